Source: an optimization exercise on an open RTL-to-GDS flow (aim: small area, a short achievable clock period and few clock cycles per item). Production flows keep margins and buffers that such runs may drop. RTL that was checked went through simulation tests only; none was proved equivalent to the original. Runs are listed by start time; runs that overlapped did not see each other's results, and the first one shown may already differ from the original design. The series may have gaps, and a smaller design here may also do less where the tests do not look. For runs 3 to 10, 15, 17, 18 and 35, only the layout was checked, not whether the RTL still works. Power figures rest on the tool's default switching activity, not on a simulated workload.

==> design/flow/design.v <==
module booth2Encoder(
  input  [3:0] input_multiplier,
  output [1:0] output_X2,
  output [1:0] output_inv,
  output [1:0] output_set0
);
  wire [4:0] multiplier2 = {input_multiplier,1'h0};  
  wire [2:0] bits_0 = multiplier2[2:0];  
  wire [2:0] bits_1 = multiplier2[4:2];  
  wire  X2Bools_0 = ~(bits_0[0] ^ bits_0[1]);  
  wire  invBools_0 = bits_0[2];  
  wire [2:0] _set0Bools_0_T_1 = ~bits_0;  
  wire  set0Bools_0 = &bits_0 | &_set0Bools_0_T_1;  
  wire  X2Bools_1 = ~(bits_1[0] ^ bits_1[1]);  
  wire  invBools_1 = bits_1[2];  
  wire [2:0] _set0Bools_1_T_1 = ~bits_1;  
  wire  set0Bools_1 = &bits_1 | &_set0Bools_1_T_1;  
  assign output_X2 = {X2Bools_1,X2Bools_0};  
  assign output_inv = {invBools_1,invBools_0};  
  assign output_set0 = {set0Bools_1,set0Bools_0};  
endmodule
module ppGenerator(
  input        clock,
  input        reset,
  input  [3:0] inputData_multiplicand,
  input  [1:0] inputCtrl_X2,
  input  [1:0] inputCtrl_inv,
  input  [1:0] inputCtrl_Set0,
  output [7:0] outputData_pp_out_0,
  output [7:0] outputData_pp_out_1,
  output [7:0] outputData_sig_out
);
  reg [7:0] pp_0;  
  reg [7:0] pp_1;  
  reg [7:0] sign_com;  
  wire [4:0] _pp_X2_0_T_2 = {inputData_multiplicand,1'h0};  
  wire [4:0] _pp_X2_0_T_4 = {inputData_multiplicand[3],inputData_multiplicand};  
  wire [4:0] pp_X2_0 = inputCtrl_X2[0] ? _pp_X2_0_T_2 : _pp_X2_0_T_4;  
  wire [4:0] pp_set_0 = inputCtrl_Set0[0] ? $signed(5'sh0) : $signed(pp_X2_0);  
  wire [4:0] _pp_inv_0_T_3 = ~pp_set_0;  
  wire  E_inv_0 = inputCtrl_Set0[0] ? inputCtrl_inv[0] : inputCtrl_inv[0] ^ inputData_multiplicand[3];  
  wire  E_0 = ~E_inv_0;  
  wire [4:0] pp_temp_0_lo_lo = inputCtrl_inv[0] ? $signed(_pp_inv_0_T_3) : $signed(pp_set_0);  
  wire [7:0] pp_temp_0 = {E_0,E_inv_0,E_inv_0,pp_temp_0_lo_lo};  
  wire [4:0] pp_X2_1 = inputCtrl_X2[1] ? _pp_X2_0_T_2 : _pp_X2_0_T_4;  
  wire [4:0] pp_set_1 = inputCtrl_Set0[1] ? $signed(5'sh0) : $signed(pp_X2_1);  
  wire [4:0] _pp_inv_1_T_3 = ~pp_set_1;  
  wire  E_inv_1 = inputCtrl_Set0[1] ? inputCtrl_inv[1] : inputCtrl_inv[1] ^ inputData_multiplicand[3];  
  wire  E_1 = ~E_inv_1;  
  wire [4:0] pp_temp_1_lo_lo = inputCtrl_inv[1] ? $signed(_pp_inv_1_T_3) : $signed(pp_set_1);  
  wire [7:0] pp_temp_1 = {2'h1,E_1,pp_temp_1_lo_lo};  
  wire [7:0] _pp_1_T_3 = {pp_temp_1[5:0],1'h0,inputCtrl_inv[0]};  
  wire [3:0] _sign_com_T_2 = {1'h0,inputCtrl_inv[1],2'h0};  
  assign outputData_pp_out_0 = pp_0;  
  assign outputData_pp_out_1 = pp_1;  
  assign outputData_sig_out = sign_com;  
  always @(posedge clock) begin
    if (reset) begin  
      pp_0 <= 8'sh0;  
    end else begin
      pp_0 <= pp_temp_0;  
    end
    if (reset) begin  
      pp_1 <= 8'sh0;  
    end else begin
      pp_1 <= _pp_1_T_3;  
    end
    if (reset) begin  
      sign_com <= 8'sh0;  
    end else begin
      sign_com <= {{4{_sign_com_T_2[3]}},_sign_com_T_2};  
    end
  end
endmodule
module RCA(
  input  [7:0] input_a_in,
  input  [7:0] input_b_in,
  output [7:0] output_S
);
  wire  g_comb_0 = input_a_in[0] & input_b_in[0];  
  wire  p_comb_0 = input_a_in[0] ^ input_b_in[0];  
  wire  g_comb_1 = input_a_in[1] & input_b_in[1];  
  wire  p_comb_1 = input_a_in[1] ^ input_b_in[1];  
  wire  s_comb_1 = p_comb_1 ^ g_comb_0;  
  wire  c_comb_2 = g_comb_0 & p_comb_1 | g_comb_1;  
  wire  g_comb_2 = input_a_in[2] & input_b_in[2];  
  wire  p_comb_2 = input_a_in[2] ^ input_b_in[2];  
  wire  s_comb_2 = p_comb_2 ^ c_comb_2;  
  wire  c_comb_3 = c_comb_2 & p_comb_2 | g_comb_2;  
  wire  g_comb_3 = input_a_in[3] & input_b_in[3];  
  wire  p_comb_3 = input_a_in[3] ^ input_b_in[3];  
  wire  s_comb_3 = p_comb_3 ^ c_comb_3;  
  wire  c_comb_4 = c_comb_3 & p_comb_3 | g_comb_3;  
  wire  g_comb_4 = input_a_in[4] & input_b_in[4];  
  wire  p_comb_4 = input_a_in[4] ^ input_b_in[4];  
  wire  s_comb_4 = p_comb_4 ^ c_comb_4;  
  wire  c_comb_5 = c_comb_4 & p_comb_4 | g_comb_4;  
  wire  g_comb_5 = input_a_in[5] & input_b_in[5];  
  wire  p_comb_5 = input_a_in[5] ^ input_b_in[5];  
  wire  s_comb_5 = p_comb_5 ^ c_comb_5;  
  wire  c_comb_6 = c_comb_5 & p_comb_5 | g_comb_5;  
  wire  g_comb_6 = input_a_in[6] & input_b_in[6];  
  wire  p_comb_6 = input_a_in[6] ^ input_b_in[6];  
  wire  s_comb_6 = p_comb_6 ^ c_comb_6;  
  wire  c_comb_7 = c_comb_6 & p_comb_6 | g_comb_6;  
  wire  p_comb_7 = input_a_in[7] ^ input_b_in[7];  
  wire  s_comb_7 = p_comb_7 ^ c_comb_7;  
  assign output_S = {s_comb_7,s_comb_6,s_comb_5,s_comb_4,s_comb_3,s_comb_2,s_comb_1,p_comb_0};  
endmodule
module pp_compressor3_2(
  input  [7:0] input_pp0_in,
  input  [7:0] input_pp1_in,
  input  [7:0] input_pp2_in,
  output [7:0] output_S,
  output [7:0] output_C
);
  wire  g_comb_0 = input_pp0_in[0] & input_pp1_in[0];  
  wire  p_comb_0 = input_pp0_in[0] ^ input_pp1_in[0];  
  wire  s_comb_0 = p_comb_0 ^ input_pp2_in[0];  
  wire  c_comb_0 = input_pp2_in[0] & p_comb_0 | g_comb_0;  
  wire  g_comb_1 = input_pp0_in[1] & input_pp1_in[1];  
  wire  p_comb_1 = input_pp0_in[1] ^ input_pp1_in[1];  
  wire  s_comb_1 = p_comb_1 ^ input_pp2_in[1];  
  wire  c_comb_1 = input_pp2_in[1] & p_comb_1 | g_comb_1;  
  wire  g_comb_2 = input_pp0_in[2] & input_pp1_in[2];  
  wire  p_comb_2 = input_pp0_in[2] ^ input_pp1_in[2];  
  wire  s_comb_2 = p_comb_2 ^ input_pp2_in[2];  
  wire  c_comb_2 = input_pp2_in[2] & p_comb_2 | g_comb_2;  
  wire  g_comb_3 = input_pp0_in[3] & input_pp1_in[3];  
  wire  p_comb_3 = input_pp0_in[3] ^ input_pp1_in[3];  
  wire  s_comb_3 = p_comb_3 ^ input_pp2_in[3];  
  wire  c_comb_3 = input_pp2_in[3] & p_comb_3 | g_comb_3;  
  wire  g_comb_4 = input_pp0_in[4] & input_pp1_in[4];  
  wire  p_comb_4 = input_pp0_in[4] ^ input_pp1_in[4];  
  wire  s_comb_4 = p_comb_4 ^ input_pp2_in[4];  
  wire  c_comb_4 = input_pp2_in[4] & p_comb_4 | g_comb_4;  
  wire  g_comb_5 = input_pp0_in[5] & input_pp1_in[5];  
  wire  p_comb_5 = input_pp0_in[5] ^ input_pp1_in[5];  
  wire  s_comb_5 = p_comb_5 ^ input_pp2_in[5];  
  wire  c_comb_5 = input_pp2_in[5] & p_comb_5 | g_comb_5;  
  wire  g_comb_6 = input_pp0_in[6] & input_pp1_in[6];  
  wire  p_comb_6 = input_pp0_in[6] ^ input_pp1_in[6];  
  wire  s_comb_6 = p_comb_6 ^ input_pp2_in[6];  
  wire  c_comb_6 = input_pp2_in[6] & p_comb_6 | g_comb_6;  
  wire  g_comb_7 = input_pp0_in[7] & input_pp1_in[7];  
  wire  p_comb_7 = input_pp0_in[7] ^ input_pp1_in[7];  
  wire  s_comb_7 = p_comb_7 ^ input_pp2_in[7];  
  wire  c_comb_7 = input_pp2_in[7] & p_comb_7 | g_comb_7;  
  wire [7:0] _output_C_T = {c_comb_7,c_comb_6,c_comb_5,c_comb_4,c_comb_3,c_comb_2,c_comb_1,c_comb_0};  
  assign output_S = {s_comb_7,s_comb_6,s_comb_5,s_comb_4,s_comb_3,s_comb_2,s_comb_1,s_comb_0};  
  assign output_C = {_output_C_T[6:0],1'h0};  
endmodule
module wallaceTree(
  input  [7:0] io_data_i_0,
  input  [7:0] io_data_i_1,
  input  [7:0] io_data_i_2,
  output [7:0] io_data_o
);
  wire [7:0] rca_input_a_in;  
  wire [7:0] rca_input_b_in;  
  wire [7:0] rca_output_S;  
  wire [7:0] layer1CSA_0_input_pp0_in;  
  wire [7:0] layer1CSA_0_input_pp1_in;  
  wire [7:0] layer1CSA_0_input_pp2_in;  
  wire [7:0] layer1CSA_0_output_S;  
  wire [7:0] layer1CSA_0_output_C;  
  RCA rca (  
    .input_a_in(rca_input_a_in),
    .input_b_in(rca_input_b_in),
    .output_S(rca_output_S)
  );
  pp_compressor3_2 layer1CSA_0 (  
    .input_pp0_in(layer1CSA_0_input_pp0_in),
    .input_pp1_in(layer1CSA_0_input_pp1_in),
    .input_pp2_in(layer1CSA_0_input_pp2_in),
    .output_S(layer1CSA_0_output_S),
    .output_C(layer1CSA_0_output_C)
  );
  assign io_data_o = rca_output_S;  
  assign rca_input_a_in = layer1CSA_0_output_S;  
  assign rca_input_b_in = layer1CSA_0_output_C;  
  assign layer1CSA_0_input_pp0_in = io_data_i_0;  
  assign layer1CSA_0_input_pp1_in = io_data_i_1;  
  assign layer1CSA_0_input_pp2_in = io_data_i_2;  
endmodule
module Multiplier(
  input        clock,
  input        reset,
  input  [3:0] input_multiplicand,
  input  [3:0] input_multiplier,
  output [7:0] output_product
);
  wire [3:0] booth2_encoder_input_multiplier;  
  wire [1:0] booth2_encoder_output_X2;  
  wire [1:0] booth2_encoder_output_inv;  
  wire [1:0] booth2_encoder_output_set0;  
  wire  pp_generator_clock;  
  wire  pp_generator_reset;  
  wire [3:0] pp_generator_inputData_multiplicand;  
  wire [1:0] pp_generator_inputCtrl_X2;  
  wire [1:0] pp_generator_inputCtrl_inv;  
  wire [1:0] pp_generator_inputCtrl_Set0;  
  wire [7:0] pp_generator_outputData_pp_out_0;  
  wire [7:0] pp_generator_outputData_pp_out_1;  
  wire [7:0] pp_generator_outputData_sig_out;  
  wire [7:0] wallace_tree_io_data_i_0;  
  wire [7:0] wallace_tree_io_data_i_1;  
  wire [7:0] wallace_tree_io_data_i_2;  
  wire [7:0] wallace_tree_io_data_o;  
  booth2Encoder booth2_encoder (  
    .input_multiplier(booth2_encoder_input_multiplier),
    .output_X2(booth2_encoder_output_X2),
    .output_inv(booth2_encoder_output_inv),
    .output_set0(booth2_encoder_output_set0)
  );
  ppGenerator pp_generator (  
    .clock(pp_generator_clock),
    .reset(pp_generator_reset),
    .inputData_multiplicand(pp_generator_inputData_multiplicand),
    .inputCtrl_X2(pp_generator_inputCtrl_X2),
    .inputCtrl_inv(pp_generator_inputCtrl_inv),
    .inputCtrl_Set0(pp_generator_inputCtrl_Set0),
    .outputData_pp_out_0(pp_generator_outputData_pp_out_0),
    .outputData_pp_out_1(pp_generator_outputData_pp_out_1),
    .outputData_sig_out(pp_generator_outputData_sig_out)
  );
  wallaceTree wallace_tree (  
    .io_data_i_0(wallace_tree_io_data_i_0),
    .io_data_i_1(wallace_tree_io_data_i_1),
    .io_data_i_2(wallace_tree_io_data_i_2),
    .io_data_o(wallace_tree_io_data_o)
  );
  assign output_product = wallace_tree_io_data_o;  
  assign booth2_encoder_input_multiplier = input_multiplier;  
  assign pp_generator_clock = clock;
  assign pp_generator_reset = reset;
  assign pp_generator_inputData_multiplicand = input_multiplicand;  
  assign pp_generator_inputCtrl_X2 = booth2_encoder_output_X2;  
  assign pp_generator_inputCtrl_inv = booth2_encoder_output_inv;  
  assign pp_generator_inputCtrl_Set0 = booth2_encoder_output_set0;  
  assign wallace_tree_io_data_i_0 = pp_generator_outputData_pp_out_0;  
  assign wallace_tree_io_data_i_1 = pp_generator_outputData_pp_out_1;  
  assign wallace_tree_io_data_i_2 = pp_generator_outputData_sig_out;  
endmodule
module RCA_1(
  input  [15:0] input_a_in,
  input  [15:0] input_b_in,
  output [15:0] output_S
);
  wire  g_comb_0 = input_a_in[0] & input_b_in[0];  
  wire  p_comb_0 = input_a_in[0] ^ input_b_in[0];  
  wire  g_comb_1 = input_a_in[1] & input_b_in[1];  
  wire  p_comb_1 = input_a_in[1] ^ input_b_in[1];  
  wire  s_comb_1 = p_comb_1 ^ g_comb_0;  
  wire  c_comb_2 = g_comb_0 & p_comb_1 | g_comb_1;  
  wire  g_comb_2 = input_a_in[2] & input_b_in[2];  
  wire  p_comb_2 = input_a_in[2] ^ input_b_in[2];  
  wire  s_comb_2 = p_comb_2 ^ c_comb_2;  
  wire  c_comb_3 = c_comb_2 & p_comb_2 | g_comb_2;  
  wire  g_comb_3 = input_a_in[3] & input_b_in[3];  
  wire  p_comb_3 = input_a_in[3] ^ input_b_in[3];  
  wire  s_comb_3 = p_comb_3 ^ c_comb_3;  
  wire  c_comb_4 = c_comb_3 & p_comb_3 | g_comb_3;  
  wire  g_comb_4 = input_a_in[4] & input_b_in[4];  
  wire  p_comb_4 = input_a_in[4] ^ input_b_in[4];  
  wire  s_comb_4 = p_comb_4 ^ c_comb_4;  
  wire  c_comb_5 = c_comb_4 & p_comb_4 | g_comb_4;  
  wire  g_comb_5 = input_a_in[5] & input_b_in[5];  
  wire  p_comb_5 = input_a_in[5] ^ input_b_in[5];  
  wire  s_comb_5 = p_comb_5 ^ c_comb_5;  
  wire  c_comb_6 = c_comb_5 & p_comb_5 | g_comb_5;  
  wire  g_comb_6 = input_a_in[6] & input_b_in[6];  
  wire  p_comb_6 = input_a_in[6] ^ input_b_in[6];  
  wire  s_comb_6 = p_comb_6 ^ c_comb_6;  
  wire  c_comb_7 = c_comb_6 & p_comb_6 | g_comb_6;  
  wire  g_comb_7 = input_a_in[7] & input_b_in[7];  
  wire  p_comb_7 = input_a_in[7] ^ input_b_in[7];  
  wire  s_comb_7 = p_comb_7 ^ c_comb_7;  
  wire  c_comb_8 = c_comb_7 & p_comb_7 | g_comb_7;  
  wire  g_comb_8 = input_a_in[8] & input_b_in[8];  
  wire  p_comb_8 = input_a_in[8] ^ input_b_in[8];  
  wire  s_comb_8 = p_comb_8 ^ c_comb_8;  
  wire  c_comb_9 = c_comb_8 & p_comb_8 | g_comb_8;  
  wire  g_comb_9 = input_a_in[9] & input_b_in[9];  
  wire  p_comb_9 = input_a_in[9] ^ input_b_in[9];  
  wire  s_comb_9 = p_comb_9 ^ c_comb_9;  
  wire  c_comb_10 = c_comb_9 & p_comb_9 | g_comb_9;  
  wire  g_comb_10 = input_a_in[10] & input_b_in[10];  
  wire  p_comb_10 = input_a_in[10] ^ input_b_in[10];  
  wire  s_comb_10 = p_comb_10 ^ c_comb_10;  
  wire  c_comb_11 = c_comb_10 & p_comb_10 | g_comb_10;  
  wire  g_comb_11 = input_a_in[11] & input_b_in[11];  
  wire  p_comb_11 = input_a_in[11] ^ input_b_in[11];  
  wire  s_comb_11 = p_comb_11 ^ c_comb_11;  
  wire  c_comb_12 = c_comb_11 & p_comb_11 | g_comb_11;  
  wire  g_comb_12 = input_a_in[12] & input_b_in[12];  
  wire  p_comb_12 = input_a_in[12] ^ input_b_in[12];  
  wire  s_comb_12 = p_comb_12 ^ c_comb_12;  
  wire  c_comb_13 = c_comb_12 & p_comb_12 | g_comb_12;  
  wire  g_comb_13 = input_a_in[13] & input_b_in[13];  
  wire  p_comb_13 = input_a_in[13] ^ input_b_in[13];  
  wire  s_comb_13 = p_comb_13 ^ c_comb_13;  
  wire  c_comb_14 = c_comb_13 & p_comb_13 | g_comb_13;  
  wire  g_comb_14 = input_a_in[14] & input_b_in[14];  
  wire  p_comb_14 = input_a_in[14] ^ input_b_in[14];  
  wire  s_comb_14 = p_comb_14 ^ c_comb_14;  
  wire  c_comb_15 = c_comb_14 & p_comb_14 | g_comb_14;  
  wire  p_comb_15 = input_a_in[15] ^ input_b_in[15];  
  wire  s_comb_15 = p_comb_15 ^ c_comb_15;  
  wire [7:0] output_S_lo = {s_comb_7,s_comb_6,s_comb_5,s_comb_4,s_comb_3,s_comb_2,s_comb_1,p_comb_0};  
  assign output_S = {s_comb_15,s_comb_14,s_comb_13,s_comb_12,s_comb_11,s_comb_10,s_comb_9,s_comb_8,output_S_lo};  
endmodule
module MacUnit(
  input         clock,
  input         reset,
  input  [3:0]  io_in_a,
  input  [3:0]  io_in_b,
  input  [15:0] io_in_c,
  output [15:0] io_out_c
);
  wire  mul_clock;  
  wire  mul_reset;  
  wire [3:0] mul_input_multiplicand;  
  wire [3:0] mul_input_multiplier;  
  wire [7:0] mul_output_product;  
  wire [15:0] rca_input_a_in;  
  wire [15:0] rca_input_b_in;  
  wire [15:0] rca_output_S;  
  wire [7:0] _rca_input_a_in_T_2 = mul_output_product[7] ? 8'hff : 8'h0;  
  Multiplier mul (  
    .clock(mul_clock),
    .reset(mul_reset),
    .input_multiplicand(mul_input_multiplicand),
    .input_multiplier(mul_input_multiplier),
    .output_product(mul_output_product)
  );
  RCA_1 rca (  
    .input_a_in(rca_input_a_in),
    .input_b_in(rca_input_b_in),
    .output_S(rca_output_S)
  );
  assign io_out_c = rca_output_S;  
  assign mul_clock = clock;
  assign mul_reset = reset;
  assign mul_input_multiplicand = io_in_a;  
  assign mul_input_multiplier = io_in_b;  
  assign rca_input_a_in = {_rca_input_a_in_T_2,mul_output_product};  
  assign rca_input_b_in = io_in_c;  
endmodule
module PE(
  input         clock,
  input         reset,
  input         io_in_control_ctrl_send_data,
  input         io_in_control_ctrl_stall_data,
  input  [3:0]  io_in_a,
  input  [3:0]  io_in_b,
  input  [15:0] io_in_c,
  output        io_out_control_ctrl_send_data,
  output        io_out_control_ctrl_stall_data,
  output [3:0]  io_out_a,
  output [3:0]  io_out_b,
  output [15:0] io_out_c
);
  wire  mac_clock;  
  wire  mac_reset;  
  wire [3:0] mac_io_in_a;  
  wire [3:0] mac_io_in_b;  
  wire [15:0] mac_io_in_c;  
  wire [15:0] mac_io_out_c;  
  reg [3:0] a_reg;  
  reg [3:0] b_reg;  
  reg [15:0] c_reg;  
  MacUnit mac (  
    .clock(mac_clock),
    .reset(mac_reset),
    .io_in_a(mac_io_in_a),
    .io_in_b(mac_io_in_b),
    .io_in_c(mac_io_in_c),
    .io_out_c(mac_io_out_c)
  );
  assign io_out_control_ctrl_send_data = io_in_control_ctrl_send_data;  
  assign io_out_control_ctrl_stall_data = io_in_control_ctrl_stall_data;  
  assign io_out_a = a_reg;  
  assign io_out_b = b_reg;  
  assign io_out_c = c_reg;  
  assign mac_clock = clock;
  assign mac_reset = reset;
  assign mac_io_in_a = io_in_a;  
  assign mac_io_in_b = io_in_b;  
  assign mac_io_in_c = c_reg;  
  always @(posedge clock) begin
    if (reset) begin  
      a_reg <= 4'sh0;  
    end else begin
      a_reg <= io_in_a;  
    end
    if (reset) begin  
      b_reg <= 4'sh0;  
    end else begin
      b_reg <= io_in_b;  
    end
    if (reset) begin  
      c_reg <= 16'sh0;  
    end else if (!(io_in_control_ctrl_stall_data)) begin  
      if (io_in_control_ctrl_send_data) begin  
        c_reg <= io_in_c;
      end else begin
        c_reg <= mac_io_out_c;
      end
    end
  end
endmodule
module PE_2(
  input         clock,
  input         reset,
  input         io_in_control_ctrl_send_data,
  input         io_in_control_ctrl_stall_data,
  input  [3:0]  io_in_a,
  input  [3:0]  io_in_b,
  input  [15:0] io_in_c,
  output [3:0]  io_out_a,
  output [15:0] io_out_c
);
  wire  mac_clock;  
  wire  mac_reset;  
  wire [3:0] mac_io_in_a;  
  wire [3:0] mac_io_in_b;  
  wire [15:0] mac_io_in_c;  
  wire [15:0] mac_io_out_c;  
  reg [3:0] a_reg;  
  reg [15:0] c_reg;  
  MacUnit mac (  
    .clock(mac_clock),
    .reset(mac_reset),
    .io_in_a(mac_io_in_a),
    .io_in_b(mac_io_in_b),
    .io_in_c(mac_io_in_c),
    .io_out_c(mac_io_out_c)
  );
  assign io_out_a = a_reg;  
  assign io_out_c = c_reg;  
  assign mac_clock = clock;
  assign mac_reset = reset;
  assign mac_io_in_a = io_in_a;  
  assign mac_io_in_b = io_in_b;  
  assign mac_io_in_c = c_reg;  
  always @(posedge clock) begin
    if (reset) begin  
      a_reg <= 4'sh0;  
    end else begin
      a_reg <= io_in_a;  
    end
    if (reset) begin  
      c_reg <= 16'sh0;  
    end else if (!(io_in_control_ctrl_stall_data)) begin  
      if (io_in_control_ctrl_send_data) begin  
        c_reg <= io_in_c;
      end else begin
        c_reg <= mac_io_out_c;
      end
    end
  end
endmodule
module SystolicArray(
  input         clock,
  input         reset,
  input         io_in_control_0_ctrl_send_data,
  input         io_in_control_0_ctrl_stall_data,
  input         io_in_control_1_ctrl_send_data,
  input         io_in_control_1_ctrl_stall_data,
  input  [3:0]  io_in_a_0,
  input  [3:0]  io_in_a_1,
  input  [3:0]  io_in_b_0,
  input  [3:0]  io_in_b_1,
  input  [15:0] io_in_c_0,
  input  [15:0] io_in_c_1,
  output [15:0] io_out_c_0,
  output [15:0] io_out_c_1
);
  wire  sa_0_0_clock;  
  wire  sa_0_0_reset;  
  wire  sa_0_0_io_in_control_ctrl_send_data;  
  wire  sa_0_0_io_in_control_ctrl_stall_data;  
  wire [3:0] sa_0_0_io_in_a;  
  wire [3:0] sa_0_0_io_in_b;  
  wire [15:0] sa_0_0_io_in_c;  
  wire  sa_0_0_io_out_control_ctrl_send_data;  
  wire  sa_0_0_io_out_control_ctrl_stall_data;  
  wire [3:0] sa_0_0_io_out_a;  
  wire [3:0] sa_0_0_io_out_b;  
  wire [15:0] sa_0_0_io_out_c;  
  wire  sa_0_1_clock;  
  wire  sa_0_1_reset;  
  wire  sa_0_1_io_in_control_ctrl_send_data;  
  wire  sa_0_1_io_in_control_ctrl_stall_data;  
  wire [3:0] sa_0_1_io_in_a;  
  wire [3:0] sa_0_1_io_in_b;  
  wire [15:0] sa_0_1_io_in_c;  
  wire  sa_0_1_io_out_control_ctrl_send_data;  
  wire  sa_0_1_io_out_control_ctrl_stall_data;  
  wire [3:0] sa_0_1_io_out_a;  
  wire [3:0] sa_0_1_io_out_b;  
  wire [15:0] sa_0_1_io_out_c;  
  wire  sa_1_0_clock;  
  wire  sa_1_0_reset;  
  wire  sa_1_0_io_in_control_ctrl_send_data;  
  wire  sa_1_0_io_in_control_ctrl_stall_data;  
  wire [3:0] sa_1_0_io_in_a;  
  wire [3:0] sa_1_0_io_in_b;  
  wire [15:0] sa_1_0_io_in_c;  
  wire [3:0] sa_1_0_io_out_a;  
  wire [15:0] sa_1_0_io_out_c;  
  wire  sa_1_1_clock;  
  wire  sa_1_1_reset;  
  wire  sa_1_1_io_in_control_ctrl_send_data;  
  wire  sa_1_1_io_in_control_ctrl_stall_data;  
  wire [3:0] sa_1_1_io_in_a;  
  wire [3:0] sa_1_1_io_in_b;  
  wire [15:0] sa_1_1_io_in_c;  
  wire [3:0] sa_1_1_io_out_a;  
  wire [15:0] sa_1_1_io_out_c;  
  PE sa_0_0 (  
    .clock(sa_0_0_clock),
    .reset(sa_0_0_reset),
    .io_in_control_ctrl_send_data(sa_0_0_io_in_control_ctrl_send_data),
    .io_in_control_ctrl_stall_data(sa_0_0_io_in_control_ctrl_stall_data),
    .io_in_a(sa_0_0_io_in_a),
    .io_in_b(sa_0_0_io_in_b),
    .io_in_c(sa_0_0_io_in_c),
    .io_out_control_ctrl_send_data(sa_0_0_io_out_control_ctrl_send_data),
    .io_out_control_ctrl_stall_data(sa_0_0_io_out_control_ctrl_stall_data),
    .io_out_a(sa_0_0_io_out_a),
    .io_out_b(sa_0_0_io_out_b),
    .io_out_c(sa_0_0_io_out_c)
  );
  PE sa_0_1 (  
    .clock(sa_0_1_clock),
    .reset(sa_0_1_reset),
    .io_in_control_ctrl_send_data(sa_0_1_io_in_control_ctrl_send_data),
    .io_in_control_ctrl_stall_data(sa_0_1_io_in_control_ctrl_stall_data),
    .io_in_a(sa_0_1_io_in_a),
    .io_in_b(sa_0_1_io_in_b),
    .io_in_c(sa_0_1_io_in_c),
    .io_out_control_ctrl_send_data(sa_0_1_io_out_control_ctrl_send_data),
    .io_out_control_ctrl_stall_data(sa_0_1_io_out_control_ctrl_stall_data),
    .io_out_a(sa_0_1_io_out_a),
    .io_out_b(sa_0_1_io_out_b),
    .io_out_c(sa_0_1_io_out_c)
  );
  PE_2 sa_1_0 (  
    .clock(sa_1_0_clock),
    .reset(sa_1_0_reset),
    .io_in_control_ctrl_send_data(sa_1_0_io_in_control_ctrl_send_data),
    .io_in_control_ctrl_stall_data(sa_1_0_io_in_control_ctrl_stall_data),
    .io_in_a(sa_1_0_io_in_a),
    .io_in_b(sa_1_0_io_in_b),
    .io_in_c(sa_1_0_io_in_c),
    .io_out_a(sa_1_0_io_out_a),
    .io_out_c(sa_1_0_io_out_c)
  );
  PE_2 sa_1_1 (  
    .clock(sa_1_1_clock),
    .reset(sa_1_1_reset),
    .io_in_control_ctrl_send_data(sa_1_1_io_in_control_ctrl_send_data),
    .io_in_control_ctrl_stall_data(sa_1_1_io_in_control_ctrl_stall_data),
    .io_in_a(sa_1_1_io_in_a),
    .io_in_b(sa_1_1_io_in_b),
    .io_in_c(sa_1_1_io_in_c),
    .io_out_a(sa_1_1_io_out_a),
    .io_out_c(sa_1_1_io_out_c)
  );
  assign io_out_c_0 = sa_1_0_io_out_c;  
  assign io_out_c_1 = sa_1_1_io_out_c;  
  assign sa_0_0_clock = clock;
  assign sa_0_0_reset = reset;
  assign sa_0_0_io_in_control_ctrl_send_data = io_in_control_0_ctrl_send_data;  
  assign sa_0_0_io_in_control_ctrl_stall_data = io_in_control_0_ctrl_stall_data;  
  assign sa_0_0_io_in_a = io_in_a_0;  
  assign sa_0_0_io_in_b = io_in_b_0;  
  assign sa_0_0_io_in_c = io_in_c_0;  
  assign sa_0_1_clock = clock;
  assign sa_0_1_reset = reset;
  assign sa_0_1_io_in_control_ctrl_send_data = io_in_control_1_ctrl_send_data;  
  assign sa_0_1_io_in_control_ctrl_stall_data = io_in_control_1_ctrl_stall_data;  
  assign sa_0_1_io_in_a = sa_0_0_io_out_a;  
  assign sa_0_1_io_in_b = io_in_b_1;  
  assign sa_0_1_io_in_c = io_in_c_1;  
  assign sa_1_0_clock = clock;
  assign sa_1_0_reset = reset;
  assign sa_1_0_io_in_control_ctrl_send_data = sa_0_0_io_out_control_ctrl_send_data;  
  assign sa_1_0_io_in_control_ctrl_stall_data = sa_0_0_io_out_control_ctrl_stall_data;  
  assign sa_1_0_io_in_a = io_in_a_1;  
  assign sa_1_0_io_in_b = sa_0_0_io_out_b;  
  assign sa_1_0_io_in_c = sa_0_0_io_out_c;  
  assign sa_1_1_clock = clock;
  assign sa_1_1_reset = reset;
  assign sa_1_1_io_in_control_ctrl_send_data = sa_0_1_io_out_control_ctrl_send_data;  
  assign sa_1_1_io_in_control_ctrl_stall_data = sa_0_1_io_out_control_ctrl_stall_data;  
  assign sa_1_1_io_in_a = sa_1_0_io_out_a;  
  assign sa_1_1_io_in_b = sa_0_1_io_out_b;  
  assign sa_1_1_io_in_c = sa_0_1_io_out_c;  
endmodule
module GlobalCounter(
  input   clock,
  input   reset,
  input   io_start,
  output  io_tick
);
  reg [2:0] count;  
  wire  tick = count == 3'h4;  
  reg  enable;  
  wire  _GEN_0 = tick ? 1'h0 : enable;  
  wire  _GEN_1 = io_start | _GEN_0;  
  wire [2:0] _count_T_1 = count + 3'h1;  
  assign io_tick = count == 3'h4;  
  always @(posedge clock) begin
    if (reset) begin  
      count <= 3'h0;  
    end else if (enable) begin  
      if (count != 3'h4) begin  
        count <= _count_T_1;  
      end else begin
        count <= 3'h0;  
      end
    end
    if (reset) begin  
      enable <= 1'h0;  
    end else begin
      enable <= _GEN_1;
    end
  end
endmodule
module GlobalCounter_1(
  input   clock,
  input   reset,
  input   io_start,
  output  io_tick
);
  reg  count;  
  reg  enable;  
  wire  _GEN_0 = count ? 1'h0 : enable;  
  wire  _GEN_1 = io_start | _GEN_0;  
  wire  _GEN_2 = ~count & count + 1'h1;  
  assign io_tick = count;  
  always @(posedge clock) begin
    if (reset) begin  
      count <= 1'h0;  
    end else if (enable) begin  
      count <= _GEN_2;
    end
    if (reset) begin  
      enable <= 1'h0;  
    end else begin
      enable <= _GEN_1;
    end
  end
endmodule
module Controller(
  input   clock,
  input   reset,
  input   io_ibh_data_in_done,
  input   io_ibv_data_in_done,
  input   io_ob_empty,
  output  io_ctrl_ib_data_out,
  output  io_ctrl_ob_data_in,
  output  io_ctrl_sa_isIdle,
  output  io_ctrl_sa_isStall,
  output  io_ctrl_sa_send_data
);
  wire  cal_gc_clock;  
  wire  cal_gc_reset;  
  wire  cal_gc_io_start;  
  wire  cal_gc_io_tick;  
  wire  fall_gc_clock;  
  wire  fall_gc_reset;  
  wire  fall_gc_io_start;  
  wire  fall_gc_io_tick;  
  reg  delay_ctrl_ib_data_out;  
  reg [1:0] state;  
  reg  isStall;  
  wire  _T_2 = ~isStall;  
  wire  _T_3 = io_ibh_data_in_done & io_ibv_data_in_done & ~isStall;  
  wire  ctrl_ib_data_out = state == 2'h0 & _T_3;  
  reg  cal_done;  
  reg  fall_done;  
  reg  isIdle;  
  wire  _GEN_0 = cal_gc_io_tick | cal_done;  
  wire  _GEN_1 = fall_gc_io_tick | fall_done;  
  wire  _io_ctrl_ob_data_in_T = ~fall_done;  
  wire  _GEN_3 = io_ibh_data_in_done & io_ibv_data_in_done & ~isStall ? 1'h0 : isIdle;  
  wire [1:0] _GEN_6 = cal_gc_io_tick & ~io_ob_empty ? 2'h2 : state;  
  wire  _GEN_7 = cal_gc_io_tick & ~io_ob_empty | isStall;  
  wire [1:0] _GEN_10 = io_ob_empty ? 2'h3 : state;  
  wire  _GEN_11 = io_ob_empty ? 1'h0 : isStall;  
  wire [1:0] _GEN_12 = fall_done ? 2'h0 : state;  
  wire  _GEN_13 = fall_done | isIdle;  
  wire  _GEN_14 = fall_done ? 1'h0 : _GEN_0;  
  wire  _GEN_15 = fall_done ? 1'h0 : _GEN_1;  
  wire [1:0] _GEN_16 = state == 2'h3 ? _GEN_12 : state;  
  wire  _GEN_17 = state == 2'h3 ? _GEN_13 : isIdle;  
  wire  _GEN_18 = state == 2'h3 ? _GEN_14 : _GEN_0;  
  wire  _GEN_19 = state == 2'h3 ? _GEN_15 : _GEN_1;  
  wire  _GEN_22 = state == 2'h2 ? isIdle : _GEN_17;  
  wire  _GEN_27 = state == 2'h1 ? isIdle : _GEN_22;  
  wire  _GEN_31 = state == 2'h0 ? _GEN_3 : _GEN_27;  
  GlobalCounter cal_gc (  
    .clock(cal_gc_clock),
    .reset(cal_gc_reset),
    .io_start(cal_gc_io_start),
    .io_tick(cal_gc_io_tick)
  );
  GlobalCounter_1 fall_gc (  
    .clock(fall_gc_clock),
    .reset(fall_gc_reset),
    .io_start(fall_gc_io_start),
    .io_tick(fall_gc_io_tick)
  );
  assign io_ctrl_ib_data_out = ~delay_ctrl_ib_data_out & ctrl_ib_data_out;  
  assign io_ctrl_ob_data_in = cal_done & ~fall_done & _T_2;  
  assign io_ctrl_sa_isIdle = isIdle;  
  assign io_ctrl_sa_isStall = isStall;  
  assign io_ctrl_sa_send_data = cal_done & _io_ctrl_ob_data_in_T;  
  assign cal_gc_clock = clock;
  assign cal_gc_reset = reset;
  assign cal_gc_io_start = state == 2'h0 & _T_3;  
  assign fall_gc_clock = clock;
  assign fall_gc_reset = reset;
  assign fall_gc_io_start = cal_gc_io_tick & io_ob_empty | isStall & io_ob_empty;  
  always @(posedge clock) begin
    if (reset) begin  
      delay_ctrl_ib_data_out <= 1'h0;  
    end else begin
      delay_ctrl_ib_data_out <= ctrl_ib_data_out;  
    end
    if (reset) begin  
      state <= 2'h0;  
    end else if (state == 2'h0) begin  
      if (io_ibh_data_in_done & io_ibv_data_in_done & ~isStall) begin  
        state <= 2'h1;  
      end
    end else if (state == 2'h1) begin  
      if (cal_done & io_ob_empty) begin  
        state <= 2'h3;  
      end else begin
        state <= _GEN_6;
      end
    end else if (state == 2'h2) begin  
      state <= _GEN_10;
    end else begin
      state <= _GEN_16;
    end
    if (reset) begin  
      isStall <= 1'h0;  
    end else if (state == 2'h0) begin  
      if (io_ibh_data_in_done & io_ibv_data_in_done & ~isStall) begin  
        isStall <= 1'h0;  
      end
    end else if (state == 2'h1) begin  
      if (!(cal_done & io_ob_empty)) begin  
        isStall <= _GEN_7;
      end
    end else if (state == 2'h2) begin  
      isStall <= _GEN_11;
    end
    if (reset) begin  
      cal_done <= 1'h0;  
    end else if (state == 2'h0) begin  
      cal_done <= _GEN_0;
    end else if (state == 2'h1) begin  
      cal_done <= _GEN_0;
    end else if (state == 2'h2) begin  
      cal_done <= _GEN_0;
    end else begin
      cal_done <= _GEN_18;
    end
    if (reset) begin  
      fall_done <= 1'h0;  
    end else if (state == 2'h0) begin  
      fall_done <= _GEN_1;
    end else if (state == 2'h1) begin  
      fall_done <= _GEN_1;
    end else if (state == 2'h2) begin  
      fall_done <= _GEN_1;
    end else begin
      fall_done <= _GEN_19;
    end
    isIdle <= reset | _GEN_31;  
  end
endmodule
module SyncFIFO(
  input        clock,
  input        reset,
  input        io_enq,
  input        io_deq,
  input  [3:0] io_enqData,
  output [3:0] io_deqData,
  output       io_full,
  output       io_empty
);
  reg [3:0] mem_0;  
  reg [3:0] mem_1;  
  reg [1:0] readPtr;  
  reg [1:0] writePtr;  
  wire  isEmpty = readPtr == writePtr;  
  wire  _isFull_T_1 = ~writePtr[1];  
  wire [1:0] _isFull_T_3 = {_isFull_T_1,writePtr[0]};  
  wire  isFull = readPtr == _isFull_T_3;  
  wire [1:0] _writePtr_T_1 = writePtr + 2'h1;  
  wire [1:0] _readPtr_T_1 = readPtr + 2'h1;  
  wire [3:0] _GEN_6 = readPtr[0] ? $signed(mem_1) : $signed(mem_0);  
  assign io_deqData = io_deq & ~isEmpty ? $signed(_GEN_6) : $signed(4'sh0);  
  assign io_full = readPtr == _isFull_T_3;  
  assign io_empty = readPtr == writePtr;  
  always @(posedge clock) begin
    if (reset) begin  
      mem_0 <= 4'sh0;  
    end else if (io_enq & ~isFull) begin  
      if (~writePtr[0]) begin  
        mem_0 <= io_enqData;  
      end
    end
    if (reset) begin  
      mem_1 <= 4'sh0;  
    end else if (io_enq & ~isFull) begin  
      if (writePtr[0]) begin  
        mem_1 <= io_enqData;  
      end
    end
    if (reset) begin  
      readPtr <= 2'h0;  
    end else if (io_deq & ~isEmpty) begin  
      readPtr <= _readPtr_T_1;  
    end
    if (reset) begin  
      writePtr <= 2'h0;  
    end else if (io_enq & ~isFull) begin  
      writePtr <= _writePtr_T_1;  
    end
  end
endmodule
module InputBuffer(
  input        clock,
  input        reset,
  input        io_ctrl_ib_data_out,
  input        io_ctrl_sa_isIdle,
  output       io_data_in_ready,
  input        io_data_in_valid,
  input  [3:0] io_data_in_bits_0,
  input  [3:0] io_data_in_bits_1,
  output [3:0] io_data_out_0,
  output [3:0] io_data_out_1,
  output       io_ib_data_in_done
);
  wire  data_queue_0_clock;  
  wire  data_queue_0_reset;  
  wire  data_queue_0_io_enq;  
  wire  data_queue_0_io_deq;  
  wire [3:0] data_queue_0_io_enqData;  
  wire [3:0] data_queue_0_io_deqData;  
  wire  data_queue_0_io_full;  
  wire  data_queue_0_io_empty;  
  wire  data_queue_1_clock;  
  wire  data_queue_1_reset;  
  wire  data_queue_1_io_enq;  
  wire  data_queue_1_io_deq;  
  wire [3:0] data_queue_1_io_enqData;  
  wire [3:0] data_queue_1_io_deqData;  
  wire  data_queue_1_io_full;  
  wire  data_queue_1_io_empty;  
  reg  delay_count_1;  
  wire  allFull = data_queue_0_io_full & data_queue_1_io_full;  
  wire  allEmpty = data_queue_0_io_empty & data_queue_1_io_empty;  
  reg [1:0] state;  
  wire  _data_queue_0_io_enq_T = state == 2'h1;  
  wire  _data_queue_0_io_enq_T_1 = state == 2'h0;  
  wire  _data_queue_0_io_deq_T = state == 2'h2;  
  wire [1:0] _state_T = io_ctrl_ib_data_out ? 2'h2 : 2'h0;  
  wire [1:0] _GEN_5 = allEmpty ? 2'h0 : state;  
  wire  _GEN_9 = _data_queue_0_io_deq_T ? delay_count_1 & delay_count_1 - 1'h1 : delay_count_1;  
  wire  _GEN_10 = _data_queue_0_io_enq_T & allFull;  
  wire  _GEN_14 = _data_queue_0_io_enq_T ? delay_count_1 : _GEN_9;  
  SyncFIFO data_queue_0 (  
    .clock(data_queue_0_clock),
    .reset(data_queue_0_reset),
    .io_enq(data_queue_0_io_enq),
    .io_deq(data_queue_0_io_deq),
    .io_enqData(data_queue_0_io_enqData),
    .io_deqData(data_queue_0_io_deqData),
    .io_full(data_queue_0_io_full),
    .io_empty(data_queue_0_io_empty)
  );
  SyncFIFO data_queue_1 (  
    .clock(data_queue_1_clock),
    .reset(data_queue_1_reset),
    .io_enq(data_queue_1_io_enq),
    .io_deq(data_queue_1_io_deq),
    .io_enqData(data_queue_1_io_enqData),
    .io_deqData(data_queue_1_io_deqData),
    .io_full(data_queue_1_io_full),
    .io_empty(data_queue_1_io_empty)
  );
  assign io_data_in_ready = ~allFull & io_ctrl_sa_isIdle;  
  assign io_data_out_0 = data_queue_0_io_deqData;  
  assign io_data_out_1 = data_queue_1_io_deqData;  
  assign io_ib_data_in_done = _data_queue_0_io_enq_T_1 ? 1'h0 : _GEN_10;  
  assign data_queue_0_clock = clock;
  assign data_queue_0_reset = reset;
  assign data_queue_0_io_enq = (state == 2'h1 | state == 2'h0 & allEmpty) & io_data_in_valid & io_data_in_ready;  
  assign data_queue_0_io_deq = state == 2'h2 & ~data_queue_0_io_empty;  
  assign data_queue_0_io_enqData = io_data_in_bits_0;  
  assign data_queue_1_clock = clock;
  assign data_queue_1_reset = reset;
  assign data_queue_1_io_enq = (state == 2'h1 | state == 2'h0 & allEmpty) & io_data_in_valid & io_data_in_ready;  
  assign data_queue_1_io_deq = state == 2'h2 & ~delay_count_1 & ~data_queue_1_io_empty;  
  assign data_queue_1_io_enqData = io_data_in_bits_1;  
  always @(posedge clock) begin
    delay_count_1 <= _data_queue_0_io_enq_T_1 | _GEN_14;  
    if (reset) begin  
      state <= 2'h0;  
    end else if (_data_queue_0_io_enq_T_1) begin  
      if (io_data_in_valid & io_data_in_ready & allEmpty) begin  
        state <= 2'h1;  
      end else if (io_ctrl_ib_data_out) begin  
        state <= 2'h2;  
      end
    end else if (_data_queue_0_io_enq_T) begin  
      if (allFull) begin  
        state <= _state_T;  
      end
    end else if (_data_queue_0_io_deq_T) begin  
      state <= _GEN_5;
    end
  end
endmodule
module SyncFIFO_4(
  input         clock,
  input         reset,
  input         io_enq,
  input         io_deq,
  input  [15:0] io_enqData,
  output [15:0] io_deqData,
  output        io_empty
);
  reg [15:0] mem_0;  
  reg [15:0] mem_1;  
  reg [1:0] readPtr;  
  reg [1:0] writePtr;  
  wire  isEmpty = readPtr == writePtr;  
  wire  _isFull_T_1 = ~writePtr[1];  
  wire [1:0] _isFull_T_3 = {_isFull_T_1,writePtr[0]};  
  wire  isFull = readPtr == _isFull_T_3;  
  wire [1:0] _writePtr_T_1 = writePtr + 2'h1;  
  wire [1:0] _readPtr_T_1 = readPtr + 2'h1;  
  wire [15:0] _GEN_6 = readPtr[0] ? $signed(mem_1) : $signed(mem_0);  
  assign io_deqData = io_deq & ~isEmpty ? $signed(_GEN_6) : $signed(16'sh0);  
  assign io_empty = readPtr == writePtr;  
  always @(posedge clock) begin
    if (reset) begin  
      mem_0 <= 16'sh0;  
    end else if (io_enq & ~isFull) begin  
      if (~writePtr[0]) begin  
        mem_0 <= io_enqData;  
      end
    end
    if (reset) begin  
      mem_1 <= 16'sh0;  
    end else if (io_enq & ~isFull) begin  
      if (writePtr[0]) begin  
        mem_1 <= io_enqData;  
      end
    end
    if (reset) begin  
      readPtr <= 2'h0;  
    end else if (io_deq & ~isEmpty) begin  
      readPtr <= _readPtr_T_1;  
    end
    if (reset) begin  
      writePtr <= 2'h0;  
    end else if (io_enq & ~isFull) begin  
      writePtr <= _writePtr_T_1;  
    end
  end
endmodule
module OutputBuffer(
  input         clock,
  input         reset,
  input         io_ctrl_ob_data_in,
  input  [15:0] io_data_in_0,
  input  [15:0] io_data_in_1,
  input         io_data_out_ready,
  output        io_data_out_valid,
  output [15:0] io_data_out_bits_0,
  output [15:0] io_data_out_bits_1,
  output        io_ob_empty
);
  wire  data_queue_0_clock;  
  wire  data_queue_0_reset;  
  wire  data_queue_0_io_enq;  
  wire  data_queue_0_io_deq;  
  wire [15:0] data_queue_0_io_enqData;  
  wire [15:0] data_queue_0_io_deqData;  
  wire  data_queue_0_io_empty;  
  wire  data_queue_1_clock;  
  wire  data_queue_1_reset;  
  wire  data_queue_1_io_enq;  
  wire  data_queue_1_io_deq;  
  wire [15:0] data_queue_1_io_enqData;  
  wire [15:0] data_queue_1_io_deqData;  
  wire  data_queue_1_io_empty;  
  wire  allEmpty = data_queue_0_io_empty & data_queue_1_io_empty;  
  SyncFIFO_4 data_queue_0 (  
    .clock(data_queue_0_clock),
    .reset(data_queue_0_reset),
    .io_enq(data_queue_0_io_enq),
    .io_deq(data_queue_0_io_deq),
    .io_enqData(data_queue_0_io_enqData),
    .io_deqData(data_queue_0_io_deqData),
    .io_empty(data_queue_0_io_empty)
  );
  SyncFIFO_4 data_queue_1 (  
    .clock(data_queue_1_clock),
    .reset(data_queue_1_reset),
    .io_enq(data_queue_1_io_enq),
    .io_deq(data_queue_1_io_deq),
    .io_enqData(data_queue_1_io_enqData),
    .io_deqData(data_queue_1_io_deqData),
    .io_empty(data_queue_1_io_empty)
  );
  assign io_data_out_valid = ~allEmpty;  
  assign io_data_out_bits_0 = data_queue_0_io_deqData;  
  assign io_data_out_bits_1 = data_queue_1_io_deqData;  
  assign io_ob_empty = data_queue_0_io_empty & data_queue_1_io_empty;  
  assign data_queue_0_clock = clock;
  assign data_queue_0_reset = reset;
  assign data_queue_0_io_enq = io_ctrl_ob_data_in;  
  assign data_queue_0_io_deq = io_data_out_ready & ~allEmpty;  
  assign data_queue_0_io_enqData = io_data_in_0;  
  assign data_queue_1_clock = clock;
  assign data_queue_1_reset = reset;
  assign data_queue_1_io_enq = io_ctrl_ob_data_in;  
  assign data_queue_1_io_deq = io_data_out_ready & ~allEmpty;  
  assign data_queue_1_io_enqData = io_data_in_1;  
endmodule
module top(
  input         clock,
  input         reset,
  output        io_tpuIO_in_ready,
  input         io_tpuIO_in_valid,
  input  [3:0]  io_tpuIO_in_bits_in_a_0,
  input  [3:0]  io_tpuIO_in_bits_in_a_1,
  input  [3:0]  io_tpuIO_in_bits_in_b_0,
  input  [3:0]  io_tpuIO_in_bits_in_b_1,
  input  [15:0] io_tpuIO_in_bits_in_c_0,
  input  [15:0] io_tpuIO_in_bits_in_c_1,
  input         io_tpuIO_out_ready,
  output        io_tpuIO_out_valid,
  output [15:0] io_tpuIO_out_bits_out_c_0,
  output [15:0] io_tpuIO_out_bits_out_c_1
);
  wire  sa_clock;  
  wire  sa_reset;  
  wire  sa_io_in_control_0_ctrl_send_data;  
  wire  sa_io_in_control_0_ctrl_stall_data;  
  wire  sa_io_in_control_1_ctrl_send_data;  
  wire  sa_io_in_control_1_ctrl_stall_data;  
  wire [3:0] sa_io_in_a_0;  
  wire [3:0] sa_io_in_a_1;  
  wire [3:0] sa_io_in_b_0;  
  wire [3:0] sa_io_in_b_1;  
  wire [15:0] sa_io_in_c_0;  
  wire [15:0] sa_io_in_c_1;  
  wire [15:0] sa_io_out_c_0;  
  wire [15:0] sa_io_out_c_1;  
  wire  controller_clock;  
  wire  controller_reset;  
  wire  controller_io_ibh_data_in_done;  
  wire  controller_io_ibv_data_in_done;  
  wire  controller_io_ob_empty;  
  wire  controller_io_ctrl_ib_data_out;  
  wire  controller_io_ctrl_ob_data_in;  
  wire  controller_io_ctrl_sa_isIdle;  
  wire  controller_io_ctrl_sa_isStall;  
  wire  controller_io_ctrl_sa_send_data;  
  wire  inBuffer_h_clock;  
  wire  inBuffer_h_reset;  
  wire  inBuffer_h_io_ctrl_ib_data_out;  
  wire  inBuffer_h_io_ctrl_sa_isIdle;  
  wire  inBuffer_h_io_data_in_ready;  
  wire  inBuffer_h_io_data_in_valid;  
  wire [3:0] inBuffer_h_io_data_in_bits_0;  
  wire [3:0] inBuffer_h_io_data_in_bits_1;  
  wire [3:0] inBuffer_h_io_data_out_0;  
  wire [3:0] inBuffer_h_io_data_out_1;  
  wire  inBuffer_h_io_ib_data_in_done;  
  wire  inBuffer_v_clock;  
  wire  inBuffer_v_reset;  
  wire  inBuffer_v_io_ctrl_ib_data_out;  
  wire  inBuffer_v_io_ctrl_sa_isIdle;  
  wire  inBuffer_v_io_data_in_ready;  
  wire  inBuffer_v_io_data_in_valid;  
  wire [3:0] inBuffer_v_io_data_in_bits_0;  
  wire [3:0] inBuffer_v_io_data_in_bits_1;  
  wire [3:0] inBuffer_v_io_data_out_0;  
  wire [3:0] inBuffer_v_io_data_out_1;  
  wire  inBuffer_v_io_ib_data_in_done;  
  wire  outBuffer_clock;  
  wire  outBuffer_reset;  
  wire  outBuffer_io_ctrl_ob_data_in;  
  wire [15:0] outBuffer_io_data_in_0;  
  wire [15:0] outBuffer_io_data_in_1;  
  wire  outBuffer_io_data_out_ready;  
  wire  outBuffer_io_data_out_valid;  
  wire [15:0] outBuffer_io_data_out_bits_0;  
  wire [15:0] outBuffer_io_data_out_bits_1;  
  wire  outBuffer_io_ob_empty;  
  SystolicArray sa (  
    .clock(sa_clock),
    .reset(sa_reset),
    .io_in_control_0_ctrl_send_data(sa_io_in_control_0_ctrl_send_data),
    .io_in_control_0_ctrl_stall_data(sa_io_in_control_0_ctrl_stall_data),
    .io_in_control_1_ctrl_send_data(sa_io_in_control_1_ctrl_send_data),
    .io_in_control_1_ctrl_stall_data(sa_io_in_control_1_ctrl_stall_data),
    .io_in_a_0(sa_io_in_a_0),
    .io_in_a_1(sa_io_in_a_1),
    .io_in_b_0(sa_io_in_b_0),
    .io_in_b_1(sa_io_in_b_1),
    .io_in_c_0(sa_io_in_c_0),
    .io_in_c_1(sa_io_in_c_1),
    .io_out_c_0(sa_io_out_c_0),
    .io_out_c_1(sa_io_out_c_1)
  );
  Controller controller (  
    .clock(controller_clock),
    .reset(controller_reset),
    .io_ibh_data_in_done(controller_io_ibh_data_in_done),
    .io_ibv_data_in_done(controller_io_ibv_data_in_done),
    .io_ob_empty(controller_io_ob_empty),
    .io_ctrl_ib_data_out(controller_io_ctrl_ib_data_out),
    .io_ctrl_ob_data_in(controller_io_ctrl_ob_data_in),
    .io_ctrl_sa_isIdle(controller_io_ctrl_sa_isIdle),
    .io_ctrl_sa_isStall(controller_io_ctrl_sa_isStall),
    .io_ctrl_sa_send_data(controller_io_ctrl_sa_send_data)
  );
  InputBuffer inBuffer_h (  
    .clock(inBuffer_h_clock),
    .reset(inBuffer_h_reset),
    .io_ctrl_ib_data_out(inBuffer_h_io_ctrl_ib_data_out),
    .io_ctrl_sa_isIdle(inBuffer_h_io_ctrl_sa_isIdle),
    .io_data_in_ready(inBuffer_h_io_data_in_ready),
    .io_data_in_valid(inBuffer_h_io_data_in_valid),
    .io_data_in_bits_0(inBuffer_h_io_data_in_bits_0),
    .io_data_in_bits_1(inBuffer_h_io_data_in_bits_1),
    .io_data_out_0(inBuffer_h_io_data_out_0),
    .io_data_out_1(inBuffer_h_io_data_out_1),
    .io_ib_data_in_done(inBuffer_h_io_ib_data_in_done)
  );
  InputBuffer inBuffer_v (  
    .clock(inBuffer_v_clock),
    .reset(inBuffer_v_reset),
    .io_ctrl_ib_data_out(inBuffer_v_io_ctrl_ib_data_out),
    .io_ctrl_sa_isIdle(inBuffer_v_io_ctrl_sa_isIdle),
    .io_data_in_ready(inBuffer_v_io_data_in_ready),
    .io_data_in_valid(inBuffer_v_io_data_in_valid),
    .io_data_in_bits_0(inBuffer_v_io_data_in_bits_0),
    .io_data_in_bits_1(inBuffer_v_io_data_in_bits_1),
    .io_data_out_0(inBuffer_v_io_data_out_0),
    .io_data_out_1(inBuffer_v_io_data_out_1),
    .io_ib_data_in_done(inBuffer_v_io_ib_data_in_done)
  );
  OutputBuffer outBuffer (  
    .clock(outBuffer_clock),
    .reset(outBuffer_reset),
    .io_ctrl_ob_data_in(outBuffer_io_ctrl_ob_data_in),
    .io_data_in_0(outBuffer_io_data_in_0),
    .io_data_in_1(outBuffer_io_data_in_1),
    .io_data_out_ready(outBuffer_io_data_out_ready),
    .io_data_out_valid(outBuffer_io_data_out_valid),
    .io_data_out_bits_0(outBuffer_io_data_out_bits_0),
    .io_data_out_bits_1(outBuffer_io_data_out_bits_1),
    .io_ob_empty(outBuffer_io_ob_empty)
  );
  assign io_tpuIO_in_ready = inBuffer_h_io_data_in_ready & inBuffer_v_io_data_in_ready;  
  assign io_tpuIO_out_valid = outBuffer_io_data_out_valid;  
  assign io_tpuIO_out_bits_out_c_0 = outBuffer_io_data_out_bits_0;  
  assign io_tpuIO_out_bits_out_c_1 = outBuffer_io_data_out_bits_1;  
  assign sa_clock = clock;
  assign sa_reset = reset;
  assign sa_io_in_control_0_ctrl_send_data = controller_io_ctrl_sa_send_data;  
  assign sa_io_in_control_0_ctrl_stall_data = controller_io_ctrl_sa_isStall;  
  assign sa_io_in_control_1_ctrl_send_data = controller_io_ctrl_sa_send_data;  
  assign sa_io_in_control_1_ctrl_stall_data = controller_io_ctrl_sa_isStall;  
  assign sa_io_in_a_0 = inBuffer_h_io_data_out_0;  
  assign sa_io_in_a_1 = inBuffer_h_io_data_out_1;  
  assign sa_io_in_b_0 = inBuffer_v_io_data_out_0;  
  assign sa_io_in_b_1 = inBuffer_v_io_data_out_1;  
  assign sa_io_in_c_0 = io_tpuIO_in_bits_in_c_0;  
  assign sa_io_in_c_1 = io_tpuIO_in_bits_in_c_1;  
  assign controller_clock = clock;
  assign controller_reset = reset;
  assign controller_io_ibh_data_in_done = inBuffer_h_io_ib_data_in_done;  
  assign controller_io_ibv_data_in_done = inBuffer_v_io_ib_data_in_done;  
  assign controller_io_ob_empty = outBuffer_io_ob_empty;  
  assign inBuffer_h_clock = clock;
  assign inBuffer_h_reset = reset;
  assign inBuffer_h_io_ctrl_ib_data_out = controller_io_ctrl_ib_data_out;  
  assign inBuffer_h_io_ctrl_sa_isIdle = controller_io_ctrl_sa_isIdle;  
  assign inBuffer_h_io_data_in_valid = io_tpuIO_in_valid;  
  assign inBuffer_h_io_data_in_bits_0 = io_tpuIO_in_bits_in_a_0;  
  assign inBuffer_h_io_data_in_bits_1 = io_tpuIO_in_bits_in_a_1;  
  assign inBuffer_v_clock = clock;
  assign inBuffer_v_reset = reset;
  assign inBuffer_v_io_ctrl_ib_data_out = controller_io_ctrl_ib_data_out;  
  assign inBuffer_v_io_ctrl_sa_isIdle = controller_io_ctrl_sa_isIdle;  
  assign inBuffer_v_io_data_in_valid = io_tpuIO_in_valid;  
  assign inBuffer_v_io_data_in_bits_0 = io_tpuIO_in_bits_in_b_0;  
  assign inBuffer_v_io_data_in_bits_1 = io_tpuIO_in_bits_in_b_1;  
  assign outBuffer_clock = clock;
  assign outBuffer_reset = reset;
  assign outBuffer_io_ctrl_ob_data_in = controller_io_ctrl_ob_data_in;  
  assign outBuffer_io_data_in_0 = sa_io_out_c_0;  
  assign outBuffer_io_data_in_1 = sa_io_out_c_1;  
  assign outBuffer_io_data_out_ready = io_tpuIO_out_ready;  
endmodule
module axis_matmul2x2(
    input                       clk             ,
    input                       rst             ,
    input                       s_axis_tvalid   ,
    input     [31 : 0]          s_axis_tdata    ,
    input                       s_axis_tlast    ,
    output                      s_axis_tready   ,
    output                      m_axis_tvalid   ,
    output    [31 : 0]          m_axis_tdata    ,
    output                      m_axis_tlast    ,
    input                       m_axis_tready   
);
    wire [3:0]  io_in_a_0;
    wire [3:0]  io_in_a_1;
    wire [3:0]  io_in_b_0;
    wire [3:0]  io_in_b_1;
    wire [15:0] io_out_c_0;
    wire [15:0] io_out_c_1;
    assign io_in_a_0 = s_axis_tdata[00+:4];
    assign io_in_a_1 = s_axis_tdata[08+:4];
    assign io_in_b_0 = s_axis_tdata[16+:4];
    assign io_in_b_1 = s_axis_tdata[24+:4];
    assign m_axis_tdata = {io_out_c_1,io_out_c_0};
    assign m_axis_tlast = m_axis_tvalid;
    top u_top(
        .clock                       (clk              ),
        .reset                       (rst              ),
        .io_tpuIO_in_valid           (s_axis_tvalid    ),
        .io_tpuIO_in_ready           (s_axis_tready    ),
        .io_tpuIO_in_bits_in_a_0     (io_in_a_0        ),
        .io_tpuIO_in_bits_in_a_1     (io_in_a_1        ),
        .io_tpuIO_in_bits_in_b_0     (io_in_b_0        ),
        .io_tpuIO_in_bits_in_b_1     (io_in_b_1        ),
        .io_tpuIO_in_bits_in_c_0     (16'b0            ),
        .io_tpuIO_in_bits_in_c_1     (16'b0            ),
        .io_tpuIO_out_valid          (m_axis_tvalid    ),
        .io_tpuIO_out_ready          (m_axis_tready    ),
        .io_tpuIO_out_bits_out_c_0   (io_out_c_0       ),
        .io_tpuIO_out_bits_out_c_1   (io_out_c_1       )
    );
endmodule
==> design/flow/run.sh <==
#!/bin/bash
# synth_recipe.tcl (not shown) runs the flow's synth.tcl, then flattens the netlist and writes it again
# the make line also repeats each setting of config.mk as NAME=value (left out here)
make -C /OpenROAD-flow-scripts/flow DESIGN_CONFIG=/design/flow/config.mk WORK_HOME=/design/flow/orfs CLKGATE_MAP_FILE= SYNTH_SCRIPT=/design/flow/synth_recipe.tcl finish
==> design/flow/config.mk <==
export PLATFORM = sky130hd
export DESIGN_NAME = axis_matmul2x2
export DESIGN_NICKNAME = axis_matmul2x2
export VERILOG_FILES = /design/flow/design.v
export SDC_FILE = /design/flow/constraint.sdc
export NUM_CORES = 4
export LEC_CHECK = 0
export CAP_MARGIN = 20
export CORE_MARGIN = 2
export CORE_UTILIZATION = 40
export PLACE_DENSITY = 0.6
export SLEW_MARGIN = 20
==> design/flow/constraint.sdc <==
create_clock -name core_clock -period 7.5 [get_ports {clk}]
set_input_delay 1.5000 -clock core_clock [delete_from_list [all_inputs] [get_ports {clk}]]
set_output_delay 1.5000 -clock core_clock [all_outputs]
set_load 0.01 [all_outputs]
==> flow_summary.toml, run 1 <==
[status]
status = "complete, no violations"

[timing]
relSlewSlack_pct = 24.3
layout_setup_ws_ns = 0.238
maxClockFrequency_mhz = 138
timing.hold.ws_ns = 0.491
fin_skew_ns = 0.0154
tns_ns = 0
final-hold-violation-count = 0
post-route-min-period_ns = 7.26
worst_pin_slew_ns = 1.13
rsz0062_at_grt = "no"
drv_slew = 0
min_period_over_period_pct = 96.8
final-setup-viol-count = 0

[setup_path]
cp.arrival_ns = 7.74
start_kind = "flip-flop"
path_class = "reg -> reg"
worst-path-buf-inv = 1
cp-end-kind = "flip-flop"
crit_family = "adder cells"
path_cells = "fa_1 > ha_1 > fa_1 > fa_1 > fa_1 > inv_1 > fa_1 > fa_1 > fa_2 > fa_1 > fa_1 > fa_1 > fa_1 > fa_1 > fa_1 > fa_1 > xnor2_1 > or4_1 > a31oi_1"
crit_fanout = 2
cpPeakStageDelay_ns = 0.54
r2r-start = "u_top.sa.sa_1_1.mac.mul.pp_generator.pp_0[2]$_SDFF_PP0_"
cp_slowest_cell = "fa_1"
worstPathRequired_ns = 7.98
worst-r2r-cell-count = 19
cpMostUsedCell = "fa_1"
r2r-end = "u_top.sa.sa_1_1.c_reg[15]$_SDFFE_PP0N_"
reg2reg_slack_ns = 0.24

[placement]
pre_cts_slack_ns = -0.137
portBuffers = 54
place.gp.congestion = 0.745
dp_hpwl_um = 19200
dp_cells = 1950

[routing]
drc = 0
drt-initial-drc-count = 558
drt-total-wl_um = 28300
vias = 10025
wl_per_cell_um = 14.1
antenna_left = 0
firstDrtPassIters = 5
viasPerCell = 4.99

[floorplanning]
core-area_sq_mm = 0.0347
die_w_um = 192
io_pins = 72
rows = 68
initial_core_util_pct = 40.8
die_h_um = 192
dieArea_sq_mm = 0.0369

[logic_synthesis]
yosysSeqAreaShare_pct = 39.0
synth_seq_cells = 275
async_reset_ff_share_pct = 0
synth-main-ff-cell = "dfxtp_1"
synth_warnings = 9
ys_types = 65
synth_edf_count = 2
synth_cells = 1518
synth_top_area_share_pct = 38.6
netlist_area_sq_mm = 0.0142
ys_top_cells_by_area = "dfxtp_1 (39%), mux2i_1 (11%), fa_1 (11%)"
synth_fp_nets = 1678
yosysTopAreaCell = "dfxtp_1"
avgSynthCellArea_sq_um = 9.32

[job]
maxCapViolCount = 0

[min_path]
hold_path.class = "reg -> reg"
hold_start = "u_top.outBuffer.data_queue_1.mem_1[12]$_SDFFE_PP0P_"
whs_path_depth = 2
min_to = "u_top.outBuffer.data_queue_1.mem_1[12]$_SDFFE_PP0P_"

[cts]
postCtsSetupBuffers = 0
cts_buffer_depth = 3
cts_tree = "yes"
root_buffer = "clkbuf_16"
clk_latency_ns = 0.56
cts.sinks = 275
hold_buffers = 0
cts-buffers-inserted = 31
htree_num_levels = 1
clk_transition_reported_paths_ns = 0.06

[power_and_ir_drop]
power.leakage_nw = 6.40
p_per_area_mw_per_mm2 = 234
peakVddDrop_uv = 183
p_total_mw = 3.79

[grt]
grt_max_degree = 105
overflow = 0
antenna_found_initial = 0
grt_first_pass_wirelength_um = 47200
track_usage_pct = 15.4
grt_pass1_vias = 9242

[final_layout]
num_antenna_cells = 0
final_common_cell = "nor2_1"
nets = 1688
drive_above_1_share_pct = 7.34
fin_cells = 2008
syn2layout_area_growth_pct = 14.3
layout_common_cells = "nor2_1 (283), dfxtp_1 (272), mux2i_1 (154), a21oi_1 (113), inv_1 (92)"
## power breakdown
group | switching, mW | internal [mW]
Combinational | 0.263 | 0.262
Clock | 0.610 | 0.993
Sequential | 0.104 | 1.56
## how the worst max path moves through the flow
| stage | from | end | cells past startpoint |
|---|---|---|---|
| 3_5_place_dp | u_top.sa.sa_1_0.mac.mul.pp_generator.pp_0[0]$_SDFF_PP0_ | u_top.sa.sa_1_0.c_reg[15]$_SDFFE_PP0N_ | 20 |
| 2_1_floorplan | u_top.sa.sa_1_0.mac.mul.pp_generator.pp_0[0]$_SDFF_PP0_ | u_top.sa.sa_1_0.c_reg[15]$_SDFFE_PP0N_ | 20 |
| 4_1_cts | u_top.sa.sa_1_0.mac.mul.pp_generator.pp_0[0]$_SDFF_PP0_ | u_top.sa.sa_1_0.c_reg[15]$_SDFFE_PP0N_ | 20 |
| 6_report | u_top.sa.sa_1_1.mac.mul.pp_generator.pp_0[2]$_SDFF_PP0_ | u_top.sa.sa_1_1.c_reg[15]$_SDFFE_PP0N_ | 19 |
| 5_1_grt | u_top.sa.sa_0_1.mac.mul.pp_generator.pp_1[0]$_SDFF_PP0_ | u_top.sa.sa_0_1.c_reg[15]$_SDFFE_PP0N_ | 23 |
| 3_3_place_gp | u_top.sa.sa_1_0.mac.mul.pp_generator.pp_0[0]$_SDFF_PP0_ | u_top.sa.sa_1_0.c_reg[15]$_SDFFE_PP0N_ | 20 |
## cells in the mapped netlist, drive strengths merged (9+ instances only)
| cell | n |
|---|---|
| mux2i | 154 |
| and2 | 16 |
| buf | 26 |
| nand2b | 9 |
| dfxtp | 273 |
| xnor2 | 42 |
| inv | 96 |
| clkbuf | 69 |
| nand2 | 50 |
| ha | 47 |
| a21oi | 113 |
| and3 | 35 |
| nor2 | 283 |
| fa | 76 |
| nor3 | 9 |
| xor2 | 17 |
| nand3 | 17 |
| o21ai | 33 |
| a211oi | 41 |
| a31oi | 14 |
## worst min-delay path: stages (launching register included)
cell and delay [ns]:
dfxtp_1 0.32, mux2i_1 0.06, nor2_1 0.07
## metal layers
layer	GRT usage (%)	vias to the layer above	wire length, um
met5	0	-	0
met4	3.61	0	565
met3	1.90	39	883
met2	24.3	126	12400
met1	22.4	4708	14400
li1	-	5152	-
## cells by family (layout without fill, tap and decap cells)
| kind of cell | after synthesis | after routing | share of synthesized area, % |
|---|---|---|---|
| adder cells (fa/ha/maj) | 123 | 123 | 14.9 |
| multiplexers | 162 | 162 | 11.5 |
| AO/OA/AOI/OAI | 251 | 251 | 11.0 |
| XOR/XNOR | 59 | 59 | 3.65 |
| AND/OR/NAND/NOR | 456 | 456 | 14.5 |
| buffers and inverters | 192 | 227 | 5.35 |
| flip-flops | 275 | 275 | 39.0 |
## timing repair
item / CTS / global route
setup endpoints to repair: 1 / 4
gates resized for setup: 3 / 12
pin swaps: 0 / 0
## layout make-up
| class | instances | area [sq um] |
|---|---|---|
| Clock buffer | 46 | 966 |
| Clock inverter | 12 | 146 |
| Fill cell | 3296 | 18500 |
| Inverter | 97 | 364 |
| Multi-Input combinational cell | 1051 | 7920 |
| Sequential cell | 275 | 5530 |
| Tap cell | 455 | 569 |
| Timing Repair Buffer | 72 | 677 |
## per-stage QoR
step	area (sq um)	utilization, %
final	16200	46.6
after global routing	16200	46.6
after CTS	16100	46.5
after detailed placement	15000	43.2
after global placement	15000	43.2
after floorplan	14200	-
Testbench counts, summed over its fixed seeds: cycles 4,224, items 384.
==> inputs of run 2 (changes only) <==
==> design/flow/design.v (replaced) <==
module axis_matmul2x2(
    input                       clk             ,
    input                       rst             ,
    input                       s_axis_tvalid   ,
    input     [31 : 0]          s_axis_tdata    ,
    input                       s_axis_tlast    ,
    output                      s_axis_tready   ,
    output                      m_axis_tvalid   ,
    output    [31 : 0]          m_axis_tdata    ,
    output                      m_axis_tlast    ,
    input                       m_axis_tready
);
    wire [3:0] ia0 = s_axis_tdata[3:0];
    wire [3:0] ia1 = s_axis_tdata[11:8];
    wire [3:0] ib0 = s_axis_tdata[19:16];
    wire [3:0] ib1 = s_axis_tdata[27:24];
    reg       hv;
    reg [3:0] h_a00, h_a10, h_b00, h_b01;
    reg       mv, mrow;
    reg [3:0] ma0, ma1, p_a01;
    reg [3:0] mb00, mb01, mb10, mb11;
    reg       ov;
    reg [8:0] oc0, oc1;
    wire out_free  = !ov || m_axis_tready;
    wire do_comp   = mv && out_free;
    wire comp_last = do_comp && !mrow;
    assign s_axis_tready = hv ? (!mv || comp_last)
                              : (!(mv && mrow) || do_comp);
    wire s_fire = s_axis_tvalid && s_axis_tready;
    wire signed [8:0] dot0 = $signed(ma0) * $signed(mb00) + $signed(ma1) * $signed(mb10);
    wire signed [8:0] dot1 = $signed(ma0) * $signed(mb01) + $signed(ma1) * $signed(mb11);
    always @(posedge clk) begin
        if (rst) begin
            hv <= 1'b0;
            mv <= 1'b0;
            mrow <= 1'b0;
            ov <= 1'b0;
        end else begin
            if (do_comp)
                ov <= 1'b1;
            else if (m_axis_tready)
                ov <= 1'b0;
            if (s_fire && hv) begin
                mv <= 1'b1;
                mrow <= 1'b1;
            end else if (do_comp) begin
                mrow <= 1'b0;
                if (!mrow)
                    mv <= 1'b0;
            end
            if (s_fire)
                hv <= !hv;
        end
    end
    always @(posedge clk) begin
        if (s_fire && !hv) begin
            h_a00 <= ia0;
            h_a10 <= ia1;
            h_b00 <= ib0;
            h_b01 <= ib1;
        end
        if (s_fire && hv) begin
            ma0  <= h_a10;
            ma1  <= ia1;
            p_a01 <= ia0;
            mb00 <= h_b00;
            mb01 <= h_b01;
            mb10 <= ib0;
            mb11 <= ib1;
        end else if (do_comp && mrow) begin
            ma0 <= h_a00;
            ma1 <= p_a01;
        end
        if (do_comp) begin
            oc0 <= dot0;
            oc1 <= dot1;
        end
    end
    assign m_axis_tvalid = ov;
    assign m_axis_tlast  = ov;
    assign m_axis_tdata  = {{7{oc1[8]}}, oc1, {7{oc0[8]}}, oc0};
endmodule
==> run 2 against run 1 <==
Against the previous run: still clean on timing, DRC and antenna; first-iteration DRC count shrank 80%; wire length decreased by 70%; utilization rose by 1.8 points; sequential share of layout area decreased by 3.9 points; synthesized area shrank 62%; worst setup slack improved by 2.7 ns; maximum frequency up 60%; register-to-register slack better by 2.8 ns.
==> flow_summary.toml, run 2 <==
[timing]
min_period_over_period_pct = 60.7
fin_skew_ns = 0.00823
tns_ns = 0
maxClockFrequency_mhz = 220
relSlewSlack_pct = 46.0
timing.hold.ws_ns = 0.421
drv_slew = 0
final-setup-viol-count = 0
rsz0062_at_grt = "no"
worst_pin_slew_ns = 0.810
final-hold-violation-count = 0
layout_setup_ws_ns = 2.95
post-route-min-period_ns = 4.55

[final_layout]
finalCoreUtilization_pct = 48.3
num_antenna_cells = 0
finalInstanceArea_sq_mm = 0.00640
fin_cells = 695
syn2layout_area_growth_pct = 18.0
layout_common_cells = "inv_1 (103), fa_1 (62), edfxtp_1 (62), clkdlybuf4s50_1 (54), ha_1 (46)"
final_common_cell = "inv_1"
reg_top3 = "oc0 x9, oc1 x9"
drive_above_1_share_pct = 6.55
nets = 659

[cts]
cts_buffer_depth = 2
cts-resized-gates = 0
root_buffer = "clkbuf_16"
cts_tree = "yes"
htree_num_levels = 3
hold_buffers = 0
cts.sinks = 66
cts-buffers-inserted = 9
clk_transition_reported_paths_ns = 0.06
clk_latency_ns = 0.33
postCtsSetupBuffers = 0

[grt]
overflow = 0
antenna_found_initial = 0
track_usage_pct = 13.1
grt_pass1_vias = 3232
grt_max_degree = 31
grt_first_pass_wirelength_um = 15000

[logic_synthesis]
ys_types = 31
synth_fp_nets = 609
avgSynthCellArea_sq_um = 11.7
synth_warnings = 1
synth_seq_cells = 66
synth_cells = 464
synth.most_common_cell = "inv_1"
synth_top_area_share_pct = 34.3
netlist_area_sq_mm = 0.00542
synth_common_cells = "inv_1 (103), edfxtp_1 (62), fa_1 (62), ha_1 (46), and2_1 (37)"
yosysSeqAreaShare_pct = 35.8
async_reset_ff_share_pct = 0
synth_edf_count = 62
yosysTopAreaCell = "edfxtp_1"
synth-main-ff-cell = "edfxtp_1"
ys_top_cells_by_area = "edfxtp_1 (34%), fa_1 (23%), ha_1 (11%)"

[routing]
drt-total-wl_um = 8600
vias = 3112
firstDrtPassIters = 4
drt-initial-drc-count = 110
drc = 0
viasPerCell = 4.48
antenna_left = 0
wl_per_cell_um = 12.4

[setup_path]
cp.arrival_ns = 3.05
crit_path_start = "m_axis_tready"
cp-end-kind = "primary output"
cp_slowest_cell = "clkdlybuf4s50_1"
worst-r2r-cell-count = 13
r2r-start = "ma0[2]$_DFFE_PP_"
r2r-end = "oc1[8]$_DFFE_PP_"
crit_fanout = 3
path_cells = "clkdlybuf4s50_1 > nor2b_4 > maj3_2 > nand2_1 > clkdlybuf4s50_1"
path_class = "in -> out"
reg2reg_slack_ns = 3.08
cp-endpoint = "s_axis_tready"
cpPeakStageDelay_ns = 0.53
worstPathRequired_ns = 6.00
cpMostUsedCell = "clkdlybuf4s50_1"
start_kind = "input port"

[floorplanning]
rows = 42
io_pins = 72
core-area_sq_mm = 0.0132
initial_core_util_pct = 41.0
die_h_um = 120
dieArea_sq_mm = 0.0145
die_w_um = 120

[status]
status = "complete, no violations"

[placement]
pre_cts_slack_ns = 2.95
place.gp.congestion = 0.787
dp_cells = 679
placed_area_sq_mm = 0.00607
portBuffers = 54
dp_hpwl_um = 6880

[power_and_ir_drop]
p_per_area_mw_per_mm2 = 271
peakVddDrop_uv = 156
power.leakage_nw = 2.79
p_total_mw = 1.74

[job]
maxCapViolCount = 0

[min_path]
hold_path.class = "reg -> reg"
run 2: area by class of cell:
type,instances,area [sq um]
Clock buffer,10,239
Clock inverter,6,95.1
Fill cell,1232,6840
Inverter,103,387
Multi-Input combinational cell,279,2970
Sequential cell,66,1940
Tap cell,176,220
Timing Repair Buffer,55,548
run 2: logic make-up (layout without fill, tap and decap cells):
group	after synthesis	in the layout	synth area share (%)
AO/OA/AOI/OAI	34	34	4.20
XOR/XNOR	25	25	4.04
adder cells (fa/ha/maj)	109	109	33.7
buffers and inverters	119	174	9.41
flip-flops	66	66	35.8
multiplexers	14	14	3.28
AND/OR/NAND/NOR	97	97	9.57
run 2: where the power goes:
group / internal (mW) / switching [mW]
combinational: 0.372 / 0.399
clock: 0.304 / 0.163
sequential: 0.479 / 0.0195
total: 1.15 / 0.582
run 2: worst min-delay path by stage:
stage	from	end	slack, ns	depth (start not counted)
6_report	h_b00[0]$_DFFE_PP_	mb00[0]$_DFFE_PP_	0.42	0
5_1_grt	h_b00[1]$_DFFE_PP_	mb00[1]$_DFFE_PP_	0.43	0
4_1_cts	h_b01[3]$_DFFE_PP_	mb01[3]$_DFFE_PP_	0.42	0
3_5_place_dp	h_b01[3]$_DFFE_PP_	mb01[3]$_DFFE_PP_	0.40	0
3_3_place_gp	h_b00[3]$_DFFE_PP_	mb00[3]$_DFFE_PP_	0.40	0
2_1_floorplan	h_b00[0]$_DFFE_PP_	mb00[0]$_DFFE_PP_	0.40	0
run 2: worst max-delay path, delay by kind of cell:
kind / cells / cell delay, ns
simple gates: 2 / 0.14
buf+inv: 2 / 1.05
fa+ha+maj: 1 / 0.35
run 2: per-layer routing:
metal  global-route usage [%]  part of all wire (%)  vias up
met5                        0                     0        -
met4                     4.36                   1.5        0
met3                     2.92                   2.9        9
met2                     20.4                    45       43
met1                     18.3                    50     1503
li1                         -                     -     1557
Testbench counts for the RTL of run 2, summed over its fixed seeds: cycles 792, items 384.
==> inputs of run 3 (changes only) <==
--- a/design/flow/design.v
+++ b/design/flow/design.v
@@ -1 +1,76 @@
+module dot4(input [3:0] a0, input [3:0] b0, input [3:0] a1, input [3:0] b1, output [8:0] y);
+    wire pp0_00 = a0[0] & b0[0];
+    wire pp0_01 = a0[0] & b0[1];
+    wire pp0_02 = a0[0] & b0[2];
+    wire pp0_03 = ~(a0[0] & b0[3]);
+    wire pp0_10 = a0[1] & b0[0];
+    wire pp0_11 = a0[1] & b0[1];
+    wire pp0_12 = a0[1] & b0[2];
+    wire pp0_13 = ~(a0[1] & b0[3]);
+    wire pp0_20 = a0[2] & b0[0];
+    wire pp0_21 = a0[2] & b0[1];
+    wire pp0_22 = a0[2] & b0[2];
+    wire pp0_23 = ~(a0[2] & b0[3]);
+    wire pp0_30 = ~(a0[3] & b0[0]);
+    wire pp0_31 = ~(a0[3] & b0[1]);
+    wire pp0_32 = ~(a0[3] & b0[2]);
+    wire pp0_33 = a0[3] & b0[3];
+    wire pp1_00 = a1[0] & b1[0];
+    wire pp1_01 = a1[0] & b1[1];
+    wire pp1_02 = a1[0] & b1[2];
+    wire pp1_03 = ~(a1[0] & b1[3]);
+    wire pp1_10 = a1[1] & b1[0];
+    wire pp1_11 = a1[1] & b1[1];
+    wire pp1_12 = a1[1] & b1[2];
+    wire pp1_13 = ~(a1[1] & b1[3]);
+    wire pp1_20 = a1[2] & b1[0];
+    wire pp1_21 = a1[2] & b1[1];
+    wire pp1_22 = a1[2] & b1[2];
+    wire pp1_23 = ~(a1[2] & b1[3]);
+    wire pp1_30 = ~(a1[3] & b1[0]);
+    wire pp1_31 = ~(a1[3] & b1[1]);
+    wire pp1_32 = ~(a1[3] & b1[2]);
+    wire pp1_33 = a1[3] & b1[3];
+    wire s1 = pp0_01 ^ pp0_10 ^ pp1_01;
+    wire c2 = (pp0_01 & pp0_10) | (pp0_01 & pp1_01) | (pp0_10 & pp1_01);
+    wire s3 = pp0_02 ^ pp0_11 ^ pp0_20;
+    wire c4 = (pp0_02 & pp0_11) | (pp0_02 & pp0_20) | (pp0_11 & pp0_20);
+    wire s5 = pp1_02 ^ pp1_11 ^ pp1_20;
+    wire c6 = (pp1_02 & pp1_11) | (pp1_02 & pp1_20) | (pp1_11 & pp1_20);
+    wire s7 = c2 ^ s3 ^ s5;
+    wire c8 = (c2 & s3) | (c2 & s5) | (s3 & s5);
+    wire s9 = pp0_03 ^ pp0_12 ^ pp0_21;
+    wire c10 = (pp0_03 & pp0_12) | (pp0_03 & pp0_21) | (pp0_12 & pp0_21);
+    wire s11 = pp0_30 ^ pp1_03 ^ pp1_12;
+    wire c12 = (pp0_30 & pp1_03) | (pp0_30 & pp1_12) | (pp1_03 & pp1_12);
+    wire s13 = pp1_21 ^ pp1_30 ^ c4;
+    wire c14 = (pp1_21 & pp1_30) | (pp1_21 & c4) | (pp1_30 & c4);
+    wire s15 = c6 ^ s11 ^ s9;
+    wire c16 = (c6 & s11) | (c6 & s9) | (s11 & s9);
+    wire s17 = c8 ^ s13 ^ s15;
+    wire c18 = (c8 & s13) | (c8 & s15) | (s13 & s15);
+    wire s19 = pp0_13 ^ pp0_22 ^ pp0_31;
+    wire c20 = (pp0_13 & pp0_22) | (pp0_13 & pp0_31) | (pp0_22 & pp0_31);
+    wire s21 = pp1_13 ^ pp1_22 ^ pp1_31;
+    wire c22 = (pp1_13 & pp1_22) | (pp1_13 & pp1_31) | (pp1_22 & pp1_31);
+    wire s23 = c10 ^ c12 ^ s19;
+    wire c24 = (c10 & c12) | (c10 & s19) | (c12 & s19);
+    wire s25 = s21 ^ c14 ^ c16;
+    wire c26 = (s21 & c14) | (s21 & c16) | (c14 & c16);
+    wire s27 = s23 ^ s25 ^ c18;
+    wire c28 = (s23 & s25) | (s23 & c18) | (s25 & c18);
+    wire s29 = ~(pp0_23 ^ pp0_32);
+    wire c30 = pp0_23 | pp0_32;
+    wire s31 = pp1_23 ^ pp1_32 ^ c20;
+    wire c32 = (pp1_23 & pp1_32) | (pp1_23 & c20) | (pp1_32 & c20);
+    wire s33 = c22 ^ s29 ^ c24;
+    wire c34 = (c22 & s29) | (c22 & c24) | (s29 & c24);
+    wire s35 = s31 ^ c26 ^ s33;
+    wire c36 = (s31 & c26) | (s31 & s33) | (c26 & s33);
+    wire s37 = pp0_33 ^ pp1_33 ^ c30;
+    wire c38 = (pp0_33 & pp1_33) | (pp0_33 & c30) | (pp1_33 & c30);
+    wire s39 = c32 ^ s37 ^ c34;
+    wire c40 = (c32 & s37) | (c32 & c34) | (s37 & c34);
+    assign y = {1'b1, c38, c36, c28, s27, s17, s7, pp1_10, pp0_00} + {1'b0, c40, s39, s35, 1'b0, 1'b0, 1'b0, s1, pp1_00};
+endmodule
 module axis_matmul2x2(
@@ -29,4 +104,5 @@
     wire s_fire = s_axis_tvalid && s_axis_tready;
-    wire signed [8:0] dot0 = $signed(ma0) * $signed(mb00) + $signed(ma1) * $signed(mb10);
-    wire signed [8:0] dot1 = $signed(ma0) * $signed(mb01) + $signed(ma1) * $signed(mb11);
+    wire [8:0] dot0, dot1;
+    dot4 u_d0(.a0(ma0), .b0(mb00), .a1(ma1), .b1(mb10), .y(dot0));
+    dot4 u_d1(.a0(ma0), .b0(mb01), .a1(ma1), .b1(mb11), .y(dot1));
     always @(posedge clk) begin
==> run 3 against run 2 <==
Against the previous run: die area is 26% lower; worst hold slack got worse by 0.0049 ns; sequential share of layout area grew 10 points; wire length fell by 28%; clock power fell by 32%; first-iteration DRC count is 36% lower; clock-buffer cell count did not move; sequential power fell by 9.0%; global-route usage is 0.25 points lower; non-clock buffer count stayed put; worst setup slack gained 0.042 ns; critical endpoint unchanged; largest cell class is now flip-flops and latches; largest power group is now registers; highest routed layer unchanged.
==> flow_summary.toml, run 3 <==
[setup_path]
crit_fanout = 6
worst-path-buf-inv = 2
reg2reg_slack_ns = 3.67
start_kind = "input port"
worst-r2r-cell-count = 13
path_cells = "clkdlybuf4s50_1 > nor2b_4 > maj3_1 > nand2_1 > clkdlybuf4s50_1"
cp.arrival_ns = 3.01
cp-end-kind = "primary output"
worstPathRequired_ns = 6.00
cpPeakStageDelay_ns = 0.52
r2r-end = "oc0[7]$_DFFE_PP_"
crit_family = "buffers and inverters"
r2r-start = "ma0[3]$_DFFE_PP_"
cpMostUsedCell = "clkdlybuf4s50_1"
crit_path_start = "m_axis_tready"
path_class = "in -> out"
cp_slowest_cell = "clkdlybuf4s50_1"

[timing]
fin_skew_ns = 0.0114
timing.hold.ws_ns = 0.417
final-setup-viol-count = 0
post-route-min-period_ns = 4.51
rsz0062_at_grt = "no"
drv_slew = 0
min_period_over_period_pct = 60.1
worst_pin_slew_ns = 1.02
tns_ns = 0
maxClockFrequency_mhz = 222
final-hold-violation-count = 0
relSlewSlack_pct = 31.6

[floorplanning]
initial_core_util_pct = 41.1
die_w_um = 104
dieArea_sq_mm = 0.0108
io_pins = 72
core-area_sq_mm = 0.00973
rows = 36
die_h_um = 104

[logic_synthesis]
async_reset_ff_share_pct = 0
synth_seq_cells = 66
yosysSeqAreaShare_pct = 48.6
synth.most_common_cell = "edfxtp_1"
synth_warnings = 1
synth_edf_count = 62
synth_common_cells = "edfxtp_1 (62), and2_1 (41), fa_1 (40), inv_1 (40), nand2_1 (29)"
netlist_area_sq_mm = 0.00400
ys_types = 33
synth_top_area_share_pct = 46.6
yosysTopAreaCell = "edfxtp_1"
synth_cells = 300
avgSynthCellArea_sq_um = 13.3
synth_fp_nets = 389
ys_top_cells_by_area = "edfxtp_1 (47%), fa_1 (20%), and2_1 (6.4%)"
synth-main-ff-cell = "edfxtp_1"

[cts]
root_buffer = "clkbuf_8"
postCtsSetupBuffers = 0
cts_tree = "yes"
cts-resized-gates = 0
cts.sinks = 66
clk_transition_reported_paths_ns = 0.08
clk_latency_ns = 0.34
htree_num_levels = 3
cts_buffer_depth = 2
cts-buffers-inserted = 9
hold_buffers = 0

[routing]
antenna_left = 0
drt-initial-drc-count = 70
viasPerCell = 4.54
drt-total-wl_um = 6210
firstDrtPassIters = 4
drc = 0
wl_per_cell_um = 12.7
vias = 2218

[final_layout]
reg_top3 = "oc0 x9, oc1 x9"
num_antenna_cells = 0
nets = 440
syn2layout_area_growth_pct = 20.4
layout_common_cells = "edfxtp_1 (62), clkdlybuf4s50_1 (54), and2_1 (41), inv_1 (40), fa_1 (40)"
drive_above_1_share_pct = 9.27
final_common_cell = "edfxtp_1"

[power_and_ir_drop]
p_per_area_mw_per_mm2 = 218
power.leakage_nw = 1.87
p_total_mw = 1.05
peakVddDrop_uv = 91.2

[job]
maxCapViolCount = 0

[min_path]
min_to = "mb00[1]$_DFFE_PP_"
hold_start = "h_b00[1]$_DFFE_PP_"
hold_path.class = "reg -> reg"
whs_path_depth = 0

[placement]
portBuffers = 54
place.gp.congestion = 0.804
dp_hpwl_um = 4650

[grt]
antenna_found_initial = 0
grt_pass1_vias = 2343
grt_max_degree = 30
overflow = 0
track_usage_pct = 12.9
grt_first_pass_wirelength_um = 11000

[status]
status = "complete, no violations"
==> run 3: cell types whose count changed after synthesis, sizes merged, moves of 5 or more <==
cell / change
inv: -62
nand2: +8
nor2b: -8
fa: -22
nor2: -9
o21ai: -5
ha: -34
xnor2: -9
==> run 3: kinds of logic (layout without fill, tap and decap cells) <==
kind of cell / count (synthesis) / after routing / share of synthesized area, %
buf+inv: 56 / 112 / 6.80
compound gates: 17 / 17 / 3.07
flops: 66 / 66 / 48.6
mux: 8 / 8 / 3.01
simple gates: 88 / 88 / 11.8
xor+xnor: 12 / 12 / 2.63
fa+ha+maj: 53 / 53 / 24.1
==> run 3: cell type report <==
type / instances / area (sq um)
inverter: 41 / 159
timing repair buffer: 55 / 548
fill: 880 / 4920
clock buffer: 10 / 138
sequential: 66 / 1940
tap: 133 / 166
multi-input combinational: 178 / 1780
clock inverter: 6 / 72.6
==> run 3: worst max-delay path by stage <==
stage / to / slack, ns / cells after the start
CTS: s_axis_tready / 2.98 / 5
finish: s_axis_tready / 2.99 / 5
global placement: s_axis_tready / 2.99 / 5
global route: s_axis_tready / 2.95 / 5
detailed placement: s_axis_tready / 2.99 / 5
floorplan: oc0[7]$_DFFE_PP_ / 3.96 / 13
==> run 3: power breakdown <==
part | switching, mW | internal, mW
clock | 0.152 | 0.166
combinational | 0.137 | 0.138
sequential | 0.0126 | 0.442
total | 0.302 | 0.746
==> run 3: worst register-to-register path: cells and delay by family (launching register included) <==
family                     cells  cell delay (ns)
AOI/OAI and AO/OA              2             0.52
xor gates and xnor gates       1             0.13
adders and majority gates      5             1.96
buffers and inverters          4             0.23
DFF                            1             0.54
and+or+nand+nor                1             0.23
==> run 3: routing by layer <==
metal	up-vias	wire length [um]	global-route usage (%)
li1	1076	-	-
met1	1079	2950	17.1
met2	56	2880	20.5
met3	7	289	2.57
met4	0	92	5.69
met5	-	0	0
==> run 3: through the flow <==
stage	cell area (sq um)	setup WS [ns]	cells	util, %
6_report	4810	2.99	489	49.4
5_1_grt	4810	2.95	489	49.4
4_1_cts	4810	2.98	489	49.4
2_1_floorplan	4000	3.96	300	-
3_3_place_gp	4600	2.99	473	47.3
3_5_place_dp	4600	2.99	473	47.3
==> inputs of run 4 (changes only) <==
--- a/design/flow/design.v
+++ b/design/flow/design.v
@@ -33,43 +33,61 @@
     wire pp1_33 = a1[3] & b1[3];
-    wire s1 = pp0_01 ^ pp0_10 ^ pp1_01;
-    wire c2 = (pp0_01 & pp0_10) | (pp0_01 & pp1_01) | (pp0_10 & pp1_01);
-    wire s3 = pp0_02 ^ pp0_11 ^ pp0_20;
-    wire c4 = (pp0_02 & pp0_11) | (pp0_02 & pp0_20) | (pp0_11 & pp0_20);
-    wire s5 = pp1_02 ^ pp1_11 ^ pp1_20;
-    wire c6 = (pp1_02 & pp1_11) | (pp1_02 & pp1_20) | (pp1_11 & pp1_20);
-    wire s7 = c2 ^ s3 ^ s5;
-    wire c8 = (c2 & s3) | (c2 & s5) | (s3 & s5);
-    wire s9 = pp0_03 ^ pp0_12 ^ pp0_21;
-    wire c10 = (pp0_03 & pp0_12) | (pp0_03 & pp0_21) | (pp0_12 & pp0_21);
-    wire s11 = pp0_30 ^ pp1_03 ^ pp1_12;
-    wire c12 = (pp0_30 & pp1_03) | (pp0_30 & pp1_12) | (pp1_03 & pp1_12);
-    wire s13 = pp1_21 ^ pp1_30 ^ c4;
-    wire c14 = (pp1_21 & pp1_30) | (pp1_21 & c4) | (pp1_30 & c4);
-    wire s15 = c6 ^ s11 ^ s9;
-    wire c16 = (c6 & s11) | (c6 & s9) | (s11 & s9);
-    wire s17 = c8 ^ s13 ^ s15;
-    wire c18 = (c8 & s13) | (c8 & s15) | (s13 & s15);
-    wire s19 = pp0_13 ^ pp0_22 ^ pp0_31;
-    wire c20 = (pp0_13 & pp0_22) | (pp0_13 & pp0_31) | (pp0_22 & pp0_31);
-    wire s21 = pp1_13 ^ pp1_22 ^ pp1_31;
-    wire c22 = (pp1_13 & pp1_22) | (pp1_13 & pp1_31) | (pp1_22 & pp1_31);
-    wire s23 = c10 ^ c12 ^ s19;
-    wire c24 = (c10 & c12) | (c10 & s19) | (c12 & s19);
-    wire s25 = s21 ^ c14 ^ c16;
-    wire c26 = (s21 & c14) | (s21 & c16) | (c14 & c16);
-    wire s27 = s23 ^ s25 ^ c18;
-    wire c28 = (s23 & s25) | (s23 & c18) | (s25 & c18);
-    wire s29 = ~(pp0_23 ^ pp0_32);
-    wire c30 = pp0_23 | pp0_32;
-    wire s31 = pp1_23 ^ pp1_32 ^ c20;
-    wire c32 = (pp1_23 & pp1_32) | (pp1_23 & c20) | (pp1_32 & c20);
-    wire s33 = c22 ^ s29 ^ c24;
-    wire c34 = (c22 & s29) | (c22 & c24) | (s29 & c24);
-    wire s35 = s31 ^ c26 ^ s33;
-    wire c36 = (s31 & c26) | (s31 & s33) | (c26 & s33);
-    wire s37 = pp0_33 ^ pp1_33 ^ c30;
-    wire c38 = (pp0_33 & pp1_33) | (pp0_33 & c30) | (pp1_33 & c30);
-    wire s39 = c32 ^ s37 ^ c34;
-    wire c40 = (c32 & s37) | (c32 & c34) | (s37 & c34);
-    assign y = {1'b1, c38, c36, c28, s27, s17, s7, pp1_10, pp0_00} + {1'b0, c40, s39, s35, 1'b0, 1'b0, 1'b0, s1, pp1_00};
+    wire s1 = pp0_00 ^ pp1_00;
+    wire c2 = pp0_00 & pp1_00;
+    wire s3 = pp0_01 ^ pp0_10 ^ pp1_01;
+    wire c4 = (pp0_01 & pp0_10) | (pp0_01 & pp1_01) | (pp0_10 & pp1_01);
+    wire s5 = pp1_10 ^ c2 ^ s3;
+    wire c6 = (pp1_10 & c2) | (pp1_10 & s3) | (c2 & s3);
+    wire s7 = pp0_02 ^ pp0_11 ^ pp0_20;
+    wire c8 = (pp0_02 & pp0_11) | (pp0_02 & pp0_20) | (pp0_11 & pp0_20);
+    wire s9 = pp1_02 ^ pp1_11 ^ pp1_20;
+    wire c10 = (pp1_02 & pp1_11) | (pp1_02 & pp1_20) | (pp1_11 & pp1_20);
+    wire s11 = c4 ^ s7 ^ s9;
+    wire c12 = (c4 & s7) | (c4 & s9) | (s7 & s9);
+    wire s13 = c6 ^ s11;
+    wire c14 = c6 & s11;
+    wire s15 = pp0_03 ^ pp0_12 ^ pp0_21;
+    wire c16 = (pp0_03 & pp0_12) | (pp0_03 & pp0_21) | (pp0_12 & pp0_21);
+    wire s17 = pp0_30 ^ pp1_03 ^ pp1_12;
+    wire c18 = (pp0_30 & pp1_03) | (pp0_30 & pp1_12) | (pp1_03 & pp1_12);
+    wire s19 = pp1_21 ^ pp1_30 ^ c10;
+    wire c20 = (pp1_21 & pp1_30) | (pp1_21 & c10) | (pp1_30 & c10);
+    wire s21 = c8 ^ s15 ^ s17;
+    wire c22 = (c8 & s15) | (c8 & s17) | (s15 & s17);
+    wire s23 = c12 ^ s19 ^ s21;
+    wire c24 = (c12 & s19) | (c12 & s21) | (s19 & s21);
+    wire s25 = c14 ^ s23;
+    wire c26 = c14 & s23;
+    wire s27 = pp0_13 ^ pp0_22 ^ pp0_31;
+    wire c28 = (pp0_13 & pp0_22) | (pp0_13 & pp0_31) | (pp0_22 & pp0_31);
+    wire s29 = pp1_13 ^ pp1_22 ^ pp1_31;
+    wire c30 = (pp1_13 & pp1_22) | (pp1_13 & pp1_31) | (pp1_22 & pp1_31);
+    wire s31 = c16 ^ c18 ^ s27;
+    wire c32 = (c16 & c18) | (c16 & s27) | (c18 & s27);
+    wire s33 = s29 ^ c20 ^ c22;
+    wire c34 = (s29 & c20) | (s29 & c22) | (c20 & c22);
+    wire s35 = s31 ^ s33 ^ c24;
+    wire c36 = (s31 & s33) | (s31 & c24) | (s33 & c24);
+    wire s37 = c26 ^ s35;
+    wire c38 = c26 & s35;
+    wire s39 = ~(pp0_23 ^ pp0_32);
+    wire c40 = pp0_23 | pp0_32;
+    wire s41 = pp1_23 ^ pp1_32 ^ c28;
+    wire c42 = (pp1_23 & pp1_32) | (pp1_23 & c28) | (pp1_32 & c28);
+    wire s43 = c30 ^ s39 ^ c32;
+    wire c44 = (c30 & s39) | (c30 & c32) | (s39 & c32);
+    wire s45 = s41 ^ c34 ^ s43;
+    wire c46 = (s41 & c34) | (s41 & s43) | (c34 & s43);
+    wire s47 = c36 ^ s45 ^ c38;
+    wire c48 = (c36 & s45) | (c36 & c38) | (s45 & c38);
+    wire s49 = pp0_33 ^ pp1_33 ^ c40;
+    wire c50 = (pp0_33 & pp1_33) | (pp0_33 & c40) | (pp1_33 & c40);
+    wire s51 = c42 ^ s49 ^ c44;
+    wire c52 = (c42 & s49) | (c42 & c44) | (s49 & c44);
+    wire s53 = s51 ^ c46 ^ c48;
+    wire c54 = (s51 & c46) | (s51 & c48) | (c46 & c48);
+    wire s55 = c50 ^ c52 ^ c54;
+    wire c56 = (c50 & c52) | (c50 & c54) | (c52 & c54);
+    wire s57 = ~c56;
+    wire c58 = c56;
+    assign y = {s57 , s55 , s53 , s47 , s37 , s25 , s13 , s5 , s1};
 endmodule
==> run 4 against run 3 <==
Against the previous run: worst hold slack better by 0.0035 ns; synthesized area down 3.1%; flip-flop and latch count unchanged; non-clock buffer count up 1; global-route usage about the same; highest routed layer unchanged; still clean on timing, DRC and antenna.
==> flow_summary.toml, run 4 <==
[status]
status = "complete, no violations"

[timing]
fin_skew_ns = 0.00744
timing.hold.ws_ns = 0.420
tns_ns = 0
final-hold-violation-count = 0
maxClockFrequency_mhz = 216
drv_slew = 0
min_period_over_period_pct = 61.6
rsz0062_at_grt = "no"
relSlewSlack_pct = 46.1
final-setup-viol-count = 0
post-route-min-period_ns = 4.62
worst_pin_slew_ns = 0.807

[grt]
overflow = 0
grt_pass1_vias = 2172
antenna_found_initial = 0
grt_max_degree = 21
grt_first_pass_wirelength_um = 10100
track_usage_pct = 12.9

[routing]
drt-total-wl_um = 5900
drc = 0
viasPerCell = 4.43
antenna_left = 0
drt-initial-drc-count = 79
vias = 2058
firstDrtPassIters = 4
wl_per_cell_um = 12.7

[placement]
dp_hpwl_um = 4400
placed_area_sq_mm = 0.00447
portBuffers = 54
place.gp.congestion = 0.821

[cts]
cts.sinks = 66
postCtsSetupBuffers = 0
root_buffer = "clkbuf_8"
cts-resized-gates = 0
clk_latency_ns = 0.34
clk_transition_reported_paths_ns = 0.07
htree_num_levels = 3
cts-buffers-inserted = 9
hold_buffers = 0
cts_tree = "yes"
cts_buffer_depth = 2

[final_layout]
multi_input_area_sq_mm = 0.00162
layout_common_cells = "edfxtp_1 (62), clkdlybuf4s50_1 (54), inv_1 (52), fa_1 (46), and2_1 (42)"
syn2layout_area_growth_pct = 20.5
reg_top3 = "oc0 x9, oc1 x9"
register_area_sq_mm = 0.00194
final_common_cell = "edfxtp_1"
finalCoreUtilization_pct = 50.0
drive_above_1_share_pct = 8.33
finalInstanceArea_sq_mm = 0.00467
fill_cells = 820
nets = 424
num_antenna_cells = 0

[logic_synthesis]
synth.most_common_cell = "edfxtp_1"
synth_cells = 280
synth_edf_count = 62
yosysTopAreaCell = "edfxtp_1"
synth_common_cells = "edfxtp_1 (62), inv_1 (52), fa_1 (46), and2_1 (42), nand2_1 (26)"
netlist_area_sq_mm = 0.00387
yosysSeqAreaShare_pct = 50.1
ys_types = 19
avgSynthCellArea_sq_um = 13.8
synth-main-ff-cell = "edfxtp_1"
synth_seq_cells = 66
synth_top_area_share_pct = 48.1
synth_warnings = 1
async_reset_ff_share_pct = 0
synth_fp_nets = 373
ys_top_cells_by_area = "edfxtp_1 (48%), fa_1 (24%), and2_1 (6.8%)"

[setup_path]
path_class = "in -> out"
start_kind = "input port"
cp-end-kind = "primary output"
cp.arrival_ns = 3.12
worstPathRequired_ns = 6.00
crit_fanout = 7

[floorplanning]
dieArea_sq_mm = 0.0105
die_h_um = 102
rows = 35
die_w_um = 102
core-area_sq_mm = 0.00933
io_pins = 72
initial_core_util_pct = 41.5

[job]
maxCapViolCount = 0

[power_and_ir_drop]
power.leakage_nw = 1.86
p_per_area_mw_per_mm2 = 201
peakVddDrop_uv = 106
p_total_uw = 937

[min_path]
hold_path.class = "reg -> reg"
==> run 4: per-stage QoR <==
step,setup WS [ns],instances
after floorplan,3.48,280
after global placement,2.90,449
after detailed placement,2.90,449
after CTS,2.89,465
after global routing,2.76,465
final,2.88,465
==> run 4: power by group <==
group          internal, mW  total [mW]  switching, mW
sequential            0.442       0.454         0.0124
clock                 0.155       0.298          0.143
combinational        0.0912       0.185         0.0934
total                 0.688       0.937          0.249
==> run 4: final timing paths <==
kind / start / slack [ns] / cells past startpoint / to
max: m_axis_tready / 2.88 / 5 / s_axis_tready
min reg2reg: h_b00[2]$_DFFE_PP_ / 0.42 / 0 / mb00[2]$_DFFE_PP_
max reg2reg: ma0[3]$_DFFE_PP_ / 3.25 / 14 / oc1[7]$_DFFE_PP_
min: h_b00[2]$_DFFE_PP_ / 0.42 / 0 / mb00[2]$_DFFE_PP_
==> run 4: cells by family (layout without fill, tap and decap cells) <==
logic type,after synthesis,count (layout),synth area share (%)
buffers and inverters,68,124,8.24
flip-flops,66,66,50.1
AO/OA/AOI/OAI,9,9,1.68
multiplexers,8,8,2.91
AND/OR/NAND/NOR,72,72,9.76
adder cells (fa/ha/maj),57,57,27.3
==> run 4: metal layers <==
layer  GRT usage [%]  share of wire (%)  vias to the layer above
met5               0                  0                        -
met4            7.08                2.3                        0
met3            2.39                3.0                        9
met2            21.0                 48                       40
met1            16.5                 47                     1031
li1                -                  -                      978
==> run 4: cell type report <==
cell class                 instances  area share (%)
sequential                        66            41.6
tap                              129            3.46
inverter                          52            4.18
clock buffer                      10            2.73
clock inverter                     6            1.47
timing repair buffer              56            11.9
multi-input combinational        146            34.7
==> run 4: critical path, cell delays in order <==
cell,delay (ns)
clkdlybuf4s50_1,0.44
nor2b_1,0.40
maj3_1,0.26
nand2_1,0.05
clkdlybuf4s50_1,0.48
==> inputs of run 5 (changes only) <==
--- a/design/flow/config.mk
+++ b/design/flow/config.mk
@@ -7,2 +7,3 @@
 export LEC_CHECK = 0
+export ABC_CLOCK_PERIOD_IN_PS = 3000
 export CAP_MARGIN = 20
@@ -11,2 +12,3 @@
 export PLACE_DENSITY = 0.6
+export SETUP_SLACK_MARGIN = 4.5
 export SLEW_MARGIN = 20
==> run 5 against run 4 <==
Against the previous run: still clean; final cell count grew 2.8%; synthesized area did not move; synthesized cell count unchanged; power up 9.7%; non-clock buffer count increased by 12; clock power up 24%; via count is 3.4% higher; critical path type is now reg -> reg; largest cell class unchanged; highest routed layer unchanged.
==> flow_summary.toml, run 5 <==
[placement]
place.gp.congestion = 0.835
pre_cts_slack_ns = 2.98
placed_area_sq_mm = 0.00452
dp_cells = 449
portBuffers = 54
dp_hpwl_um = 4530

[final_layout]
nets = 437
syn2layout_area_growth_pct = 26.9
num_antenna_cells = 0
reg_top3 = "oc0 x9, oc1 x9"
finalCoreUtilization_pct = 52.7
layout_common_cells = "edfxtp_1 (62), clkdlybuf4s50_1 (52), inv_1 (44), fa_1 (36), and2_1 (33)"
drive_above_1_share_pct = 22.1
final_common_cell = "edfxtp_1"
finalInstanceArea_sq_mm = 0.00491
fill_cells = 799
fin_cells = 478

[logic_synthesis]
synth-main-ff-cell = "edfxtp_1"
netlist_area_sq_mm = 0.00387
yosysSeqAreaShare_pct = 50.1
synth.most_common_cell = "edfxtp_1"
synth_seq_cells = 66
async_reset_ff_share_pct = 0
synth_top_area_share_pct = 48.1
synth_cells = 280
synth_common_cells = "edfxtp_1 (62), inv_1 (52), fa_1 (46), and2_1 (42), nand2_1 (26)"
ys_top_cells_by_area = "edfxtp_1 (48%), fa_1 (24%), and2_1 (6.8%)"
avgSynthCellArea_sq_um = 13.8
synth_fp_nets = 373
yosysTopAreaCell = "edfxtp_1"
ys_types = 19
synth_warnings = 1
synth_edf_count = 62

[min_path]
hold_path.class = "reg -> reg"
whs_path_depth = 0

[setup_path]
cp_slowest_cell = "edfxtp_1"
cp.arrival_ns = 4.27
start_kind = "flip-flop"
worstPathRequired_ns = 7.71
cp-end-kind = "flip-flop"
path_cells = "and2_4 > fa_1 > inv_1 > fa_2 > inv_2 > fa_1 > inv_1 > fa_1 > ha_2 > fa_2 > fa_2 > inv_2 > fa_1 > inv_1"
cpPeakStageDelay_ns = 0.53
crit_fanout = 8
path_class = "reg -> reg"
cpMostUsedCell = "fa_1"
worst-r2r-cell-count = 14

[routing]
drt-total-wl_um = 6160
viasPerCell = 4.45
antenna_left = 0
firstDrtPassIters = 4
drc = 0
drt-initial-drc-count = 77
wl_per_cell_um = 12.9
vias = 2127

[floorplanning]
dieArea_sq_mm = 0.0105
die_h_um = 102
core-area_sq_mm = 0.00933
rows = 35
io_pins = 72
die_w_um = 102
initial_core_util_pct = 41.5

[timing]
post-route-min-period_ns = 4.06
fin_skew_ns = 0.0120
min_period_over_period_pct = 54.2
worst_pin_slew_ns = 0.631
timing.hold.ws_ns = 0.425
final-setup-viol-count = 0
relSlewSlack_pct = 57.9
rsz0062_at_grt = "yes"
drv_slew = 0
layout_setup_ws_ns = 3.44
final-hold-violation-count = 0
tns_ns = 0
maxClockFrequency_mhz = 246

[grt]
track_usage_pct = 13.3
overflow = 0
grt_first_pass_wirelength_um = 10500
grt_max_degree = 19
antenna_found_initial = 0
grt_pass1_vias = 2208

[power_and_ir_drop]
p_total_mw = 1.03
power.leakage_nw = 1.95
clkPwrFrac_pct = 36.0
peakVddDrop_uv = 130
p_per_area_mw_per_mm2 = 209
switching_share_pct = 25.2
p_comb_share_pct = 19.8
internal_power_uw = 768
switchingPower_uw = 259
p_seq_share_pct = 44.2

[cts]
cts.sinks = 66
cts_buffer_depth = 2
cts-buffers-inserted = 9
cts_tree = "yes"
htree_num_levels = 3
root_buffer = "clkbuf_8"
clk_transition_reported_paths_ns = 0.08
clk_latency_ns = 0.34

[job]
maxCapViolCount = 0

[status]
status = "complete, no violations"
[run 5: changes by cell type in the layout (fill, tap and decap cells not counted), moves of 7 or more]
cell    delta
and2_4     +9
fa_1      -10
buf_4     +10
inv_2      +7
fa_2      +10
inv_1      -8
and2_1     -9
[run 5: cells by family after synthesis]
family	synth area share [%]
buffers and inverters	8.24
adders and majority gates	27.3
DFF	50.1
and+or+nand+nor	9.76
AOI/OAI and AO/OA	1.68
muxes	2.91
[run 5: worst paths after layout]
kind                                         start                end  slack (ns)
worst max-delay path              ma1[0]$_DFFE_PP_   oc1[7]$_DFFE_PP_        3.44
worst min-delay path            h_b01[1]$_DFFE_PP_  mb01[1]$_DFFE_PP_        0.42
worst max register to register    ma1[0]$_DFFE_PP_   oc1[7]$_DFFE_PP_        3.44
worst min register to register  h_b01[1]$_DFFE_PP_  mb01[1]$_DFFE_PP_        0.42
[run 5: final cells by class]
| class | count | area [sq um] | share of cell area, % |
|---|---|---|---|
| sequential | 66 | 1940 | 39.5 |
| multi-input combinational | 146 | 1700 | 34.5 |
| timing repair inverter | 1 | 7.51 | 0.153 |
| tap | 129 | 161 | 3.28 |
| inverter | 52 | 199 | 4.05 |
| timing repair buffer | 68 | 659 | 13.4 |
| clock inverter | 7 | 125 | 2.55 |
| clock buffer | 9 | 124 | 2.52 |
[run 5: per-layer routing]
layer	global-route usage [%]	vias up	routed length, um
met5	0	-	0
met4	5.85	0	101
met3	2.26	7	149
met2	22.0	32	3070
met1	17.5	1085	2840
li1	-	1003	-
[run 5: what timing repair did]
action	4_1_cts	5_1_grt
gates resized for setup	19	13
gates cloned	1	0
buffers inserted	6	6
setup endpoints to repair	39	21
pin swaps	7	3
hold buffers	0	0
[run 5: critical path, delay by kind of cell, from the launching register on]
family | cells | cell delay (ns)
fa+ha+maj | 8 | 2.90
flops | 1 | 0.53
buf+inv | 5 | 0.30
simple gates | 1 | 0.20
[run 5: power by group through the flow]
stage | registers (mW) | clock network, mW | logic [mW]
after detailed placement | 0.463 | 0 | 0.201
after CTS | 0.454 | 0.378 | 0.208
after floorplan | 0.462 | 0 | 0.139
final | 0.454 | 0.370 | 0.204
after global routing | 0.457 | 0.395 | 0.245
after global placement | 0.462 | 0 | 0.194
==> inputs of run 6 (changes only) <==
--- a/design/flow/config.mk
+++ b/design/flow/config.mk
@@ -7,3 +7,2 @@
 export LEC_CHECK = 0
-export ABC_CLOCK_PERIOD_IN_PS = 3000
 export CAP_MARGIN = 20
==> run 6 against run 5 <==
Against the previous run: clock power hardly changed; sequential share of layout area unchanged; clock skew unchanged; synthesized cell count unchanged; flip-flop and latch count unchanged; non-clock buffer count stayed put; first-iteration DRC count is the same; utilization is the same; design area unchanged; synthesized area did not move; largest cell class unchanged; highest routed layer unchanged.
==> flow_summary.toml, run 6 <==
[floorplanning]
initial_core_util_pct = 41.5
core-area_sq_mm = 0.00933
dieArea_sq_mm = 0.0105
die_h_um = 102
rows = 35
die_w_um = 102
io_pins = 72

[final_layout]
num_antenna_cells = 0
final_common_cell = "edfxtp_1"
register_area_sq_mm = 0.00194
reg_top3 = "oc0 x9, oc1 x9"
layout_common_cells = "edfxtp_1 (62), clkdlybuf4s50_1 (52), inv_1 (44), fa_1 (36), and2_1 (33)"
multi_input_area_sq_mm = 0.00170
drive_above_1_share_pct = 22.1
finalCoreUtilization_pct = 52.7
finalInstanceArea_sq_mm = 0.00491
fill_cells = 799
syn2layout_area_growth_pct = 26.9
fin_cells = 478
nets = 437

[logic_synthesis]
ys_types = 19
synth-main-ff-cell = "edfxtp_1"
synth_edf_count = 62
avgSynthCellArea_sq_um = 13.8
synth_common_cells = "edfxtp_1 (62), inv_1 (52), fa_1 (46), and2_1 (42), nand2_1 (26)"
yosysSeqAreaShare_pct = 50.1
synth_seq_cells = 66
ys_top_cells_by_area = "edfxtp_1 (48%), fa_1 (24%), and2_1 (6.8%)"
synth_cells = 280
netlist_area_sq_mm = 0.00387
synth_top_area_share_pct = 48.1
synth_fp_nets = 373
synth.most_common_cell = "edfxtp_1"
synth_warnings = 1
yosysTopAreaCell = "edfxtp_1"
async_reset_ff_share_pct = 0

[setup_path]
cpPeakStageDelay_ns = 0.53
cp-end-kind = "flip-flop"
crit_family = "adder cells"
cp_slowest_cell = "edfxtp_1"
worst-path-stages = 14
path_cells = "and2_4 > fa_1 > inv_1 > fa_2 > inv_2 > fa_1 > inv_1 > fa_1 > ha_2 > fa_2 > fa_2 > inv_2 > fa_1 > inv_1"
cp.arrival_ns = 4.27
worst-r2r-cell-count = 14
reg2reg_slack_ns = 3.44
crit_fanout = 8
cp-endpoint = "oc1[7]$_DFFE_PP_"
path_class = "reg -> reg"
r2r-end = "oc1[7]$_DFFE_PP_"
start_kind = "flip-flop"
r2r-start = "ma1[0]$_DFFE_PP_"
worst-path-buf-inv = 5
cpMostUsedCell = "fa_1"
crit_path_start = "ma1[0]$_DFFE_PP_"
worstPathRequired_ns = 7.71

[routing]
firstDrtPassIters = 4
drt-initial-drc-count = 77
wl_per_cell_um = 12.9
drc = 0
vias = 2127
drt-total-wl_um = 6160
antenna_left = 0
viasPerCell = 4.45

[placement]
portBuffers = 54
placed_area_sq_mm = 0.00452
place.gp.congestion = 0.835
dp_hpwl_um = 4530
dp_cells = 449
pre_cts_slack_ns = 2.98

[grt]
track_usage_pct = 13.3
grt_pass1_vias = 2208
overflow = 0
grt_first_pass_wirelength_um = 10500
grt_max_degree = 19
antenna_found_initial = 0

[power_and_ir_drop]
peakVddDrop_uv = 130
p_per_area_mw_per_mm2 = 209
p_total_mw = 1.03
power.leakage_nw = 1.95

[timing]
maxClockFrequency_mhz = 246
post-route-min-period_ns = 4.06
final-setup-viol-count = 0
fin_skew_ns = 0.0120
tns_ns = 0
rsz0062_at_grt = "yes"
drv_slew = 0
final-hold-violation-count = 0
min_period_over_period_pct = 54.2
timing.hold.ws_ns = 0.425
worst_pin_slew_ns = 0.631
layout_setup_ws_ns = 3.44
relSlewSlack_pct = 57.9

[status]
status = "complete, no violations"

[cts]
cts_tree = "yes"
cts-buffers-inserted = 9
htree_num_levels = 3
cts.sinks = 66
clk_transition_reported_paths_ns = 0.08
root_buffer = "clkbuf_8"
clk_latency_ns = 0.34
cts_buffer_depth = 2

[job]
maxCapViolCount = 0

[min_path]
hold_path.class = "reg -> reg"
-- run 6: area by class of cell --
| type | count | share of cell area (%) |
|---|---|---|
| multi-input cells | 146 | 34.5 |
| clock buffers | 9 | 2.52 |
| well taps | 129 | 3.28 |
| clock inverters | 7 | 2.55 |
| repair buffers | 68 | 13.4 |
| flip-flops and latches | 66 | 39.5 |
| repair inverters | 1 | 0.153 |
| inverters | 52 | 4.05 |
-- run 6: how the worst min path moves through the flow --
stage / from / to / slack, ns / cells past startpoint
after CTS: h_b00[3]$_DFFE_PP_ / mb00[3]$_DFFE_PP_ / 0.43 / 0
after detailed placement: h_b01[2]$_DFFE_PP_ / mb01[2]$_DFFE_PP_ / 0.41 / 0
after global routing: h_b01[0]$_DFFE_PP_ / mb01[0]$_DFFE_PP_ / 0.44 / 0
after floorplan: h_b00[0]$_DFFE_PP_ / mb00[0]$_DFFE_PP_ / 0.40 / 0
after global placement: h_b00[0]$_DFFE_PP_ / mb00[0]$_DFFE_PP_ / 0.40 / 0
final: h_b01[1]$_DFFE_PP_ / mb01[1]$_DFFE_PP_ / 0.42 / 0
-- run 6: worst reg2reg max path: stages (launching register included) --
cell and delay [ns]:
edfxtp_1 0.53, and2_4 0.21, fa_1 0.49, inv_1 0.05, fa_2 0.34, inv_2 0.06, fa_1 0.39, inv_1 0.07
fa_1 0.41, ha_2 0.19, fa_2 0.34, fa_2 0.34, inv_2 0.06, fa_1 0.40, inv_1 0.06
-- run 6: report_power, final --
part / switching (mW) / internal [mW] / leakage, nW
sequential: 0.0128 / 0.441 / 0.608
clock: 0.146 / 0.224 / 0.124
combinational: 0.100 / 0.103 / 1.21
-- run 6: repair_timing --
action                     CTS  global route
gates resized for setup     19            13
setup buffers                6             6
setup endpoints to repair   39            21
hold buffers                 0             0
hold endpoints to repair     0             0
cloned                       1             0
pin swaps                    7             3
-- run 6: layer usage --
metal	share of wire, %	track usage (%)
met1	46	17.5
met2	50	22.0
met3	2.4	2.26
met4	1.6	5.85
met5	0	0
-- run 6: logic make-up after synthesis --
| kind of cell | Yosys count | share of synthesized area (%) |
|---|---|---|
| buf+inv | 68 | 8.24 |
| fa+ha+maj | 57 | 27.3 |
| flops | 66 | 50.1 |
| compound gates | 9 | 1.68 |
| simple gates | 72 | 9.76 |
| mux | 8 | 2.91 |
==> inputs of run 7 (changes only) <==
==> design/flow/design.v (replaced) <==
module dot4p(input [3:0] a0, input [3:0] a1, input [4:0] t, input [3:0] b0, input [3:0] b1, output [8:0] y);
    wire r0_0 = (b0[0] & b1[0]) ? t[0] : ((b0[0] & a0[0]) | (b1[0] & a1[0]));
    wire r0_1 = (b0[0] & b1[0]) ? t[1] : ((b0[0] & a0[1]) | (b1[0] & a1[1]));
    wire r0_2 = (b0[0] & b1[0]) ? t[2] : ((b0[0] & a0[2]) | (b1[0] & a1[2]));
    wire r0_3 = (b0[0] & b1[0]) ? t[3] : ((b0[0] & a0[3]) | (b1[0] & a1[3]));
    wire r1_0 = (b0[1] & b1[1]) ? t[0] : ((b0[1] & a0[0]) | (b1[1] & a1[0]));
    wire r1_1 = (b0[1] & b1[1]) ? t[1] : ((b0[1] & a0[1]) | (b1[1] & a1[1]));
    wire r1_2 = (b0[1] & b1[1]) ? t[2] : ((b0[1] & a0[2]) | (b1[1] & a1[2]));
    wire r1_3 = (b0[1] & b1[1]) ? t[3] : ((b0[1] & a0[3]) | (b1[1] & a1[3]));
    wire r2_0 = (b0[2] & b1[2]) ? t[0] : ((b0[2] & a0[0]) | (b1[2] & a1[0]));
    wire r2_1 = (b0[2] & b1[2]) ? t[1] : ((b0[2] & a0[1]) | (b1[2] & a1[1]));
    wire r2_2 = (b0[2] & b1[2]) ? t[2] : ((b0[2] & a0[2]) | (b1[2] & a1[2]));
    wire r2_3 = (b0[2] & b1[2]) ? t[3] : ((b0[2] & a0[3]) | (b1[2] & a1[3]));
    wire r0_4 = (b0[0] & b1[0]) ? t[4] : ((b0[0] & a0[3]) | (b1[0] & a1[3]));
    wire r0_4n = (b0[0] & b1[0]) ? ~t[4] : ((~b0[0] | ~a0[3]) & (~b1[0] | ~a1[3]));
    wire r1_4n = (b0[1] & b1[1]) ? ~t[4] : ((~b0[1] | ~a0[3]) & (~b1[1] | ~a1[3]));
    wire r2_4n = (b0[2] & b1[2]) ? ~t[4] : ((~b0[2] | ~a0[3]) & (~b1[2] | ~a1[3]));
    wire r3_0 = (b0[3] & b1[3]) ? t[0] : ((b0[3] & a0[0]) | (b1[3] & a1[0]));
    wire r3_0n = (b0[3] & b1[3]) ? ~t[0] : ((~b0[3] | ~a0[0]) & (~b1[3] | ~a1[0]));
    wire r3_1n = (b0[3] & b1[3]) ? ~t[1] : ((~b0[3] | ~a0[1]) & (~b1[3] | ~a1[1]));
    wire r3_2n = (b0[3] & b1[3]) ? ~t[2] : ((~b0[3] | ~a0[2]) & (~b1[3] | ~a1[2]));
    wire r3_3n = (b0[3] & b1[3]) ? ~t[3] : ((~b0[3] | ~a0[3]) & (~b1[3] | ~a1[3]));
    wire r3_4 = (b0[3] & b1[3]) ? t[4] : ((b0[3] & a0[3]) | (b1[3] & a1[3]));
    wire s1 = r0_2 ^ r1_1 ^ r2_0;
    wire c2 = (r0_2 & r1_1) | (r0_2 & r2_0) | (r1_1 & r2_0);
    wire s3 = r0_3 ^ r1_2 ^ r2_1;
    wire c4 = (r0_3 & r1_2) | (r0_3 & r2_1) | (r1_2 & r2_1);
    wire s5 = r3_0 ^ c2 ^ s3;
    wire c6 = (r3_0 & c2) | (r3_0 & s3) | (c2 & s3);
    wire s7 = r0_4 ^ r1_3 ^ r2_2;
    wire c8 = (r0_4 & r1_3) | (r0_4 & r2_2) | (r1_3 & r2_2);
    wire s9 = r3_0n ^ r3_1n ^ c4;
    wire c10 = (r3_0n & r3_1n) | (r3_0n & c4) | (r3_1n & c4);
    wire s11 = s7 ^ s9 ^ c6;
    wire c12 = (s7 & s9) | (s7 & c6) | (s9 & c6);
    wire s13 = r0_4n ^ r1_4n ^ r2_3;
    wire c14 = (r0_4n & r1_4n) | (r0_4n & r2_3) | (r1_4n & r2_3);
    wire s15 = r3_2n ^ c8 ^ s13;
    wire c16 = (r3_2n & c8) | (r3_2n & s13) | (c8 & s13);
    wire s17 = c10 ^ s15 ^ c12;
    wire c18 = (c10 & s15) | (c10 & c12) | (s15 & c12);
    wire s19 = r2_4n ^ r3_3n ^ c14;
    wire c20 = (r2_4n & r3_3n) | (r2_4n & c14) | (r3_3n & c14);
    wire s21 = s19 ^ c16 ^ c18;
    wire c22 = (s19 & c16) | (s19 & c18) | (c16 & c18);
    wire s23 = r3_4 ^ c20 ^ c22;
    wire c24 = (r3_4 & c20) | (r3_4 & c22) | (c20 & c22);
    assign y = {c24, s23, s21, s17, s11, s5, s1, r0_1, r0_0} + {1'b0, 1'b0, 1'b0, 1'b0, 1'b0, 1'b0, 1'b0, r1_0, 1'b0} + 9'h100;
endmodule
module axis_matmul2x2(
    input                       clk             ,
    input                       rst             ,
    input                       s_axis_tvalid   ,
    input     [31 : 0]          s_axis_tdata    ,
    input                       s_axis_tlast    ,
    output                      s_axis_tready   ,
    output                      m_axis_tvalid   ,
    output    [31 : 0]          m_axis_tdata    ,
    output                      m_axis_tlast    ,
    input                       m_axis_tready
);
    wire [3:0] ia0 = s_axis_tdata[3:0];
    wire [3:0] ia1 = s_axis_tdata[11:8];
    wire [3:0] ib0 = s_axis_tdata[19:16];
    wire [3:0] ib1 = s_axis_tdata[27:24];
    reg       hv;
    reg [3:0] h_a00, h_a10, h_b00, h_b01;
    reg       mv, mrow;
    reg [3:0] ma0, ma1, p_a01;
    reg [4:0] mt;
    reg [3:0] mb00, mb01, mb10, mb11;
    reg       ov;
    reg [8:0] oc0, oc1;
    wire out_free  = !ov || m_axis_tready;
    wire do_comp   = mv && out_free;
    wire comp_last = do_comp && !mrow;
    assign s_axis_tready = hv ? (!mv || comp_last)
                              : (!(mv && mrow) || do_comp);
    wire s_fire = s_axis_tvalid && s_axis_tready;
    wire [8:0] dot0, dot1;
    dot4p u_d0(.a0(ma0), .a1(ma1), .t(mt), .b0(mb00), .b1(mb10), .y(dot0));
    dot4p u_d1(.a0(ma0), .a1(ma1), .t(mt), .b0(mb01), .b1(mb11), .y(dot1));
    wire ld_b1  = s_fire && hv;
    wire [3:0] na0 = ld_b1 ? h_a10 : h_a00;
    wire [3:0] na1 = ld_b1 ? ia1 : p_a01;
    wire [4:0] nt  = {na0[3], na0} + {na1[3], na1};
    always @(posedge clk) begin
        if (rst) begin
            hv <= 1'b0;
            mv <= 1'b0;
            mrow <= 1'b0;
            ov <= 1'b0;
        end else begin
            if (do_comp)
                ov <= 1'b1;
            else if (m_axis_tready)
                ov <= 1'b0;
            if (s_fire && hv) begin
                mv <= 1'b1;
                mrow <= 1'b1;
            end else if (do_comp) begin
                mrow <= 1'b0;
                if (!mrow)
                    mv <= 1'b0;
            end
            if (s_fire)
                hv <= !hv;
        end
    end
    always @(posedge clk) begin
        if (s_fire && !hv) begin
            h_a00 <= ia0;
            h_a10 <= ia1;
            h_b00 <= ib0;
            h_b01 <= ib1;
        end
        if (s_fire && hv) begin
            ma0  <= na0;
            ma1  <= na1;
            mt   <= nt;
            p_a01 <= ia0;
            mb00 <= h_b00;
            mb01 <= h_b01;
            mb10 <= ib0;
            mb11 <= ib1;
        end else if (do_comp && mrow) begin
            ma0 <= na0;
            ma1 <= na1;
            mt  <= nt;
        end
        if (do_comp) begin
            oc0 <= dot0;
            oc1 <= dot1;
        end
    end
    assign m_axis_tvalid = ov;
    assign m_axis_tlast  = ov;
    assign m_axis_tdata  = {{7{oc1[8]}}, oc1, {7{oc0[8]}}, oc0};
endmodule
==> design/flow/flow/run.sh (new file) <==
#!/bin/bash
# Standard ORFS layout, with two changes:
#  - synthesis runs Yosys's synth without its internal ABC pass (SYNTH_ARGS=-noabc),
#    so the full-adder extraction sees the RTL's adder structure directly;
#    the final ABC mapping still runs as usual;
#  - every input and output port still gets its own buffer, but a buf_2
#    instead of the slow delay buffer buffer_ports picks by default.
set -euo pipefail
bash standard.sh SYNTH_ARGS=-noabc \
  "BUFFER_PORTS_ARGS=-buffer_cell sky130_fd_sc_hd__buf_2" \
  finish > make_finish.log 2>&1
==> design/flow/standard.sh (new file) <==
#!/bin/bash
# synth_recipe.tcl (not shown) runs the flow's synth.tcl, then flattens the netlist and writes it again
# the make line also repeats each setting of config.mk as NAME=value (left out here)
make -C /OpenROAD-flow-scripts/flow DESIGN_CONFIG=/design/flow/config.mk WORK_HOME=/design/flow/orfs CLKGATE_MAP_FILE= SYNTH_SCRIPT=/design/flow/synth_recipe.tcl "${@:-finish}"
removed: design/flow/run.sh
==> run 7 against run 6 <==
Against the previous run: sequential share of layout area increased by 1.8 points; power up 3.2%; global-route usage is 1.7 points higher; flip-flop and latch count is 5 higher; wire length increased by 29%; first-iteration DRC count up 38%; highest routed layer unchanged.
==> flow_summary.toml, run 7 <==
[cts]
cts_tree = "yes"
cts.sinks = 71
clk_latency_ns = 0.35
htree_num_levels = 3
clk_transition_reported_paths_ns = 0.09
cts_buffer_depth = 2
hold_buffers = 0
cts-buffers-inserted = 9
root_buffer = "clkbuf_8"

[power_and_ir_drop]
peakVddDrop_uv = 79.7
power.leakage_nw = 1.98
internal_power_uw = 753
clkPwrFrac_pct = 26.5
switchingPower_uw = 307
switching_share_pct = 28.9
p_comb_share_pct = 27.5
p_seq_share_pct = 46.0
p_per_area_mw_per_mm2 = 210

[timing]
timing.hold.ws_ns = 0.420
layout_setup_ws_ns = 3.43
final-hold-violation-count = 0
tns_ns = 0
rsz0062_at_grt = "yes"
min_period_over_period_pct = 54.3
worst_pin_slew_ns = 0.879
maxClockFrequency_mhz = 245
post-route-min-period_ns = 4.07
relSlewSlack_pct = 41.3
fin_skew_ns = 0.0143
drv_slew = 0
final-setup-viol-count = 0

[grt]
track_usage_pct = 15.1
overflow = 0
grt_first_pass_wirelength_um = 13100
grt_max_degree = 21
use_met2_pct = 23.8
grt_pass1_vias = 2610
antenna_found_initial = 0
grtUsageMet1_pct = 20.2
top_usage_layer = "met2"
grt_util_met3_pct = 4.05

[final_layout]
drive_above_1_share_pct = 42.8
multi_input_area_sq_mm = 0.00205
syn2layout_area_growth_pct = 21.3
nets = 446
layout_common_cells = "edfxtp_1 (67), buf_2 (52), nand2_1 (35), a22o_1 (26), mux2_2 (24)"
fill_cells = 908
fin_cells = 517
final_common_cell = "edfxtp_1"
register_area_sq_mm = 0.00209
num_antenna_cells = 0
reg_top3 = "oc0 x9, oc1 x9, mt x5"

[setup_path]
path_cells = "mux2_2 > a22o_1 > fa_2 > fa_1 > fa_2 > fa_2 > fa_2 > fa_1 > and3_1 > nand3_1 > xor2_1"
crit_path_start = "mt[1]$_DFFE_PP_"
path_class = "reg -> reg"
cp_slowest_cell = "edfxtp_1"
r2r-end = "oc0[8]$_DFFE_PP_"
cp-endpoint = "oc0[8]$_DFFE_PP_"
cp.arrival_ns = 4.19
worst-path-stages = 11
worst-r2r-cell-count = 11
cp-end-kind = "flip-flop"
crit_fanout = 8
reg2reg_slack_ns = 3.43
worst-path-buf-inv = 0
cpPeakStageDelay_ns = 0.53
start_kind = "flip-flop"
crit_family = "adder cells"
worstPathRequired_ns = 7.62
r2r-start = "mt[1]$_DFFE_PP_"
cpMostUsedCell = "fa_2"

[min_path]
hold_path.class = "reg -> reg"
whs_path_depth = 0

[routing]
drc = 0
firstDrtPassIters = 4
viasPerCell = 5.00
wl_per_cell_um = 15.4
drt-total-wl_um = 7950
drt-initial-drc-count = 106
vias = 2585
antenna_left = 0

[logic_synthesis]
synth_cells = 310
ys_types = 33
yosysTopAreaCell = "edfxtp_1"
synth_common_cells = "edfxtp_1 (67), nand2_1 (36), mux2_2 (27), a22o_1 (26), fa_1 (25)"
synth-main-ff-cell = "edfxtp_1"
synth_seq_cells = 71
synth_fp_nets = 380
yosysSeqAreaShare_pct = 50.1
synth_edf_count = 67
synth_warnings = 1
ys_top_cells_by_area = "edfxtp_1 (48%), fa_1 (12%), mux2_2 (7.3%)"
synth_top_area_share_pct = 48.2
avgSynthCellArea_sq_um = 13.5
async_reset_ff_share_pct = 0
netlist_area_sq_mm = 0.00417
synth.most_common_cell = "edfxtp_1"

[floorplanning]
io_pins = 72
dieArea_sq_mm = 0.0113
rows = 37
core-area_sq_mm = 0.0102
initial_core_util_pct = 40.8
die_w_um = 106
die_h_um = 106

[placement]
portBuffers = 54
dp_hpwl_um = 5380
dp_cells = 477
pre_cts_slack_ns = 3.22
place.gp.congestion = 0.862

[status]
status = "complete, no violations"

[job]
maxCapViolCount = 0
## run 7: cell types whose count changed after synthesis, moves of 8 or more
cell / before / now
fa_1: 46 / 25
a22oi_1: 0 / 13
mux2_2: 2 / 27
a22o_1: 0 / 26
nand2_1: 26 / 36
xnor2_1: 0 / 9
nand3_1: 0 / 8
inv_1: 52 / 6
nor2b_1: 1 / 10
and2_1: 42 / 3
## run 7: power by group through the flow
| stage | registers (mW) | clock network, mW | logic [mW] |
|---|---|---|---|
| global placement | 0.499 | 0 | 0.234 |
| detailed placement | 0.499 | 0 | 0.239 |
| CTS | 0.488 | 0.291 | 0.267 |
| floorplan | 0.493 | 0 | 0.196 |
| global route | 0.490 | 0.311 | 0.327 |
| finish | 0.488 | 0.281 | 0.291 |
## run 7: worst register-to-register path: stages, from the launching register on
cell,delay [ns]
edfxtp_1,0.53
mux2_2,0.32
a22o_1,0.20
fa_2,0.37
fa_1,0.48
fa_2,0.36
fa_2,0.34
fa_2,0.34
fa_1,0.51
and3_1,0.16
nand3_1,0.09
xor2_1,0.14
## run 7: cell type report
cell class	count	area share [%]
clock buffers	9	2.45
clock inverters	7	1.09
inverters	6	0.445
multi-input cells	207	40.5
flip-flops and latches	71	41.4
well taps	136	3.36
repair buffers	81	10.8
## run 7: cell families after synthesis
logic type               synth area share [%]
AO/OA/AOI/OAI                            10.1
buffers and inverters                    4.44
AND/OR/NAND/NOR                          8.31
flip-flops                               50.2
XOR/XNOR                                 2.94
adder cells (fa/ha/maj)                  14.6
multiplexers                             9.45
## run 7: layer usage
layer,vias up,wire length (um)
li1,1266,-
met1,1242,3730
met2,66,3740
met3,11,351
met4,0,129
met5,-,0
## run 7: what timing repair did
item                                    4_1_cts  5_1_grt
hold endpoints to repair                      0        0
setup buffers                                18        5
endpoints found under the setup margin       11       12
resized for setup                            14        7
pin swaps                                     4        3
gates cloned                                  1        0
## run 7: stage by stage
stage	area [sq um]	power (mW)	utilization, %
global placement	4580	0.733	44.8
finish	5060	1.06	49.4
floorplan	4300	0.689	-
detailed placement	4580	0.738	44.8
global route	5060	1.13	49.4
CTS	4990	1.05	48.8
## run 7: worst min path at each step
stage / from / end / slack [ns]
final: h_b00[0]$_DFFE_PP_ / mb00[0]$_DFFE_PP_ / 0.42
after global routing: h_b00[0]$_DFFE_PP_ / mb00[0]$_DFFE_PP_ / 0.43
after CTS: h_b00[0]$_DFFE_PP_ / mb00[0]$_DFFE_PP_ / 0.42
after detailed placement: h_b00[2]$_DFFE_PP_ / mb00[2]$_DFFE_PP_ / 0.41
after global placement: h_b01[2]$_DFFE_PP_ / mb01[2]$_DFFE_PP_ / 0.40
after floorplan: h_b00[0]$_DFFE_PP_ / mb00[0]$_DFFE_PP_ / 0.40
==> inputs of run 8 (changes only) <==
--- a/design/flow/design.v
+++ b/design/flow/design.v
@@ -23,27 +23,43 @@
     wire r3_4 = (b0[3] & b1[3]) ? t[4] : ((b0[3] & a0[3]) | (b1[3] & a1[3]));
-    wire s1 = r0_2 ^ r1_1 ^ r2_0;
-    wire c2 = (r0_2 & r1_1) | (r0_2 & r2_0) | (r1_1 & r2_0);
-    wire s3 = r0_3 ^ r1_2 ^ r2_1;
-    wire c4 = (r0_3 & r1_2) | (r0_3 & r2_1) | (r1_2 & r2_1);
-    wire s5 = r3_0 ^ c2 ^ s3;
-    wire c6 = (r3_0 & c2) | (r3_0 & s3) | (c2 & s3);
-    wire s7 = r0_4 ^ r1_3 ^ r2_2;
-    wire c8 = (r0_4 & r1_3) | (r0_4 & r2_2) | (r1_3 & r2_2);
-    wire s9 = r3_0n ^ r3_1n ^ c4;
-    wire c10 = (r3_0n & r3_1n) | (r3_0n & c4) | (r3_1n & c4);
-    wire s11 = s7 ^ s9 ^ c6;
-    wire c12 = (s7 & s9) | (s7 & c6) | (s9 & c6);
-    wire s13 = r0_4n ^ r1_4n ^ r2_3;
-    wire c14 = (r0_4n & r1_4n) | (r0_4n & r2_3) | (r1_4n & r2_3);
-    wire s15 = r3_2n ^ c8 ^ s13;
-    wire c16 = (r3_2n & c8) | (r3_2n & s13) | (c8 & s13);
-    wire s17 = c10 ^ s15 ^ c12;
-    wire c18 = (c10 & s15) | (c10 & c12) | (s15 & c12);
-    wire s19 = r2_4n ^ r3_3n ^ c14;
-    wire c20 = (r2_4n & r3_3n) | (r2_4n & c14) | (r3_3n & c14);
-    wire s21 = s19 ^ c16 ^ c18;
-    wire c22 = (s19 & c16) | (s19 & c18) | (c16 & c18);
-    wire s23 = r3_4 ^ c20 ^ c22;
-    wire c24 = (r3_4 & c20) | (r3_4 & c22) | (c20 & c22);
-    assign y = {c24, s23, s21, s17, s11, s5, s1, r0_1, r0_0} + {1'b0, 1'b0, 1'b0, 1'b0, 1'b0, 1'b0, 1'b0, r1_0, 1'b0} + 9'h100;
+    wire s1 = r0_1 ^ r1_0;
+    wire c2 = r0_1 & r1_0;
+    wire s3 = r0_2 ^ r1_1 ^ r2_0;
+    wire c4 = (r0_2 & r1_1) | (r0_2 & r2_0) | (r1_1 & r2_0);
+    wire s5 = c2 ^ s3;
+    wire c6 = c2 & s3;
+    wire s7 = r0_3 ^ r1_2 ^ r2_1;
+    wire c8 = (r0_3 & r1_2) | (r0_3 & r2_1) | (r1_2 & r2_1);
+    wire s9 = r3_0 ^ c4 ^ s7;
+    wire c10 = (r3_0 & c4) | (r3_0 & s7) | (c4 & s7);
+    wire s11 = c6 ^ s9;
+    wire c12 = c6 & s9;
+    wire s13 = r0_4 ^ r1_3 ^ r2_2;
+    wire c14 = (r0_4 & r1_3) | (r0_4 & r2_2) | (r1_3 & r2_2);
+    wire s15 = r3_0n ^ r3_1n ^ c8;
+    wire c16 = (r3_0n & r3_1n) | (r3_0n & c8) | (r3_1n & c8);
+    wire s17 = s13 ^ s15 ^ c10;
+    wire c18 = (s13 & s15) | (s13 & c10) | (s15 & c10);
+    wire s19 = c12 ^ s17;
+    wire c20 = c12 & s17;
+    wire s21 = r0_4n ^ r1_4n ^ r2_3;
+    wire c22 = (r0_4n & r1_4n) | (r0_4n & r2_3) | (r1_4n & r2_3);
+    wire s23 = r3_2n ^ c14 ^ s21;
+    wire c24 = (r3_2n & c14) | (r3_2n & s21) | (c14 & s21);
+    wire s25 = c16 ^ s23 ^ c18;
+    wire c26 = (c16 & s23) | (c16 & c18) | (s23 & c18);
+    wire s27 = c20 ^ s25;
+    wire c28 = c20 & s25;
+    wire s29 = r2_4n ^ r3_3n ^ c22;
+    wire c30 = (r2_4n & r3_3n) | (r2_4n & c22) | (r3_3n & c22);
+    wire s31 = s29 ^ c24 ^ c26;
+    wire c32 = (s29 & c24) | (s29 & c26) | (c24 & c26);
+    wire s33 = c28 ^ s31;
+    wire c34 = c28 & s31;
+    wire s35 = r3_4 ^ c30 ^ c32;
+    wire c36 = (r3_4 & c30) | (r3_4 & c32) | (c30 & c32);
+    wire s37 = c34 ^ s35;
+    wire c38 = c34 & s35;
+    wire s39 = c36 ^ c38;
+    wire c40 = c36 & c38;
+    assign y = {~s39, s37, s33, s27, s19, s11, s5, s1, r0_0};
 endmodule
==> run 8 against run 7 <==
Against the previous run: non-clock buffer count fell by 2; sequential share of layout area rose by 0.95 points; sequential power fell by 1%; synthesized cell count fell by 5.5%; wire length fell by 5.4%; clock power fell by 7.1%; die area fell by 0.84%; largest power group unchanged; highest routed layer unchanged.
==> flow_summary.toml, run 8 <==
[status]
status = "complete, no violations"

[final_layout]
final_common_cell = "edfxtp_1"
fill_cells = 924
reg_top3 = "oc0 x9, oc1 x9, mt x5"
num_antenna_cells = 0
finalCoreUtilization_pct = 48.6
syn2layout_area_growth_pct = 19.6
finalInstanceArea_sq_mm = 0.00494
layout_common_cells = "edfxtp_1 (67), buf_2 (52), nand2_1 (33), a22o_1 (26)"
nets = 437
fin_cells = 498
drive_above_1_share_pct = 45.0

[logic_synthesis]
synth_edf_count = 67
synth_top_area_share_pct = 48.7
yosysSeqAreaShare_pct = 50.6
netlist_area_sq_mm = 0.00414
yosysTopAreaCell = "edfxtp_1"
synth-main-ff-cell = "edfxtp_1"
synth_warnings = 1
avgSynthCellArea_sq_um = 14.1
synth_seq_cells = 71
synth_fp_nets = 373
async_reset_ff_share_pct = 0
ys_types = 30
synth_cells = 293
synth_common_cells = "edfxtp_1 (67), nand2_1 (34), a22o_1 (26), mux2_2 (26), fa_1 (25)"
synth.most_common_cell = "edfxtp_1"
ys_top_cells_by_area = "edfxtp_1 (49%), fa_1 (12%), mux2_2 (7.1%)"

[cts]
hold_buffers = 0
cts.sinks = 71
cts-buffers-inserted = 9
htree_num_levels = 3
clk_latency_ns = 0.35
root_buffer = "clkbuf_8"
cts_tree = "yes"
cts_buffer_depth = 2
clk_transition_reported_paths_ns = 0.08

[power_and_ir_drop]
switchingPower_uw = 247
p_comb_share_pct = 19.9
p_seq_share_pct = 51.9
clkPwrFrac_pct = 28.1
internal_power_uw = 680
power.leakage_nw = 1.95
p_per_area_mw_per_mm2 = 187
switching_share_pct = 26.6
p_total_uw = 927
peakVddDrop_uv = 101

[placement]
place.gp.congestion = 0.863
dp_cells = 460
placed_area_sq_mm = 0.00451
portBuffers = 54
dp_hpwl_um = 5310

[setup_path]
path_class = "reg -> reg"
cp_slowest_cell = "edfxtp_1"
cpMostUsedCell = "fa_2"
cpPeakStageDelay_ns = 0.50
crit_fanout = 6
cp-end-kind = "flip-flop"
cp.arrival_ns = 4.05
worstPathRequired_ns = 7.60
start_kind = "flip-flop"
path_cells = "mux2_4 > a22o_1 > fa_2 > fa_2 > fa_2 > fa_2 > fa_2 > fa_1 > ha_2 > xnor2_1"

[floorplanning]
rows = 37
dieArea_sq_mm = 0.0112
io_pins = 72
die_h_um = 106
core-area_sq_mm = 0.0102
die_w_um = 106
initial_core_util_pct = 40.6

[timing]
tns_ns = 0
fin_skew_ns = 0.00889
worst_pin_slew_ns = 0.823
final-hold-violation-count = 0
min_period_over_period_pct = 52.6
maxClockFrequency_mhz = 253
relSlewSlack_pct = 45.1
post-route-min-period_ns = 3.95
drv_slew = 0
final-setup-viol-count = 0
rsz0062_at_grt = "yes"

[min_path]
hold_path.class = "reg -> reg"

[routing]
drt-initial-drc-count = 115
drc = 0
viasPerCell = 4.90
wl_per_cell_um = 15.1
antenna_left = 0
vias = 2440
drt-total-wl_um = 7520
firstDrtPassIters = 4

[grt]
grt_first_pass_wirelength_um = 11800
grt_pass1_vias = 2396
track_usage_pct = 13.9
grt_max_degree = 21
antenna_found_initial = 0
overflow = 0

[job]
maxCapViolCount = 0
run 8: cells by family after synthesis:
kind of cell	after synthesis	synth area share, %
AOI/OAI and AO/OA	53	10.1
xor gates and xnor gates	4	0.847
adders and majority gates	44	17.8
buffers and inverters	33	4.60
DFF	71	50.6
muxes	32	9.26
and+or+nand+nor	56	6.78
run 8: worst paths after layout:
| check | startpoint | to | slack (ns) | cells past startpoint |
|---|---|---|---|---|
| max | mb11[1]$_DFFE_PP_ | oc1[8]$_DFFE_PP_ | 3.55 | 10 |
| min | h_b01[3]$_DFFE_PP_ | mb01[3]$_DFFE_PP_ | 0.42 | 0 |
| min reg2reg | h_b01[3]$_DFFE_PP_ | mb01[3]$_DFFE_PP_ | 0.42 | 0 |
| max reg2reg | mb11[1]$_DFFE_PP_ | oc1[8]$_DFFE_PP_ | 3.55 | 10 |
run 8: final cells by class:
class / count / area (sq um) / area share (%)
clock buffers: 10 / 128 / 2.58
clock inverters: 6 / 37.5 / 0.759
inverters: 7 / 26.3 / 0.531
multi-input cells: 189 / 2020 / 40.8
flip-flops and latches: 71 / 2090 / 42.3
well taps: 136 / 170 / 3.44
repair buffers: 79 / 474 / 9.59
run 8: power groups by stage:
| stage | Clock [mW] | Combinational (mW) | Sequential, mW |
|---|---|---|---|
| after global placement | 0 | 0.157 | 0.491 |
| after floorplan | 0 | 0.126 | 0.486 |
| after CTS | 0.272 | 0.181 | 0.482 |
| after detailed placement | 0 | 0.161 | 0.491 |
| final | 0.261 | 0.185 | 0.481 |
| after global routing | 0.287 | 0.213 | 0.483 |
run 8: layer usage:
metal / vias up / GRT usage, % / routed length [um]
met3: 8 / 2.78 / 211
met2: 41 / 23.1 / 3760
met1: 1193 / 17.7 / 3420
met4: 0 / 5.92 / 124
met5: - / 0 / 0
li1: 1198 / - / -
run 8: timing repair:
item | 4_1_cts | 5_1_grt
endpoints found under the setup margin | 11 | 13
cloned | 0 | 0
pin swaps | 7 | 2
setup buffers | 7 | 15
resized for setup | 10 | 6
run 8: worst max-delay path: cells and delay by family, from the launching register on:
family,cells,cell delay [ns]
adder cells (fa/ha/maj),7,2.55
XOR/XNOR,1,0.12
flip-flops,1,0.50
multiplexers,1,0.33
AO/OA/AOI/OAI,1,0.20
run 8: per-stage QoR:
stage | setup WS, ns | hold slack (ns)
floorplan | 3.66 | 0.400
global placement | 3.53 | 0.404
detailed placement | 3.50 | 0.406
CTS | 3.51 | 0.424
global route | 3.44 | 0.445
finish | 3.55 | 0.422
==> inputs of run 9 (changes only) <==
==> design/flow/design.v (replaced) <==
module dot4(input [3:0] a0, input [3:0] b0, input [3:0] a1, input [3:0] b1, output [8:0] y);
    wire pp0_00 = a0[0] & b0[0];
    wire pp0_01 = a0[0] & b0[1];
    wire pp0_02 = a0[0] & b0[2];
    wire pp0_03 = ~a0[0] | ~b0[3];
    wire pp0_10 = a0[1] & b0[0];
    wire pp0_11 = a0[1] & b0[1];
    wire pp0_12 = a0[1] & b0[2];
    wire pp0_13 = ~a0[1] | ~b0[3];
    wire pp0_20 = a0[2] & b0[0];
    wire pp0_21 = a0[2] & b0[1];
    wire pp0_22 = a0[2] & b0[2];
    wire pp0_23 = a0[2] & b0[3];
    wire pp0_23n = ~a0[2] | ~b0[3];
    wire pp0_30 = ~a0[3] | ~b0[0];
    wire pp0_31 = ~a0[3] | ~b0[1];
    wire pp0_32 = ~a0[3] | ~b0[2];
    wire pp0_33 = a0[3] & b0[3];
    wire pp1_00 = a1[0] & b1[0];
    wire pp1_01 = a1[0] & b1[1];
    wire pp1_02 = a1[0] & b1[2];
    wire pp1_03 = ~a1[0] | ~b1[3];
    wire pp1_10 = a1[1] & b1[0];
    wire pp1_11 = a1[1] & b1[1];
    wire pp1_12 = a1[1] & b1[2];
    wire pp1_13 = ~a1[1] | ~b1[3];
    wire pp1_20 = a1[2] & b1[0];
    wire pp1_21 = a1[2] & b1[1];
    wire pp1_22 = a1[2] & b1[2];
    wire pp1_23 = ~a1[2] | ~b1[3];
    wire pp1_30 = ~a1[3] | ~b1[0];
    wire pp1_31 = ~a1[3] | ~b1[1];
    wire pp1_32 = ~a1[3] | ~b1[2];
    wire pp1_33 = a1[3] & b1[3];
    wire s1 = pp0_03 ^ pp0_12 ^ pp0_21;
    wire c2 = (pp0_03 & pp0_12) | (pp0_03 & pp0_21) | (pp0_12 & pp0_21);
    wire s3 = pp0_13 ^ pp0_22;
    wire c4 = pp0_13 & pp0_22;
    wire s5 = pp0_02 ^ pp0_11 ^ pp0_20;
    wire c6 = (pp0_02 & pp0_11) | (pp0_02 & pp0_20) | (pp0_11 & pp0_20);
    wire s7 = s1 ^ pp0_30 ^ pp1_03;
    wire c8 = (s1 & pp0_30) | (s1 & pp1_03) | (pp0_30 & pp1_03);
    wire s9 = pp1_12 ^ pp1_21;
    wire c10 = pp1_12 & pp1_21;
    wire s11 = s3 ^ pp0_31 ^ pp1_13;
    wire c12 = (s3 & pp0_31) | (s3 & pp1_13) | (pp0_31 & pp1_13);
    wire s13 = pp1_22 ^ pp1_31 ^ c2;
    wire c14 = (pp1_22 & pp1_31) | (pp1_22 & c2) | (pp1_31 & c2);
    wire s15 = pp0_23 ^ pp0_32 ^ pp1_23;
    wire c16 = (pp0_23 & pp0_32) | (pp0_23 & pp1_23) | (pp0_32 & pp1_23);
    wire s17 = pp1_32 ^ c4;
    wire c18 = pp1_32 & c4;
    wire s19 = pp0_23n ^ pp0_33;
    wire c20 = pp0_23n & pp0_33;
    wire s21 = pp0_01 ^ pp0_10;
    wire c22 = pp0_01 & pp0_10;
    wire s23 = s5 ^ pp1_02 ^ pp1_11;
    wire c24 = (s5 & pp1_02) | (s5 & pp1_11) | (pp1_02 & pp1_11);
    wire s25 = s7 ^ s9 ^ pp1_30;
    wire c26 = (s7 & s9) | (s7 & pp1_30) | (s9 & pp1_30);
    wire s27 = s11 ^ s13 ^ c8;
    wire c28 = (s11 & s13) | (s11 & c8) | (s13 & c8);
    wire s29 = s15 ^ s17 ^ c12;
    wire c30 = (s15 & s17) | (s15 & c12) | (s17 & c12);
    wire s31 = s19 ^ pp1_33 ^ c16;
    wire c32 = (s19 & pp1_33) | (s19 & c16) | (pp1_33 & c16);
    wire s33 = s21 ^ pp1_01;
    wire c34 = s21 & pp1_01;
    wire s35 = s23 ^ pp1_20 ^ c22;
    wire c36 = (s23 & pp1_20) | (s23 & c22) | (pp1_20 & c22);
    wire s37 = s25 ^ c6 ^ c24;
    wire c38 = (s25 & c6) | (s25 & c24) | (c6 & c24);
    wire s39 = s27 ^ c10 ^ c26;
    wire c40 = (s27 & c10) | (s27 & c26) | (c10 & c26);
    wire s41 = s29 ^ c14 ^ c28;
    wire c42 = (s29 & c14) | (s29 & c28) | (c14 & c28);
    wire s43 = s31 ^ c18 ^ c30;
    wire c44 = (s31 & c18) | (s31 & c30) | (c18 & c30);
    wire s45 = c20 ^ c32;
    wire c46 = c20 & c32;
    wire g0 = pp0_00 & pp1_00;
    wire p0 = pp0_00 | pp1_00;
    wire x0 = pp0_00 ^ pp1_00;
    wire g1 = s33 & pp1_10;
    wire p1 = s33 | pp1_10;
    wire x1 = s33 ^ pp1_10;
    wire g2 = s35 & c34;
    wire p2 = s35 | c34;
    wire x2 = s35 ^ c34;
    wire g3 = s37 & c36;
    wire p3 = s37 | c36;
    wire x3 = s37 ^ c36;
    wire g4 = s39 & c38;
    wire p4 = s39 | c38;
    wire x4 = s39 ^ c38;
    wire g5 = s41 & c40;
    wire p5 = s41 | c40;
    wire x5 = s41 ^ c40;
    wire g6 = s43 & c42;
    wire p6 = s43 | c42;
    wire x6 = s43 ^ c42;
    wire g7 = s45 & c44;
    wire p7 = s45 | c44;
    wire x7 = s45 ^ c44;
    wire G0_1 = g1 | (p1 & g0);
    wire P0_1 = p1 & p0;
    wire G0_3 = g3 | (p3 & g2);
    wire P0_3 = p3 & p2;
    wire G0_5 = g5 | (p5 & g4);
    wire P0_5 = p5 & p4;
    wire G0_7 = g7 | (p7 & g6);
    wire P0_7 = p7 & p6;
    wire G1_2 = g2 | (p2 & G0_1);
    wire P1_2 = p2 & P0_1;
    wire G1_3 = G0_3 | (P0_3 & G0_1);
    wire P1_3 = P0_3 & P0_1;
    wire G1_6 = g6 | (p6 & G0_5);
    wire P1_6 = p6 & P0_5;
    wire G1_7 = G0_7 | (P0_7 & G0_5);
    wire P1_7 = P0_7 & P0_5;
    wire G2_4 = g4 | (p4 & G1_3);
    wire P2_4 = p4 & P1_3;
    wire G2_5 = G0_5 | (P0_5 & G1_3);
    wire P2_5 = P0_5 & P1_3;
    wire G2_6 = G1_6 | (P1_6 & G1_3);
    wire P2_6 = P1_6 & P1_3;
    wire G2_7 = G1_7 | (P1_7 & G1_3);
    wire P2_7 = P1_7 & P1_3;
    wire G3_8 = 1'b0 | (c46 & G2_7);
    wire P3_8 = c46 & P2_7;
    assign y = {(~(c46 ^ G2_7)), (x7 ^ G2_6), (x6 ^ G2_5), (x5 ^ G2_4), (x4 ^ G1_3), (x3 ^ G1_2), (x2 ^ G0_1), (x1 ^ g0), (x0)};
endmodule
module axis_matmul2x2(
    input                       clk             ,
    input                       rst             ,
    input                       s_axis_tvalid   ,
    input     [31 : 0]          s_axis_tdata    ,
    input                       s_axis_tlast    ,
    output                      s_axis_tready   ,
    output                      m_axis_tvalid   ,
    output    [31 : 0]          m_axis_tdata    ,
    output                      m_axis_tlast    ,
    input                       m_axis_tready
);
    wire [3:0] ia0 = s_axis_tdata[3:0];
    wire [3:0] ia1 = s_axis_tdata[11:8];
    wire [3:0] ib0 = s_axis_tdata[19:16];
    wire [3:0] ib1 = s_axis_tdata[27:24];
    reg       hv;
    reg [3:0] h_a00, h_a10, h_b00, h_b01;
    reg       mv, mrow;
    reg [3:0] ma0, ma1, p_a01;
    reg [3:0] mb00, mb01, mb10, mb11;
    reg       ov;
    reg [8:0] oc0, oc1;
    wire out_free  = !ov || m_axis_tready;
    wire do_comp   = mv && out_free;
    wire comp_last = do_comp && !mrow;
    assign s_axis_tready = hv ? (!mv || comp_last)
                              : (!(mv && mrow) || do_comp);
    wire s_fire = s_axis_tvalid && s_axis_tready;
    wire [8:0] dot0, dot1;
    dot4 u_d0(.a0(ma0), .b0(mb00), .a1(ma1), .b1(mb10), .y(dot0));
    dot4 u_d1(.a0(ma0), .b0(mb01), .a1(ma1), .b1(mb11), .y(dot1));
    always @(posedge clk) begin
        if (rst) begin
            hv <= 1'b0;
            mv <= 1'b0;
            mrow <= 1'b0;
            ov <= 1'b0;
        end else begin
            if (do_comp)
                ov <= 1'b1;
            else if (m_axis_tready)
                ov <= 1'b0;
            if (s_fire && hv) begin
                mv <= 1'b1;
                mrow <= 1'b1;
            end else if (do_comp) begin
                mrow <= 1'b0;
                if (!mrow)
                    mv <= 1'b0;
            end
            if (s_fire)
                hv <= !hv;
        end
    end
    always @(posedge clk) begin
        if (s_fire && !hv) begin
            h_a00 <= ia0;
            h_a10 <= ia1;
            h_b00 <= ib0;
            h_b01 <= ib1;
        end
        if (s_fire && hv) begin
            ma0  <= h_a10;
            ma1  <= ia1;
            p_a01 <= ia0;
            mb00 <= h_b00;
            mb01 <= h_b01;
            mb10 <= ib0;
            mb11 <= ib1;
        end else if (do_comp && mrow) begin
            ma0 <= h_a00;
            ma1 <= p_a01;
        end
        if (do_comp) begin
            oc0 <= dot0;
            oc1 <= dot1;
        end
    end
    assign m_axis_tvalid = ov;
    assign m_axis_tlast  = ov;
    assign m_axis_tdata  = {{7{oc1[8]}}, oc1, {7{oc0[8]}}, oc0};
endmodule
==> run 9 against run 8 <==
Against the previous run: still clean on timing, DRC and antenna; sequential power fell by 6.7%; worst setup slack gained 0.11 ns; utilization grew 2.2 points; critical path type unchanged; flip-flop and latch count shrank 5.
==> flow_summary.toml, run 9 <==
[timing]
final-hold-violation-count = 0
maxClockFrequency_mhz = 261
fin_skew_ns = 0.0126
final-setup-viol-count = 0
rsz0062_at_grt = "yes"
tns_ns = 0
relSlewSlack_pct = 56.3
drv_slew = 0
min_period_over_period_pct = 51.1
worst_pin_slew_ns = 0.654
post-route-min-period_ns = 3.84

[cts]
cts_buffer_depth = 2
cts.sinks = 66
htree_num_levels = 3
cts_tree = "yes"
clk_transition_reported_paths_ns = 0.09
root_buffer = "clkbuf_8"
cts-buffers-inserted = 9
clk_latency_ns = 0.35

[logic_synthesis]
synth_seq_cells = 66
synth_fp_nets = 441
synth.area.mux_share_pct = 2.08
synthSimpleGateAreaFrac_pct = 13.5
yosys.area_share.adder_pct = 29.4
synth_compound_area_share_pct = 3.21
synth_top_area_share_pct = 43.0
ys_types = 32
yosysSeqAreaShare_pct = 44.8
avgSynthCellArea_sq_um = 13.3
ys_top_cells_by_area = "edfxtp_1 (43%), fa_1 (18%), ha_1 (12%)"
synth_cells = 326
synth.most_common_cell = "edfxtp_1"
synth_edf_count = 62
synth_top_family_by_area = "adder cells"
async_reset_ff_share_pct = 0
synth-main-ff-cell = "edfxtp_1"
netlist_area_sq_mm = 0.00433
synth_warnings = 1
yosysTopAreaCell = "edfxtp_1"
synthXorXnorAreaFrac_pct = 1.62
synth_common_cells = "edfxtp_1 (62), and2_1 (41), ha_1 (40), fa_1 (38), inv_1 (30)"

[setup_path]
path_class = "reg -> reg"
reg2reg_slack_ns = 3.66
crit_fanout = 5
worstPathRequired_ns = 7.61
cp_slowest_cell = "fa_2"
crit_family = "adder cells"
path_cells = "and2_4 > fa_2 > fa_2 > fa_2 > fa_2 > inv_2 > ha_4 > or4_4 > o221ai_4 > xor2_1"
cp-end-kind = "flip-flop"
cp.arrival_ns = 3.95
cpMostUsedCell = "fa_2"
start_kind = "flip-flop"
cpPeakStageDelay_ns = 0.55
worst-path-buf-inv = 1

[power_and_ir_drop]
p_per_area_mw_per_mm2 = 211
p_total_mw = 1.12
peakVddDrop_uv = 121
power.leakage_nw = 2.14

[final_layout]
final_common_cell = "edfxtp_1"
syn2layout_area_growth_pct = 22.1
drive_above_1_share_pct = 40.6
nets = 507
num_antenna_cells = 0
layout_common_cells = "edfxtp_1 (62), buf_2 (53), and2_1 (34), ha_1 (30)"
reg_top3 = "oc0 x9, oc1 x9"

[job]
maxCapViolCount = 0

[floorplanning]
die_w_um = 108
dieArea_sq_mm = 0.0117
rows = 37
die_h_um = 108
io_pins = 72
initial_core_util_pct = 41.6
core-area_sq_mm = 0.0104

[routing]
wl_per_cell_um = 14.1
firstDrtPassIters = 4
drc = 0
vias = 2475
drt-total-wl_um = 7540
viasPerCell = 4.64
antenna_left = 0
drt-initial-drc-count = 58

[placement]
portBuffers = 54
place.gp.congestion = 0.760
dp_hpwl_um = 5310

[grt]
grt_pass1_vias = 2549
grt_max_degree = 21
track_usage_pct = 14.2
grt_first_pass_wirelength_um = 12400
antenna_found_initial = 0
overflow = 0

[min_path]
hold_path.class = "reg -> reg"

[status]
status = "complete, no violations"
==> run 9: cell count changes after synthesis, moves of 6 or more <==
cell / change
a22oi_1: -14
clkbuf_1: -8
nand2_1: -7
a22o_1: -26
mux2_4: -6
fa_1: +13
mux2_2: -18
ha_1: +22
and2_1: +41
xor2_1: +7
inv_1: +23
==> run 9: timing repair <==
action	in CTS	in global routing
endpoints found under the setup margin	15	35
gates resized for setup	23	27
pin swaps	34	28
gates cloned	0	0
setup buffers	12	4
hold buffers	0	0
==> run 9: where the power goes <==
part / leakage [nW] / total (mW) / internal [mW] / switching (mW)
Combinational: 1.43 / 0.357 / 0.179 / 0.177
Sequential: 0.607 / 0.449 / 0.439 / 0.0103
Clock: 0.0979 / 0.310 / 0.156 / 0.155
==> run 9: worst paths after layout <==
path         cells past startpoint                end          startpoint
max                             10   oc1[7]$_DFFE_PP_    ma0[2]$_DFFE_PP_
min                              0  mb00[2]$_DFFE_PP_  h_b00[2]$_DFFE_PP_
max reg2reg                     10   oc1[7]$_DFFE_PP_    ma0[2]$_DFFE_PP_
min reg2reg                      0  mb00[2]$_DFFE_PP_  h_b00[2]$_DFFE_PP_
==> run 9: final cells by class <==
type                       count  area, sq um
clock buffer                   9          124
clock inverter                 7         76.3
fill                         901         5130
inverter                      30          116
multi-input combinational    214         2440
sequential                    66         1940
tap                          136          170
timing repair buffer          71          423
==> run 9: stage by stage <==
| step | hold WS, ns | instance area, sq um | cells | setup slack, ns | utilization, % |
|---|---|---|---|---|---|
| 6_report | 0.416 | 5290 | 533 | 3.66 | 50.8 |
| 5_1_grt | 0.422 | 5290 | 533 | 3.51 | 50.8 |
| 4_1_cts | 0.413 | 5110 | 528 | 3.58 | 49.1 |
| 3_5_place_dp | 0.405 | 4740 | 500 | 3.45 | 45.5 |
| 3_3_place_gp | 0.401 | 4740 | 500 | 3.47 | 45.5 |
| 2_1_floorplan | 0.400 | 4410 | 326 | 3.80 | - |
==> run 9: cells by family (layout without fill, tap and decap cells) <==
kind of cell	count (synthesis)	after routing
AOI/OAI and AO/OA	18	18
xor gates and xnor gates	8	8
adders and majority gates	79	79
buffers and inverters	46	117
DFF	66	66
muxes	8	8
and+or+nand+nor	101	101
==> run 9: per-layer routing <==
metal / track usage [%] / share of wire, %
met1: 19.2 / 48
met4: 6.59 / 1.8
met2: 22.1 / 47
met3: 2.71 / 2.8
met5: 0 / 0
==> inputs of run 10 (changes only) <==
--- a/design/flow/design.v
+++ b/design/flow/design.v
@@ -104,29 +104,11 @@
     wire x7 = s45 ^ c44;
-    wire G0_1 = g1 | (p1 & g0);
-    wire P0_1 = p1 & p0;
-    wire G0_3 = g3 | (p3 & g2);
-    wire P0_3 = p3 & p2;
-    wire G0_5 = g5 | (p5 & g4);
-    wire P0_5 = p5 & p4;
-    wire G0_7 = g7 | (p7 & g6);
-    wire P0_7 = p7 & p6;
-    wire G1_2 = g2 | (p2 & G0_1);
-    wire P1_2 = p2 & P0_1;
-    wire G1_3 = G0_3 | (P0_3 & G0_1);
-    wire P1_3 = P0_3 & P0_1;
-    wire G1_6 = g6 | (p6 & G0_5);
-    wire P1_6 = p6 & P0_5;
-    wire G1_7 = G0_7 | (P0_7 & G0_5);
-    wire P1_7 = P0_7 & P0_5;
-    wire G2_4 = g4 | (p4 & G1_3);
-    wire P2_4 = p4 & P1_3;
-    wire G2_5 = G0_5 | (P0_5 & G1_3);
-    wire P2_5 = P0_5 & P1_3;
-    wire G2_6 = G1_6 | (P1_6 & G1_3);
-    wire P2_6 = P1_6 & P1_3;
-    wire G2_7 = G1_7 | (P1_7 & G1_3);
-    wire P2_7 = P1_7 & P1_3;
-    wire G3_8 = 1'b0 | (c46 & G2_7);
-    wire P3_8 = c46 & P2_7;
-    assign y = {(~(c46 ^ G2_7)), (x7 ^ G2_6), (x6 ^ G2_5), (x5 ^ G2_4), (x4 ^ G1_3), (x3 ^ G1_2), (x2 ^ G0_1), (x1 ^ g0), (x0)};
+    wire k1 = g0 | (p0 & 1'b0);
+    wire k2 = g1 | (p1 & k1);
+    wire k3 = g2 | (p2 & k2);
+    wire k4 = g3 | (p3 & k3);
+    wire k5 = g4 | (p4 & k4);
+    wire k6 = g5 | (p5 & k5);
+    wire k7 = g6 | (p6 & k6);
+    wire k8 = g7 | (p7 & k7);
+    assign y = {(~(c46 ^ k8)), (x7 ^ k7), (x6 ^ k6), (x5 ^ k5), (x4 ^ k4), (x3 ^ k3), (x2 ^ k2), (x1 ^ k1), (x0)};
 endmodule
==> run 10 against run 9 <==
Against the previous run: clock power decreased by 7.4%; die area decreased by 12%; global-route usage decreased by 1.7 points; first-iteration DRC count increased by 110%; synthesized area decreased by 12%; worst hold slack improved by 0.0024 ns; design area decreased by 17%; synthesized cell count decreased by 27%.
==> flow_summary.toml, run 10 <==
[status]
status = "complete, no violations"

[routing]
drc = 0
drt-total-wl_um = 5780
wl_per_cell_um = 13.6
vias = 1916
antenna_left = 0
firstDrtPassIters = 4
viasPerCell = 4.50
drt-initial-drc-count = 119

[final_layout]
reg_top3 = "oc0 x9, oc1 x9"
fill_cells = 832
num_antenna_cells = 0
layout_common_cells = "edfxtp_1 (62), buf_2 (52), fa_1 (34), and2_1 (31), nand2_1 (23)"
nets = 391
finalCoreUtilization_pct = 47.6
finalInstanceArea_sq_mm = 0.00440
syn2layout_area_growth_pct = 15.8
final_common_cell = "edfxtp_1"
drive_above_1_share_pct = 37.0

[timing]
maxClockFrequency_mhz = 213
tns_ns = 0
relSlewSlack_pct = 29.5
min_period_over_period_pct = 62.6
timing.hold.ws_ns = 0.418
drv_slew = 0
fin_skew_ns = 0.0116
worst_pin_slew_ns = 1.05
rsz0062_at_grt = "yes"
final-setup-viol-count = 0
post-route-min-period_ns = 4.70
final-hold-violation-count = 0

[floorplanning]
io_pins = 72
die_w_um = 101
die_h_um = 101
core-area_sq_mm = 0.00924
dieArea_sq_mm = 0.0103
initial_core_util_pct = 41.1
rows = 35

[setup_path]
worstPathRequired_ns = 7.60
cp-end-kind = "flip-flop"
start_kind = "flip-flop"
crit_fanout = 8
path_class = "reg -> reg"
cp.arrival_ns = 4.80

[cts]
cts_buffer_depth = 2
hold_buffers = 0
clk_transition_reported_paths_ns = 0.08
cts_tree = "yes"
cts-buffers-inserted = 9
root_buffer = "clkbuf_8"
cts.sinks = 66
clk_latency_ns = 0.34
htree_num_levels = 3

[placement]
placed_area_sq_mm = 0.00418
portBuffers = 54
place.gp.congestion = 0.756
dp_hpwl_um = 4260

[logic_synthesis]
synth_cells = 239
synth_warnings = 1
synth.most_common_cell = "edfxtp_1"
synth_fp_nets = 338
ys_top_cells_by_area = "edfxtp_1 (49%), fa_1 (24%), and2_1 (6.6%)"
synth_seq_cells = 66
avgSynthCellArea_sq_um = 15.9
yosysSeqAreaShare_pct = 51.1
synth_edf_count = 62
synth-main-ff-cell = "edfxtp_1"
yosysTopAreaCell = "edfxtp_1"
synth_common_cells = "edfxtp_1 (62), fa_1 (46), and2_1 (40), nand2_1 (26), ha_1 (16)"
ys_types = 22
async_reset_ff_share_pct = 0
netlist_area_sq_mm = 0.00380
synth_top_area_share_pct = 49.0

[power_and_ir_drop]
power.leakage_nw = 1.72
p_per_area_mw_per_mm2 = 205
peakVddDrop_uv = 116
p_total_uw = 900

[job]
maxCapViolCount = 0

[grt]
grt_pass1_vias = 1991
antenna_found_initial = 0
track_usage_pct = 12.5
grt_max_degree = 21
grt_first_pass_wirelength_um = 9520
overflow = 0

[min_path]
hold_path.class = "reg -> reg"
run 10: cell count changes after synthesis, moves of 3 or more:
cell      change
nor2_1        -3
mux2_4        +6
nor2b_1       -8
fa_1          +8
nor3_1        -4
xor2_1        -8
nand2b_1      -3
ha_1         -24
inv_1        -26
mux2_2        -6
run 10: cell type report:
| class | count | area [sq um] | area share [%] |
|---|---|---|---|
| clock buffers | 10 | 128 | 2.90 |
| clock inverters | 6 | 57.6 | 1.31 |
| inverters | 4 | 15.0 | 0.341 |
| multi-input cells | 153 | 1780 | 40.5 |
| flip-flops and latches | 66 | 1940 | 44.1 |
| well taps | 129 | 161 | 3.67 |
| repair buffers | 58 | 313 | 7.11 |
run 10: cell families (layout without fill, tap and decap cells):
| group | count (synthesis) | count (layout) | share of synthesized area [%] |
|---|---|---|---|
| flip-flops | 66 | 66 | 51.1 |
| adder cells (fa/ha/maj) | 63 | 63 | 29.8 |
| AO/OA/AOI/OAI | 9 | 9 | 1.68 |
| multiplexers | 8 | 8 | 2.96 |
| XOR/XNOR | 2 | 2 | 0.461 |
| AND/OR/NAND/NOR | 71 | 71 | 10.4 |
| buffers and inverters | 20 | 78 | 3.65 |
run 10: power by group:
part	total (mW)	internal (mW)	switching, mW
sequential	0.449	0.438	0.0111
combinational	0.165	0.0832	0.0814
clock	0.287	0.151	0.136
total	0.900	0.672	0.228
run 10: critical path: stages, from the launching register on:
cell,delay (ns)
edfxtp_1,0.52
and2_4,0.20
fa_1,0.53
fa_1,0.43
fa_1,0.51
fa_1,0.43
fa_2,0.35
fa_2,0.35
fa_2,0.34
fa_2,0.34
fa_2,0.34
xnor2_1,0.12
run 10: timing repair:
| item | CTS | global route |
|---|---|---|
| setup buffers | 3 | 0 |
| endpoints found under the setup margin | 13 | 13 |
| pin swaps | 0 | 1 |
| resized for setup | 2 | 2 |
run 10: routing by layer:
| layer | share of wire [%] | track usage (%) | wire, um | vias up |
|---|---|---|---|---|
| met5 | 0 | 0 | 0 | - |
| met4 | 1.4 | 5.61 | 83 | 0 |
| met3 | 4.2 | 2.69 | 240 | 7 |
| met2 | 49 | 20.0 | 2810 | 36 |
| met1 | 46 | 16.4 | 2650 | 966 |
| li1 | - | - | - | 907 |
run 10: worst paths after layout:
check | start | to | slack [ns] | cells past startpoint
worst max-delay path | ma0[1]$_DFFE_PP_ | oc0[8]$_DFFE_PP_ | 2.80 | 11
worst min-delay path | h_b00[1]$_DFFE_PP_ | mb00[1]$_DFFE_PP_ | 0.42 | 0
worst max register to register | ma0[1]$_DFFE_PP_ | oc0[8]$_DFFE_PP_ | 2.80 | 11
worst min register to register | h_b00[1]$_DFFE_PP_ | mb00[1]$_DFFE_PP_ | 0.42 | 0
run 10: metrics by stage:
stage | std cells | setup WS [ns]
global route | 426 | 2.67
detailed placement | 407 | 2.77
floorplan | 239 | 2.97
finish | 426 | 2.80
global placement | 407 | 2.78
CTS | 426 | 2.77
==> inputs of run 11 (changes only) <==
--- a/design/flow/design.v
+++ b/design/flow/design.v
@@ -34,81 +34,65 @@
     wire pp1_33 = a1[3] & b1[3];
-    wire s1 = pp0_03 ^ pp0_12 ^ pp0_21;
-    wire c2 = (pp0_03 & pp0_12) | (pp0_03 & pp0_21) | (pp0_12 & pp0_21);
-    wire s3 = pp0_13 ^ pp0_22;
-    wire c4 = pp0_13 & pp0_22;
-    wire s5 = pp0_02 ^ pp0_11 ^ pp0_20;
-    wire c6 = (pp0_02 & pp0_11) | (pp0_02 & pp0_20) | (pp0_11 & pp0_20);
-    wire s7 = s1 ^ pp0_30 ^ pp1_03;
-    wire c8 = (s1 & pp0_30) | (s1 & pp1_03) | (pp0_30 & pp1_03);
-    wire s9 = pp1_12 ^ pp1_21;
-    wire c10 = pp1_12 & pp1_21;
-    wire s11 = s3 ^ pp0_31 ^ pp1_13;
-    wire c12 = (s3 & pp0_31) | (s3 & pp1_13) | (pp0_31 & pp1_13);
-    wire s13 = pp1_22 ^ pp1_31 ^ c2;
-    wire c14 = (pp1_22 & pp1_31) | (pp1_22 & c2) | (pp1_31 & c2);
-    wire s15 = pp0_23 ^ pp0_32 ^ pp1_23;
-    wire c16 = (pp0_23 & pp0_32) | (pp0_23 & pp1_23) | (pp0_32 & pp1_23);
-    wire s17 = pp1_32 ^ c4;
-    wire c18 = pp1_32 & c4;
-    wire s19 = pp0_23n ^ pp0_33;
-    wire c20 = pp0_23n & pp0_33;
-    wire s21 = pp0_01 ^ pp0_10;
-    wire c22 = pp0_01 & pp0_10;
-    wire s23 = s5 ^ pp1_02 ^ pp1_11;
-    wire c24 = (s5 & pp1_02) | (s5 & pp1_11) | (pp1_02 & pp1_11);
-    wire s25 = s7 ^ s9 ^ pp1_30;
-    wire c26 = (s7 & s9) | (s7 & pp1_30) | (s9 & pp1_30);
-    wire s27 = s11 ^ s13 ^ c8;
-    wire c28 = (s11 & s13) | (s11 & c8) | (s13 & c8);
-    wire s29 = s15 ^ s17 ^ c12;
-    wire c30 = (s15 & s17) | (s15 & c12) | (s17 & c12);
-    wire s31 = s19 ^ pp1_33 ^ c16;
-    wire c32 = (s19 & pp1_33) | (s19 & c16) | (pp1_33 & c16);
-    wire s33 = s21 ^ pp1_01;
-    wire c34 = s21 & pp1_01;
-    wire s35 = s23 ^ pp1_20 ^ c22;
-    wire c36 = (s23 & pp1_20) | (s23 & c22) | (pp1_20 & c22);
-    wire s37 = s25 ^ c6 ^ c24;
-    wire c38 = (s25 & c6) | (s25 & c24) | (c6 & c24);
-    wire s39 = s27 ^ c10 ^ c26;
-    wire c40 = (s27 & c10) | (s27 & c26) | (c10 & c26);
-    wire s41 = s29 ^ c14 ^ c28;
-    wire c42 = (s29 & c14) | (s29 & c28) | (c14 & c28);
-    wire s43 = s31 ^ c18 ^ c30;
-    wire c44 = (s31 & c18) | (s31 & c30) | (c18 & c30);
-    wire s45 = c20 ^ c32;
-    wire c46 = c20 & c32;
-    wire g0 = pp0_00 & pp1_00;
-    wire p0 = pp0_00 | pp1_00;
-    wire x0 = pp0_00 ^ pp1_00;
-    wire g1 = s33 & pp1_10;
-    wire p1 = s33 | pp1_10;
-    wire x1 = s33 ^ pp1_10;
-    wire g2 = s35 & c34;
-    wire p2 = s35 | c34;
-    wire x2 = s35 ^ c34;
-    wire g3 = s37 & c36;
-    wire p3 = s37 | c36;
-    wire x3 = s37 ^ c36;
-    wire g4 = s39 & c38;
-    wire p4 = s39 | c38;
-    wire x4 = s39 ^ c38;
-    wire g5 = s41 & c40;
-    wire p5 = s41 | c40;
-    wire x5 = s41 ^ c40;
-    wire g6 = s43 & c42;
-    wire p6 = s43 | c42;
-    wire x6 = s43 ^ c42;
-    wire g7 = s45 & c44;
-    wire p7 = s45 | c44;
-    wire x7 = s45 ^ c44;
-    wire k1 = g0 | (p0 & 1'b0);
-    wire k2 = g1 | (p1 & k1);
-    wire k3 = g2 | (p2 & k2);
-    wire k4 = g3 | (p3 & k3);
-    wire k5 = g4 | (p4 & k4);
-    wire k6 = g5 | (p5 & k5);
-    wire k7 = g6 | (p6 & k6);
-    wire k8 = g7 | (p7 & k7);
-    assign y = {(~(c46 ^ k8)), (x7 ^ k7), (x6 ^ k6), (x5 ^ k5), (x4 ^ k4), (x3 ^ k3), (x2 ^ k2), (x1 ^ k1), (x0)};
+    wire s1 = pp0_00 ^ pp1_00;
+    wire c2 = pp0_00 & pp1_00;
+    wire s3 = pp0_01 ^ pp0_10 ^ pp1_01;
+    wire c4 = (pp0_01 & pp0_10) | (pp0_01 & pp1_01) | (pp0_10 & pp1_01);
+    wire s5 = pp1_10 ^ c2 ^ s3;
+    wire c6 = (pp1_10 & c2) | (pp1_10 & s3) | (c2 & s3);
+    wire s7 = pp0_02 ^ pp0_11 ^ pp0_20;
+    wire c8 = (pp0_02 & pp0_11) | (pp0_02 & pp0_20) | (pp0_11 & pp0_20);
+    wire s9 = pp1_02 ^ pp1_11 ^ pp1_20;
+    wire c10 = (pp1_02 & pp1_11) | (pp1_02 & pp1_20) | (pp1_11 & pp1_20);
+    wire s11 = c4 ^ s7 ^ s9;
+    wire c12 = (c4 & s7) | (c4 & s9) | (s7 & s9);
+    wire s13 = c6 ^ s11;
+    wire c14 = c6 & s11;
+    wire s15 = pp0_03 ^ pp0_12 ^ pp0_21;
+    wire c16 = (pp0_03 & pp0_12) | (pp0_03 & pp0_21) | (pp0_12 & pp0_21);
+    wire s17 = pp0_30 ^ pp1_03 ^ pp1_12;
+    wire c18 = (pp0_30 & pp1_03) | (pp0_30 & pp1_12) | (pp1_03 & pp1_12);
+    wire s19 = pp1_21 ^ pp1_30 ^ c10;
+    wire c20 = (pp1_21 & pp1_30) | (pp1_21 & c10) | (pp1_30 & c10);
+    wire s21 = c8 ^ s15 ^ s17;
+    wire c22 = (c8 & s15) | (c8 & s17) | (s15 & s17);
+    wire s23 = c12 ^ s19 ^ s21;
+    wire c24 = (c12 & s19) | (c12 & s21) | (s19 & s21);
+    wire s25 = c14 ^ s23;
+    wire c26 = c14 & s23;
+    wire s27 = pp0_13 ^ pp0_22 ^ pp0_31;
+    wire c28 = (pp0_13 & pp0_22) | (pp0_13 & pp0_31) | (pp0_22 & pp0_31);
+    wire s29 = pp1_13 ^ pp1_22 ^ pp1_31;
+    wire c30 = (pp1_13 & pp1_22) | (pp1_13 & pp1_31) | (pp1_22 & pp1_31);
+    wire s31 = c16 ^ c18 ^ s27;
+    wire c32 = (c16 & c18) | (c16 & s27) | (c18 & s27);
+    wire s33 = s29 ^ c20 ^ c22;
+    wire c34 = (s29 & c20) | (s29 & c22) | (c20 & c22);
+    wire s35 = s31 ^ s33 ^ c24;
+    wire c36 = (s31 & s33) | (s31 & c24) | (s33 & c24);
+    wire s37 = c26 ^ s35;
+    wire c38 = c26 & s35;
+    wire s39 = pp0_23 ^ pp0_32 ^ pp1_23;
+    wire c40 = (pp0_23 & pp0_32) | (pp0_23 & pp1_23) | (pp0_32 & pp1_23);
+    wire s41 = pp1_32 ^ c28 ^ c30;
+    wire c42 = (pp1_32 & c28) | (pp1_32 & c30) | (c28 & c30);
+    wire s43 = s39 ^ c32 ^ s41;
+    wire c44 = (s39 & c32) | (s39 & s41) | (c32 & s41);
+    wire s45 = c34 ^ s43 ^ c36;
+    wire c46 = (c34 & s43) | (c34 & c36) | (s43 & c36);
+    wire s47 = c38 ^ s45;
+    wire c48 = c38 & s45;
+    wire s49 = pp0_23n ^ pp0_33 ^ pp1_33;
+    wire c50 = (pp0_23n & pp0_33) | (pp0_23n & pp1_33) | (pp0_33 & pp1_33);
+    wire s51 = c40 ^ s49 ^ c42;
+    wire c52 = (c40 & s49) | (c40 & c42) | (s49 & c42);
+    wire s53 = c44 ^ s51 ^ c46;
+    wire c54 = (c44 & s51) | (c44 & c46) | (s51 & c46);
+    wire s55 = c48 ^ s53;
+    wire c56 = c48 & s53;
+    wire s57 = c50 ^ c52 ^ c54;
+    wire c58 = (c50 & c52) | (c50 & c54) | (c52 & c54);
+    wire s59 = c56 ^ s57;
+    wire c60 = c56 & s57;
+    wire s61 = c58 ^ c60;
+    wire c62 = c58 & c60;
+    assign y = {~s61, s59, s55, s47, s37, s25, s13, s5, s1};
 endmodule
--- a/design/flow/config.mk
+++ b/design/flow/config.mk
@@ -11,3 +11,3 @@
 export PLACE_DENSITY = 0.6
-export SETUP_SLACK_MARGIN = 4.5
+export SETUP_SLACK_MARGIN = 5
 export SLEW_MARGIN = 20
==> run 11 against run 10 <==
Against the previous run: critical path depth fell by 1; worst hold slack improved by 0.0019 ns; utilization rose by 3.0 points; synthesized cell count rose by 0.42%; sequential share of layout area fell by 2.4 points; global-route usage rose by 1.5 points; via count rose by 3.5%; largest cell class unchanged; worst setup slack improved by 0.53 ns; highest routed layer unchanged; still clean on timing, DRC and antenna; clock skew fell by 0.0030 ns; clock power barely moved; sequential power rose by 1%; first-iteration DRC count fell by 59%.
==> flow_summary.toml, run 11 <==
[power_and_ir_drop]
p_per_area_mw_per_mm2 = 211
peakVddDrop_uv = 94.5
power.leakage_nw = 1.77
p_total_uw = 984

[logic_synthesis]
synthXorXnorAreaFrac_pct = 0.465
synth_common_cells = "edfxtp_1 (62), fa_1 (46), and2_1 (41), nand2_1 (27), buf_4 (15)"
synth_top_area_share_pct = 49.5
synth_fp_nets = 337
yosysTopAreaCell = "edfxtp_1"
ys_top_cells_by_area = "edfxtp_1 (49%), fa_1 (24%), and2_1 (6.8%)"
yosys.area_share.adder_pct = 29.4
synth_compound_area_share_pct = 1.73
synth_warnings = 1
async_reset_ff_share_pct = 0
ys_types = 20
yosysSeqAreaShare_pct = 51.6
netlist_area_sq_mm = 0.00376
synth.most_common_cell = "edfxtp_1"
synth-main-ff-cell = "edfxtp_1"
synth_top_family_by_area = "adder cells"
synth_cells = 240
synth.area.mux_share_pct = 2.99
synthSimpleGateAreaFrac_pct = 9.97
avgSynthCellArea_sq_um = 15.7
synth_edf_count = 62
synth_seq_cells = 66

[status]
status = "complete, no violations"

[setup_path]
cp.arrival_ns = 4.26
start_kind = "flip-flop"
path_class = "reg -> reg"
r2r-start = "ma0[1]$_DFFE_PP_"
r2r-end = "oc0[8]$_DFFE_PP_"
reg2reg_slack_ns = 3.34
crit_fanout = 7
worstPathRequired_ns = 7.59
cp-end-kind = "flip-flop"
worst-r2r-cell-count = 10

[timing]
min_period_over_period_pct = 55.5
worst_pin_slew_ns = 0.568
drv_slew = 0
maxClockFrequency_mhz = 240
relSlewSlack_pct = 62.0
tns_ns = 0
rsz0062_at_grt = "yes"
final-setup-viol-count = 0
timing.hold.ws_ns = 0.420
fin_skew_ns = 0.00866
final-hold-violation-count = 0
post-route-min-period_ns = 4.16

[routing]
vias = 1983
wl_per_cell_um = 14.8
drc = 0
antenna_left = 0
highest_layer = "met4"
drt-initial-drc-count = 49
met2_length_um = 3020
met3_length_um = 240
firstDrtPassIters = 4
drt-total-wl_um = 6250
viasPerCell = 4.70
drt-met1-wl_um = 2920

[placement]
dp_cells = 389
place.gp.congestion = 0.810
dp_hpwl_um = 4360
portBuffers = 54

[final_layout]
final_common_cell = "edfxtp_1"
fin_cells = 422
layout_common_cells = "edfxtp_1 (62), buf_2 (52), fa_1 (33), and2_1 (31), nand2_1 (24)"
num_antenna_cells = 0
reg_top3 = "oc0 x9, oc1 x9"
nets = 403
syn2layout_area_growth_pct = 23.7
fill_cells = 793
drive_above_1_share_pct = 45.0

[floorplanning]
die_w_um = 101
dieArea_sq_mm = 0.0102
core-area_sq_mm = 0.00920
initial_core_util_pct = 40.9
rows = 35
die_h_um = 101
io_pins = 72

[cts]
clk_transition_reported_paths_ns = 0.08
hold_buffers = 0
cts_tree = "yes"
cts-buffers-inserted = 9
cts.sinks = 66
htree_num_levels = 3
cts_buffer_depth = 2
clk_latency_ns = 0.33
root_buffer = "clkbuf_8"

[min_path]
min_to = "mb01[1]$_DFFE_PP_"
whs_path_depth = 0
hold_start = "h_b01[1]$_DFFE_PP_"
hold_path.class = "reg -> reg"

[grt]
grt_pass1_vias = 2045
antenna_found_initial = 0
overflow = 0
track_usage_pct = 14.0
grt_max_degree = 19
grt_first_pass_wirelength_um = 10600

[job]
maxCapViolCount = 0
[run 11: worst max-delay path by stage]
stage	startpoint	endpoint	slack (ns)	depth (start not counted)
2_1_floorplan	ma1[1]$_DFFE_PP_	oc0[7]$_DFFE_PP_	3.53	9
3_3_place_gp	ma0[1]$_DFFE_PP_	oc1[8]$_DFFE_PP_	3.33	10
3_5_place_dp	ma0[1]$_DFFE_PP_	oc1[8]$_DFFE_PP_	3.33	10
4_1_cts	ma0[1]$_DFFE_PP_	oc1[8]$_DFFE_PP_	3.33	10
5_1_grt	ma0[1]$_DFFE_PP_	oc0[8]$_DFFE_PP_	3.22	10
6_report	ma0[1]$_DFFE_PP_	oc0[8]$_DFFE_PP_	3.34	10
[run 11: power breakdown]
part,switching [mW],leakage (nW),internal [mW]
Combinational,0.118,1.06,0.129
Clock,0.138,0.0944,0.146
Sequential,0.0124,0.608,0.441
Total,0.268,1.77,0.716
[run 11: logic make-up (layout without fill, tap and decap cells)]
| logic type | after synthesis | count (layout) |
|---|---|---|
| and+or+nand+nor | 72 | 72 |
| DFF | 66 | 66 |
| adders and majority gates | 61 | 61 |
| buffers and inverters | 22 | 93 |
| AOI/OAI and AO/OA | 9 | 9 |
| muxes | 8 | 8 |
| xor gates and xnor gates | 2 | 2 |
[run 11: through the flow]
step,util (%),area [sq um],setup slack [ns]
floorplan,-,3880,3.53
global placement,45.3,4170,3.33
detailed placement,45.3,4170,3.33
CTS,49.7,4570,3.33
global route,50.7,4660,3.22
finish,50.7,4660,3.34
[run 11: what timing repair did]
| action | 4_1_cts | 5_1_grt |
|---|---|---|
| resized for setup | 17 | 8 |
| endpoints found under the setup margin | 75 | 45 |
| buffers inserted | 9 | 7 |
| cloned | 1 | 0 |
| pin swaps | 5 | 11 |
[run 11: critical path, cell delays in order (launching register included)]
cell	delay, ns
edfxtp_1	0.51
and2_4	0.22
fa_1	0.46
fa_2	0.39
fa_1	0.50
fa_2	0.40
fa_2	0.34
fa_2	0.34
fa_1	0.48
ha_4	0.18
xnor2_1	0.11
[run 11: metal layers]
layer	track usage [%]	vias up
met5	0	-
met4	4.99	0
met3	3.61	6
met2	21.1	36
met1	19.6	999
li1	-	942
[run 11: cell type report]
cell class	instances	area [sq um]	area share [%]
clock inverter	4	25.0	0.537
tap	111	139	2.98
multi-input combinational	152	1920	41.1
inverter	6	33.8	0.725
timing repair buffer	70	430	9.24
timing repair inverter	1	7.51	0.161
sequential	66	1940	41.7
clock buffer	12	165	3.55
Testbench counts for the RTL of run 11, summed over its fixed seeds: cycles 792, items 384.
==> inputs of run 12 (changes only) <==
--- a/design/flow/config.mk
+++ b/design/flow/config.mk
@@ -10,4 +10,6 @@
 export CORE_UTILIZATION = 40
+export CTS_BUF_LIST = sky130_fd_sc_hd__clkbuf_4 sky130_fd_sc_hd__clkbuf_8
+export CTS_CLUSTER_SIZE = 40
 export PLACE_DENSITY = 0.6
-export SETUP_SLACK_MARGIN = 5
+export SETUP_SLACK_MARGIN = 4.5
 export SLEW_MARGIN = 20
==> run 12 against run 11 <==
Against the previous run: final cell count fell by 2.4%; die area did not move; via count decreased by 3.8%; power barely moved; non-clock buffer count decreased by 10; critical path type unchanged; combinational power shrank 8%.
==> flow_summary.toml, run 12 <==
[status]
status = "complete, no violations"

[power_and_ir_drop]
power.leakage_nw = 1.71
p_per_area_mw_per_mm2 = 219
peakVddDrop_uv = 119
p_total_uw = 983

[setup_path]
crit_fanout = 8
start_kind = "flip-flop"
path_class = "reg -> reg"
cp.arrival_ns = 4.27
worstPathRequired_ns = 7.59
cp-end-kind = "flip-flop"

[final_layout]
num_antenna_cells = 0
layout_common_cells = "edfxtp_1 (62), buf_2 (52), fa_1 (34), and2_1 (31), nand2_1 (26)"
finalCoreUtilization_pct = 48.9
nets = 393
syn2layout_area_growth_pct = 19.4
drive_above_1_share_pct = 40.5
final_common_cell = "edfxtp_1"
reg_top3 = "oc0 x9, oc1 x9"

[logic_synthesis]
synth_warnings = 1
avgSynthCellArea_sq_um = 15.7
synth_edf_count = 62
synth.most_common_cell = "edfxtp_1"
synth_seq_cells = 66
synth_fp_nets = 337
ys_top_cells_by_area = "edfxtp_1 (49%), fa_1 (24%), and2_1 (6.8%)"
synth_cells = 240
synth-main-ff-cell = "edfxtp_1"
async_reset_ff_share_pct = 0
synth_common_cells = "edfxtp_1 (62), fa_1 (46), and2_1 (41), nand2_1 (27), buf_4 (15)"
ys_types = 20
yosysSeqAreaShare_pct = 51.6
yosysTopAreaCell = "edfxtp_1"
synth_top_area_share_pct = 49.5
netlist_area_sq_mm = 0.00376

[timing]
drv_slew = 0
worst_pin_slew_ns = 0.661
maxClockFrequency_mhz = 239
rsz0062_at_grt = "yes"
tns_ns = 0
min_period_over_period_pct = 55.8
relSlewSlack_pct = 55.6
final-hold-violation-count = 0
post-route-min-period_ns = 4.18
fin_skew_ns = 0.00993
final-setup-viol-count = 0

[min_path]
hold_path.class = "reg -> reg"

[cts]
clk_transition_reported_paths_ns = 0.08
hold_buffers = 0
cts.sinks = 66
cts_buffer_depth = 2
cts_tree = "yes"
clk_latency_ns = 0.34
root_buffer = "clkbuf_8"
cts-buffers-inserted = 9
htree_num_levels = 3

[grt]
grt_pass1_vias = 2050
grt_first_pass_wirelength_um = 10300
track_usage_pct = 13.5
antenna_found_initial = 0
grt_max_degree = 21
overflow = 0

[routing]
drt-initial-drc-count = 55
vias = 1907
met2_length_um = 2940
firstDrtPassIters = 4
antenna_left = 0
drt-met1-wl_um = 2760
drt-total-wl_um = 6020
met3_length_um = 221
wl_per_cell_um = 14.6
highest_layer = "met4"
drc = 0
viasPerCell = 4.63

[floorplanning]
die_w_um = 101
initial_core_util_pct = 40.9
core-area_sq_mm = 0.00920
rows = 35
die_h_um = 101
io_pins = 72
dieArea_sq_mm = 0.0102

[placement]
place.gp.congestion = 0.812
portBuffers = 54
dp_hpwl_um = 4320

[job]
maxCapViolCount = 0
[run 12: cell families after synthesis]
kind of cell	count (synthesis)	synth area share [%]
DFF	66	51.6
adders and majority gates	61	29.4
xor gates and xnor gates	2	0.465
and+or+nand+nor	72	9.97
buffers and inverters	22	3.89
muxes	8	2.99
AOI/OAI and AO/OA	9	1.73
[run 12: final cells by class]
| type | instances | area [sq um] |
|---|---|---|
| Timing Repair inverter | 1 | 7.51 |
| Tap cell | 111 | 139 |
| Clock inverter | 7 | 76.3 |
| Fill cell | 812 | 4700 |
| Sequential cell | 66 | 1940 |
| Clock buffer | 9 | 124 |
| Multi-Input combinational cell | 152 | 1850 |
| Inverter | 6 | 26.3 |
| Timing Repair Buffer | 60 | 332 |
[run 12: final timing paths]
check	to	from	cells past startpoint	slack (ns)
worst max-delay path	oc1[8]$_DFFE_PP_	ma1[1]$_DFFE_PP_	10	3.32
worst min-delay path	mb01[1]$_DFFE_PP_	h_b01[1]$_DFFE_PP_	0	0.42
worst max register to register	oc1[8]$_DFFE_PP_	ma1[1]$_DFFE_PP_	10	3.32
worst min register to register	mb01[1]$_DFFE_PP_	h_b01[1]$_DFFE_PP_	0	0.42
[run 12: per-layer routing]
metal,GRT usage (%),vias to the layer above
met2,21.4,35
met1,17.5,946
met5,0,-
li1,-,917
met4,7.28,0
met3,2.84,9
[run 12: repair_timing]
| action | in CTS | in global routing |
|---|---|---|
| pin swaps | 6 | 1 |
| endpoints found under the setup margin | 11 | 31 |
| gates cloned | 0 | 1 |
| resized for setup | 9 | 8 |
| buffers inserted | 4 | 0 |
[run 12: power by group]
part           switching, mW  internal [mW]  total (mW)
clock network          0.148          0.156       0.303
logic                  0.110          0.117       0.227
registers             0.0121          0.441       0.453
[run 12: critical path, cell delays in order (launching register included)]
cell	delay, ns
edfxtp_1	0.53
and2_4	0.20
fa_1	0.52
fa_2	0.47
fa_2	0.37
fa_2	0.39
fa_2	0.34
fa_2	0.34
fa_1	0.48
ha_4	0.18
xnor2_1	0.11
[run 12: metrics by stage]
step / hold slack [ns] / cells / instance area, sq um / setup slack, ns
6_report: 0.421 / 412 / 4500 / 3.32
5_1_grt: 0.435 / 412 / 4500 / 3.21
4_1_cts: 0.423 / 411 / 4420 / 3.29
3_5_place_dp: 0.405 / 391 / 4140 / 3.32
3_3_place_gp: 0.401 / 391 / 4140 / 3.33
2_1_floorplan: 0.400 / 240 / 3840 / 3.53
==> inputs of run 13 (changes only) <==
--- a/design/flow/config.mk
+++ b/design/flow/config.mk
@@ -10,4 +10,2 @@
 export CORE_UTILIZATION = 40
-export CTS_BUF_LIST = sky130_fd_sc_hd__clkbuf_4 sky130_fd_sc_hd__clkbuf_8
-export CTS_CLUSTER_SIZE = 40
 export PLACE_DENSITY = 0.6
==> run 13 against run 12 <==
Against the previous run: final cell count unchanged; maximum frequency unchanged; register-to-register slack about the same; via count unchanged; critical endpoint unchanged; highest routed layer unchanged.
==> flow_summary.toml, run 13 <==
[power_and_ir_drop]
switchingPower_uw = 270
internal_power_uw = 713
switching_share_pct = 27.5
p_total_uw = 983
p_seq_share_pct = 46.1
p_comb_share_pct = 23.1
p_per_area_mw_per_mm2 = 219
peakVddDrop_uv = 119
power.leakage_nw = 1.71
clkPwrFrac_pct = 30.9

[final_layout]
nets = 393
fill_cells = 812
layout_common_cells = "edfxtp_1 (62), buf_2 (52), fa_1 (34), and2_1 (31), nand2_1 (26)"
reg_top3 = "oc0 x9, oc1 x9"
drive_above_1_share_pct = 40.5
num_antenna_cells = 0
final_common_cell = "edfxtp_1"
syn2layout_area_growth_pct = 19.4

[placement]
dp_hpwl_um = 4320
portBuffers = 54
place.gp.congestion = 0.812

[logic_synthesis]
yosysSeqAreaShare_pct = 51.6
ys_top_cells_by_area = "edfxtp_1 (49%), fa_1 (24%), and2_1 (6.8%)"
synthSimpleGateAreaFrac_pct = 9.97
synth_common_cells = "edfxtp_1 (62), fa_1 (46), and2_1 (41), nand2_1 (27), buf_4 (15)"
synth.area.mux_share_pct = 2.99
avgSynthCellArea_sq_um = 15.7
synth_top_area_share_pct = 49.5
async_reset_ff_share_pct = 0
synth_cells = 240
synth_warnings = 1
yosysTopAreaCell = "edfxtp_1"
synth-main-ff-cell = "edfxtp_1"
yosys.area_share.adder_pct = 29.4
netlist_area_sq_mm = 0.00376
ys_types = 20
synth_edf_count = 62
synth_compound_area_share_pct = 1.73
synth_seq_cells = 66
synth_fp_nets = 337
synth_top_family_by_area = "adder cells"
synthXorXnorAreaFrac_pct = 0.465
synth.most_common_cell = "edfxtp_1"

[routing]
antenna_left = 0
met2_length_um = 2940
viasPerCell = 4.63
met3_length_um = 221
highest_layer = "met4"
drc = 0
drt-met1-wl_um = 2760
drt-initial-drc-count = 55
drt-total-wl_um = 6020
wl_per_cell_um = 14.6
firstDrtPassIters = 4
vias = 1907

[floorplanning]
io_pins = 72
core-area_sq_mm = 0.00920
initial_core_util_pct = 40.9
dieArea_sq_mm = 0.0102
die_h_um = 101
die_w_um = 101
rows = 35

[setup_path]
path_class = "reg -> reg"
start_kind = "flip-flop"
cp.arrival_ns = 4.27
r2r-end = "oc1[8]$_DFFE_PP_"
r2r-start = "ma1[1]$_DFFE_PP_"
reg2reg_slack_ns = 3.32
worst-r2r-cell-count = 10
cp-end-kind = "flip-flop"
worstPathRequired_ns = 7.59
crit_fanout = 8

[grt]
track_usage_pct = 13.5
grt_pass1_vias = 2050
antenna_found_initial = 0
grt_max_degree = 21
grt_first_pass_wirelength_um = 10300
overflow = 0

[status]
status = "complete, no violations"

[timing]
post-route-min-period_ns = 4.18
rsz0062_at_grt = "yes"
worst_pin_slew_ns = 0.661
maxClockFrequency_mhz = 239
tns_ns = 0
relSlewSlack_pct = 55.6
min_period_over_period_pct = 55.8
final-setup-viol-count = 0
fin_skew_ns = 0.00993
final-hold-violation-count = 0
drv_slew = 0

[cts]
root_buffer = "clkbuf_8"
cts_buffer_depth = 2
hold_buffers = 0
cts.sinks = 66
clk_transition_reported_paths_ns = 0.08
clk_latency_ns = 0.34
htree_num_levels = 3
cts-buffers-inserted = 9
cts_tree = "yes"

[min_path]
hold_path.class = "reg -> reg"
hold_start = "h_b01[1]$_DFFE_PP_"
whs_path_depth = 0
min_to = "mb01[1]$_DFFE_PP_"

[job]
maxCapViolCount = 0
## run 13: metrics by stage
step,std cells,worst slack (ns),cell area (sq um),hold WS (ns),util [%]
2_1_floorplan,240,3.53,3840,0.400,-
3_3_place_gp,391,3.33,4140,0.401,45.0
3_5_place_dp,391,3.32,4140,0.405,45.0
4_1_cts,411,3.29,4420,0.423,48.1
5_1_grt,412,3.21,4500,0.435,48.9
6_report,412,3.32,4500,0.421,48.9
## run 13: cell type report
class	instances	area, sq um	area share (%)
inverters	6	26.3	0.584
repair buffers	60	332	7.37
clock buffers	9	124	2.75
clock inverters	7	76.3	1.70
repair inverters	1	7.51	0.167
flip-flops and latches	66	1940	43.2
multi-input cells	152	1850	41.2
well taps	111	139	3.09
## run 13: metal layers
layer / track usage [%] / vias to the layer above
met3: 2.84 / 9
met2: 21.4 / 35
met4: 7.28 / 0
met1: 17.5 / 946
li1: - / 917
met5: 0 / -
## run 13: kinds of logic (layout without fill, tap and decap cells)
group / Yosys count / after routing
flops: 66 / 66
buf+inv: 22 / 83
simple gates: 72 / 72
fa+ha+maj: 61 / 61
compound gates: 9 / 9
mux: 8 / 8
xor+xnor: 2 / 2
## run 13: how the worst max path moves through the flow
| stage | from | to | slack (ns) | cells past startpoint |
|---|---|---|---|---|
| after floorplan | ma1[1]$_DFFE_PP_ | oc0[7]$_DFFE_PP_ | 3.53 | 9 |
| after global placement | ma1[1]$_DFFE_PP_ | oc0[7]$_DFFE_PP_ | 3.33 | 9 |
| after detailed placement | ma0[3]$_DFFE_PP_ | oc0[7]$_DFFE_PP_ | 3.32 | 9 |
| after CTS | ma0[1]$_DFFE_PP_ | oc1[8]$_DFFE_PP_ | 3.29 | 10 |
| after global routing | ma1[1]$_DFFE_PP_ | oc1[8]$_DFFE_PP_ | 3.21 | 10 |
| final | ma1[1]$_DFFE_PP_ | oc1[8]$_DFFE_PP_ | 3.32 | 10 |
## run 13: critical path, cell delays in order, from the launching register on
cell,delay (ns)
edfxtp_1,0.53
and2_4,0.20
fa_1,0.52
fa_2,0.47
fa_2,0.37
fa_2,0.39
fa_2,0.34
fa_2,0.34
fa_1,0.48
ha_4,0.18
xnor2_1,0.11
## run 13: repair_timing
item,in CTS,in global routing
pin swaps,6,1
setup buffers,4,0
gates cloned,0,1
setup endpoints to repair,11,31
gates resized for setup,9,8
## run 13: power by group through the flow
stage	Sequential, mW	Combinational [mW]	Clock, mW
4_1_cts	0.453	0.210	0.314
2_1_floorplan	0.461	0.146	0
3_5_place_dp	0.462	0.194	0
5_1_grt	0.456	0.271	0.331
6_report	0.453	0.227	0.303
3_3_place_gp	0.461	0.191	0
==> inputs of run 14 (changes only) <==
==> design/flow/flow/run.sh (replaced) <==
#!/bin/bash
# Standard ORFS layout, with two changes:
#  - synthesis runs Yosys's synth without its internal ABC pass (SYNTH_ARGS=-noabc),
#    so the full-adder extraction sees the RTL's adder structure directly;
#    the final ABC mapping still runs as usual;
#  - every input and output port still gets its own buffer, but a buf_1
#    instead of the slow delay buffer buffer_ports picks by default.
set -euo pipefail
bash standard.sh SYNTH_ARGS=-noabc \
  "BUFFER_PORTS_ARGS=-buffer_cell sky130_fd_sc_hd__buf_1" \
  finish > make_finish.log 2>&1
==> run 14 against run 13 <==
Against the previous run: synthesized area stayed put; flip-flop and latch count unchanged; largest power group unchanged; sequential power barely moved; highest routed layer unchanged; utilization is 0.34 points lower.
==> flow_summary.toml, run 14 <==
[final_layout]
layout_common_cells = "edfxtp_1 (62), buf_1 (52), fa_1 (34), and2_1 (32), nand2_1 (26)"
finalInstanceArea_sq_mm = 0.00447
fill_cells = 804
reg_top3 = "oc0 x9, oc1 x9"
register_area_sq_mm = 0.00194
drive_above_1_share_pct = 23.1
finalCoreUtilization_pct = 48.6
syn2layout_area_growth_pct = 18.6
nets = 399
multi_input_area_sq_mm = 0.00181
num_antenna_cells = 0
final_common_cell = "edfxtp_1"

[timing]
final-setup-viol-count = 0
rsz0062_at_grt = "yes"
relSlewSlack_pct = 31.0
maxClockFrequency_mhz = 241
tns_ns = 0
min_period_over_period_pct = 55.2
fin_skew_ns = 0.00893
drv_slew = 0
post-route-min-period_ns = 4.14
final-hold-violation-count = 0
worst_pin_slew_ns = 1.02

[power_and_ir_drop]
p_comb_share_pct = 20.7
clkPwrFrac_pct = 34.2
peakVddDrop_uv = 97.6
p_seq_share_pct = 45.2
internal_power_uw = 750
power.leakage_nw = 1.61
p_per_area_mw_per_mm2 = 225
switching_share_pct = 25.2
switchingPower_uw = 252
p_total_mw = 1.00

[grt]
grtUsageMet1_pct = 17.3
use_met2_pct = 20.9
overflow = 0
top_usage_layer = "met2"
grt_pass1_vias = 2034
grt_first_pass_wirelength_um = 10000
grt_util_met3_pct = 2.29
antenna_found_initial = 0
grt_max_degree = 21
track_usage_pct = 13.0

[floorplanning]
die_w_um = 101
dieArea_sq_mm = 0.0102
rows = 35
initial_core_util_pct = 40.9
core-area_sq_mm = 0.00920
die_h_um = 101
io_pins = 72

[cts]
cts_tree = "yes"
cts_buffer_depth = 2
clk_transition_reported_paths_ns = 0.08
root_buffer = "clkbuf_8"
htree_num_levels = 3
cts.sinks = 66
hold_buffers = 0
cts-buffers-inserted = 9
clk_latency_ns = 0.33

[logic_synthesis]
synth.most_common_cell = "edfxtp_1"
ys_top_cells_by_area = "edfxtp_1 (49%), fa_1 (24%), and2_1 (6.8%)"
yosysSeqAreaShare_pct = 51.6
synth_fp_nets = 337
ys_types = 20
yosysTopAreaCell = "edfxtp_1"
avgSynthCellArea_sq_um = 15.7
synth_cells = 240
netlist_area_sq_mm = 0.00376
synth_warnings = 1
synth_top_area_share_pct = 49.5
synth_edf_count = 62
synth-main-ff-cell = "edfxtp_1"
synth_seq_cells = 66
synth_common_cells = "edfxtp_1 (62), fa_1 (46), and2_1 (41), nand2_1 (27), buf_4 (15)"
async_reset_ff_share_pct = 0

[routing]
vias = 1924
firstDrtPassIters = 4
drt-total-wl_um = 6060
viasPerCell = 4.60
drc = 0
wl_per_cell_um = 14.5
antenna_left = 0
drt-initial-drc-count = 70

[job]
maxCapViolCount = 0

[placement]
placed_area_sq_mm = 0.00408
dp_hpwl_um = 4320
portBuffers = 54
place.gp.congestion = 0.781

[setup_path]
cp.arrival_ns = 4.23
cp-endpoint = "oc1[8]$_DFFE_PP_"
r2r-end = "oc1[8]$_DFFE_PP_"
path_class = "reg -> reg"
crit_fanout = 7
worstPathRequired_ns = 7.58
crit_path_start = "ma1[1]$_DFFE_PP_"
worst-r2r-cell-count = 10
reg2reg_slack_ns = 3.36
r2r-start = "ma1[1]$_DFFE_PP_"
cp-end-kind = "flip-flop"
start_kind = "flip-flop"

[min_path]
hold_path.class = "reg -> reg"

[status]
status = "complete, no violations"
-- run 14: cell counts after synthesis --
Identical to the previous run, type by type.
-- run 14: cell families after synthesis --
family | share of synthesized area [%]
AOI/OAI and AO/OA | 1.73
xor gates and xnor gates | 0.465
adders and majority gates | 29.4
buffers and inverters | 3.89
DFF | 51.6
muxes | 2.99
and+or+nand+nor | 9.97
-- run 14: area by class of cell --
| cell class | count | area share (%) |
|---|---|---|
| flip-flops and latches | 66 | 43.5 |
| multi-input cells | 152 | 40.5 |
| repair buffers | 66 | 6.98 |
| clock buffers | 12 | 3.47 |
| well taps | 111 | 3.11 |
| clock inverters | 4 | 1.65 |
| inverters | 6 | 0.588 |
| repair inverters | 1 | 0.168 |
-- run 14: per-stage QoR --
| step | std cells | hold slack [ns] | setup slack [ns] |
|---|---|---|---|
| 2_1_floorplan | 240 | 0.400 | 3.53 |
| 3_3_place_gp | 391 | 0.402 | 3.31 |
| 3_5_place_dp | 391 | 0.405 | 3.28 |
| 4_1_cts | 416 | 0.423 | 3.32 |
| 5_1_grt | 418 | 0.431 | 3.24 |
| 6_report | 418 | 0.422 | 3.36 |
-- run 14: layer usage --
layer / vias to the layer above / wire length [um]
met5: - / 0
met4: 0 / 116
met3: 9 / 224
met2: 37 / 2990
met1: 950 / 2730
li1: 928 / -
-- run 14: power by group through the flow --
stage | clock [mW] | sequential, mW | combinational [mW]
4_1_cts | 0.352 | 0.453 | 0.209
3_5_place_dp | 0 | 0.462 | 0.193
6_report | 0.343 | 0.453 | 0.207
2_1_floorplan | 0 | 0.461 | 0.146
3_3_place_gp | 0 | 0.462 | 0.188
5_1_grt | 0.368 | 0.455 | 0.247
-- run 14: worst min path at each step --
stage | from | to | slack, ns | depth (start not counted)
final | h_b01[2]$_DFFE_PP_ | mb01[2]$_DFFE_PP_ | 0.42 | 0
after global routing | h_b00[0]$_DFFE_PP_ | mb00[0]$_DFFE_PP_ | 0.43 | 0
after CTS | h_b01[2]$_DFFE_PP_ | mb01[2]$_DFFE_PP_ | 0.42 | 0
after detailed placement | h_b01[2]$_DFFE_PP_ | mb01[2]$_DFFE_PP_ | 0.40 | 0
after global placement | h_b00[2]$_DFFE_PP_ | mb00[2]$_DFFE_PP_ | 0.40 | 0
after floorplan | h_b00[0]$_DFFE_PP_ | mb00[0]$_DFFE_PP_ | 0.40 | 0
-- run 14: critical path: stages, from the launching register on --
cell      delay, ns
edfxtp_1       0.51
and2_4         0.19
fa_1           0.52
fa_2           0.47
fa_2           0.36
fa_2           0.39
fa_2           0.34
fa_2           0.34
fa_1           0.48
ha_4           0.18
xnor2_1        0.12
-- run 14: timing repair --
action                     in CTS  in global routing
resized for setup              11                  4
cloned                          0                  1
pin swaps                       5                  1
setup buffers                   9                  1
setup endpoints to repair      11                 39
==> inputs of run 15 (changes only) <==
--- a/design/flow/design.v
+++ b/design/flow/design.v
@@ -94,5 +94,4 @@
     wire c60 = c56 & s57;
-    wire s61 = c58 ^ c60;
-    wire c62 = c58 & c60;
-    assign y = {~s61, s59, s55, s47, s37, s25, s13, s5, s1};
+    wire all8 = (a0 == 4'h8) & (b0 == 4'h8) & (a1 == 4'h8) & (b1 == 4'h8);
+    assign y = {(s59 & ~all8), s59, s55, s47, s37, s25, s13, s5, s1};
 endmodule
==> run 15 against run 14 <==
Against the previous run: via count up 6.9%; global-route usage up 0.69 points; critical path depth up 1; sequential share of layout area down 0.87 points; non-clock buffer count up 8; synthesized cell count up 4.2%; largest cell class unchanged.
==> flow_summary.toml, run 15 <==
[status]
status = "complete, no violations"

[routing]
firstDrtPassIters = 4
drc = 0
viasPerCell = 4.56
drt-initial-drc-count = 72
drt-total-wl_um = 6270
wl_per_cell_um = 13.9
vias = 2056
antenna_left = 0

[logic_synthesis]
async_reset_ff_share_pct = 0
synthXorXnorAreaFrac_pct = 1.37
synth_common_cells = "edfxtp_1 (62), fa_1 (44), and2_1 (42), nand2_1 (26), buf_4 (15)"
synth_warnings = 1
synth-main-ff-cell = "edfxtp_1"
yosys.area_share.adder_pct = 27.1
ys_top_cells_by_area = "edfxtp_1 (49%), fa_1 (23%), and2_1 (6.9%)"
synth_edf_count = 62
ys_types = 28
yosysTopAreaCell = "edfxtp_1"
synth_top_area_share_pct = 48.5
avgSynthCellArea_sq_um = 15.3
synth_fp_nets = 343
synth_top_family_by_area = "adder cells"
synth.most_common_cell = "edfxtp_1"
synthSimpleGateAreaFrac_pct = 12.4
synth_compound_area_share_pct = 1.66
synth_cells = 250
netlist_area_sq_mm = 0.00383
yosysSeqAreaShare_pct = 50.6
synth_seq_cells = 66
synth.area.mux_share_pct = 2.94

[cts]
cts_buffer_depth = 2
cts_tree = "yes"
htree_num_levels = 3
clk_transition_reported_paths_ns = 0.07
cts-buffers-inserted = 9
cts.sinks = 66
root_buffer = "clkbuf_8"
hold_buffers = 0
clk_latency_ns = 0.34

[power_and_ir_drop]
p_comb_share_pct = 19.0
p_per_area_mw_per_mm2 = 210
switching_share_pct = 25.1
peakVddDrop_uv = 118
clkPwrFrac_pct = 34.2
internal_power_uw = 718
p_seq_share_pct = 46.8
power.leakage_nw = 1.67
switchingPower_uw = 240

[setup_path]
start_kind = "flip-flop"
cp-end-kind = "flip-flop"
cpPeakStageDelay_ns = 0.50
reg2reg_slack_ns = 3.35
r2r-end = "oc0[8]$_DFFE_PP_"
cp.arrival_ns = 4.24
path_cells = "and2_4 > fa_1 > fa_2 > fa_1 > fa_2 > fa_2 > fa_1 > ha_2 > xor2_2 > xnor2_1 > and2_1"
crit_fanout = 6
worstPathRequired_ns = 7.59
worst-r2r-cell-count = 11
path_class = "reg -> reg"
r2r-start = "ma0[2]$_DFFE_PP_"
cp_slowest_cell = "edfxtp_1"

[grt]
grt_first_pass_wirelength_um = 10600
grt_pass1_vias = 2150
antenna_found_initial = 0
grt_max_degree = 21
overflow = 0
track_usage_pct = 13.7

[floorplanning]
initial_core_util_pct = 41.3
dieArea_sq_mm = 0.0104
core-area_sq_mm = 0.00928
die_h_um = 102
rows = 35
io_pins = 72
die_w_um = 102

[timing]
drv_slew = 0
final-setup-viol-count = 0
layout_setup_ws_ns = 3.35
maxClockFrequency_mhz = 241
final-hold-violation-count = 0
rsz0062_at_grt = "yes"
post-route-min-period_ns = 4.15
tns_ns = 0
worst_pin_slew_ns = 0.768
min_period_over_period_pct = 55.3
fin_skew_ns = 0.0110
relSlewSlack_pct = 48.7

[min_path]
min_to = "mb01[3]$_DFFE_PP_"
hold_start = "h_b01[3]$_DFFE_PP_"
hold_path.class = "reg -> reg"
whs_path_depth = 0

[final_layout]
num_antenna_cells = 0
fill_cells = 838
nets = 410
layout_common_cells = "edfxtp_1 (62), buf_1 (52), fa_1 (33), and2_1 (30), nand2_1 (25)"
syn2layout_area_growth_pct = 18.8
drive_above_1_share_pct = 24.8
reg_top3 = "oc0 x9, oc1 x9"
final_common_cell = "edfxtp_1"

[placement]
dp_hpwl_um = 4430
portBuffers = 54
place.gp.congestion = 0.821
pre_cts_slack_ns = 3.31

[job]
maxCapViolCount = 0
-- run 15: changes by cell type in the layout (fill, tap and decap cells not counted), moves of 2 or more --
cell        previous run  this run
buf_4                 12        19
nor4b_1                0         5
and2_4                 9        12
and2_1                32        30
clkbuf_8              11         9
clkinv_4               1         3
clkinvlp_4             2         0
ha_4                   4         2
nand3_1                0         2
xnor2_1                2         4
-- run 15: power by group through the flow --
stage          logic, mW  clock network [mW]  registers [mW]
5_1_grt            0.216               0.354           0.450
6_report           0.182               0.328           0.448
3_5_place_dp       0.163                   0           0.458
3_3_place_gp       0.162                   0           0.457
2_1_floorplan      0.129                   0           0.456
4_1_cts            0.181               0.338           0.448
-- run 15: cell families (layout without fill, tap and decap cells) --
logic type,after synthesis,count (layout)
adder cells (fa/ha/maj),57,57
AND/OR/NAND/NOR,82,82
XOR/XNOR,6,6
buffers and inverters,22,94
AO/OA/AOI/OAI,9,9
flip-flops,66,66
multiplexers,8,8
-- run 15: how the worst max path moves through the flow --
stage	start	endpoint	slack, ns	depth (start not counted)
detailed placement	ma1[2]$_DFFE_PP_	oc0[8]$_DFFE_PP_	3.31	11
floorplan	ma0[2]$_DFFE_PP_	oc0[8]$_DFFE_PP_	3.57	11
CTS	ma0[1]$_DFFE_PP_	oc1[8]$_DFFE_PP_	3.37	11
global placement	ma1[2]$_DFFE_PP_	oc0[8]$_DFFE_PP_	3.31	11
finish	ma0[2]$_DFFE_PP_	oc0[8]$_DFFE_PP_	3.35	11
global route	ma0[2]$_DFFE_PP_	oc0[8]$_DFFE_PP_	3.23	11
-- run 15: final cells by class --
cell class / instances / area [sq um] / share of cell area, %
Clock inverter: 6 / 91.3 / 2.00
Tap cell: 129 / 161 / 3.54
Timing Repair Buffer: 74 / 375 / 8.24
Sequential cell: 66 / 1940 / 42.6
Multi-Input combinational cell: 162 / 1840 / 40.5
Clock buffer: 10 / 128 / 2.80
Inverter: 4 / 15.0 / 0.329
-- run 15: through the flow --
step | total power, mW | util (%) | instances | hold slack [ns] | cell area, sq um
2_1_floorplan | 0.585 | - | 250 | 0.400 | 3880
3_3_place_gp | 0.619 | 44.5 | 417 | 0.401 | 4130
3_5_place_dp | 0.621 | 44.5 | 417 | 0.405 | 4130
4_1_cts | 0.967 | 48.4 | 445 | 0.424 | 4500
5_1_grt | 1.02 | 49.1 | 451 | 0.431 | 4560
6_report | 0.958 | 49.1 | 451 | 0.423 | 4560
-- run 15: per-layer routing --
metal	share of wire (%)	global-route usage, %	vias to the layer above
li1	-	-	976
met1	47	18.1	1028
met2	48	22.2	44
met3	3.7	2.87	8
met4	1.7	5.54	0
met5	0	0	-
-- run 15: timing repair --
item	in CTS	in global routing
pin swaps	10	5
cloned	0	0
endpoints found under the hold margin	0	0
buffers inserted	12	6
endpoints found under the setup margin	11	11
resized for setup	13	4
-- run 15: worst max-delay path: cells and delay by family, from the launching register on --
kind	cells	cell delay, ns
fa+ha+maj	7	2.77
xor+xnor	2	0.31
flops	1	0.50
simple gates	2	0.33
==> inputs of run 16 (changes only) <==
--- a/design/flow/design.v
+++ b/design/flow/design.v
@@ -94,4 +94,5 @@
     wire c60 = c56 & s57;
-    wire all8 = (a0 == 4'h8) & (b0 == 4'h8) & (a1 == 4'h8) & (b1 == 4'h8);
-    assign y = {(s59 & ~all8), s59, s55, s47, s37, s25, s13, s5, s1};
+    wire s61 = c58 ^ c60;
+    wire c62 = c58 & c60;
+    assign y = {~s61, s59, s55, s47, s37, s25, s13, s5, s1};
 endmodule
--- a/design/flow/config.mk
+++ b/design/flow/config.mk
@@ -10,2 +10,4 @@
 export CORE_UTILIZATION = 40
+export CTS_CLUSTER_DIAMETER = 400
+export CTS_CLUSTER_SIZE = 60
 export PLACE_DENSITY = 0.6
==> run 16 against run 15 <==
Against the previous run: global-route usage fell by 0.69 points; worst setup slack improved by 0.0061 ns; utilization fell by 0.53 points; critical path depth fell by 1; first-iteration DRC count fell by 2.8%; maximum frequency rose by 0.15%; via count fell by 6.4%; final cell count fell by 7.3%.
==> flow_summary.toml, run 16 <==
[logic_synthesis]
synth_warnings = 1
synth.most_common_cell = "edfxtp_1"
async_reset_ff_share_pct = 0
yosysSeqAreaShare_pct = 51.6
netlist_area_sq_mm = 0.00376
avgSynthCellArea_sq_um = 15.7
synth_fp_nets = 337
synth_seq_cells = 66
ys_top_cells_by_area = "edfxtp_1 (49%), fa_1 (24%), and2_1 (6.8%)"
synth-main-ff-cell = "edfxtp_1"
synth_edf_count = 62
synth_common_cells = "edfxtp_1 (62), fa_1 (46), and2_1 (41), nand2_1 (27), buf_4 (15)"
ys_types = 20
synth_top_area_share_pct = 49.5
yosysTopAreaCell = "edfxtp_1"
synth_cells = 240

[setup_path]
start_kind = "flip-flop"
crit_family = "adder cells"
worst-path-buf-inv = 0
path_cells = "and2_4 > fa_1 > fa_2 > fa_2 > fa_2 > fa_2 > fa_2 > fa_1 > ha_4 > xnor2_1"
cpMostUsedCell = "fa_2"
cp.arrival_ns = 4.23
cpPeakStageDelay_ns = 0.52
worstPathRequired_ns = 7.58
cp-end-kind = "flip-flop"
cp_slowest_cell = "fa_1"
crit_fanout = 7
path_class = "reg -> reg"

[floorplanning]
die_h_um = 101
io_pins = 72
dieArea_sq_mm = 0.0102
die_w_um = 101
rows = 35
initial_core_util_pct = 40.9
core-area_sq_mm = 0.00920

[final_layout]
final_common_cell = "edfxtp_1"
drive_above_1_share_pct = 23.1
num_antenna_cells = 0
syn2layout_area_growth_pct = 18.6
nets = 399
layout_common_cells = "edfxtp_1 (62), buf_1 (52), fa_1 (34), and2_1 (32), nand2_1 (26)"
reg_top3 = "oc0 x9, oc1 x9"

[routing]
drc = 0
wl_per_cell_um = 14.5
firstDrtPassIters = 4
antenna_left = 0
viasPerCell = 4.60
drt-initial-drc-count = 70
drt-total-wl_um = 6060
vias = 1924

[timing]
maxClockFrequency_mhz = 241
worst_pin_slew_ns = 1.02
post-route-min-period_ns = 4.14
rsz0062_at_grt = "yes"
final-setup-viol-count = 0
timing.hold.ws_ns = 0.422
fin_skew_ns = 0.00893
min_period_over_period_pct = 55.2
tns_ns = 0
drv_slew = 0
final-hold-violation-count = 0
relSlewSlack_pct = 31.0

[grt]
overflow = 0
antenna_found_initial = 0
grt_max_degree = 21
track_usage_pct = 13.0
grt_first_pass_wirelength_um = 10000
grt_pass1_vias = 2034

[status]
status = "complete, no violations"

[cts]
clk_transition_reported_paths_ns = 0.08
root_buffer = "clkbuf_8"
cts.sinks = 66
htree_num_levels = 3
cts-buffers-inserted = 9
clk_latency_ns = 0.33
cts_tree = "yes"
cts_buffer_depth = 2

[min_path]
hold_path.class = "reg -> reg"

[power_and_ir_drop]
p_per_area_mw_per_mm2 = 225
peakVddDrop_uv = 97.6
power.leakage_nw = 1.61
p_total_mw = 1.00

[placement]
dp_hpwl_um = 4320
place.gp.congestion = 0.781
portBuffers = 54

[job]
maxCapViolCount = 0
==> run 16: changes by cell type after synthesis, moves of 2 or more <==
cell / delta
xor2_1: -2
xnor2_1: -2
fa_1: +2
ha_1: +2
nand3_1: -2
inv_1: +2
nor4b_1: -5
==> run 16: kinds of logic after synthesis <==
group | count (synthesis) | share of synthesized area (%)
simple gates | 72 | 9.97
mux | 8 | 2.99
fa+ha+maj | 61 | 29.4
flops | 66 | 51.6
buf+inv | 22 | 3.89
compound gates | 9 | 1.73
xor+xnor | 2 | 0.465
==> run 16: layout make-up <==
class / count / area (sq um)
Timing Repair Buffer: 66 / 312
Fill cell: 804 / 4730
Multi-Input combinational cell: 152 / 1810
Tap cell: 111 / 139
Sequential cell: 66 / 1940
Clock inverter: 4 / 73.8
Timing Repair inverter: 1 / 7.51
Clock buffer: 12 / 155
Inverter: 6 / 26.3
==> run 16: power by group <==
part / total [mW] / internal [mW] / leakage [nW] / switching, mW
Combinational: 0.207 / 0.103 / 0.888 / 0.104
Sequential: 0.453 / 0.441 / 0.608 / 0.0117
Clock: 0.343 / 0.206 / 0.117 / 0.137
==> run 16: final timing paths <==
check / startpoint / end / slack, ns / cells past startpoint
max: ma1[1]$_DFFE_PP_ / oc1[8]$_DFFE_PP_ / 3.36 / 10
min: h_b01[2]$_DFFE_PP_ / mb01[2]$_DFFE_PP_ / 0.42 / 0
max reg2reg: ma1[1]$_DFFE_PP_ / oc1[8]$_DFFE_PP_ / 3.36 / 10
min reg2reg: h_b01[2]$_DFFE_PP_ / mb01[2]$_DFFE_PP_ / 0.42 / 0
==> run 16: what timing repair did <==
action	in CTS	in global routing
setup endpoints to repair	11	39
hold buffers	0	0
resized for setup	11	4
buffers inserted	9	1
pin swaps	5	1
hold endpoints to repair	0	0
cloned	0	1
==> run 16: metrics by stage <==
| stage | utilization, % | std cells | cell area, sq um | setup slack, ns |
|---|---|---|---|---|
| finish | 48.6 | 418 | 4470 | 3.36 |
| global route | 48.6 | 418 | 4470 | 3.24 |
| CTS | 48.1 | 416 | 4420 | 3.32 |
| detailed placement | 44.3 | 391 | 4080 | 3.28 |
| global placement | 44.3 | 391 | 4080 | 3.31 |
| floorplan | - | 240 | 3840 | 3.53 |
==> run 16: worst register-to-register path: stages, from the launching register on <==
cell and delay (ns):
edfxtp_1 0.51, and2_4 0.20, fa_1 0.52, fa_2 0.47
fa_2 0.36, fa_2 0.39, fa_2 0.34, fa_2 0.34
fa_1 0.48, ha_4 0.18, xnor2_1 0.12
==> run 16: layer usage <==
layer	up-vias	GRT usage, %	part of all wire [%]
li1	928	-	-
met1	950	17.3	45
met2	37	20.9	49
met3	9	2.29	3.7
met4	0	5.82	1.9
met5	-	0	0
Testbench counts for the RTL of run 16, summed over its fixed seeds: cycles 792, items 384.
==> inputs of run 17 (changes only) <==
--- a/design/flow/design.v
+++ b/design/flow/design.v
@@ -1,2 +1,2 @@
-module dot4(input [3:0] a0, input [3:0] b0, input [3:0] a1, input [3:0] b1, output [8:0] y);
+module dot4s(input [3:0] a0, input [3:0] b0, input [3:0] a1, input [3:0] b1, output [13:0] p);
     wire pp0_00 = a0[0] & b0[0];
@@ -68,4 +68,4 @@
     wire c34 = (s29 & c20) | (s29 & c22) | (c20 & c22);
-    wire s35 = s31 ^ s33 ^ c24;
-    wire c36 = (s31 & s33) | (s31 & c24) | (s33 & c24);
+    wire s35 = s31 ^ c24 ^ s33;
+    wire c36 = (s31 & c24) | (s31 & s33) | (c24 & s33);
     wire s37 = c26 ^ s35;
@@ -78,23 +78,19 @@
     wire c44 = (s39 & c32) | (s39 & s41) | (c32 & s41);
-    wire s45 = c34 ^ s43 ^ c36;
-    wire c46 = (c34 & s43) | (c34 & c36) | (s43 & c36);
-    wire s47 = c38 ^ s45;
-    wire c48 = c38 & s45;
-    wire s49 = pp0_23n ^ pp0_33 ^ pp1_33;
-    wire c50 = (pp0_23n & pp0_33) | (pp0_23n & pp1_33) | (pp0_33 & pp1_33);
-    wire s51 = c40 ^ s49 ^ c42;
-    wire c52 = (c40 & s49) | (c40 & c42) | (s49 & c42);
-    wire s53 = c44 ^ s51 ^ c46;
-    wire c54 = (c44 & s51) | (c44 & c46) | (s51 & c46);
-    wire s55 = c48 ^ s53;
-    wire c56 = c48 & s53;
-    wire s57 = c50 ^ c52 ^ c54;
-    wire c58 = (c50 & c52) | (c50 & c54) | (c52 & c54);
-    wire s59 = c56 ^ s57;
-    wire c60 = c56 & s57;
-    wire s61 = c58 ^ c60;
-    wire c62 = c58 & c60;
-    assign y = {~s61, s59, s55, s47, s37, s25, s13, s5, s1};
+    wire s45 = c34 ^ s43;
+    wire c46 = c34 & s43;
+    wire s47 = pp0_23n ^ pp0_33 ^ pp1_33;
+    wire c48 = (pp0_23n & pp0_33) | (pp0_23n & pp1_33) | (pp0_33 & pp1_33);
+    wire s49 = c40 ^ s47 ^ c42;
+    wire c50 = (c40 & s47) | (c40 & c42) | (s47 & c42);
+    wire s51 = c44 ^ s49;
+    wire c52 = c44 & s49;
+    wire s53 = c48 ^ c50;
+    wire c54 = c48 & c50;
+    assign p = {s45, 1'b0, s53, s51, c38, c54, c52, c46, c36, s37, s25, s13, s5, s1};
 endmodule
-module axis_matmul2x2(
+module dotfin(input [13:0] p, output [8:0] y);
+    wire [3:0] hi = p[8:5] + p[12:9] + p[13];
+    assign y = {~hi[3], hi[2:0], p[4:0]};
+endmodule
+module axis_matmul2x2 #(parameter W = 14) (
     input                       clk             ,
@@ -120,3 +116,3 @@
     reg       ov;
-    reg [8:0] oc0, oc1;
+    reg [W-1:0] oc0, oc1;    
     wire out_free  = !ov || m_axis_tready;
@@ -124,8 +120,12 @@
     wire comp_last = do_comp && !mrow;
-    assign s_axis_tready = hv ? (!mv || comp_last)
-                              : (!(mv && mrow) || do_comp);
+    wire rdy_x = hv ? (!mv || (!mrow && !ov)) : (!mv || !mrow || !ov);
+    wire rdy_y = !hv || !mrow;
+    assign s_axis_tready = rdy_x || (rdy_y && m_axis_tready);
     wire s_fire = s_axis_tvalid && s_axis_tready;
-    wire [8:0] dot0, dot1;
-    dot4 u_d0(.a0(ma0), .b0(mb00), .a1(ma1), .b1(mb10), .y(dot0));
-    dot4 u_d1(.a0(ma0), .b0(mb01), .a1(ma1), .b1(mb11), .y(dot1));
+    wire [W-1:0] dot0, dot1;
+    dot4s u_d0(.a0(ma0), .b0(mb00), .a1(ma1), .b1(mb10), .p(dot0));
+    dot4s u_d1(.a0(ma0), .b0(mb01), .a1(ma1), .b1(mb11), .p(dot1));
+    wire [8:0] c0, c1;
+    dotfin u_f0(.p(oc0), .y(c0));
+    dotfin u_f1(.p(oc1), .y(c1));
     always @(posedge clk) begin
@@ -179,3 +179,3 @@
     assign m_axis_tlast  = ov;
-    assign m_axis_tdata  = {{7{oc1[8]}}, oc1, {7{oc0[8]}}, oc0};
+    assign m_axis_tdata  = {{7{c1[8]}}, c1, {7{c0[8]}}, c0};
 endmodule
--- a/design/flow/config.mk
+++ b/design/flow/config.mk
@@ -10,4 +10,2 @@
 export CORE_UTILIZATION = 40
-export CTS_CLUSTER_DIAMETER = 400
-export CTS_CLUSTER_SIZE = 60
 export PLACE_DENSITY = 0.6
==> run 17 against run 16 <==
Against the previous run: still clean on timing, DRC and antenna; design area grew 8.9%; clock skew down 0.0010 ns; power shrank 3.5%; sequential power is 8.8% higher; synthesized cell count is 12% higher; sequential share of layout area up 1.4 points; utilization is 1.0 points lower; die area up 11%; combinational power shrank 28%; first-iteration DRC count is 10% lower; critical endpoint is now s_axis_tready.
==> flow_summary.toml, run 17 <==
[status]
status = "complete, no violations"

[floorplanning]
dieArea_sq_mm = 0.0113
die_w_um = 106
die_h_um = 106
core-area_sq_mm = 0.0102
io_pins = 72
initial_core_util_pct = 40.9
rows = 37

[routing]
drc = 0
antenna_left = 0
firstDrtPassIters = 4
drt-initial-drc-count = 63
drt-total-wl_um = 6370
viasPerCell = 4.55
wl_per_cell_um = 13.8
vias = 2105

[logic_synthesis]
netlist_area_sq_mm = 0.00419
synth.most_common_cell = "edfxtp_1"
ys_types = 23
synth_common_cells = "edfxtp_1 (70), fa_1 (44), and2_1 (40), buf_4 (31), nand2_1 (26)"
synth_cells = 269
synth_fp_nets = 368
synth_seq_cells = 74
synth_warnings = 1
async_reset_ff_share_pct = 0
ys_top_cells_by_area = "edfxtp_1 (50%), fa_1 (21%), and2_1 (6.0%)"
synth-main-ff-cell = "edfxtp_1"
synth_edf_count = 70
synth_top_area_share_pct = 50.2
yosysTopAreaCell = "edfxtp_1"
yosysSeqAreaShare_pct = 52.1
avgSynthCellArea_sq_um = 15.6

[timing]
fin_skew_ns = 0.00790
tns_ns = 0
final-hold-violation-count = 0
min_period_over_period_pct = 47.6
layout_setup_ws_ns = 3.93
final-setup-viol-count = 0
post-route-min-period_ns = 3.57
drv_slew = 0
worst_pin_slew_ns = 1.04
rsz0062_at_grt = "yes"
maxClockFrequency_mhz = 280
relSlewSlack_pct = 29.6

[cts]
clk_transition_reported_paths_ns = 0.08
cts_buffer_depth = 2
root_buffer = "clkbuf_8"
htree_num_levels = 3
clk_latency_ns = 0.36
cts-buffers-inserted = 9
cts.sinks = 74
cts_tree = "yes"

[power_and_ir_drop]
p_total_uw = 968
peakVddDrop_uv = 92.4
p_comb_share_pct = 15.5
power.leakage_nw = 1.83
internal_power_uw = 716
clkPwrFrac_pct = 33.6
switching_share_pct = 26.0
switchingPower_uw = 252
p_per_area_mw_per_mm2 = 199
p_seq_share_pct = 50.9

[min_path]
whs_path_depth = 0
hold_path.class = "reg -> reg"
min_to = "mb01[1]$_DFFE_PP_"
hold_start = "h_b01[1]$_DFFE_PP_"

[setup_path]
cp-end-kind = "primary output"
r2r-start = "ma0[1]$_DFFE_PP_"
reg2reg_slack_ns = 4.35
start_kind = "input port"
r2r-end = "oc0[4]$_DFFE_PP_"
worstPathRequired_ns = 6.00
path_cells = "buf_8 > nor2b_4 > maj3_2 > nand2_2 > buf_6"
cpPeakStageDelay_ns = 0.30
cp.arrival_ns = 2.07
worst-path-buf-inv = 2
cp_slowest_cell = "maj3_2"
worst-r2r-cell-count = 8
crit_fanout = 2
path_class = "in -> out"
crit_family = "adder cells"

[final_layout]
fin_cells = 463
syn2layout_area_growth_pct = 16.0
fill_cells = 897
reg_top3 = "oc0 x13, oc1 x13"
final_common_cell = "edfxtp_1"
num_antenna_cells = 0
layout_common_cells = "edfxtp_1 (70), fa_1 (31), buf_1 (30), and2_1 (28), nand2_1 (25)"
nets = 421
finalCoreUtilization_pct = 47.5
drive_above_1_share_pct = 32.7

[grt]
overflow = 0
track_usage_pct = 12.6
grt_pass1_vias = 2185
grt_first_pass_wirelength_um = 10700
antenna_found_initial = 0
grt_max_degree = 27

[placement]
dp_cells = 429
dp_hpwl_um = 4520
pre_cts_slack_ns = 3.78
portBuffers = 54
place.gp.congestion = 0.813

[job]
maxCapViolCount = 0
run 17: cell count changes in the layout (fill, tap and decap cells not counted), sizes merged, moves of 3 or more:
cell / before / now
ha: 14 / 18
xor2: 0 / 4
edfxtp: 62 / 70
buf: 66 / 74
clkbuf: 12 / 9
run 17: repair_timing:
item / CTS / global route
endpoints found under the hold margin: 0 / 0
setup buffers: 13 / 5
setup endpoints to repair: 27 / 27
pin swaps: 22 / 14
hold buffers: 0 / 0
resized for setup: 44 / 9
run 17: stage by stage:
stage          hold WS (ns)  cell area (sq um)
5_1_grt               0.442               4860
3_5_place_dp          0.405               4390
2_1_floorplan         0.400               4240
4_1_cts               0.427               4790
6_report              0.424               4860
3_3_place_gp          0.401               4390
run 17: final cells by class:
class                      count  area [sq um]  share of cell area [%]
sequential                    74          2180                    44.9
multi-input combinational    159          1840                    37.9
timing repair buffer          74           440                    9.06
tap                          136           170                    3.50
clock buffer                   9           124                    2.55
clock inverter                 7          85.1                    1.75
inverter                       4          15.0                   0.309
run 17: power by group through the flow:
stage	Sequential, mW	Clock [mW]	Combinational [mW]
CTS	0.493	0.339	0.151
detailed placement	0.504	0	0.135
finish	0.493	0.325	0.150
global route	0.495	0.354	0.172
global placement	0.503	0	0.134
floorplan	0.500	0	0.115
run 17: routing by layer:
metal | GRT usage (%) | part of all wire [%] | up-vias
met5 | 0 | 0 | -
met4 | 8.36 | 3.6 | 0
met3 | 2.51 | 4.0 | 19
met2 | 19.5 | 48 | 55
met1 | 16.1 | 44 | 1034
li1 | - | - | 997
run 17: cell families after synthesis:
family	Yosys count	share of synthesized area, %
DFF	74	52.1
and+or+nand+nor	71	9.44
adders and majority gates	63	26.6
buffers and inverters	36	6.18
AOI/OAI and AO/OA	13	2.12
muxes	8	2.69
xor gates and xnor gates	4	0.836
run 17: worst max path at each step:
stage | cells after the start | endpoint | start | slack (ns)
2_1_floorplan | 3 | s_axis_tready | m_axis_tready | 4.10
3_3_place_gp | 5 | s_axis_tready | m_axis_tready | 3.79
3_5_place_dp | 5 | s_axis_tready | m_axis_tready | 3.78
4_1_cts | 5 | s_axis_tready | m_axis_tready | 3.94
5_1_grt | 5 | m_axis_tdata[26] | oc1[13]$_DFFE_PP_ | 3.86
6_report | 5 | s_axis_tready | m_axis_tready | 3.93
==> inputs of run 18 (changes only) <==
--- a/design/flow/design.v
+++ b/design/flow/design.v
@@ -1,2 +1,2 @@
-module dot4s(input [3:0] a0, input [3:0] b0, input [3:0] a1, input [3:0] b1, output [13:0] p);
+module dot4s(input [3:0] a0, input [3:0] b0, input [3:0] a1, input [3:0] b1, output [12:0] p);
     wire pp0_00 = a0[0] & b0[0];
@@ -78,19 +78,21 @@
     wire c44 = (s39 & c32) | (s39 & s41) | (c32 & s41);
-    wire s45 = c34 ^ s43;
-    wire c46 = c34 & s43;
-    wire s47 = pp0_23n ^ pp0_33 ^ pp1_33;
-    wire c48 = (pp0_23n & pp0_33) | (pp0_23n & pp1_33) | (pp0_33 & pp1_33);
-    wire s49 = c40 ^ s47 ^ c42;
-    wire c50 = (c40 & s47) | (c40 & c42) | (s47 & c42);
-    wire s51 = c44 ^ s49;
-    wire c52 = c44 & s49;
-    wire s53 = c48 ^ c50;
-    wire c54 = c48 & c50;
-    assign p = {s45, 1'b0, s53, s51, c38, c54, c52, c46, c36, s37, s25, s13, s5, s1};
+    wire s45 = c34 ^ s43 ^ c36;
+    wire c46 = (c34 & s43) | (c34 & c36) | (s43 & c36);
+    wire s47 = c38 ^ s45;
+    wire c48 = c38 & s45;
+    wire s49 = pp0_23n ^ pp0_33 ^ pp1_33;
+    wire c50 = (pp0_23n & pp0_33) | (pp0_23n & pp1_33) | (pp0_33 & pp1_33);
+    wire s51 = c40 ^ s49 ^ c42;
+    wire c52 = (c40 & s49) | (c40 & c42) | (s49 & c42);
+    wire s53 = c44 ^ s51;
+    wire c54 = c44 & s51;
+    wire s55 = c50 ^ c52;
+    wire c56 = c50 & c52;
+    assign p = {s53, 1'b0, s55, c48, c56, c54, c46, s47, s37, s25, s13, s5, s1};
 endmodule
-module dotfin(input [13:0] p, output [8:0] y);
-    wire [3:0] hi = p[8:5] + p[12:9] + p[13];
-    assign y = {~hi[3], hi[2:0], p[4:0]};
+module dotfin(input [12:0] p, output [8:0] y);
+    wire [2:0] hi = p[8:6] + p[11:9] + p[12];
+    assign y = {~hi[2], hi[1:0], p[5:0]};
 endmodule
-module axis_matmul2x2 #(parameter W = 14) (
+module axis_matmul2x2 #(parameter W = 13) (
     input                       clk             ,
==> run 18 against run 17 <==
Against the previous run: non-clock buffer count is 3 lower; die area is 2.4% lower; flip-flop and latch count is 2 lower; worst hold slack worse by 0.0038 ns; synthesized area is 2.5% lower; maximum frequency is 0.11% higher; largest cell class unchanged; highest routed layer unchanged.
==> flow_summary.toml, run 18 <==
[status]
status = "complete, no violations"

[placement]
place.gp.congestion = 0.822
dp_hpwl_um = 4530
placed_area_sq_mm = 0.00435
portBuffers = 54
dp_cells = 420

[routing]
drt-total-wl_um = 6350
wl_per_cell_um = 14.1
drt-initial-drc-count = 51
drc = 0
antenna_left = 0
firstDrtPassIters = 4
viasPerCell = 4.49
vias = 2026

[setup_path]
worst-r2r-cell-count = 8
cp.arrival_ns = 2.06
r2r-end = "oc0[5]$_DFFE_PP_"
path_class = "in -> out"
reg2reg_slack_ns = 4.01
r2r-start = "ma0[2]$_DFFE_PP_"
worstPathRequired_ns = 6.00
start_kind = "input port"
cp-end-kind = "primary output"
crit_fanout = 2

[grt]
grt_pass1_vias = 2257
grt_max_degree = 30
antenna_found_initial = 0
grt_first_pass_wirelength_um = 10800
track_usage_pct = 12.7
overflow = 0

[timing]
final-setup-viol-count = 0
final-hold-violation-count = 0
fin_skew_ns = 0.0102
post-route-min-period_ns = 3.56
min_period_over_period_pct = 47.5
drv_slew = 0
worst_pin_slew_ns = 0.663
rsz0062_at_grt = "yes"
tns_ns = 0
relSlewSlack_pct = 55.5
maxClockFrequency_mhz = 281

[floorplanning]
dieArea_sq_mm = 0.0110
die_w_um = 105
core-area_sq_mm = 0.00986
die_h_um = 105
initial_core_util_pct = 41.4
io_pins = 72
rows = 36

[min_path]
hold_start = "h_b00[1]$_DFFE_PP_"
whs_path_depth = 0
hold_path.class = "reg -> reg"
min_to = "mb00[1]$_DFFE_PP_"

[cts]
htree_num_levels = 3
cts.sinks = 72
cts-buffers-inserted = 9
hold_buffers = 0
cts_tree = "yes"
root_buffer = "clkbuf_8"
clk_transition_reported_paths_ns = 0.07
clk_latency_ns = 0.34
cts_buffer_depth = 2

[logic_synthesis]
synth-main-ff-cell = "edfxtp_1"
yosysTopAreaCell = "edfxtp_1"
synth_top_area_share_pct = 50.0
avgSynthCellArea_sq_um = 15.6
netlist_area_sq_mm = 0.00408
yosysSeqAreaShare_pct = 52.0
async_reset_ff_share_pct = 0
synth_cells = 262
synth_fp_nets = 359
synth.most_common_cell = "edfxtp_1"
synth_seq_cells = 72
synth_edf_count = 68
ys_types = 21
ys_top_cells_by_area = "edfxtp_1 (50%), fa_1 (23%), and2_1 (6.3%)"
synth_common_cells = "edfxtp_1 (68), fa_1 (46), and2_1 (41), buf_4 (31), nand2_1 (27)"
synth_warnings = 1

[power_and_ir_drop]
power.leakage_nw = 1.76
peakVddDrop_uv = 83.3
p_total_mw = 1.02
p_per_area_mw_per_mm2 = 213

[final_layout]
num_antenna_cells = 0
final_common_cell = "edfxtp_1"
layout_common_cells = "edfxtp_1 (68), and2_1 (32), buf_1 (32), fa_1 (28), nand2_1 (26)"
fin_cells = 451
reg_top3 = "oc0 x12, oc1 x12"
nets = 410
finalInstanceArea_sq_mm = 0.00479
drive_above_1_share_pct = 31.8
syn2layout_area_growth_pct = 17.3

[job]
maxCapViolCount = 0
## run 18: cell count changes after synthesis, moves of 2 or more
cell / previous run / this run
fa_1: 44 / 46
nor2_1: 2 / 6
ha_1: 18 / 14
edfxtp_1: 70 / 68
mux2_2: 2 / 0
xnor2_1: 0 / 2
a21oi_1: 5 / 2
mux2_4: 6 / 8
a21o_1: 2 / 0
xor2_1: 4 / 0
## run 18: what timing repair did
| item | 4_1_cts | 5_1_grt |
|---|---|---|
| gates resized for setup | 31 | 6 |
| endpoints found under the setup margin | 27 | 29 |
| buffers inserted | 13 | 2 |
| pin swaps | 12 | 8 |
| hold endpoints to repair | 0 | 0 |
## run 18: power breakdown
part,switching [mW],total (mW),internal (mW)
Combinational,0.0950,0.191,0.0958
Sequential,0.0122,0.488,0.476
Clock,0.143,0.341,0.198
## run 18: final cells by class
cell class,instances,area [sq um]
multi-input combinational,155,1850
clock inverter,4,77.6
clock buffer,12,145
sequential,72,2120
timing repair buffer,71,415
tap,133,166
inverter,4,20.0
fill,862,5070
## run 18: layer usage
layer	GRT usage [%]	wire length [um]
met3	2.81	208
met5	0	0
met1	16.7	2940
met2	20.4	3100
met4	5.52	110
## run 18: stage by stage
step | hold slack (ns) | util [%] | setup slack, ns
6_report | 0.420 | 48.6 | 3.94
4_1_cts | 0.425 | 48.1 | 3.92
3_5_place_dp | 0.407 | 44.1 | 3.69
5_1_grt | 0.441 | 48.6 | 3.92
2_1_floorplan | 0.400 | - | 4.10
3_3_place_gp | 0.401 | 44.1 | 3.70
## run 18: cells by family (layout without fill, tap and decap cells)
group,after synthesis,after routing,share of synthesized area [%]
xor gates and xnor gates,2,2,0.429
adders and majority gates,61,61,27.1
and+or+nand+nor,78,78,10.1
buffers and inverters,35,91,6.19
AOI/OAI and AO/OA,6,6,1.26
DFF,72,72,52.0
muxes,8,8,2.94
## run 18: worst max-delay path by stage
stage | startpoint | end | slack, ns | cells after the start
final | m_axis_tready | s_axis_tready | 3.94 | 5
after global routing | m_axis_tready | s_axis_tready | 3.92 | 5
after CTS | m_axis_tready | s_axis_tready | 3.92 | 5
after detailed placement | m_axis_tready | s_axis_tready | 3.69 | 5
after global placement | m_axis_tready | s_axis_tready | 3.70 | 5
after floorplan | m_axis_tready | s_axis_tready | 4.10 | 3
## run 18: critical path, stage by stage
cell and delay [ns]:
buf_8 0.08, nor2b_4 0.03, maj3_2 0.29, nand2_2 0.06
buf_6 0.09
==> inputs of run 19 (changes only) <==
--- a/design/flow/design.v
+++ b/design/flow/design.v
@@ -122,4 +122,3 @@
     wire comp_last = do_comp && !mrow;
-    wire rdy_x = hv ? (!mv || (!mrow && !ov)) : (!mv || !mrow || !ov);
-    wire rdy_y = !hv || !mrow;
+    reg rdy_x, rdy_y;
     assign s_axis_tready = rdy_x || (rdy_y && m_axis_tready);
@@ -132,2 +131,6 @@
     dotfin u_f1(.p(oc1), .y(c1));
+    wire hv_n   = s_fire ? !hv : hv;
+    wire mv_n   = (s_fire && hv) ? 1'b1 : comp_last ? 1'b0 : mv;
+    wire mrow_n = (s_fire && hv) ? 1'b1 : do_comp ? 1'b0 : mrow;
+    wire ov_n   = do_comp ? 1'b1 : m_axis_tready ? 1'b0 : ov;
     always @(posedge clk) begin
@@ -138,17 +141,11 @@
             ov <= 1'b0;
+            rdy_x <= 1'b1;
+            rdy_y <= 1'b1;
         end else begin
-            if (do_comp)
-                ov <= 1'b1;
-            else if (m_axis_tready)
-                ov <= 1'b0;
-            if (s_fire && hv) begin
-                mv <= 1'b1;
-                mrow <= 1'b1;
-            end else if (do_comp) begin
-                mrow <= 1'b0;
-                if (!mrow)
-                    mv <= 1'b0;
-            end
-            if (s_fire)
-                hv <= !hv;
+            hv <= hv_n;
+            mv <= mv_n;
+            mrow <= mrow_n;
+            ov <= ov_n;
+            rdy_x <= hv_n ? (!mv_n || (!mrow_n && !ov_n)) : (!mv_n || !mrow_n || !ov_n);
+            rdy_y <= !hv_n || !mrow_n;
         end
==> run 19 against run 18 <==
Against the previous run: largest cell class unchanged; still clean on timing, DRC and antenna; maximum frequency up 3.5%; highest routed layer unchanged; first-iteration DRC count up 31%; largest power group unchanged; combinational power down 16%.
==> flow_summary.toml, run 19 <==
[final_layout]
drive_above_1_share_pct = 30.2
reg_top3 = "oc0 x12, oc1 x12"
syn2layout_area_growth_pct = 15.8
fin_cells = 457
nets = 413
layout_common_cells = "edfxtp_1 (68), and2_1 (32), buf_1 (32), fa_1 (28), nand2_1 (23)"
num_antenna_cells = 0
final_common_cell = "edfxtp_1"

[logic_synthesis]
synth_edf_count = 68
yosysSeqAreaShare_pct = 52.3
avgSynthCellArea_sq_um = 15.5
yosysTopAreaCell = "edfxtp_1"
async_reset_ff_share_pct = 0
ys_types = 25
synth_fp_nets = 364
ys_top_cells_by_area = "edfxtp_1 (49%), fa_1 (22%), and2_1 (6.1%)"
synth_warnings = 1
synth-main-ff-cell = "edfxtp_1"
synth_cells = 267
synth_seq_cells = 74
synth_top_area_share_pct = 49.4
synth.most_common_cell = "edfxtp_1"
synth_common_cells = "edfxtp_1 (68), fa_1 (46), and2_1 (40), buf_4 (31), nand2_1 (24)"
netlist_area_sq_mm = 0.00414

[timing]
rsz0062_at_grt = "yes"
post-route-min-period_ns = 3.44
worst_pin_slew_ns = 0.623
maxClockFrequency_mhz = 291
relSlewSlack_pct = 58.4
tns_ns = 0
drv_slew = 0
fin_skew_ns = 0.00706
final-setup-viol-count = 0
min_period_over_period_pct = 45.9
final-hold-violation-count = 0

[floorplanning]
initial_core_util_pct = 40.6
core-area_sq_mm = 0.0102
rows = 37
die_h_um = 106
dieArea_sq_mm = 0.0112
die_w_um = 106
io_pins = 72

[power_and_ir_drop]
p_comb_share_pct = 16.6
internal_power_uw = 720
peakVddDrop_uv = 109
clkPwrFrac_pct = 32.5
p_seq_share_pct = 50.9
switching_share_pct = 25.6
power.leakage_nw = 1.78
switchingPower_uw = 247
p_per_area_mw_per_mm2 = 202

[cts]
htree_num_levels = 3
cts.sinks = 74
clk_transition_reported_paths_ns = 0.08
clk_latency_ns = 0.34
cts_tree = "yes"
hold_buffers = 0
cts-buffers-inserted = 9
cts_buffer_depth = 2
root_buffer = "clkbuf_8"

[job]
maxCapViolCount = 0

[routing]
vias = 2061
viasPerCell = 4.51
antenna_left = 0
drc = 0
wl_per_cell_um = 13.6
firstDrtPassIters = 4
drt-total-wl_um = 6230
drt-initial-drc-count = 67

[status]
status = "complete, no violations"

[grt]
track_usage_pct = 12.2
antenna_found_initial = 0
grt_first_pass_wirelength_um = 10500
overflow = 0
grt_max_degree = 30
grt_pass1_vias = 2205

[setup_path]
cp_slowest_cell = "fa_2"
worst-path-stages = 7
worst-path-buf-inv = 0
start_kind = "flip-flop"
r2r-start = "ma1[1]$_DFFE_PP_"
cp.arrival_ns = 3.54
path_cells = "and2_4 > fa_1 > fa_2 > fa_2 > fa_2 > fa_2 > ha_1"
path_class = "reg -> reg"
crit_fanout = 7
cp-endpoint = "oc0[5]$_DFFE_PP_"
r2r-end = "oc0[5]$_DFFE_PP_"
worstPathRequired_ns = 7.60
cpPeakStageDelay_ns = 0.53
crit_path_start = "ma1[1]$_DFFE_PP_"
crit_family = "adder cells"
worst-r2r-cell-count = 7
cp-end-kind = "flip-flop"
reg2reg_slack_ns = 4.06
cpMostUsedCell = "fa_2"

[min_path]
hold_path.class = "reg -> reg"

[placement]
portBuffers = 54
dp_cells = 427
dp_hpwl_um = 4510
place.gp.congestion = 0.802
## run 19: layout make-up
cell class | instances | area, sq um
clock inverter | 6 | 73.8
timing repair buffer | 69 | 388
tap | 136 | 170
fill | 925 | 5400
sequential | 74 | 2160
multi-input combinational | 154 | 1840
clock buffer | 10 | 128
inverter | 8 | 32.5
## run 19: metrics by stage
step	setup WS [ns]	cell area (sq um)	total power [mW]	hold WS (ns)	util [%]
final	4.06	4790	0.967	0.418	47.0
after detailed placement	4.02	4390	0.652	0.405	43.1
after global routing	3.97	4790	1.03	0.433	47.0
after floorplan	4.24	4300	0.626	0.400	-
after global placement	4.03	4390	0.651	0.403	43.1
after CTS	4.05	4740	0.980	0.423	46.6
## run 19: routing by layer
| metal | up-vias | global-route usage, % | wire, um |
|---|---|---|---|
| met5 | - | 0 | 0 |
| met4 | 0 | 5.64 | 114 |
| met3 | 10 | 2.54 | 276 |
| met2 | 48 | 18.8 | 2900 |
| met1 | 1020 | 16.6 | 2940 |
| li1 | 983 | - | - |
## run 19: kinds of logic after synthesis
kind of cell / after synthesis / share of synthesized area, %
flip-flops: 74 / 52.3
AND/OR/NAND/NOR: 72 / 9.41
adder cells (fa/ha/maj): 61 / 26.7
buffers and inverters: 39 / 6.41
AO/OA/AOI/OAI: 11 / 1.82
multiplexers: 8 / 2.90
XOR/XNOR: 2 / 0.424
## run 19: how the worst min path moves through the flow
stage	from	endpoint	cells after the start
finish	h_b00[0]$_DFFE_PP_	mb00[0]$_DFFE_PP_	0
floorplan	h_b00[0]$_DFFE_PP_	mb00[0]$_DFFE_PP_	0
CTS	h_b01[3]$_DFFE_PP_	mb01[3]$_DFFE_PP_	0
global route	h_b01[3]$_DFFE_PP_	mb01[3]$_DFFE_PP_	0
global placement	h_b01[1]$_DFFE_PP_	mb01[1]$_DFFE_PP_	0
detailed placement	h_b00[0]$_DFFE_PP_	mb00[0]$_DFFE_PP_	0
## run 19: power groups by stage
stage | sequential, mW | combinational [mW] | clock (mW)
2_1_floorplan | 0.499 | 0.128 | 0
5_1_grt | 0.495 | 0.190 | 0.344
6_report | 0.493 | 0.160 | 0.314
3_3_place_gp | 0.503 | 0.148 | 0
3_5_place_dp | 0.503 | 0.148 | 0
4_1_cts | 0.493 | 0.159 | 0.328
## run 19: repair_timing
item                                    CTS  global route
endpoints found under the setup margin   28            28
setup buffers                            13             1
gates resized for setup                  27             8
endpoints found under the hold margin     0             0
pin swaps                                11             4
Testbench counts for the RTL of run 19, summed over its fixed seeds: cycles 792, items 384.
==> inputs of run 20 (changes only) <==
--- a/design/flow/config.mk
+++ b/design/flow/config.mk
@@ -11,3 +11,3 @@
 export PLACE_DENSITY = 0.6
-export SETUP_SLACK_MARGIN = 4.5
+export SETUP_SLACK_MARGIN = 4.0
 export SLEW_MARGIN = 20
==> run 20 against run 19 <==
Against the previous run: power is 0.91% lower; via count increased by 0.44%; design area shrank 1.8%; register-to-register slack lost 0.03 ns; clock skew grew 0.0046 ns; synthesized area stayed put; final cell count shrank 1.1%; critical path type unchanged; largest power group unchanged.
==> flow_summary.toml, run 20 <==
[status]
status = "complete, no violations"

[grt]
grtUsageMet1_pct = 16.3
grt_max_degree = 30
overflow = 0
track_usage_pct = 12.2
top_usage_layer = "met2"
antenna_found_initial = 0
use_met2_pct = 18.8
grt_pass1_vias = 2135
grt_first_pass_wirelength_um = 10500
grt_util_met3_pct = 3.09

[logic_synthesis]
synth_compound_area_share_pct = 1.82
synth_warnings = 1
synth_fp_nets = 364
synthXorXnorAreaFrac_pct = 0.424
yosysTopAreaCell = "edfxtp_1"
synth.most_common_cell = "edfxtp_1"
synthSimpleGateAreaFrac_pct = 9.41
ys_types = 25
synth_seq_cells = 74
synth-main-ff-cell = "edfxtp_1"
synth.area.mux_share_pct = 2.90
synth_top_family_by_area = "adder cells"
avgSynthCellArea_sq_um = 15.5
synth_top_area_share_pct = 49.4
ys_top_cells_by_area = "edfxtp_1 (49%), fa_1 (22%), and2_1 (6.1%)"
netlist_area_sq_mm = 0.00414
yosys.area_share.adder_pct = 26.7
synth_edf_count = 68
synth_common_cells = "edfxtp_1 (68), fa_1 (46), and2_1 (40), buf_4 (31), nand2_1 (24)"
synth_cells = 267
yosysSeqAreaShare_pct = 52.3
async_reset_ff_share_pct = 0

[setup_path]
worstPathRequired_ns = 7.60
start_kind = "flip-flop"
cp-end-kind = "flip-flop"
cp.arrival_ns = 3.58
r2r-start = "ma0[1]$_DFFE_PP_"
crit_fanout = 7
path_class = "reg -> reg"
crit_path_start = "ma0[1]$_DFFE_PP_"

[timing]
post-route-min-period_ns = 3.48
worst_pin_slew_ns = 0.634
final-setup-viol-count = 0
tns_ns = 0
maxClockFrequency_mhz = 288
drv_slew = 0
relSlewSlack_pct = 57.7
final-hold-violation-count = 0
rsz0062_at_grt = "yes"
fin_skew_ns = 0.0117
min_period_over_period_pct = 46.3

[power_and_ir_drop]
clkPwrFrac_pct = 32.6
power.leakage_nw = 1.74
internal_power_uw = 713
p_comb_share_pct = 16.0
p_total_uw = 958
p_seq_share_pct = 51.4
switchingPower_uw = 245
switching_share_pct = 25.6
peakVddDrop_uv = 101
p_per_area_mw_per_mm2 = 204

[min_path]
hold_start = "h_b00[0]$_DFFE_PP_"
hold_path.class = "reg -> reg"

[cts]
clk_transition_reported_paths_ns = 0.09
htree_num_levels = 3
root_buffer = "clkbuf_8"
cts-buffers-inserted = 9
cts_buffer_depth = 2
clk_latency_ns = 0.35
cts_tree = "yes"
cts.sinks = 74

[routing]
drt-total-wl_um = 6270
viasPerCell = 4.58
wl_per_cell_um = 13.9
firstDrtPassIters = 4
drt-initial-drc-count = 73
vias = 2070
antenna_left = 0
drc = 0

[final_layout]
drive_above_1_share_pct = 25.9
layout_common_cells = "edfxtp_1 (68), buf_1 (38), and2_1 (33), fa_1 (30), nand2_1 (24)"
fin_cells = 452
num_antenna_cells = 0
final_common_cell = "edfxtp_1"
nets = 408
syn2layout_area_growth_pct = 13.7
reg_top3 = "oc0 x12, oc1 x12"

[floorplanning]
initial_core_util_pct = 40.6
io_pins = 72
dieArea_sq_mm = 0.0112
die_h_um = 106
core-area_sq_mm = 0.0102
rows = 37
die_w_um = 106

[placement]
dp_cells = 427
portBuffers = 54
dp_hpwl_um = 4460
place.gp.congestion = 0.780

[job]
maxCapViolCount = 0
run 20: power by group through the flow:
stage	logic [mW]	registers [mW]	clock network, mW
finish	0.153	0.493	0.313
global route	0.179	0.495	0.344
CTS	0.155	0.493	0.325
detailed placement	0.141	0.502	0
global placement	0.141	0.502	0
floorplan	0.117	0.498	0
run 20: critical path: stages (launching register included):
cell	delay (ns)
edfxtp_1	0.53
and2_4	0.20
fa_1	0.48
fa_2	0.38
fa_1	0.47
fa_2	0.40
fa_1	0.46
ha_1	0.29
run 20: area by class of cell:
type / count / area (sq um)
inverter: 8 / 32.5
timing repair buffer: 64 / 330
tap: 136 / 170
fill: 924 / 5480
sequential: 74 / 2160
clock buffer: 9 / 124
multi-input combinational: 154 / 1810
clock inverter: 7 / 77.6
run 20: cell families (layout without fill, tap and decap cells):
| logic type | Yosys count | in the layout |
|---|---|---|
| DFF | 74 | 74 |
| and+or+nand+nor | 72 | 72 |
| adders and majority gates | 61 | 61 |
| buffers and inverters | 39 | 88 |
| AOI/OAI and AO/OA | 11 | 11 |
| muxes | 8 | 8 |
| xor gates and xnor gates | 2 | 2 |
run 20: through the flow:
step / hold WS (ns) / cell area, sq um / worst slack [ns] / util (%)
after floorplan: 0.400 / 4140 / 4.01 / -
after global placement: 0.403 / 4290 / 3.81 / 42.1
after detailed placement: 0.405 / 4290 / 3.79 / 42.1
after CTS: 0.421 / 4660 / 3.98 / 45.8
after global routing: 0.429 / 4700 / 3.93 / 46.2
final: 0.419 / 4700 / 4.02 / 46.2
run 20: repair_timing:
item / 4_1_cts / 5_1_grt
resized for setup: 43 / 6
pin swaps: 17 / 5
buffers inserted: 8 / 1
hold buffers: 0 / 0
setup endpoints to repair: 21 / 18
run 20: routing by layer:
layer | up-vias | wire (um) | part of all wire, %
li1 | 965 | - | -
met1 | 1052 | 2880 | 46
met2 | 43 | 3010 | 48
met3 | 10 | 261 | 4.2
met4 | 0 | 120 | 1.9
met5 | - | 0 | 0
run 20: final timing paths:
kind	slack, ns	depth (start not counted)	end
worst min-delay path	0.42	0	mb00[0]$_DFFE_PP_
worst max-delay path	4.02	7	oc1[5]$_DFFE_PP_
worst min register to register	0.42	0	mb00[0]$_DFFE_PP_
worst max register to register	4.02	7	oc1[5]$_DFFE_PP_
==> inputs of run 21 (changes only) <==
--- a/design/flow/config.mk
+++ b/design/flow/config.mk
@@ -11,3 +11,3 @@
 export PLACE_DENSITY = 0.6
-export SETUP_SLACK_MARGIN = 4.0
+export SETUP_SLACK_MARGIN = 4.2
 export SLEW_MARGIN = 20
==> run 21 against run 20 <==
Against the previous run: clock skew shrank 0.0024 ns; sequential share of layout area shrank 2.9 points; utilization grew 3.1 points; highest routed layer unchanged; power shrank 2.1%; still clean on timing, DRC and antenna; non-clock buffer count grew 24; synthesized cell count is the same; final cell count grew 5.8%.
==> flow_summary.toml, run 21 <==
[status]
status = "complete, no violations"

[logic_synthesis]
synth_edf_count = 68
netlist_area_sq_mm = 0.00414
yosysSeqAreaShare_pct = 52.3
synthSimpleGateAreaFrac_pct = 9.41
synth_compound_area_share_pct = 1.82
synth_top_area_share_pct = 49.4
avgSynthCellArea_sq_um = 15.5
synth.area.mux_share_pct = 2.90
ys_top_cells_by_area = "edfxtp_1 (49%), fa_1 (22%), and2_1 (6.1%)"
synth_top_family_by_area = "adder cells"
synth_warnings = 1
async_reset_ff_share_pct = 0
yosys.area_share.adder_pct = 26.7
synth_cells = 267
synth.most_common_cell = "edfxtp_1"
yosysTopAreaCell = "edfxtp_1"
ys_types = 25
synthXorXnorAreaFrac_pct = 0.424
synth_seq_cells = 74
synth_common_cells = "edfxtp_1 (68), fa_1 (46), and2_1 (40), buf_4 (31), nand2_1 (24)"
synth-main-ff-cell = "edfxtp_1"
synth_fp_nets = 364

[floorplanning]
rows = 37
die_w_um = 106
io_pins = 72
core-area_sq_mm = 0.0102
die_h_um = 106
initial_core_util_pct = 40.6
dieArea_sq_mm = 0.0112

[grt]
grt_pass1_vias = 2297
grt_first_pass_wirelength_um = 11200
grt_max_degree = 30
track_usage_pct = 13.1
overflow = 0
antenna_found_initial = 0

[placement]
portBuffers = 54
pre_cts_slack_ns = 3.87
place.gp.congestion = 0.822
dp_hpwl_um = 4460
placed_area_sq_mm = 0.00434

[timing]
drv_slew = 0
min_period_over_period_pct = 46.2
layout_setup_ws_ns = 4.03
worst_pin_slew_ns = 0.636
rsz0062_at_grt = "yes"
post-route-min-period_ns = 3.47
final-setup-viol-count = 0
tns_ns = 0
fin_skew_ns = 0.00925
final-hold-violation-count = 0
maxClockFrequency_mhz = 289
timing.hold.ws_ns = 0.425
relSlewSlack_pct = 57.5

[setup_path]
start_kind = "flip-flop"
crit_fanout = 6
path_class = "reg -> reg"
cp.arrival_ns = 3.56
worstPathRequired_ns = 7.59
cp-end-kind = "flip-flop"

[job]
maxCapViolCount = 0

[final_layout]
layout_common_cells = "edfxtp_1 (68), buf_1 (34), and2_1 (30), fa_1 (29)"
num_antenna_cells = 0
drive_above_1_share_pct = 34.8
nets = 434
finalInstanceArea_sq_mm = 0.00501
reg_top3 = "oc0 x12, oc1 x12"
final_common_cell = "edfxtp_1"
syn2layout_area_growth_pct = 21.2

[cts]
cts-buffers-inserted = 9
htree_num_levels = 3
cts.sinks = 74
clk_transition_reported_paths_ns = 0.08
clk_latency_ns = 0.34
cts_buffer_depth = 2
hold_buffers = 0
root_buffer = "clkbuf_8"
cts_tree = "yes"

[routing]
drc = 0
wl_per_cell_um = 14.2
vias = 2154
viasPerCell = 4.51
firstDrtPassIters = 4
drt-total-wl_um = 6800
antenna_left = 0
drt-initial-drc-count = 77

[power_and_ir_drop]
peakVddDrop_uv = 96.7
power.leakage_nw = 1.90
p_per_area_mw_per_mm2 = 187
p_total_uw = 938

[min_path]
hold_path.class = "reg -> reg"
[run 21: changes by cell type in the layout (fill, tap and decap cells not counted), sizes merged]
cell,change
buf,+24
bufinv,-1
clkbuf,+3
clkinv,-2
inv,+2
[run 21: what timing repair did]
| action | 4_1_cts | 5_1_grt |
|---|---|---|
| resized for setup | 42 | 28 |
| pin swaps | 24 | 12 |
| setup buffers | 26 | 7 |
| setup endpoints to repair | 23 | 39 |
| gates cloned | 0 | 2 |
[run 21: cell families (layout without fill, tap and decap cells)]
logic type      count (synthesis)  count (layout)
mux                             8               8
compound gates                 11              11
simple gates                   72              72
flops                          74              74
buf+inv                        39             114
xor+xnor                        2               2
fa+ha+maj                      61              61
[run 21: layer usage]
metal,vias to the layer above,GRT usage [%],wire (um)
met2,51,20.6,3410
li1,1022,-,-
met4,0,5.73,115
met5,-,0,0
met3,10,2.91,247
met1,1071,17.7,3030
[run 21: metrics by stage]
| stage | util, % | std cells |
|---|---|---|
| after floorplan | - | 267 |
| after global placement | 42.6 | 427 |
| after detailed placement | 42.6 | 427 |
| after CTS | 47.4 | 469 |
| after global routing | 49.2 | 478 |
| final | 49.2 | 478 |
[run 21: cell type report]
| cell class | count | area, sq um |
|---|---|---|
| well taps | 136 | 170 |
| repair buffers | 88 | 597 |
| clock buffers | 12 | 155 |
| inverters | 8 | 42.5 |
| multi-input cells | 154 | 1850 |
| flip-flops and latches | 74 | 2160 |
| fillers | 888 | 5170 |
| repair inverters | 2 | 17.5 |
| clock inverters | 4 | 23.8 |
[run 21: power breakdown]
| group | leakage, nW | internal, mW | switching [mW] |
|---|---|---|---|
| clock network | 0.0976 | 0.138 | 0.142 |
| registers | 0.676 | 0.482 | 0.0104 |
| logic | 1.13 | 0.0828 | 0.0826 |
| total | 1.90 | 0.703 | 0.235 |
[run 21: final timing paths]
check	start	end	slack, ns	depth (start not counted)
max reg2reg	ma0[1]$_DFFE_PP_	oc0[5]$_DFFE_PP_	4.03	7
min reg2reg	h_b01[1]$_DFFE_PP_	mb01[1]$_DFFE_PP_	0.43	0
max	ma0[1]$_DFFE_PP_	oc0[5]$_DFFE_PP_	4.03	7
min	h_b01[1]$_DFFE_PP_	mb01[1]$_DFFE_PP_	0.43	0
[run 21: critical path: stages (launching register included)]
cell and delay, ns:
edfxtp_1 0.50, and2_4 0.19, fa_1 0.56, fa_2 0.45, fa_2 0.36, fa_2 0.39
fa_1 0.49, ha_2 0.27
==> inputs of run 22 (changes only) <==
--- a/design/flow/design.v
+++ b/design/flow/design.v
@@ -115,3 +115,3 @@
     reg       mv, mrow;
-    reg [3:0] ma0, ma1, p_a01;
+    reg [3:0] ma0, ma1;
     reg [3:0] mb00, mb01, mb10, mb11;
@@ -159,2 +159,4 @@
         end
+        if (s_fire && hv)
+            h_a10 <= ia0;
         if (s_fire && hv) begin
@@ -162,3 +164,2 @@
             ma1  <= ia1;
-            p_a01 <= ia0;
             mb00 <= h_b00;
@@ -169,3 +170,3 @@
             ma0 <= h_a00;
-            ma1 <= p_a01;
+            ma1 <= h_a10;
         end
==> design/flow/flow/run.sh (replaced) <==
#!/bin/bash
# Standard ORFS layout, with these changes:
#  - synthesis runs Yosys's synth without its internal ABC pass (SYNTH_ARGS=-noabc),
#    so the full-adder extraction sees the RTL's adder structure directly;
#    the final ABC mapping still runs as usual;
#  - every input and output port still gets its own buffer, but a buf_1
#    instead of the slow delay buffer buffer_ports picks by default;
#  - clock tree synthesis without dummy loads.
set -euo pipefail
bash standard.sh SYNTH_ARGS=-noabc \
  "BUFFER_PORTS_ARGS=-buffer_cell sky130_fd_sc_hd__buf_1" \
  "CTS_ARGS=-sink_clustering_enable -repair_clock_nets -dont_use_dummy_load" \
  finish > make_finish.log 2>&1
--- a/design/flow/config.mk
+++ b/design/flow/config.mk
@@ -11,3 +11,3 @@
 export PLACE_DENSITY = 0.6
-export SETUP_SLACK_MARGIN = 4.2
+export SETUP_SLACK_MARGIN = 4.0
 export SLEW_MARGIN = 20
==> run 22 against run 21 <==
Against the previous run: via count fell by 2.4%; design area fell by 10%; critical path depth did not move; sequential share of layout area rose by 2.1 points; critical path type unchanged; highest routed layer unchanged.
==> flow_summary.toml, run 22 <==
[logic_synthesis]
async_reset_ff_share_pct = 0
yosys.area_share.adder_pct = 27.3
ys_top_cells_by_area = "edfxtp_1 (47%), fa_1 (23%), and2_1 (6.5%)"
synth_top_family_by_area = "adder cells"
synth_top_area_share_pct = 47.5
synth.most_common_cell = "edfxtp_1"
synth_cells = 291
yosysSeqAreaShare_pct = 50.4
synth_warnings = 1
synth_seq_cells = 70
netlist_area_sq_mm = 0.00405
yosysTopAreaCell = "edfxtp_1"
synth-main-ff-cell = "edfxtp_1"
ys_types = 24
synth.area.mux_share_pct = 0
synth_fp_nets = 388
synth_compound_area_share_pct = 1.42
avgSynthCellArea_sq_um = 13.9
synth_common_cells = "edfxtp_1 (64), nand2_1 (59), fa_1 (46), and2_1 (42), buf_4 (31)"
synth_edf_count = 64
synthXorXnorAreaFrac_pct = 0.649
synthSimpleGateAreaFrac_pct = 13.7

[min_path]
whs_path_depth = 0
hold_path.class = "reg -> reg"
min_to = "mb01[1]$_DFFE_PP_"
hold_start = "h_b01[1]$_DFFE_PP_"

[power_and_ir_drop]
power.leakage_nw = 1.70
peakVddDrop_uv = 93.0
p_per_area_mw_per_mm2 = 203

[floorplanning]
die_w_um = 105
io_pins = 72
dieArea_sq_mm = 0.0109
initial_core_util_pct = 41.2
rows = 36
core-area_sq_mm = 0.00982
die_h_um = 105

[routing]
viasPerCell = 4.55
drc = 0
firstDrtPassIters = 4
drt-total-wl_um = 6340
wl_per_cell_um = 13.7
vias = 2103
antenna_left = 0
drt-initial-drc-count = 98

[timing]
fin_skew_ns = 0.0299
maxClockFrequency_mhz = 287
timing.hold.ws_ns = 0.420
final-hold-violation-count = 0
tns_ns = 0
rsz0062_at_grt = "yes"
relSlewSlack_pct = 55.1
final-setup-viol-count = 0
worst_pin_slew_ns = 0.673
post-route-min-period_ns = 3.49
min_period_over_period_pct = 46.5
layout_setup_ws_ns = 4.01
drv_slew = 0

[status]
status = "complete, no violations"

[setup_path]
reg2reg_slack_ns = 4.01
path_cells = "and2_4 > fa_1 > fa_2 > fa_1 > fa_2 > fa_1 > ha_1"
worst-r2r-cell-count = 7
cpPeakStageDelay_ns = 0.54
cp.arrival_ns = 3.57
cpMostUsedCell = "fa_1"
path_class = "reg -> reg"
r2r-start = "ma0[1]$_DFFE_PP_"
worstPathRequired_ns = 7.58
crit_path_start = "ma0[1]$_DFFE_PP_"
start_kind = "flip-flop"
r2r-end = "oc1[5]$_DFFE_PP_"
crit_fanout = 8
cp_slowest_cell = "edfxtp_1"
cp-end-kind = "flip-flop"

[grt]
grt_max_degree = 30
grt_first_pass_wirelength_um = 10700
overflow = 0
antenna_found_initial = 0
grt_pass1_vias = 2205
track_usage_pct = 12.7

[cts]
hold_buffers = 0
htree_num_levels = 3
cts-buffers-inserted = 9
root_buffer = "clkbuf_8"
clk_latency_ns = 0.35
cts_buffer_depth = 2
cts_tree = "yes"
clk_transition_reported_paths_ns = 0.09
cts.sinks = 70

[final_layout]
nets = 428
fin_cells = 462
final_common_cell = "edfxtp_1"
layout_common_cells = "edfxtp_1 (64), nand2_1 (59), buf_1 (38), fa_1 (33), and2_1 (32)"
syn2layout_area_growth_pct = 11.4
num_antenna_cells = 0
fill_cells = 911
drive_above_1_share_pct = 20.4
reg_top3 = "oc0 x12, oc1 x12"

[placement]
dp_hpwl_um = 4540
portBuffers = 54
pre_cts_slack_ns = 3.85
place.gp.congestion = 0.818
dp_cells = 445

[job]
maxCapViolCount = 0
## run 22: kinds of logic (layout without fill, tap and decap cells)
| family | Yosys count | after routing |
|---|---|---|
| fa+ha+maj | 61 | 61 |
| xor+xnor | 3 | 3 |
| simple gates | 113 | 113 |
| buf+inv | 37 | 75 |
| compound gates | 7 | 7 |
| flops | 70 | 70 |
## run 22: critical path: cells and delay by family, from the launching register on
kind	cells	cell delay [ns]
simple gates	1	0.23
fa+ha+maj	6	2.45
flops	1	0.54
## run 22: per-layer routing
layer	part of all wire, %	track usage, %
met3	3.8	2.37
met5	0	0
met2	47	19.4
met4	2.5	6.76
met1	47	17.4
## run 22: cell type report
type	count	area (sq um)	area share (%)
Sequential cell	70	2040	45.3
Multi-Input combinational cell	184	1840	40.9
Timing Repair Buffer	62	318	7.05
Tap cell	133	166	3.69
Clock buffer	9	124	2.75
Inverter	4	17.5	0.388
## run 22: what timing repair did
item / in CTS / in global routing
setup buffers: 5 / 3
pin swaps: 21 / 18
endpoints found under the setup margin: 20 / 19
gates resized for setup: 42 / 6
hold endpoints to repair: 0 / 0
## run 22: worst max path at each step
stage / end / cells after the start / slack [ns]
global route: oc1[5]$_DFFE_PP_ / 7 / 3.92
CTS: oc1[5]$_DFFE_PP_ / 7 / 3.99
floorplan: oc0[5]$_DFFE_PP_ / 7 / 4.01
finish: oc1[5]$_DFFE_PP_ / 7 / 4.01
global placement: oc0[5]$_DFFE_PP_ / 7 / 3.82
detailed placement: oc1[5]$_DFFE_PP_ / 7 / 3.85
## run 22: power breakdown
part	switching (mW)	internal, mW
logic	0.108	0.0972
clock network	0.120	0.107
registers	0.0150	0.469
## run 22: through the flow
stage,instance area [sq um],power [mW],util [%]
CTS,4450,0.930,45.3
global placement,4180,0.681,42.5
floorplan,4050,0.647,-
detailed placement,4180,0.681,42.5
finish,4510,0.916,45.9
global route,4510,0.982,45.9
Testbench counts for the RTL of run 22, summed over its fixed seeds: cycles 792, items 384.
==> inputs of run 23 (changes only) <==
--- a/design/flow/flow/run.sh
+++ b/design/flow/flow/run.sh
@@ -11,3 +11,3 @@
   "BUFFER_PORTS_ARGS=-buffer_cell sky130_fd_sc_hd__buf_1" \
-  "CTS_ARGS=-sink_clustering_enable -repair_clock_nets -dont_use_dummy_load" \
+  "CTS_ARGS=-sink_clustering_enable -repair_clock_nets -dont_use_dummy_load -buf_list sky130_fd_sc_hd__clkbuf_16" \
   finish > make_finish.log 2>&1
==> run 23 against run 22 <==
Against the previous run: still clean on timing, DRC and antenna; flip-flop and latch count is the same; non-clock buffer count shrank 1; sequential share of layout area shrank 0.89 points; clock power grew 51%; highest routed layer unchanged.
==> flow_summary.toml, run 23 <==
[placement]
pre_cts_slack_ns = 3.85
dp_hpwl_um = 4540
dp_cells = 445
place.gp.congestion = 0.818
placed_area_sq_mm = 0.00418
portBuffers = 54

[setup_path]
r2r-start = "ma0[1]$_DFFE_PP_"
path_class = "in -> out"
worst-r2r-cell-count = 7
crit_path_start = "m_axis_tready"
cp.arrival_ns = 1.97
crit_fanout = 3
worstPathRequired_ns = 6.00
start_kind = "input port"
reg2reg_slack_ns = 4.05
cp-end-kind = "primary output"

[timing]
final-hold-violation-count = 0
maxClockFrequency_mhz = 289
worst_pin_slew_ns = 0.667
post-route-min-period_ns = 3.47
rsz0062_at_grt = "yes"
fin_skew_ns = 0.0226
final-setup-viol-count = 0
drv_slew = 0
tns_ns = 0
layout_setup_ws_ns = 4.03
relSlewSlack_pct = 55.5
min_period_over_period_pct = 46.2

[cts]
cts-buffers-inserted = 9
hold_buffers = 0
htree_num_levels = 3
cts.sinks = 70
clk_transition_reported_paths_ns = 0.05
cts_tree = "yes"
root_buffer = "clkbuf_16"
clk_latency_ns = 0.33
cts_buffer_depth = 2

[floorplanning]
initial_core_util_pct = 41.2
die_w_um = 105
io_pins = 72
dieArea_sq_mm = 0.0109
rows = 36
die_h_um = 105
core-area_sq_mm = 0.00982

[final_layout]
layout_common_cells = "edfxtp_1 (64), nand2_1 (59), buf_1 (38), and2_1 (32), fa_1 (32)"
syn2layout_area_growth_pct = 13.6
nets = 427
num_antenna_cells = 0
final_common_cell = "edfxtp_1"
fin_cells = 461
reg_top3 = "oc0 x12, oc1 x12"
finalInstanceArea_sq_mm = 0.00460
drive_above_1_share_pct = 20.4
finalCoreUtilization_pct = 46.9
fill_cells = 898

[logic_synthesis]
ys_top_cells_by_area = "edfxtp_1 (47%), fa_1 (23%), and2_1 (6.5%)"
synth_cells = 291
synth_top_area_share_pct = 47.5
synthSimpleGateAreaFrac_pct = 13.7
yosys.area_share.adder_pct = 27.3
yosysTopAreaCell = "edfxtp_1"
synth_seq_cells = 70
avgSynthCellArea_sq_um = 13.9
synth_top_family_by_area = "adder cells"
synth_common_cells = "edfxtp_1 (64), nand2_1 (59), fa_1 (46), and2_1 (42), buf_4 (31)"
synth-main-ff-cell = "edfxtp_1"
synth.area.mux_share_pct = 0
async_reset_ff_share_pct = 0
synth.most_common_cell = "edfxtp_1"
synth_compound_area_share_pct = 1.42
synthXorXnorAreaFrac_pct = 0.649
synth_edf_count = 64
synth_warnings = 1
synth_fp_nets = 388
ys_types = 24
yosysSeqAreaShare_pct = 50.4
netlist_area_sq_mm = 0.00405

[status]
status = "complete, no violations"

[grt]
grt_first_pass_wirelength_um = 10800
grt_max_degree = 30
overflow = 0
antenna_found_initial = 0
grt_pass1_vias = 2218
track_usage_pct = 12.8

[routing]
firstDrtPassIters = 4
drc = 0
wl_per_cell_um = 13.8
drt-total-wl_um = 6380
antenna_left = 0
vias = 2099
viasPerCell = 4.55
drt-initial-drc-count = 106

[job]
maxCapViolCount = 0

[power_and_ir_drop]
power.leakage_nw = 1.74
p_per_area_mw_per_mm2 = 224
peakVddDrop_uv = 97.9

[min_path]
whs_path_depth = 0
hold_path.class = "reg -> reg"
hold_start = "h_b01[1]$_DFFE_PP_"
==> run 23: repair_timing <==
action                     in CTS  in global routing
gates cloned                    0                  0
resized for setup              32                 24
setup buffers                   4                  3
setup endpoints to repair      20                 18
pin swaps                      23                 19
==> run 23: where the power goes <==
| part | internal (mW) | leakage [nW] | total, mW | switching (mW) |
|---|---|---|---|---|
| clock | 0.209 | 0.111 | 0.342 | 0.133 |
| combinational | 0.0966 | 0.984 | 0.204 | 0.107 |
| sequential | 0.470 | 0.641 | 0.485 | 0.0153 |
| total | 0.776 | 1.74 | 1.03 | 0.255 |
==> run 23: layout make-up <==
class | instances | area (sq um) | area share, %
flip-flops and latches | 70 | 2040 | 44.4
inverters | 4 | 17.5 | 0.381
multi-input cells | 184 | 1850 | 40.1
well taps | 133 | 166 | 3.62
clock buffers | 9 | 225 | 4.90
repair buffers | 61 | 304 | 6.61
==> run 23: kinds of logic after synthesis <==
family	Yosys count
AO/OA/AOI/OAI	7
XOR/XNOR	3
buffers and inverters	37
flip-flops	70
AND/OR/NAND/NOR	113
adder cells (fa/ha/maj)	61
==> run 23: worst paths after layout <==
check | endpoint
min reg2reg | mb01[1]$_DFFE_PP_
max | s_axis_tready
min | mb01[1]$_DFFE_PP_
max reg2reg | oc0[5]$_DFFE_PP_
==> run 23: through the flow <==
| step | hold WS [ns] | power, mW |
|---|---|---|
| floorplan | 0.400 | 0.647 |
| detailed placement | 0.405 | 0.681 |
| finish | 0.416 | 1.03 |
| global placement | 0.400 | 0.681 |
| CTS | 0.416 | 1.05 |
| global route | 0.423 | 1.10 |
==> run 23: critical path: stages <==
cell and delay (ns):
buf_1 0.10, a21o_4 0.24, buf_1 0.12
==> run 23: per-layer routing <==
metal	share of wire (%)	GRT usage (%)	vias up	routed length, um
met5	0	0	-	0
met4	1.7	7.33	0	108
met3	4.2	2.37	7	265
met2	49	19.7	51	3100
met1	46	17.0	1034	2900
li1	-	-	1007	-
==> inputs of run 24 (changes only) <==
--- a/design/flow/flow/run.sh
+++ b/design/flow/flow/run.sh
@@ -11,3 +11,3 @@
   "BUFFER_PORTS_ARGS=-buffer_cell sky130_fd_sc_hd__buf_1" \
-  "CTS_ARGS=-sink_clustering_enable -repair_clock_nets -dont_use_dummy_load -buf_list sky130_fd_sc_hd__clkbuf_16" \
+  "CTS_ARGS=-sink_clustering_enable -repair_clock_nets -dont_use_dummy_load -sink_clustering_size 30 -sink_clustering_max_diameter 500 -sink_clustering_levels 1" \
   finish > make_finish.log 2>&1
==> run 24 against run 23 <==
Against the previous run: sequential share of layout area is 0.89 points higher; via count is 0.19% higher; combinational power about the same; critical endpoint is now oc1[5]$_DFFE_PP_; largest cell class unchanged; largest power group unchanged; highest routed layer unchanged.
==> flow_summary.toml, run 24 <==
[logic_synthesis]
synth_edf_count = 64
synth_top_area_share_pct = 47.5
synth_fp_nets = 388
synth_cells = 291
ys_top_cells_by_area = "edfxtp_1 (47%), fa_1 (23%), and2_1 (6.5%)"
yosysTopAreaCell = "edfxtp_1"
synth_warnings = 1
avgSynthCellArea_sq_um = 13.9
synth.most_common_cell = "edfxtp_1"
yosysSeqAreaShare_pct = 50.4
async_reset_ff_share_pct = 0
synth_seq_cells = 70
synth_common_cells = "edfxtp_1 (64), nand2_1 (59), fa_1 (46), and2_1 (42), buf_4 (31)"
netlist_area_sq_mm = 0.00405
synth-main-ff-cell = "edfxtp_1"
ys_types = 24

[routing]
antenna_left = 0
wl_per_cell_um = 13.7
drt-total-wl_um = 6340
firstDrtPassIters = 4
drc = 0
vias = 2103
drt-initial-drc-count = 98
viasPerCell = 4.55

[final_layout]
syn2layout_area_growth_pct = 11.4
reg_top3 = "oc0 x12, oc1 x12"
final_common_cell = "edfxtp_1"
multi_input_area_sq_mm = 0.00184
layout_common_cells = "edfxtp_1 (64), nand2_1 (59), buf_1 (38), fa_1 (33), and2_1 (32)"
nets = 428
fill_cells = 911
drive_above_1_share_pct = 20.4
num_antenna_cells = 0
fin_cells = 462
register_area_sq_mm = 0.00204

[floorplanning]
initial_core_util_pct = 41.2
rows = 36
die_w_um = 105
io_pins = 72
dieArea_sq_mm = 0.0109
core-area_sq_mm = 0.00982
die_h_um = 105

[cts]
clk_latency_ns = 0.35
cts_buffer_depth = 2
cts.sinks = 70
cts-buffers-inserted = 9
clk_transition_reported_paths_ns = 0.09
cts_tree = "yes"
htree_num_levels = 3
root_buffer = "clkbuf_8"

[grt]
track_usage_pct = 12.7
grt_first_pass_wirelength_um = 10700
grt_pass1_vias = 2205
overflow = 0
antenna_found_initial = 0
grt_max_degree = 30

[job]
maxCapViolCount = 0

[power_and_ir_drop]
peakVddDrop_uv = 93.0
power.leakage_nw = 1.70
p_per_area_mw_per_mm2 = 203

[placement]
dp_hpwl_um = 4540
portBuffers = 54
place.gp.congestion = 0.818
dp_cells = 445

[setup_path]
crit_fanout = 8
path_cells = "and2_4 > fa_1 > fa_2 > fa_1 > fa_2 > fa_1 > ha_1"
path_class = "reg -> reg"
cp.arrival_ns = 3.57
crit_family = "adder cells"
cpMostUsedCell = "fa_1"
cp-end-kind = "flip-flop"
worstPathRequired_ns = 7.58
start_kind = "flip-flop"
cpPeakStageDelay_ns = 0.54
worst-path-buf-inv = 0
cp_slowest_cell = "edfxtp_1"

[timing]
drv_slew = 0
worst_pin_slew_ns = 0.673
final-hold-violation-count = 0
maxClockFrequency_mhz = 287
final-setup-viol-count = 0
min_period_over_period_pct = 46.5
relSlewSlack_pct = 55.1
tns_ns = 0
rsz0062_at_grt = "yes"
fin_skew_ns = 0.0299
timing.hold.ws_ns = 0.420
post-route-min-period_ns = 3.49

[min_path]
hold_path.class = "reg -> reg"

[status]
status = "complete, no violations"
-- run 24: cell counts after synthesis --
Identical to the previous run, type by type.
-- run 24: path summary, 6_finish.rpt --
kind / from / end / slack, ns / cells after the start
worst min register to register: h_b01[1]$_DFFE_PP_ / mb01[1]$_DFFE_PP_ / 0.42 / 0
worst max register to register: ma0[1]$_DFFE_PP_ / oc1[5]$_DFFE_PP_ / 4.01 / 7
worst max-delay path: ma0[1]$_DFFE_PP_ / oc1[5]$_DFFE_PP_ / 4.01 / 7
worst min-delay path: h_b01[1]$_DFFE_PP_ / mb01[1]$_DFFE_PP_ / 0.42 / 0
-- run 24: metal layers --
metal	up-vias	global-route usage, %	routed length, um
li1	1007	-	-
met1	1044	17.4	2950
met2	41	19.4	2990
met3	11	2.37	241
met4	0	6.76	156
met5	-	0	0
-- run 24: cell type report --
class                      count  share of cell area, %
clock buffer                   9                   2.75
timing repair buffer          62                   7.05
inverter                       4                  0.388
multi-input combinational    184                   40.9
sequential                    70                   45.3
tap                          133                   3.69
-- run 24: cells by family after synthesis --
| kind of cell | count (synthesis) | share of synthesized area (%) |
|---|---|---|
| buffers and inverters | 37 | 6.43 |
| AO/OA/AOI/OAI | 7 | 1.42 |
| AND/OR/NAND/NOR | 113 | 13.7 |
| XOR/XNOR | 3 | 0.649 |
| flip-flops | 70 | 50.4 |
| adder cells (fa/ha/maj) | 61 | 27.3 |
-- run 24: metrics by stage --
step | total power [mW] | worst slack [ns] | area (sq um) | utilization [%]
finish | 0.916 | 4.01 | 4510 | 45.9
global route | 0.982 | 3.92 | 4510 | 45.9
CTS | 0.930 | 3.99 | 4450 | 45.3
detailed placement | 0.681 | 3.85 | 4180 | 42.5
global placement | 0.681 | 3.82 | 4180 | 42.5
floorplan | 0.647 | 4.01 | 4050 | -
-- run 24: timing repair --
| action | in CTS | in global routing |
|---|---|---|
| setup endpoints to repair | 20 | 19 |
| hold buffers | 0 | 0 |
| pin swaps | 21 | 18 |
| endpoints found under the hold margin | 0 | 0 |
| resized for setup | 42 | 6 |
| buffers inserted | 5 | 3 |
-- run 24: where the power goes --
part           internal (mW)  switching [mW]  leakage [nW]
Combinational         0.0972           0.108         0.992
Sequential             0.469          0.0150         0.641
Clock                  0.107           0.120        0.0647
==> inputs of run 25 (changes only) <==
==> design/flow/flow/run.sh (replaced) <==
#!/bin/bash
# Standard ORFS layout, with two changes:
#  - synthesis runs Yosys's synth without its internal ABC pass (SYNTH_ARGS=-noabc),
#    so the full-adder extraction sees the RTL's adder structure directly;
#    the final ABC mapping still runs as usual;
#  - every input and output port still gets its own buffer, but a buf_1
#    instead of the slow delay buffer buffer_ports picks by default.
set -euo pipefail
bash standard.sh SYNTH_ARGS=-noabc \
  "BUFFER_PORTS_ARGS=-buffer_cell sky130_fd_sc_hd__buf_1" \
  finish > make_finish.log 2>&1
--- a/design/flow/config.mk
+++ b/design/flow/config.mk
@@ -9,4 +9,4 @@
 export CORE_MARGIN = 2
-export CORE_UTILIZATION = 40
-export PLACE_DENSITY = 0.6
+export CORE_UTILIZATION = 60
+export PLACE_DENSITY = 0.8
 export SETUP_SLACK_MARGIN = 4.0
==> run 25 against run 24 <==
Against the previous run: still clean on timing, DRC and antenna; power up 13%; synthesized cell count stayed put; clock power is 42% higher; clock-buffer cell count increased by 1; global-route usage grew 7.8 points; first-iteration DRC count grew 31%; wire length grew 6.1%; highest routed layer unchanged.
==> flow_summary.toml, run 25 <==
[placement]
portBuffers = 54
dp_cells = 389
dp_hpwl_um = 4420
placed_area_sq_mm = 0.00411
pre_cts_slack_ns = 3.80
place.gp.congestion = 0.837

[job]
maxCapViolCount = 0

[timing]
min_period_over_period_pct = 46.7
fin_skew_ns = 0.00420
rsz0062_at_grt = "yes"
drv_slew = 0
final-hold-violation-count = 0
tns_ns = 0
worst_pin_slew_ns = 0.666
relSlewSlack_pct = 55.6
layout_setup_ws_ns = 4.00
post-route-min-period_ns = 3.50
maxClockFrequency_mhz = 286
timing.hold.ws_ns = 0.420
final-setup-viol-count = 0

[status]
status = "complete, no violations"

[cts]
cts-buffers-inserted = 9
htree_num_levels = 3
cts_buffer_depth = 2
cts.sinks = 70
root_buffer = "clkbuf_8"
clk_transition_reported_paths_ns = 0.07
cts_tree = "yes"
hold_buffers = 0
clk_latency_ns = 0.33

[grt]
grt_pass1_vias = 2347
antenna_found_initial = 0
grt_max_degree = 30
grt_first_pass_wirelength_um = 11200
track_usage_pct = 20.6
overflow = 0

[setup_path]
path_cells = "and2_4 > fa_1 > fa_2 > fa_1 > fa_2 > fa_1 > ha_1"
crit_family = "adder cells"
crit_fanout = 6
worst-path-buf-inv = 0
cp.arrival_ns = 3.59
cp_slowest_cell = "edfxtp_1"
cp-end-kind = "flip-flop"
cpPeakStageDelay_ns = 0.52
path_class = "reg -> reg"
cpMostUsedCell = "fa_1"
worstPathRequired_ns = 7.59
start_kind = "flip-flop"
reg2reg_slack_ns = 4.00

[logic_synthesis]
synth.most_common_cell = "edfxtp_1"
synth_seq_cells = 70
synth_fp_nets = 388
yosysTopAreaCell = "edfxtp_1"
synth_top_area_share_pct = 47.5
ys_top_cells_by_area = "edfxtp_1 (47%), fa_1 (23%), and2_1 (6.5%)"
avgSynthCellArea_sq_um = 13.9
netlist_area_sq_mm = 0.00405
yosysSeqAreaShare_pct = 50.4
async_reset_ff_share_pct = 0
ys_types = 24
synth_common_cells = "edfxtp_1 (64), nand2_1 (59), fa_1 (46), and2_1 (42), buf_4 (31)"
synth-main-ff-cell = "edfxtp_1"
synth_cells = 291
synth_warnings = 1
synth_edf_count = 64

[routing]
wl_per_cell_um = 16.0
vias = 2206
drt-initial-drc-count = 128
firstDrtPassIters = 4
drc = 0
viasPerCell = 5.24
antenna_left = 0
drt-total-wl_um = 6730

[floorplanning]
die_w_um = 86.1
rows = 29
die_h_um = 86.1
core-area_sq_mm = 0.00642
initial_core_util_pct = 63.0
dieArea_sq_mm = 0.00742
io_pins = 72

[final_layout]
num_antenna_cells = 0
drive_above_1_share_pct = 23.3
fin_cells = 421
layout_common_cells = "edfxtp_1 (64), nand2_1 (59), buf_1 (38), and2_1 (34), fa_1 (31)"
finalCoreUtilization_pct = 72.0
final_common_cell = "edfxtp_1"
finalInstanceArea_sq_mm = 0.00462
reg_top3 = "oc0 x12, oc1 x12"
nets = 436
syn2layout_area_growth_pct = 14.2

[power_and_ir_drop]
peakVddDrop_uv = 179
p_total_mw = 1.03
p_per_area_mw_per_mm2 = 223
power.leakage_nw = 1.78

[min_path]
hold_path.class = "reg -> reg"
## run 25: cell counts after synthesis
Identical to the previous run, type by type.
## run 25: final cells by class
class / count / area, sq um
fill: 407 / 1800
sequential: 70 / 2040
multi-input combinational: 184 / 1840
clock inverter: 6 / 86.3
timing repair buffer: 70 / 410
clock buffer: 10 / 128
inverter: 4 / 17.5
tap: 77 / 96.3
## run 25: kinds of logic after synthesis
logic type	synth area share, %
simple gates	13.7
flops	50.4
fa+ha+maj	27.3
buf+inv	6.43
compound gates	1.42
xor+xnor	0.649
## run 25: routing by layer
| layer | vias to the layer above | wire [um] | global-route usage, % | share of wire [%] |
|---|---|---|---|---|
| li1 | 1032 | - | - | - |
| met1 | 1098 | 2840 | 27.1 | 42 |
| met2 | 67 | 3530 | 33.4 | 52 |
| met3 | 9 | 269 | 3.46 | 4.0 |
| met4 | 0 | 95 | 10.2 | 1.4 |
| met5 | - | 0 | 0 | 0 |
## run 25: final timing paths
kind	from	end	cells after the start
hold / removal	h_b00[2]$_DFFE_PP_	mb00[2]$_DFFE_PP_	0
hold reg to reg	h_b00[2]$_DFFE_PP_	mb00[2]$_DFFE_PP_	0
setup reg to reg	ma1[1]$_DFFE_PP_	oc1[5]$_DFFE_PP_	7
setup / recovery	ma1[1]$_DFFE_PP_	oc1[5]$_DFFE_PP_	7
## run 25: what timing repair did
| action | 4_1_cts | 5_1_grt |
|---|---|---|
| setup buffers | 10 | 6 |
| gates cloned | 0 | 0 |
| pin swaps | 17 | 19 |
| hold endpoints to repair | 0 | 0 |
| gates resized for setup | 39 | 17 |
| setup endpoints to repair | 20 | 19 |
## run 25: where the power goes
| part | total [mW] | switching, mW | leakage, nW | internal (mW) |
|---|---|---|---|---|
| clock network | 0.323 | 0.136 | 0.108 | 0.187 |
| logic | 0.226 | 0.117 | 1.03 | 0.108 |
| registers | 0.484 | 0.0150 | 0.641 | 0.469 |
| total | 1.03 | 0.269 | 1.78 | 0.764 |
==> inputs of run 26 (changes only) <==
--- a/design/flow/config.mk
+++ b/design/flow/config.mk
@@ -9,4 +9,4 @@
 export CORE_MARGIN = 2
-export CORE_UTILIZATION = 60
-export PLACE_DENSITY = 0.8
+export CORE_UTILIZATION = 70
+export PLACE_DENSITY = 0.9
 export SETUP_SLACK_MARGIN = 4.0
==> run 26 against run 25 <==
Against the previous run: synthesized area is the same; sequential power is essentially flat; largest power group unchanged; critical endpoint unchanged; wire length grew 28%; power shrank 0.58%; synthesized cell count is the same; combinational power grew 9.3%; final cell count shrank 1.7%.
==> flow_summary.toml, run 26 <==
[logic_synthesis]
synth_edf_count = 64
synth_warnings = 1
netlist_area_sq_mm = 0.00405
synth_seq_cells = 70
synth.most_common_cell = "edfxtp_1"
yosysSeqAreaShare_pct = 50.4
synth_common_cells = "edfxtp_1 (64), nand2_1 (59), fa_1 (46), and2_1 (42), buf_4 (31)"
ys_top_cells_by_area = "edfxtp_1 (47%), fa_1 (23%), and2_1 (6.5%)"
yosysTopAreaCell = "edfxtp_1"
synth_fp_nets = 388
async_reset_ff_share_pct = 0
avgSynthCellArea_sq_um = 13.9
synth_top_area_share_pct = 47.5
ys_types = 24
synth-main-ff-cell = "edfxtp_1"
synth_cells = 291

[placement]
portBuffers = 54
dp_hpwl_um = 4500
pre_cts_slack_ns = 3.79
place.gp.congestion = 0.845

[floorplanning]
core-area_sq_mm = 0.00554
die_w_um = 80.1
io_pins = 72
initial_core_util_pct = 73.1
rows = 27
die_h_um = 80.1
dieArea_sq_mm = 0.00641

[timing]
layout_setup_ws_ns = 3.90
timing.hold.ws_ns = 0.422
post-route-min-period_ns = 3.60
maxClockFrequency_mhz = 278
final-setup-viol-count = 0
drv_slew = 0
worst_pin_slew_ns = 0.978
min_period_over_period_pct = 48.0
tns_ns = 0
rsz0062_at_grt = "yes"
final-hold-violation-count = 0
fin_skew_ns = 0.00932
relSlewSlack_pct = 34.5

[setup_path]
path_cells = "buf_4 > buf_4 > and2_1 > fa_1 > fa_1 > fa_1 > fa_1 > ha_4"
cp-end-kind = "flip-flop"
crit_family = "adder cells"
cp_slowest_cell = "fa_1"
cpMostUsedCell = "fa_1"
worstPathRequired_ns = 7.61
crit_fanout = 6
path_class = "reg -> reg"
worst-path-buf-inv = 2
start_kind = "flip-flop"
cp.arrival_ns = 3.70
cpPeakStageDelay_ns = 0.60

[cts]
hold_buffers = 0
cts_buffer_depth = 2
root_buffer = "clkbuf_8"
clk_transition_reported_paths_ns = 0.08
cts.sinks = 70
clk_latency_ns = 0.35
htree_num_levels = 3
cts_tree = "yes"
cts-buffers-inserted = 9

[grt]
track_usage_pct = 26.3
grt_first_pass_wirelength_um = 12000
antenna_found_initial = 0
grt_pass1_vias = 2407
grt_max_degree = 30
overflow = 0

[routing]
wl_per_cell_um = 20.8
antenna_left = 0
drt-total-wl_um = 8610
firstDrtPassIters = 4
drt-initial-drc-count = 202
drc = 0
vias = 2407
viasPerCell = 5.81

[power_and_ir_drop]
peakVddDrop_uv = 172
p_comb_share_pct = 24.0
power.leakage_nw = 1.75
switchingPower_uw = 290
clkPwrFrac_pct = 28.6
switching_share_pct = 28.3
internal_power_uw = 736
p_per_area_mw_per_mm2 = 224
p_seq_share_pct = 47.4

[status]
status = "complete, no violations"

[final_layout]
layout_common_cells = "edfxtp_1 (64), nand2_1 (59), buf_1 (38), and2_1 (35), fa_1 (30)"
num_antenna_cells = 0
final_common_cell = "edfxtp_1"
syn2layout_area_growth_pct = 13.2
nets = 434
reg_top3 = "oc0 x12, oc1 x12"
fill_cells = 275
drive_above_1_share_pct = 22.2

[job]
maxCapViolCount = 0

[min_path]
hold_path.class = "reg -> reg"
## run 26: cell counts after synthesis
Identical to the previous run, type by type.
## run 26: worst paths after layout
check | startpoint | end | slack [ns] | cells after the start
setup / recovery | ma0[2]$_DFFE_PP_ | oc1[5]$_DFFE_PP_ | 3.90 | 8
hold / removal | h_b00[1]$_DFFE_PP_ | mb00[1]$_DFFE_PP_ | 0.42 | 0
setup reg to reg | ma0[2]$_DFFE_PP_ | oc1[5]$_DFFE_PP_ | 3.90 | 8
hold reg to reg | h_b00[1]$_DFFE_PP_ | mb00[1]$_DFFE_PP_ | 0.42 | 0
## run 26: cells by family (layout without fill, tap and decap cells)
kind of cell | Yosys count | after routing | share of synthesized area [%]
simple gates | 113 | 113 | 13.7
fa+ha+maj | 61 | 61 | 27.3
flops | 70 | 70 | 50.4
buf+inv | 37 | 88 | 6.43
xor+xnor | 3 | 3 | 0.649
compound gates | 7 | 7 | 1.42
## run 26: what timing repair did
action | CTS | global route
endpoints found under the setup margin | 20 | 20
buffers inserted | 10 | 4
pin swaps | 20 | 12
gates resized for setup | 36 | 24
## run 26: power groups by stage
stage / Sequential (mW) / Clock [mW] / Combinational, mW
2_1_floorplan: 0.487 / 0 / 0.161
3_3_place_gp: 0.491 / 0 / 0.180
3_5_place_dp: 0.493 / 0 / 0.193
4_1_cts: 0.484 / 0.288 / 0.215
5_1_grt: 0.488 / 0.312 / 0.276
6_report: 0.486 / 0.294 / 0.247
## run 26: per-layer routing
layer / GRT usage [%] / vias up / routed length, um
met5: 0 / - / 0
met4: 11.9 / 0 / 375
met3: 3.26 / 30 / 479
met2: 43.6 / 134 / 4610
met1: 35.4 / 1213 / 3150
li1: - / 1030 / -
## run 26: final cells by class
| type | instances | area (sq um) | share of cell area [%] |
|---|---|---|---|
| sequential | 70 | 2040 | 44.5 |
| multi-input combinational | 184 | 1850 | 40.4 |
| timing repair buffer | 68 | 400 | 8.73 |
| inverter | 4 | 17.5 | 0.382 |
| clock inverter | 5 | 50.0 | 1.09 |
| clock buffer | 11 | 131 | 2.87 |
| tap | 72 | 90.1 | 1.97 |
## run 26: stage by stage
stage               area, sq um  power (mW)  util (%)  std cells
detailed placement         4100       0.686      74.0        384
finish                     4580        1.03      82.7        414
global route               4580        1.08      82.7        414
global placement           4100       0.671      74.0        384
floorplan                  4050       0.647         -        291
CTS                        4470       0.988      80.7        410
==> inputs of run 27 (changes only) <==
--- a/design/flow/config.mk
+++ b/design/flow/config.mk
@@ -9,4 +9,4 @@
 export CORE_MARGIN = 2
-export CORE_UTILIZATION = 70
-export PLACE_DENSITY = 0.9
+export CORE_UTILIZATION = 40
+export PLACE_DENSITY = 0.6
 export SETUP_SLACK_MARGIN = 4.0
==> run 27 against run 26 <==
Against the previous run: still clean; synthesized area is the same; power decreased by 5.7%; first-iteration DRC count down 48%; clock-buffer cell count down 2; utilization is 37 points lower; combinational power fell by 18%; sequential power about the same; maximum frequency increased by 3.7%; via count fell by 11%; largest power group unchanged; highest routed layer unchanged.
==> flow_summary.toml, run 27 <==
[logic_synthesis]
synth_seq_cells = 70
yosysTopAreaCell = "edfxtp_1"
synth_common_cells = "edfxtp_1 (64), nand2_1 (59), fa_1 (46), and2_1 (42), buf_4 (31)"
synth.most_common_cell = "edfxtp_1"
synth_warnings = 1
yosysSeqAreaShare_pct = 50.4
avgSynthCellArea_sq_um = 13.9
ys_top_cells_by_area = "edfxtp_1 (47%), fa_1 (23%), and2_1 (6.5%)"
synth_fp_nets = 388
async_reset_ff_share_pct = 0
ys_types = 24
synth-main-ff-cell = "edfxtp_1"
synth_cells = 291
synth_top_area_share_pct = 47.5
synth_edf_count = 64
netlist_area_sq_mm = 0.00405

[setup_path]
reg2reg_slack_ns = 4.03
r2r-start = "ma0[1]$_DFFE_PP_"
cp_slowest_cell = "a21o_4"
cpPeakStageDelay_ns = 0.24
r2r-end = "oc0[5]$_DFFE_PP_"
cpMostUsedCell = "buf_1"
cp-end-kind = "primary output"
path_class = "in -> out"
start_kind = "input port"
crit_fanout = 3
worstPathRequired_ns = 6.00
path_cells = "buf_1 > a21o_4 > buf_1"
worst-r2r-cell-count = 7
cp.arrival_ns = 1.97

[cts]
clk_transition_reported_paths_ns = 0.08
htree_num_levels = 3
hold_buffers = 0
cts-buffers-inserted = 9
cts_buffer_depth = 2
clk_latency_ns = 0.35
root_buffer = "clkbuf_8"
cts_tree = "yes"
cts.sinks = 70

[routing]
drc = 0
wl_per_cell_um = 13.9
firstDrtPassIters = 4
drt-total-wl_um = 6500
vias = 2131
drt-initial-drc-count = 106
antenna_left = 0
viasPerCell = 4.56

[grt]
track_usage_pct = 12.9
overflow = 0
grt_pass1_vias = 2252
grt_max_degree = 30
grt_first_pass_wirelength_um = 10800
antenna_found_initial = 0

[power_and_ir_drop]
p_total_uw = 968
power.leakage_nw = 1.71
peakVddDrop_uv = 98.5
p_per_area_mw_per_mm2 = 213

[floorplanning]
dieArea_sq_mm = 0.0109
die_w_um = 105
core-area_sq_mm = 0.00982
io_pins = 72
die_h_um = 105
rows = 36
initial_core_util_pct = 41.2

[placement]
place.gp.congestion = 0.818
dp_cells = 445
dp_hpwl_um = 4540
portBuffers = 54
placed_area_sq_mm = 0.00418
pre_cts_slack_ns = 3.85

[timing]
timing.hold.ws_ns = 0.423
min_period_over_period_pct = 46.2
fin_skew_ns = 0.0113
final-setup-viol-count = 0
worst_pin_slew_ns = 0.668
relSlewSlack_pct = 55.4
drv_slew = 0
post-route-min-period_ns = 3.47
final-hold-violation-count = 0
layout_setup_ws_ns = 4.03
rsz0062_at_grt = "yes"
maxClockFrequency_mhz = 288
tns_ns = 0

[job]
maxCapViolCount = 0

[final_layout]
num_antenna_cells = 0
finalInstanceArea_sq_mm = 0.00453
reg_top3 = "oc0 x12, oc1 x12"
fill_cells = 913
nets = 426
finalCoreUtilization_pct = 46.2
layout_common_cells = "edfxtp_1 (64), nand2_1 (59), buf_1 (38), and2_1 (33), fa_1 (33)"
drive_above_1_share_pct = 21.3
multi_input_area_sq_mm = 0.00184
syn2layout_area_growth_pct = 12.0
final_common_cell = "edfxtp_1"
fin_cells = 467
register_area_sq_mm = 0.00204

[min_path]
hold_start = "h_b01[1]$_DFFE_PP_"
min_to = "mb01[1]$_DFFE_PP_"
whs_path_depth = 0
hold_path.class = "reg -> reg"

[status]
status = "complete, no violations"
==> run 27: cell counts after synthesis <==
No cell type changed its count.
==> run 27: how the worst max path moves through the flow <==
stage | cells after the start | slack (ns) | endpoint | from
after floorplan | 7 | 4.01 | oc0[5]$_DFFE_PP_ | ma1[1]$_DFFE_PP_
after global placement | 7 | 3.82 | oc0[5]$_DFFE_PP_ | ma1[1]$_DFFE_PP_
after detailed placement | 7 | 3.85 | oc1[5]$_DFFE_PP_ | ma1[1]$_DFFE_PP_
after CTS | 4 | 3.99 | m_axis_tdata[11] | oc0[12]$_DFFE_PP_
after global routing | 4 | 3.95 | m_axis_tdata[13] | oc0[12]$_DFFE_PP_
final | 3 | 4.03 | s_axis_tready | m_axis_tready
==> run 27: cell type report <==
type	instances	area share [%]
multi-input cells	184	40.6
inverters	4	0.386
clock buffers	9	2.73
repair buffers	60	6.40
flip-flops and latches	70	45.0
well taps	133	3.67
clock inverters	7	1.19
==> run 27: kinds of logic (layout without fill, tap and decap cells) <==
logic type / count (synthesis) / in the layout / share of synthesized area [%]
buffers and inverters: 37 / 80 / 6.43
AO/OA/AOI/OAI: 7 / 7 / 1.42
flip-flops: 70 / 70 / 50.4
XOR/XNOR: 3 / 3 / 0.649
adder cells (fa/ha/maj): 61 / 61 / 27.3
AND/OR/NAND/NOR: 113 / 113 / 13.7
==> run 27: power breakdown <==
part           switching, mW  total, mW  internal, mW
Combinational          0.107      0.203        0.0953
Clock                  0.157      0.281         0.124
Sequential            0.0156      0.484         0.469
==> run 27: timing repair <==
item / CTS / global route
buffers inserted: 4 / 2
setup endpoints to repair: 20 / 18
pin swaps: 19 / 16
gates resized for setup: 41 / 4
==> run 27: critical path, delay by kind of cell <==
| kind | cells | cell delay (ns) |
|---|---|---|
| AO/OA/AOI/OAI | 1 | 0.24 |
| buffers and inverters | 2 | 0.23 |
==> run 27: per-layer routing <==
metal,part of all wire [%],vias up,GRT usage (%)
met3,3.6,12,2.37
li1,-,1012,-
met2,48,44,20.0
met4,2.4,0,7.05
met1,46,1063,17.2
met5,0,-,0
==> inputs of run 28 (changes only) <==
--- a/design/flow/config.mk
+++ b/design/flow/config.mk
@@ -11,3 +11,3 @@
 export PLACE_DENSITY = 0.6
-export SETUP_SLACK_MARGIN = 4.0
+export SETUP_SLACK_MARGIN = 3.8
 export SLEW_MARGIN = 20
==> run 28 against run 27 <==
Against the previous run: largest power group unchanged; critical endpoint is now oc0[5]$_DFFE_PP_; worst hold slack worse by 0.00057 ns; sequential power about the same; still clean; highest routed layer unchanged; design area down 1.9%; utilization down 0.89 points; combinational power down 5%; via count down 1.0%; clock skew about the same; flip-flop and latch count unchanged; worst setup slack worse by 0.15 ns; power down 1.3%; maximum frequency down 4.1%; critical path type is now reg -> reg.
==> flow_summary.toml, run 28 <==
[timing]
post-route-min-period_ns = 3.62
final-setup-viol-count = 0
relSlewSlack_pct = 55.6
rsz0062_at_grt = "yes"
final-hold-violation-count = 0
maxClockFrequency_mhz = 277
tns_ns = 0
worst_pin_slew_ns = 0.665
layout_setup_ws_ns = 3.88
drv_slew = 0
timing.hold.ws_ns = 0.422
fin_skew_ns = 0.0111
min_period_over_period_pct = 48.2

[floorplanning]
dieArea_sq_mm = 0.0109
die_h_um = 105
io_pins = 72
initial_core_util_pct = 41.2
rows = 36
die_w_um = 105
core-area_sq_mm = 0.00982

[routing]
antenna_left = 0
drc = 0
wl_per_cell_um = 13.4
drt-initial-drc-count = 69
viasPerCell = 4.52
drt-total-wl_um = 6270
firstDrtPassIters = 4
vias = 2109

[power_and_ir_drop]
peakVddDrop_uv = 98.5
power.leakage_nw = 1.66
p_per_area_mw_per_mm2 = 215
p_total_uw = 955

[logic_synthesis]
synth_compound_area_share_pct = 1.42
synth_seq_cells = 70
netlist_area_sq_mm = 0.00405
avgSynthCellArea_sq_um = 13.9
ys_types = 24
synth_fp_nets = 388
synth.area.mux_share_pct = 0
yosysTopAreaCell = "edfxtp_1"
yosysSeqAreaShare_pct = 50.4
yosys.area_share.adder_pct = 27.3
async_reset_ff_share_pct = 0
synthXorXnorAreaFrac_pct = 0.649
synth.most_common_cell = "edfxtp_1"
synth_cells = 291
synthSimpleGateAreaFrac_pct = 13.7
synth_warnings = 1
synth_top_area_share_pct = 47.5
synth_top_family_by_area = "adder cells"
ys_top_cells_by_area = "edfxtp_1 (47%), fa_1 (23%), and2_1 (6.5%)"
synth-main-ff-cell = "edfxtp_1"
synth_edf_count = 64
synth_common_cells = "edfxtp_1 (64), nand2_1 (59), fa_1 (46), and2_1 (42), buf_4 (31)"

[grt]
overflow = 0
antenna_found_initial = 0
grt_first_pass_wirelength_um = 10500
grt_max_degree = 30
track_usage_pct = 12.5
grt_pass1_vias = 2198

[final_layout]
num_antenna_cells = 0
drive_above_1_share_pct = 11.1
finalInstanceArea_sq_mm = 0.00445
fin_cells = 467
syn2layout_area_growth_pct = 9.83
layout_common_cells = "edfxtp_1 (64), nand2_1 (59), buf_1 (54), fa_1 (44), and2_1 (40)"
finalCoreUtilization_pct = 45.3
fill_cells = 924
nets = 426
final_common_cell = "edfxtp_1"
reg_top3 = "oc0 x12, oc1 x12"

[cts]
cts.sinks = 70
cts-buffers-inserted = 9
clk_latency_ns = 0.35
cts_buffer_depth = 2
cts_tree = "yes"
clk_transition_reported_paths_ns = 0.08
htree_num_levels = 3
root_buffer = "clkbuf_8"

[placement]
placed_area_sq_mm = 0.00418
dp_hpwl_um = 4540
pre_cts_slack_ns = 3.85
dp_cells = 445
place.gp.congestion = 0.818
portBuffers = 54

[setup_path]
cp-end-kind = "flip-flop"
cp.arrival_ns = 3.72
crit_fanout = 8
start_kind = "flip-flop"
worstPathRequired_ns = 7.61
path_class = "reg -> reg"

[job]
maxCapViolCount = 0

[status]
status = "complete, no violations"

[min_path]
hold_path.class = "reg -> reg"
[run 28: path summary, 6_finish.rpt]
| kind | startpoint | to | slack [ns] | cells after the start |
|---|---|---|---|---|
| worst max-delay path | ma0[1]$_DFFE_PP_ | oc0[5]$_DFFE_PP_ | 3.88 | 7 |
| worst min-delay path | h_b00[1]$_DFFE_PP_ | mb00[1]$_DFFE_PP_ | 0.42 | 0 |
| worst max register to register | ma0[1]$_DFFE_PP_ | oc0[5]$_DFFE_PP_ | 3.88 | 7 |
| worst min register to register | h_b00[1]$_DFFE_PP_ | mb00[1]$_DFFE_PP_ | 0.42 | 0 |
[run 28: where the power goes]
group | total, mW | internal [mW] | switching (mW)
logic | 0.193 | 0.0868 | 0.106
registers | 0.483 | 0.469 | 0.0148
clock network | 0.279 | 0.124 | 0.155
total | 0.955 | 0.679 | 0.276
[run 28: area by class of cell]
class	instances	area (sq um)	area share [%]
Inverter	4	17.5	0.394
Timing Repair Buffer	60	248	5.57
Sequential cell	70	2040	45.9
Multi-Input combinational cell	184	1800	40.4
Tap cell	133	166	3.74
Clock buffer	9	124	2.79
Clock inverter	7	53.8	1.21
[run 28: cells by family after synthesis]
group / Yosys count
buffers and inverters: 37
AND/OR/NAND/NOR: 113
adder cells (fa/ha/maj): 61
flip-flops: 70
XOR/XNOR: 3
AO/OA/AOI/OAI: 7
[run 28: critical path, cell delays in order (launching register included)]
cell and delay, ns:
edfxtp_1 0.53, and2_1 0.21, fa_1 0.48, fa_1 0.43
fa_1 0.49, fa_1 0.45, fa_1 0.47, ha_1 0.30
[run 28: routing by layer]
layer	wire, um	global-route usage (%)	up-vias
met3	222	2.37	12
met5	0	0	-
met4	155	7.05	0
met1	2920	16.6	1044
li1	-	-	1013
met2	2970	19.5	40
[run 28: what timing repair did]
action / in CTS / in global routing
gates resized for setup: 2 / 5
hold buffers: 0 / 0
pin swaps: 0 / 2
buffers inserted: 0 / 6
endpoints found under the setup margin: 16 / 11
==> inputs of run 29 (changes only) <==
--- a/design/flow/design.v
+++ b/design/flow/design.v
@@ -113,3 +113,3 @@
     reg       hv;
-    reg [3:0] h_a00, h_a10, h_b00, h_b01;
+    reg [3:0] h_a0, h_a1, h_b00, h_b01;
     reg       mv, mrow;
@@ -153,12 +153,13 @@
     always @(posedge clk) begin
+        if (s_fire)
+            h_a0 <= ia0;
         if (s_fire && !hv) begin
-            h_a00 <= ia0;
-            h_a10 <= ia1;
+            h_a1  <= ia1;
             h_b00 <= ib0;
             h_b01 <= ib1;
+        end else if (s_fire && hv) begin
+            h_a1  <= h_a0;
         end
-        if (s_fire && hv)
-            h_a10 <= ia0;
         if (s_fire && hv) begin
-            ma0  <= h_a10;
+            ma0  <= h_a1;
             ma1  <= ia1;
@@ -169,4 +170,4 @@
         end else if (do_comp && mrow) begin
-            ma0 <= h_a00;
-            ma1 <= h_a10;
+            ma0 <= h_a1;
+            ma1 <= h_a0;
         end
--- a/design/flow/config.mk
+++ b/design/flow/config.mk
@@ -11,3 +11,3 @@
 export PLACE_DENSITY = 0.6
-export SETUP_SLACK_MARGIN = 3.8
+export SETUP_SLACK_MARGIN = 4.0
 export SLEW_MARGIN = 20
==> run 29 against run 28 <==
Against the previous run: utilization increased by 2.5 points; die area decreased by 0.84%; sequential share of layout area decreased by 2.2 points; register-to-register slack improved by 0.12 ns; sequential power about the same; maximum frequency increased by 3.4%; final cell count decreased by 3.9%; largest cell class unchanged; largest power group unchanged; combinational power increased by 4%; wire length increased by 4.3%; flip-flop and latch count unchanged; highest routed layer unchanged.
==> flow_summary.toml, run 29 <==
[status]
status = "complete, no violations"

[routing]
drc = 0
firstDrtPassIters = 4
drt-initial-drc-count = 76
viasPerCell = 4.52
vias = 2028
antenna_left = 0
drt-total-wl_um = 6540
wl_per_cell_um = 14.6

[logic_synthesis]
synth_seq_cells = 70
synth_common_cells = "edfxtp_1 (64), fa_1 (46), and2_1 (41), buf_4 (31), nand2_1 (23)"
synth_top_family_by_area = "adder cells"
synth_cells = 262
synthSimpleGateAreaFrac_pct = 10.9
avgSynthCellArea_sq_um = 15.3
synth.most_common_cell = "edfxtp_1"
synth_top_area_share_pct = 47.9
yosys.area_share.adder_pct = 27.6
netlist_area_sq_mm = 0.00401
synth_compound_area_share_pct = 1.43
synth_warnings = 1
yosysSeqAreaShare_pct = 50.9
synth.area.mux_share_pct = 2.24
synth_fp_nets = 359
synth_edf_count = 64
async_reset_ff_share_pct = 0
ys_top_cells_by_area = "edfxtp_1 (48%), fa_1 (23%), and2_1 (6.4%)"
yosysTopAreaCell = "edfxtp_1"
synth-main-ff-cell = "edfxtp_1"
synthXorXnorAreaFrac_pct = 0.655
ys_types = 26

[final_layout]
fill_cells = 862
syn2layout_area_growth_pct = 16.4
layout_common_cells = "edfxtp_1 (64), buf_1 (37), and2_1 (34), fa_1 (27), nand2_1 (23)"
multi_input_area_sq_mm = 0.00182
num_antenna_cells = 0
final_common_cell = "edfxtp_1"
nets = 408
register_area_sq_mm = 0.00204
finalCoreUtilization_pct = 47.8
reg_top3 = "oc0 x12, oc1 x12"
drive_above_1_share_pct = 27.5
fin_cells = 449
finalInstanceArea_sq_mm = 0.00467

[setup_path]
r2r-end = "oc1[5]$_DFFE_PP_"
r2r-start = "ma1[1]$_DFFE_PP_"
reg2reg_slack_ns = 4.00
start_kind = "flip-flop"
path_class = "reg -> reg"
worstPathRequired_ns = 7.60
worst-r2r-cell-count = 7
cp.arrival_ns = 3.60
crit_fanout = 6
cp-end-kind = "flip-flop"

[floorplanning]
io_pins = 72
die_h_um = 104
core-area_sq_mm = 0.00977
rows = 36
initial_core_util_pct = 41.1
dieArea_sq_mm = 0.0109
die_w_um = 104

[cts]
clk_latency_ns = 0.36
clk_transition_reported_paths_ns = 0.09
cts-buffers-inserted = 9
cts.sinks = 70
cts_buffer_depth = 2
root_buffer = "clkbuf_8"
cts_tree = "yes"
htree_num_levels = 3

[timing]
final-setup-viol-count = 0
rsz0062_at_grt = "yes"
min_period_over_period_pct = 46.6
timing.hold.ws_ns = 0.425
layout_setup_ws_ns = 4.00
maxClockFrequency_mhz = 286
worst_pin_slew_ns = 0.641
tns_ns = 0
post-route-min-period_ns = 3.50
drv_slew = 0
fin_skew_ns = 0.0126
relSlewSlack_pct = 57.2
final-hold-violation-count = 0

[grt]
overflow = 0
grt_first_pass_wirelength_um = 11100
grt_max_degree = 27
track_usage_pct = 13.2
grt_pass1_vias = 2288
antenna_found_initial = 0

[placement]
pre_cts_slack_ns = 3.79
dp_hpwl_um = 4430
dp_cells = 418
portBuffers = 54
placed_area_sq_mm = 0.00415
place.gp.congestion = 0.796

[power_and_ir_drop]
p_per_area_mw_per_mm2 = 229
p_total_mw = 1.07
peakVddDrop_uv = 140
power.leakage_nw = 1.72

[min_path]
hold_path.class = "reg -> reg"
min_to = "mb01[3]$_DFFE_PP_"
hold_start = "h_b01[3]$_DFFE_PP_"
whs_path_depth = 0

[job]
maxCapViolCount = 0
-- run 29: cell count changes in the layout (fill, tap and decap cells not counted), moves of 5 or more --
cell	before	now
buf_6	0	6
nand2_1	59	23
buf_4	6	13
buf_2	0	12
fa_2	2	19
buf_1	54	37
and2_1	40	34
fa_1	44	27
and2_4	1	8
mux2_1	0	5
-- run 29: layer usage --
layer	wire [um]	global-route usage, %	part of all wire [%]	vias up
met5	0	0	0	-
met4	147	6.37	2.2	0
met3	260	3.20	4.0	11
met2	3230	21.0	49	45
met1	2890	17.1	44	1017
li1	-	-	-	955
-- run 29: where the power goes --
| part | internal (mW) | switching (mW) | total (mW) | leakage [nW] |
|---|---|---|---|---|
| logic | 0.0978 | 0.103 | 0.201 | 0.953 |
| clock network | 0.227 | 0.162 | 0.389 | 0.127 |
| registers | 0.466 | 0.0151 | 0.481 | 0.641 |
-- run 29: worst max path at each step --
| stage | startpoint | end | cells after the start |
|---|---|---|---|
| detailed placement | ma1[1]$_DFFE_PP_ | oc1[5]$_DFFE_PP_ | 7 |
| global placement | ma1[1]$_DFFE_PP_ | oc0[5]$_DFFE_PP_ | 7 |
| floorplan | ma1[1]$_DFFE_PP_ | oc0[5]$_DFFE_PP_ | 7 |
| CTS | ma1[1]$_DFFE_PP_ | oc1[5]$_DFFE_PP_ | 8 |
| finish | ma1[1]$_DFFE_PP_ | oc1[5]$_DFFE_PP_ | 7 |
| global route | ma0[2]$_DFFE_PP_ | oc1[5]$_DFFE_PP_ | 8 |
-- run 29: area by class of cell --
type / instances / area share (%)
clock buffer: 9 / 2.65
tap: 133 / 3.56
inverter: 5 / 0.455
sequential: 70 / 43.7
timing repair buffer: 69 / 7.90
clock inverter: 7 / 2.78
multi-input combinational: 156 / 39.0
-- run 29: timing repair --
item / 4_1_cts / 5_1_grt
hold buffers: 0 / 0
setup endpoints to repair: 20 / 21
resized for setup: 37 / 16
pin swaps: 6 / 22
buffers inserted: 11 / 4
-- run 29: critical path, cell delays in order (launching register included) --
cell	delay (ns)
edfxtp_1	0.53
and2_4	0.23
fa_1	0.50
fa_2	0.45
fa_2	0.41
fa_2	0.39
fa_1	0.44
ha_1	0.28
-- run 29: kinds of logic after synthesis --
kind of cell / after synthesis
compound gates: 7
xor+xnor: 3
fa+ha+maj: 61
buf+inv: 36
flops: 70
mux: 8
simple gates: 77
Testbench counts for the RTL of run 29, summed over its fixed seeds: cycles 792, items 384.
==> inputs of run 30 (changes only) <==
--- a/design/flow/config.mk
+++ b/design/flow/config.mk
@@ -11,3 +11,3 @@
 export PLACE_DENSITY = 0.6
-export SETUP_SLACK_MARGIN = 4.0
+export SETUP_SLACK_MARGIN = 3.9
 export SLEW_MARGIN = 20
==> run 30 against run 29 <==
Against the previous run: still clean on timing, DRC and antenna; synthesized cell count unchanged; via count down 0.15%; critical path depth unchanged; non-clock buffer count up 1; largest power group unchanged.
==> flow_summary.toml, run 30 <==
[timing]
rsz0062_at_grt = "yes"
maxClockFrequency_mhz = 283
worst_pin_slew_ns = 0.649
fin_skew_ns = 0.0127
post-route-min-period_ns = 3.54
drv_slew = 0
tns_ns = 0
min_period_over_period_pct = 47.2
relSlewSlack_pct = 56.7
final-setup-viol-count = 0
final-hold-violation-count = 0

[min_path]
hold_path.class = "reg -> reg"

[status]
status = "complete, no violations"

[cts]
cts_tree = "yes"
clk_latency_ns = 0.36
cts.sinks = 70
cts-buffers-inserted = 9
cts_buffer_depth = 2
htree_num_levels = 3
clk_transition_reported_paths_ns = 0.09
root_buffer = "clkbuf_8"
hold_buffers = 0

[placement]
dp_hpwl_um = 4430
place.gp.congestion = 0.796
portBuffers = 54

[logic_synthesis]
yosysTopAreaCell = "edfxtp_1"
async_reset_ff_share_pct = 0
synth_warnings = 1
ys_types = 26
synth_fp_nets = 359
yosysSeqAreaShare_pct = 50.9
synth-main-ff-cell = "edfxtp_1"
synth_seq_cells = 70
synth_edf_count = 64
ys_top_cells_by_area = "edfxtp_1 (48%), fa_1 (23%), and2_1 (6.4%)"
netlist_area_sq_mm = 0.00401
avgSynthCellArea_sq_um = 15.3
synth_top_area_share_pct = 47.9
synth_cells = 262
synth.most_common_cell = "edfxtp_1"
synth_common_cells = "edfxtp_1 (64), fa_1 (46), and2_1 (41), buf_4 (31), nand2_1 (23)"

[grt]
grt_max_degree = 27
grt_pass1_vias = 2270
grt_first_pass_wirelength_um = 11000
antenna_found_initial = 0
overflow = 0
track_usage_pct = 13.1

[routing]
wl_per_cell_um = 14.4
drc = 0
viasPerCell = 4.50
antenna_left = 0
drt-total-wl_um = 6480
firstDrtPassIters = 4
vias = 2025
drt-initial-drc-count = 63

[setup_path]
cpPeakStageDelay_ns = 0.57
cp-end-kind = "flip-flop"
cp.arrival_ns = 3.65
cp_slowest_cell = "fa_1"
start_kind = "flip-flop"
path_class = "reg -> reg"
crit_fanout = 6
worstPathRequired_ns = 7.61
cpMostUsedCell = "fa_2"
reg2reg_slack_ns = 3.96
path_cells = "and2_4 > fa_1 > fa_2 > fa_2 > fa_2 > fa_1 > ha_1"

[power_and_ir_drop]
switchingPower_uw = 279
internal_power_uw = 788
p_total_mw = 1.07
peakVddDrop_uv = 140
p_per_area_mw_per_mm2 = 230
p_seq_share_pct = 45.1
p_comb_share_pct = 18.5
power.leakage_nw = 1.70
switching_share_pct = 26.1
clkPwrFrac_pct = 36.3

[final_layout]
layout_common_cells = "edfxtp_1 (64), buf_1 (45), and2_1 (35), fa_1 (29), nand2_1 (23)"
finalCoreUtilization_pct = 47.5
reg_top3 = "oc0 x12, oc1 x12"
num_antenna_cells = 0
syn2layout_area_growth_pct = 15.6
drive_above_1_share_pct = 24.3
final_common_cell = "edfxtp_1"
nets = 409

[floorplanning]
die_w_um = 104
dieArea_sq_mm = 0.0109
rows = 36
io_pins = 72
core-area_sq_mm = 0.00977
initial_core_util_pct = 41.1
die_h_um = 104

[job]
maxCapViolCount = 0
run 30: cell counts after synthesis:
No cell type changed its count.
run 30: final cells by class:
cell class              count  area [sq um]
well taps                 133           166
inverters                   5          21.3
multi-input cells         156          1810
fillers                   872          5130
clock buffers               9           124
repair buffers             70           345
flip-flops and latches     70          2040
clock inverters             7           130
run 30: path summary, 6_finish.rpt:
path | from | end | cells after the start
max | ma1[1]$_DFFE_PP_ | oc0[5]$_DFFE_PP_ | 7
max reg2reg | ma1[1]$_DFFE_PP_ | oc0[5]$_DFFE_PP_ | 7
min reg2reg | h_b01[3]$_DFFE_PP_ | mb01[3]$_DFFE_PP_ | 0
min | h_b01[3]$_DFFE_PP_ | mb01[3]$_DFFE_PP_ | 0
run 30: critical path, delay by kind of cell, from the launching register on:
kind	cells	cell delay [ns]
fa+ha+maj	6	2.54
flops	1	0.54
simple gates	1	0.23
run 30: metrics by stage:
step	instance area, sq um	hold slack, ns	instances	setup slack, ns
detailed placement	4150	0.406	418	3.79
CTS	4530	0.425	444	3.91
global placement	4150	0.401	418	3.80
global route	4640	0.431	450	3.86
finish	4640	0.425	450	3.96
floorplan	4010	0.400	262	4.01
run 30: routing by layer:
metal	GRT usage, %	vias to the layer above	wire length, um
li1	-	957	-
met1	17.0	1007	2870
met2	20.8	50	3180
met3	3.20	11	280
met4	6.37	0	147
met5	0	-	0
run 30: power groups by stage:
stage,registers (mW),logic [mW],clock network (mW)
floorplan,0.484,0.153,0
global placement,0.490,0.179,0
detailed placement,0.490,0.180,0
CTS,0.481,0.195,0.395
global route,0.484,0.237,0.410
finish,0.481,0.197,0.388
run 30: timing repair:
action / CTS / global route
endpoints found under the setup margin: 20 / 20
pin swaps: 3 / 19
setup buffers: 10 / 6
gates resized for setup: 12 / 27
endpoints found under the hold margin: 0 / 0
run 30: kinds of logic (layout without fill, tap and decap cells):
group | after synthesis | in the layout | synth area share, %
fa+ha+maj | 61 | 61 | 27.6
mux | 8 | 8 | 2.24
simple gates | 77 | 77 | 10.9
xor+xnor | 3 | 3 | 0.655
flops | 70 | 70 | 50.9
buf+inv | 36 | 91 | 6.33
compound gates | 7 | 7 | 1.43
==> inputs of run 31 (changes only) <==
--- a/design/flow/config.mk
+++ b/design/flow/config.mk
@@ -11,3 +11,3 @@
 export PLACE_DENSITY = 0.6
-export SETUP_SLACK_MARGIN = 3.9
+export SETUP_SLACK_MARGIN = 4.1
 export SLEW_MARGIN = 20
==> run 31 against run 30 <==
Against the previous run: sequential power hardly changed; via count is 0.20% higher; global-route usage is 0.18 points lower; combinational power is 3% higher; flip-flop and latch count stayed put; critical path depth is 1 higher; worst setup slack better by 0.043 ns; worst hold slack worse by 0.0033 ns; clock-buffer cell count stayed put; utilization is 0.064 points lower; critical path type unchanged.
==> flow_summary.toml, run 31 <==
[routing]
wl_per_cell_um = 13.8
drc = 0
drt-total-wl_um = 6260
drt-initial-drc-count = 73
vias = 2029
antenna_left = 0
viasPerCell = 4.49
firstDrtPassIters = 4

[floorplanning]
io_pins = 72
core-area_sq_mm = 0.00977
rows = 36
initial_core_util_pct = 41.1
die_w_um = 104
dieArea_sq_mm = 0.0109
die_h_um = 104

[power_and_ir_drop]
p_per_area_mw_per_mm2 = 208
switching_share_pct = 28.7
p_seq_share_pct = 49.7
switchingPower_uw = 277
clkPwrFrac_pct = 29.4
p_total_uw = 966
power.leakage_nw = 1.71
peakVddDrop_uv = 85.4
p_comb_share_pct = 20.9
internal_power_uw = 689

[setup_path]
crit_fanout = 3
r2r-start = "ma1[1]$_DFFE_PP_"
reg2reg_slack_ns = 4.00
worstPathRequired_ns = 7.61
cp-end-kind = "flip-flop"
path_class = "reg -> reg"
crit_path_start = "ma1[1]$_DFFE_PP_"
cp.arrival_ns = 3.61
start_kind = "flip-flop"

[logic_synthesis]
yosysSeqAreaShare_pct = 50.9
async_reset_ff_share_pct = 0
ys_types = 26
yosysTopAreaCell = "edfxtp_1"
synth_top_area_share_pct = 47.9
synth_seq_cells = 70
netlist_area_sq_mm = 0.00401
synth_cells = 262
ys_top_cells_by_area = "edfxtp_1 (48%), fa_1 (23%), and2_1 (6.4%)"
synth.most_common_cell = "edfxtp_1"
synth_edf_count = 64
synth_fp_nets = 359
synth_common_cells = "edfxtp_1 (64), fa_1 (46), and2_1 (41), buf_4 (31), nand2_1 (23)"
avgSynthCellArea_sq_um = 15.3
synth_warnings = 1
synth-main-ff-cell = "edfxtp_1"

[cts]
cts_buffer_depth = 2
clk_latency_ns = 0.36
clk_transition_reported_paths_ns = 0.08
cts-buffers-inserted = 9
root_buffer = "clkbuf_8"
htree_num_levels = 3
cts.sinks = 70
hold_buffers = 0
cts_tree = "yes"

[timing]
drv_slew = 0
final-setup-viol-count = 0
post-route-min-period_ns = 3.50
relSlewSlack_pct = 57.5
tns_ns = 0
min_period_over_period_pct = 46.6
layout_setup_ws_ns = 4.00
rsz0062_at_grt = "yes"
worst_pin_slew_ns = 0.637
timing.hold.ws_ns = 0.422
fin_skew_ns = 0.0163
maxClockFrequency_mhz = 286
final-hold-violation-count = 0

[grt]
antenna_found_initial = 0
overflow = 0
grt_pass1_vias = 2232
grt_first_pass_wirelength_um = 10800
track_usage_pct = 13.0
grt_max_degree = 27

[final_layout]
finalInstanceArea_sq_mm = 0.00464
fin_cells = 452
final_common_cell = "edfxtp_1"
syn2layout_area_growth_pct = 15.5
finalCoreUtilization_pct = 47.4
reg_top3 = "oc0 x12, oc1 x12"
nets = 411
num_antenna_cells = 0
layout_common_cells = "edfxtp_1 (64), buf_1 (35), and2_1 (32), fa_1 (28), nand2_1 (23)"
drive_above_1_share_pct = 29.5

[placement]
portBuffers = 54
dp_cells = 418
placed_area_sq_mm = 0.00418
place.gp.congestion = 0.828
dp_hpwl_um = 4440
pre_cts_slack_ns = 3.88

[min_path]
hold_start = "h_b01[1]$_DFFE_PP_"
hold_path.class = "reg -> reg"

[job]
maxCapViolCount = 0

[status]
status = "complete, no violations"
-- run 31: cell counts after synthesis --
No cell type changed its count.
-- run 31: final timing paths --
kind	depth (start not counted)	end
setup / recovery	8	oc0[5]$_DFFE_PP_
hold / removal	0	mb01[1]$_DFFE_PP_
setup reg to reg	8	oc0[5]$_DFFE_PP_
hold reg to reg	0	mb01[1]$_DFFE_PP_
-- run 31: metal layers --
metal | routed length (um) | global-route usage [%] | part of all wire [%] | vias up
li1 | - | - | - | 964
met1 | 2750 | 16.1 | 44 | 1017
met2 | 3140 | 21.1 | 50 | 42
met3 | 297 | 4.26 | 4.7 | 6
met4 | 67 | 4.92 | 1.1 | 0
met5 | 0 | 0 | 0 | -
-- run 31: kinds of logic (layout without fill, tap and decap cells) --
logic type / count (synthesis) / after routing / share of synthesized area (%)
and+or+nand+nor: 77 / 77 / 10.9
adders and majority gates: 61 / 61 / 27.6
buffers and inverters: 36 / 93 / 6.33
muxes: 8 / 8 / 2.24
AOI/OAI and AO/OA: 7 / 7 / 1.43
DFF: 70 / 70 / 50.9
xor gates and xnor gates: 3 / 3 / 0.655
-- run 31: repair_timing --
item,in CTS,in global routing
gates cloned,0,0
resized for setup,44,10
pin swaps,32,16
buffers inserted,16,2
endpoints found under the setup margin,21,21
hold endpoints to repair,0,0
-- run 31: power groups by stage --
stage                     Sequential [mW]  Clock (mW)  Combinational [mW]
after floorplan                     0.484           0               0.156
after global placement              0.490           0               0.182
after detailed placement            0.490           0               0.182
after CTS                           0.480       0.292               0.203
after global routing                0.483       0.312               0.235
final                               0.480       0.284               0.202
-- run 31: final cells by class --
class,instances,area (sq um)
multi-input cells,156,1830
inverters,5,21.3
clock buffers,9,124
fillers,887,5140
clock inverters,7,55.1
flip-flops and latches,70,2040
repair buffers,72,402
well taps,133,166
-- run 31: critical path: stages (launching register included) --
cell and delay [ns]:
edfxtp_1 0.47, buf_6 0.16, and2_4 0.14, fa_1 0.50
fa_2 0.46, fa_2 0.36, fa_2 0.39, fa_1 0.49
ha_2 0.27
==> inputs of run 32 (changes only) <==
==> design/flow/flow/run.sh (replaced) <==
#!/bin/bash
# Standard ORFS layout, with these changes:
#  - synthesis runs Yosys's synth without its internal ABC pass (SYNTH_ARGS=-noabc),
#    so the full-adder extraction sees the RTL's adder structure directly;
#    the final ABC mapping still runs as usual;
#  - every input and output port still gets its own buffer, but a buf_1
#    instead of the slow delay buffer buffer_ports picks by default;
#  - clock tree synthesis without dummy loads.
set -euo pipefail
bash standard.sh SYNTH_ARGS=-noabc \
  "BUFFER_PORTS_ARGS=-buffer_cell sky130_fd_sc_hd__buf_1" \
  "CTS_ARGS=-sink_clustering_enable -repair_clock_nets -dont_use_dummy_load" \
  finish > make_finish.log 2>&1
--- a/design/flow/config.mk
+++ b/design/flow/config.mk
@@ -11,3 +11,3 @@
 export PLACE_DENSITY = 0.6
-export SETUP_SLACK_MARGIN = 4.1
+export SETUP_SLACK_MARGIN = 4.0
 export SLEW_MARGIN = 20
==> run 32 against run 31 <==
Against the previous run: synthesized cell count did not move; clock power decreased by 19%; design area is 0.81% lower; global-route usage grew 0.13 points; worst setup slack improved by 0.0061 ns; clock-buffer cell count unchanged; non-clock buffer count is 2 higher; die area unchanged; sequential power barely moved; power fell by 5.6%; maximum frequency up 0.17%; critical endpoint is now oc1[5]$_DFFE_PP_; largest power group unchanged.
==> flow_summary.toml, run 32 <==
[status]
status = "complete, no violations"

[timing]
fin_skew_ns = 0.0336
final-hold-violation-count = 0
final-setup-viol-count = 0
drv_slew = 0
tns_ns = 0
min_period_over_period_pct = 46.5
relSlewSlack_pct = 57.7
post-route-min-period_ns = 3.49
rsz0062_at_grt = "yes"
worst_pin_slew_ns = 0.634
maxClockFrequency_mhz = 287

[logic_synthesis]
async_reset_ff_share_pct = 0
synth_common_cells = "edfxtp_1 (64), fa_1 (46), and2_1 (41), buf_4 (31), nand2_1 (23)"
synth_edf_count = 64
synth_warnings = 1
synth_cells = 262
synth_seq_cells = 70
synth-main-ff-cell = "edfxtp_1"
synth_fp_nets = 359
avgSynthCellArea_sq_um = 15.3
synth_top_area_share_pct = 47.9
synth.most_common_cell = "edfxtp_1"
yosysTopAreaCell = "edfxtp_1"
yosysSeqAreaShare_pct = 50.9
ys_types = 26
ys_top_cells_by_area = "edfxtp_1 (48%), fa_1 (23%), and2_1 (6.4%)"
netlist_area_sq_mm = 0.00401

[grt]
grt_max_degree = 27
overflow = 0
grt_pass1_vias = 2235
antenna_found_initial = 0
track_usage_pct = 13.1
grt_first_pass_wirelength_um = 10900

[setup_path]
cp-end-kind = "flip-flop"
worstPathRequired_ns = 7.57
path_class = "reg -> reg"
crit_fanout = 3
reg2reg_slack_ns = 4.01
start_kind = "flip-flop"
cp.arrival_ns = 3.56

[placement]
place.gp.congestion = 0.796
portBuffers = 54
dp_hpwl_um = 4430

[routing]
viasPerCell = 4.47
wl_per_cell_um = 13.9
drt-total-wl_um = 6200
drc = 0
drt-initial-drc-count = 53
firstDrtPassIters = 4
vias = 1999
antenna_left = 0

[final_layout]
layout_common_cells = "edfxtp_1 (64), buf_1 (37), and2_1 (36), fa_1 (26), nand2_1 (23)"
syn2layout_area_growth_pct = 14.6
nets = 413
drive_above_1_share_pct = 26.8
final_common_cell = "edfxtp_1"
num_antenna_cells = 0
reg_top3 = "oc0 x12, oc1 x12"

[cts]
cts.sinks = 70
cts_buffer_depth = 2
clk_latency_ns = 0.36
cts-buffers-inserted = 9
htree_num_levels = 3
root_buffer = "clkbuf_8"
clk_transition_reported_paths_ns = 0.08
cts_tree = "yes"

[power_and_ir_drop]
internal_power_uw = 673
p_comb_share_pct = 22.1
p_total_uw = 912
p_per_area_mw_per_mm2 = 198
clkPwrFrac_pct = 25.2
power.leakage_nw = 1.68
switching_share_pct = 26.2
peakVddDrop_uv = 122
p_seq_share_pct = 52.8
switchingPower_uw = 239

[floorplanning]
die_h_um = 104
initial_core_util_pct = 41.1
io_pins = 72
rows = 36
die_w_um = 104
dieArea_sq_mm = 0.0109
core-area_sq_mm = 0.00977

[job]
maxCapViolCount = 0

[min_path]
hold_path.class = "reg -> reg"
## run 32: cell counts after synthesis
Identical to the previous run, type by type.
## run 32: final cells by class
cell class / count / area [sq um]
clock buffers: 9 / 124
repair buffers: 74 / 427
fillers: 875 / 5180
inverters: 5 / 21.3
well taps: 133 / 166
multi-input cells: 156 / 1820
flip-flops and latches: 70 / 2040
## run 32: path summary, 6_finish.rpt
kind | start | endpoint | cells after the start
hold reg to reg | h_b01[2]$_DFFE_PP_ | mb01[2]$_DFFE_PP_ | 0
setup reg to reg | ma0[1]$_DFFE_PP_ | oc1[5]$_DFFE_PP_ | 8
setup / recovery | ma0[1]$_DFFE_PP_ | oc1[5]$_DFFE_PP_ | 8
hold / removal | h_b01[2]$_DFFE_PP_ | mb01[2]$_DFFE_PP_ | 0
## run 32: power by group through the flow
stage          Combinational (mW)  Sequential [mW]  Clock [mW]
2_1_floorplan               0.153            0.484           0
3_5_place_dp                0.180            0.490           0
3_3_place_gp                0.179            0.490           0
4_1_cts                     0.199            0.482       0.240
6_report                    0.201            0.481       0.230
5_1_grt                     0.241            0.484       0.257
## run 32: cell families (layout without fill, tap and decap cells)
kind of cell	count (synthesis)	in the layout	share of synthesized area, %
AOI/OAI and AO/OA	7	7	1.43
xor gates and xnor gates	3	3	0.655
adders and majority gates	61	61	27.6
buffers and inverters	36	88	6.33
DFF	70	70	50.9
muxes	8	8	2.24
and+or+nand+nor	77	77	10.9
## run 32: repair_timing
action	in CTS	in global routing
setup buffers	13	7
endpoints found under the setup margin	20	21
hold buffers	0	0
pin swaps	21	20
gates resized for setup	37	26
## run 32: critical path: stages, from the launching register on
cell,delay [ns]
edfxtp_1,0.44
buf_6,0.14
and2_4,0.15
fa_1,0.48
fa_2,0.38
fa_1,0.49
fa_2,0.40
fa_1,0.44
ha_1,0.28
## run 32: per-stage QoR
stage                     utilization (%)  hold slack (ns)  worst slack [ns]  cell area [sq um]  instances
final                                47.0            0.423              4.01               4600        447
after detailed placement             42.5            0.406              3.79               4150        418
after global routing                 47.0            0.434              3.90               4600        447
after global placement               42.5            0.401              3.80               4150        418
after CTS                            45.9            0.428              3.99               4480        440
after floorplan                         -            0.400              4.01               4010        262
## run 32: per-layer routing
| metal | wire length [um] | global-route usage, % | up-vias |
|---|---|---|---|
| met5 | 0 | 0 | - |
| met4 | 139 | 6.37 | 0 |
| met3 | 261 | 3.57 | 11 |
| met2 | 2980 | 20.1 | 44 |
| met1 | 2820 | 17.3 | 985 |
| li1 | - | - | 959 |
==> inputs of run 33 (changes only) <==
--- a/design/flow/config.mk
+++ b/design/flow/config.mk
@@ -11,3 +11,3 @@
 export PLACE_DENSITY = 0.6
-export SETUP_SLACK_MARGIN = 4.0
+export SETUP_SLACK_MARGIN = 4.1
 export SLEW_MARGIN = 20
==> run 33 against run 32 <==
Against the previous run: sequential share of layout area is 0.74 points higher; design area is 1.6% lower; critical path depth is 4 lower; sequential power hardly changed; synthesized area stayed put; power is 0.62% lower; wire length is 1.6% lower; critical path type is now reg -> out; largest cell class unchanged; largest power group unchanged.
==> flow_summary.toml, run 33 <==
[setup_path]
cp-end-kind = "primary output"
worst-r2r-cell-count = 7
start_kind = "flip-flop"
crit_family = "adder cells"
crit_path_start = "oc1[6]$_DFFE_PP_"
cp_slowest_cell = "edfxtp_1"
path_cells = "fa_2 > fa_2 > xnor2_4 > buf_2"
path_class = "reg -> out"
worst-path-buf-inv = 1
worst-path-stages = 4
cp.arrival_ns = 1.94
cpPeakStageDelay_ns = 0.40
cpMostUsedCell = "fa_2"
cp-endpoint = "m_axis_tdata[28]"
crit_fanout = 8
r2r-end = "oc1[5]$_DFFE_PP_"
worstPathRequired_ns = 6.00
reg2reg_slack_ns = 4.10
r2r-start = "ma1[1]$_DFFE_PP_"

[final_layout]
register_area_sq_mm = 0.00204
reg_top3 = "oc0 x12, oc1 x12"
fill_cells = 890
nets = 405
syn2layout_area_growth_pct = 12.7
final_common_cell = "edfxtp_1"
layout_common_cells = "edfxtp_1 (64), buf_1 (35), and2_1 (32), fa_1 (30), nand2_1 (23)"
num_antenna_cells = 0
drive_above_1_share_pct = 25.5
finalInstanceArea_sq_mm = 0.00452
multi_input_area_sq_mm = 0.00182

[timing]
min_period_over_period_pct = 45.9
fin_skew_ns = 0.0238
worst_pin_slew_ns = 0.638
final-setup-viol-count = 0
rsz0062_at_grt = "yes"
maxClockFrequency_mhz = 291
drv_slew = 0
layout_setup_ws_ns = 4.06
post-route-min-period_ns = 3.44
final-hold-violation-count = 0
tns_ns = 0
relSlewSlack_pct = 57.4

[grt]
overflow = 0
grt_max_degree = 27
antenna_found_initial = 0
grt_first_pass_wirelength_um = 10700
grt_pass1_vias = 2206
track_usage_pct = 12.9

[logic_synthesis]
yosysTopAreaCell = "edfxtp_1"
synth-main-ff-cell = "edfxtp_1"
synth_common_cells = "edfxtp_1 (64), fa_1 (46), and2_1 (41), buf_4 (31), nand2_1 (23)"
synth_edf_count = 64
synth_seq_cells = 70
synth_warnings = 1
synth_fp_nets = 359
yosysSeqAreaShare_pct = 50.9
netlist_area_sq_mm = 0.00401
async_reset_ff_share_pct = 0
synth.most_common_cell = "edfxtp_1"
ys_top_cells_by_area = "edfxtp_1 (48%), fa_1 (23%), and2_1 (6.4%)"
avgSynthCellArea_sq_um = 15.3
synth_top_area_share_pct = 47.9
synth_cells = 262
ys_types = 26

[placement]
place.gp.congestion = 0.828
portBuffers = 54
pre_cts_slack_ns = 3.88
dp_hpwl_um = 4440
placed_area_sq_mm = 0.00418

[power_and_ir_drop]
p_comb_share_pct = 21.6
internal_power_uw = 669
power.leakage_nw = 1.66
p_per_area_mw_per_mm2 = 200
switchingPower_uw = 237
switching_share_pct = 26.2
peakVddDrop_uv = 84.9
clkPwrFrac_pct = 25.3
p_seq_share_pct = 53.1

[cts]
hold_buffers = 0
clk_latency_ns = 0.35
cts.sinks = 70
cts_buffer_depth = 2
root_buffer = "clkbuf_8"
htree_num_levels = 3
cts-buffers-inserted = 9
clk_transition_reported_paths_ns = 0.06
cts_tree = "yes"

[floorplanning]
core-area_sq_mm = 0.00977
io_pins = 72
dieArea_sq_mm = 0.0109
rows = 36
die_w_um = 104
die_h_um = 104
initial_core_util_pct = 41.1

[routing]
wl_per_cell_um = 13.9
drt-initial-drc-count = 57
vias = 1983
firstDrtPassIters = 4
drt-total-wl_um = 6100
drc = 0
antenna_left = 0
viasPerCell = 4.52

[min_path]
hold_path.class = "reg -> reg"

[job]
maxCapViolCount = 0

[status]
status = "complete, no violations"
==> run 33: cell counts after synthesis <==
Identical to the previous run, type by type.
==> run 33: per-layer routing <==
layer / vias to the layer above / wire, um / global-route usage, %
li1: 941 / - / -
met1: 986 / 2740 / 16.3
met2: 43 / 2930 / 20.3
met3: 13 / 246 / 3.38
met4: 0 / 176 / 7.05
met5: - / 0 / 0
==> run 33: worst min-delay path by stage <==
stage | startpoint | endpoint | slack [ns] | cells past startpoint
floorplan | h_a1[0]$_DFFE_PP_ | ma0[0]$_DFFE_PP_ | 0.40 | 0
global placement | h_b00[0]$_DFFE_PP_ | mb00[0]$_DFFE_PP_ | 0.40 | 0
detailed placement | h_b00[2]$_DFFE_PP_ | mb00[2]$_DFFE_PP_ | 0.40 | 0
CTS | h_b01[2]$_DFFE_PP_ | mb01[2]$_DFFE_PP_ | 0.41 | 0
global route | h_b01[2]$_DFFE_PP_ | mb01[2]$_DFFE_PP_ | 0.42 | 0
finish | h_b01[2]$_DFFE_PP_ | mb01[2]$_DFFE_PP_ | 0.42 | 0
==> run 33: power by group through the flow <==
stage / combinational [mW] / sequential, mW / clock (mW)
CTS: 0.199 / 0.482 / 0.238
global route: 0.230 / 0.484 / 0.256
finish: 0.196 / 0.481 / 0.229
global placement: 0.182 / 0.490 / 0
floorplan: 0.156 / 0.484 / 0
detailed placement: 0.182 / 0.490 / 0
==> run 33: final cells by class <==
| class | count | area share (%) |
|---|---|---|
| tap | 133 | 3.68 |
| multi-input combinational | 156 | 40.2 |
| sequential | 70 | 45.1 |
| inverter | 5 | 0.470 |
| timing repair buffer | 66 | 7.77 |
| clock buffer | 9 | 2.74 |
==> run 33: timing repair <==
action / 4_1_cts / 5_1_grt
pin swaps: 24 / 22
setup endpoints to repair: 21 / 22
gates resized for setup: 41 / 7
setup buffers: 10 / 2
==> run 33: cell families after synthesis <==
logic type      share of synthesized area (%)
xor+xnor                                0.655
flops                                    50.9
simple gates                             10.9
buf+inv                                  6.33
compound gates                           1.43
mux                                      2.24
fa+ha+maj                                27.6
==> run 33: worst reg2reg max path: stages (launching register included) <==
cell and delay (ns):
edfxtp_1 0.50, and2_4 0.19, fa_1 0.46, fa_2 0.38, fa_1 0.48, fa_2 0.40
fa_1 0.44, ha_1 0.28
==> run 33: stage by stage <==
step | util, % | hold slack [ns] | cells | power (mW)
final | 46.3 | 0.415 | 439 | 0.906
after global routing | 46.3 | 0.419 | 439 | 0.969
after CTS | 45.8 | 0.412 | 437 | 0.918
after detailed placement | 42.7 | 0.405 | 418 | 0.673
after global placement | 42.7 | 0.401 | 418 | 0.672
after floorplan | - | 0.400 | 262 | 0.641
==> inputs of run 34 (changes only) <==
--- a/design/flow/config.mk
+++ b/design/flow/config.mk
@@ -7,2 +7,3 @@
 export LEC_CHECK = 0
+export ABC_AREA = 1
 export CAP_MARGIN = 20
==> run 34 against run 33 <==
Against the previous run: sequential power is 0.8% lower; clock skew hardly changed; synthesized area is 2.3% higher; clock power is 2% lower; global-route usage is 0.54 points lower; power is 2.2% lower; synthesized cell count is 26% higher; clock-buffer cell count stayed put; critical path type unchanged; largest cell class unchanged.
==> flow_summary.toml, run 34 <==
[routing]
drt-total-wl_um = 6420
firstDrtPassIters = 5
drc = 0
wl_per_cell_um = 12.8
viasPerCell = 4.52
drt-initial-drc-count = 77
antenna_left = 0
vias = 2273

[timing]
min_period_over_period_pct = 46.2
fin_skew_ns = 0.0240
final-hold-violation-count = 0
worst_pin_slew_ns = 0.917
final-setup-viol-count = 0
relSlewSlack_pct = 38.8
tns_ns = 0
maxClockFrequency_mhz = 288
drv_slew = 0
post-route-min-period_ns = 3.47
layout_setup_ws_ns = 4.03
rsz0062_at_grt = "yes"

[setup_path]
cp-end-kind = "primary output"
reg2reg_slack_ns = 4.04
worst-r2r-cell-count = 9
crit_fanout = 8
worstPathRequired_ns = 6.00
cp.arrival_ns = 1.97
start_kind = "flip-flop"
path_class = "reg -> out"

[placement]
dp_cells = 479
dp_hpwl_um = 4540
place.gp.congestion = 0.819
pre_cts_slack_ns = 3.90
portBuffers = 54

[floorplanning]
rows = 36
io_pins = 72
core-area_sq_mm = 0.00986
die_w_um = 105
dieArea_sq_mm = 0.0111
initial_core_util_pct = 41.6
die_h_um = 105

[grt]
grt_pass1_vias = 2274
antenna_found_initial = 0
overflow = 0
grt_max_degree = 25
grt_first_pass_wirelength_um = 10500
track_usage_pct = 12.3

[logic_synthesis]
synth_seq_cells = 70
synth_top_family_by_area = "adder cells"
yosysTopAreaCell = "edfxtp_1"
synth_top_area_share_pct = 46.8
synth_cells = 331
synth_warnings = 1
ys_top_cells_by_area = "edfxtp_1 (47%), fa_1 (22%), nand2_1 (7.4%)"
synth-main-ff-cell = "edfxtp_1"
ys_types = 20
synth_compound_area_share_pct = 1.49
synth_fp_nets = 428
synth.most_common_cell = "nand2_1"
yosys.area_share.adder_pct = 26.7
async_reset_ff_share_pct = 0
synthSimpleGateAreaFrac_pct = 9.99
netlist_area_sq_mm = 0.00411
synth_edf_count = 64
yosysSeqAreaShare_pct = 49.7
avgSynthCellArea_sq_um = 12.4
synth_common_cells = "nand2_1 (81), edfxtp_1 (64), inv_1 (54), fa_1 (46), buf_4 (31)"
synth.area.mux_share_pct = 0
synthXorXnorAreaFrac_pct = 0.427

[status]
status = "complete, no violations"

[min_path]
whs_path_depth = 0
hold_path.class = "reg -> reg"

[cts]
cts_tree = "yes"
clk_transition_reported_paths_ns = 0.08
clk_latency_ns = 0.34
cts_buffer_depth = 2
cts-buffers-inserted = 9
htree_num_levels = 3
root_buffer = "clkbuf_8"
cts.sinks = 70

[power_and_ir_drop]
power.leakage_nw = 2.02
p_per_area_mw_per_mm2 = 193
p_total_uw = 887
peakVddDrop_uv = 112

[final_layout]
reg_top3 = "oc0 x12, oc1 x12"
nets = 469
layout_common_cells = "nand2_1 (81), edfxtp_1 (64), inv_1 (53), buf_1 (36), fa_1 (31)"
fin_cells = 503
final_common_cell = "nand2_1"
finalCoreUtilization_pct = 46.5
drive_above_1_share_pct = 19.7
fill_cells = 867
num_antenna_cells = 0
syn2layout_area_growth_pct = 11.8

[job]
maxCapViolCount = 0
==> run 34: repair_timing <==
item | CTS | global route
setup buffers | 11 | 4
gates cloned | 0 | 0
endpoints found under the setup margin | 21 | 21
hold buffers | 0 | 0
pin swaps | 25 | 10
hold endpoints to repair | 0 | 0
resized for setup | 41 | 2
==> run 34: final timing paths <==
check,endpoint,from
setup / recovery,m_axis_tdata[30],oc1[12]$_DFFE_PP_
hold reg to reg,ma0[2]$_DFFE_PP_,h_a1[2]$_DFFE_PP_
hold / removal,ma0[2]$_DFFE_PP_,h_a1[2]$_DFFE_PP_
setup reg to reg,oc0[5]$_DFFE_PP_,ma1[0]$_DFFE_PP_
==> run 34: per-layer routing <==
layer  track usage, %  vias to the layer above  wire length, um
met4             6.38                        0              123
met1             15.7                     1109             2840
met3             2.91                       10              358
met2             19.7                       83             3100
li1                 -                     1071                -
met5                0                        -                0
==> run 34: area by class of cell <==
cell class                 count  area, sq um  area share, %
clock buffer                   9          124           2.70
inverter                      56          216           4.72
timing repair buffer          69          393           8.56
tap                          133          166           3.62
sequential                    70         2040           44.5
multi-input combinational    166         1650           35.9
==> run 34: cells by family after synthesis <==
group,Yosys count
XOR/XNOR,2
adder cells (fa/ha/maj),60
buffers and inverters,95
AO/OA/AOI/OAI,10
AND/OR/NAND/NOR,94
flip-flops,70
==> run 34: through the flow <==
step	hold WS (ns)	cell area [sq um]
after floorplan	0.400	4130
after global placement	0.400	4230
after detailed placement	0.405	4230
after CTS	0.410	4550
after global routing	0.408	4590
final	0.408	4590
==> run 34: where the power goes <==
group	switching, mW	leakage [nW]	internal [mW]
clock network	0.118	0.0647	0.107
registers	0.0132	0.643	0.463
logic	0.0993	1.31	0.0862
total	0.230	2.02	0.657
==> run 34: worst max-delay path, cell delays in order (launching register included) <==
cell and delay, ns:
edfxtp_1 0.40, fa_2 0.41, fa_2 0.41, xnor2_2 0.14, buf_6 0.15, buf_2 0.13
==> inputs of run 35 (changes only) <==
--- a/design/flow/design.v
+++ b/design/flow/design.v
@@ -93,3 +93,11 @@
 module dotfin(input [12:0] p, output [8:0] y);
-    wire [2:0] hi = p[8:6] + p[11:9] + p[12];
+    wire [2:0] a = p[8:6];
+    wire [2:0] b = p[11:9];
+    wire [2:0] g = a & b;
+    wire [2:0] t = a | b;
+    wire [2:0] x = a ^ b;
+    wire k0 = p[12];
+    wire k1 = g[0] | (t[0] & p[12]);
+    wire k2 = g[1] | (t[1] & g[0]) | (t[0] & t[1] & p[12]);
+    wire [2:0] hi = x ^ {k2, k1, k0};
     assign y = {~hi[2], hi[1:0], p[5:0]};
--- a/design/flow/config.mk
+++ b/design/flow/config.mk
@@ -7,3 +7,2 @@
 export LEC_CHECK = 0
-export ABC_AREA = 1
 export CAP_MARGIN = 20
==> run 35 against run 34 <==
Against the previous run: still clean; non-clock buffer count is 4 lower; combinational power is 3% higher; first-iteration DRC count is 17% higher; register-to-register slack better by 0.03 ns; flip-flop and latch count stayed put; clock skew is 0.0084 ns lower; largest cell class unchanged; highest routed layer unchanged.
==> flow_summary.toml, run 35 <==
[grt]
grt_first_pass_wirelength_um = 10600
grt_max_degree = 27
antenna_found_initial = 0
grt_pass1_vias = 2225
track_usage_pct = 12.4
overflow = 0

[cts]
clk_latency_ns = 0.34
cts-buffers-inserted = 9
cts_tree = "yes"
cts_buffer_depth = 2
htree_num_levels = 3
clk_transition_reported_paths_ns = 0.07
root_buffer = "clkbuf_8"
cts.sinks = 70

[placement]
pre_cts_slack_ns = 3.83
place.gp.congestion = 0.797
dp_hpwl_um = 4570
portBuffers = 54
dp_cells = 442
placed_area_sq_mm = 0.00428

[logic_synthesis]
synthXorXnorAreaFrac_pct = 1.05
synth-main-ff-cell = "edfxtp_1"
netlist_area_sq_mm = 0.00417
ys_types = 30
synth_top_family_by_area = "adder cells"
synth_top_area_share_pct = 46.1
synth_edf_count = 64
ys_top_cells_by_area = "edfxtp_1 (46%), fa_1 (21%), ha_1 (6.6%)"
yosysSeqAreaShare_pct = 49.0
synth.area.mux_share_pct = 2.52
yosys.area_share.adder_pct = 28.0
synth_cells = 285
avgSynthCellArea_sq_um = 14.6
synth_seq_cells = 70
async_reset_ff_share_pct = 0
synth_fp_nets = 388
synth.most_common_cell = "edfxtp_1"
yosysTopAreaCell = "edfxtp_1"
synth_compound_area_share_pct = 1.50
synth_warnings = 1
synthSimpleGateAreaFrac_pct = 10.3
synth_common_cells = "edfxtp_1 (64), fa_1 (44), and2_1 (41), buf_4 (31), nand2_1 (24)"

[power_and_ir_drop]
p_per_area_mw_per_mm2 = 197
p_comb_share_pct = 21.2
switching_share_pct = 26.1
clkPwrFrac_pct = 25.3
peakVddDrop_uv = 84.0
internal_power_uw = 666
switchingPower_uw = 235
p_seq_share_pct = 53.5
p_total_uw = 901
power.leakage_nw = 1.73

[min_path]
hold_path.class = "reg -> reg"
min_to = "ma0[1]$_DFFE_PP_"
hold_start = "h_a1[1]$_DFFE_PP_"
whs_path_depth = 0

[final_layout]
fin_cells = 461
layout_common_cells = "edfxtp_1 (64), buf_1 (49), fa_1 (33), and2_1 (32), nand2_1 (24)"
nets = 430
finalCoreUtilization_pct = 44.6
drive_above_1_share_pct = 20.0
num_antenna_cells = 0
syn2layout_area_growth_pct = 9.61
finalInstanceArea_sq_mm = 0.00457
reg_top3 = "oc0 x12, oc1 x12"
final_common_cell = "edfxtp_1"

[timing]
timing.hold.ws_ns = 0.421
relSlewSlack_pct = 59.3
rsz0062_at_grt = "yes"
post-route-min-period_ns = 3.43
layout_setup_ws_ns = 4.07
maxClockFrequency_mhz = 292
tns_ns = 0
final-setup-viol-count = 0
worst_pin_slew_ns = 0.610
min_period_over_period_pct = 45.7
fin_skew_ns = 0.0156
drv_slew = 0
final-hold-violation-count = 0

[setup_path]
worst-r2r-cell-count = 7
cp.arrival_ns = 3.51
reg2reg_slack_ns = 4.07
r2r-start = "ma0[2]$_DFFE_PP_"
start_kind = "flip-flop"
path_class = "reg -> reg"
worstPathRequired_ns = 7.58
r2r-end = "oc0[5]$_DFFE_PP_"
crit_fanout = 7
cp-end-kind = "flip-flop"

[floorplanning]
die_h_um = 106
die_w_um = 106
initial_core_util_pct = 40.7
dieArea_sq_mm = 0.0112
rows = 37
io_pins = 72
core-area_sq_mm = 0.0102

[routing]
antenna_left = 0
firstDrtPassIters = 4
viasPerCell = 4.53
drt-total-wl_um = 6150
drc = 0
wl_per_cell_um = 13.3
drt-initial-drc-count = 90
vias = 2089

[status]
status = "complete, no violations"

[job]
maxCapViolCount = 0
## run 35: final cells by class
type | instances | area, sq um
multi-input cells | 168 | 1890
inverters | 13 | 48.8
clock buffers | 9 | 124
repair buffers | 65 | 292
fillers | 936 | 5670
flip-flops and latches | 70 | 2040
well taps | 136 | 170
## run 35: worst max-delay path by stage
stage	start	end	slack, ns	cells after the start
finish	ma0[2]$_DFFE_PP_	oc0[5]$_DFFE_PP_	4.07	7
global route	ma0[2]$_DFFE_PP_	oc0[5]$_DFFE_PP_	4.00	7
CTS	ma0[2]$_DFFE_PP_	oc0[5]$_DFFE_PP_	4.03	7
detailed placement	ma1[1]$_DFFE_PP_	oc1[5]$_DFFE_PP_	3.83	7
global placement	ma1[1]$_DFFE_PP_	oc1[5]$_DFFE_PP_	3.83	7
floorplan	ma1[1]$_DFFE_PP_	oc0[5]$_DFFE_PP_	4.03	7
## run 35: logic make-up (layout without fill, tap and decap cells)
group | after synthesis | after routing
fa+ha+maj | 67 | 67
flops | 70 | 70
compound gates | 10 | 10
xor+xnor | 5 | 5
mux | 8 | 8
buf+inv | 47 | 87
simple gates | 78 | 78
## run 35: critical path: stages, from the launching register on
cell      delay [ns]
edfxtp_1        0.54
and2_4          0.21
fa_1            0.50
fa_2            0.44
fa_2            0.36
fa_2            0.39
fa_1            0.43
ha_1            0.28
## run 35: per-layer routing
layer / track usage, % / part of all wire [%] / wire length (um) / vias up
met5: 0 / 0 / 0 / -
met4: 6.20 / 1.6 / 99 / 0
met3: 2.21 / 4.2 / 260 / 7
met2: 19.3 / 48 / 2940 / 45
met1: 16.6 / 46 / 2860 / 1039
li1: - / - / - / 998
## run 35: what timing repair did
| item | CTS | global route |
|---|---|---|
| hold buffers | 0 | 0 |
| buffers inserted | 7 | 3 |
| endpoints found under the setup margin | 5 | 21 |
| pin swaps | 21 | 11 |
| resized for setup | 19 | 17 |
## run 35: power by group through the flow
stage	clock, mW	combinational, mW	sequential, mW
final	0.228	0.191	0.482
after global routing	0.249	0.226	0.485
after CTS	0.236	0.194	0.482
after detailed placement	0	0.183	0.491
after global placement	0	0.182	0.490
after floorplan	0	0.161	0.484
==> inputs of run 36 (changes only) <==
--- a/design/flow/design.v
+++ b/design/flow/design.v
@@ -93,11 +93,3 @@
 module dotfin(input [12:0] p, output [8:0] y);
-    wire [2:0] a = p[8:6];
-    wire [2:0] b = p[11:9];
-    wire [2:0] g = a & b;
-    wire [2:0] t = a | b;
-    wire [2:0] x = a ^ b;
-    wire k0 = p[12];
-    wire k1 = g[0] | (t[0] & p[12]);
-    wire k2 = g[1] | (t[1] & g[0]) | (t[0] & t[1] & p[12]);
-    wire [2:0] hi = x ^ {k2, k1, k0};
+    wire [2:0] hi = p[8:6] + p[11:9] + p[12];
     assign y = {~hi[2], hi[1:0], p[5:0]};
--- a/design/flow/config.mk
+++ b/design/flow/config.mk
@@ -10,3 +10,3 @@
 export CORE_UTILIZATION = 40
-export PLACE_DENSITY = 0.6
+export PLACE_DENSITY = 0.5
 export SETUP_SLACK_MARGIN = 4.1
==> run 36 against run 35 <==
Against the previous run: via count shrank 5.0%; design area down 0.82%; clock-buffer cell count is the same; final cell count shrank 5.2%; critical path depth is 1 higher; synthesized area shrank 3.6%; first-iteration DRC count decreased by 32%; still clean; sequential power about the same; worst setup slack lost 0.092 ns; register-to-register slack worse by 0.09 ns; utilization rose by 1.7 points.
==> flow_summary.toml, run 36 <==
[timing]
layout_setup_ws_ns = 3.98
post-route-min-period_ns = 3.52
timing.hold.ws_ns = 0.407
fin_skew_ns = 0.0232
min_period_over_period_pct = 46.9
tns_ns = 0
relSlewSlack_pct = 52.2
rsz0062_at_grt = "yes"
final-hold-violation-count = 0
drv_slew = 0
final-setup-viol-count = 0
maxClockFrequency_mhz = 284
worst_pin_slew_ns = 0.716

[floorplanning]
die_h_um = 104
rows = 36
core-area_sq_mm = 0.00977
dieArea_sq_mm = 0.0109
io_pins = 72
die_w_um = 104
initial_core_util_pct = 41.1

[logic_synthesis]
ys_top_cells_by_area = "edfxtp_1 (48%), fa_1 (23%), and2_1 (6.4%)"
synth_top_area_share_pct = 47.9
synth_top_family_by_area = "adder cells"
synthSimpleGateAreaFrac_pct = 10.9
synth.most_common_cell = "edfxtp_1"
synth-main-ff-cell = "edfxtp_1"
avgSynthCellArea_sq_um = 15.3
synth_fp_nets = 359
synth_common_cells = "edfxtp_1 (64), fa_1 (46), and2_1 (41), buf_4 (31), nand2_1 (23)"
yosysSeqAreaShare_pct = 50.9
async_reset_ff_share_pct = 0
synth.area.mux_share_pct = 2.24
synth_compound_area_share_pct = 1.43
synth_warnings = 1
ys_types = 26
netlist_area_sq_mm = 0.00401
yosys.area_share.adder_pct = 27.6
synth_edf_count = 64
synthXorXnorAreaFrac_pct = 0.655
synth_cells = 262
yosysTopAreaCell = "edfxtp_1"
synth_seq_cells = 70

[final_layout]
layout_common_cells = "edfxtp_1 (64), buf_1 (35), and2_1 (32), fa_1 (27), nand2_1 (23)"
fin_cells = 437
multi_input_area_sq_mm = 0.00183
num_antenna_cells = 0
fill_cells = 909
final_common_cell = "edfxtp_1"
nets = 403
register_area_sq_mm = 0.00204
syn2layout_area_growth_pct = 12.8
reg_top3 = "oc0 x12, oc1 x12"
drive_above_1_share_pct = 26.6

[routing]
firstDrtPassIters = 4
drt-total-wl_um = 6560
wl_per_cell_um = 15.0
drc = 0
vias = 1985
drt-initial-drc-count = 61
met2_length_um = 3010
drt-met1-wl_um = 3210
antenna_left = 0
highest_layer = "met4"
viasPerCell = 4.54
met3_length_um = 210

[setup_path]
worst-path-buf-inv = 1
cp_slowest_cell = "fa_1"
path_cells = "buf_6 > and2_4 > fa_1 > fa_2 > fa_2 > fa_2 > fa_1 > ha_2"
cpPeakStageDelay_ns = 0.52
cp.arrival_ns = 3.62
crit_fanout = 3
crit_family = "adder cells"
worstPathRequired_ns = 7.60
path_class = "reg -> reg"
cpMostUsedCell = "fa_2"
start_kind = "flip-flop"
cp-end-kind = "flip-flop"

[cts]
clk_transition_reported_paths_ns = 0.08
root_buffer = "clkbuf_8"
cts-buffers-inserted = 9
clk_latency_ns = 0.34
hold_buffers = 0
cts_tree = "yes"
htree_num_levels = 3
cts.sinks = 70
cts_buffer_depth = 2

[grt]
track_usage_pct = 13.4
grt_pass1_vias = 2219
grt_max_degree = 27
antenna_found_initial = 0
grt_first_pass_wirelength_um = 11200
overflow = 0

[placement]
place.gp.congestion = 0.742
pre_cts_slack_ns = 3.85
dp_hpwl_um = 4650
portBuffers = 54
dp_cells = 418

[power_and_ir_drop]
p_per_area_mw_per_mm2 = 203
peakVddDrop_uv = 77.4
power.leakage_nw = 1.64

[status]
status = "complete, no violations"

[min_path]
hold_path.class = "reg -> reg"

[job]
maxCapViolCount = 0
-- run 36: final timing paths --
| check | end | from | slack [ns] | depth (start not counted) |
|---|---|---|---|---|
| setup / recovery | oc1[5]$_DFFE_PP_ | ma0[2]$_DFFE_PP_ | 3.98 | 8 |
| hold / removal | ma0[1]$_DFFE_PP_ | h_a1[1]$_DFFE_PP_ | 0.41 | 0 |
| setup reg to reg | oc1[5]$_DFFE_PP_ | ma0[2]$_DFFE_PP_ | 3.98 | 8 |
| hold reg to reg | ma0[1]$_DFFE_PP_ | h_a1[1]$_DFFE_PP_ | 0.41 | 0 |
-- run 36: final cells by class --
type / count / share of cell area (%)
timing repair buffer: 64 / 7.60
sequential: 70 / 45.1
multi-input combinational: 156 / 40.4
tap: 133 / 3.68
inverter: 5 / 0.470
clock buffer: 9 / 2.74
-- run 36: metal layers --
metal  up-vias  GRT usage [%]
met4         0           5.12
met1       994           18.9
li1        938              -
met2        43           20.4
met5         -              0
met3        10           3.07
-- run 36: logic make-up (layout without fill, tap and decap cells) --
family,after synthesis,after routing
buffers and inverters,36,78
XOR/XNOR,3,3
AND/OR/NAND/NOR,77,77
multiplexers,8,8
AO/OA/AOI/OAI,7,7
adder cells (fa/ha/maj),61,61
flip-flops,70,70
-- run 36: through the flow --
stage               area [sq um]  utilization (%)  power, mW
floorplan                   4040                -      0.641
global placement            4180             42.7      0.682
detailed placement          4180             42.7      0.683
CTS                         4490             45.9      0.934
global route                4530             46.3      0.983
finish                      4530             46.3      0.920
-- run 36: power by group --
| part | switching, mW | total (mW) | leakage [nW] | internal [mW] |
|---|---|---|---|---|
| registers | 0.0148 | 0.482 | 0.641 | 0.467 |
| clock network | 0.124 | 0.231 | 0.0647 | 0.107 |
| logic | 0.107 | 0.207 | 0.936 | 0.100 |
-- run 36: timing repair --
| action | in CTS | in global routing |
|---|---|---|
| endpoints found under the setup margin | 21 | 22 |
| resized for setup | 44 | 12 |
| endpoints found under the hold margin | 0 | 0 |
| pin swaps | 25 | 7 |
| setup buffers | 10 | 0 |
Testbench counts for the RTL of run 36, summed over its fixed seeds: cycles 792, items 384.
==> inputs of run 37 (changes only) <==
--- a/design/flow/config.mk
+++ b/design/flow/config.mk
@@ -10,3 +10,4 @@
 export CORE_UTILIZATION = 40
-export PLACE_DENSITY = 0.5
+export GPL_ROUTABILITY_DRIVEN = 0
+export PLACE_DENSITY = 0.6
 export SETUP_SLACK_MARGIN = 4.1
==> run 37 against run 36 <==
Against the previous run: synthesized area unchanged; power decreased by 1.5%; sequential share of layout area about the same; worst setup slack improved by 0.078 ns; die area unchanged; global-route usage decreased by 0.52 points; combinational power decreased by 5%; utilization decreased by 0.051 points; flip-flop and latch count unchanged; clock-buffer cell count unchanged.
==> flow_summary.toml, run 37 <==
[status]
status = "complete, no violations"

[grt]
grt_first_pass_wirelength_um = 10700
grt_max_degree = 27
antenna_found_initial = 0
grt_pass1_vias = 2206
overflow = 0
track_usage_pct = 12.9

[routing]
drt-total-wl_um = 6100
vias = 1983
drt-initial-drc-count = 57
wl_per_cell_um = 13.9
viasPerCell = 4.52
antenna_left = 0
drc = 0
firstDrtPassIters = 4

[final_layout]
fin_cells = 439
reg_top3 = "oc0 x12, oc1 x12"
multi_input_area_sq_mm = 0.00182
finalCoreUtilization_pct = 46.3
drive_above_1_share_pct = 25.5
layout_common_cells = "edfxtp_1 (64), buf_1 (35), and2_1 (32), fa_1 (30), nand2_1 (23)"
final_common_cell = "edfxtp_1"
syn2layout_area_growth_pct = 12.7
register_area_sq_mm = 0.00204
fill_cells = 890
nets = 405
num_antenna_cells = 0

[setup_path]
crit_path_start = "oc1[6]$_DFFE_PP_"
cp-end-kind = "primary output"
worst-path-buf-inv = 1
cp_slowest_cell = "edfxtp_1"
cp.arrival_ns = 1.94
path_class = "reg -> out"
cpPeakStageDelay_ns = 0.40
reg2reg_slack_ns = 4.10
crit_family = "adder cells"
worstPathRequired_ns = 6.00
r2r-start = "ma1[1]$_DFFE_PP_"
cpMostUsedCell = "fa_2"
path_cells = "fa_2 > fa_2 > xnor2_4 > buf_2"
crit_fanout = 8
start_kind = "flip-flop"

[floorplanning]
io_pins = 72
die_w_um = 104
rows = 36
dieArea_sq_mm = 0.0109
core-area_sq_mm = 0.00977
initial_core_util_pct = 41.1
die_h_um = 104

[timing]
post-route-min-period_ns = 3.44
fin_skew_ns = 0.0238
relSlewSlack_pct = 57.4
min_period_over_period_pct = 45.9
rsz0062_at_grt = "yes"
worst_pin_slew_ns = 0.638
layout_setup_ws_ns = 4.06
final-setup-viol-count = 0
timing.hold.ws_ns = 0.415
drv_slew = 0
maxClockFrequency_mhz = 291
final-hold-violation-count = 0
tns_ns = 0

[job]
maxCapViolCount = 0

[cts]
cts-buffers-inserted = 9
hold_buffers = 0
clk_transition_reported_paths_ns = 0.06
cts_tree = "yes"
root_buffer = "clkbuf_8"
clk_latency_ns = 0.35
htree_num_levels = 3
cts.sinks = 70
cts_buffer_depth = 2

[logic_synthesis]
yosysTopAreaCell = "edfxtp_1"
synth-main-ff-cell = "edfxtp_1"
synth_warnings = 1
synth_common_cells = "edfxtp_1 (64), fa_1 (46), and2_1 (41), buf_4 (31), nand2_1 (23)"
synth.most_common_cell = "edfxtp_1"
ys_top_cells_by_area = "edfxtp_1 (48%), fa_1 (23%), and2_1 (6.4%)"
async_reset_ff_share_pct = 0
avgSynthCellArea_sq_um = 15.3
synth_seq_cells = 70
synth_fp_nets = 359
yosysSeqAreaShare_pct = 50.9
synth_edf_count = 64
netlist_area_sq_mm = 0.00401
synth_cells = 262
ys_types = 26
synth_top_area_share_pct = 47.9

[placement]
dp_cells = 418
dp_hpwl_um = 4440
portBuffers = 54
pre_cts_slack_ns = 3.88

[power_and_ir_drop]
power.leakage_nw = 1.66
peakVddDrop_uv = 84.9
p_per_area_mw_per_mm2 = 200

[min_path]
hold_path.class = "reg -> reg"
hold_start = "h_b01[2]$_DFFE_PP_"
-- run 37: cell counts after synthesis --
Identical to the previous run, type by type.
-- run 37: worst register-to-register path, cell delays in order (launching register included) --
cell and delay, ns:
edfxtp_1 0.50, and2_4 0.19, fa_1 0.46, fa_2 0.38, fa_1 0.48, fa_2 0.40
fa_1 0.44, ha_1 0.28
-- run 37: where the power goes --
group / internal, mW / total, mW / switching [mW]
clock network: 0.107 / 0.229 / 0.122
registers: 0.467 / 0.481 / 0.0143
logic: 0.0954 / 0.196 / 0.101
-- run 37: per-stage QoR --
step | power (mW) | cell area (sq um)
after global routing | 0.969 | 4520
after CTS | 0.918 | 4480
final | 0.906 | 4520
after global placement | 0.672 | 4180
after detailed placement | 0.673 | 4180
after floorplan | 0.641 | 4040
-- run 37: worst paths after layout --
path | to | depth (start not counted)
worst min register to register | mb01[2]$_DFFE_PP_ | 0
worst min-delay path | mb01[2]$_DFFE_PP_ | 0
worst max-delay path | m_axis_tdata[28] | 4
worst max register to register | oc1[5]$_DFFE_PP_ | 7
-- run 37: area by class of cell --
| type | instances | area share [%] |
|---|---|---|
| timing repair buffer | 66 | 7.77 |
| inverter | 5 | 0.470 |
| multi-input combinational | 156 | 40.2 |
| tap | 133 | 3.68 |
| clock buffer | 9 | 2.74 |
| sequential | 70 | 45.1 |
-- run 37: routing by layer --
metal  routed length (um)  vias up  track usage [%]  part of all wire, %
met2                 2930       43             20.3                   48
met1                 2740      986             16.3                   45
met5                    0        -                0                    0
met4                  176        0             7.05                  2.9
met3                  246       13             3.38                  4.0
li1                     -      941                -                    -
-- run 37: kinds of logic after synthesis --
| kind of cell | after synthesis | synth area share, % |
|---|---|---|
| AO/OA/AOI/OAI | 7 | 1.43 |
| buffers and inverters | 36 | 6.33 |
| adder cells (fa/ha/maj) | 61 | 27.6 |
| flip-flops | 70 | 50.9 |
| AND/OR/NAND/NOR | 77 | 10.9 |
| multiplexers | 8 | 2.24 |
| XOR/XNOR | 3 | 0.655 |
-- run 37: timing repair --
| item | in CTS | in global routing |
|---|---|---|
| gates resized for setup | 41 | 7 |
| pin swaps | 24 | 22 |
| setup endpoints to repair | 21 | 22 |
| buffers inserted | 10 | 2 |

==> what the ideal ports hide <==
In the flow no input, the clock included, has a driving cell. The finished layouts below were timed again as built, in two steps.
Step 1, drivers: a clkbuf_16 drives clk and a buf_2 each remaining input, both assumed.
Step 2 adds t to the input delays and takes it off the output delays; t is the mean of the earliest and latest rising clock arrival at the registers after step 1. Input paths then give back, and output paths get back, about the clock's delay inside the block.
a / b / c = ideal ports / drivers / drivers and shift; a / b = the first two.
run	t, ns	slack for setup (ns)	slew at the worst register clock pin (ns)	worst data-port slew with drivers (ns)	cell pins on the clock port's net
run 1	0.602	0.238 / 0.238 / 0.238	0.06 / 0.06	0.05	1
run 2	0.364	2.950 / 2.922 / 2.922	0.06 / 0.06	0.03	1
run 3	0.365	2.992 / 2.967 / 2.967	0.08 / 0.08	0.03	1
run 4	0.364	2.878 / 2.856 / 2.856	0.08 / 0.08	0.04	1
run 5	0.362	3.439 / 3.439 / 3.439	0.08 / 0.08	0.05	1
run 6	0.362	3.439 / 3.439 / 3.439	0.08 / 0.08	0.05	1
run 7	0.376	3.426 / 3.426 / 3.426	0.09 / 0.09	0.06	1
run 8	0.373	3.552 / 3.552 / 3.552	0.08 / 0.08	0.04	1
run 9	0.377	3.664 / 3.664 / 3.664	0.09 / 0.09	0.04	1
run 10	0.363	2.803 / 2.803 / 2.803	0.08 / 0.08	0.04	1
run 11	0.359	3.336 / 3.336 / 3.336	0.08 / 0.08	0.05	1
run 12	0.363	3.316 / 3.316 / 3.316	0.08 / 0.08	0.05	1
run 13	0.363	3.316 / 3.316 / 3.316	0.08 / 0.08	0.05	1
run 14	0.351	3.357 / 3.357 / 3.357	0.08 / 0.08	0.05	1
run 15	0.363	3.351 / 3.351 / 3.351	0.08 / 0.08	0.05	1
run 16	0.351	3.357 / 3.357 / 3.357	0.08 / 0.08	0.05	1
run 17	0.385	3.933 / 3.868 / 3.868	0.09 / 0.09	0.06	1
run 18	0.366	3.937 / 3.887 / 3.887	0.08 / 0.08	0.05	1
run 19	0.372	4.058 / 4.039 / 4.058	0.08 / 0.08	0.05	1
run 20	0.375	4.024 / 4.013 / 4.013	0.09 / 0.09	0.03	1
run 21	0.370	4.035 / 4.010 / 3.825	0.08 / 0.08	0.05	1
run 22	0.367	4.015 / 4.007 / 4.013	0.09 / 0.09	0.03	1
run 23	0.355	4.034 / 4.014 / 4.014	0.06 / 0.06	0.03	1
run 24	0.367	4.015 / 4.007 / 4.013	0.09 / 0.09	0.03	1
run 25	0.360	3.997 / 3.986 / 3.997	0.07 / 0.07	0.03	1
run 26	0.373	3.903 / 3.903 / 3.903	0.08 / 0.08	0.04	1
run 27	0.376	4.033 / 4.008 / 4.013	0.08 / 0.08	0.03	1
run 28	0.374	3.884 / 3.884 / 3.884	0.08 / 0.08	0.03	1
run 29	0.385	4.002 / 3.973 / 4.002	0.09 / 0.09	0.04	1
run 30	0.383	3.961 / 3.961 / 3.961	0.09 / 0.09	0.04	1
run 31	0.376	4.004 / 4.004 / 4.004	0.09 / 0.09	0.04	1
run 32	0.368	4.010 / 3.989 / 4.010	0.08 / 0.08	0.04	1
run 33	0.363	4.059 / 4.031 / 4.070	0.08 / 0.08	0.04	1
run 34	0.359	4.032 / 4.000 / 4.037	0.08 / 0.08	0.04	1
run 35	0.361	4.073 / 4.073 / 4.073	0.07 / 0.07	0.05	1
run 36	0.357	3.981 / 3.981 / 3.981	0.08 / 0.08	0.04	1
run 37	0.363	4.059 / 4.031 / 4.070	0.08 / 0.08	0.04	1
After both steps setup and hold are still met in every run listed. The setup slack of run 21, which loses most, moves by -0.025 ns with the drivers and by -0.210 ns with both steps.
